What follows belongs to an exercise in optimizing a design on an open flow for small area, a short achievable clock period and few clock cycles; a production flow would make more cautious choices.
Only simulation tests tie the RTL to the original design; equivalence was not proved.
The runs stand in the order in which they began. Some may have run side by side, so a run need not build on the results above it, and the first need not be the original design.
Some runs may be left out. An edit can pass the tests and still lose a function that they never use.

`design.v`:
```
module mul_csa(input logic [63:0] a, input logic [63:0] b, output logic [63:0] s, output logic [63:0] c);
  wire one0 = b[0] ^ 1'b0;
  wire two0 = (b[1] & ~b[0] & ~1'b0) | (~b[1] & b[0] & 1'b0);
  wire neg0 = b[1];
  wire p0_0 = (one0 & a[0]) ^ neg0;
  wire p0_1 = ((one0 & a[1]) | (two0 & a[0])) ^ neg0;
  wire p0_2 = ((one0 & a[2]) | (two0 & a[1])) ^ neg0;
  wire p0_3 = ((one0 & a[3]) | (two0 & a[2])) ^ neg0;
  wire p0_4 = ((one0 & a[4]) | (two0 & a[3])) ^ neg0;
  wire p0_5 = ((one0 & a[5]) | (two0 & a[4])) ^ neg0;
  wire p0_6 = ((one0 & a[6]) | (two0 & a[5])) ^ neg0;
  wire p0_7 = ((one0 & a[7]) | (two0 & a[6])) ^ neg0;
  wire p0_8 = ((one0 & a[8]) | (two0 & a[7])) ^ neg0;
  wire p0_9 = ((one0 & a[9]) | (two0 & a[8])) ^ neg0;
  wire p0_10 = ((one0 & a[10]) | (two0 & a[9])) ^ neg0;
  wire p0_11 = ((one0 & a[11]) | (two0 & a[10])) ^ neg0;
  wire p0_12 = ((one0 & a[12]) | (two0 & a[11])) ^ neg0;
  wire p0_13 = ((one0 & a[13]) | (two0 & a[12])) ^ neg0;
  wire p0_14 = ((one0 & a[14]) | (two0 & a[13])) ^ neg0;
  wire p0_15 = ((one0 & a[15]) | (two0 & a[14])) ^ neg0;
  wire p0_16 = ((one0 & a[16]) | (two0 & a[15])) ^ neg0;
  wire p0_17 = ((one0 & a[17]) | (two0 & a[16])) ^ neg0;
  wire p0_18 = ((one0 & a[18]) | (two0 & a[17])) ^ neg0;
  wire p0_19 = ((one0 & a[19]) | (two0 & a[18])) ^ neg0;
  wire p0_20 = ((one0 & a[20]) | (two0 & a[19])) ^ neg0;
  wire p0_21 = ((one0 & a[21]) | (two0 & a[20])) ^ neg0;
  wire p0_22 = ((one0 & a[22]) | (two0 & a[21])) ^ neg0;
  wire p0_23 = ((one0 & a[23]) | (two0 & a[22])) ^ neg0;
  wire p0_24 = ((one0 & a[24]) | (two0 & a[23])) ^ neg0;
  wire p0_25 = ((one0 & a[25]) | (two0 & a[24])) ^ neg0;
  wire p0_26 = ((one0 & a[26]) | (two0 & a[25])) ^ neg0;
  wire p0_27 = ((one0 & a[27]) | (two0 & a[26])) ^ neg0;
  wire p0_28 = ((one0 & a[28]) | (two0 & a[27])) ^ neg0;
  wire p0_29 = ((one0 & a[29]) | (two0 & a[28])) ^ neg0;
  wire p0_30 = ((one0 & a[30]) | (two0 & a[29])) ^ neg0;
  wire p0_31 = ((one0 & a[31]) | (two0 & a[30])) ^ neg0;
  wire p0_32 = ((one0 & a[32]) | (two0 & a[31])) ^ neg0;
  wire p0_33 = ((one0 & a[33]) | (two0 & a[32])) ^ neg0;
  wire p0_34 = ((one0 & a[34]) | (two0 & a[33])) ^ neg0;
  wire p0_35 = ((one0 & a[35]) | (two0 & a[34])) ^ neg0;
  wire p0_36 = ((one0 & a[36]) | (two0 & a[35])) ^ neg0;
  wire p0_37 = ((one0 & a[37]) | (two0 & a[36])) ^ neg0;
  wire p0_38 = ((one0 & a[38]) | (two0 & a[37])) ^ neg0;
  wire p0_39 = ((one0 & a[39]) | (two0 & a[38])) ^ neg0;
  wire p0_40 = ((one0 & a[40]) | (two0 & a[39])) ^ neg0;
  wire p0_41 = ((one0 & a[41]) | (two0 & a[40])) ^ neg0;
  wire p0_42 = ((one0 & a[42]) | (two0 & a[41])) ^ neg0;
  wire p0_43 = ((one0 & a[43]) | (two0 & a[42])) ^ neg0;
  wire p0_44 = ((one0 & a[44]) | (two0 & a[43])) ^ neg0;
  wire p0_45 = ((one0 & a[45]) | (two0 & a[44])) ^ neg0;
  wire p0_46 = ((one0 & a[46]) | (two0 & a[45])) ^ neg0;
  wire p0_47 = ((one0 & a[47]) | (two0 & a[46])) ^ neg0;
  wire p0_48 = ((one0 & a[48]) | (two0 & a[47])) ^ neg0;
  wire p0_49 = ((one0 & a[49]) | (two0 & a[48])) ^ neg0;
  wire p0_50 = ((one0 & a[50]) | (two0 & a[49])) ^ neg0;
  wire p0_51 = ((one0 & a[51]) | (two0 & a[50])) ^ neg0;
  wire p0_52 = ((one0 & a[52]) | (two0 & a[51])) ^ neg0;
  wire p0_53 = ((one0 & a[53]) | (two0 & a[52])) ^ neg0;
  wire p0_54 = ((one0 & a[54]) | (two0 & a[53])) ^ neg0;
  wire p0_55 = ((one0 & a[55]) | (two0 & a[54])) ^ neg0;
  wire p0_56 = ((one0 & a[56]) | (two0 & a[55])) ^ neg0;
  wire p0_57 = ((one0 & a[57]) | (two0 & a[56])) ^ neg0;
  wire p0_58 = ((one0 & a[58]) | (two0 & a[57])) ^ neg0;
  wire p0_59 = ((one0 & a[59]) | (two0 & a[58])) ^ neg0;
  wire p0_60 = ((one0 & a[60]) | (two0 & a[59])) ^ neg0;
  wire p0_61 = ((one0 & a[61]) | (two0 & a[60])) ^ neg0;
  wire p0_62 = ((one0 & a[62]) | (two0 & a[61])) ^ neg0;
  wire p0_63 = ((one0 & a[63]) | (two0 & a[62])) ^ neg0;
  wire one1 = b[2] ^ b[1];
  wire two1 = (b[3] & ~b[2] & ~b[1]) | (~b[3] & b[2] & b[1]);
  wire neg1 = b[3];
  wire p1_2 = (one1 & a[0]) ^ neg1;
  wire p1_3 = ((one1 & a[1]) | (two1 & a[0])) ^ neg1;
  wire p1_4 = ((one1 & a[2]) | (two1 & a[1])) ^ neg1;
  wire p1_5 = ((one1 & a[3]) | (two1 & a[2])) ^ neg1;
  wire p1_6 = ((one1 & a[4]) | (two1 & a[3])) ^ neg1;
  wire p1_7 = ((one1 & a[5]) | (two1 & a[4])) ^ neg1;
  wire p1_8 = ((one1 & a[6]) | (two1 & a[5])) ^ neg1;
  wire p1_9 = ((one1 & a[7]) | (two1 & a[6])) ^ neg1;
  wire p1_10 = ((one1 & a[8]) | (two1 & a[7])) ^ neg1;
  wire p1_11 = ((one1 & a[9]) | (two1 & a[8])) ^ neg1;
  wire p1_12 = ((one1 & a[10]) | (two1 & a[9])) ^ neg1;
  wire p1_13 = ((one1 & a[11]) | (two1 & a[10])) ^ neg1;
  wire p1_14 = ((one1 & a[12]) | (two1 & a[11])) ^ neg1;
  wire p1_15 = ((one1 & a[13]) | (two1 & a[12])) ^ neg1;
  wire p1_16 = ((one1 & a[14]) | (two1 & a[13])) ^ neg1;
  wire p1_17 = ((one1 & a[15]) | (two1 & a[14])) ^ neg1;
  wire p1_18 = ((one1 & a[16]) | (two1 & a[15])) ^ neg1;
  wire p1_19 = ((one1 & a[17]) | (two1 & a[16])) ^ neg1;
  wire p1_20 = ((one1 & a[18]) | (two1 & a[17])) ^ neg1;
  wire p1_21 = ((one1 & a[19]) | (two1 & a[18])) ^ neg1;
  wire p1_22 = ((one1 & a[20]) | (two1 & a[19])) ^ neg1;
  wire p1_23 = ((one1 & a[21]) | (two1 & a[20])) ^ neg1;
  wire p1_24 = ((one1 & a[22]) | (two1 & a[21])) ^ neg1;
  wire p1_25 = ((one1 & a[23]) | (two1 & a[22])) ^ neg1;
  wire p1_26 = ((one1 & a[24]) | (two1 & a[23])) ^ neg1;
  wire p1_27 = ((one1 & a[25]) | (two1 & a[24])) ^ neg1;
  wire p1_28 = ((one1 & a[26]) | (two1 & a[25])) ^ neg1;
  wire p1_29 = ((one1 & a[27]) | (two1 & a[26])) ^ neg1;
  wire p1_30 = ((one1 & a[28]) | (two1 & a[27])) ^ neg1;
  wire p1_31 = ((one1 & a[29]) | (two1 & a[28])) ^ neg1;
  wire p1_32 = ((one1 & a[30]) | (two1 & a[29])) ^ neg1;
  wire p1_33 = ((one1 & a[31]) | (two1 & a[30])) ^ neg1;
  wire p1_34 = ((one1 & a[32]) | (two1 & a[31])) ^ neg1;
  wire p1_35 = ((one1 & a[33]) | (two1 & a[32])) ^ neg1;
  wire p1_36 = ((one1 & a[34]) | (two1 & a[33])) ^ neg1;
  wire p1_37 = ((one1 & a[35]) | (two1 & a[34])) ^ neg1;
  wire p1_38 = ((one1 & a[36]) | (two1 & a[35])) ^ neg1;
  wire p1_39 = ((one1 & a[37]) | (two1 & a[36])) ^ neg1;
  wire p1_40 = ((one1 & a[38]) | (two1 & a[37])) ^ neg1;
  wire p1_41 = ((one1 & a[39]) | (two1 & a[38])) ^ neg1;
  wire p1_42 = ((one1 & a[40]) | (two1 & a[39])) ^ neg1;
  wire p1_43 = ((one1 & a[41]) | (two1 & a[40])) ^ neg1;
  wire p1_44 = ((one1 & a[42]) | (two1 & a[41])) ^ neg1;
  wire p1_45 = ((one1 & a[43]) | (two1 & a[42])) ^ neg1;
  wire p1_46 = ((one1 & a[44]) | (two1 & a[43])) ^ neg1;
  wire p1_47 = ((one1 & a[45]) | (two1 & a[44])) ^ neg1;
  wire p1_48 = ((one1 & a[46]) | (two1 & a[45])) ^ neg1;
  wire p1_49 = ((one1 & a[47]) | (two1 & a[46])) ^ neg1;
  wire p1_50 = ((one1 & a[48]) | (two1 & a[47])) ^ neg1;
  wire p1_51 = ((one1 & a[49]) | (two1 & a[48])) ^ neg1;
  wire p1_52 = ((one1 & a[50]) | (two1 & a[49])) ^ neg1;
  wire p1_53 = ((one1 & a[51]) | (two1 & a[50])) ^ neg1;
  wire p1_54 = ((one1 & a[52]) | (two1 & a[51])) ^ neg1;
  wire p1_55 = ((one1 & a[53]) | (two1 & a[52])) ^ neg1;
  wire p1_56 = ((one1 & a[54]) | (two1 & a[53])) ^ neg1;
  wire p1_57 = ((one1 & a[55]) | (two1 & a[54])) ^ neg1;
  wire p1_58 = ((one1 & a[56]) | (two1 & a[55])) ^ neg1;
  wire p1_59 = ((one1 & a[57]) | (two1 & a[56])) ^ neg1;
  wire p1_60 = ((one1 & a[58]) | (two1 & a[57])) ^ neg1;
  wire p1_61 = ((one1 & a[59]) | (two1 & a[58])) ^ neg1;
  wire p1_62 = ((one1 & a[60]) | (two1 & a[59])) ^ neg1;
  wire p1_63 = ((one1 & a[61]) | (two1 & a[60])) ^ neg1;
  wire one2 = b[4] ^ b[3];
  wire two2 = (b[5] & ~b[4] & ~b[3]) | (~b[5] & b[4] & b[3]);
  wire neg2 = b[5];
  wire p2_4 = (one2 & a[0]) ^ neg2;
  wire p2_5 = ((one2 & a[1]) | (two2 & a[0])) ^ neg2;
  wire p2_6 = ((one2 & a[2]) | (two2 & a[1])) ^ neg2;
  wire p2_7 = ((one2 & a[3]) | (two2 & a[2])) ^ neg2;
  wire p2_8 = ((one2 & a[4]) | (two2 & a[3])) ^ neg2;
  wire p2_9 = ((one2 & a[5]) | (two2 & a[4])) ^ neg2;
  wire p2_10 = ((one2 & a[6]) | (two2 & a[5])) ^ neg2;
  wire p2_11 = ((one2 & a[7]) | (two2 & a[6])) ^ neg2;
  wire p2_12 = ((one2 & a[8]) | (two2 & a[7])) ^ neg2;
  wire p2_13 = ((one2 & a[9]) | (two2 & a[8])) ^ neg2;
  wire p2_14 = ((one2 & a[10]) | (two2 & a[9])) ^ neg2;
  wire p2_15 = ((one2 & a[11]) | (two2 & a[10])) ^ neg2;
  wire p2_16 = ((one2 & a[12]) | (two2 & a[11])) ^ neg2;
  wire p2_17 = ((one2 & a[13]) | (two2 & a[12])) ^ neg2;
  wire p2_18 = ((one2 & a[14]) | (two2 & a[13])) ^ neg2;
  wire p2_19 = ((one2 & a[15]) | (two2 & a[14])) ^ neg2;
  wire p2_20 = ((one2 & a[16]) | (two2 & a[15])) ^ neg2;
  wire p2_21 = ((one2 & a[17]) | (two2 & a[16])) ^ neg2;
  wire p2_22 = ((one2 & a[18]) | (two2 & a[17])) ^ neg2;
  wire p2_23 = ((one2 & a[19]) | (two2 & a[18])) ^ neg2;
  wire p2_24 = ((one2 & a[20]) | (two2 & a[19])) ^ neg2;
  wire p2_25 = ((one2 & a[21]) | (two2 & a[20])) ^ neg2;
  wire p2_26 = ((one2 & a[22]) | (two2 & a[21])) ^ neg2;
  wire p2_27 = ((one2 & a[23]) | (two2 & a[22])) ^ neg2;
  wire p2_28 = ((one2 & a[24]) | (two2 & a[23])) ^ neg2;
  wire p2_29 = ((one2 & a[25]) | (two2 & a[24])) ^ neg2;
  wire p2_30 = ((one2 & a[26]) | (two2 & a[25])) ^ neg2;
  wire p2_31 = ((one2 & a[27]) | (two2 & a[26])) ^ neg2;
  wire p2_32 = ((one2 & a[28]) | (two2 & a[27])) ^ neg2;
  wire p2_33 = ((one2 & a[29]) | (two2 & a[28])) ^ neg2;
  wire p2_34 = ((one2 & a[30]) | (two2 & a[29])) ^ neg2;
  wire p2_35 = ((one2 & a[31]) | (two2 & a[30])) ^ neg2;
  wire p2_36 = ((one2 & a[32]) | (two2 & a[31])) ^ neg2;
  wire p2_37 = ((one2 & a[33]) | (two2 & a[32])) ^ neg2;
  wire p2_38 = ((one2 & a[34]) | (two2 & a[33])) ^ neg2;
  wire p2_39 = ((one2 & a[35]) | (two2 & a[34])) ^ neg2;
  wire p2_40 = ((one2 & a[36]) | (two2 & a[35])) ^ neg2;
  wire p2_41 = ((one2 & a[37]) | (two2 & a[36])) ^ neg2;
  wire p2_42 = ((one2 & a[38]) | (two2 & a[37])) ^ neg2;
  wire p2_43 = ((one2 & a[39]) | (two2 & a[38])) ^ neg2;
  wire p2_44 = ((one2 & a[40]) | (two2 & a[39])) ^ neg2;
  wire p2_45 = ((one2 & a[41]) | (two2 & a[40])) ^ neg2;
  wire p2_46 = ((one2 & a[42]) | (two2 & a[41])) ^ neg2;
  wire p2_47 = ((one2 & a[43]) | (two2 & a[42])) ^ neg2;
  wire p2_48 = ((one2 & a[44]) | (two2 & a[43])) ^ neg2;
  wire p2_49 = ((one2 & a[45]) | (two2 & a[44])) ^ neg2;
  wire p2_50 = ((one2 & a[46]) | (two2 & a[45])) ^ neg2;
  wire p2_51 = ((one2 & a[47]) | (two2 & a[46])) ^ neg2;
  wire p2_52 = ((one2 & a[48]) | (two2 & a[47])) ^ neg2;
  wire p2_53 = ((one2 & a[49]) | (two2 & a[48])) ^ neg2;
  wire p2_54 = ((one2 & a[50]) | (two2 & a[49])) ^ neg2;
  wire p2_55 = ((one2 & a[51]) | (two2 & a[50])) ^ neg2;
  wire p2_56 = ((one2 & a[52]) | (two2 & a[51])) ^ neg2;
  wire p2_57 = ((one2 & a[53]) | (two2 & a[52])) ^ neg2;
  wire p2_58 = ((one2 & a[54]) | (two2 & a[53])) ^ neg2;
  wire p2_59 = ((one2 & a[55]) | (two2 & a[54])) ^ neg2;
  wire p2_60 = ((one2 & a[56]) | (two2 & a[55])) ^ neg2;
  wire p2_61 = ((one2 & a[57]) | (two2 & a[56])) ^ neg2;
  wire p2_62 = ((one2 & a[58]) | (two2 & a[57])) ^ neg2;
  wire p2_63 = ((one2 & a[59]) | (two2 & a[58])) ^ neg2;
  wire one3 = b[6] ^ b[5];
  wire two3 = (b[7] & ~b[6] & ~b[5]) | (~b[7] & b[6] & b[5]);
  wire neg3 = b[7];
  wire p3_6 = (one3 & a[0]) ^ neg3;
  wire p3_7 = ((one3 & a[1]) | (two3 & a[0])) ^ neg3;
  wire p3_8 = ((one3 & a[2]) | (two3 & a[1])) ^ neg3;
  wire p3_9 = ((one3 & a[3]) | (two3 & a[2])) ^ neg3;
  wire p3_10 = ((one3 & a[4]) | (two3 & a[3])) ^ neg3;
  wire p3_11 = ((one3 & a[5]) | (two3 & a[4])) ^ neg3;
  wire p3_12 = ((one3 & a[6]) | (two3 & a[5])) ^ neg3;
  wire p3_13 = ((one3 & a[7]) | (two3 & a[6])) ^ neg3;
  wire p3_14 = ((one3 & a[8]) | (two3 & a[7])) ^ neg3;
  wire p3_15 = ((one3 & a[9]) | (two3 & a[8])) ^ neg3;
  wire p3_16 = ((one3 & a[10]) | (two3 & a[9])) ^ neg3;
  wire p3_17 = ((one3 & a[11]) | (two3 & a[10])) ^ neg3;
  wire p3_18 = ((one3 & a[12]) | (two3 & a[11])) ^ neg3;
  wire p3_19 = ((one3 & a[13]) | (two3 & a[12])) ^ neg3;
  wire p3_20 = ((one3 & a[14]) | (two3 & a[13])) ^ neg3;
  wire p3_21 = ((one3 & a[15]) | (two3 & a[14])) ^ neg3;
  wire p3_22 = ((one3 & a[16]) | (two3 & a[15])) ^ neg3;
  wire p3_23 = ((one3 & a[17]) | (two3 & a[16])) ^ neg3;
  wire p3_24 = ((one3 & a[18]) | (two3 & a[17])) ^ neg3;
  wire p3_25 = ((one3 & a[19]) | (two3 & a[18])) ^ neg3;
  wire p3_26 = ((one3 & a[20]) | (two3 & a[19])) ^ neg3;
  wire p3_27 = ((one3 & a[21]) | (two3 & a[20])) ^ neg3;
  wire p3_28 = ((one3 & a[22]) | (two3 & a[21])) ^ neg3;
  wire p3_29 = ((one3 & a[23]) | (two3 & a[22])) ^ neg3;
  wire p3_30 = ((one3 & a[24]) | (two3 & a[23])) ^ neg3;
  wire p3_31 = ((one3 & a[25]) | (two3 & a[24])) ^ neg3;
  wire p3_32 = ((one3 & a[26]) | (two3 & a[25])) ^ neg3;
  wire p3_33 = ((one3 & a[27]) | (two3 & a[26])) ^ neg3;
  wire p3_34 = ((one3 & a[28]) | (two3 & a[27])) ^ neg3;
  wire p3_35 = ((one3 & a[29]) | (two3 & a[28])) ^ neg3;
  wire p3_36 = ((one3 & a[30]) | (two3 & a[29])) ^ neg3;
  wire p3_37 = ((one3 & a[31]) | (two3 & a[30])) ^ neg3;
  wire p3_38 = ((one3 & a[32]) | (two3 & a[31])) ^ neg3;
  wire p3_39 = ((one3 & a[33]) | (two3 & a[32])) ^ neg3;
  wire p3_40 = ((one3 & a[34]) | (two3 & a[33])) ^ neg3;
  wire p3_41 = ((one3 & a[35]) | (two3 & a[34])) ^ neg3;
  wire p3_42 = ((one3 & a[36]) | (two3 & a[35])) ^ neg3;
  wire p3_43 = ((one3 & a[37]) | (two3 & a[36])) ^ neg3;
  wire p3_44 = ((one3 & a[38]) | (two3 & a[37])) ^ neg3;
  wire p3_45 = ((one3 & a[39]) | (two3 & a[38])) ^ neg3;
  wire p3_46 = ((one3 & a[40]) | (two3 & a[39])) ^ neg3;
  wire p3_47 = ((one3 & a[41]) | (two3 & a[40])) ^ neg3;
  wire p3_48 = ((one3 & a[42]) | (two3 & a[41])) ^ neg3;
  wire p3_49 = ((one3 & a[43]) | (two3 & a[42])) ^ neg3;
  wire p3_50 = ((one3 & a[44]) | (two3 & a[43])) ^ neg3;
  wire p3_51 = ((one3 & a[45]) | (two3 & a[44])) ^ neg3;
  wire p3_52 = ((one3 & a[46]) | (two3 & a[45])) ^ neg3;
  wire p3_53 = ((one3 & a[47]) | (two3 & a[46])) ^ neg3;
  wire p3_54 = ((one3 & a[48]) | (two3 & a[47])) ^ neg3;
  wire p3_55 = ((one3 & a[49]) | (two3 & a[48])) ^ neg3;
  wire p3_56 = ((one3 & a[50]) | (two3 & a[49])) ^ neg3;
  wire p3_57 = ((one3 & a[51]) | (two3 & a[50])) ^ neg3;
  wire p3_58 = ((one3 & a[52]) | (two3 & a[51])) ^ neg3;
  wire p3_59 = ((one3 & a[53]) | (two3 & a[52])) ^ neg3;
  wire p3_60 = ((one3 & a[54]) | (two3 & a[53])) ^ neg3;
  wire p3_61 = ((one3 & a[55]) | (two3 & a[54])) ^ neg3;
  wire p3_62 = ((one3 & a[56]) | (two3 & a[55])) ^ neg3;
  wire p3_63 = ((one3 & a[57]) | (two3 & a[56])) ^ neg3;
  wire one4 = b[8] ^ b[7];
  wire two4 = (b[9] & ~b[8] & ~b[7]) | (~b[9] & b[8] & b[7]);
  wire neg4 = b[9];
  wire p4_8 = (one4 & a[0]) ^ neg4;
  wire p4_9 = ((one4 & a[1]) | (two4 & a[0])) ^ neg4;
  wire p4_10 = ((one4 & a[2]) | (two4 & a[1])) ^ neg4;
  wire p4_11 = ((one4 & a[3]) | (two4 & a[2])) ^ neg4;
  wire p4_12 = ((one4 & a[4]) | (two4 & a[3])) ^ neg4;
  wire p4_13 = ((one4 & a[5]) | (two4 & a[4])) ^ neg4;
  wire p4_14 = ((one4 & a[6]) | (two4 & a[5])) ^ neg4;
  wire p4_15 = ((one4 & a[7]) | (two4 & a[6])) ^ neg4;
  wire p4_16 = ((one4 & a[8]) | (two4 & a[7])) ^ neg4;
  wire p4_17 = ((one4 & a[9]) | (two4 & a[8])) ^ neg4;
  wire p4_18 = ((one4 & a[10]) | (two4 & a[9])) ^ neg4;
  wire p4_19 = ((one4 & a[11]) | (two4 & a[10])) ^ neg4;
  wire p4_20 = ((one4 & a[12]) | (two4 & a[11])) ^ neg4;
  wire p4_21 = ((one4 & a[13]) | (two4 & a[12])) ^ neg4;
  wire p4_22 = ((one4 & a[14]) | (two4 & a[13])) ^ neg4;
  wire p4_23 = ((one4 & a[15]) | (two4 & a[14])) ^ neg4;
  wire p4_24 = ((one4 & a[16]) | (two4 & a[15])) ^ neg4;
  wire p4_25 = ((one4 & a[17]) | (two4 & a[16])) ^ neg4;
  wire p4_26 = ((one4 & a[18]) | (two4 & a[17])) ^ neg4;
  wire p4_27 = ((one4 & a[19]) | (two4 & a[18])) ^ neg4;
  wire p4_28 = ((one4 & a[20]) | (two4 & a[19])) ^ neg4;
  wire p4_29 = ((one4 & a[21]) | (two4 & a[20])) ^ neg4;
  wire p4_30 = ((one4 & a[22]) | (two4 & a[21])) ^ neg4;
  wire p4_31 = ((one4 & a[23]) | (two4 & a[22])) ^ neg4;
  wire p4_32 = ((one4 & a[24]) | (two4 & a[23])) ^ neg4;
  wire p4_33 = ((one4 & a[25]) | (two4 & a[24])) ^ neg4;
  wire p4_34 = ((one4 & a[26]) | (two4 & a[25])) ^ neg4;
  wire p4_35 = ((one4 & a[27]) | (two4 & a[26])) ^ neg4;
  wire p4_36 = ((one4 & a[28]) | (two4 & a[27])) ^ neg4;
  wire p4_37 = ((one4 & a[29]) | (two4 & a[28])) ^ neg4;
  wire p4_38 = ((one4 & a[30]) | (two4 & a[29])) ^ neg4;
  wire p4_39 = ((one4 & a[31]) | (two4 & a[30])) ^ neg4;
  wire p4_40 = ((one4 & a[32]) | (two4 & a[31])) ^ neg4;
  wire p4_41 = ((one4 & a[33]) | (two4 & a[32])) ^ neg4;
  wire p4_42 = ((one4 & a[34]) | (two4 & a[33])) ^ neg4;
  wire p4_43 = ((one4 & a[35]) | (two4 & a[34])) ^ neg4;
  wire p4_44 = ((one4 & a[36]) | (two4 & a[35])) ^ neg4;
  wire p4_45 = ((one4 & a[37]) | (two4 & a[36])) ^ neg4;
  wire p4_46 = ((one4 & a[38]) | (two4 & a[37])) ^ neg4;
  wire p4_47 = ((one4 & a[39]) | (two4 & a[38])) ^ neg4;
  wire p4_48 = ((one4 & a[40]) | (two4 & a[39])) ^ neg4;
  wire p4_49 = ((one4 & a[41]) | (two4 & a[40])) ^ neg4;
  wire p4_50 = ((one4 & a[42]) | (two4 & a[41])) ^ neg4;
  wire p4_51 = ((one4 & a[43]) | (two4 & a[42])) ^ neg4;
  wire p4_52 = ((one4 & a[44]) | (two4 & a[43])) ^ neg4;
  wire p4_53 = ((one4 & a[45]) | (two4 & a[44])) ^ neg4;
  wire p4_54 = ((one4 & a[46]) | (two4 & a[45])) ^ neg4;
  wire p4_55 = ((one4 & a[47]) | (two4 & a[46])) ^ neg4;
  wire p4_56 = ((one4 & a[48]) | (two4 & a[47])) ^ neg4;
  wire p4_57 = ((one4 & a[49]) | (two4 & a[48])) ^ neg4;
  wire p4_58 = ((one4 & a[50]) | (two4 & a[49])) ^ neg4;
  wire p4_59 = ((one4 & a[51]) | (two4 & a[50])) ^ neg4;
  wire p4_60 = ((one4 & a[52]) | (two4 & a[51])) ^ neg4;
  wire p4_61 = ((one4 & a[53]) | (two4 & a[52])) ^ neg4;
  wire p4_62 = ((one4 & a[54]) | (two4 & a[53])) ^ neg4;
  wire p4_63 = ((one4 & a[55]) | (two4 & a[54])) ^ neg4;
  wire one5 = b[10] ^ b[9];
  wire two5 = (b[11] & ~b[10] & ~b[9]) | (~b[11] & b[10] & b[9]);
  wire neg5 = b[11];
  wire p5_10 = (one5 & a[0]) ^ neg5;
  wire p5_11 = ((one5 & a[1]) | (two5 & a[0])) ^ neg5;
  wire p5_12 = ((one5 & a[2]) | (two5 & a[1])) ^ neg5;
  wire p5_13 = ((one5 & a[3]) | (two5 & a[2])) ^ neg5;
  wire p5_14 = ((one5 & a[4]) | (two5 & a[3])) ^ neg5;
  wire p5_15 = ((one5 & a[5]) | (two5 & a[4])) ^ neg5;
  wire p5_16 = ((one5 & a[6]) | (two5 & a[5])) ^ neg5;
  wire p5_17 = ((one5 & a[7]) | (two5 & a[6])) ^ neg5;
  wire p5_18 = ((one5 & a[8]) | (two5 & a[7])) ^ neg5;
  wire p5_19 = ((one5 & a[9]) | (two5 & a[8])) ^ neg5;
  wire p5_20 = ((one5 & a[10]) | (two5 & a[9])) ^ neg5;
  wire p5_21 = ((one5 & a[11]) | (two5 & a[10])) ^ neg5;
  wire p5_22 = ((one5 & a[12]) | (two5 & a[11])) ^ neg5;
  wire p5_23 = ((one5 & a[13]) | (two5 & a[12])) ^ neg5;
  wire p5_24 = ((one5 & a[14]) | (two5 & a[13])) ^ neg5;
  wire p5_25 = ((one5 & a[15]) | (two5 & a[14])) ^ neg5;
  wire p5_26 = ((one5 & a[16]) | (two5 & a[15])) ^ neg5;
  wire p5_27 = ((one5 & a[17]) | (two5 & a[16])) ^ neg5;
  wire p5_28 = ((one5 & a[18]) | (two5 & a[17])) ^ neg5;
  wire p5_29 = ((one5 & a[19]) | (two5 & a[18])) ^ neg5;
  wire p5_30 = ((one5 & a[20]) | (two5 & a[19])) ^ neg5;
  wire p5_31 = ((one5 & a[21]) | (two5 & a[20])) ^ neg5;
  wire p5_32 = ((one5 & a[22]) | (two5 & a[21])) ^ neg5;
  wire p5_33 = ((one5 & a[23]) | (two5 & a[22])) ^ neg5;
  wire p5_34 = ((one5 & a[24]) | (two5 & a[23])) ^ neg5;
  wire p5_35 = ((one5 & a[25]) | (two5 & a[24])) ^ neg5;
  wire p5_36 = ((one5 & a[26]) | (two5 & a[25])) ^ neg5;
  wire p5_37 = ((one5 & a[27]) | (two5 & a[26])) ^ neg5;
  wire p5_38 = ((one5 & a[28]) | (two5 & a[27])) ^ neg5;
  wire p5_39 = ((one5 & a[29]) | (two5 & a[28])) ^ neg5;
  wire p5_40 = ((one5 & a[30]) | (two5 & a[29])) ^ neg5;
  wire p5_41 = ((one5 & a[31]) | (two5 & a[30])) ^ neg5;
  wire p5_42 = ((one5 & a[32]) | (two5 & a[31])) ^ neg5;
  wire p5_43 = ((one5 & a[33]) | (two5 & a[32])) ^ neg5;
  wire p5_44 = ((one5 & a[34]) | (two5 & a[33])) ^ neg5;
  wire p5_45 = ((one5 & a[35]) | (two5 & a[34])) ^ neg5;
  wire p5_46 = ((one5 & a[36]) | (two5 & a[35])) ^ neg5;
  wire p5_47 = ((one5 & a[37]) | (two5 & a[36])) ^ neg5;
  wire p5_48 = ((one5 & a[38]) | (two5 & a[37])) ^ neg5;
  wire p5_49 = ((one5 & a[39]) | (two5 & a[38])) ^ neg5;
  wire p5_50 = ((one5 & a[40]) | (two5 & a[39])) ^ neg5;
  wire p5_51 = ((one5 & a[41]) | (two5 & a[40])) ^ neg5;
  wire p5_52 = ((one5 & a[42]) | (two5 & a[41])) ^ neg5;
  wire p5_53 = ((one5 & a[43]) | (two5 & a[42])) ^ neg5;
  wire p5_54 = ((one5 & a[44]) | (two5 & a[43])) ^ neg5;
  wire p5_55 = ((one5 & a[45]) | (two5 & a[44])) ^ neg5;
  wire p5_56 = ((one5 & a[46]) | (two5 & a[45])) ^ neg5;
  wire p5_57 = ((one5 & a[47]) | (two5 & a[46])) ^ neg5;
  wire p5_58 = ((one5 & a[48]) | (two5 & a[47])) ^ neg5;
  wire p5_59 = ((one5 & a[49]) | (two5 & a[48])) ^ neg5;
  wire p5_60 = ((one5 & a[50]) | (two5 & a[49])) ^ neg5;
  wire p5_61 = ((one5 & a[51]) | (two5 & a[50])) ^ neg5;
  wire p5_62 = ((one5 & a[52]) | (two5 & a[51])) ^ neg5;
  wire p5_63 = ((one5 & a[53]) | (two5 & a[52])) ^ neg5;
  wire one6 = b[12] ^ b[11];
  wire two6 = (b[13] & ~b[12] & ~b[11]) | (~b[13] & b[12] & b[11]);
  wire neg6 = b[13];
  wire p6_12 = (one6 & a[0]) ^ neg6;
  wire p6_13 = ((one6 & a[1]) | (two6 & a[0])) ^ neg6;
  wire p6_14 = ((one6 & a[2]) | (two6 & a[1])) ^ neg6;
  wire p6_15 = ((one6 & a[3]) | (two6 & a[2])) ^ neg6;
  wire p6_16 = ((one6 & a[4]) | (two6 & a[3])) ^ neg6;
  wire p6_17 = ((one6 & a[5]) | (two6 & a[4])) ^ neg6;
  wire p6_18 = ((one6 & a[6]) | (two6 & a[5])) ^ neg6;
  wire p6_19 = ((one6 & a[7]) | (two6 & a[6])) ^ neg6;
  wire p6_20 = ((one6 & a[8]) | (two6 & a[7])) ^ neg6;
  wire p6_21 = ((one6 & a[9]) | (two6 & a[8])) ^ neg6;
  wire p6_22 = ((one6 & a[10]) | (two6 & a[9])) ^ neg6;
  wire p6_23 = ((one6 & a[11]) | (two6 & a[10])) ^ neg6;
  wire p6_24 = ((one6 & a[12]) | (two6 & a[11])) ^ neg6;
  wire p6_25 = ((one6 & a[13]) | (two6 & a[12])) ^ neg6;
  wire p6_26 = ((one6 & a[14]) | (two6 & a[13])) ^ neg6;
  wire p6_27 = ((one6 & a[15]) | (two6 & a[14])) ^ neg6;
  wire p6_28 = ((one6 & a[16]) | (two6 & a[15])) ^ neg6;
  wire p6_29 = ((one6 & a[17]) | (two6 & a[16])) ^ neg6;
  wire p6_30 = ((one6 & a[18]) | (two6 & a[17])) ^ neg6;
  wire p6_31 = ((one6 & a[19]) | (two6 & a[18])) ^ neg6;
  wire p6_32 = ((one6 & a[20]) | (two6 & a[19])) ^ neg6;
  wire p6_33 = ((one6 & a[21]) | (two6 & a[20])) ^ neg6;
  wire p6_34 = ((one6 & a[22]) | (two6 & a[21])) ^ neg6;
  wire p6_35 = ((one6 & a[23]) | (two6 & a[22])) ^ neg6;
  wire p6_36 = ((one6 & a[24]) | (two6 & a[23])) ^ neg6;
  wire p6_37 = ((one6 & a[25]) | (two6 & a[24])) ^ neg6;
  wire p6_38 = ((one6 & a[26]) | (two6 & a[25])) ^ neg6;
  wire p6_39 = ((one6 & a[27]) | (two6 & a[26])) ^ neg6;
  wire p6_40 = ((one6 & a[28]) | (two6 & a[27])) ^ neg6;
  wire p6_41 = ((one6 & a[29]) | (two6 & a[28])) ^ neg6;
  wire p6_42 = ((one6 & a[30]) | (two6 & a[29])) ^ neg6;
  wire p6_43 = ((one6 & a[31]) | (two6 & a[30])) ^ neg6;
  wire p6_44 = ((one6 & a[32]) | (two6 & a[31])) ^ neg6;
  wire p6_45 = ((one6 & a[33]) | (two6 & a[32])) ^ neg6;
  wire p6_46 = ((one6 & a[34]) | (two6 & a[33])) ^ neg6;
  wire p6_47 = ((one6 & a[35]) | (two6 & a[34])) ^ neg6;
  wire p6_48 = ((one6 & a[36]) | (two6 & a[35])) ^ neg6;
  wire p6_49 = ((one6 & a[37]) | (two6 & a[36])) ^ neg6;
  wire p6_50 = ((one6 & a[38]) | (two6 & a[37])) ^ neg6;
  wire p6_51 = ((one6 & a[39]) | (two6 & a[38])) ^ neg6;
  wire p6_52 = ((one6 & a[40]) | (two6 & a[39])) ^ neg6;
  wire p6_53 = ((one6 & a[41]) | (two6 & a[40])) ^ neg6;
  wire p6_54 = ((one6 & a[42]) | (two6 & a[41])) ^ neg6;
  wire p6_55 = ((one6 & a[43]) | (two6 & a[42])) ^ neg6;
  wire p6_56 = ((one6 & a[44]) | (two6 & a[43])) ^ neg6;
  wire p6_57 = ((one6 & a[45]) | (two6 & a[44])) ^ neg6;
  wire p6_58 = ((one6 & a[46]) | (two6 & a[45])) ^ neg6;
  wire p6_59 = ((one6 & a[47]) | (two6 & a[46])) ^ neg6;
  wire p6_60 = ((one6 & a[48]) | (two6 & a[47])) ^ neg6;
  wire p6_61 = ((one6 & a[49]) | (two6 & a[48])) ^ neg6;
  wire p6_62 = ((one6 & a[50]) | (two6 & a[49])) ^ neg6;
  wire p6_63 = ((one6 & a[51]) | (two6 & a[50])) ^ neg6;
  wire one7 = b[14] ^ b[13];
  wire two7 = (b[15] & ~b[14] & ~b[13]) | (~b[15] & b[14] & b[13]);
  wire neg7 = b[15];
  wire p7_14 = (one7 & a[0]) ^ neg7;
  wire p7_15 = ((one7 & a[1]) | (two7 & a[0])) ^ neg7;
  wire p7_16 = ((one7 & a[2]) | (two7 & a[1])) ^ neg7;
  wire p7_17 = ((one7 & a[3]) | (two7 & a[2])) ^ neg7;
  wire p7_18 = ((one7 & a[4]) | (two7 & a[3])) ^ neg7;
  wire p7_19 = ((one7 & a[5]) | (two7 & a[4])) ^ neg7;
  wire p7_20 = ((one7 & a[6]) | (two7 & a[5])) ^ neg7;
  wire p7_21 = ((one7 & a[7]) | (two7 & a[6])) ^ neg7;
  wire p7_22 = ((one7 & a[8]) | (two7 & a[7])) ^ neg7;
  wire p7_23 = ((one7 & a[9]) | (two7 & a[8])) ^ neg7;
  wire p7_24 = ((one7 & a[10]) | (two7 & a[9])) ^ neg7;
  wire p7_25 = ((one7 & a[11]) | (two7 & a[10])) ^ neg7;
  wire p7_26 = ((one7 & a[12]) | (two7 & a[11])) ^ neg7;
  wire p7_27 = ((one7 & a[13]) | (two7 & a[12])) ^ neg7;
  wire p7_28 = ((one7 & a[14]) | (two7 & a[13])) ^ neg7;
  wire p7_29 = ((one7 & a[15]) | (two7 & a[14])) ^ neg7;
  wire p7_30 = ((one7 & a[16]) | (two7 & a[15])) ^ neg7;
  wire p7_31 = ((one7 & a[17]) | (two7 & a[16])) ^ neg7;
  wire p7_32 = ((one7 & a[18]) | (two7 & a[17])) ^ neg7;
  wire p7_33 = ((one7 & a[19]) | (two7 & a[18])) ^ neg7;
  wire p7_34 = ((one7 & a[20]) | (two7 & a[19])) ^ neg7;
  wire p7_35 = ((one7 & a[21]) | (two7 & a[20])) ^ neg7;
  wire p7_36 = ((one7 & a[22]) | (two7 & a[21])) ^ neg7;
  wire p7_37 = ((one7 & a[23]) | (two7 & a[22])) ^ neg7;
  wire p7_38 = ((one7 & a[24]) | (two7 & a[23])) ^ neg7;
  wire p7_39 = ((one7 & a[25]) | (two7 & a[24])) ^ neg7;
  wire p7_40 = ((one7 & a[26]) | (two7 & a[25])) ^ neg7;
  wire p7_41 = ((one7 & a[27]) | (two7 & a[26])) ^ neg7;
  wire p7_42 = ((one7 & a[28]) | (two7 & a[27])) ^ neg7;
  wire p7_43 = ((one7 & a[29]) | (two7 & a[28])) ^ neg7;
  wire p7_44 = ((one7 & a[30]) | (two7 & a[29])) ^ neg7;
  wire p7_45 = ((one7 & a[31]) | (two7 & a[30])) ^ neg7;
  wire p7_46 = ((one7 & a[32]) | (two7 & a[31])) ^ neg7;
  wire p7_47 = ((one7 & a[33]) | (two7 & a[32])) ^ neg7;
  wire p7_48 = ((one7 & a[34]) | (two7 & a[33])) ^ neg7;
  wire p7_49 = ((one7 & a[35]) | (two7 & a[34])) ^ neg7;
  wire p7_50 = ((one7 & a[36]) | (two7 & a[35])) ^ neg7;
  wire p7_51 = ((one7 & a[37]) | (two7 & a[36])) ^ neg7;
  wire p7_52 = ((one7 & a[38]) | (two7 & a[37])) ^ neg7;
  wire p7_53 = ((one7 & a[39]) | (two7 & a[38])) ^ neg7;
  wire p7_54 = ((one7 & a[40]) | (two7 & a[39])) ^ neg7;
  wire p7_55 = ((one7 & a[41]) | (two7 & a[40])) ^ neg7;
  wire p7_56 = ((one7 & a[42]) | (two7 & a[41])) ^ neg7;
  wire p7_57 = ((one7 & a[43]) | (two7 & a[42])) ^ neg7;
  wire p7_58 = ((one7 & a[44]) | (two7 & a[43])) ^ neg7;
  wire p7_59 = ((one7 & a[45]) | (two7 & a[44])) ^ neg7;
  wire p7_60 = ((one7 & a[46]) | (two7 & a[45])) ^ neg7;
  wire p7_61 = ((one7 & a[47]) | (two7 & a[46])) ^ neg7;
  wire p7_62 = ((one7 & a[48]) | (two7 & a[47])) ^ neg7;
  wire p7_63 = ((one7 & a[49]) | (two7 & a[48])) ^ neg7;
  wire one8 = b[16] ^ b[15];
  wire two8 = (b[17] & ~b[16] & ~b[15]) | (~b[17] & b[16] & b[15]);
  wire neg8 = b[17];
  wire p8_16 = (one8 & a[0]) ^ neg8;
  wire p8_17 = ((one8 & a[1]) | (two8 & a[0])) ^ neg8;
  wire p8_18 = ((one8 & a[2]) | (two8 & a[1])) ^ neg8;
  wire p8_19 = ((one8 & a[3]) | (two8 & a[2])) ^ neg8;
  wire p8_20 = ((one8 & a[4]) | (two8 & a[3])) ^ neg8;
  wire p8_21 = ((one8 & a[5]) | (two8 & a[4])) ^ neg8;
  wire p8_22 = ((one8 & a[6]) | (two8 & a[5])) ^ neg8;
  wire p8_23 = ((one8 & a[7]) | (two8 & a[6])) ^ neg8;
  wire p8_24 = ((one8 & a[8]) | (two8 & a[7])) ^ neg8;
  wire p8_25 = ((one8 & a[9]) | (two8 & a[8])) ^ neg8;
  wire p8_26 = ((one8 & a[10]) | (two8 & a[9])) ^ neg8;
  wire p8_27 = ((one8 & a[11]) | (two8 & a[10])) ^ neg8;
  wire p8_28 = ((one8 & a[12]) | (two8 & a[11])) ^ neg8;
  wire p8_29 = ((one8 & a[13]) | (two8 & a[12])) ^ neg8;
  wire p8_30 = ((one8 & a[14]) | (two8 & a[13])) ^ neg8;
  wire p8_31 = ((one8 & a[15]) | (two8 & a[14])) ^ neg8;
  wire p8_32 = ((one8 & a[16]) | (two8 & a[15])) ^ neg8;
  wire p8_33 = ((one8 & a[17]) | (two8 & a[16])) ^ neg8;
  wire p8_34 = ((one8 & a[18]) | (two8 & a[17])) ^ neg8;
  wire p8_35 = ((one8 & a[19]) | (two8 & a[18])) ^ neg8;
  wire p8_36 = ((one8 & a[20]) | (two8 & a[19])) ^ neg8;
  wire p8_37 = ((one8 & a[21]) | (two8 & a[20])) ^ neg8;
  wire p8_38 = ((one8 & a[22]) | (two8 & a[21])) ^ neg8;
  wire p8_39 = ((one8 & a[23]) | (two8 & a[22])) ^ neg8;
  wire p8_40 = ((one8 & a[24]) | (two8 & a[23])) ^ neg8;
  wire p8_41 = ((one8 & a[25]) | (two8 & a[24])) ^ neg8;
  wire p8_42 = ((one8 & a[26]) | (two8 & a[25])) ^ neg8;
  wire p8_43 = ((one8 & a[27]) | (two8 & a[26])) ^ neg8;
  wire p8_44 = ((one8 & a[28]) | (two8 & a[27])) ^ neg8;
  wire p8_45 = ((one8 & a[29]) | (two8 & a[28])) ^ neg8;
  wire p8_46 = ((one8 & a[30]) | (two8 & a[29])) ^ neg8;
  wire p8_47 = ((one8 & a[31]) | (two8 & a[30])) ^ neg8;
  wire p8_48 = ((one8 & a[32]) | (two8 & a[31])) ^ neg8;
  wire p8_49 = ((one8 & a[33]) | (two8 & a[32])) ^ neg8;
  wire p8_50 = ((one8 & a[34]) | (two8 & a[33])) ^ neg8;
  wire p8_51 = ((one8 & a[35]) | (two8 & a[34])) ^ neg8;
  wire p8_52 = ((one8 & a[36]) | (two8 & a[35])) ^ neg8;
  wire p8_53 = ((one8 & a[37]) | (two8 & a[36])) ^ neg8;
  wire p8_54 = ((one8 & a[38]) | (two8 & a[37])) ^ neg8;
  wire p8_55 = ((one8 & a[39]) | (two8 & a[38])) ^ neg8;
  wire p8_56 = ((one8 & a[40]) | (two8 & a[39])) ^ neg8;
  wire p8_57 = ((one8 & a[41]) | (two8 & a[40])) ^ neg8;
  wire p8_58 = ((one8 & a[42]) | (two8 & a[41])) ^ neg8;
  wire p8_59 = ((one8 & a[43]) | (two8 & a[42])) ^ neg8;
  wire p8_60 = ((one8 & a[44]) | (two8 & a[43])) ^ neg8;
  wire p8_61 = ((one8 & a[45]) | (two8 & a[44])) ^ neg8;
  wire p8_62 = ((one8 & a[46]) | (two8 & a[45])) ^ neg8;
  wire p8_63 = ((one8 & a[47]) | (two8 & a[46])) ^ neg8;
  wire one9 = b[18] ^ b[17];
  wire two9 = (b[19] & ~b[18] & ~b[17]) | (~b[19] & b[18] & b[17]);
  wire neg9 = b[19];
  wire p9_18 = (one9 & a[0]) ^ neg9;
  wire p9_19 = ((one9 & a[1]) | (two9 & a[0])) ^ neg9;
  wire p9_20 = ((one9 & a[2]) | (two9 & a[1])) ^ neg9;
  wire p9_21 = ((one9 & a[3]) | (two9 & a[2])) ^ neg9;
  wire p9_22 = ((one9 & a[4]) | (two9 & a[3])) ^ neg9;
  wire p9_23 = ((one9 & a[5]) | (two9 & a[4])) ^ neg9;
  wire p9_24 = ((one9 & a[6]) | (two9 & a[5])) ^ neg9;
  wire p9_25 = ((one9 & a[7]) | (two9 & a[6])) ^ neg9;
  wire p9_26 = ((one9 & a[8]) | (two9 & a[7])) ^ neg9;
  wire p9_27 = ((one9 & a[9]) | (two9 & a[8])) ^ neg9;
  wire p9_28 = ((one9 & a[10]) | (two9 & a[9])) ^ neg9;
  wire p9_29 = ((one9 & a[11]) | (two9 & a[10])) ^ neg9;
  wire p9_30 = ((one9 & a[12]) | (two9 & a[11])) ^ neg9;
  wire p9_31 = ((one9 & a[13]) | (two9 & a[12])) ^ neg9;
  wire p9_32 = ((one9 & a[14]) | (two9 & a[13])) ^ neg9;
  wire p9_33 = ((one9 & a[15]) | (two9 & a[14])) ^ neg9;
  wire p9_34 = ((one9 & a[16]) | (two9 & a[15])) ^ neg9;
  wire p9_35 = ((one9 & a[17]) | (two9 & a[16])) ^ neg9;
  wire p9_36 = ((one9 & a[18]) | (two9 & a[17])) ^ neg9;
  wire p9_37 = ((one9 & a[19]) | (two9 & a[18])) ^ neg9;
  wire p9_38 = ((one9 & a[20]) | (two9 & a[19])) ^ neg9;
  wire p9_39 = ((one9 & a[21]) | (two9 & a[20])) ^ neg9;
  wire p9_40 = ((one9 & a[22]) | (two9 & a[21])) ^ neg9;
  wire p9_41 = ((one9 & a[23]) | (two9 & a[22])) ^ neg9;
  wire p9_42 = ((one9 & a[24]) | (two9 & a[23])) ^ neg9;
  wire p9_43 = ((one9 & a[25]) | (two9 & a[24])) ^ neg9;
  wire p9_44 = ((one9 & a[26]) | (two9 & a[25])) ^ neg9;
  wire p9_45 = ((one9 & a[27]) | (two9 & a[26])) ^ neg9;
  wire p9_46 = ((one9 & a[28]) | (two9 & a[27])) ^ neg9;
  wire p9_47 = ((one9 & a[29]) | (two9 & a[28])) ^ neg9;
  wire p9_48 = ((one9 & a[30]) | (two9 & a[29])) ^ neg9;
  wire p9_49 = ((one9 & a[31]) | (two9 & a[30])) ^ neg9;
  wire p9_50 = ((one9 & a[32]) | (two9 & a[31])) ^ neg9;
  wire p9_51 = ((one9 & a[33]) | (two9 & a[32])) ^ neg9;
  wire p9_52 = ((one9 & a[34]) | (two9 & a[33])) ^ neg9;
  wire p9_53 = ((one9 & a[35]) | (two9 & a[34])) ^ neg9;
  wire p9_54 = ((one9 & a[36]) | (two9 & a[35])) ^ neg9;
  wire p9_55 = ((one9 & a[37]) | (two9 & a[36])) ^ neg9;
  wire p9_56 = ((one9 & a[38]) | (two9 & a[37])) ^ neg9;
  wire p9_57 = ((one9 & a[39]) | (two9 & a[38])) ^ neg9;
  wire p9_58 = ((one9 & a[40]) | (two9 & a[39])) ^ neg9;
  wire p9_59 = ((one9 & a[41]) | (two9 & a[40])) ^ neg9;
  wire p9_60 = ((one9 & a[42]) | (two9 & a[41])) ^ neg9;
  wire p9_61 = ((one9 & a[43]) | (two9 & a[42])) ^ neg9;
  wire p9_62 = ((one9 & a[44]) | (two9 & a[43])) ^ neg9;
  wire p9_63 = ((one9 & a[45]) | (two9 & a[44])) ^ neg9;
  wire one10 = b[20] ^ b[19];
  wire two10 = (b[21] & ~b[20] & ~b[19]) | (~b[21] & b[20] & b[19]);
  wire neg10 = b[21];
  wire p10_20 = (one10 & a[0]) ^ neg10;
  wire p10_21 = ((one10 & a[1]) | (two10 & a[0])) ^ neg10;
  wire p10_22 = ((one10 & a[2]) | (two10 & a[1])) ^ neg10;
  wire p10_23 = ((one10 & a[3]) | (two10 & a[2])) ^ neg10;
  wire p10_24 = ((one10 & a[4]) | (two10 & a[3])) ^ neg10;
  wire p10_25 = ((one10 & a[5]) | (two10 & a[4])) ^ neg10;
  wire p10_26 = ((one10 & a[6]) | (two10 & a[5])) ^ neg10;
  wire p10_27 = ((one10 & a[7]) | (two10 & a[6])) ^ neg10;
  wire p10_28 = ((one10 & a[8]) | (two10 & a[7])) ^ neg10;
  wire p10_29 = ((one10 & a[9]) | (two10 & a[8])) ^ neg10;
  wire p10_30 = ((one10 & a[10]) | (two10 & a[9])) ^ neg10;
  wire p10_31 = ((one10 & a[11]) | (two10 & a[10])) ^ neg10;
  wire p10_32 = ((one10 & a[12]) | (two10 & a[11])) ^ neg10;
  wire p10_33 = ((one10 & a[13]) | (two10 & a[12])) ^ neg10;
  wire p10_34 = ((one10 & a[14]) | (two10 & a[13])) ^ neg10;
  wire p10_35 = ((one10 & a[15]) | (two10 & a[14])) ^ neg10;
  wire p10_36 = ((one10 & a[16]) | (two10 & a[15])) ^ neg10;
  wire p10_37 = ((one10 & a[17]) | (two10 & a[16])) ^ neg10;
  wire p10_38 = ((one10 & a[18]) | (two10 & a[17])) ^ neg10;
  wire p10_39 = ((one10 & a[19]) | (two10 & a[18])) ^ neg10;
  wire p10_40 = ((one10 & a[20]) | (two10 & a[19])) ^ neg10;
  wire p10_41 = ((one10 & a[21]) | (two10 & a[20])) ^ neg10;
  wire p10_42 = ((one10 & a[22]) | (two10 & a[21])) ^ neg10;
  wire p10_43 = ((one10 & a[23]) | (two10 & a[22])) ^ neg10;
  wire p10_44 = ((one10 & a[24]) | (two10 & a[23])) ^ neg10;
  wire p10_45 = ((one10 & a[25]) | (two10 & a[24])) ^ neg10;
  wire p10_46 = ((one10 & a[26]) | (two10 & a[25])) ^ neg10;
  wire p10_47 = ((one10 & a[27]) | (two10 & a[26])) ^ neg10;
  wire p10_48 = ((one10 & a[28]) | (two10 & a[27])) ^ neg10;
  wire p10_49 = ((one10 & a[29]) | (two10 & a[28])) ^ neg10;
  wire p10_50 = ((one10 & a[30]) | (two10 & a[29])) ^ neg10;
  wire p10_51 = ((one10 & a[31]) | (two10 & a[30])) ^ neg10;
  wire p10_52 = ((one10 & a[32]) | (two10 & a[31])) ^ neg10;
  wire p10_53 = ((one10 & a[33]) | (two10 & a[32])) ^ neg10;
  wire p10_54 = ((one10 & a[34]) | (two10 & a[33])) ^ neg10;
  wire p10_55 = ((one10 & a[35]) | (two10 & a[34])) ^ neg10;
  wire p10_56 = ((one10 & a[36]) | (two10 & a[35])) ^ neg10;
  wire p10_57 = ((one10 & a[37]) | (two10 & a[36])) ^ neg10;
  wire p10_58 = ((one10 & a[38]) | (two10 & a[37])) ^ neg10;
  wire p10_59 = ((one10 & a[39]) | (two10 & a[38])) ^ neg10;
  wire p10_60 = ((one10 & a[40]) | (two10 & a[39])) ^ neg10;
  wire p10_61 = ((one10 & a[41]) | (two10 & a[40])) ^ neg10;
  wire p10_62 = ((one10 & a[42]) | (two10 & a[41])) ^ neg10;
  wire p10_63 = ((one10 & a[43]) | (two10 & a[42])) ^ neg10;
  wire one11 = b[22] ^ b[21];
  wire two11 = (b[23] & ~b[22] & ~b[21]) | (~b[23] & b[22] & b[21]);
  wire neg11 = b[23];
  wire p11_22 = (one11 & a[0]) ^ neg11;
  wire p11_23 = ((one11 & a[1]) | (two11 & a[0])) ^ neg11;
  wire p11_24 = ((one11 & a[2]) | (two11 & a[1])) ^ neg11;
  wire p11_25 = ((one11 & a[3]) | (two11 & a[2])) ^ neg11;
  wire p11_26 = ((one11 & a[4]) | (two11 & a[3])) ^ neg11;
  wire p11_27 = ((one11 & a[5]) | (two11 & a[4])) ^ neg11;
  wire p11_28 = ((one11 & a[6]) | (two11 & a[5])) ^ neg11;
  wire p11_29 = ((one11 & a[7]) | (two11 & a[6])) ^ neg11;
  wire p11_30 = ((one11 & a[8]) | (two11 & a[7])) ^ neg11;
  wire p11_31 = ((one11 & a[9]) | (two11 & a[8])) ^ neg11;
  wire p11_32 = ((one11 & a[10]) | (two11 & a[9])) ^ neg11;
  wire p11_33 = ((one11 & a[11]) | (two11 & a[10])) ^ neg11;
  wire p11_34 = ((one11 & a[12]) | (two11 & a[11])) ^ neg11;
  wire p11_35 = ((one11 & a[13]) | (two11 & a[12])) ^ neg11;
  wire p11_36 = ((one11 & a[14]) | (two11 & a[13])) ^ neg11;
  wire p11_37 = ((one11 & a[15]) | (two11 & a[14])) ^ neg11;
  wire p11_38 = ((one11 & a[16]) | (two11 & a[15])) ^ neg11;
  wire p11_39 = ((one11 & a[17]) | (two11 & a[16])) ^ neg11;
  wire p11_40 = ((one11 & a[18]) | (two11 & a[17])) ^ neg11;
  wire p11_41 = ((one11 & a[19]) | (two11 & a[18])) ^ neg11;
  wire p11_42 = ((one11 & a[20]) | (two11 & a[19])) ^ neg11;
  wire p11_43 = ((one11 & a[21]) | (two11 & a[20])) ^ neg11;
  wire p11_44 = ((one11 & a[22]) | (two11 & a[21])) ^ neg11;
  wire p11_45 = ((one11 & a[23]) | (two11 & a[22])) ^ neg11;
  wire p11_46 = ((one11 & a[24]) | (two11 & a[23])) ^ neg11;
  wire p11_47 = ((one11 & a[25]) | (two11 & a[24])) ^ neg11;
  wire p11_48 = ((one11 & a[26]) | (two11 & a[25])) ^ neg11;
  wire p11_49 = ((one11 & a[27]) | (two11 & a[26])) ^ neg11;
  wire p11_50 = ((one11 & a[28]) | (two11 & a[27])) ^ neg11;
  wire p11_51 = ((one11 & a[29]) | (two11 & a[28])) ^ neg11;
  wire p11_52 = ((one11 & a[30]) | (two11 & a[29])) ^ neg11;
  wire p11_53 = ((one11 & a[31]) | (two11 & a[30])) ^ neg11;
  wire p11_54 = ((one11 & a[32]) | (two11 & a[31])) ^ neg11;
  wire p11_55 = ((one11 & a[33]) | (two11 & a[32])) ^ neg11;
  wire p11_56 = ((one11 & a[34]) | (two11 & a[33])) ^ neg11;
  wire p11_57 = ((one11 & a[35]) | (two11 & a[34])) ^ neg11;
  wire p11_58 = ((one11 & a[36]) | (two11 & a[35])) ^ neg11;
  wire p11_59 = ((one11 & a[37]) | (two11 & a[36])) ^ neg11;
  wire p11_60 = ((one11 & a[38]) | (two11 & a[37])) ^ neg11;
  wire p11_61 = ((one11 & a[39]) | (two11 & a[38])) ^ neg11;
  wire p11_62 = ((one11 & a[40]) | (two11 & a[39])) ^ neg11;
  wire p11_63 = ((one11 & a[41]) | (two11 & a[40])) ^ neg11;
  wire one12 = b[24] ^ b[23];
  wire two12 = (b[25] & ~b[24] & ~b[23]) | (~b[25] & b[24] & b[23]);
  wire neg12 = b[25];
  wire p12_24 = (one12 & a[0]) ^ neg12;
  wire p12_25 = ((one12 & a[1]) | (two12 & a[0])) ^ neg12;
  wire p12_26 = ((one12 & a[2]) | (two12 & a[1])) ^ neg12;
  wire p12_27 = ((one12 & a[3]) | (two12 & a[2])) ^ neg12;
  wire p12_28 = ((one12 & a[4]) | (two12 & a[3])) ^ neg12;
  wire p12_29 = ((one12 & a[5]) | (two12 & a[4])) ^ neg12;
  wire p12_30 = ((one12 & a[6]) | (two12 & a[5])) ^ neg12;
  wire p12_31 = ((one12 & a[7]) | (two12 & a[6])) ^ neg12;
  wire p12_32 = ((one12 & a[8]) | (two12 & a[7])) ^ neg12;
  wire p12_33 = ((one12 & a[9]) | (two12 & a[8])) ^ neg12;
  wire p12_34 = ((one12 & a[10]) | (two12 & a[9])) ^ neg12;
  wire p12_35 = ((one12 & a[11]) | (two12 & a[10])) ^ neg12;
  wire p12_36 = ((one12 & a[12]) | (two12 & a[11])) ^ neg12;
  wire p12_37 = ((one12 & a[13]) | (two12 & a[12])) ^ neg12;
  wire p12_38 = ((one12 & a[14]) | (two12 & a[13])) ^ neg12;
  wire p12_39 = ((one12 & a[15]) | (two12 & a[14])) ^ neg12;
  wire p12_40 = ((one12 & a[16]) | (two12 & a[15])) ^ neg12;
  wire p12_41 = ((one12 & a[17]) | (two12 & a[16])) ^ neg12;
  wire p12_42 = ((one12 & a[18]) | (two12 & a[17])) ^ neg12;
  wire p12_43 = ((one12 & a[19]) | (two12 & a[18])) ^ neg12;
  wire p12_44 = ((one12 & a[20]) | (two12 & a[19])) ^ neg12;
  wire p12_45 = ((one12 & a[21]) | (two12 & a[20])) ^ neg12;
  wire p12_46 = ((one12 & a[22]) | (two12 & a[21])) ^ neg12;
  wire p12_47 = ((one12 & a[23]) | (two12 & a[22])) ^ neg12;
  wire p12_48 = ((one12 & a[24]) | (two12 & a[23])) ^ neg12;
  wire p12_49 = ((one12 & a[25]) | (two12 & a[24])) ^ neg12;
  wire p12_50 = ((one12 & a[26]) | (two12 & a[25])) ^ neg12;
  wire p12_51 = ((one12 & a[27]) | (two12 & a[26])) ^ neg12;
  wire p12_52 = ((one12 & a[28]) | (two12 & a[27])) ^ neg12;
  wire p12_53 = ((one12 & a[29]) | (two12 & a[28])) ^ neg12;
  wire p12_54 = ((one12 & a[30]) | (two12 & a[29])) ^ neg12;
  wire p12_55 = ((one12 & a[31]) | (two12 & a[30])) ^ neg12;
  wire p12_56 = ((one12 & a[32]) | (two12 & a[31])) ^ neg12;
  wire p12_57 = ((one12 & a[33]) | (two12 & a[32])) ^ neg12;
  wire p12_58 = ((one12 & a[34]) | (two12 & a[33])) ^ neg12;
  wire p12_59 = ((one12 & a[35]) | (two12 & a[34])) ^ neg12;
  wire p12_60 = ((one12 & a[36]) | (two12 & a[35])) ^ neg12;
  wire p12_61 = ((one12 & a[37]) | (two12 & a[36])) ^ neg12;
  wire p12_62 = ((one12 & a[38]) | (two12 & a[37])) ^ neg12;
  wire p12_63 = ((one12 & a[39]) | (two12 & a[38])) ^ neg12;
  wire one13 = b[26] ^ b[25];
  wire two13 = (b[27] & ~b[26] & ~b[25]) | (~b[27] & b[26] & b[25]);
  wire neg13 = b[27];
  wire p13_26 = (one13 & a[0]) ^ neg13;
  wire p13_27 = ((one13 & a[1]) | (two13 & a[0])) ^ neg13;
  wire p13_28 = ((one13 & a[2]) | (two13 & a[1])) ^ neg13;
  wire p13_29 = ((one13 & a[3]) | (two13 & a[2])) ^ neg13;
  wire p13_30 = ((one13 & a[4]) | (two13 & a[3])) ^ neg13;
  wire p13_31 = ((one13 & a[5]) | (two13 & a[4])) ^ neg13;
  wire p13_32 = ((one13 & a[6]) | (two13 & a[5])) ^ neg13;
  wire p13_33 = ((one13 & a[7]) | (two13 & a[6])) ^ neg13;
  wire p13_34 = ((one13 & a[8]) | (two13 & a[7])) ^ neg13;
  wire p13_35 = ((one13 & a[9]) | (two13 & a[8])) ^ neg13;
  wire p13_36 = ((one13 & a[10]) | (two13 & a[9])) ^ neg13;
  wire p13_37 = ((one13 & a[11]) | (two13 & a[10])) ^ neg13;
  wire p13_38 = ((one13 & a[12]) | (two13 & a[11])) ^ neg13;
  wire p13_39 = ((one13 & a[13]) | (two13 & a[12])) ^ neg13;
  wire p13_40 = ((one13 & a[14]) | (two13 & a[13])) ^ neg13;
  wire p13_41 = ((one13 & a[15]) | (two13 & a[14])) ^ neg13;
  wire p13_42 = ((one13 & a[16]) | (two13 & a[15])) ^ neg13;
  wire p13_43 = ((one13 & a[17]) | (two13 & a[16])) ^ neg13;
  wire p13_44 = ((one13 & a[18]) | (two13 & a[17])) ^ neg13;
  wire p13_45 = ((one13 & a[19]) | (two13 & a[18])) ^ neg13;
  wire p13_46 = ((one13 & a[20]) | (two13 & a[19])) ^ neg13;
  wire p13_47 = ((one13 & a[21]) | (two13 & a[20])) ^ neg13;
  wire p13_48 = ((one13 & a[22]) | (two13 & a[21])) ^ neg13;
  wire p13_49 = ((one13 & a[23]) | (two13 & a[22])) ^ neg13;
  wire p13_50 = ((one13 & a[24]) | (two13 & a[23])) ^ neg13;
  wire p13_51 = ((one13 & a[25]) | (two13 & a[24])) ^ neg13;
  wire p13_52 = ((one13 & a[26]) | (two13 & a[25])) ^ neg13;
  wire p13_53 = ((one13 & a[27]) | (two13 & a[26])) ^ neg13;
  wire p13_54 = ((one13 & a[28]) | (two13 & a[27])) ^ neg13;
  wire p13_55 = ((one13 & a[29]) | (two13 & a[28])) ^ neg13;
  wire p13_56 = ((one13 & a[30]) | (two13 & a[29])) ^ neg13;
  wire p13_57 = ((one13 & a[31]) | (two13 & a[30])) ^ neg13;
  wire p13_58 = ((one13 & a[32]) | (two13 & a[31])) ^ neg13;
  wire p13_59 = ((one13 & a[33]) | (two13 & a[32])) ^ neg13;
  wire p13_60 = ((one13 & a[34]) | (two13 & a[33])) ^ neg13;
  wire p13_61 = ((one13 & a[35]) | (two13 & a[34])) ^ neg13;
  wire p13_62 = ((one13 & a[36]) | (two13 & a[35])) ^ neg13;
  wire p13_63 = ((one13 & a[37]) | (two13 & a[36])) ^ neg13;
  wire one14 = b[28] ^ b[27];
  wire two14 = (b[29] & ~b[28] & ~b[27]) | (~b[29] & b[28] & b[27]);
  wire neg14 = b[29];
  wire p14_28 = (one14 & a[0]) ^ neg14;
  wire p14_29 = ((one14 & a[1]) | (two14 & a[0])) ^ neg14;
  wire p14_30 = ((one14 & a[2]) | (two14 & a[1])) ^ neg14;
  wire p14_31 = ((one14 & a[3]) | (two14 & a[2])) ^ neg14;
  wire p14_32 = ((one14 & a[4]) | (two14 & a[3])) ^ neg14;
  wire p14_33 = ((one14 & a[5]) | (two14 & a[4])) ^ neg14;
  wire p14_34 = ((one14 & a[6]) | (two14 & a[5])) ^ neg14;
  wire p14_35 = ((one14 & a[7]) | (two14 & a[6])) ^ neg14;
  wire p14_36 = ((one14 & a[8]) | (two14 & a[7])) ^ neg14;
  wire p14_37 = ((one14 & a[9]) | (two14 & a[8])) ^ neg14;
  wire p14_38 = ((one14 & a[10]) | (two14 & a[9])) ^ neg14;
  wire p14_39 = ((one14 & a[11]) | (two14 & a[10])) ^ neg14;
  wire p14_40 = ((one14 & a[12]) | (two14 & a[11])) ^ neg14;
  wire p14_41 = ((one14 & a[13]) | (two14 & a[12])) ^ neg14;
  wire p14_42 = ((one14 & a[14]) | (two14 & a[13])) ^ neg14;
  wire p14_43 = ((one14 & a[15]) | (two14 & a[14])) ^ neg14;
  wire p14_44 = ((one14 & a[16]) | (two14 & a[15])) ^ neg14;
  wire p14_45 = ((one14 & a[17]) | (two14 & a[16])) ^ neg14;
  wire p14_46 = ((one14 & a[18]) | (two14 & a[17])) ^ neg14;
  wire p14_47 = ((one14 & a[19]) | (two14 & a[18])) ^ neg14;
  wire p14_48 = ((one14 & a[20]) | (two14 & a[19])) ^ neg14;
  wire p14_49 = ((one14 & a[21]) | (two14 & a[20])) ^ neg14;
  wire p14_50 = ((one14 & a[22]) | (two14 & a[21])) ^ neg14;
  wire p14_51 = ((one14 & a[23]) | (two14 & a[22])) ^ neg14;
  wire p14_52 = ((one14 & a[24]) | (two14 & a[23])) ^ neg14;
  wire p14_53 = ((one14 & a[25]) | (two14 & a[24])) ^ neg14;
  wire p14_54 = ((one14 & a[26]) | (two14 & a[25])) ^ neg14;
  wire p14_55 = ((one14 & a[27]) | (two14 & a[26])) ^ neg14;
  wire p14_56 = ((one14 & a[28]) | (two14 & a[27])) ^ neg14;
  wire p14_57 = ((one14 & a[29]) | (two14 & a[28])) ^ neg14;
  wire p14_58 = ((one14 & a[30]) | (two14 & a[29])) ^ neg14;
  wire p14_59 = ((one14 & a[31]) | (two14 & a[30])) ^ neg14;
  wire p14_60 = ((one14 & a[32]) | (two14 & a[31])) ^ neg14;
  wire p14_61 = ((one14 & a[33]) | (two14 & a[32])) ^ neg14;
  wire p14_62 = ((one14 & a[34]) | (two14 & a[33])) ^ neg14;
  wire p14_63 = ((one14 & a[35]) | (two14 & a[34])) ^ neg14;
  wire one15 = b[30] ^ b[29];
  wire two15 = (b[31] & ~b[30] & ~b[29]) | (~b[31] & b[30] & b[29]);
  wire neg15 = b[31];
  wire p15_30 = (one15 & a[0]) ^ neg15;
  wire p15_31 = ((one15 & a[1]) | (two15 & a[0])) ^ neg15;
  wire p15_32 = ((one15 & a[2]) | (two15 & a[1])) ^ neg15;
  wire p15_33 = ((one15 & a[3]) | (two15 & a[2])) ^ neg15;
  wire p15_34 = ((one15 & a[4]) | (two15 & a[3])) ^ neg15;
  wire p15_35 = ((one15 & a[5]) | (two15 & a[4])) ^ neg15;
  wire p15_36 = ((one15 & a[6]) | (two15 & a[5])) ^ neg15;
  wire p15_37 = ((one15 & a[7]) | (two15 & a[6])) ^ neg15;
  wire p15_38 = ((one15 & a[8]) | (two15 & a[7])) ^ neg15;
  wire p15_39 = ((one15 & a[9]) | (two15 & a[8])) ^ neg15;
  wire p15_40 = ((one15 & a[10]) | (two15 & a[9])) ^ neg15;
  wire p15_41 = ((one15 & a[11]) | (two15 & a[10])) ^ neg15;
  wire p15_42 = ((one15 & a[12]) | (two15 & a[11])) ^ neg15;
  wire p15_43 = ((one15 & a[13]) | (two15 & a[12])) ^ neg15;
  wire p15_44 = ((one15 & a[14]) | (two15 & a[13])) ^ neg15;
  wire p15_45 = ((one15 & a[15]) | (two15 & a[14])) ^ neg15;
  wire p15_46 = ((one15 & a[16]) | (two15 & a[15])) ^ neg15;
  wire p15_47 = ((one15 & a[17]) | (two15 & a[16])) ^ neg15;
  wire p15_48 = ((one15 & a[18]) | (two15 & a[17])) ^ neg15;
  wire p15_49 = ((one15 & a[19]) | (two15 & a[18])) ^ neg15;
  wire p15_50 = ((one15 & a[20]) | (two15 & a[19])) ^ neg15;
  wire p15_51 = ((one15 & a[21]) | (two15 & a[20])) ^ neg15;
  wire p15_52 = ((one15 & a[22]) | (two15 & a[21])) ^ neg15;
  wire p15_53 = ((one15 & a[23]) | (two15 & a[22])) ^ neg15;
  wire p15_54 = ((one15 & a[24]) | (two15 & a[23])) ^ neg15;
  wire p15_55 = ((one15 & a[25]) | (two15 & a[24])) ^ neg15;
  wire p15_56 = ((one15 & a[26]) | (two15 & a[25])) ^ neg15;
  wire p15_57 = ((one15 & a[27]) | (two15 & a[26])) ^ neg15;
  wire p15_58 = ((one15 & a[28]) | (two15 & a[27])) ^ neg15;
  wire p15_59 = ((one15 & a[29]) | (two15 & a[28])) ^ neg15;
  wire p15_60 = ((one15 & a[30]) | (two15 & a[29])) ^ neg15;
  wire p15_61 = ((one15 & a[31]) | (two15 & a[30])) ^ neg15;
  wire p15_62 = ((one15 & a[32]) | (two15 & a[31])) ^ neg15;
  wire p15_63 = ((one15 & a[33]) | (two15 & a[32])) ^ neg15;
  wire one16 = b[32] ^ b[31];
  wire two16 = (b[33] & ~b[32] & ~b[31]) | (~b[33] & b[32] & b[31]);
  wire neg16 = b[33];
  wire p16_32 = (one16 & a[0]) ^ neg16;
  wire p16_33 = ((one16 & a[1]) | (two16 & a[0])) ^ neg16;
  wire p16_34 = ((one16 & a[2]) | (two16 & a[1])) ^ neg16;
  wire p16_35 = ((one16 & a[3]) | (two16 & a[2])) ^ neg16;
  wire p16_36 = ((one16 & a[4]) | (two16 & a[3])) ^ neg16;
  wire p16_37 = ((one16 & a[5]) | (two16 & a[4])) ^ neg16;
  wire p16_38 = ((one16 & a[6]) | (two16 & a[5])) ^ neg16;
  wire p16_39 = ((one16 & a[7]) | (two16 & a[6])) ^ neg16;
  wire p16_40 = ((one16 & a[8]) | (two16 & a[7])) ^ neg16;
  wire p16_41 = ((one16 & a[9]) | (two16 & a[8])) ^ neg16;
  wire p16_42 = ((one16 & a[10]) | (two16 & a[9])) ^ neg16;
  wire p16_43 = ((one16 & a[11]) | (two16 & a[10])) ^ neg16;
  wire p16_44 = ((one16 & a[12]) | (two16 & a[11])) ^ neg16;
  wire p16_45 = ((one16 & a[13]) | (two16 & a[12])) ^ neg16;
  wire p16_46 = ((one16 & a[14]) | (two16 & a[13])) ^ neg16;
  wire p16_47 = ((one16 & a[15]) | (two16 & a[14])) ^ neg16;
  wire p16_48 = ((one16 & a[16]) | (two16 & a[15])) ^ neg16;
  wire p16_49 = ((one16 & a[17]) | (two16 & a[16])) ^ neg16;
  wire p16_50 = ((one16 & a[18]) | (two16 & a[17])) ^ neg16;
  wire p16_51 = ((one16 & a[19]) | (two16 & a[18])) ^ neg16;
  wire p16_52 = ((one16 & a[20]) | (two16 & a[19])) ^ neg16;
  wire p16_53 = ((one16 & a[21]) | (two16 & a[20])) ^ neg16;
  wire p16_54 = ((one16 & a[22]) | (two16 & a[21])) ^ neg16;
  wire p16_55 = ((one16 & a[23]) | (two16 & a[22])) ^ neg16;
  wire p16_56 = ((one16 & a[24]) | (two16 & a[23])) ^ neg16;
  wire p16_57 = ((one16 & a[25]) | (two16 & a[24])) ^ neg16;
  wire p16_58 = ((one16 & a[26]) | (two16 & a[25])) ^ neg16;
  wire p16_59 = ((one16 & a[27]) | (two16 & a[26])) ^ neg16;
  wire p16_60 = ((one16 & a[28]) | (two16 & a[27])) ^ neg16;
  wire p16_61 = ((one16 & a[29]) | (two16 & a[28])) ^ neg16;
  wire p16_62 = ((one16 & a[30]) | (two16 & a[29])) ^ neg16;
  wire p16_63 = ((one16 & a[31]) | (two16 & a[30])) ^ neg16;
  wire one17 = b[34] ^ b[33];
  wire two17 = (b[35] & ~b[34] & ~b[33]) | (~b[35] & b[34] & b[33]);
  wire neg17 = b[35];
  wire p17_34 = (one17 & a[0]) ^ neg17;
  wire p17_35 = ((one17 & a[1]) | (two17 & a[0])) ^ neg17;
  wire p17_36 = ((one17 & a[2]) | (two17 & a[1])) ^ neg17;
  wire p17_37 = ((one17 & a[3]) | (two17 & a[2])) ^ neg17;
  wire p17_38 = ((one17 & a[4]) | (two17 & a[3])) ^ neg17;
  wire p17_39 = ((one17 & a[5]) | (two17 & a[4])) ^ neg17;
  wire p17_40 = ((one17 & a[6]) | (two17 & a[5])) ^ neg17;
  wire p17_41 = ((one17 & a[7]) | (two17 & a[6])) ^ neg17;
  wire p17_42 = ((one17 & a[8]) | (two17 & a[7])) ^ neg17;
  wire p17_43 = ((one17 & a[9]) | (two17 & a[8])) ^ neg17;
  wire p17_44 = ((one17 & a[10]) | (two17 & a[9])) ^ neg17;
  wire p17_45 = ((one17 & a[11]) | (two17 & a[10])) ^ neg17;
  wire p17_46 = ((one17 & a[12]) | (two17 & a[11])) ^ neg17;
  wire p17_47 = ((one17 & a[13]) | (two17 & a[12])) ^ neg17;
  wire p17_48 = ((one17 & a[14]) | (two17 & a[13])) ^ neg17;
  wire p17_49 = ((one17 & a[15]) | (two17 & a[14])) ^ neg17;
  wire p17_50 = ((one17 & a[16]) | (two17 & a[15])) ^ neg17;
  wire p17_51 = ((one17 & a[17]) | (two17 & a[16])) ^ neg17;
  wire p17_52 = ((one17 & a[18]) | (two17 & a[17])) ^ neg17;
  wire p17_53 = ((one17 & a[19]) | (two17 & a[18])) ^ neg17;
  wire p17_54 = ((one17 & a[20]) | (two17 & a[19])) ^ neg17;
  wire p17_55 = ((one17 & a[21]) | (two17 & a[20])) ^ neg17;
  wire p17_56 = ((one17 & a[22]) | (two17 & a[21])) ^ neg17;
  wire p17_57 = ((one17 & a[23]) | (two17 & a[22])) ^ neg17;
  wire p17_58 = ((one17 & a[24]) | (two17 & a[23])) ^ neg17;
  wire p17_59 = ((one17 & a[25]) | (two17 & a[24])) ^ neg17;
  wire p17_60 = ((one17 & a[26]) | (two17 & a[25])) ^ neg17;
  wire p17_61 = ((one17 & a[27]) | (two17 & a[26])) ^ neg17;
  wire p17_62 = ((one17 & a[28]) | (two17 & a[27])) ^ neg17;
  wire p17_63 = ((one17 & a[29]) | (two17 & a[28])) ^ neg17;
  wire one18 = b[36] ^ b[35];
  wire two18 = (b[37] & ~b[36] & ~b[35]) | (~b[37] & b[36] & b[35]);
  wire neg18 = b[37];
  wire p18_36 = (one18 & a[0]) ^ neg18;
  wire p18_37 = ((one18 & a[1]) | (two18 & a[0])) ^ neg18;
  wire p18_38 = ((one18 & a[2]) | (two18 & a[1])) ^ neg18;
  wire p18_39 = ((one18 & a[3]) | (two18 & a[2])) ^ neg18;
  wire p18_40 = ((one18 & a[4]) | (two18 & a[3])) ^ neg18;
  wire p18_41 = ((one18 & a[5]) | (two18 & a[4])) ^ neg18;
  wire p18_42 = ((one18 & a[6]) | (two18 & a[5])) ^ neg18;
  wire p18_43 = ((one18 & a[7]) | (two18 & a[6])) ^ neg18;
  wire p18_44 = ((one18 & a[8]) | (two18 & a[7])) ^ neg18;
  wire p18_45 = ((one18 & a[9]) | (two18 & a[8])) ^ neg18;
  wire p18_46 = ((one18 & a[10]) | (two18 & a[9])) ^ neg18;
  wire p18_47 = ((one18 & a[11]) | (two18 & a[10])) ^ neg18;
  wire p18_48 = ((one18 & a[12]) | (two18 & a[11])) ^ neg18;
  wire p18_49 = ((one18 & a[13]) | (two18 & a[12])) ^ neg18;
  wire p18_50 = ((one18 & a[14]) | (two18 & a[13])) ^ neg18;
  wire p18_51 = ((one18 & a[15]) | (two18 & a[14])) ^ neg18;
  wire p18_52 = ((one18 & a[16]) | (two18 & a[15])) ^ neg18;
  wire p18_53 = ((one18 & a[17]) | (two18 & a[16])) ^ neg18;
  wire p18_54 = ((one18 & a[18]) | (two18 & a[17])) ^ neg18;
  wire p18_55 = ((one18 & a[19]) | (two18 & a[18])) ^ neg18;
  wire p18_56 = ((one18 & a[20]) | (two18 & a[19])) ^ neg18;
  wire p18_57 = ((one18 & a[21]) | (two18 & a[20])) ^ neg18;
  wire p18_58 = ((one18 & a[22]) | (two18 & a[21])) ^ neg18;
  wire p18_59 = ((one18 & a[23]) | (two18 & a[22])) ^ neg18;
  wire p18_60 = ((one18 & a[24]) | (two18 & a[23])) ^ neg18;
  wire p18_61 = ((one18 & a[25]) | (two18 & a[24])) ^ neg18;
  wire p18_62 = ((one18 & a[26]) | (two18 & a[25])) ^ neg18;
  wire p18_63 = ((one18 & a[27]) | (two18 & a[26])) ^ neg18;
  wire one19 = b[38] ^ b[37];
  wire two19 = (b[39] & ~b[38] & ~b[37]) | (~b[39] & b[38] & b[37]);
  wire neg19 = b[39];
  wire p19_38 = (one19 & a[0]) ^ neg19;
  wire p19_39 = ((one19 & a[1]) | (two19 & a[0])) ^ neg19;
  wire p19_40 = ((one19 & a[2]) | (two19 & a[1])) ^ neg19;
  wire p19_41 = ((one19 & a[3]) | (two19 & a[2])) ^ neg19;
  wire p19_42 = ((one19 & a[4]) | (two19 & a[3])) ^ neg19;
  wire p19_43 = ((one19 & a[5]) | (two19 & a[4])) ^ neg19;
  wire p19_44 = ((one19 & a[6]) | (two19 & a[5])) ^ neg19;
  wire p19_45 = ((one19 & a[7]) | (two19 & a[6])) ^ neg19;
  wire p19_46 = ((one19 & a[8]) | (two19 & a[7])) ^ neg19;
  wire p19_47 = ((one19 & a[9]) | (two19 & a[8])) ^ neg19;
  wire p19_48 = ((one19 & a[10]) | (two19 & a[9])) ^ neg19;
  wire p19_49 = ((one19 & a[11]) | (two19 & a[10])) ^ neg19;
  wire p19_50 = ((one19 & a[12]) | (two19 & a[11])) ^ neg19;
  wire p19_51 = ((one19 & a[13]) | (two19 & a[12])) ^ neg19;
  wire p19_52 = ((one19 & a[14]) | (two19 & a[13])) ^ neg19;
  wire p19_53 = ((one19 & a[15]) | (two19 & a[14])) ^ neg19;
  wire p19_54 = ((one19 & a[16]) | (two19 & a[15])) ^ neg19;
  wire p19_55 = ((one19 & a[17]) | (two19 & a[16])) ^ neg19;
  wire p19_56 = ((one19 & a[18]) | (two19 & a[17])) ^ neg19;
  wire p19_57 = ((one19 & a[19]) | (two19 & a[18])) ^ neg19;
  wire p19_58 = ((one19 & a[20]) | (two19 & a[19])) ^ neg19;
  wire p19_59 = ((one19 & a[21]) | (two19 & a[20])) ^ neg19;
  wire p19_60 = ((one19 & a[22]) | (two19 & a[21])) ^ neg19;
  wire p19_61 = ((one19 & a[23]) | (two19 & a[22])) ^ neg19;
  wire p19_62 = ((one19 & a[24]) | (two19 & a[23])) ^ neg19;
  wire p19_63 = ((one19 & a[25]) | (two19 & a[24])) ^ neg19;
  wire one20 = b[40] ^ b[39];
  wire two20 = (b[41] & ~b[40] & ~b[39]) | (~b[41] & b[40] & b[39]);
  wire neg20 = b[41];
  wire p20_40 = (one20 & a[0]) ^ neg20;
  wire p20_41 = ((one20 & a[1]) | (two20 & a[0])) ^ neg20;
  wire p20_42 = ((one20 & a[2]) | (two20 & a[1])) ^ neg20;
  wire p20_43 = ((one20 & a[3]) | (two20 & a[2])) ^ neg20;
  wire p20_44 = ((one20 & a[4]) | (two20 & a[3])) ^ neg20;
  wire p20_45 = ((one20 & a[5]) | (two20 & a[4])) ^ neg20;
  wire p20_46 = ((one20 & a[6]) | (two20 & a[5])) ^ neg20;
  wire p20_47 = ((one20 & a[7]) | (two20 & a[6])) ^ neg20;
  wire p20_48 = ((one20 & a[8]) | (two20 & a[7])) ^ neg20;
  wire p20_49 = ((one20 & a[9]) | (two20 & a[8])) ^ neg20;
  wire p20_50 = ((one20 & a[10]) | (two20 & a[9])) ^ neg20;
  wire p20_51 = ((one20 & a[11]) | (two20 & a[10])) ^ neg20;
  wire p20_52 = ((one20 & a[12]) | (two20 & a[11])) ^ neg20;
  wire p20_53 = ((one20 & a[13]) | (two20 & a[12])) ^ neg20;
  wire p20_54 = ((one20 & a[14]) | (two20 & a[13])) ^ neg20;
  wire p20_55 = ((one20 & a[15]) | (two20 & a[14])) ^ neg20;
  wire p20_56 = ((one20 & a[16]) | (two20 & a[15])) ^ neg20;
  wire p20_57 = ((one20 & a[17]) | (two20 & a[16])) ^ neg20;
  wire p20_58 = ((one20 & a[18]) | (two20 & a[17])) ^ neg20;
  wire p20_59 = ((one20 & a[19]) | (two20 & a[18])) ^ neg20;
  wire p20_60 = ((one20 & a[20]) | (two20 & a[19])) ^ neg20;
  wire p20_61 = ((one20 & a[21]) | (two20 & a[20])) ^ neg20;
  wire p20_62 = ((one20 & a[22]) | (two20 & a[21])) ^ neg20;
  wire p20_63 = ((one20 & a[23]) | (two20 & a[22])) ^ neg20;
  wire one21 = b[42] ^ b[41];
  wire two21 = (b[43] & ~b[42] & ~b[41]) | (~b[43] & b[42] & b[41]);
  wire neg21 = b[43];
  wire p21_42 = (one21 & a[0]) ^ neg21;
  wire p21_43 = ((one21 & a[1]) | (two21 & a[0])) ^ neg21;
  wire p21_44 = ((one21 & a[2]) | (two21 & a[1])) ^ neg21;
  wire p21_45 = ((one21 & a[3]) | (two21 & a[2])) ^ neg21;
  wire p21_46 = ((one21 & a[4]) | (two21 & a[3])) ^ neg21;
  wire p21_47 = ((one21 & a[5]) | (two21 & a[4])) ^ neg21;
  wire p21_48 = ((one21 & a[6]) | (two21 & a[5])) ^ neg21;
  wire p21_49 = ((one21 & a[7]) | (two21 & a[6])) ^ neg21;
  wire p21_50 = ((one21 & a[8]) | (two21 & a[7])) ^ neg21;
  wire p21_51 = ((one21 & a[9]) | (two21 & a[8])) ^ neg21;
  wire p21_52 = ((one21 & a[10]) | (two21 & a[9])) ^ neg21;
  wire p21_53 = ((one21 & a[11]) | (two21 & a[10])) ^ neg21;
  wire p21_54 = ((one21 & a[12]) | (two21 & a[11])) ^ neg21;
  wire p21_55 = ((one21 & a[13]) | (two21 & a[12])) ^ neg21;
  wire p21_56 = ((one21 & a[14]) | (two21 & a[13])) ^ neg21;
  wire p21_57 = ((one21 & a[15]) | (two21 & a[14])) ^ neg21;
  wire p21_58 = ((one21 & a[16]) | (two21 & a[15])) ^ neg21;
  wire p21_59 = ((one21 & a[17]) | (two21 & a[16])) ^ neg21;
  wire p21_60 = ((one21 & a[18]) | (two21 & a[17])) ^ neg21;
  wire p21_61 = ((one21 & a[19]) | (two21 & a[18])) ^ neg21;
  wire p21_62 = ((one21 & a[20]) | (two21 & a[19])) ^ neg21;
  wire p21_63 = ((one21 & a[21]) | (two21 & a[20])) ^ neg21;
  wire one22 = b[44] ^ b[43];
  wire two22 = (b[45] & ~b[44] & ~b[43]) | (~b[45] & b[44] & b[43]);
  wire neg22 = b[45];
  wire p22_44 = (one22 & a[0]) ^ neg22;
  wire p22_45 = ((one22 & a[1]) | (two22 & a[0])) ^ neg22;
  wire p22_46 = ((one22 & a[2]) | (two22 & a[1])) ^ neg22;
  wire p22_47 = ((one22 & a[3]) | (two22 & a[2])) ^ neg22;
  wire p22_48 = ((one22 & a[4]) | (two22 & a[3])) ^ neg22;
  wire p22_49 = ((one22 & a[5]) | (two22 & a[4])) ^ neg22;
  wire p22_50 = ((one22 & a[6]) | (two22 & a[5])) ^ neg22;
  wire p22_51 = ((one22 & a[7]) | (two22 & a[6])) ^ neg22;
  wire p22_52 = ((one22 & a[8]) | (two22 & a[7])) ^ neg22;
  wire p22_53 = ((one22 & a[9]) | (two22 & a[8])) ^ neg22;
  wire p22_54 = ((one22 & a[10]) | (two22 & a[9])) ^ neg22;
  wire p22_55 = ((one22 & a[11]) | (two22 & a[10])) ^ neg22;
  wire p22_56 = ((one22 & a[12]) | (two22 & a[11])) ^ neg22;
  wire p22_57 = ((one22 & a[13]) | (two22 & a[12])) ^ neg22;
  wire p22_58 = ((one22 & a[14]) | (two22 & a[13])) ^ neg22;
  wire p22_59 = ((one22 & a[15]) | (two22 & a[14])) ^ neg22;
  wire p22_60 = ((one22 & a[16]) | (two22 & a[15])) ^ neg22;
  wire p22_61 = ((one22 & a[17]) | (two22 & a[16])) ^ neg22;
  wire p22_62 = ((one22 & a[18]) | (two22 & a[17])) ^ neg22;
  wire p22_63 = ((one22 & a[19]) | (two22 & a[18])) ^ neg22;
  wire one23 = b[46] ^ b[45];
  wire two23 = (b[47] & ~b[46] & ~b[45]) | (~b[47] & b[46] & b[45]);
  wire neg23 = b[47];
  wire p23_46 = (one23 & a[0]) ^ neg23;
  wire p23_47 = ((one23 & a[1]) | (two23 & a[0])) ^ neg23;
  wire p23_48 = ((one23 & a[2]) | (two23 & a[1])) ^ neg23;
  wire p23_49 = ((one23 & a[3]) | (two23 & a[2])) ^ neg23;
  wire p23_50 = ((one23 & a[4]) | (two23 & a[3])) ^ neg23;
  wire p23_51 = ((one23 & a[5]) | (two23 & a[4])) ^ neg23;
  wire p23_52 = ((one23 & a[6]) | (two23 & a[5])) ^ neg23;
  wire p23_53 = ((one23 & a[7]) | (two23 & a[6])) ^ neg23;
  wire p23_54 = ((one23 & a[8]) | (two23 & a[7])) ^ neg23;
  wire p23_55 = ((one23 & a[9]) | (two23 & a[8])) ^ neg23;
  wire p23_56 = ((one23 & a[10]) | (two23 & a[9])) ^ neg23;
  wire p23_57 = ((one23 & a[11]) | (two23 & a[10])) ^ neg23;
  wire p23_58 = ((one23 & a[12]) | (two23 & a[11])) ^ neg23;
  wire p23_59 = ((one23 & a[13]) | (two23 & a[12])) ^ neg23;
  wire p23_60 = ((one23 & a[14]) | (two23 & a[13])) ^ neg23;
  wire p23_61 = ((one23 & a[15]) | (two23 & a[14])) ^ neg23;
  wire p23_62 = ((one23 & a[16]) | (two23 & a[15])) ^ neg23;
  wire p23_63 = ((one23 & a[17]) | (two23 & a[16])) ^ neg23;
  wire one24 = b[48] ^ b[47];
  wire two24 = (b[49] & ~b[48] & ~b[47]) | (~b[49] & b[48] & b[47]);
  wire neg24 = b[49];
  wire p24_48 = (one24 & a[0]) ^ neg24;
  wire p24_49 = ((one24 & a[1]) | (two24 & a[0])) ^ neg24;
  wire p24_50 = ((one24 & a[2]) | (two24 & a[1])) ^ neg24;
  wire p24_51 = ((one24 & a[3]) | (two24 & a[2])) ^ neg24;
  wire p24_52 = ((one24 & a[4]) | (two24 & a[3])) ^ neg24;
  wire p24_53 = ((one24 & a[5]) | (two24 & a[4])) ^ neg24;
  wire p24_54 = ((one24 & a[6]) | (two24 & a[5])) ^ neg24;
  wire p24_55 = ((one24 & a[7]) | (two24 & a[6])) ^ neg24;
  wire p24_56 = ((one24 & a[8]) | (two24 & a[7])) ^ neg24;
  wire p24_57 = ((one24 & a[9]) | (two24 & a[8])) ^ neg24;
  wire p24_58 = ((one24 & a[10]) | (two24 & a[9])) ^ neg24;
  wire p24_59 = ((one24 & a[11]) | (two24 & a[10])) ^ neg24;
  wire p24_60 = ((one24 & a[12]) | (two24 & a[11])) ^ neg24;
  wire p24_61 = ((one24 & a[13]) | (two24 & a[12])) ^ neg24;
  wire p24_62 = ((one24 & a[14]) | (two24 & a[13])) ^ neg24;
  wire p24_63 = ((one24 & a[15]) | (two24 & a[14])) ^ neg24;
  wire one25 = b[50] ^ b[49];
  wire two25 = (b[51] & ~b[50] & ~b[49]) | (~b[51] & b[50] & b[49]);
  wire neg25 = b[51];
  wire p25_50 = (one25 & a[0]) ^ neg25;
  wire p25_51 = ((one25 & a[1]) | (two25 & a[0])) ^ neg25;
  wire p25_52 = ((one25 & a[2]) | (two25 & a[1])) ^ neg25;
  wire p25_53 = ((one25 & a[3]) | (two25 & a[2])) ^ neg25;
  wire p25_54 = ((one25 & a[4]) | (two25 & a[3])) ^ neg25;
  wire p25_55 = ((one25 & a[5]) | (two25 & a[4])) ^ neg25;
  wire p25_56 = ((one25 & a[6]) | (two25 & a[5])) ^ neg25;
  wire p25_57 = ((one25 & a[7]) | (two25 & a[6])) ^ neg25;
  wire p25_58 = ((one25 & a[8]) | (two25 & a[7])) ^ neg25;
  wire p25_59 = ((one25 & a[9]) | (two25 & a[8])) ^ neg25;
  wire p25_60 = ((one25 & a[10]) | (two25 & a[9])) ^ neg25;
  wire p25_61 = ((one25 & a[11]) | (two25 & a[10])) ^ neg25;
  wire p25_62 = ((one25 & a[12]) | (two25 & a[11])) ^ neg25;
  wire p25_63 = ((one25 & a[13]) | (two25 & a[12])) ^ neg25;
  wire one26 = b[52] ^ b[51];
  wire two26 = (b[53] & ~b[52] & ~b[51]) | (~b[53] & b[52] & b[51]);
  wire neg26 = b[53];
  wire p26_52 = (one26 & a[0]) ^ neg26;
  wire p26_53 = ((one26 & a[1]) | (two26 & a[0])) ^ neg26;
  wire p26_54 = ((one26 & a[2]) | (two26 & a[1])) ^ neg26;
  wire p26_55 = ((one26 & a[3]) | (two26 & a[2])) ^ neg26;
  wire p26_56 = ((one26 & a[4]) | (two26 & a[3])) ^ neg26;
  wire p26_57 = ((one26 & a[5]) | (two26 & a[4])) ^ neg26;
  wire p26_58 = ((one26 & a[6]) | (two26 & a[5])) ^ neg26;
  wire p26_59 = ((one26 & a[7]) | (two26 & a[6])) ^ neg26;
  wire p26_60 = ((one26 & a[8]) | (two26 & a[7])) ^ neg26;
  wire p26_61 = ((one26 & a[9]) | (two26 & a[8])) ^ neg26;
  wire p26_62 = ((one26 & a[10]) | (two26 & a[9])) ^ neg26;
  wire p26_63 = ((one26 & a[11]) | (two26 & a[10])) ^ neg26;
  wire one27 = b[54] ^ b[53];
  wire two27 = (b[55] & ~b[54] & ~b[53]) | (~b[55] & b[54] & b[53]);
  wire neg27 = b[55];
  wire p27_54 = (one27 & a[0]) ^ neg27;
  wire p27_55 = ((one27 & a[1]) | (two27 & a[0])) ^ neg27;
  wire p27_56 = ((one27 & a[2]) | (two27 & a[1])) ^ neg27;
  wire p27_57 = ((one27 & a[3]) | (two27 & a[2])) ^ neg27;
  wire p27_58 = ((one27 & a[4]) | (two27 & a[3])) ^ neg27;
  wire p27_59 = ((one27 & a[5]) | (two27 & a[4])) ^ neg27;
  wire p27_60 = ((one27 & a[6]) | (two27 & a[5])) ^ neg27;
  wire p27_61 = ((one27 & a[7]) | (two27 & a[6])) ^ neg27;
  wire p27_62 = ((one27 & a[8]) | (two27 & a[7])) ^ neg27;
  wire p27_63 = ((one27 & a[9]) | (two27 & a[8])) ^ neg27;
  wire one28 = b[56] ^ b[55];
  wire two28 = (b[57] & ~b[56] & ~b[55]) | (~b[57] & b[56] & b[55]);
  wire neg28 = b[57];
  wire p28_56 = (one28 & a[0]) ^ neg28;
  wire p28_57 = ((one28 & a[1]) | (two28 & a[0])) ^ neg28;
  wire p28_58 = ((one28 & a[2]) | (two28 & a[1])) ^ neg28;
  wire p28_59 = ((one28 & a[3]) | (two28 & a[2])) ^ neg28;
  wire p28_60 = ((one28 & a[4]) | (two28 & a[3])) ^ neg28;
  wire p28_61 = ((one28 & a[5]) | (two28 & a[4])) ^ neg28;
  wire p28_62 = ((one28 & a[6]) | (two28 & a[5])) ^ neg28;
  wire p28_63 = ((one28 & a[7]) | (two28 & a[6])) ^ neg28;
  wire one29 = b[58] ^ b[57];
  wire two29 = (b[59] & ~b[58] & ~b[57]) | (~b[59] & b[58] & b[57]);
  wire neg29 = b[59];
  wire p29_58 = (one29 & a[0]) ^ neg29;
  wire p29_59 = ((one29 & a[1]) | (two29 & a[0])) ^ neg29;
  wire p29_60 = ((one29 & a[2]) | (two29 & a[1])) ^ neg29;
  wire p29_61 = ((one29 & a[3]) | (two29 & a[2])) ^ neg29;
  wire p29_62 = ((one29 & a[4]) | (two29 & a[3])) ^ neg29;
  wire p29_63 = ((one29 & a[5]) | (two29 & a[4])) ^ neg29;
  wire one30 = b[60] ^ b[59];
  wire two30 = (b[61] & ~b[60] & ~b[59]) | (~b[61] & b[60] & b[59]);
  wire neg30 = b[61];
  wire p30_60 = (one30 & a[0]) ^ neg30;
  wire p30_61 = ((one30 & a[1]) | (two30 & a[0])) ^ neg30;
  wire p30_62 = ((one30 & a[2]) | (two30 & a[1])) ^ neg30;
  wire p30_63 = ((one30 & a[3]) | (two30 & a[2])) ^ neg30;
  wire one31 = b[62] ^ b[61];
  wire two31 = (b[63] & ~b[62] & ~b[61]) | (~b[63] & b[62] & b[61]);
  wire neg31 = b[63];
  wire p31_62 = (one31 & a[0]) ^ neg31;
  wire p31_63 = ((one31 & a[1]) | (two31 & a[0])) ^ neg31;
  wire s0 = p0_54 ^ p1_54;
  wire c0 = p0_54 & p1_54;
  wire s1 = p0_55 ^ p1_55;
  wire c1 = p0_55 & p1_55;
  wire s2 = p0_56 ^ p1_56 ^ p2_56;
  wire c2 = (p0_56 & p1_56) | (p0_56 & p2_56) | (p1_56 & p2_56);
  wire s3 = p3_56 ^ p4_56;
  wire c3 = p3_56 & p4_56;
  wire s4 = p0_57 ^ p1_57 ^ p2_57;
  wire c4 = (p0_57 & p1_57) | (p0_57 & p2_57) | (p1_57 & p2_57);
  wire s5 = p3_57 ^ p4_57;
  wire c5 = p3_57 & p4_57;
  wire s6 = p0_58 ^ p1_58 ^ p2_58;
  wire c6 = (p0_58 & p1_58) | (p0_58 & p2_58) | (p1_58 & p2_58);
  wire s7 = p3_58 ^ p4_58 ^ p5_58;
  wire c7 = (p3_58 & p4_58) | (p3_58 & p5_58) | (p4_58 & p5_58);
  wire s8 = p6_58 ^ p7_58;
  wire c8 = p6_58 & p7_58;
  wire s9 = p0_59 ^ p1_59 ^ p2_59;
  wire c9 = (p0_59 & p1_59) | (p0_59 & p2_59) | (p1_59 & p2_59);
  wire s10 = p3_59 ^ p4_59 ^ p5_59;
  wire c10 = (p3_59 & p4_59) | (p3_59 & p5_59) | (p4_59 & p5_59);
  wire s11 = p6_59 ^ p7_59;
  wire c11 = p6_59 & p7_59;
  wire s12 = p0_60 ^ p1_60 ^ p2_60;
  wire c12 = (p0_60 & p1_60) | (p0_60 & p2_60) | (p1_60 & p2_60);
  wire s13 = p3_60 ^ p4_60 ^ p5_60;
  wire c13 = (p3_60 & p4_60) | (p3_60 & p5_60) | (p4_60 & p5_60);
  wire s14 = p6_60 ^ p7_60 ^ p8_60;
  wire c14 = (p6_60 & p7_60) | (p6_60 & p8_60) | (p7_60 & p8_60);
  wire s15 = p9_60 ^ p10_60;
  wire c15 = p9_60 & p10_60;
  wire s16 = p0_61 ^ p1_61 ^ p2_61;
  wire c16 = (p0_61 & p1_61) | (p0_61 & p2_61) | (p1_61 & p2_61);
  wire s17 = p3_61 ^ p4_61 ^ p5_61;
  wire c17 = (p3_61 & p4_61) | (p3_61 & p5_61) | (p4_61 & p5_61);
  wire s18 = p6_61 ^ p7_61 ^ p8_61;
  wire c18 = (p6_61 & p7_61) | (p6_61 & p8_61) | (p7_61 & p8_61);
  wire s19 = p9_61 ^ p10_61;
  wire c19 = p9_61 & p10_61;
  wire s20 = p0_62 ^ p1_62 ^ p2_62;
  wire c20 = (p0_62 & p1_62) | (p0_62 & p2_62) | (p1_62 & p2_62);
  wire s21 = p3_62 ^ p4_62 ^ p5_62;
  wire c21 = (p3_62 & p4_62) | (p3_62 & p5_62) | (p4_62 & p5_62);
  wire s22 = p6_62 ^ p7_62 ^ p8_62;
  wire c22 = (p6_62 & p7_62) | (p6_62 & p8_62) | (p7_62 & p8_62);
  wire s23 = p9_62 ^ p10_62 ^ p11_62;
  wire c23 = (p9_62 & p10_62) | (p9_62 & p11_62) | (p10_62 & p11_62);
  wire s24 = p12_62 ^ p13_62;
  wire c24 = p12_62 & p13_62;
  wire s25 = p0_63 ^ p1_63 ^ p2_63;
  wire s26 = p3_63 ^ p4_63 ^ p5_63;
  wire s27 = p6_63 ^ p7_63 ^ p8_63;
  wire s28 = p9_63 ^ p10_63 ^ p11_63;
  wire s29 = p12_63 ^ p13_63;
  wire s30 = p0_36 ^ p1_36;
  wire c30 = p0_36 & p1_36;
  wire s31 = p0_37 ^ p1_37;
  wire c31 = p0_37 & p1_37;
  wire s32 = p0_38 ^ p1_38 ^ p2_38;
  wire c32 = (p0_38 & p1_38) | (p0_38 & p2_38) | (p1_38 & p2_38);
  wire s33 = p3_38 ^ p4_38;
  wire c33 = p3_38 & p4_38;
  wire s34 = p0_39 ^ p1_39 ^ p2_39;
  wire c34 = (p0_39 & p1_39) | (p0_39 & p2_39) | (p1_39 & p2_39);
  wire s35 = p3_39 ^ p4_39;
  wire c35 = p3_39 & p4_39;
  wire s36 = p0_40 ^ p1_40 ^ p2_40;
  wire c36 = (p0_40 & p1_40) | (p0_40 & p2_40) | (p1_40 & p2_40);
  wire s37 = p3_40 ^ p4_40 ^ p5_40;
  wire c37 = (p3_40 & p4_40) | (p3_40 & p5_40) | (p4_40 & p5_40);
  wire s38 = p6_40 ^ p7_40;
  wire c38 = p6_40 & p7_40;
  wire s39 = p0_41 ^ p1_41 ^ p2_41;
  wire c39 = (p0_41 & p1_41) | (p0_41 & p2_41) | (p1_41 & p2_41);
  wire s40 = p3_41 ^ p4_41 ^ p5_41;
  wire c40 = (p3_41 & p4_41) | (p3_41 & p5_41) | (p4_41 & p5_41);
  wire s41 = p6_41 ^ p7_41;
  wire c41 = p6_41 & p7_41;
  wire s42 = p0_42 ^ p1_42 ^ p2_42;
  wire c42 = (p0_42 & p1_42) | (p0_42 & p2_42) | (p1_42 & p2_42);
  wire s43 = p3_42 ^ p4_42 ^ p5_42;
  wire c43 = (p3_42 & p4_42) | (p3_42 & p5_42) | (p4_42 & p5_42);
  wire s44 = p6_42 ^ p7_42 ^ p8_42;
  wire c44 = (p6_42 & p7_42) | (p6_42 & p8_42) | (p7_42 & p8_42);
  wire s45 = p9_42 ^ p10_42;
  wire c45 = p9_42 & p10_42;
  wire s46 = p0_43 ^ p1_43 ^ p2_43;
  wire c46 = (p0_43 & p1_43) | (p0_43 & p2_43) | (p1_43 & p2_43);
  wire s47 = p3_43 ^ p4_43 ^ p5_43;
  wire c47 = (p3_43 & p4_43) | (p3_43 & p5_43) | (p4_43 & p5_43);
  wire s48 = p6_43 ^ p7_43 ^ p8_43;
  wire c48 = (p6_43 & p7_43) | (p6_43 & p8_43) | (p7_43 & p8_43);
  wire s49 = p9_43 ^ p10_43;
  wire c49 = p9_43 & p10_43;
  wire s50 = p0_44 ^ p1_44 ^ p2_44;
  wire c50 = (p0_44 & p1_44) | (p0_44 & p2_44) | (p1_44 & p2_44);
  wire s51 = p3_44 ^ p4_44 ^ p5_44;
  wire c51 = (p3_44 & p4_44) | (p3_44 & p5_44) | (p4_44 & p5_44);
  wire s52 = p6_44 ^ p7_44 ^ p8_44;
  wire c52 = (p6_44 & p7_44) | (p6_44 & p8_44) | (p7_44 & p8_44);
  wire s53 = p9_44 ^ p10_44 ^ p11_44;
  wire c53 = (p9_44 & p10_44) | (p9_44 & p11_44) | (p10_44 & p11_44);
  wire s54 = p12_44 ^ p13_44;
  wire c54 = p12_44 & p13_44;
  wire s55 = p0_45 ^ p1_45 ^ p2_45;
  wire c55 = (p0_45 & p1_45) | (p0_45 & p2_45) | (p1_45 & p2_45);
  wire s56 = p3_45 ^ p4_45 ^ p5_45;
  wire c56 = (p3_45 & p4_45) | (p3_45 & p5_45) | (p4_45 & p5_45);
  wire s57 = p6_45 ^ p7_45 ^ p8_45;
  wire c57 = (p6_45 & p7_45) | (p6_45 & p8_45) | (p7_45 & p8_45);
  wire s58 = p9_45 ^ p10_45 ^ p11_45;
  wire c58 = (p9_45 & p10_45) | (p9_45 & p11_45) | (p10_45 & p11_45);
  wire s59 = p12_45 ^ p13_45;
  wire c59 = p12_45 & p13_45;
  wire s60 = p0_46 ^ p1_46 ^ p2_46;
  wire c60 = (p0_46 & p1_46) | (p0_46 & p2_46) | (p1_46 & p2_46);
  wire s61 = p3_46 ^ p4_46 ^ p5_46;
  wire c61 = (p3_46 & p4_46) | (p3_46 & p5_46) | (p4_46 & p5_46);
  wire s62 = p6_46 ^ p7_46 ^ p8_46;
  wire c62 = (p6_46 & p7_46) | (p6_46 & p8_46) | (p7_46 & p8_46);
  wire s63 = p9_46 ^ p10_46 ^ p11_46;
  wire c63 = (p9_46 & p10_46) | (p9_46 & p11_46) | (p10_46 & p11_46);
  wire s64 = p12_46 ^ p13_46 ^ p14_46;
  wire c64 = (p12_46 & p13_46) | (p12_46 & p14_46) | (p13_46 & p14_46);
  wire s65 = p15_46 ^ p16_46;
  wire c65 = p15_46 & p16_46;
  wire s66 = p0_47 ^ p1_47 ^ p2_47;
  wire c66 = (p0_47 & p1_47) | (p0_47 & p2_47) | (p1_47 & p2_47);
  wire s67 = p3_47 ^ p4_47 ^ p5_47;
  wire c67 = (p3_47 & p4_47) | (p3_47 & p5_47) | (p4_47 & p5_47);
  wire s68 = p6_47 ^ p7_47 ^ p8_47;
  wire c68 = (p6_47 & p7_47) | (p6_47 & p8_47) | (p7_47 & p8_47);
  wire s69 = p9_47 ^ p10_47 ^ p11_47;
  wire c69 = (p9_47 & p10_47) | (p9_47 & p11_47) | (p10_47 & p11_47);
  wire s70 = p12_47 ^ p13_47 ^ p14_47;
  wire c70 = (p12_47 & p13_47) | (p12_47 & p14_47) | (p13_47 & p14_47);
  wire s71 = p15_47 ^ p16_47;
  wire c71 = p15_47 & p16_47;
  wire s72 = p0_48 ^ p1_48 ^ p2_48;
  wire c72 = (p0_48 & p1_48) | (p0_48 & p2_48) | (p1_48 & p2_48);
  wire s73 = p3_48 ^ p4_48 ^ p5_48;
  wire c73 = (p3_48 & p4_48) | (p3_48 & p5_48) | (p4_48 & p5_48);
  wire s74 = p6_48 ^ p7_48 ^ p8_48;
  wire c74 = (p6_48 & p7_48) | (p6_48 & p8_48) | (p7_48 & p8_48);
  wire s75 = p9_48 ^ p10_48 ^ p11_48;
  wire c75 = (p9_48 & p10_48) | (p9_48 & p11_48) | (p10_48 & p11_48);
  wire s76 = p12_48 ^ p13_48 ^ p14_48;
  wire c76 = (p12_48 & p13_48) | (p12_48 & p14_48) | (p13_48 & p14_48);
  wire s77 = p15_48 ^ p16_48 ^ p17_48;
  wire c77 = (p15_48 & p16_48) | (p15_48 & p17_48) | (p16_48 & p17_48);
  wire s78 = p18_48 ^ p19_48;
  wire c78 = p18_48 & p19_48;
  wire s79 = p0_49 ^ p1_49 ^ p2_49;
  wire c79 = (p0_49 & p1_49) | (p0_49 & p2_49) | (p1_49 & p2_49);
  wire s80 = p3_49 ^ p4_49 ^ p5_49;
  wire c80 = (p3_49 & p4_49) | (p3_49 & p5_49) | (p4_49 & p5_49);
  wire s81 = p6_49 ^ p7_49 ^ p8_49;
  wire c81 = (p6_49 & p7_49) | (p6_49 & p8_49) | (p7_49 & p8_49);
  wire s82 = p9_49 ^ p10_49 ^ p11_49;
  wire c82 = (p9_49 & p10_49) | (p9_49 & p11_49) | (p10_49 & p11_49);
  wire s83 = p12_49 ^ p13_49 ^ p14_49;
  wire c83 = (p12_49 & p13_49) | (p12_49 & p14_49) | (p13_49 & p14_49);
  wire s84 = p15_49 ^ p16_49 ^ p17_49;
  wire c84 = (p15_49 & p16_49) | (p15_49 & p17_49) | (p16_49 & p17_49);
  wire s85 = p18_49 ^ p19_49;
  wire c85 = p18_49 & p19_49;
  wire s86 = p0_50 ^ p1_50 ^ p2_50;
  wire c86 = (p0_50 & p1_50) | (p0_50 & p2_50) | (p1_50 & p2_50);
  wire s87 = p3_50 ^ p4_50 ^ p5_50;
  wire c87 = (p3_50 & p4_50) | (p3_50 & p5_50) | (p4_50 & p5_50);
  wire s88 = p6_50 ^ p7_50 ^ p8_50;
  wire c88 = (p6_50 & p7_50) | (p6_50 & p8_50) | (p7_50 & p8_50);
  wire s89 = p9_50 ^ p10_50 ^ p11_50;
  wire c89 = (p9_50 & p10_50) | (p9_50 & p11_50) | (p10_50 & p11_50);
  wire s90 = p12_50 ^ p13_50 ^ p14_50;
  wire c90 = (p12_50 & p13_50) | (p12_50 & p14_50) | (p13_50 & p14_50);
  wire s91 = p15_50 ^ p16_50 ^ p17_50;
  wire c91 = (p15_50 & p16_50) | (p15_50 & p17_50) | (p16_50 & p17_50);
  wire s92 = p18_50 ^ p19_50 ^ p20_50;
  wire c92 = (p18_50 & p19_50) | (p18_50 & p20_50) | (p19_50 & p20_50);
  wire s93 = p21_50 ^ p22_50;
  wire c93 = p21_50 & p22_50;
  wire s94 = p0_51 ^ p1_51 ^ p2_51;
  wire c94 = (p0_51 & p1_51) | (p0_51 & p2_51) | (p1_51 & p2_51);
  wire s95 = p3_51 ^ p4_51 ^ p5_51;
  wire c95 = (p3_51 & p4_51) | (p3_51 & p5_51) | (p4_51 & p5_51);
  wire s96 = p6_51 ^ p7_51 ^ p8_51;
  wire c96 = (p6_51 & p7_51) | (p6_51 & p8_51) | (p7_51 & p8_51);
  wire s97 = p9_51 ^ p10_51 ^ p11_51;
  wire c97 = (p9_51 & p10_51) | (p9_51 & p11_51) | (p10_51 & p11_51);
  wire s98 = p12_51 ^ p13_51 ^ p14_51;
  wire c98 = (p12_51 & p13_51) | (p12_51 & p14_51) | (p13_51 & p14_51);
  wire s99 = p15_51 ^ p16_51 ^ p17_51;
  wire c99 = (p15_51 & p16_51) | (p15_51 & p17_51) | (p16_51 & p17_51);
  wire s100 = p18_51 ^ p19_51 ^ p20_51;
  wire c100 = (p18_51 & p19_51) | (p18_51 & p20_51) | (p19_51 & p20_51);
  wire s101 = p21_51 ^ p22_51;
  wire c101 = p21_51 & p22_51;
  wire s102 = p0_52 ^ p1_52 ^ p2_52;
  wire c102 = (p0_52 & p1_52) | (p0_52 & p2_52) | (p1_52 & p2_52);
  wire s103 = p3_52 ^ p4_52 ^ p5_52;
  wire c103 = (p3_52 & p4_52) | (p3_52 & p5_52) | (p4_52 & p5_52);
  wire s104 = p6_52 ^ p7_52 ^ p8_52;
  wire c104 = (p6_52 & p7_52) | (p6_52 & p8_52) | (p7_52 & p8_52);
  wire s105 = p9_52 ^ p10_52 ^ p11_52;
  wire c105 = (p9_52 & p10_52) | (p9_52 & p11_52) | (p10_52 & p11_52);
  wire s106 = p12_52 ^ p13_52 ^ p14_52;
  wire c106 = (p12_52 & p13_52) | (p12_52 & p14_52) | (p13_52 & p14_52);
  wire s107 = p15_52 ^ p16_52 ^ p17_52;
  wire c107 = (p15_52 & p16_52) | (p15_52 & p17_52) | (p16_52 & p17_52);
  wire s108 = p18_52 ^ p19_52 ^ p20_52;
  wire c108 = (p18_52 & p19_52) | (p18_52 & p20_52) | (p19_52 & p20_52);
  wire s109 = p21_52 ^ p22_52 ^ p23_52;
  wire c109 = (p21_52 & p22_52) | (p21_52 & p23_52) | (p22_52 & p23_52);
  wire s110 = p24_52 ^ p25_52;
  wire c110 = p24_52 & p25_52;
  wire s111 = p0_53 ^ p1_53 ^ p2_53;
  wire c111 = (p0_53 & p1_53) | (p0_53 & p2_53) | (p1_53 & p2_53);
  wire s112 = p3_53 ^ p4_53 ^ p5_53;
  wire c112 = (p3_53 & p4_53) | (p3_53 & p5_53) | (p4_53 & p5_53);
  wire s113 = p6_53 ^ p7_53 ^ p8_53;
  wire c113 = (p6_53 & p7_53) | (p6_53 & p8_53) | (p7_53 & p8_53);
  wire s114 = p9_53 ^ p10_53 ^ p11_53;
  wire c114 = (p9_53 & p10_53) | (p9_53 & p11_53) | (p10_53 & p11_53);
  wire s115 = p12_53 ^ p13_53 ^ p14_53;
  wire c115 = (p12_53 & p13_53) | (p12_53 & p14_53) | (p13_53 & p14_53);
  wire s116 = p15_53 ^ p16_53 ^ p17_53;
  wire c116 = (p15_53 & p16_53) | (p15_53 & p17_53) | (p16_53 & p17_53);
  wire s117 = p18_53 ^ p19_53 ^ p20_53;
  wire c117 = (p18_53 & p19_53) | (p18_53 & p20_53) | (p19_53 & p20_53);
  wire s118 = p21_53 ^ p22_53 ^ p23_53;
  wire c118 = (p21_53 & p22_53) | (p21_53 & p23_53) | (p22_53 & p23_53);
  wire s119 = p24_53 ^ p25_53;
  wire c119 = p24_53 & p25_53;
  wire s120 = s0 ^ p2_54 ^ p3_54;
  wire c120 = (s0 & p2_54) | (s0 & p3_54) | (p2_54 & p3_54);
  wire s121 = p4_54 ^ p5_54 ^ p6_54;
  wire c121 = (p4_54 & p5_54) | (p4_54 & p6_54) | (p5_54 & p6_54);
  wire s122 = p7_54 ^ p8_54 ^ p9_54;
  wire c122 = (p7_54 & p8_54) | (p7_54 & p9_54) | (p8_54 & p9_54);
  wire s123 = p10_54 ^ p11_54 ^ p12_54;
  wire c123 = (p10_54 & p11_54) | (p10_54 & p12_54) | (p11_54 & p12_54);
  wire s124 = p13_54 ^ p14_54 ^ p15_54;
  wire c124 = (p13_54 & p14_54) | (p13_54 & p15_54) | (p14_54 & p15_54);
  wire s125 = p16_54 ^ p17_54 ^ p18_54;
  wire c125 = (p16_54 & p17_54) | (p16_54 & p18_54) | (p17_54 & p18_54);
  wire s126 = p19_54 ^ p20_54 ^ p21_54;
  wire c126 = (p19_54 & p20_54) | (p19_54 & p21_54) | (p20_54 & p21_54);
  wire s127 = p22_54 ^ p23_54 ^ p24_54;
  wire c127 = (p22_54 & p23_54) | (p22_54 & p24_54) | (p23_54 & p24_54);
  wire s128 = p25_54 ^ p26_54 ^ p27_54;
  wire c128 = (p25_54 & p26_54) | (p25_54 & p27_54) | (p26_54 & p27_54);
  wire s129 = s1 ^ p2_55 ^ p3_55;
  wire c129 = (s1 & p2_55) | (s1 & p3_55) | (p2_55 & p3_55);
  wire s130 = p4_55 ^ p5_55 ^ p6_55;
  wire c130 = (p4_55 & p5_55) | (p4_55 & p6_55) | (p5_55 & p6_55);
  wire s131 = p7_55 ^ p8_55 ^ p9_55;
  wire c131 = (p7_55 & p8_55) | (p7_55 & p9_55) | (p8_55 & p9_55);
  wire s132 = p10_55 ^ p11_55 ^ p12_55;
  wire c132 = (p10_55 & p11_55) | (p10_55 & p12_55) | (p11_55 & p12_55);
  wire s133 = p13_55 ^ p14_55 ^ p15_55;
  wire c133 = (p13_55 & p14_55) | (p13_55 & p15_55) | (p14_55 & p15_55);
  wire s134 = p16_55 ^ p17_55 ^ p18_55;
  wire c134 = (p16_55 & p17_55) | (p16_55 & p18_55) | (p17_55 & p18_55);
  wire s135 = p19_55 ^ p20_55 ^ p21_55;
  wire c135 = (p19_55 & p20_55) | (p19_55 & p21_55) | (p20_55 & p21_55);
  wire s136 = p22_55 ^ p23_55 ^ p24_55;
  wire c136 = (p22_55 & p23_55) | (p22_55 & p24_55) | (p23_55 & p24_55);
  wire s137 = p25_55 ^ p26_55 ^ p27_55;
  wire c137 = (p25_55 & p26_55) | (p25_55 & p27_55) | (p26_55 & p27_55);
  wire s138 = s2 ^ s3 ^ p5_56;
  wire c138 = (s2 & s3) | (s2 & p5_56) | (s3 & p5_56);
  wire s139 = p6_56 ^ p7_56 ^ p8_56;
  wire c139 = (p6_56 & p7_56) | (p6_56 & p8_56) | (p7_56 & p8_56);
  wire s140 = p9_56 ^ p10_56 ^ p11_56;
  wire c140 = (p9_56 & p10_56) | (p9_56 & p11_56) | (p10_56 & p11_56);
  wire s141 = p12_56 ^ p13_56 ^ p14_56;
  wire c141 = (p12_56 & p13_56) | (p12_56 & p14_56) | (p13_56 & p14_56);
  wire s142 = p15_56 ^ p16_56 ^ p17_56;
  wire c142 = (p15_56 & p16_56) | (p15_56 & p17_56) | (p16_56 & p17_56);
  wire s143 = p18_56 ^ p19_56 ^ p20_56;
  wire c143 = (p18_56 & p19_56) | (p18_56 & p20_56) | (p19_56 & p20_56);
  wire s144 = p21_56 ^ p22_56 ^ p23_56;
  wire c144 = (p21_56 & p22_56) | (p21_56 & p23_56) | (p22_56 & p23_56);
  wire s145 = p24_56 ^ p25_56 ^ p26_56;
  wire c145 = (p24_56 & p25_56) | (p24_56 & p26_56) | (p25_56 & p26_56);
  wire s146 = p27_56 ^ p28_56 ^ neg28;
  wire c146 = (p27_56 & p28_56) | (p27_56 & neg28) | (p28_56 & neg28);
  wire s147 = s4 ^ s5 ^ p5_57;
  wire c147 = (s4 & s5) | (s4 & p5_57) | (s5 & p5_57);
  wire s148 = p6_57 ^ p7_57 ^ p8_57;
  wire c148 = (p6_57 & p7_57) | (p6_57 & p8_57) | (p7_57 & p8_57);
  wire s149 = p9_57 ^ p10_57 ^ p11_57;
  wire c149 = (p9_57 & p10_57) | (p9_57 & p11_57) | (p10_57 & p11_57);
  wire s150 = p12_57 ^ p13_57 ^ p14_57;
  wire c150 = (p12_57 & p13_57) | (p12_57 & p14_57) | (p13_57 & p14_57);
  wire s151 = p15_57 ^ p16_57 ^ p17_57;
  wire c151 = (p15_57 & p16_57) | (p15_57 & p17_57) | (p16_57 & p17_57);
  wire s152 = p18_57 ^ p19_57 ^ p20_57;
  wire c152 = (p18_57 & p19_57) | (p18_57 & p20_57) | (p19_57 & p20_57);
  wire s153 = p21_57 ^ p22_57 ^ p23_57;
  wire c153 = (p21_57 & p22_57) | (p21_57 & p23_57) | (p22_57 & p23_57);
  wire s154 = p24_57 ^ p25_57 ^ p26_57;
  wire c154 = (p24_57 & p25_57) | (p24_57 & p26_57) | (p25_57 & p26_57);
  wire s155 = p27_57 ^ p28_57 ^ c2;
  wire c155 = (p27_57 & p28_57) | (p27_57 & c2) | (p28_57 & c2);
  wire s156 = s6 ^ s7 ^ s8;
  wire c156 = (s6 & s7) | (s6 & s8) | (s7 & s8);
  wire s157 = p8_58 ^ p9_58 ^ p10_58;
  wire c157 = (p8_58 & p9_58) | (p8_58 & p10_58) | (p9_58 & p10_58);
  wire s158 = p11_58 ^ p12_58 ^ p13_58;
  wire c158 = (p11_58 & p12_58) | (p11_58 & p13_58) | (p12_58 & p13_58);
  wire s159 = p14_58 ^ p15_58 ^ p16_58;
  wire c159 = (p14_58 & p15_58) | (p14_58 & p16_58) | (p15_58 & p16_58);
  wire s160 = p17_58 ^ p18_58 ^ p19_58;
  wire c160 = (p17_58 & p18_58) | (p17_58 & p19_58) | (p18_58 & p19_58);
  wire s161 = p20_58 ^ p21_58 ^ p22_58;
  wire c161 = (p20_58 & p21_58) | (p20_58 & p22_58) | (p21_58 & p22_58);
  wire s162 = p23_58 ^ p24_58 ^ p25_58;
  wire c162 = (p23_58 & p24_58) | (p23_58 & p25_58) | (p24_58 & p25_58);
  wire s163 = p26_58 ^ p27_58 ^ p28_58;
  wire c163 = (p26_58 & p27_58) | (p26_58 & p28_58) | (p27_58 & p28_58);
  wire s164 = p29_58 ^ neg29 ^ c4;
  wire c164 = (p29_58 & neg29) | (p29_58 & c4) | (neg29 & c4);
  wire s165 = s9 ^ s10 ^ s11;
  wire c165 = (s9 & s10) | (s9 & s11) | (s10 & s11);
  wire s166 = p8_59 ^ p9_59 ^ p10_59;
  wire c166 = (p8_59 & p9_59) | (p8_59 & p10_59) | (p9_59 & p10_59);
  wire s167 = p11_59 ^ p12_59 ^ p13_59;
  wire c167 = (p11_59 & p12_59) | (p11_59 & p13_59) | (p12_59 & p13_59);
  wire s168 = p14_59 ^ p15_59 ^ p16_59;
  wire c168 = (p14_59 & p15_59) | (p14_59 & p16_59) | (p15_59 & p16_59);
  wire s169 = p17_59 ^ p18_59 ^ p19_59;
  wire c169 = (p17_59 & p18_59) | (p17_59 & p19_59) | (p18_59 & p19_59);
  wire s170 = p20_59 ^ p21_59 ^ p22_59;
  wire c170 = (p20_59 & p21_59) | (p20_59 & p22_59) | (p21_59 & p22_59);
  wire s171 = p23_59 ^ p24_59 ^ p25_59;
  wire c171 = (p23_59 & p24_59) | (p23_59 & p25_59) | (p24_59 & p25_59);
  wire s172 = p26_59 ^ p27_59 ^ p28_59;
  wire c172 = (p26_59 & p27_59) | (p26_59 & p28_59) | (p27_59 & p28_59);
  wire s173 = p29_59 ^ c6 ^ c7;
  wire c173 = (p29_59 & c6) | (p29_59 & c7) | (c6 & c7);
  wire s174 = s12 ^ s13 ^ s14;
  wire c174 = (s12 & s13) | (s12 & s14) | (s13 & s14);
  wire s175 = s15 ^ p11_60 ^ p12_60;
  wire c175 = (s15 & p11_60) | (s15 & p12_60) | (p11_60 & p12_60);
  wire s176 = p13_60 ^ p14_60 ^ p15_60;
  wire c176 = (p13_60 & p14_60) | (p13_60 & p15_60) | (p14_60 & p15_60);
  wire s177 = p16_60 ^ p17_60 ^ p18_60;
  wire c177 = (p16_60 & p17_60) | (p16_60 & p18_60) | (p17_60 & p18_60);
  wire s178 = p19_60 ^ p20_60 ^ p21_60;
  wire c178 = (p19_60 & p20_60) | (p19_60 & p21_60) | (p20_60 & p21_60);
  wire s179 = p22_60 ^ p23_60 ^ p24_60;
  wire c179 = (p22_60 & p23_60) | (p22_60 & p24_60) | (p23_60 & p24_60);
  wire s180 = p25_60 ^ p26_60 ^ p27_60;
  wire c180 = (p25_60 & p26_60) | (p25_60 & p27_60) | (p26_60 & p27_60);
  wire s181 = p28_60 ^ p29_60 ^ p30_60;
  wire c181 = (p28_60 & p29_60) | (p28_60 & p30_60) | (p29_60 & p30_60);
  wire s182 = neg30 ^ c9 ^ c10;
  wire c182 = (neg30 & c9) | (neg30 & c10) | (c9 & c10);
  wire s183 = s16 ^ s17 ^ s18;
  wire c183 = (s16 & s17) | (s16 & s18) | (s17 & s18);
  wire s184 = s19 ^ p11_61 ^ p12_61;
  wire c184 = (s19 & p11_61) | (s19 & p12_61) | (p11_61 & p12_61);
  wire s185 = p13_61 ^ p14_61 ^ p15_61;
  wire c185 = (p13_61 & p14_61) | (p13_61 & p15_61) | (p14_61 & p15_61);
  wire s186 = p16_61 ^ p17_61 ^ p18_61;
  wire c186 = (p16_61 & p17_61) | (p16_61 & p18_61) | (p17_61 & p18_61);
  wire s187 = p19_61 ^ p20_61 ^ p21_61;
  wire c187 = (p19_61 & p20_61) | (p19_61 & p21_61) | (p20_61 & p21_61);
  wire s188 = p22_61 ^ p23_61 ^ p24_61;
  wire c188 = (p22_61 & p23_61) | (p22_61 & p24_61) | (p23_61 & p24_61);
  wire s189 = p25_61 ^ p26_61 ^ p27_61;
  wire c189 = (p25_61 & p26_61) | (p25_61 & p27_61) | (p26_61 & p27_61);
  wire s190 = p28_61 ^ p29_61 ^ p30_61;
  wire c190 = (p28_61 & p29_61) | (p28_61 & p30_61) | (p29_61 & p30_61);
  wire s191 = c12 ^ c13 ^ c14;
  wire c191 = (c12 & c13) | (c12 & c14) | (c13 & c14);
  wire s192 = s20 ^ s21 ^ s22;
  wire c192 = (s20 & s21) | (s20 & s22) | (s21 & s22);
  wire s193 = s23 ^ s24 ^ p14_62;
  wire c193 = (s23 & s24) | (s23 & p14_62) | (s24 & p14_62);
  wire s194 = p15_62 ^ p16_62 ^ p17_62;
  wire c194 = (p15_62 & p16_62) | (p15_62 & p17_62) | (p16_62 & p17_62);
  wire s195 = p18_62 ^ p19_62 ^ p20_62;
  wire c195 = (p18_62 & p19_62) | (p18_62 & p20_62) | (p19_62 & p20_62);
  wire s196 = p21_62 ^ p22_62 ^ p23_62;
  wire c196 = (p21_62 & p22_62) | (p21_62 & p23_62) | (p22_62 & p23_62);
  wire s197 = p24_62 ^ p25_62 ^ p26_62;
  wire c197 = (p24_62 & p25_62) | (p24_62 & p26_62) | (p25_62 & p26_62);
  wire s198 = p27_62 ^ p28_62 ^ p29_62;
  wire c198 = (p27_62 & p28_62) | (p27_62 & p29_62) | (p28_62 & p29_62);
  wire s199 = p30_62 ^ p31_62 ^ neg31;
  wire c199 = (p30_62 & p31_62) | (p30_62 & neg31) | (p31_62 & neg31);
  wire s200 = c16 ^ c17 ^ c18;
  wire c200 = (c16 & c17) | (c16 & c18) | (c17 & c18);
  wire s201 = s25 ^ s26 ^ s27;
  wire s202 = s28 ^ s29 ^ p14_63;
  wire s203 = p15_63 ^ p16_63 ^ p17_63;
  wire s204 = p18_63 ^ p19_63 ^ p20_63;
  wire s205 = p21_63 ^ p22_63 ^ p23_63;
  wire s206 = p24_63 ^ p25_63 ^ p26_63;
  wire s207 = p27_63 ^ p28_63 ^ p29_63;
  wire s208 = p30_63 ^ p31_63 ^ c20;
  wire s209 = c21 ^ c22 ^ c23;
  wire s210 = p0_24 ^ p1_24;
  wire c210 = p0_24 & p1_24;
  wire s211 = p0_25 ^ p1_25;
  wire c211 = p0_25 & p1_25;
  wire s212 = p0_26 ^ p1_26 ^ p2_26;
  wire c212 = (p0_26 & p1_26) | (p0_26 & p2_26) | (p1_26 & p2_26);
  wire s213 = p3_26 ^ p4_26;
  wire c213 = p3_26 & p4_26;
  wire s214 = p0_27 ^ p1_27 ^ p2_27;
  wire c214 = (p0_27 & p1_27) | (p0_27 & p2_27) | (p1_27 & p2_27);
  wire s215 = p3_27 ^ p4_27;
  wire c215 = p3_27 & p4_27;
  wire s216 = p0_28 ^ p1_28 ^ p2_28;
  wire c216 = (p0_28 & p1_28) | (p0_28 & p2_28) | (p1_28 & p2_28);
  wire s217 = p3_28 ^ p4_28 ^ p5_28;
  wire c217 = (p3_28 & p4_28) | (p3_28 & p5_28) | (p4_28 & p5_28);
  wire s218 = p6_28 ^ p7_28;
  wire c218 = p6_28 & p7_28;
  wire s219 = p0_29 ^ p1_29 ^ p2_29;
  wire c219 = (p0_29 & p1_29) | (p0_29 & p2_29) | (p1_29 & p2_29);
  wire s220 = p3_29 ^ p4_29 ^ p5_29;
  wire c220 = (p3_29 & p4_29) | (p3_29 & p5_29) | (p4_29 & p5_29);
  wire s221 = p6_29 ^ p7_29;
  wire c221 = p6_29 & p7_29;
  wire s222 = p0_30 ^ p1_30 ^ p2_30;
  wire c222 = (p0_30 & p1_30) | (p0_30 & p2_30) | (p1_30 & p2_30);
  wire s223 = p3_30 ^ p4_30 ^ p5_30;
  wire c223 = (p3_30 & p4_30) | (p3_30 & p5_30) | (p4_30 & p5_30);
  wire s224 = p6_30 ^ p7_30 ^ p8_30;
  wire c224 = (p6_30 & p7_30) | (p6_30 & p8_30) | (p7_30 & p8_30);
  wire s225 = p9_30 ^ p10_30;
  wire c225 = p9_30 & p10_30;
  wire s226 = p0_31 ^ p1_31 ^ p2_31;
  wire c226 = (p0_31 & p1_31) | (p0_31 & p2_31) | (p1_31 & p2_31);
  wire s227 = p3_31 ^ p4_31 ^ p5_31;
  wire c227 = (p3_31 & p4_31) | (p3_31 & p5_31) | (p4_31 & p5_31);
  wire s228 = p6_31 ^ p7_31 ^ p8_31;
  wire c228 = (p6_31 & p7_31) | (p6_31 & p8_31) | (p7_31 & p8_31);
  wire s229 = p9_31 ^ p10_31;
  wire c229 = p9_31 & p10_31;
  wire s230 = p0_32 ^ p1_32 ^ p2_32;
  wire c230 = (p0_32 & p1_32) | (p0_32 & p2_32) | (p1_32 & p2_32);
  wire s231 = p3_32 ^ p4_32 ^ p5_32;
  wire c231 = (p3_32 & p4_32) | (p3_32 & p5_32) | (p4_32 & p5_32);
  wire s232 = p6_32 ^ p7_32 ^ p8_32;
  wire c232 = (p6_32 & p7_32) | (p6_32 & p8_32) | (p7_32 & p8_32);
  wire s233 = p9_32 ^ p10_32 ^ p11_32;
  wire c233 = (p9_32 & p10_32) | (p9_32 & p11_32) | (p10_32 & p11_32);
  wire s234 = p12_32 ^ p13_32;
  wire c234 = p12_32 & p13_32;
  wire s235 = p0_33 ^ p1_33 ^ p2_33;
  wire c235 = (p0_33 & p1_33) | (p0_33 & p2_33) | (p1_33 & p2_33);
  wire s236 = p3_33 ^ p4_33 ^ p5_33;
  wire c236 = (p3_33 & p4_33) | (p3_33 & p5_33) | (p4_33 & p5_33);
  wire s237 = p6_33 ^ p7_33 ^ p8_33;
  wire c237 = (p6_33 & p7_33) | (p6_33 & p8_33) | (p7_33 & p8_33);
  wire s238 = p9_33 ^ p10_33 ^ p11_33;
  wire c238 = (p9_33 & p10_33) | (p9_33 & p11_33) | (p10_33 & p11_33);
  wire s239 = p12_33 ^ p13_33;
  wire c239 = p12_33 & p13_33;
  wire s240 = p0_34 ^ p1_34 ^ p2_34;
  wire c240 = (p0_34 & p1_34) | (p0_34 & p2_34) | (p1_34 & p2_34);
  wire s241 = p3_34 ^ p4_34 ^ p5_34;
  wire c241 = (p3_34 & p4_34) | (p3_34 & p5_34) | (p4_34 & p5_34);
  wire s242 = p6_34 ^ p7_34 ^ p8_34;
  wire c242 = (p6_34 & p7_34) | (p6_34 & p8_34) | (p7_34 & p8_34);
  wire s243 = p9_34 ^ p10_34 ^ p11_34;
  wire c243 = (p9_34 & p10_34) | (p9_34 & p11_34) | (p10_34 & p11_34);
  wire s244 = p12_34 ^ p13_34 ^ p14_34;
  wire c244 = (p12_34 & p13_34) | (p12_34 & p14_34) | (p13_34 & p14_34);
  wire s245 = p15_34 ^ p16_34;
  wire c245 = p15_34 & p16_34;
  wire s246 = p0_35 ^ p1_35 ^ p2_35;
  wire c246 = (p0_35 & p1_35) | (p0_35 & p2_35) | (p1_35 & p2_35);
  wire s247 = p3_35 ^ p4_35 ^ p5_35;
  wire c247 = (p3_35 & p4_35) | (p3_35 & p5_35) | (p4_35 & p5_35);
  wire s248 = p6_35 ^ p7_35 ^ p8_35;
  wire c248 = (p6_35 & p7_35) | (p6_35 & p8_35) | (p7_35 & p8_35);
  wire s249 = p9_35 ^ p10_35 ^ p11_35;
  wire c249 = (p9_35 & p10_35) | (p9_35 & p11_35) | (p10_35 & p11_35);
  wire s250 = p12_35 ^ p13_35 ^ p14_35;
  wire c250 = (p12_35 & p13_35) | (p12_35 & p14_35) | (p13_35 & p14_35);
  wire s251 = p15_35 ^ p16_35;
  wire c251 = p15_35 & p16_35;
  wire s252 = s30 ^ p2_36 ^ p3_36;
  wire c252 = (s30 & p2_36) | (s30 & p3_36) | (p2_36 & p3_36);
  wire s253 = p4_36 ^ p5_36 ^ p6_36;
  wire c253 = (p4_36 & p5_36) | (p4_36 & p6_36) | (p5_36 & p6_36);
  wire s254 = p7_36 ^ p8_36 ^ p9_36;
  wire c254 = (p7_36 & p8_36) | (p7_36 & p9_36) | (p8_36 & p9_36);
  wire s255 = p10_36 ^ p11_36 ^ p12_36;
  wire c255 = (p10_36 & p11_36) | (p10_36 & p12_36) | (p11_36 & p12_36);
  wire s256 = p13_36 ^ p14_36 ^ p15_36;
  wire c256 = (p13_36 & p14_36) | (p13_36 & p15_36) | (p14_36 & p15_36);
  wire s257 = p16_36 ^ p17_36 ^ p18_36;
  wire c257 = (p16_36 & p17_36) | (p16_36 & p18_36) | (p17_36 & p18_36);
  wire s258 = s31 ^ p2_37 ^ p3_37;
  wire c258 = (s31 & p2_37) | (s31 & p3_37) | (p2_37 & p3_37);
  wire s259 = p4_37 ^ p5_37 ^ p6_37;
  wire c259 = (p4_37 & p5_37) | (p4_37 & p6_37) | (p5_37 & p6_37);
  wire s260 = p7_37 ^ p8_37 ^ p9_37;
  wire c260 = (p7_37 & p8_37) | (p7_37 & p9_37) | (p8_37 & p9_37);
  wire s261 = p10_37 ^ p11_37 ^ p12_37;
  wire c261 = (p10_37 & p11_37) | (p10_37 & p12_37) | (p11_37 & p12_37);
  wire s262 = p13_37 ^ p14_37 ^ p15_37;
  wire c262 = (p13_37 & p14_37) | (p13_37 & p15_37) | (p14_37 & p15_37);
  wire s263 = p16_37 ^ p17_37 ^ p18_37;
  wire c263 = (p16_37 & p17_37) | (p16_37 & p18_37) | (p17_37 & p18_37);
  wire s264 = s32 ^ s33 ^ p5_38;
  wire c264 = (s32 & s33) | (s32 & p5_38) | (s33 & p5_38);
  wire s265 = p6_38 ^ p7_38 ^ p8_38;
  wire c265 = (p6_38 & p7_38) | (p6_38 & p8_38) | (p7_38 & p8_38);
  wire s266 = p9_38 ^ p10_38 ^ p11_38;
  wire c266 = (p9_38 & p10_38) | (p9_38 & p11_38) | (p10_38 & p11_38);
  wire s267 = p12_38 ^ p13_38 ^ p14_38;
  wire c267 = (p12_38 & p13_38) | (p12_38 & p14_38) | (p13_38 & p14_38);
  wire s268 = p15_38 ^ p16_38 ^ p17_38;
  wire c268 = (p15_38 & p16_38) | (p15_38 & p17_38) | (p16_38 & p17_38);
  wire s269 = p18_38 ^ p19_38 ^ neg19;
  wire c269 = (p18_38 & p19_38) | (p18_38 & neg19) | (p19_38 & neg19);
  wire s270 = s34 ^ s35 ^ p5_39;
  wire c270 = (s34 & s35) | (s34 & p5_39) | (s35 & p5_39);
  wire s271 = p6_39 ^ p7_39 ^ p8_39;
  wire c271 = (p6_39 & p7_39) | (p6_39 & p8_39) | (p7_39 & p8_39);
  wire s272 = p9_39 ^ p10_39 ^ p11_39;
  wire c272 = (p9_39 & p10_39) | (p9_39 & p11_39) | (p10_39 & p11_39);
  wire s273 = p12_39 ^ p13_39 ^ p14_39;
  wire c273 = (p12_39 & p13_39) | (p12_39 & p14_39) | (p13_39 & p14_39);
  wire s274 = p15_39 ^ p16_39 ^ p17_39;
  wire c274 = (p15_39 & p16_39) | (p15_39 & p17_39) | (p16_39 & p17_39);
  wire s275 = p18_39 ^ p19_39 ^ c32;
  wire c275 = (p18_39 & p19_39) | (p18_39 & c32) | (p19_39 & c32);
  wire s276 = s36 ^ s37 ^ s38;
  wire c276 = (s36 & s37) | (s36 & s38) | (s37 & s38);
  wire s277 = p8_40 ^ p9_40 ^ p10_40;
  wire c277 = (p8_40 & p9_40) | (p8_40 & p10_40) | (p9_40 & p10_40);
  wire s278 = p11_40 ^ p12_40 ^ p13_40;
  wire c278 = (p11_40 & p12_40) | (p11_40 & p13_40) | (p12_40 & p13_40);
  wire s279 = p14_40 ^ p15_40 ^ p16_40;
  wire c279 = (p14_40 & p15_40) | (p14_40 & p16_40) | (p15_40 & p16_40);
  wire s280 = p17_40 ^ p18_40 ^ p19_40;
  wire c280 = (p17_40 & p18_40) | (p17_40 & p19_40) | (p18_40 & p19_40);
  wire s281 = p20_40 ^ neg20 ^ c34;
  wire c281 = (p20_40 & neg20) | (p20_40 & c34) | (neg20 & c34);
  wire s282 = s39 ^ s40 ^ s41;
  wire c282 = (s39 & s40) | (s39 & s41) | (s40 & s41);
  wire s283 = p8_41 ^ p9_41 ^ p10_41;
  wire c283 = (p8_41 & p9_41) | (p8_41 & p10_41) | (p9_41 & p10_41);
  wire s284 = p11_41 ^ p12_41 ^ p13_41;
  wire c284 = (p11_41 & p12_41) | (p11_41 & p13_41) | (p12_41 & p13_41);
  wire s285 = p14_41 ^ p15_41 ^ p16_41;
  wire c285 = (p14_41 & p15_41) | (p14_41 & p16_41) | (p15_41 & p16_41);
  wire s286 = p17_41 ^ p18_41 ^ p19_41;
  wire c286 = (p17_41 & p18_41) | (p17_41 & p19_41) | (p18_41 & p19_41);
  wire s287 = p20_41 ^ c36 ^ c37;
  wire c287 = (p20_41 & c36) | (p20_41 & c37) | (c36 & c37);
  wire s288 = s42 ^ s43 ^ s44;
  wire c288 = (s42 & s43) | (s42 & s44) | (s43 & s44);
  wire s289 = s45 ^ p11_42 ^ p12_42;
  wire c289 = (s45 & p11_42) | (s45 & p12_42) | (p11_42 & p12_42);
  wire s290 = p13_42 ^ p14_42 ^ p15_42;
  wire c290 = (p13_42 & p14_42) | (p13_42 & p15_42) | (p14_42 & p15_42);
  wire s291 = p16_42 ^ p17_42 ^ p18_42;
  wire c291 = (p16_42 & p17_42) | (p16_42 & p18_42) | (p17_42 & p18_42);
  wire s292 = p19_42 ^ p20_42 ^ p21_42;
  wire c292 = (p19_42 & p20_42) | (p19_42 & p21_42) | (p20_42 & p21_42);
  wire s293 = neg21 ^ c39 ^ c40;
  wire c293 = (neg21 & c39) | (neg21 & c40) | (c39 & c40);
  wire s294 = s46 ^ s47 ^ s48;
  wire c294 = (s46 & s47) | (s46 & s48) | (s47 & s48);
  wire s295 = s49 ^ p11_43 ^ p12_43;
  wire c295 = (s49 & p11_43) | (s49 & p12_43) | (p11_43 & p12_43);
  wire s296 = p13_43 ^ p14_43 ^ p15_43;
  wire c296 = (p13_43 & p14_43) | (p13_43 & p15_43) | (p14_43 & p15_43);
  wire s297 = p16_43 ^ p17_43 ^ p18_43;
  wire c297 = (p16_43 & p17_43) | (p16_43 & p18_43) | (p17_43 & p18_43);
  wire s298 = p19_43 ^ p20_43 ^ p21_43;
  wire c298 = (p19_43 & p20_43) | (p19_43 & p21_43) | (p20_43 & p21_43);
  wire s299 = c42 ^ c43 ^ c44;
  wire c299 = (c42 & c43) | (c42 & c44) | (c43 & c44);
  wire s300 = s50 ^ s51 ^ s52;
  wire c300 = (s50 & s51) | (s50 & s52) | (s51 & s52);
  wire s301 = s53 ^ s54 ^ p14_44;
  wire c301 = (s53 & s54) | (s53 & p14_44) | (s54 & p14_44);
  wire s302 = p15_44 ^ p16_44 ^ p17_44;
  wire c302 = (p15_44 & p16_44) | (p15_44 & p17_44) | (p16_44 & p17_44);
  wire s303 = p18_44 ^ p19_44 ^ p20_44;
  wire c303 = (p18_44 & p19_44) | (p18_44 & p20_44) | (p19_44 & p20_44);
  wire s304 = p21_44 ^ p22_44 ^ neg22;
  wire c304 = (p21_44 & p22_44) | (p21_44 & neg22) | (p22_44 & neg22);
  wire s305 = c46 ^ c47 ^ c48;
  wire c305 = (c46 & c47) | (c46 & c48) | (c47 & c48);
  wire s306 = s55 ^ s56 ^ s57;
  wire c306 = (s55 & s56) | (s55 & s57) | (s56 & s57);
  wire s307 = s58 ^ s59 ^ p14_45;
  wire c307 = (s58 & s59) | (s58 & p14_45) | (s59 & p14_45);
  wire s308 = p15_45 ^ p16_45 ^ p17_45;
  wire c308 = (p15_45 & p16_45) | (p15_45 & p17_45) | (p16_45 & p17_45);
  wire s309 = p18_45 ^ p19_45 ^ p20_45;
  wire c309 = (p18_45 & p19_45) | (p18_45 & p20_45) | (p19_45 & p20_45);
  wire s310 = p21_45 ^ p22_45 ^ c50;
  wire c310 = (p21_45 & p22_45) | (p21_45 & c50) | (p22_45 & c50);
  wire s311 = c51 ^ c52 ^ c53;
  wire c311 = (c51 & c52) | (c51 & c53) | (c52 & c53);
  wire s312 = s60 ^ s61 ^ s62;
  wire c312 = (s60 & s61) | (s60 & s62) | (s61 & s62);
  wire s313 = s63 ^ s64 ^ s65;
  wire c313 = (s63 & s64) | (s63 & s65) | (s64 & s65);
  wire s314 = p17_46 ^ p18_46 ^ p19_46;
  wire c314 = (p17_46 & p18_46) | (p17_46 & p19_46) | (p18_46 & p19_46);
  wire s315 = p20_46 ^ p21_46 ^ p22_46;
  wire c315 = (p20_46 & p21_46) | (p20_46 & p22_46) | (p21_46 & p22_46);
  wire s316 = p23_46 ^ neg23 ^ c55;
  wire c316 = (p23_46 & neg23) | (p23_46 & c55) | (neg23 & c55);
  wire s317 = c56 ^ c57 ^ c58;
  wire c317 = (c56 & c57) | (c56 & c58) | (c57 & c58);
  wire s318 = s66 ^ s67 ^ s68;
  wire c318 = (s66 & s67) | (s66 & s68) | (s67 & s68);
  wire s319 = s69 ^ s70 ^ s71;
  wire c319 = (s69 & s70) | (s69 & s71) | (s70 & s71);
  wire s320 = p17_47 ^ p18_47 ^ p19_47;
  wire c320 = (p17_47 & p18_47) | (p17_47 & p19_47) | (p18_47 & p19_47);
  wire s321 = p20_47 ^ p21_47 ^ p22_47;
  wire c321 = (p20_47 & p21_47) | (p20_47 & p22_47) | (p21_47 & p22_47);
  wire s322 = p23_47 ^ c60 ^ c61;
  wire c322 = (p23_47 & c60) | (p23_47 & c61) | (c60 & c61);
  wire s323 = c62 ^ c63 ^ c64;
  wire c323 = (c62 & c63) | (c62 & c64) | (c63 & c64);
  wire s324 = s72 ^ s73 ^ s74;
  wire c324 = (s72 & s73) | (s72 & s74) | (s73 & s74);
  wire s325 = s75 ^ s76 ^ s77;
  wire c325 = (s75 & s76) | (s75 & s77) | (s76 & s77);
  wire s326 = s78 ^ p20_48 ^ p21_48;
  wire c326 = (s78 & p20_48) | (s78 & p21_48) | (p20_48 & p21_48);
  wire s327 = p22_48 ^ p23_48 ^ p24_48;
  wire c327 = (p22_48 & p23_48) | (p22_48 & p24_48) | (p23_48 & p24_48);
  wire s328 = neg24 ^ c66 ^ c67;
  wire c328 = (neg24 & c66) | (neg24 & c67) | (c66 & c67);
  wire s329 = c68 ^ c69 ^ c70;
  wire c329 = (c68 & c69) | (c68 & c70) | (c69 & c70);
  wire s330 = s79 ^ s80 ^ s81;
  wire c330 = (s79 & s80) | (s79 & s81) | (s80 & s81);
  wire s331 = s82 ^ s83 ^ s84;
  wire c331 = (s82 & s83) | (s82 & s84) | (s83 & s84);
  wire s332 = s85 ^ p20_49 ^ p21_49;
  wire c332 = (s85 & p20_49) | (s85 & p21_49) | (p20_49 & p21_49);
  wire s333 = p22_49 ^ p23_49 ^ p24_49;
  wire c333 = (p22_49 & p23_49) | (p22_49 & p24_49) | (p23_49 & p24_49);
  wire s334 = c72 ^ c73 ^ c74;
  wire c334 = (c72 & c73) | (c72 & c74) | (c73 & c74);
  wire s335 = c75 ^ c76 ^ c77;
  wire c335 = (c75 & c76) | (c75 & c77) | (c76 & c77);
  wire s336 = s86 ^ s87 ^ s88;
  wire c336 = (s86 & s87) | (s86 & s88) | (s87 & s88);
  wire s337 = s89 ^ s90 ^ s91;
  wire c337 = (s89 & s90) | (s89 & s91) | (s90 & s91);
  wire s338 = s92 ^ s93 ^ p23_50;
  wire c338 = (s92 & s93) | (s92 & p23_50) | (s93 & p23_50);
  wire s339 = p24_50 ^ p25_50 ^ neg25;
  wire c339 = (p24_50 & p25_50) | (p24_50 & neg25) | (p25_50 & neg25);
  wire s340 = c79 ^ c80 ^ c81;
  wire c340 = (c79 & c80) | (c79 & c81) | (c80 & c81);
  wire s341 = c82 ^ c83 ^ c84;
  wire c341 = (c82 & c83) | (c82 & c84) | (c83 & c84);
  wire s342 = s94 ^ s95 ^ s96;
  wire c342 = (s94 & s95) | (s94 & s96) | (s95 & s96);
  wire s343 = s97 ^ s98 ^ s99;
  wire c343 = (s97 & s98) | (s97 & s99) | (s98 & s99);
  wire s344 = s100 ^ s101 ^ p23_51;
  wire c344 = (s100 & s101) | (s100 & p23_51) | (s101 & p23_51);
  wire s345 = p24_51 ^ p25_51 ^ c86;
  wire c345 = (p24_51 & p25_51) | (p24_51 & c86) | (p25_51 & c86);
  wire s346 = c87 ^ c88 ^ c89;
  wire c346 = (c87 & c88) | (c87 & c89) | (c88 & c89);
  wire s347 = c90 ^ c91 ^ c92;
  wire c347 = (c90 & c91) | (c90 & c92) | (c91 & c92);
  wire s348 = s102 ^ s103 ^ s104;
  wire c348 = (s102 & s103) | (s102 & s104) | (s103 & s104);
  wire s349 = s105 ^ s106 ^ s107;
  wire c349 = (s105 & s106) | (s105 & s107) | (s106 & s107);
  wire s350 = s108 ^ s109 ^ s110;
  wire c350 = (s108 & s109) | (s108 & s110) | (s109 & s110);
  wire s351 = p26_52 ^ neg26 ^ c94;
  wire c351 = (p26_52 & neg26) | (p26_52 & c94) | (neg26 & c94);
  wire s352 = c95 ^ c96 ^ c97;
  wire c352 = (c95 & c96) | (c95 & c97) | (c96 & c97);
  wire s353 = c98 ^ c99 ^ c100;
  wire c353 = (c98 & c99) | (c98 & c100) | (c99 & c100);
  wire s354 = s111 ^ s112 ^ s113;
  wire c354 = (s111 & s112) | (s111 & s113) | (s112 & s113);
  wire s355 = s114 ^ s115 ^ s116;
  wire c355 = (s114 & s115) | (s114 & s116) | (s115 & s116);
  wire s356 = s117 ^ s118 ^ s119;
  wire c356 = (s117 & s118) | (s117 & s119) | (s118 & s119);
  wire s357 = p26_53 ^ c102 ^ c103;
  wire c357 = (p26_53 & c102) | (p26_53 & c103) | (c102 & c103);
  wire s358 = c104 ^ c105 ^ c106;
  wire c358 = (c104 & c105) | (c104 & c106) | (c105 & c106);
  wire s359 = c107 ^ c108 ^ c109;
  wire c359 = (c107 & c108) | (c107 & c109) | (c108 & c109);
  wire s360 = s120 ^ s121 ^ s122;
  wire c360 = (s120 & s121) | (s120 & s122) | (s121 & s122);
  wire s361 = s123 ^ s124 ^ s125;
  wire c361 = (s123 & s124) | (s123 & s125) | (s124 & s125);
  wire s362 = s126 ^ s127 ^ s128;
  wire c362 = (s126 & s127) | (s126 & s128) | (s127 & s128);
  wire s363 = neg27 ^ c111 ^ c112;
  wire c363 = (neg27 & c111) | (neg27 & c112) | (c111 & c112);
  wire s364 = c113 ^ c114 ^ c115;
  wire c364 = (c113 & c114) | (c113 & c115) | (c114 & c115);
  wire s365 = c116 ^ c117 ^ c118;
  wire c365 = (c116 & c117) | (c116 & c118) | (c117 & c118);
  wire s366 = s129 ^ s130 ^ s131;
  wire c366 = (s129 & s130) | (s129 & s131) | (s130 & s131);
  wire s367 = s132 ^ s133 ^ s134;
  wire c367 = (s132 & s133) | (s132 & s134) | (s133 & s134);
  wire s368 = s135 ^ s136 ^ s137;
  wire c368 = (s135 & s136) | (s135 & s137) | (s136 & s137);
  wire s369 = c0 ^ c120 ^ c121;
  wire c369 = (c0 & c120) | (c0 & c121) | (c120 & c121);
  wire s370 = c122 ^ c123 ^ c124;
  wire c370 = (c122 & c123) | (c122 & c124) | (c123 & c124);
  wire s371 = c125 ^ c126 ^ c127;
  wire c371 = (c125 & c126) | (c125 & c127) | (c126 & c127);
  wire s372 = s138 ^ s139 ^ s140;
  wire c372 = (s138 & s139) | (s138 & s140) | (s139 & s140);
  wire s373 = s141 ^ s142 ^ s143;
  wire c373 = (s141 & s142) | (s141 & s143) | (s142 & s143);
  wire s374 = s144 ^ s145 ^ s146;
  wire c374 = (s144 & s145) | (s144 & s146) | (s145 & s146);
  wire s375 = c1 ^ c129 ^ c130;
  wire c375 = (c1 & c129) | (c1 & c130) | (c129 & c130);
  wire s376 = c131 ^ c132 ^ c133;
  wire c376 = (c131 & c132) | (c131 & c133) | (c132 & c133);
  wire s377 = c134 ^ c135 ^ c136;
  wire c377 = (c134 & c135) | (c134 & c136) | (c135 & c136);
  wire s378 = s147 ^ s148 ^ s149;
  wire c378 = (s147 & s148) | (s147 & s149) | (s148 & s149);
  wire s379 = s150 ^ s151 ^ s152;
  wire c379 = (s150 & s151) | (s150 & s152) | (s151 & s152);
  wire s380 = s153 ^ s154 ^ s155;
  wire c380 = (s153 & s154) | (s153 & s155) | (s154 & s155);
  wire s381 = c3 ^ c138 ^ c139;
  wire c381 = (c3 & c138) | (c3 & c139) | (c138 & c139);
  wire s382 = c140 ^ c141 ^ c142;
  wire c382 = (c140 & c141) | (c140 & c142) | (c141 & c142);
  wire s383 = c143 ^ c144 ^ c145;
  wire c383 = (c143 & c144) | (c143 & c145) | (c144 & c145);
  wire s384 = s156 ^ s157 ^ s158;
  wire c384 = (s156 & s157) | (s156 & s158) | (s157 & s158);
  wire s385 = s159 ^ s160 ^ s161;
  wire c385 = (s159 & s160) | (s159 & s161) | (s160 & s161);
  wire s386 = s162 ^ s163 ^ s164;
  wire c386 = (s162 & s163) | (s162 & s164) | (s163 & s164);
  wire s387 = c5 ^ c147 ^ c148;
  wire c387 = (c5 & c147) | (c5 & c148) | (c147 & c148);
  wire s388 = c149 ^ c150 ^ c151;
  wire c388 = (c149 & c150) | (c149 & c151) | (c150 & c151);
  wire s389 = c152 ^ c153 ^ c154;
  wire c389 = (c152 & c153) | (c152 & c154) | (c153 & c154);
  wire s390 = s165 ^ s166 ^ s167;
  wire c390 = (s165 & s166) | (s165 & s167) | (s166 & s167);
  wire s391 = s168 ^ s169 ^ s170;
  wire c391 = (s168 & s169) | (s168 & s170) | (s169 & s170);
  wire s392 = s171 ^ s172 ^ s173;
  wire c392 = (s171 & s172) | (s171 & s173) | (s172 & s173);
  wire s393 = c8 ^ c156 ^ c157;
  wire c393 = (c8 & c156) | (c8 & c157) | (c156 & c157);
  wire s394 = c158 ^ c159 ^ c160;
  wire c394 = (c158 & c159) | (c158 & c160) | (c159 & c160);
  wire s395 = c161 ^ c162 ^ c163;
  wire c395 = (c161 & c162) | (c161 & c163) | (c162 & c163);
  wire s396 = s174 ^ s175 ^ s176;
  wire c396 = (s174 & s175) | (s174 & s176) | (s175 & s176);
  wire s397 = s177 ^ s178 ^ s179;
  wire c397 = (s177 & s178) | (s177 & s179) | (s178 & s179);
  wire s398 = s180 ^ s181 ^ s182;
  wire c398 = (s180 & s181) | (s180 & s182) | (s181 & s182);
  wire s399 = c11 ^ c165 ^ c166;
  wire c399 = (c11 & c165) | (c11 & c166) | (c165 & c166);
  wire s400 = c167 ^ c168 ^ c169;
  wire c400 = (c167 & c168) | (c167 & c169) | (c168 & c169);
  wire s401 = c170 ^ c171 ^ c172;
  wire c401 = (c170 & c171) | (c170 & c172) | (c171 & c172);
  wire s402 = s183 ^ s184 ^ s185;
  wire c402 = (s183 & s184) | (s183 & s185) | (s184 & s185);
  wire s403 = s186 ^ s187 ^ s188;
  wire c403 = (s186 & s187) | (s186 & s188) | (s187 & s188);
  wire s404 = s189 ^ s190 ^ s191;
  wire c404 = (s189 & s190) | (s189 & s191) | (s190 & s191);
  wire s405 = c15 ^ c174 ^ c175;
  wire c405 = (c15 & c174) | (c15 & c175) | (c174 & c175);
  wire s406 = c176 ^ c177 ^ c178;
  wire c406 = (c176 & c177) | (c176 & c178) | (c177 & c178);
  wire s407 = c179 ^ c180 ^ c181;
  wire c407 = (c179 & c180) | (c179 & c181) | (c180 & c181);
  wire s408 = s192 ^ s193 ^ s194;
  wire c408 = (s192 & s193) | (s192 & s194) | (s193 & s194);
  wire s409 = s195 ^ s196 ^ s197;
  wire c409 = (s195 & s196) | (s195 & s197) | (s196 & s197);
  wire s410 = s198 ^ s199 ^ s200;
  wire c410 = (s198 & s199) | (s198 & s200) | (s199 & s200);
  wire s411 = c19 ^ c183 ^ c184;
  wire c411 = (c19 & c183) | (c19 & c184) | (c183 & c184);
  wire s412 = c185 ^ c186 ^ c187;
  wire c412 = (c185 & c186) | (c185 & c187) | (c186 & c187);
  wire s413 = c188 ^ c189 ^ c190;
  wire c413 = (c188 & c189) | (c188 & c190) | (c189 & c190);
  wire s414 = s201 ^ s202 ^ s203;
  wire s415 = s204 ^ s205 ^ s206;
  wire s416 = s207 ^ s208 ^ s209;
  wire s417 = c24 ^ c192 ^ c193;
  wire s418 = c194 ^ c195 ^ c196;
  wire s419 = c197 ^ c198 ^ c199;
  wire s420 = p0_16 ^ p1_16;
  wire c420 = p0_16 & p1_16;
  wire s421 = p0_17 ^ p1_17;
  wire c421 = p0_17 & p1_17;
  wire s422 = p0_18 ^ p1_18 ^ p2_18;
  wire c422 = (p0_18 & p1_18) | (p0_18 & p2_18) | (p1_18 & p2_18);
  wire s423 = p3_18 ^ p4_18;
  wire c423 = p3_18 & p4_18;
  wire s424 = p0_19 ^ p1_19 ^ p2_19;
  wire c424 = (p0_19 & p1_19) | (p0_19 & p2_19) | (p1_19 & p2_19);
  wire s425 = p3_19 ^ p4_19;
  wire c425 = p3_19 & p4_19;
  wire s426 = p0_20 ^ p1_20 ^ p2_20;
  wire c426 = (p0_20 & p1_20) | (p0_20 & p2_20) | (p1_20 & p2_20);
  wire s427 = p3_20 ^ p4_20 ^ p5_20;
  wire c427 = (p3_20 & p4_20) | (p3_20 & p5_20) | (p4_20 & p5_20);
  wire s428 = p6_20 ^ p7_20;
  wire c428 = p6_20 & p7_20;
  wire s429 = p0_21 ^ p1_21 ^ p2_21;
  wire c429 = (p0_21 & p1_21) | (p0_21 & p2_21) | (p1_21 & p2_21);
  wire s430 = p3_21 ^ p4_21 ^ p5_21;
  wire c430 = (p3_21 & p4_21) | (p3_21 & p5_21) | (p4_21 & p5_21);
  wire s431 = p6_21 ^ p7_21;
  wire c431 = p6_21 & p7_21;
  wire s432 = p0_22 ^ p1_22 ^ p2_22;
  wire c432 = (p0_22 & p1_22) | (p0_22 & p2_22) | (p1_22 & p2_22);
  wire s433 = p3_22 ^ p4_22 ^ p5_22;
  wire c433 = (p3_22 & p4_22) | (p3_22 & p5_22) | (p4_22 & p5_22);
  wire s434 = p6_22 ^ p7_22 ^ p8_22;
  wire c434 = (p6_22 & p7_22) | (p6_22 & p8_22) | (p7_22 & p8_22);
  wire s435 = p9_22 ^ p10_22;
  wire c435 = p9_22 & p10_22;
  wire s436 = p0_23 ^ p1_23 ^ p2_23;
  wire c436 = (p0_23 & p1_23) | (p0_23 & p2_23) | (p1_23 & p2_23);
  wire s437 = p3_23 ^ p4_23 ^ p5_23;
  wire c437 = (p3_23 & p4_23) | (p3_23 & p5_23) | (p4_23 & p5_23);
  wire s438 = p6_23 ^ p7_23 ^ p8_23;
  wire c438 = (p6_23 & p7_23) | (p6_23 & p8_23) | (p7_23 & p8_23);
  wire s439 = p9_23 ^ p10_23;
  wire c439 = p9_23 & p10_23;
  wire s440 = s210 ^ p2_24 ^ p3_24;
  wire c440 = (s210 & p2_24) | (s210 & p3_24) | (p2_24 & p3_24);
  wire s441 = p4_24 ^ p5_24 ^ p6_24;
  wire c441 = (p4_24 & p5_24) | (p4_24 & p6_24) | (p5_24 & p6_24);
  wire s442 = p7_24 ^ p8_24 ^ p9_24;
  wire c442 = (p7_24 & p8_24) | (p7_24 & p9_24) | (p8_24 & p9_24);
  wire s443 = p10_24 ^ p11_24 ^ p12_24;
  wire c443 = (p10_24 & p11_24) | (p10_24 & p12_24) | (p11_24 & p12_24);
  wire s444 = s211 ^ p2_25 ^ p3_25;
  wire c444 = (s211 & p2_25) | (s211 & p3_25) | (p2_25 & p3_25);
  wire s445 = p4_25 ^ p5_25 ^ p6_25;
  wire c445 = (p4_25 & p5_25) | (p4_25 & p6_25) | (p5_25 & p6_25);
  wire s446 = p7_25 ^ p8_25 ^ p9_25;
  wire c446 = (p7_25 & p8_25) | (p7_25 & p9_25) | (p8_25 & p9_25);
  wire s447 = p10_25 ^ p11_25 ^ p12_25;
  wire c447 = (p10_25 & p11_25) | (p10_25 & p12_25) | (p11_25 & p12_25);
  wire s448 = s212 ^ s213 ^ p5_26;
  wire c448 = (s212 & s213) | (s212 & p5_26) | (s213 & p5_26);
  wire s449 = p6_26 ^ p7_26 ^ p8_26;
  wire c449 = (p6_26 & p7_26) | (p6_26 & p8_26) | (p7_26 & p8_26);
  wire s450 = p9_26 ^ p10_26 ^ p11_26;
  wire c450 = (p9_26 & p10_26) | (p9_26 & p11_26) | (p10_26 & p11_26);
  wire s451 = p12_26 ^ p13_26 ^ neg13;
  wire c451 = (p12_26 & p13_26) | (p12_26 & neg13) | (p13_26 & neg13);
  wire s452 = s214 ^ s215 ^ p5_27;
  wire c452 = (s214 & s215) | (s214 & p5_27) | (s215 & p5_27);
  wire s453 = p6_27 ^ p7_27 ^ p8_27;
  wire c453 = (p6_27 & p7_27) | (p6_27 & p8_27) | (p7_27 & p8_27);
  wire s454 = p9_27 ^ p10_27 ^ p11_27;
  wire c454 = (p9_27 & p10_27) | (p9_27 & p11_27) | (p10_27 & p11_27);
  wire s455 = p12_27 ^ p13_27 ^ c212;
  wire c455 = (p12_27 & p13_27) | (p12_27 & c212) | (p13_27 & c212);
  wire s456 = s216 ^ s217 ^ s218;
  wire c456 = (s216 & s217) | (s216 & s218) | (s217 & s218);
  wire s457 = p8_28 ^ p9_28 ^ p10_28;
  wire c457 = (p8_28 & p9_28) | (p8_28 & p10_28) | (p9_28 & p10_28);
  wire s458 = p11_28 ^ p12_28 ^ p13_28;
  wire c458 = (p11_28 & p12_28) | (p11_28 & p13_28) | (p12_28 & p13_28);
  wire s459 = p14_28 ^ neg14 ^ c214;
  wire c459 = (p14_28 & neg14) | (p14_28 & c214) | (neg14 & c214);
  wire s460 = s219 ^ s220 ^ s221;
  wire c460 = (s219 & s220) | (s219 & s221) | (s220 & s221);
  wire s461 = p8_29 ^ p9_29 ^ p10_29;
  wire c461 = (p8_29 & p9_29) | (p8_29 & p10_29) | (p9_29 & p10_29);
  wire s462 = p11_29 ^ p12_29 ^ p13_29;
  wire c462 = (p11_29 & p12_29) | (p11_29 & p13_29) | (p12_29 & p13_29);
  wire s463 = p14_29 ^ c216 ^ c217;
  wire c463 = (p14_29 & c216) | (p14_29 & c217) | (c216 & c217);
  wire s464 = s222 ^ s223 ^ s224;
  wire c464 = (s222 & s223) | (s222 & s224) | (s223 & s224);
  wire s465 = s225 ^ p11_30 ^ p12_30;
  wire c465 = (s225 & p11_30) | (s225 & p12_30) | (p11_30 & p12_30);
  wire s466 = p13_30 ^ p14_30 ^ p15_30;
  wire c466 = (p13_30 & p14_30) | (p13_30 & p15_30) | (p14_30 & p15_30);
  wire s467 = neg15 ^ c219 ^ c220;
  wire c467 = (neg15 & c219) | (neg15 & c220) | (c219 & c220);
  wire s468 = s226 ^ s227 ^ s228;
  wire c468 = (s226 & s227) | (s226 & s228) | (s227 & s228);
  wire s469 = s229 ^ p11_31 ^ p12_31;
  wire c469 = (s229 & p11_31) | (s229 & p12_31) | (p11_31 & p12_31);
  wire s470 = p13_31 ^ p14_31 ^ p15_31;
  wire c470 = (p13_31 & p14_31) | (p13_31 & p15_31) | (p14_31 & p15_31);
  wire s471 = c222 ^ c223 ^ c224;
  wire c471 = (c222 & c223) | (c222 & c224) | (c223 & c224);
  wire s472 = s230 ^ s231 ^ s232;
  wire c472 = (s230 & s231) | (s230 & s232) | (s231 & s232);
  wire s473 = s233 ^ s234 ^ p14_32;
  wire c473 = (s233 & s234) | (s233 & p14_32) | (s234 & p14_32);
  wire s474 = p15_32 ^ p16_32 ^ neg16;
  wire c474 = (p15_32 & p16_32) | (p15_32 & neg16) | (p16_32 & neg16);
  wire s475 = c226 ^ c227 ^ c228;
  wire c475 = (c226 & c227) | (c226 & c228) | (c227 & c228);
  wire s476 = s235 ^ s236 ^ s237;
  wire c476 = (s235 & s236) | (s235 & s237) | (s236 & s237);
  wire s477 = s238 ^ s239 ^ p14_33;
  wire c477 = (s238 & s239) | (s238 & p14_33) | (s239 & p14_33);
  wire s478 = p15_33 ^ p16_33 ^ c230;
  wire c478 = (p15_33 & p16_33) | (p15_33 & c230) | (p16_33 & c230);
  wire s479 = c231 ^ c232 ^ c233;
  wire c479 = (c231 & c232) | (c231 & c233) | (c232 & c233);
  wire s480 = s240 ^ s241 ^ s242;
  wire c480 = (s240 & s241) | (s240 & s242) | (s241 & s242);
  wire s481 = s243 ^ s244 ^ s245;
  wire c481 = (s243 & s244) | (s243 & s245) | (s244 & s245);
  wire s482 = p17_34 ^ neg17 ^ c235;
  wire c482 = (p17_34 & neg17) | (p17_34 & c235) | (neg17 & c235);
  wire s483 = c236 ^ c237 ^ c238;
  wire c483 = (c236 & c237) | (c236 & c238) | (c237 & c238);
  wire s484 = s246 ^ s247 ^ s248;
  wire c484 = (s246 & s247) | (s246 & s248) | (s247 & s248);
  wire s485 = s249 ^ s250 ^ s251;
  wire c485 = (s249 & s250) | (s249 & s251) | (s250 & s251);
  wire s486 = p17_35 ^ c240 ^ c241;
  wire c486 = (p17_35 & c240) | (p17_35 & c241) | (c240 & c241);
  wire s487 = c242 ^ c243 ^ c244;
  wire c487 = (c242 & c243) | (c242 & c244) | (c243 & c244);
  wire s488 = s252 ^ s253 ^ s254;
  wire c488 = (s252 & s253) | (s252 & s254) | (s253 & s254);
  wire s489 = s255 ^ s256 ^ s257;
  wire c489 = (s255 & s256) | (s255 & s257) | (s256 & s257);
  wire s490 = neg18 ^ c246 ^ c247;
  wire c490 = (neg18 & c246) | (neg18 & c247) | (c246 & c247);
  wire s491 = c248 ^ c249 ^ c250;
  wire c491 = (c248 & c249) | (c248 & c250) | (c249 & c250);
  wire s492 = s258 ^ s259 ^ s260;
  wire c492 = (s258 & s259) | (s258 & s260) | (s259 & s260);
  wire s493 = s261 ^ s262 ^ s263;
  wire c493 = (s261 & s262) | (s261 & s263) | (s262 & s263);
  wire s494 = c30 ^ c252 ^ c253;
  wire c494 = (c30 & c252) | (c30 & c253) | (c252 & c253);
  wire s495 = c254 ^ c255 ^ c256;
  wire c495 = (c254 & c255) | (c254 & c256) | (c255 & c256);
  wire s496 = s264 ^ s265 ^ s266;
  wire c496 = (s264 & s265) | (s264 & s266) | (s265 & s266);
  wire s497 = s267 ^ s268 ^ s269;
  wire c497 = (s267 & s268) | (s267 & s269) | (s268 & s269);
  wire s498 = c31 ^ c258 ^ c259;
  wire c498 = (c31 & c258) | (c31 & c259) | (c258 & c259);
  wire s499 = c260 ^ c261 ^ c262;
  wire c499 = (c260 & c261) | (c260 & c262) | (c261 & c262);
  wire s500 = s270 ^ s271 ^ s272;
  wire c500 = (s270 & s271) | (s270 & s272) | (s271 & s272);
  wire s501 = s273 ^ s274 ^ s275;
  wire c501 = (s273 & s274) | (s273 & s275) | (s274 & s275);
  wire s502 = c33 ^ c264 ^ c265;
  wire c502 = (c33 & c264) | (c33 & c265) | (c264 & c265);
  wire s503 = c266 ^ c267 ^ c268;
  wire c503 = (c266 & c267) | (c266 & c268) | (c267 & c268);
  wire s504 = s276 ^ s277 ^ s278;
  wire c504 = (s276 & s277) | (s276 & s278) | (s277 & s278);
  wire s505 = s279 ^ s280 ^ s281;
  wire c505 = (s279 & s280) | (s279 & s281) | (s280 & s281);
  wire s506 = c35 ^ c270 ^ c271;
  wire c506 = (c35 & c270) | (c35 & c271) | (c270 & c271);
  wire s507 = c272 ^ c273 ^ c274;
  wire c507 = (c272 & c273) | (c272 & c274) | (c273 & c274);
  wire s508 = s282 ^ s283 ^ s284;
  wire c508 = (s282 & s283) | (s282 & s284) | (s283 & s284);
  wire s509 = s285 ^ s286 ^ s287;
  wire c509 = (s285 & s286) | (s285 & s287) | (s286 & s287);
  wire s510 = c38 ^ c276 ^ c277;
  wire c510 = (c38 & c276) | (c38 & c277) | (c276 & c277);
  wire s511 = c278 ^ c279 ^ c280;
  wire c511 = (c278 & c279) | (c278 & c280) | (c279 & c280);
  wire s512 = s288 ^ s289 ^ s290;
  wire c512 = (s288 & s289) | (s288 & s290) | (s289 & s290);
  wire s513 = s291 ^ s292 ^ s293;
  wire c513 = (s291 & s292) | (s291 & s293) | (s292 & s293);
  wire s514 = c41 ^ c282 ^ c283;
  wire c514 = (c41 & c282) | (c41 & c283) | (c282 & c283);
  wire s515 = c284 ^ c285 ^ c286;
  wire c515 = (c284 & c285) | (c284 & c286) | (c285 & c286);
  wire s516 = s294 ^ s295 ^ s296;
  wire c516 = (s294 & s295) | (s294 & s296) | (s295 & s296);
  wire s517 = s297 ^ s298 ^ s299;
  wire c517 = (s297 & s298) | (s297 & s299) | (s298 & s299);
  wire s518 = c45 ^ c288 ^ c289;
  wire c518 = (c45 & c288) | (c45 & c289) | (c288 & c289);
  wire s519 = c290 ^ c291 ^ c292;
  wire c519 = (c290 & c291) | (c290 & c292) | (c291 & c292);
  wire s520 = s300 ^ s301 ^ s302;
  wire c520 = (s300 & s301) | (s300 & s302) | (s301 & s302);
  wire s521 = s303 ^ s304 ^ s305;
  wire c521 = (s303 & s304) | (s303 & s305) | (s304 & s305);
  wire s522 = c49 ^ c294 ^ c295;
  wire c522 = (c49 & c294) | (c49 & c295) | (c294 & c295);
  wire s523 = c296 ^ c297 ^ c298;
  wire c523 = (c296 & c297) | (c296 & c298) | (c297 & c298);
  wire s524 = s306 ^ s307 ^ s308;
  wire c524 = (s306 & s307) | (s306 & s308) | (s307 & s308);
  wire s525 = s309 ^ s310 ^ s311;
  wire c525 = (s309 & s310) | (s309 & s311) | (s310 & s311);
  wire s526 = c54 ^ c300 ^ c301;
  wire c526 = (c54 & c300) | (c54 & c301) | (c300 & c301);
  wire s527 = c302 ^ c303 ^ c304;
  wire c527 = (c302 & c303) | (c302 & c304) | (c303 & c304);
  wire s528 = s312 ^ s313 ^ s314;
  wire c528 = (s312 & s313) | (s312 & s314) | (s313 & s314);
  wire s529 = s315 ^ s316 ^ s317;
  wire c529 = (s315 & s316) | (s315 & s317) | (s316 & s317);
  wire s530 = c59 ^ c306 ^ c307;
  wire c530 = (c59 & c306) | (c59 & c307) | (c306 & c307);
  wire s531 = c308 ^ c309 ^ c310;
  wire c531 = (c308 & c309) | (c308 & c310) | (c309 & c310);
  wire s532 = s318 ^ s319 ^ s320;
  wire c532 = (s318 & s319) | (s318 & s320) | (s319 & s320);
  wire s533 = s321 ^ s322 ^ s323;
  wire c533 = (s321 & s322) | (s321 & s323) | (s322 & s323);
  wire s534 = c65 ^ c312 ^ c313;
  wire c534 = (c65 & c312) | (c65 & c313) | (c312 & c313);
  wire s535 = c314 ^ c315 ^ c316;
  wire c535 = (c314 & c315) | (c314 & c316) | (c315 & c316);
  wire s536 = s324 ^ s325 ^ s326;
  wire c536 = (s324 & s325) | (s324 & s326) | (s325 & s326);
  wire s537 = s327 ^ s328 ^ s329;
  wire c537 = (s327 & s328) | (s327 & s329) | (s328 & s329);
  wire s538 = c71 ^ c318 ^ c319;
  wire c538 = (c71 & c318) | (c71 & c319) | (c318 & c319);
  wire s539 = c320 ^ c321 ^ c322;
  wire c539 = (c320 & c321) | (c320 & c322) | (c321 & c322);
  wire s540 = s330 ^ s331 ^ s332;
  wire c540 = (s330 & s331) | (s330 & s332) | (s331 & s332);
  wire s541 = s333 ^ s334 ^ s335;
  wire c541 = (s333 & s334) | (s333 & s335) | (s334 & s335);
  wire s542 = c78 ^ c324 ^ c325;
  wire c542 = (c78 & c324) | (c78 & c325) | (c324 & c325);
  wire s543 = c326 ^ c327 ^ c328;
  wire c543 = (c326 & c327) | (c326 & c328) | (c327 & c328);
  wire s544 = s336 ^ s337 ^ s338;
  wire c544 = (s336 & s337) | (s336 & s338) | (s337 & s338);
  wire s545 = s339 ^ s340 ^ s341;
  wire c545 = (s339 & s340) | (s339 & s341) | (s340 & s341);
  wire s546 = c85 ^ c330 ^ c331;
  wire c546 = (c85 & c330) | (c85 & c331) | (c330 & c331);
  wire s547 = c332 ^ c333 ^ c334;
  wire c547 = (c332 & c333) | (c332 & c334) | (c333 & c334);
  wire s548 = s342 ^ s343 ^ s344;
  wire c548 = (s342 & s343) | (s342 & s344) | (s343 & s344);
  wire s549 = s345 ^ s346 ^ s347;
  wire c549 = (s345 & s346) | (s345 & s347) | (s346 & s347);
  wire s550 = c93 ^ c336 ^ c337;
  wire c550 = (c93 & c336) | (c93 & c337) | (c336 & c337);
  wire s551 = c338 ^ c339 ^ c340;
  wire c551 = (c338 & c339) | (c338 & c340) | (c339 & c340);
  wire s552 = s348 ^ s349 ^ s350;
  wire c552 = (s348 & s349) | (s348 & s350) | (s349 & s350);
  wire s553 = s351 ^ s352 ^ s353;
  wire c553 = (s351 & s352) | (s351 & s353) | (s352 & s353);
  wire s554 = c101 ^ c342 ^ c343;
  wire c554 = (c101 & c342) | (c101 & c343) | (c342 & c343);
  wire s555 = c344 ^ c345 ^ c346;
  wire c555 = (c344 & c345) | (c344 & c346) | (c345 & c346);
  wire s556 = s354 ^ s355 ^ s356;
  wire c556 = (s354 & s355) | (s354 & s356) | (s355 & s356);
  wire s557 = s357 ^ s358 ^ s359;
  wire c557 = (s357 & s358) | (s357 & s359) | (s358 & s359);
  wire s558 = c110 ^ c348 ^ c349;
  wire c558 = (c110 & c348) | (c110 & c349) | (c348 & c349);
  wire s559 = c350 ^ c351 ^ c352;
  wire c559 = (c350 & c351) | (c350 & c352) | (c351 & c352);
  wire s560 = s360 ^ s361 ^ s362;
  wire c560 = (s360 & s361) | (s360 & s362) | (s361 & s362);
  wire s561 = s363 ^ s364 ^ s365;
  wire c561 = (s363 & s364) | (s363 & s365) | (s364 & s365);
  wire s562 = c119 ^ c354 ^ c355;
  wire c562 = (c119 & c354) | (c119 & c355) | (c354 & c355);
  wire s563 = c356 ^ c357 ^ c358;
  wire c563 = (c356 & c357) | (c356 & c358) | (c357 & c358);
  wire s564 = s366 ^ s367 ^ s368;
  wire c564 = (s366 & s367) | (s366 & s368) | (s367 & s368);
  wire s565 = s369 ^ s370 ^ s371;
  wire c565 = (s369 & s370) | (s369 & s371) | (s370 & s371);
  wire s566 = c128 ^ c360 ^ c361;
  wire c566 = (c128 & c360) | (c128 & c361) | (c360 & c361);
  wire s567 = c362 ^ c363 ^ c364;
  wire c567 = (c362 & c363) | (c362 & c364) | (c363 & c364);
  wire s568 = s372 ^ s373 ^ s374;
  wire c568 = (s372 & s373) | (s372 & s374) | (s373 & s374);
  wire s569 = s375 ^ s376 ^ s377;
  wire c569 = (s375 & s376) | (s375 & s377) | (s376 & s377);
  wire s570 = c137 ^ c366 ^ c367;
  wire c570 = (c137 & c366) | (c137 & c367) | (c366 & c367);
  wire s571 = c368 ^ c369 ^ c370;
  wire c571 = (c368 & c369) | (c368 & c370) | (c369 & c370);
  wire s572 = s378 ^ s379 ^ s380;
  wire c572 = (s378 & s379) | (s378 & s380) | (s379 & s380);
  wire s573 = s381 ^ s382 ^ s383;
  wire c573 = (s381 & s382) | (s381 & s383) | (s382 & s383);
  wire s574 = c146 ^ c372 ^ c373;
  wire c574 = (c146 & c372) | (c146 & c373) | (c372 & c373);
  wire s575 = c374 ^ c375 ^ c376;
  wire c575 = (c374 & c375) | (c374 & c376) | (c375 & c376);
  wire s576 = s384 ^ s385 ^ s386;
  wire c576 = (s384 & s385) | (s384 & s386) | (s385 & s386);
  wire s577 = s387 ^ s388 ^ s389;
  wire c577 = (s387 & s388) | (s387 & s389) | (s388 & s389);
  wire s578 = c155 ^ c378 ^ c379;
  wire c578 = (c155 & c378) | (c155 & c379) | (c378 & c379);
  wire s579 = c380 ^ c381 ^ c382;
  wire c579 = (c380 & c381) | (c380 & c382) | (c381 & c382);
  wire s580 = s390 ^ s391 ^ s392;
  wire c580 = (s390 & s391) | (s390 & s392) | (s391 & s392);
  wire s581 = s393 ^ s394 ^ s395;
  wire c581 = (s393 & s394) | (s393 & s395) | (s394 & s395);
  wire s582 = c164 ^ c384 ^ c385;
  wire c582 = (c164 & c384) | (c164 & c385) | (c384 & c385);
  wire s583 = c386 ^ c387 ^ c388;
  wire c583 = (c386 & c387) | (c386 & c388) | (c387 & c388);
  wire s584 = s396 ^ s397 ^ s398;
  wire c584 = (s396 & s397) | (s396 & s398) | (s397 & s398);
  wire s585 = s399 ^ s400 ^ s401;
  wire c585 = (s399 & s400) | (s399 & s401) | (s400 & s401);
  wire s586 = c173 ^ c390 ^ c391;
  wire c586 = (c173 & c390) | (c173 & c391) | (c390 & c391);
  wire s587 = c392 ^ c393 ^ c394;
  wire c587 = (c392 & c393) | (c392 & c394) | (c393 & c394);
  wire s588 = s402 ^ s403 ^ s404;
  wire c588 = (s402 & s403) | (s402 & s404) | (s403 & s404);
  wire s589 = s405 ^ s406 ^ s407;
  wire c589 = (s405 & s406) | (s405 & s407) | (s406 & s407);
  wire s590 = c182 ^ c396 ^ c397;
  wire c590 = (c182 & c396) | (c182 & c397) | (c396 & c397);
  wire s591 = c398 ^ c399 ^ c400;
  wire c591 = (c398 & c399) | (c398 & c400) | (c399 & c400);
  wire s592 = s408 ^ s409 ^ s410;
  wire c592 = (s408 & s409) | (s408 & s410) | (s409 & s410);
  wire s593 = s411 ^ s412 ^ s413;
  wire c593 = (s411 & s412) | (s411 & s413) | (s412 & s413);
  wire s594 = c191 ^ c402 ^ c403;
  wire c594 = (c191 & c402) | (c191 & c403) | (c402 & c403);
  wire s595 = c404 ^ c405 ^ c406;
  wire c595 = (c404 & c405) | (c404 & c406) | (c405 & c406);
  wire s596 = s414 ^ s415 ^ s416;
  wire s597 = s417 ^ s418 ^ s419;
  wire s598 = c200 ^ c408 ^ c409;
  wire s599 = c410 ^ c411 ^ c412;
  wire s600 = p0_10 ^ p1_10;
  wire c600 = p0_10 & p1_10;
  wire s601 = p0_11 ^ p1_11;
  wire c601 = p0_11 & p1_11;
  wire s602 = p0_12 ^ p1_12 ^ p2_12;
  wire c602 = (p0_12 & p1_12) | (p0_12 & p2_12) | (p1_12 & p2_12);
  wire s603 = p3_12 ^ p4_12;
  wire c603 = p3_12 & p4_12;
  wire s604 = p0_13 ^ p1_13 ^ p2_13;
  wire c604 = (p0_13 & p1_13) | (p0_13 & p2_13) | (p1_13 & p2_13);
  wire s605 = p3_13 ^ p4_13;
  wire c605 = p3_13 & p4_13;
  wire s606 = p0_14 ^ p1_14 ^ p2_14;
  wire c606 = (p0_14 & p1_14) | (p0_14 & p2_14) | (p1_14 & p2_14);
  wire s607 = p3_14 ^ p4_14 ^ p5_14;
  wire c607 = (p3_14 & p4_14) | (p3_14 & p5_14) | (p4_14 & p5_14);
  wire s608 = p6_14 ^ p7_14;
  wire c608 = p6_14 & p7_14;
  wire s609 = p0_15 ^ p1_15 ^ p2_15;
  wire c609 = (p0_15 & p1_15) | (p0_15 & p2_15) | (p1_15 & p2_15);
  wire s610 = p3_15 ^ p4_15 ^ p5_15;
  wire c610 = (p3_15 & p4_15) | (p3_15 & p5_15) | (p4_15 & p5_15);
  wire s611 = p6_15 ^ p7_15;
  wire c611 = p6_15 & p7_15;
  wire s612 = s420 ^ p2_16 ^ p3_16;
  wire c612 = (s420 & p2_16) | (s420 & p3_16) | (p2_16 & p3_16);
  wire s613 = p4_16 ^ p5_16 ^ p6_16;
  wire c613 = (p4_16 & p5_16) | (p4_16 & p6_16) | (p5_16 & p6_16);
  wire s614 = p7_16 ^ p8_16 ^ neg8;
  wire c614 = (p7_16 & p8_16) | (p7_16 & neg8) | (p8_16 & neg8);
  wire s615 = s421 ^ p2_17 ^ p3_17;
  wire c615 = (s421 & p2_17) | (s421 & p3_17) | (p2_17 & p3_17);
  wire s616 = p4_17 ^ p5_17 ^ p6_17;
  wire c616 = (p4_17 & p5_17) | (p4_17 & p6_17) | (p5_17 & p6_17);
  wire s617 = p7_17 ^ p8_17 ^ c420;
  wire c617 = (p7_17 & p8_17) | (p7_17 & c420) | (p8_17 & c420);
  wire s618 = s422 ^ s423 ^ p5_18;
  wire c618 = (s422 & s423) | (s422 & p5_18) | (s423 & p5_18);
  wire s619 = p6_18 ^ p7_18 ^ p8_18;
  wire c619 = (p6_18 & p7_18) | (p6_18 & p8_18) | (p7_18 & p8_18);
  wire s620 = p9_18 ^ neg9 ^ c421;
  wire c620 = (p9_18 & neg9) | (p9_18 & c421) | (neg9 & c421);
  wire s621 = s424 ^ s425 ^ p5_19;
  wire c621 = (s424 & s425) | (s424 & p5_19) | (s425 & p5_19);
  wire s622 = p6_19 ^ p7_19 ^ p8_19;
  wire c622 = (p6_19 & p7_19) | (p6_19 & p8_19) | (p7_19 & p8_19);
  wire s623 = p9_19 ^ c422 ^ c423;
  wire c623 = (p9_19 & c422) | (p9_19 & c423) | (c422 & c423);
  wire s624 = s426 ^ s427 ^ s428;
  wire c624 = (s426 & s427) | (s426 & s428) | (s427 & s428);
  wire s625 = p8_20 ^ p9_20 ^ p10_20;
  wire c625 = (p8_20 & p9_20) | (p8_20 & p10_20) | (p9_20 & p10_20);
  wire s626 = neg10 ^ c424 ^ c425;
  wire c626 = (neg10 & c424) | (neg10 & c425) | (c424 & c425);
  wire s627 = s429 ^ s430 ^ s431;
  wire c627 = (s429 & s430) | (s429 & s431) | (s430 & s431);
  wire s628 = p8_21 ^ p9_21 ^ p10_21;
  wire c628 = (p8_21 & p9_21) | (p8_21 & p10_21) | (p9_21 & p10_21);
  wire s629 = c426 ^ c427 ^ c428;
  wire c629 = (c426 & c427) | (c426 & c428) | (c427 & c428);
  wire s630 = s432 ^ s433 ^ s434;
  wire c630 = (s432 & s433) | (s432 & s434) | (s433 & s434);
  wire s631 = s435 ^ p11_22 ^ neg11;
  wire c631 = (s435 & p11_22) | (s435 & neg11) | (p11_22 & neg11);
  wire s632 = c429 ^ c430 ^ c431;
  wire c632 = (c429 & c430) | (c429 & c431) | (c430 & c431);
  wire s633 = s436 ^ s437 ^ s438;
  wire c633 = (s436 & s437) | (s436 & s438) | (s437 & s438);
  wire s634 = s439 ^ p11_23 ^ c432;
  wire c634 = (s439 & p11_23) | (s439 & c432) | (p11_23 & c432);
  wire s635 = c433 ^ c434 ^ c435;
  wire c635 = (c433 & c434) | (c433 & c435) | (c434 & c435);
  wire s636 = s440 ^ s441 ^ s442;
  wire c636 = (s440 & s441) | (s440 & s442) | (s441 & s442);
  wire s637 = s443 ^ neg12 ^ c436;
  wire c637 = (s443 & neg12) | (s443 & c436) | (neg12 & c436);
  wire s638 = c437 ^ c438 ^ c439;
  wire c638 = (c437 & c438) | (c437 & c439) | (c438 & c439);
  wire s639 = s444 ^ s445 ^ s446;
  wire c639 = (s444 & s445) | (s444 & s446) | (s445 & s446);
  wire s640 = s447 ^ c210 ^ c440;
  wire c640 = (s447 & c210) | (s447 & c440) | (c210 & c440);
  wire s641 = c441 ^ c442 ^ c443;
  wire c641 = (c441 & c442) | (c441 & c443) | (c442 & c443);
  wire s642 = s448 ^ s449 ^ s450;
  wire c642 = (s448 & s449) | (s448 & s450) | (s449 & s450);
  wire s643 = s451 ^ c211 ^ c444;
  wire c643 = (s451 & c211) | (s451 & c444) | (c211 & c444);
  wire s644 = c445 ^ c446 ^ c447;
  wire c644 = (c445 & c446) | (c445 & c447) | (c446 & c447);
  wire s645 = s452 ^ s453 ^ s454;
  wire c645 = (s452 & s453) | (s452 & s454) | (s453 & s454);
  wire s646 = s455 ^ c213 ^ c448;
  wire c646 = (s455 & c213) | (s455 & c448) | (c213 & c448);
  wire s647 = c449 ^ c450 ^ c451;
  wire c647 = (c449 & c450) | (c449 & c451) | (c450 & c451);
  wire s648 = s456 ^ s457 ^ s458;
  wire c648 = (s456 & s457) | (s456 & s458) | (s457 & s458);
  wire s649 = s459 ^ c215 ^ c452;
  wire c649 = (s459 & c215) | (s459 & c452) | (c215 & c452);
  wire s650 = c453 ^ c454 ^ c455;
  wire c650 = (c453 & c454) | (c453 & c455) | (c454 & c455);
  wire s651 = s460 ^ s461 ^ s462;
  wire c651 = (s460 & s461) | (s460 & s462) | (s461 & s462);
  wire s652 = s463 ^ c218 ^ c456;
  wire c652 = (s463 & c218) | (s463 & c456) | (c218 & c456);
  wire s653 = c457 ^ c458 ^ c459;
  wire c653 = (c457 & c458) | (c457 & c459) | (c458 & c459);
  wire s654 = s464 ^ s465 ^ s466;
  wire c654 = (s464 & s465) | (s464 & s466) | (s465 & s466);
  wire s655 = s467 ^ c221 ^ c460;
  wire c655 = (s467 & c221) | (s467 & c460) | (c221 & c460);
  wire s656 = c461 ^ c462 ^ c463;
  wire c656 = (c461 & c462) | (c461 & c463) | (c462 & c463);
  wire s657 = s468 ^ s469 ^ s470;
  wire c657 = (s468 & s469) | (s468 & s470) | (s469 & s470);
  wire s658 = s471 ^ c225 ^ c464;
  wire c658 = (s471 & c225) | (s471 & c464) | (c225 & c464);
  wire s659 = c465 ^ c466 ^ c467;
  wire c659 = (c465 & c466) | (c465 & c467) | (c466 & c467);
  wire s660 = s472 ^ s473 ^ s474;
  wire c660 = (s472 & s473) | (s472 & s474) | (s473 & s474);
  wire s661 = s475 ^ c229 ^ c468;
  wire c661 = (s475 & c229) | (s475 & c468) | (c229 & c468);
  wire s662 = c469 ^ c470 ^ c471;
  wire c662 = (c469 & c470) | (c469 & c471) | (c470 & c471);
  wire s663 = s476 ^ s477 ^ s478;
  wire c663 = (s476 & s477) | (s476 & s478) | (s477 & s478);
  wire s664 = s479 ^ c234 ^ c472;
  wire c664 = (s479 & c234) | (s479 & c472) | (c234 & c472);
  wire s665 = c473 ^ c474 ^ c475;
  wire c665 = (c473 & c474) | (c473 & c475) | (c474 & c475);
  wire s666 = s480 ^ s481 ^ s482;
  wire c666 = (s480 & s481) | (s480 & s482) | (s481 & s482);
  wire s667 = s483 ^ c239 ^ c476;
  wire c667 = (s483 & c239) | (s483 & c476) | (c239 & c476);
  wire s668 = c477 ^ c478 ^ c479;
  wire c668 = (c477 & c478) | (c477 & c479) | (c478 & c479);
  wire s669 = s484 ^ s485 ^ s486;
  wire c669 = (s484 & s485) | (s484 & s486) | (s485 & s486);
  wire s670 = s487 ^ c245 ^ c480;
  wire c670 = (s487 & c245) | (s487 & c480) | (c245 & c480);
  wire s671 = c481 ^ c482 ^ c483;
  wire c671 = (c481 & c482) | (c481 & c483) | (c482 & c483);
  wire s672 = s488 ^ s489 ^ s490;
  wire c672 = (s488 & s489) | (s488 & s490) | (s489 & s490);
  wire s673 = s491 ^ c251 ^ c484;
  wire c673 = (s491 & c251) | (s491 & c484) | (c251 & c484);
  wire s674 = c485 ^ c486 ^ c487;
  wire c674 = (c485 & c486) | (c485 & c487) | (c486 & c487);
  wire s675 = s492 ^ s493 ^ s494;
  wire c675 = (s492 & s493) | (s492 & s494) | (s493 & s494);
  wire s676 = s495 ^ c257 ^ c488;
  wire c676 = (s495 & c257) | (s495 & c488) | (c257 & c488);
  wire s677 = c489 ^ c490 ^ c491;
  wire c677 = (c489 & c490) | (c489 & c491) | (c490 & c491);
  wire s678 = s496 ^ s497 ^ s498;
  wire c678 = (s496 & s497) | (s496 & s498) | (s497 & s498);
  wire s679 = s499 ^ c263 ^ c492;
  wire c679 = (s499 & c263) | (s499 & c492) | (c263 & c492);
  wire s680 = c493 ^ c494 ^ c495;
  wire c680 = (c493 & c494) | (c493 & c495) | (c494 & c495);
  wire s681 = s500 ^ s501 ^ s502;
  wire c681 = (s500 & s501) | (s500 & s502) | (s501 & s502);
  wire s682 = s503 ^ c269 ^ c496;
  wire c682 = (s503 & c269) | (s503 & c496) | (c269 & c496);
  wire s683 = c497 ^ c498 ^ c499;
  wire c683 = (c497 & c498) | (c497 & c499) | (c498 & c499);
  wire s684 = s504 ^ s505 ^ s506;
  wire c684 = (s504 & s505) | (s504 & s506) | (s505 & s506);
  wire s685 = s507 ^ c275 ^ c500;
  wire c685 = (s507 & c275) | (s507 & c500) | (c275 & c500);
  wire s686 = c501 ^ c502 ^ c503;
  wire c686 = (c501 & c502) | (c501 & c503) | (c502 & c503);
  wire s687 = s508 ^ s509 ^ s510;
  wire c687 = (s508 & s509) | (s508 & s510) | (s509 & s510);
  wire s688 = s511 ^ c281 ^ c504;
  wire c688 = (s511 & c281) | (s511 & c504) | (c281 & c504);
  wire s689 = c505 ^ c506 ^ c507;
  wire c689 = (c505 & c506) | (c505 & c507) | (c506 & c507);
  wire s690 = s512 ^ s513 ^ s514;
  wire c690 = (s512 & s513) | (s512 & s514) | (s513 & s514);
  wire s691 = s515 ^ c287 ^ c508;
  wire c691 = (s515 & c287) | (s515 & c508) | (c287 & c508);
  wire s692 = c509 ^ c510 ^ c511;
  wire c692 = (c509 & c510) | (c509 & c511) | (c510 & c511);
  wire s693 = s516 ^ s517 ^ s518;
  wire c693 = (s516 & s517) | (s516 & s518) | (s517 & s518);
  wire s694 = s519 ^ c293 ^ c512;
  wire c694 = (s519 & c293) | (s519 & c512) | (c293 & c512);
  wire s695 = c513 ^ c514 ^ c515;
  wire c695 = (c513 & c514) | (c513 & c515) | (c514 & c515);
  wire s696 = s520 ^ s521 ^ s522;
  wire c696 = (s520 & s521) | (s520 & s522) | (s521 & s522);
  wire s697 = s523 ^ c299 ^ c516;
  wire c697 = (s523 & c299) | (s523 & c516) | (c299 & c516);
  wire s698 = c517 ^ c518 ^ c519;
  wire c698 = (c517 & c518) | (c517 & c519) | (c518 & c519);
  wire s699 = s524 ^ s525 ^ s526;
  wire c699 = (s524 & s525) | (s524 & s526) | (s525 & s526);
  wire s700 = s527 ^ c305 ^ c520;
  wire c700 = (s527 & c305) | (s527 & c520) | (c305 & c520);
  wire s701 = c521 ^ c522 ^ c523;
  wire c701 = (c521 & c522) | (c521 & c523) | (c522 & c523);
  wire s702 = s528 ^ s529 ^ s530;
  wire c702 = (s528 & s529) | (s528 & s530) | (s529 & s530);
  wire s703 = s531 ^ c311 ^ c524;
  wire c703 = (s531 & c311) | (s531 & c524) | (c311 & c524);
  wire s704 = c525 ^ c526 ^ c527;
  wire c704 = (c525 & c526) | (c525 & c527) | (c526 & c527);
  wire s705 = s532 ^ s533 ^ s534;
  wire c705 = (s532 & s533) | (s532 & s534) | (s533 & s534);
  wire s706 = s535 ^ c317 ^ c528;
  wire c706 = (s535 & c317) | (s535 & c528) | (c317 & c528);
  wire s707 = c529 ^ c530 ^ c531;
  wire c707 = (c529 & c530) | (c529 & c531) | (c530 & c531);
  wire s708 = s536 ^ s537 ^ s538;
  wire c708 = (s536 & s537) | (s536 & s538) | (s537 & s538);
  wire s709 = s539 ^ c323 ^ c532;
  wire c709 = (s539 & c323) | (s539 & c532) | (c323 & c532);
  wire s710 = c533 ^ c534 ^ c535;
  wire c710 = (c533 & c534) | (c533 & c535) | (c534 & c535);
  wire s711 = s540 ^ s541 ^ s542;
  wire c711 = (s540 & s541) | (s540 & s542) | (s541 & s542);
  wire s712 = s543 ^ c329 ^ c536;
  wire c712 = (s543 & c329) | (s543 & c536) | (c329 & c536);
  wire s713 = c537 ^ c538 ^ c539;
  wire c713 = (c537 & c538) | (c537 & c539) | (c538 & c539);
  wire s714 = s544 ^ s545 ^ s546;
  wire c714 = (s544 & s545) | (s544 & s546) | (s545 & s546);
  wire s715 = s547 ^ c335 ^ c540;
  wire c715 = (s547 & c335) | (s547 & c540) | (c335 & c540);
  wire s716 = c541 ^ c542 ^ c543;
  wire c716 = (c541 & c542) | (c541 & c543) | (c542 & c543);
  wire s717 = s548 ^ s549 ^ s550;
  wire c717 = (s548 & s549) | (s548 & s550) | (s549 & s550);
  wire s718 = s551 ^ c341 ^ c544;
  wire c718 = (s551 & c341) | (s551 & c544) | (c341 & c544);
  wire s719 = c545 ^ c546 ^ c547;
  wire c719 = (c545 & c546) | (c545 & c547) | (c546 & c547);
  wire s720 = s552 ^ s553 ^ s554;
  wire c720 = (s552 & s553) | (s552 & s554) | (s553 & s554);
  wire s721 = s555 ^ c347 ^ c548;
  wire c721 = (s555 & c347) | (s555 & c548) | (c347 & c548);
  wire s722 = c549 ^ c550 ^ c551;
  wire c722 = (c549 & c550) | (c549 & c551) | (c550 & c551);
  wire s723 = s556 ^ s557 ^ s558;
  wire c723 = (s556 & s557) | (s556 & s558) | (s557 & s558);
  wire s724 = s559 ^ c353 ^ c552;
  wire c724 = (s559 & c353) | (s559 & c552) | (c353 & c552);
  wire s725 = c553 ^ c554 ^ c555;
  wire c725 = (c553 & c554) | (c553 & c555) | (c554 & c555);
  wire s726 = s560 ^ s561 ^ s562;
  wire c726 = (s560 & s561) | (s560 & s562) | (s561 & s562);
  wire s727 = s563 ^ c359 ^ c556;
  wire c727 = (s563 & c359) | (s563 & c556) | (c359 & c556);
  wire s728 = c557 ^ c558 ^ c559;
  wire c728 = (c557 & c558) | (c557 & c559) | (c558 & c559);
  wire s729 = s564 ^ s565 ^ s566;
  wire c729 = (s564 & s565) | (s564 & s566) | (s565 & s566);
  wire s730 = s567 ^ c365 ^ c560;
  wire c730 = (s567 & c365) | (s567 & c560) | (c365 & c560);
  wire s731 = c561 ^ c562 ^ c563;
  wire c731 = (c561 & c562) | (c561 & c563) | (c562 & c563);
  wire s732 = s568 ^ s569 ^ s570;
  wire c732 = (s568 & s569) | (s568 & s570) | (s569 & s570);
  wire s733 = s571 ^ c371 ^ c564;
  wire c733 = (s571 & c371) | (s571 & c564) | (c371 & c564);
  wire s734 = c565 ^ c566 ^ c567;
  wire c734 = (c565 & c566) | (c565 & c567) | (c566 & c567);
  wire s735 = s572 ^ s573 ^ s574;
  wire c735 = (s572 & s573) | (s572 & s574) | (s573 & s574);
  wire s736 = s575 ^ c377 ^ c568;
  wire c736 = (s575 & c377) | (s575 & c568) | (c377 & c568);
  wire s737 = c569 ^ c570 ^ c571;
  wire c737 = (c569 & c570) | (c569 & c571) | (c570 & c571);
  wire s738 = s576 ^ s577 ^ s578;
  wire c738 = (s576 & s577) | (s576 & s578) | (s577 & s578);
  wire s739 = s579 ^ c383 ^ c572;
  wire c739 = (s579 & c383) | (s579 & c572) | (c383 & c572);
  wire s740 = c573 ^ c574 ^ c575;
  wire c740 = (c573 & c574) | (c573 & c575) | (c574 & c575);
  wire s741 = s580 ^ s581 ^ s582;
  wire c741 = (s580 & s581) | (s580 & s582) | (s581 & s582);
  wire s742 = s583 ^ c389 ^ c576;
  wire c742 = (s583 & c389) | (s583 & c576) | (c389 & c576);
  wire s743 = c577 ^ c578 ^ c579;
  wire c743 = (c577 & c578) | (c577 & c579) | (c578 & c579);
  wire s744 = s584 ^ s585 ^ s586;
  wire c744 = (s584 & s585) | (s584 & s586) | (s585 & s586);
  wire s745 = s587 ^ c395 ^ c580;
  wire c745 = (s587 & c395) | (s587 & c580) | (c395 & c580);
  wire s746 = c581 ^ c582 ^ c583;
  wire c746 = (c581 & c582) | (c581 & c583) | (c582 & c583);
  wire s747 = s588 ^ s589 ^ s590;
  wire c747 = (s588 & s589) | (s588 & s590) | (s589 & s590);
  wire s748 = s591 ^ c401 ^ c584;
  wire c748 = (s591 & c401) | (s591 & c584) | (c401 & c584);
  wire s749 = c585 ^ c586 ^ c587;
  wire c749 = (c585 & c586) | (c585 & c587) | (c586 & c587);
  wire s750 = s592 ^ s593 ^ s594;
  wire c750 = (s592 & s593) | (s592 & s594) | (s593 & s594);
  wire s751 = s595 ^ c407 ^ c588;
  wire c751 = (s595 & c407) | (s595 & c588) | (c407 & c588);
  wire s752 = c589 ^ c590 ^ c591;
  wire c752 = (c589 & c590) | (c589 & c591) | (c590 & c591);
  wire s753 = s596 ^ s597 ^ s598;
  wire s754 = s599 ^ c413 ^ c592;
  wire s755 = c593 ^ c594 ^ c595;
  wire s756 = p0_6 ^ p1_6;
  wire c756 = p0_6 & p1_6;
  wire s757 = p0_7 ^ p1_7;
  wire c757 = p0_7 & p1_7;
  wire s758 = p0_8 ^ p1_8 ^ p2_8;
  wire c758 = (p0_8 & p1_8) | (p0_8 & p2_8) | (p1_8 & p2_8);
  wire s759 = p3_8 ^ p4_8;
  wire c759 = p3_8 & p4_8;
  wire s760 = p0_9 ^ p1_9 ^ p2_9;
  wire c760 = (p0_9 & p1_9) | (p0_9 & p2_9) | (p1_9 & p2_9);
  wire s761 = p3_9 ^ p4_9;
  wire c761 = p3_9 & p4_9;
  wire s762 = s600 ^ p2_10 ^ p3_10;
  wire c762 = (s600 & p2_10) | (s600 & p3_10) | (p2_10 & p3_10);
  wire s763 = p4_10 ^ p5_10 ^ neg5;
  wire c763 = (p4_10 & p5_10) | (p4_10 & neg5) | (p5_10 & neg5);
  wire s764 = s601 ^ p2_11 ^ p3_11;
  wire c764 = (s601 & p2_11) | (s601 & p3_11) | (p2_11 & p3_11);
  wire s765 = p4_11 ^ p5_11 ^ c600;
  wire c765 = (p4_11 & p5_11) | (p4_11 & c600) | (p5_11 & c600);
  wire s766 = s602 ^ s603 ^ p5_12;
  wire c766 = (s602 & s603) | (s602 & p5_12) | (s603 & p5_12);
  wire s767 = p6_12 ^ neg6 ^ c601;
  wire c767 = (p6_12 & neg6) | (p6_12 & c601) | (neg6 & c601);
  wire s768 = s604 ^ s605 ^ p5_13;
  wire c768 = (s604 & s605) | (s604 & p5_13) | (s605 & p5_13);
  wire s769 = p6_13 ^ c602 ^ c603;
  wire c769 = (p6_13 & c602) | (p6_13 & c603) | (c602 & c603);
  wire s770 = s606 ^ s607 ^ s608;
  wire c770 = (s606 & s607) | (s606 & s608) | (s607 & s608);
  wire s771 = neg7 ^ c604 ^ c605;
  wire c771 = (neg7 & c604) | (neg7 & c605) | (c604 & c605);
  wire s772 = s609 ^ s610 ^ s611;
  wire c772 = (s609 & s610) | (s609 & s611) | (s610 & s611);
  wire s773 = c606 ^ c607 ^ c608;
  wire c773 = (c606 & c607) | (c606 & c608) | (c607 & c608);
  wire s774 = s612 ^ s613 ^ s614;
  wire c774 = (s612 & s613) | (s612 & s614) | (s613 & s614);
  wire s775 = c609 ^ c610 ^ c611;
  wire c775 = (c609 & c610) | (c609 & c611) | (c610 & c611);
  wire s776 = s615 ^ s616 ^ s617;
  wire c776 = (s615 & s616) | (s615 & s617) | (s616 & s617);
  wire s777 = c612 ^ c613 ^ c614;
  wire c777 = (c612 & c613) | (c612 & c614) | (c613 & c614);
  wire s778 = s618 ^ s619 ^ s620;
  wire c778 = (s618 & s619) | (s618 & s620) | (s619 & s620);
  wire s779 = c615 ^ c616 ^ c617;
  wire c779 = (c615 & c616) | (c615 & c617) | (c616 & c617);
  wire s780 = s621 ^ s622 ^ s623;
  wire c780 = (s621 & s622) | (s621 & s623) | (s622 & s623);
  wire s781 = c618 ^ c619 ^ c620;
  wire c781 = (c618 & c619) | (c618 & c620) | (c619 & c620);
  wire s782 = s624 ^ s625 ^ s626;
  wire c782 = (s624 & s625) | (s624 & s626) | (s625 & s626);
  wire s783 = c621 ^ c622 ^ c623;
  wire c783 = (c621 & c622) | (c621 & c623) | (c622 & c623);
  wire s784 = s627 ^ s628 ^ s629;
  wire c784 = (s627 & s628) | (s627 & s629) | (s628 & s629);
  wire s785 = c624 ^ c625 ^ c626;
  wire c785 = (c624 & c625) | (c624 & c626) | (c625 & c626);
  wire s786 = s630 ^ s631 ^ s632;
  wire c786 = (s630 & s631) | (s630 & s632) | (s631 & s632);
  wire s787 = c627 ^ c628 ^ c629;
  wire c787 = (c627 & c628) | (c627 & c629) | (c628 & c629);
  wire s788 = s633 ^ s634 ^ s635;
  wire c788 = (s633 & s634) | (s633 & s635) | (s634 & s635);
  wire s789 = c630 ^ c631 ^ c632;
  wire c789 = (c630 & c631) | (c630 & c632) | (c631 & c632);
  wire s790 = s636 ^ s637 ^ s638;
  wire c790 = (s636 & s637) | (s636 & s638) | (s637 & s638);
  wire s791 = c633 ^ c634 ^ c635;
  wire c791 = (c633 & c634) | (c633 & c635) | (c634 & c635);
  wire s792 = s639 ^ s640 ^ s641;
  wire c792 = (s639 & s640) | (s639 & s641) | (s640 & s641);
  wire s793 = c636 ^ c637 ^ c638;
  wire c793 = (c636 & c637) | (c636 & c638) | (c637 & c638);
  wire s794 = s642 ^ s643 ^ s644;
  wire c794 = (s642 & s643) | (s642 & s644) | (s643 & s644);
  wire s795 = c639 ^ c640 ^ c641;
  wire c795 = (c639 & c640) | (c639 & c641) | (c640 & c641);
  wire s796 = s645 ^ s646 ^ s647;
  wire c796 = (s645 & s646) | (s645 & s647) | (s646 & s647);
  wire s797 = c642 ^ c643 ^ c644;
  wire c797 = (c642 & c643) | (c642 & c644) | (c643 & c644);
  wire s798 = s648 ^ s649 ^ s650;
  wire c798 = (s648 & s649) | (s648 & s650) | (s649 & s650);
  wire s799 = c645 ^ c646 ^ c647;
  wire c799 = (c645 & c646) | (c645 & c647) | (c646 & c647);
  wire s800 = s651 ^ s652 ^ s653;
  wire c800 = (s651 & s652) | (s651 & s653) | (s652 & s653);
  wire s801 = c648 ^ c649 ^ c650;
  wire c801 = (c648 & c649) | (c648 & c650) | (c649 & c650);
  wire s802 = s654 ^ s655 ^ s656;
  wire c802 = (s654 & s655) | (s654 & s656) | (s655 & s656);
  wire s803 = c651 ^ c652 ^ c653;
  wire c803 = (c651 & c652) | (c651 & c653) | (c652 & c653);
  wire s804 = s657 ^ s658 ^ s659;
  wire c804 = (s657 & s658) | (s657 & s659) | (s658 & s659);
  wire s805 = c654 ^ c655 ^ c656;
  wire c805 = (c654 & c655) | (c654 & c656) | (c655 & c656);
  wire s806 = s660 ^ s661 ^ s662;
  wire c806 = (s660 & s661) | (s660 & s662) | (s661 & s662);
  wire s807 = c657 ^ c658 ^ c659;
  wire c807 = (c657 & c658) | (c657 & c659) | (c658 & c659);
  wire s808 = s663 ^ s664 ^ s665;
  wire c808 = (s663 & s664) | (s663 & s665) | (s664 & s665);
  wire s809 = c660 ^ c661 ^ c662;
  wire c809 = (c660 & c661) | (c660 & c662) | (c661 & c662);
  wire s810 = s666 ^ s667 ^ s668;
  wire c810 = (s666 & s667) | (s666 & s668) | (s667 & s668);
  wire s811 = c663 ^ c664 ^ c665;
  wire c811 = (c663 & c664) | (c663 & c665) | (c664 & c665);
  wire s812 = s669 ^ s670 ^ s671;
  wire c812 = (s669 & s670) | (s669 & s671) | (s670 & s671);
  wire s813 = c666 ^ c667 ^ c668;
  wire c813 = (c666 & c667) | (c666 & c668) | (c667 & c668);
  wire s814 = s672 ^ s673 ^ s674;
  wire c814 = (s672 & s673) | (s672 & s674) | (s673 & s674);
  wire s815 = c669 ^ c670 ^ c671;
  wire c815 = (c669 & c670) | (c669 & c671) | (c670 & c671);
  wire s816 = s675 ^ s676 ^ s677;
  wire c816 = (s675 & s676) | (s675 & s677) | (s676 & s677);
  wire s817 = c672 ^ c673 ^ c674;
  wire c817 = (c672 & c673) | (c672 & c674) | (c673 & c674);
  wire s818 = s678 ^ s679 ^ s680;
  wire c818 = (s678 & s679) | (s678 & s680) | (s679 & s680);
  wire s819 = c675 ^ c676 ^ c677;
  wire c819 = (c675 & c676) | (c675 & c677) | (c676 & c677);
  wire s820 = s681 ^ s682 ^ s683;
  wire c820 = (s681 & s682) | (s681 & s683) | (s682 & s683);
  wire s821 = c678 ^ c679 ^ c680;
  wire c821 = (c678 & c679) | (c678 & c680) | (c679 & c680);
  wire s822 = s684 ^ s685 ^ s686;
  wire c822 = (s684 & s685) | (s684 & s686) | (s685 & s686);
  wire s823 = c681 ^ c682 ^ c683;
  wire c823 = (c681 & c682) | (c681 & c683) | (c682 & c683);
  wire s824 = s687 ^ s688 ^ s689;
  wire c824 = (s687 & s688) | (s687 & s689) | (s688 & s689);
  wire s825 = c684 ^ c685 ^ c686;
  wire c825 = (c684 & c685) | (c684 & c686) | (c685 & c686);
  wire s826 = s690 ^ s691 ^ s692;
  wire c826 = (s690 & s691) | (s690 & s692) | (s691 & s692);
  wire s827 = c687 ^ c688 ^ c689;
  wire c827 = (c687 & c688) | (c687 & c689) | (c688 & c689);
  wire s828 = s693 ^ s694 ^ s695;
  wire c828 = (s693 & s694) | (s693 & s695) | (s694 & s695);
  wire s829 = c690 ^ c691 ^ c692;
  wire c829 = (c690 & c691) | (c690 & c692) | (c691 & c692);
  wire s830 = s696 ^ s697 ^ s698;
  wire c830 = (s696 & s697) | (s696 & s698) | (s697 & s698);
  wire s831 = c693 ^ c694 ^ c695;
  wire c831 = (c693 & c694) | (c693 & c695) | (c694 & c695);
  wire s832 = s699 ^ s700 ^ s701;
  wire c832 = (s699 & s700) | (s699 & s701) | (s700 & s701);
  wire s833 = c696 ^ c697 ^ c698;
  wire c833 = (c696 & c697) | (c696 & c698) | (c697 & c698);
  wire s834 = s702 ^ s703 ^ s704;
  wire c834 = (s702 & s703) | (s702 & s704) | (s703 & s704);
  wire s835 = c699 ^ c700 ^ c701;
  wire c835 = (c699 & c700) | (c699 & c701) | (c700 & c701);
  wire s836 = s705 ^ s706 ^ s707;
  wire c836 = (s705 & s706) | (s705 & s707) | (s706 & s707);
  wire s837 = c702 ^ c703 ^ c704;
  wire c837 = (c702 & c703) | (c702 & c704) | (c703 & c704);
  wire s838 = s708 ^ s709 ^ s710;
  wire c838 = (s708 & s709) | (s708 & s710) | (s709 & s710);
  wire s839 = c705 ^ c706 ^ c707;
  wire c839 = (c705 & c706) | (c705 & c707) | (c706 & c707);
  wire s840 = s711 ^ s712 ^ s713;
  wire c840 = (s711 & s712) | (s711 & s713) | (s712 & s713);
  wire s841 = c708 ^ c709 ^ c710;
  wire c841 = (c708 & c709) | (c708 & c710) | (c709 & c710);
  wire s842 = s714 ^ s715 ^ s716;
  wire c842 = (s714 & s715) | (s714 & s716) | (s715 & s716);
  wire s843 = c711 ^ c712 ^ c713;
  wire c843 = (c711 & c712) | (c711 & c713) | (c712 & c713);
  wire s844 = s717 ^ s718 ^ s719;
  wire c844 = (s717 & s718) | (s717 & s719) | (s718 & s719);
  wire s845 = c714 ^ c715 ^ c716;
  wire c845 = (c714 & c715) | (c714 & c716) | (c715 & c716);
  wire s846 = s720 ^ s721 ^ s722;
  wire c846 = (s720 & s721) | (s720 & s722) | (s721 & s722);
  wire s847 = c717 ^ c718 ^ c719;
  wire c847 = (c717 & c718) | (c717 & c719) | (c718 & c719);
  wire s848 = s723 ^ s724 ^ s725;
  wire c848 = (s723 & s724) | (s723 & s725) | (s724 & s725);
  wire s849 = c720 ^ c721 ^ c722;
  wire c849 = (c720 & c721) | (c720 & c722) | (c721 & c722);
  wire s850 = s726 ^ s727 ^ s728;
  wire c850 = (s726 & s727) | (s726 & s728) | (s727 & s728);
  wire s851 = c723 ^ c724 ^ c725;
  wire c851 = (c723 & c724) | (c723 & c725) | (c724 & c725);
  wire s852 = s729 ^ s730 ^ s731;
  wire c852 = (s729 & s730) | (s729 & s731) | (s730 & s731);
  wire s853 = c726 ^ c727 ^ c728;
  wire c853 = (c726 & c727) | (c726 & c728) | (c727 & c728);
  wire s854 = s732 ^ s733 ^ s734;
  wire c854 = (s732 & s733) | (s732 & s734) | (s733 & s734);
  wire s855 = c729 ^ c730 ^ c731;
  wire c855 = (c729 & c730) | (c729 & c731) | (c730 & c731);
  wire s856 = s735 ^ s736 ^ s737;
  wire c856 = (s735 & s736) | (s735 & s737) | (s736 & s737);
  wire s857 = c732 ^ c733 ^ c734;
  wire c857 = (c732 & c733) | (c732 & c734) | (c733 & c734);
  wire s858 = s738 ^ s739 ^ s740;
  wire c858 = (s738 & s739) | (s738 & s740) | (s739 & s740);
  wire s859 = c735 ^ c736 ^ c737;
  wire c859 = (c735 & c736) | (c735 & c737) | (c736 & c737);
  wire s860 = s741 ^ s742 ^ s743;
  wire c860 = (s741 & s742) | (s741 & s743) | (s742 & s743);
  wire s861 = c738 ^ c739 ^ c740;
  wire c861 = (c738 & c739) | (c738 & c740) | (c739 & c740);
  wire s862 = s744 ^ s745 ^ s746;
  wire c862 = (s744 & s745) | (s744 & s746) | (s745 & s746);
  wire s863 = c741 ^ c742 ^ c743;
  wire c863 = (c741 & c742) | (c741 & c743) | (c742 & c743);
  wire s864 = s747 ^ s748 ^ s749;
  wire c864 = (s747 & s748) | (s747 & s749) | (s748 & s749);
  wire s865 = c744 ^ c745 ^ c746;
  wire c865 = (c744 & c745) | (c744 & c746) | (c745 & c746);
  wire s866 = s750 ^ s751 ^ s752;
  wire c866 = (s750 & s751) | (s750 & s752) | (s751 & s752);
  wire s867 = c747 ^ c748 ^ c749;
  wire c867 = (c747 & c748) | (c747 & c749) | (c748 & c749);
  wire s868 = s753 ^ s754 ^ s755;
  wire s869 = c750 ^ c751 ^ c752;
  wire s870 = p0_4 ^ p1_4;
  wire c870 = p0_4 & p1_4;
  wire s871 = p0_5 ^ p1_5;
  wire c871 = p0_5 & p1_5;
  wire s872 = s756 ^ p2_6 ^ p3_6;
  wire c872 = (s756 & p2_6) | (s756 & p3_6) | (p2_6 & p3_6);
  wire s873 = s757 ^ p2_7 ^ p3_7;
  wire c873 = (s757 & p2_7) | (s757 & p3_7) | (p2_7 & p3_7);
  wire s874 = s758 ^ s759 ^ neg4;
  wire c874 = (s758 & s759) | (s758 & neg4) | (s759 & neg4);
  wire s875 = s760 ^ s761 ^ c758;
  wire c875 = (s760 & s761) | (s760 & c758) | (s761 & c758);
  wire s876 = s762 ^ s763 ^ c760;
  wire c876 = (s762 & s763) | (s762 & c760) | (s763 & c760);
  wire s877 = s764 ^ s765 ^ c762;
  wire c877 = (s764 & s765) | (s764 & c762) | (s765 & c762);
  wire s878 = s766 ^ s767 ^ c764;
  wire c878 = (s766 & s767) | (s766 & c764) | (s767 & c764);
  wire s879 = s768 ^ s769 ^ c766;
  wire c879 = (s768 & s769) | (s768 & c766) | (s769 & c766);
  wire s880 = s770 ^ s771 ^ c768;
  wire c880 = (s770 & s771) | (s770 & c768) | (s771 & c768);
  wire s881 = s772 ^ s773 ^ c770;
  wire c881 = (s772 & s773) | (s772 & c770) | (s773 & c770);
  wire s882 = s774 ^ s775 ^ c772;
  wire c882 = (s774 & s775) | (s774 & c772) | (s775 & c772);
  wire s883 = s776 ^ s777 ^ c774;
  wire c883 = (s776 & s777) | (s776 & c774) | (s777 & c774);
  wire s884 = s778 ^ s779 ^ c776;
  wire c884 = (s778 & s779) | (s778 & c776) | (s779 & c776);
  wire s885 = s780 ^ s781 ^ c778;
  wire c885 = (s780 & s781) | (s780 & c778) | (s781 & c778);
  wire s886 = s782 ^ s783 ^ c780;
  wire c886 = (s782 & s783) | (s782 & c780) | (s783 & c780);
  wire s887 = s784 ^ s785 ^ c782;
  wire c887 = (s784 & s785) | (s784 & c782) | (s785 & c782);
  wire s888 = s786 ^ s787 ^ c784;
  wire c888 = (s786 & s787) | (s786 & c784) | (s787 & c784);
  wire s889 = s788 ^ s789 ^ c786;
  wire c889 = (s788 & s789) | (s788 & c786) | (s789 & c786);
  wire s890 = s790 ^ s791 ^ c788;
  wire c890 = (s790 & s791) | (s790 & c788) | (s791 & c788);
  wire s891 = s792 ^ s793 ^ c790;
  wire c891 = (s792 & s793) | (s792 & c790) | (s793 & c790);
  wire s892 = s794 ^ s795 ^ c792;
  wire c892 = (s794 & s795) | (s794 & c792) | (s795 & c792);
  wire s893 = s796 ^ s797 ^ c794;
  wire c893 = (s796 & s797) | (s796 & c794) | (s797 & c794);
  wire s894 = s798 ^ s799 ^ c796;
  wire c894 = (s798 & s799) | (s798 & c796) | (s799 & c796);
  wire s895 = s800 ^ s801 ^ c798;
  wire c895 = (s800 & s801) | (s800 & c798) | (s801 & c798);
  wire s896 = s802 ^ s803 ^ c800;
  wire c896 = (s802 & s803) | (s802 & c800) | (s803 & c800);
  wire s897 = s804 ^ s805 ^ c802;
  wire c897 = (s804 & s805) | (s804 & c802) | (s805 & c802);
  wire s898 = s806 ^ s807 ^ c804;
  wire c898 = (s806 & s807) | (s806 & c804) | (s807 & c804);
  wire s899 = s808 ^ s809 ^ c806;
  wire c899 = (s808 & s809) | (s808 & c806) | (s809 & c806);
  wire s900 = s810 ^ s811 ^ c808;
  wire c900 = (s810 & s811) | (s810 & c808) | (s811 & c808);
  wire s901 = s812 ^ s813 ^ c810;
  wire c901 = (s812 & s813) | (s812 & c810) | (s813 & c810);
  wire s902 = s814 ^ s815 ^ c812;
  wire c902 = (s814 & s815) | (s814 & c812) | (s815 & c812);
  wire s903 = s816 ^ s817 ^ c814;
  wire c903 = (s816 & s817) | (s816 & c814) | (s817 & c814);
  wire s904 = s818 ^ s819 ^ c816;
  wire c904 = (s818 & s819) | (s818 & c816) | (s819 & c816);
  wire s905 = s820 ^ s821 ^ c818;
  wire c905 = (s820 & s821) | (s820 & c818) | (s821 & c818);
  wire s906 = s822 ^ s823 ^ c820;
  wire c906 = (s822 & s823) | (s822 & c820) | (s823 & c820);
  wire s907 = s824 ^ s825 ^ c822;
  wire c907 = (s824 & s825) | (s824 & c822) | (s825 & c822);
  wire s908 = s826 ^ s827 ^ c824;
  wire c908 = (s826 & s827) | (s826 & c824) | (s827 & c824);
  wire s909 = s828 ^ s829 ^ c826;
  wire c909 = (s828 & s829) | (s828 & c826) | (s829 & c826);
  wire s910 = s830 ^ s831 ^ c828;
  wire c910 = (s830 & s831) | (s830 & c828) | (s831 & c828);
  wire s911 = s832 ^ s833 ^ c830;
  wire c911 = (s832 & s833) | (s832 & c830) | (s833 & c830);
  wire s912 = s834 ^ s835 ^ c832;
  wire c912 = (s834 & s835) | (s834 & c832) | (s835 & c832);
  wire s913 = s836 ^ s837 ^ c834;
  wire c913 = (s836 & s837) | (s836 & c834) | (s837 & c834);
  wire s914 = s838 ^ s839 ^ c836;
  wire c914 = (s838 & s839) | (s838 & c836) | (s839 & c836);
  wire s915 = s840 ^ s841 ^ c838;
  wire c915 = (s840 & s841) | (s840 & c838) | (s841 & c838);
  wire s916 = s842 ^ s843 ^ c840;
  wire c916 = (s842 & s843) | (s842 & c840) | (s843 & c840);
  wire s917 = s844 ^ s845 ^ c842;
  wire c917 = (s844 & s845) | (s844 & c842) | (s845 & c842);
  wire s918 = s846 ^ s847 ^ c844;
  wire c918 = (s846 & s847) | (s846 & c844) | (s847 & c844);
  wire s919 = s848 ^ s849 ^ c846;
  wire c919 = (s848 & s849) | (s848 & c846) | (s849 & c846);
  wire s920 = s850 ^ s851 ^ c848;
  wire c920 = (s850 & s851) | (s850 & c848) | (s851 & c848);
  wire s921 = s852 ^ s853 ^ c850;
  wire c921 = (s852 & s853) | (s852 & c850) | (s853 & c850);
  wire s922 = s854 ^ s855 ^ c852;
  wire c922 = (s854 & s855) | (s854 & c852) | (s855 & c852);
  wire s923 = s856 ^ s857 ^ c854;
  wire c923 = (s856 & s857) | (s856 & c854) | (s857 & c854);
  wire s924 = s858 ^ s859 ^ c856;
  wire c924 = (s858 & s859) | (s858 & c856) | (s859 & c856);
  wire s925 = s860 ^ s861 ^ c858;
  wire c925 = (s860 & s861) | (s860 & c858) | (s861 & c858);
  wire s926 = s862 ^ s863 ^ c860;
  wire c926 = (s862 & s863) | (s862 & c860) | (s863 & c860);
  wire s927 = s864 ^ s865 ^ c862;
  wire c927 = (s864 & s865) | (s864 & c862) | (s865 & c862);
  wire s928 = s866 ^ s867 ^ c864;
  wire c928 = (s866 & s867) | (s866 & c864) | (s867 & c864);
  wire s929 = s868 ^ s869 ^ c866;
  wire s930 = p0_2 ^ p1_2;
  wire c930 = p0_2 & p1_2;
  wire s931 = p0_3 ^ p1_3;
  wire c931 = p0_3 & p1_3;
  wire s932 = s870 ^ p2_4 ^ neg2;
  wire c932 = (s870 & p2_4) | (s870 & neg2) | (p2_4 & neg2);
  wire s933 = s871 ^ p2_5 ^ c870;
  wire c933 = (s871 & p2_5) | (s871 & c870) | (p2_5 & c870);
  wire s934 = s872 ^ neg3 ^ c871;
  wire c934 = (s872 & neg3) | (s872 & c871) | (neg3 & c871);
  wire s935 = s873 ^ c756 ^ c872;
  wire c935 = (s873 & c756) | (s873 & c872) | (c756 & c872);
  wire s936 = s874 ^ c757 ^ c873;
  wire c936 = (s874 & c757) | (s874 & c873) | (c757 & c873);
  wire s937 = s875 ^ c759 ^ c874;
  wire c937 = (s875 & c759) | (s875 & c874) | (c759 & c874);
  wire s938 = s876 ^ c761 ^ c875;
  wire c938 = (s876 & c761) | (s876 & c875) | (c761 & c875);
  wire s939 = s877 ^ c763 ^ c876;
  wire c939 = (s877 & c763) | (s877 & c876) | (c763 & c876);
  wire s940 = s878 ^ c765 ^ c877;
  wire c940 = (s878 & c765) | (s878 & c877) | (c765 & c877);
  wire s941 = s879 ^ c767 ^ c878;
  wire c941 = (s879 & c767) | (s879 & c878) | (c767 & c878);
  wire s942 = s880 ^ c769 ^ c879;
  wire c942 = (s880 & c769) | (s880 & c879) | (c769 & c879);
  wire s943 = s881 ^ c771 ^ c880;
  wire c943 = (s881 & c771) | (s881 & c880) | (c771 & c880);
  wire s944 = s882 ^ c773 ^ c881;
  wire c944 = (s882 & c773) | (s882 & c881) | (c773 & c881);
  wire s945 = s883 ^ c775 ^ c882;
  wire c945 = (s883 & c775) | (s883 & c882) | (c775 & c882);
  wire s946 = s884 ^ c777 ^ c883;
  wire c946 = (s884 & c777) | (s884 & c883) | (c777 & c883);
  wire s947 = s885 ^ c779 ^ c884;
  wire c947 = (s885 & c779) | (s885 & c884) | (c779 & c884);
  wire s948 = s886 ^ c781 ^ c885;
  wire c948 = (s886 & c781) | (s886 & c885) | (c781 & c885);
  wire s949 = s887 ^ c783 ^ c886;
  wire c949 = (s887 & c783) | (s887 & c886) | (c783 & c886);
  wire s950 = s888 ^ c785 ^ c887;
  wire c950 = (s888 & c785) | (s888 & c887) | (c785 & c887);
  wire s951 = s889 ^ c787 ^ c888;
  wire c951 = (s889 & c787) | (s889 & c888) | (c787 & c888);
  wire s952 = s890 ^ c789 ^ c889;
  wire c952 = (s890 & c789) | (s890 & c889) | (c789 & c889);
  wire s953 = s891 ^ c791 ^ c890;
  wire c953 = (s891 & c791) | (s891 & c890) | (c791 & c890);
  wire s954 = s892 ^ c793 ^ c891;
  wire c954 = (s892 & c793) | (s892 & c891) | (c793 & c891);
  wire s955 = s893 ^ c795 ^ c892;
  wire c955 = (s893 & c795) | (s893 & c892) | (c795 & c892);
  wire s956 = s894 ^ c797 ^ c893;
  wire c956 = (s894 & c797) | (s894 & c893) | (c797 & c893);
  wire s957 = s895 ^ c799 ^ c894;
  wire c957 = (s895 & c799) | (s895 & c894) | (c799 & c894);
  wire s958 = s896 ^ c801 ^ c895;
  wire c958 = (s896 & c801) | (s896 & c895) | (c801 & c895);
  wire s959 = s897 ^ c803 ^ c896;
  wire c959 = (s897 & c803) | (s897 & c896) | (c803 & c896);
  wire s960 = s898 ^ c805 ^ c897;
  wire c960 = (s898 & c805) | (s898 & c897) | (c805 & c897);
  wire s961 = s899 ^ c807 ^ c898;
  wire c961 = (s899 & c807) | (s899 & c898) | (c807 & c898);
  wire s962 = s900 ^ c809 ^ c899;
  wire c962 = (s900 & c809) | (s900 & c899) | (c809 & c899);
  wire s963 = s901 ^ c811 ^ c900;
  wire c963 = (s901 & c811) | (s901 & c900) | (c811 & c900);
  wire s964 = s902 ^ c813 ^ c901;
  wire c964 = (s902 & c813) | (s902 & c901) | (c813 & c901);
  wire s965 = s903 ^ c815 ^ c902;
  wire c965 = (s903 & c815) | (s903 & c902) | (c815 & c902);
  wire s966 = s904 ^ c817 ^ c903;
  wire c966 = (s904 & c817) | (s904 & c903) | (c817 & c903);
  wire s967 = s905 ^ c819 ^ c904;
  wire c967 = (s905 & c819) | (s905 & c904) | (c819 & c904);
  wire s968 = s906 ^ c821 ^ c905;
  wire c968 = (s906 & c821) | (s906 & c905) | (c821 & c905);
  wire s969 = s907 ^ c823 ^ c906;
  wire c969 = (s907 & c823) | (s907 & c906) | (c823 & c906);
  wire s970 = s908 ^ c825 ^ c907;
  wire c970 = (s908 & c825) | (s908 & c907) | (c825 & c907);
  wire s971 = s909 ^ c827 ^ c908;
  wire c971 = (s909 & c827) | (s909 & c908) | (c827 & c908);
  wire s972 = s910 ^ c829 ^ c909;
  wire c972 = (s910 & c829) | (s910 & c909) | (c829 & c909);
  wire s973 = s911 ^ c831 ^ c910;
  wire c973 = (s911 & c831) | (s911 & c910) | (c831 & c910);
  wire s974 = s912 ^ c833 ^ c911;
  wire c974 = (s912 & c833) | (s912 & c911) | (c833 & c911);
  wire s975 = s913 ^ c835 ^ c912;
  wire c975 = (s913 & c835) | (s913 & c912) | (c835 & c912);
  wire s976 = s914 ^ c837 ^ c913;
  wire c976 = (s914 & c837) | (s914 & c913) | (c837 & c913);
  wire s977 = s915 ^ c839 ^ c914;
  wire c977 = (s915 & c839) | (s915 & c914) | (c839 & c914);
  wire s978 = s916 ^ c841 ^ c915;
  wire c978 = (s916 & c841) | (s916 & c915) | (c841 & c915);
  wire s979 = s917 ^ c843 ^ c916;
  wire c979 = (s917 & c843) | (s917 & c916) | (c843 & c916);
  wire s980 = s918 ^ c845 ^ c917;
  wire c980 = (s918 & c845) | (s918 & c917) | (c845 & c917);
  wire s981 = s919 ^ c847 ^ c918;
  wire c981 = (s919 & c847) | (s919 & c918) | (c847 & c918);
  wire s982 = s920 ^ c849 ^ c919;
  wire c982 = (s920 & c849) | (s920 & c919) | (c849 & c919);
  wire s983 = s921 ^ c851 ^ c920;
  wire c983 = (s921 & c851) | (s921 & c920) | (c851 & c920);
  wire s984 = s922 ^ c853 ^ c921;
  wire c984 = (s922 & c853) | (s922 & c921) | (c853 & c921);
  wire s985 = s923 ^ c855 ^ c922;
  wire c985 = (s923 & c855) | (s923 & c922) | (c855 & c922);
  wire s986 = s924 ^ c857 ^ c923;
  wire c986 = (s924 & c857) | (s924 & c923) | (c857 & c923);
  wire s987 = s925 ^ c859 ^ c924;
  wire c987 = (s925 & c859) | (s925 & c924) | (c859 & c924);
  wire s988 = s926 ^ c861 ^ c925;
  wire c988 = (s926 & c861) | (s926 & c925) | (c861 & c925);
  wire s989 = s927 ^ c863 ^ c926;
  wire c989 = (s927 & c863) | (s927 & c926) | (c863 & c926);
  wire s990 = s928 ^ c865 ^ c927;
  wire c990 = (s928 & c865) | (s928 & c927) | (c865 & c927);
  wire s991 = s929 ^ c867 ^ c928;
  assign s = {s991, s990, s989, s988, s987, s986, s985, s984, s983, s982, s981, s980, s979, s978, s977, s976, s975, s974, s973, s972, s971, s970, s969, s968, s967, s966, s965, s964, s963, s962, s961, s960, s959, s958, s957, s956, s955, s954, s953, s952, s951, s950, s949, s948, s947, s946, s945, s944, s943, s942, s941, s940, s939, s938, s937, s936, s935, s934, s933, s932, s931, s930, p0_1, p0_0};
  assign c = {c990, c989, c988, c987, c986, c985, c984, c983, c982, c981, c980, c979, c978, c977, c976, c975, c974, c973, c972, c971, c970, c969, c968, c967, c966, c965, c964, c963, c962, c961, c960, c959, c958, c957, c956, c955, c954, c953, c952, c951, c950, c949, c948, c947, c946, c945, c944, c943, c942, c941, c940, c939, c938, c937, c936, c935, c934, c933, c932, c931, c930, neg1, 1'b0, neg0};
endmodule
`timescale 1ns/10ps
module cpu(clk, reset, imem_addr, imem_data, dmem_addr, dmem_we, dmem_wdata, dmem_rdata);
	input logic clk, reset;
	output logic [7:0] imem_addr;
	input logic [31:0] imem_data;
	output logic [6:0] dmem_addr;
	output logic dmem_we;
	output logic [63:0] dmem_wdata;
	input logic [63:0] dmem_rdata;
	logic [7:0]  pc, pcD;           
	logic [31:0] ir;
	logic [63:0] mres, msd;         
	logic [4:0]  mrd;
	logic        mwr, mfwd, mld, mmul, mst;
	logic        fn, fv;            
	logic [30:0][63:0] rf;
	logic [31:0][63:0] rfv;          
	assign rfv = {64'b0, rf};
	assign imem_addr  = pc;
	assign dmem_addr  = mres[9:3];
	assign dmem_we    = mst;
	assign dmem_wdata = msd;
	logic i_addi, i_adds, i_subs, i_mul, i_lsl, i_lsr, i_ldur, i_stur, i_b, i_blt, i_cbz;
	assign i_addi = ir[31:22] == 10'b1001000100;
	assign i_adds = ir[31:21] == 11'b10101011000;
	assign i_b    = ir[31:26] == 6'b000101;
	assign i_blt  = ir[31:24] == 8'b01010100 && ir[4:0] == 5'b01011;
	assign i_cbz  = ir[31:24] == 8'b10110100;
	assign i_ldur = ir[31:21] == 11'b11111000010 && ir[11:10] == 2'b0;
	assign i_lsl  = ir[31:21] == 11'b11010011011 && ir[20:16] == 5'b0;
	assign i_lsr  = ir[31:21] == 11'b11010011010 && ir[20:16] == 5'b0;
	assign i_mul  = ir[31:21] == 11'b10011011000 && ir[14:10] == 5'h1F;   
	assign i_stur = ir[31:21] == 11'b11111000000 && ir[11:10] == 2'b0;
	assign i_subs = ir[31:21] == 11'b11101011000 && ir[15:10] == 6'b0;
	logic [4:0] rd, rn, rb;
	assign rd = ir[4:0];
	assign rn = ir[9:5];
	assign rb = ir[25] ? ir[20:16] : ir[4:0];
	logic uses_rn, uses_rb, writes;
	assign uses_rn = i_addi | i_adds | i_subs | i_mul | i_lsl | i_lsr | i_ldur | i_stur;
	assign uses_rb = i_adds | i_subs | i_mul | i_stur | i_cbz;
	assign writes  = (i_addi | i_adds | i_subs | i_mul | i_lsl | i_lsr | i_ldur) && rd != 5'd31;
	logic stall;
	assign stall = mmul && ((uses_rn && mrd == rn) || (uses_rb && mrd == rb));
	logic [63:0] rdA, rdB, opA, opB;
	logic [31:0] selA, selB;
	assign selA = 32'b1 << rn;
	assign selB = 32'b1 << rb;
	always_comb begin
		rdA = 64'b0;
		rdB = 64'b0;
		for (int k = 0; k < 31; k++) begin
			rdA = rdA | ({64{selA[k]}} & rf[k]);
			rdB = rdB | ({64{selB[k]}} & rf[k]);
		end
	end
	assign opA = (mfwd && mrd == rn) ? mres : rdA;
	assign opB = (mfwd && mrd == rb) ? mres : rdB;
	logic [63:0] bsel, bx, sum, shl, shr, mulS, mulC;
	logic cout, ovf;
	assign bsel = i_addi ? {52'b0, ir[21:10]} : (i_ldur | i_stur) ? {{55{ir[20]}}, ir[20:12]} : opB;
	assign bx   = i_subs ? ~opB : bsel;
	assign {cout, sum} = {1'b0, opA} + {1'b0, bx} + {64'b0, i_subs};
	assign ovf  = (opA[63] == bx[63]) && (sum[63] != opA[63]);
	assign shl  = opA << ir[15:10];
	assign shr  = opA >> ir[15:10];
	mul_csa mult (.a(opA), .b(opB), .s(mulS), .c(mulC));
	logic [63:0] res_n, sd_n;
	assign res_n = i_mul ? mulS : i_lsl ? shl : i_lsr ? shr : sum;
	assign sd_n  = i_mul ? mulC : opB;
	logic taken;
	logic [7:0] off, pc_n;
	assign taken = i_b | (i_blt & (fn ^ fv)) | (i_cbz & ~|opB);
	assign off   = i_b ? ir[7:0] : ir[12:5];
	assign pc_n  = taken ? pcD + off : pc + 8'd1;
	always_ff @(posedge clk) begin
		if (reset) begin
			pc <= 8'd0;
			ir <= 32'b0;
		end else if (!stall) begin
			pc <= pc_n;
			ir <= imem_data;
		end
	end
	always_ff @(posedge clk)
		if (!stall) pcD <= pc;
	always_ff @(posedge clk)
		if (!stall && (i_adds | i_subs)) begin
			fn <= sum[63];
			fv <= ovf;
		end
	always_ff @(posedge clk) begin
		if (reset || stall) begin
			mwr  <= 1'b0;
			mfwd <= 1'b0;
			mst  <= 1'b0;
			mmul <= 1'b0;
		end else begin
			mwr  <= writes;
			mfwd <= writes & ~i_ldur & ~i_mul;
			mst  <= i_stur;
			mmul <= writes & i_mul;
		end
	end
	always_ff @(posedge clk) begin
		mld  <= i_ldur;
		mrd  <= rd;
		mres <= res_n;
		msd  <= sd_n;
	end
	logic [63:0] wb;
	assign wb = mld ? dmem_rdata : mmul ? mres + msd : mres;
	genvar g;
	generate
		for (g = 0; g < 31; g++) begin : regs
			always_ff @(posedge clk)
				if (mwr && mrd == g) rf[g] <= wb;
		end
	endgenerate
endmodule
```
`run.sh`:
```
#!/bin/bash
# synth_recipe.tcl (not shown) runs the flow's synth.tcl, then flattens the netlist and writes it again
# the make line also repeats each setting of config.mk as NAME=value (left out here)
make -C /OpenROAD-flow-scripts/flow DESIGN_CONFIG=/design/flow/config.mk WORK_HOME=/design/flow/orfs CLKGATE_MAP_FILE= SYNTH_SCRIPT=/design/flow/synth_recipe.tcl finish
```
`config.mk`:
```
export PLATFORM = sky130hd
export DESIGN_NAME = cpu
export DESIGN_NICKNAME = cpu
export VERILOG_FILES = /design/flow/design.v
export SDC_FILE = /design/flow/constraint.sdc
export NUM_CORES = 4
export LEC_CHECK = 0
export ABC_AREA = 1
export CAP_MARGIN = 20
export CORE_MARGIN = 2
export CORE_UTILIZATION = 40
export PLACE_DENSITY = 0.6
export SLEW_MARGIN = 20
```
`constraint.sdc`:
```
create_clock -name core_clock -period 34.0 [get_ports {clk}]
set_input_delay 6.8000 -clock core_clock [delete_from_list [all_inputs] [get_ports {clk}]]
set_output_delay 6.8000 -clock core_clock [all_outputs]
set_load 0.01 [all_outputs]
```
==> flow_metrics.py, run 1 <==
metrics = {
    "worst_setup_path": {
        "path_class": "reg2reg",
        "setup.worst_path.start_class": "flop",
        "critical_path_required_ns": 34.76,
        "cp_slowest_stage_delay_ns": 0.87,
        "cp_data_arrival_time_ns": 13.62,
        "end_kind": "flop",
        "critical_path_buf_inv_count": 13,
        "crit_fanout": 51,
        "crit_slowest_cell": "a41oi_1",
        "cp_common_cell": "buf_4",
        "crit_family": "buffers and inverters",
    },
    "grt": {
        "grt_pass1_wl_mm": 1300,
        "grt_max_degree": 80,
        "antenna_found_initial": 114,
        "grt_remaining_overflow": 0,
        "grt_pass1_vias": 148000,
        "grtUsageTotal_pct": 48.0,
    },
    "logic_synthesis": {
        "syn_avg_cell_area_um2": 8.48,
        "synth-edff-count": 1994,
        "ys_seq_elements": 2172,
        "async_flop_share_pct": 0,
        "synthTopCellsByArea": "edfxtp_1, fa_1, nand2_1",
        "netlist_area_um2": 158000,
        "seq_area_frac_synth_pct": 40.1,
        "synth_top_area_share_pct": 37.9,
        "syn-num-nets": 19800,
        "yosysTopAreaCell": "edfxtp_1",
        "ys_types": 65,
        "synth_ff_type": "edfxtp_1",
        "syn-instance-count": 18700,
        "ys_warn_count": 1,
    },
    "clock_tree": {
        "clock_path_buffers": 4,
        "holdBufCountCts": 0,
        "cts_resized": 0,
        "cts_tree": "done",
        "post_cts_buffers": 0,
        "htree_levels": 4,
        "cts.sinks": 2172,
        "numCtsBuffers": 244,
        "cts_root_buffer": "clkbuf_16",
        "cts.clk_slew.worst_paths_ns": 0.07,
        "clk_latency_ns": 1.10,
    },
    "status": {
        "status": "complete, no violations",
    },
    "drt": {
        "ant_nets": 0,
        "totalWireLength_mm": 989,
        "drt-pass1-iter-count": 13,
        "drt_first_iter_violations": 33600,
        "routedWlPerCell_um": 40.9,
        "via_per_inst": 6.73,
        "num_vias": 163000,
        "remaining_drc_errors": 0,
    },
    "final_layout": {
        "nNetsFinal": 19800,
        "area_delta_synth_final_pct": 12.0,
        "most-common-layout-cells": "nand2_1, inv_1, edfxtp_1",
        "fill_cells": 38900,
        "drive_gt1_share_pct": 7.78,
        "layout_commonest_cell": "nand2_1",
    },
    "timing": {
        "slew-limit-headroom_pct": 6.58,
        "finalSetupTns_ns": 0,
        "worst_pin_slew_ns": 1.40,
        "finClkSkew_ns": 0.167,
        "clock.fmax_mhz": 77.8,
        "hold_slack_ns": 0.387,
        "fin_crit_ns": 12.86,
        "hold_viol": 0,
        "rsz0062_at_grt": "no",
        "setup_viol": 0,
        "slew_viol_final": 0,
        "fin_crit_sh_pct": 37.8,
    },
    "place": {
        "io_buffers": 177,
        "dp_hpwl_mm": 685,
        "gp_congestion": 1.11,
    },
    "floorplan": {
        "die_h_um": 633,
        "die_x_um": 633,
        "core_um2": 393000,
        "ios": 178,
        "rows": 230,
        "die-area_um2": 401000,
        "initial_core_util_pct": 40.2,
    },
    "min_path": {
        "min_path_type": "reg2reg",
    },
    "run": {
        "drv_cap": 0,
    },
}
==> cell usage after synthesis, drive strengths merged (32+ instances only) <==
cell and number:
nor3 75, xor2 1083, a211oi 80, o211ai 71
a31oi 92, a21oi 440, or2 34, edfxtp 1994
fa 885, nand4 318, dfxtp 178, nand3 795
ha 194, clkinv 32, buf 425, a22oi 68
a22o 55, inv 2145, nor4 32, a221oi 213
clkbuf 740, o2111ai 51, nor2 1673, o22ai 1186
nand2 4437, o21ai 1140, xnor2 46
==> routing by layer <==
metal | wire length, um | up-vias | global-route usage (%)
li1 | - | 62900 | -
met2 | 384000 | 17200 | 65.4
met3 | 168000 | 5315 | 23.9
met4 | 119000 | 66 | 45.0
met5 | 2200 | - | 3.33
met1 | 316000 | 77100 | 53.9
==> per-stage QoR <==
stage	worst slack [ns]	util, %	cells	instance area [um^2]
finish	21.14	45.1	24200	177000
detailed placement	22.01	42.8	23600	168000
global route	21.31	45.0	24100	177000
CTS	21.97	45.0	24000	177000
global placement	21.88	42.8	23600	168000
floorplan	25.91	-	18700	158000
==> flip-flops by register name, summed over array words and instances (netlist names), 5 cells and up <==
register / flops
pcD: 8
msd: 64
pc: 8
ir: 32
mrd: 5
rf: 1984
mres: 64
==> kinds of logic (layout without fill, tap and decap cells) <==
| family | count (synthesis) | in the layout | synth area share [%] |
|---|---|---|---|
| compound gates | 3523 | 3523 | 13.6 |
| xor+xnor | 1129 | 1129 | 6.25 |
| fa+ha+maj | 1079 | 1079 | 12.7 |
| buf+inv | 3342 | 3495 | 8.12 |
| flops | 2172 | 2172 | 40.1 |
| mux | 18 | 18 | 0.114 |
| other cells | 0 | 121 | 0 |
| simple gates | 7403 | 7403 | 19.1 |
==> final timing paths <==
path	from	end	slack (ns)	cells past startpoint
setup / recovery	ir[25]	mres[25]	21.14	34
setup reg to reg	ir[25]	mres[25]	21.14	34
hold / removal	ir[0]	mrd[0]	0.39	0
hold reg to reg	ir[0]	mrd[0]	0.39	0
==> cell type report <==
class	count	area, um^2	share of cell area, %
diodes	121	303	0.171
clock inverters	182	2140	1.21
multi-input cells	13200	83100	46.9
clock buffers	273	6310	3.56
flip-flops and latches	2172	63500	35.8
inverters	2177	8190	4.62
well taps	5220	6530	3.69
repair buffers	863	7190	4.06
Testbench counts, summed over its fixed seeds: cycles 70,079.
Power of run 1 is not shown: default switching activity piles up to over one toggle a cycle in this logic, so the estimate is an artifact.
## Run 2: large edit since run 1, in outline
design.v: 3229 -> 3026 lines; modules unchanged: 0
  mul_csa: edited, 3109 -> 2869 lines, shown in part
  cpu: edited, 119 -> 156 lines
==> module mul_csa, changes in run 2, first 42 of 3520 lines <==
@@ -1,4 +1,4 @@
-module mul_csa(input logic [63:0] a, input logic [63:0] b, output logic [63:0] s, output logic [63:0] c);
+module mul_csa(input logic [63:0] a, input logic [63:0] b, output logic [3:0][63:0] r);
   wire one0 = b[0] ^ 1'b0;
   wire two0 = (b[1] & ~b[0] & ~1'b0) | (~b[1] & b[0] & 1'b0);
   wire neg0 = b[1];
@@ -1155,50 +1155,50 @@
   wire c0 = p0_54 & p1_54;
   wire s1 = p0_55 ^ p1_55;
   wire c1 = p0_55 & p1_55;
-  wire s2 = p0_56 ^ p1_56 ^ p2_56;
-  wire c2 = (p0_56 & p1_56) | (p0_56 & p2_56) | (p1_56 & p2_56);
+  wire s2, c2;
+  assign {c2, s2} = {1'b0, p0_56} + {1'b0, p1_56} + {1'b0, p2_56};
   wire s3 = p3_56 ^ p4_56;
   wire c3 = p3_56 & p4_56;
-  wire s4 = p0_57 ^ p1_57 ^ p2_57;
-  wire c4 = (p0_57 & p1_57) | (p0_57 & p2_57) | (p1_57 & p2_57);
+  wire s4, c4;
+  assign {c4, s4} = {1'b0, p0_57} + {1'b0, p1_57} + {1'b0, p2_57};
   wire s5 = p3_57 ^ p4_57;
   wire c5 = p3_57 & p4_57;
-  wire s6 = p0_58 ^ p1_58 ^ p2_58;
-  wire c6 = (p0_58 & p1_58) | (p0_58 & p2_58) | (p1_58 & p2_58);
-  wire s7 = p3_58 ^ p4_58 ^ p5_58;
-  wire c7 = (p3_58 & p4_58) | (p3_58 & p5_58) | (p4_58 & p5_58);
+  wire s6, c6;
+  assign {c6, s6} = {1'b0, p0_58} + {1'b0, p1_58} + {1'b0, p2_58};
+  wire s7, c7;
+  assign {c7, s7} = {1'b0, p3_58} + {1'b0, p4_58} + {1'b0, p5_58};
   wire s8 = p6_58 ^ p7_58;
   wire c8 = p6_58 & p7_58;
-  wire s9 = p0_59 ^ p1_59 ^ p2_59;
-  wire c9 = (p0_59 & p1_59) | (p0_59 & p2_59) | (p1_59 & p2_59);
-  wire s10 = p3_59 ^ p4_59 ^ p5_59;
-  wire c10 = (p3_59 & p4_59) | (p3_59 & p5_59) | (p4_59 & p5_59);
+  wire s9, c9;
+  assign {c9, s9} = {1'b0, p0_59} + {1'b0, p1_59} + {1'b0, p2_59};
+  wire s10, c10;
+  assign {c10, s10} = {1'b0, p3_59} + {1'b0, p4_59} + {1'b0, p5_59};
   wire s11 = p6_59 ^ p7_59;
   wire c11 = p6_59 & p7_59;
==> module cpu as of run 2 <==
module cpu(clk, reset, imem_addr, imem_data, dmem_addr, dmem_we, dmem_wdata, dmem_rdata);
	input logic clk, reset;
	output logic [7:0] imem_addr;
	input logic [31:0] imem_data;
	output logic [6:0] dmem_addr;
	output logic dmem_we;
	output logic [63:0] dmem_wdata;
	input logic [63:0] dmem_rdata;
	logic [7:0]  pc, pcD;           
	logic [31:0] ir;
	logic [30:0] selA, selB;        
	logic        fwdA, fwdB;        
	logic        haz;               
	logic [63:0] mres, msd;         
	logic [63:0] mx2, mx3;          
	logic [6:0]  maddr;             
	logic [4:0]  mrd;
	logic        mwr, mld, mmul, mrev, mst;
	logic        fn, fv;            
	logic [30:0][63:0] rf;
	assign imem_addr  = pc;
	assign dmem_addr  = maddr;
	assign dmem_we    = mst;
	assign dmem_wdata = msd;
	function automatic logic [10:0] dec(input logic [31:0] x);
		dec[10] = x[31:22] == 10'b1001000100;
		dec[9]  = x[31:21] == 11'b10101011000;
		dec[8]  = x[31:21] == 11'b11101011000 && x[15:10] == 6'b0;
		dec[7]  = x[31:21] == 11'b10011011000 && x[14:10] == 5'h1F;   
		dec[6]  = x[31:21] == 11'b11010011011 && x[20:16] == 5'b0;
		dec[5]  = x[31:21] == 11'b11010011010 && x[20:16] == 5'b0;
		dec[4]  = x[31:21] == 11'b11111000010 && x[11:10] == 2'b0;
		dec[3]  = x[31:21] == 11'b11111000000 && x[11:10] == 2'b0;
		dec[2]  = x[31:26] == 6'b000101;
		dec[1]  = x[31:24] == 8'b01010100 && x[4:0] == 5'b01011;
		dec[0]  = x[31:24] == 8'b10110100;
	endfunction
	logic i_addi, i_adds, i_subs, i_mul, i_lsl, i_lsr, i_ldur, i_stur, i_b, i_blt, i_cbz;
	assign {i_addi, i_adds, i_subs, i_mul, i_lsl, i_lsr, i_ldur, i_stur, i_b, i_blt, i_cbz} = dec(ir);
	logic [4:0] rd;
	assign rd = ir[4:0];
	logic writes, alu_wr, mul_wr;
	assign writes = (i_addi | i_adds | i_subs | i_mul | i_lsl | i_lsr | i_ldur) && rd != 5'd31;
	assign alu_wr = writes & ~i_ldur & ~i_mul & ~i_lsl & ~i_lsr;
	assign mul_wr = writes & (i_mul | i_lsl | i_lsr);
	logic stall;
	assign stall = haz;
	logic [10:0] nd;
	logic [4:0]  n_rn, n_rb;
	logic        n_usesA, n_usesB;
	assign nd = dec(imem_data);
	assign n_rn = imem_data[9:5];
	assign n_rb = imem_data[25] ? imem_data[20:16] : imem_data[4:0];
	assign n_usesA = |{nd[10:3]};
	assign n_usesB = nd[9] | nd[8] | nd[7] | nd[3] | nd[0];
	logic [31:0] n_selA, n_selB;
	assign n_selA = 32'b1 << n_rn;
	assign n_selB = 32'b1 << n_rb;
	logic taken;
	logic [7:0] off, pc_n;
	assign taken = i_b | (i_blt & (fn ^ fv)) | (i_cbz & ~|opB);
	assign off   = i_b ? ir[7:0] : ir[12:5];
	assign pc_n  = taken ? pcD + off : pc + 8'd1;
	always_ff @(posedge clk) begin
		if (reset) begin
			pc <= 8'd0;
			ir <= 32'b0;
		end else if (!stall) begin
			pc <= pc_n;
			ir <= imem_data;
		end
	end
	always_ff @(posedge clk)
		if (!stall) begin
			pcD  <= pc;
			selA <= n_selA[30:0];
			selB <= n_selB[30:0];
		end
	always_ff @(posedge clk) begin
		if (reset || stall) begin
			fwdA <= 1'b0;
			fwdB <= 1'b0;
			haz  <= 1'b0;
		end else begin
			fwdA <= alu_wr && rd == n_rn;
			fwdB <= alu_wr && rd == n_rb;
			haz  <= mul_wr && ((n_usesA && rd == n_rn) || (n_usesB && rd == n_rb));
		end
	end
	logic [63:0] rdA, rdB, opA, opB;
	always_comb begin
		rdA = 64'b0;
		rdB = 64'b0;
		for (int k = 0; k < 31; k++) begin
			rdA = rdA | ({64{selA[k]}} & rf[k]);
			rdB = rdB | ({64{selB[k]}} & rf[k]);
		end
	end
	assign opA = fwdA ? mres : rdA;
	assign opB = fwdB ? mres : rdB;
	logic [63:0] bsel, bx, sum;
	logic [3:0][63:0] mrow;
	logic cout, ovf;
	assign bsel = i_addi ? {52'b0, ir[21:10]} : (i_ldur | i_stur) ? {{55{ir[20]}}, ir[20:12]} : opB;
	assign bx   = i_subs ? ~opB : bsel;
	assign {cout, sum} = {1'b0, opA} + {1'b0, bx} + {64'b0, i_subs};
	assign ovf  = (opA[63] == bx[63]) && (sum[63] != opA[63]);
	logic [63:0] revA, mulA, mulB;
	logic use_mul;
	assign use_mul = i_mul | i_lsl | i_lsr;
	always_comb for (int k = 0; k < 64; k++) revA[k] = opA[63 - k];
	assign mulA = i_lsr ? revA : opA;
	assign mulB = (i_lsl | i_lsr) ? (64'b1 << ir[15:10]) : opB;
	mul_csa mult (.a(mulA), .b(mulB), .r(mrow));
	logic [63:0] res_n, sd_n;
	assign res_n = use_mul ? mrow[0] : sum;
	assign sd_n  = use_mul ? mrow[1] : opB;
	always_ff @(posedge clk)
		if (!stall && (i_adds | i_subs)) begin
			fn <= sum[63];
			fv <= ovf;
		end
	always_ff @(posedge clk) begin
		if (reset || stall) begin
			mwr  <= 1'b0;
			mst  <= 1'b0;
			mmul <= 1'b0;
			mrev <= 1'b0;
		end else begin
			mwr  <= writes;
			mst  <= i_stur;
			mmul <= mul_wr;
			mrev <= i_lsr;
		end
	end
	always_ff @(posedge clk) begin
		mld   <= i_ldur;
		mrd   <= rd;
		mres  <= res_n;
		msd   <= sd_n;
		maddr <= sum[9:3];
		mx2   <= mrow[2];
		mx3   <= mrow[3];
	end
	logic [63:0] prod, revP, wb;
	assign prod = mres + msd + mx2 + mx3;
	always_comb for (int k = 0; k < 64; k++) revP[k] = prod[63 - k];
	assign wb = mld ? dmem_rdata : mmul ? (mrev ? revP : prod) : mres;
	genvar g;
	generate
		for (g = 0; g < 31; g++) begin : regs
			always_ff @(posedge clk)
				if (mwr && mrd == g) rf[g] <= wb;
		end
	endgenerate
endmodule
--- a/config.mk
+++ b/config.mk
@@ -6,8 +6,8 @@
 export NUM_CORES = 4
 export LEC_CHECK = 0
 export ABC_AREA = 1
-export CAP_MARGIN = 20
+export CAP_MARGIN = 40
 export CORE_MARGIN = 2
 export CORE_UTILIZATION = 40
 export PLACE_DENSITY = 0.6
-export SLEW_MARGIN = 20
+export SLEW_MARGIN = 60
==> flow_metrics.py, run 2 <==
metrics = {
    "clock_tree": {
        "cts.clk_slew.worst_paths_ns": 0.07,
        "cts_root_buffer": "clkbuf_16",
        "cts.sinks": 2364,
        "clk_latency_ns": 0.97,
        "holdBufCountCts": 0,
        "clock_path_buffers": 4,
        "numCtsBuffers": 271,
        "htree_levels": 5,
        "post_cts_buffers": 0,
        "cts_tree": "done",
        "cts_resized": 0,
    },
    "timing": {
        "fin_crit_ns": 9.19,
        "slew-limit-headroom_pct": 49.5,
        "fin_crit_sh_pct": 27.0,
        "hold_viol": 0,
        "rsz0062_at_grt": "no",
        "finalSetupTns_ns": 0,
        "clock.fmax_mhz": 109,
        "finClkSkew_ns": 0.0668,
        "worst_pin_slew_ns": 0.757,
        "setup_viol": 0,
        "slew_viol_final": 0,
    },
    "worst_setup_path": {
        "end_kind": "output port",
        "critical_path_buf_inv_count": 1,
        "crit_family": "flip-flops",
        "r2r-end": "mres[63]",
        "crit_fanout": 2,
        "rrSetupSlack_ns": 24.93,
        "crit_chain": "clkdlybuf4s50_1",
        "critical_path_required_ns": 27.20,
        "rr_startpoint": "selB[14]",
        "setup.worst_path.start_class": "flop",
        "path_class": "reg2out",
        "cp_slowest_stage_delay_ns": 0.74,
        "worstRegToRegCells": 38,
        "cp_data_arrival_time_ns": 2.39,
        "crit_slowest_cell": "dfxtp_1",
    },
    "run": {
        "drv_cap": 0,
    },
    "final_layout": {
        "layout_commonest_cell": "nand2_1",
        "area_delta_synth_final_pct": 13.5,
        "drive_gt1_share_pct": 7.96,
        "most-common-layout-cells": "nand2_1, edfxtp_1, inv_1",
        "largestRegisters": "rf: 1984 flops, mres: 64 flops, msd: 64 flops",
        "regMostFlops": "rf",
        "largest_register_ffs": 1984,
        "fill_cells": 38300,
        "nNetsFinal": 19800,
    },
    "min_path": {
        "hold_start": "ir[3]",
        "hold-path-cell-count": 0,
        "min_path_type": "reg2reg",
        "hold_path_end": "mrd[3]",
    },
    "floorplan": {
        "die_h_um": 633,
        "die-area_um2": 400000,
        "ios": 178,
        "die_x_um": 633,
        "rows": 230,
        "initial_core_util_pct": 40.2,
        "core_um2": 393000,
    },
    "grt": {
        "grt_pass1_vias": 143000,
        "gr-usage-met1_pct": 55.8,
        "grtUsageTotal_pct": 43.9,
        "grt_max_degree": 65,
        "use_met2_pct": 56.4,
        "grt_remaining_overflow": 0,
        "grt_use_met3_pct": 21.7,
        "antenna_found_initial": 55,
        "grt_pass1_wl_mm": 1200,
        "top_usage_layer": "met2",
    },
    "logic_synthesis": {
        "syn-num-nets": 19800,
        "ys_top_cells_by_count": "nand2_1, edfxtp_1, inv_1",
        "synth-edff-count": 2056,
        "ys_types": 61,
        "synthTopCellsByArea": "edfxtp_1, nand2_1, fa_1",
        "seq_area_frac_synth_pct": 42.9,
        "ys_seq_elements": 2364,
        "syn-instance-count": 18600,
        "synth_ff_type": "edfxtp_1",
        "ys_warn_count": 1,
        "syn_avg_cell_area_um2": 8.51,
        "yosysMostFrequentCell": "nand2_1",
        "synth_top_area_share_pct": 39.0,
        "async_flop_share_pct": 0,
        "netlist_area_um2": 158000,
        "yosysTopAreaCell": "edfxtp_1",
    },
    "drt": {
        "drt_first_iter_violations": 33300,
        "totalWireLength_mm": 908,
        "ant_nets": 0,
        "via_per_inst": 6.54,
        "remaining_drc_errors": 0,
        "routedWlPerCell_um": 37.7,
        "drt-pass1-iter-count": 14,
        "num_vias": 157000,
    },
    "place": {
        "dp_hpwl_mm": 592,
        "gp_congestion": 1.11,
        "io_buffers": 177,
    },
    "status": {
        "status": "complete, no violations",
    },
}
-- run 2: cells by family after synthesis --
logic type,Yosys count,synth area share [%]
simple gates,9317,23.5
buf+inv,2542,6.44
flops,2364,42.9
compound gates,2149,8.02
xor+xnor,1134,6.28
fa+ha+maj,1083,12.8
mux,4,0.0261
-- run 2: area by class of cell --
class	instances	area, um^2	area share (%)
clock buffer	340	7310	4.07
sequential	2364	67900	37.8
inverter	1463	5530	3.08
timing repair buffer	826	8890	4.95
clock inverter	138	1530	0.852
tap	5220	6530	3.64
multi-input combinational	13700	81700	45.5
antenna	39	97.6	0.0544
-- run 2: how the worst max path moves through the flow --
stage / to / start / slack (ns) / depth (start not counted)
after floorplan: selB[24] / imem_data[25] / 25.69 / 7
after global routing: dmem_wdata[18] / msd[18] / 24.87 / 1
after global placement: selB[18] / imem_data[25] / 24.61 / 6
after detailed placement: selB[18] / imem_data[25] / 24.58 / 6
final: dmem_wdata[18] / msd[18] / 24.81 / 1
after CTS: dmem_wdata[4] / msd[4] / 24.85 / 1
-- run 2: per-stage QoR --
step	std cells	area, um^2	worst slack, ns	util [%]	hold slack [ns]
final	24100	180000	24.81	45.7	0.410
after global routing	24000	179000	24.87	45.7	0.417
after CTS	24000	179000	24.85	45.4	0.404
after detailed placement	23500	170000	24.58	43.2	0.410
after global placement	23400	167000	24.61	42.4	0.402
after floorplan	18600	158000	25.69	-	0.351
-- run 2: per-layer routing --
layer	share of wire, %	routed length [um]
met5	0.12	1060
met2	37	332000
met4	9.7	88500
met1	34	312000
met3	19	174000
Testbench counts for the RTL of run 2, summed over its fixed seeds: cycles 70,492.
Power of run 2 is not shown: the default activity estimate is doubtful for this run.
==> inputs of run 3 (changes only) <==
--- a/design.v
+++ b/design.v
@@ -1,3 +1,29 @@
+module bk_add64(input logic [63:0] a, input logic [63:0] b, input logic ci, output logic [63:0] s, output logic co);
+	logic [63:0] p, g;
+	logic [63:0] G, P;      
+	logic [64:0] c;
+	always_comb begin
+		p = a ^ b;
+		g = a & b;
+		g[0] = g[0] | (p[0] & ci);
+		G = g;
+		P = p;
+		for (int l = 1; l < 64; l = l * 2)
+			for (int i = 2 * l - 1; i < 64; i = i + 2 * l) begin
+				G[i] = G[i] | (P[i] & G[i - l]);
+				P[i] = P[i] & P[i - l];
+			end
+		for (int l = 16; l >= 1; l = l / 2)
+			for (int i = 3 * l - 1; i < 64; i = i + 2 * l) begin
+				G[i] = G[i] | (P[i] & G[i - l]);
+				P[i] = P[i] & P[i - l];
+			end
+		c[0] = ci;
+		for (int i = 0; i < 64; i++) c[i + 1] = G[i];
+		s = p ^ c[63:0];
+		co = c[64];
+	end
+endmodule
 module mul_csa(input logic [63:0] a, input logic [63:0] b, output logic [3:0][63:0] r);
   wire one0 = b[0] ^ 1'b0;
   wire two0 = (b[1] & ~b[0] & ~1'b0) | (~b[1] & b[0] & 1'b0);
@@ -2973,7 +2999,7 @@
 	logic cout, ovf;
 	assign bsel = i_addi ? {52'b0, ir[21:10]} : (i_ldur | i_stur) ? {{55{ir[20]}}, ir[20:12]} : opB;
 	assign bx   = i_subs ? ~opB : bsel;
-	assign {cout, sum} = {1'b0, opA} + {1'b0, bx} + {64'b0, i_subs};
+	bk_add64 alu_add (.a(opA), .b(bx), .ci(i_subs), .s(sum), .co(cout));
 	assign ovf  = (opA[63] == bx[63]) && (sum[63] != opA[63]);
 	logic [63:0] revA, mulA, mulB;
 	logic use_mul;
@@ -3013,7 +3039,13 @@
 		mx3   <= mrow[3];
 	end
 	logic [63:0] prod, revP, wb;
-	assign prod = mres + msd + mx2 + mx3;
+	logic [63:0] t1s, t1c, t2s, t2c;
+	logic pco;
+	assign t1s = mres ^ msd ^ mx2;
+	assign t1c = {(mres[62:0] & msd[62:0]) | (mres[62:0] & mx2[62:0]) | (msd[62:0] & mx2[62:0]), 1'b0};
+	assign t2s = t1s ^ t1c ^ mx3;
+	assign t2c = {(t1s[62:0] & t1c[62:0]) | (t1s[62:0] & mx3[62:0]) | (t1c[62:0] & mx3[62:0]), 1'b0};
+	bk_add64 mul_add (.a(t2s), .b(t2c), .ci(1'b0), .s(prod), .co(pco));
 	always_comb for (int k = 0; k < 64; k++) revP[k] = prod[63 - k];
 	assign wb = mld ? dmem_rdata : mmul ? (mrev ? revP : prod) : mres;
 	genvar g;
==> flow_metrics.py, run 3 <==
metrics = {
    "logic_synthesis": {
        "seq_area_frac_synth_pct": 44.0,
        "synth-edff-count": 2056,
        "netlist_area_um2": 154000,
        "syn-instance-count": 17600,
        "ys_top_cells_by_count": "nand2_1, edfxtp_1, inv_1",
        "synth_ff_type": "edfxtp_1",
        "syn-num-nets": 18800,
        "ys_seq_elements": 2364,
        "syn_avg_cell_area_um2": 8.79,
        "ys_types": 64,
        "synthTopCellsByArea": "edfxtp_1, nand2_1, fa_1",
        "synth_top_area_share_pct": 40.0,
        "async_flop_share_pct": 0,
        "yosysMostFrequentCell": "nand2_1",
        "ys_warn_count": 2,
        "yosysTopAreaCell": "edfxtp_1",
    },
    "worst_setup_path": {
        "crit_slowest_cell": "clkdlybuf4s50_1",
        "path_class": "reg2out",
        "critPathLaunch": "msd[46]",
        "critical_path_required_ns": 27.20,
        "cp_data_arrival_time_ns": 2.41,
        "crit_chain": "clkdlybuf4s50_1",
        "rr_startpoint": "msd[4]",
        "cp_slowest_stage_delay_ns": 0.77,
        "crit_fanout": 2,
        "setup.worst_path.start_class": "flop",
        "end_kind": "output port",
        "crit_family": "buffers and inverters",
        "critical_path_buf_inv_count": 1,
    },
    "grt": {
        "grt_remaining_overflow": 0,
        "grt_pass1_vias": 137000,
        "grt_pass1_wl_mm": 1120,
        "grtUsageTotal_pct": 41.4,
        "antenna_found_initial": 37,
        "grt_max_degree": 74,
    },
    "clock_tree": {
        "cts_root_buffer": "clkbuf_16",
        "post_cts_buffers": 0,
        "holdBufCountCts": 0,
        "clock_path_buffers": 4,
        "cts_tree": "done",
        "htree_levels": 5,
        "numCtsBuffers": 268,
        "cts.clk_slew.worst_paths_ns": 0.06,
        "clk_latency_ns": 1.00,
        "cts_resized": 0,
        "cts.sinks": 2364,
    },
    "final_layout": {
        "multiInputGateArea_um2": 78400,
        "design_area_um2": 175000,
        "area_delta_synth_final_pct": 13.3,
        "most-common-layout-cells": "nand2_1, edfxtp_1, inv_1",
        "largestRegisters": "rf: 1984 flops, mres: 64 flops, msd: 64 flops",
        "layout_commonest_cell": "nand2_1",
        "largest_register_ffs": 1984,
        "regArea_um2": 67900,
        "fill_cells": 37100,
        "nNetsFinal": 18800,
        "regMostFlops": "rf",
        "drive_gt1_share_pct": 7.69,
    },
    "timing": {
        "rsz0062_at_grt": "no",
        "fin_ws_ns": 24.79,
        "fin_crit_ns": 9.21,
        "hold_slack_ns": 0.446,
        "finClkSkew_ns": 0.0751,
        "fin_crit_sh_pct": 27.1,
        "worst_pin_slew_ns": 0.765,
        "slew-limit-headroom_pct": 49.0,
        "hold_viol": 0,
        "setup_viol": 0,
        "finalSetupTns_ns": 0,
        "clock.fmax_mhz": 109,
        "slew_viol_final": 0,
    },
    "run": {
        "drv_cap": 0,
    },
    "drt": {
        "highest_layer": "met5",
        "num_vias": 148000,
        "wl_met2_mm": 312,
        "via_per_inst": 6.45,
        "remaining_drc_errors": 0,
        "drt-pass1-iter-count": 11,
        "routedWlPerCell_um": 36.4,
        "dr_wl_met3_mm": 156,
        "ant_nets": 0,
        "totalWireLength_mm": 833,
        "wl_met1_mm": 285,
        "drt_first_iter_violations": 29200,
    },
    "floorplan": {
        "die_h_um": 625,
        "ios": 178,
        "die-area_um2": 391000,
        "die_x_um": 625,
        "rows": 228,
        "core_um2": 385000,
        "initial_core_util_pct": 40.1,
    },
    "place": {
        "gp_congestion": 1.07,
        "placed_area_um2": 166000,
        "place_ws_ns": 24.98,
        "io_buffers": 177,
        "dp_hpwl_mm": 536,
    },
    "min_path": {
        "hold_start": "ir[2]",
        "min_path_type": "reg2reg",
    },
    "status": {
        "status": "complete, no violations",
    },
}
[run 3: changes by cell type in the layout (fill, tap and decap cells not counted), moves of 20 or more]
cell      delta
nand3_1     -86
o211ai_1    -43
inv_1      -181
a221oi_1    +29
nor3_1      -26
nor2_1      -60
nand2_1    -482
a31oi_1     -33
xnor2_1     -28
clkinv_1    +20
or2_2       -27
fa_1        +62
[run 3: per-layer routing]
layer | vias up | GRT usage [%]
li1 | 57800 | -
met3 | 3780 | 19.9
met4 | 52 | 30.8
met5 | - | 2.38
met2 | 15400 | 54.0
met1 | 70700 | 52.0
[run 3: layout make-up]
type                       instances  share of cell area (%)
multi-input combinational      12800                    44.8
timing repair buffer             812                    4.92
clock inverter                   157                   0.909
clock buffer                     318                    4.04
tap                             5060                    3.62
inverter                        1297                    2.83
antenna                           40                  0.0572
sequential                      2364                    38.8
[run 3: final timing paths]
path | endpoint | slack (ns) | cells past startpoint
worst max-delay path | dmem_wdata[46] | 24.79 | 1
worst min-delay path | mrd[2] | 0.45 | 0
worst max register to register | rf[1408] | 25.02 | 34
worst min register to register | mrd[2] | 0.45 | 0
[run 3: cell families (layout without fill, tap and decap cells)]
kind of cell / count (synthesis) / in the layout / share of synthesized area [%]
XOR/XNOR: 1114 / 1114 / 6.32
AO/OA/AOI/OAI: 2009 / 2009 / 7.68
other: 0 / 40 / 0
multiplexers: 8 / 8 / 0.0519
buffers and inverters: 2359 / 2584 / 6.02
flip-flops: 2364 / 2364 / 44.0
AND/OR/NAND/NOR: 8573 / 8573 / 22.1
adder cells (fa/ha/maj): 1140 / 1140 / 13.9
[run 3: per-stage QoR]
step | instances | util [%]
after global routing | 22900 | 45.5
after detailed placement | 22400 | 43.1
after floorplan | 17600 | -
final | 22900 | 45.5
after global placement | 22200 | 42.3
after CTS | 22800 | 45.3
Testbench counts for the RTL of run 3, summed over its fixed seeds: cycles 70,492.
Power of run 3 is not shown: the default activity estimate is doubtful for this run.
==> inputs of run 4 (changes only) <==
==> flow/run.sh (new file) <==
#!/bin/bash
# Layout flow: the standard ORFS flow (standard.sh: same synthesis, floorplan, power
# grid, placement, CTS and routing, same clock period and SDC), with two changes to how
# the layout is optimised:
#  - SETUP_SLACK_MARGIN asks ORFS's timing repair to leave 25.5 ns of slack on the 34 ns
#    clock, so it sizes and buffers the design for a period of about 8.5 ns;
#  - the port buffers that buffer_ports inserts are plain buffers (buf_2, which repair may
#    resize) rather than its default delay-buffer cell.
# make's full output goes to standard_flow.log here; ORFS's per-step logs stay under orfs/logs.
set -euo pipefail
bash standard.sh SETUP_SLACK_MARGIN=25.5 TNS_END_PERCENT=20 \
  "BUFFER_PORTS_ARGS=-buffer_cell sky130_fd_sc_hd__buf_2" finish > standard_flow.log 2>&1
==> standard.sh (new file) <==
#!/bin/bash
# synth_recipe.tcl (not shown) runs the flow's synth.tcl, then flattens the netlist and writes it again
# the make line also repeats each setting of config.mk as NAME=value (left out here)
make -C /OpenROAD-flow-scripts/flow DESIGN_CONFIG=/design/flow/config.mk WORK_HOME=/design/flow/orfs CLKGATE_MAP_FILE= SYNTH_SCRIPT=/design/flow/synth_recipe.tcl "${@:-finish}"
removed: run.sh
==> flow_metrics.py, run 4 <==
metrics = {
    "clock_tree": {
        "cts.sinks": 2364,
        "clock_path_buffers": 4,
        "cts_root_buffer": "clkbuf_16",
        "clk_latency_ns": 0.97,
        "numCtsBuffers": 275,
        "htree_levels": 5,
        "holdBufCountCts": 0,
        "cts_tree": "done",
        "cts.clk_slew.worst_paths_ns": 0.06,
        "post_cts_buffers": 0,
    },
    "drt": {
        "drt_first_iter_violations": 31300,
        "via_per_inst": 6.42,
        "remaining_drc_errors": 0,
        "num_vias": 147000,
        "routedWlPerCell_um": 37.0,
        "ant_nets": 0,
        "drt-pass1-iter-count": 8,
        "totalWireLength_mm": 845,
    },
    "timing": {
        "finalSetupTns_ns": 0,
        "setup_viol": 0,
        "fin_crit_sh_pct": 25.5,
        "slew-limit-headroom_pct": 50.8,
        "rsz0062_at_grt": "yes",
        "finClkSkew_ns": 0.0571,
        "hold_viol": 0,
        "fin_crit_ns": 8.69,
        "slew_viol_final": 0,
        "fin_ws_ns": 25.31,
        "clock.fmax_mhz": 115,
        "worst_pin_slew_ns": 0.738,
    },
    "logic_synthesis": {
        "synthTopCellsByArea": "edfxtp_1, nand2_1, fa_1",
        "ys_types": 64,
        "ys_top_cells_by_count": "nand2_1, edfxtp_1, inv_1",
        "async_flop_share_pct": 0,
        "synth_top_area_share_pct": 40.0,
        "netlist_area_um2": 154000,
        "yosysTopAreaCell": "edfxtp_1",
        "ys_seq_elements": 2364,
        "synth_ff_type": "edfxtp_1",
        "syn_avg_cell_area_um2": 8.79,
        "syn-instance-count": 17600,
        "ys_warn_count": 2,
        "syn-num-nets": 18800,
        "yosysMostFrequentCell": "nand2_1",
        "synth-edff-count": 2056,
        "seq_area_frac_synth_pct": 44.0,
    },
    "floorplan": {
        "initial_core_util_pct": 40.1,
        "ios": 178,
        "die_h_um": 625,
        "die-area_um2": 391000,
        "die_x_um": 625,
        "core_um2": 385000,
        "rows": 228,
    },
    "final_layout": {
        "area_delta_synth_final_pct": 12.6,
        "regMostFlops": "rf",
        "most-common-layout-cells": "nand2_1, edfxtp_1, inv_1",
        "nNetsFinal": 18800,
        "largestRegisters": "rf: 1984 flops, mres: 64 flops, msd: 64 flops",
        "layout_commonest_cell": "nand2_1",
        "drive_gt1_share_pct": 8.67,
        "largest_register_ffs": 1984,
    },
    "grt": {
        "grt_remaining_overflow": 0,
        "grt_pass1_vias": 136000,
        "grt_max_degree": 73,
        "grtUsageTotal_pct": 42.0,
        "gr-usage-met1_pct": 54.0,
        "top_usage_layer": "met2",
        "grt_pass1_wl_mm": 1130,
        "antenna_found_initial": 52,
        "grt_use_met3_pct": 18.6,
        "use_met2_pct": 55.0,
    },
    "worst_setup_path": {
        "rrSetupSlack_ns": 25.33,
        "critPathLaunch": "msd[43]",
        "cp_slowest_stage_delay_ns": 0.70,
        "path_class": "reg2out",
        "crit_fanout": 3,
        "crit_slowest_cell": "dfxtp_1",
        "critical_path_buf_inv_count": 1,
        "rr_startpoint": "selB[26]",
        "setup.worst_path.start_class": "flop",
        "cp_data_arrival_time_ns": 1.89,
        "crit_family": "flip-flops",
        "worstRegToRegCells": 28,
        "critical_path_required_ns": 27.20,
        "r2r-end": "mres[62]",
        "crit_cells": 1,
        "end_kind": "output port",
        "crit_chain": "buf_2",
        "critical_path.endpoint": "dmem_wdata[43]",
    },
    "place": {
        "gp_congestion": 1.08,
        "dp_hpwl_mm": 539,
        "place_ws_ns": 25.35,
        "io_buffers": 177,
    },
    "status": {
        "status": "complete, no violations",
    },
    "run": {
        "drv_cap": 0,
    },
    "min_path": {
        "hold_start": "ir[0]",
        "min_path_type": "reg2reg",
    },
}
run 4: timing repair:
| item | in CTS | in global routing |
|---|---|---|
| pin swaps | 0 | 0 |
| resized for setup | 3 | 4 |
| endpoints found under the setup margin | 18 | 76 |
run 4: final cells by class:
type	count	area [um^2]
Fill cell	36900	211000
Inverter	1297	4910
Timing Repair Buffer	778	7410
Clock inverter	143	1450
Antenna cell	33	82.6
Tap cell	5060	6330
Clock buffer	339	7270
Multi-Input combinational cell	12800	78500
Sequential cell	2364	67900
run 4: worst min path at each step:
stage | end | cells after the start
floorplan | mrd[0] | 0
global placement | mrd[0] | 0
detailed placement | mrd[0] | 0
CTS | mrd[0] | 0
global route | mrd[0] | 0
finish | mrd[0] | 0
run 4: per-layer routing:
metal | up-vias | share of wire [%]
met5 | - | 0.072
met4 | 39 | 9.3
met3 | 3570 | 19
met2 | 15400 | 38
met1 | 70100 | 34
li1 | 57700 | -
run 4: worst reg2reg max path: cells and delay by family, from the launching register on:
family	cells	cell delay [ns]
adder cells (fa/ha/maj)	6	2.97
buffers and inverters	8	2.94
AND/OR/NAND/NOR	11	1.85
AO/OA/AOI/OAI	2	0.27
XOR/XNOR	1	0.19
flip-flops	1	0.34
run 4: per-stage QoR:
stage | std cells | area, um^2 | utilization (%) | hold slack, ns
floorplan | 17600 | 154000 | - | 0.364
global placement | 22200 | 162000 | 42.1 | 0.423
detailed placement | 22300 | 165000 | 42.8 | 0.429
CTS | 22800 | 173000 | 45.0 | 0.440
global route | 22800 | 174000 | 45.2 | 0.449
finish | 22900 | 174000 | 45.2 | 0.446
run 4: cells by family (layout without fill, tap and decap cells):
family                     after synthesis  after routing  synth area share [%]
muxes                                    8              8                0.0519
buffers and inverters                 2359           2557                  6.02
xor gates and xnor gates              1114           1114                  6.32
and+or+nand+nor                       8573           8573                  22.1
other                                    0             33                     0
adders and majority gates             1140           1140                  13.9
AOI/OAI and AO/OA                     2009           2009                  7.68
DFF                                   2364           2364                  44.0
Power of run 4 is not shown: the default activity estimate is doubtful for this run.
==> inputs of run 5 (changes only) <==
--- a/design.v
+++ b/design.v
@@ -2906,9 +2906,8 @@
 	logic [31:0] ir;
 	logic [30:0] selA, selB;        
 	logic        fwdA, fwdB;        
-	logic        haz;               
 	logic [63:0] mres, msd;         
-	logic [63:0] mx2, mx3;          
+	logic [63:0] mx1, mx2, mx3;     
 	logic [6:0]  maddr;             
 	logic [4:0]  mrd;
 	logic        mwr, mld, mmul, mrev, mst;
@@ -2939,8 +2938,6 @@
 	assign writes = (i_addi | i_adds | i_subs | i_mul | i_lsl | i_lsr | i_ldur) && rd != 5'd31;
 	assign alu_wr = writes & ~i_ldur & ~i_mul & ~i_lsl & ~i_lsr;
 	assign mul_wr = writes & (i_mul | i_lsl | i_lsr);
-	logic stall;
-	assign stall = haz;
 	logic [10:0] nd;
 	logic [4:0]  n_rn, n_rb;
 	logic        n_usesA, n_usesB;
@@ -2957,31 +2954,23 @@
 	assign taken = i_b | (i_blt & (fn ^ fv)) | (i_cbz & ~|opB);
 	assign off   = i_b ? ir[7:0] : ir[12:5];
 	assign pc_n  = taken ? pcD + off : pc + 8'd1;
+	logic bubble;
+	assign bubble = mul_wr && ((n_usesA && rd == n_rn) || (n_usesB && rd == n_rb));
 	always_ff @(posedge clk) begin
 		if (reset) begin
 			pc <= 8'd0;
 			ir <= 32'b0;
-		end else if (!stall) begin
-			pc <= pc_n;
-			ir <= imem_data;
+		end else begin
+			if (!bubble) pc <= pc_n;
+			ir <= bubble ? 32'b0 : imem_data;
 		end
 	end
-	always_ff @(posedge clk)
-		if (!stall) begin
-			pcD  <= pc;
-			selA <= n_selA[30:0];
-			selB <= n_selB[30:0];
-		end
 	always_ff @(posedge clk) begin
-		if (reset || stall) begin
-			fwdA <= 1'b0;
-			fwdB <= 1'b0;
-			haz  <= 1'b0;
-		end else begin
-			fwdA <= alu_wr && rd == n_rn;
-			fwdB <= alu_wr && rd == n_rb;
-			haz  <= mul_wr && ((n_usesA && rd == n_rn) || (n_usesB && rd == n_rb));
-		end
+		pcD  <= pc;
+		selA <= n_selA[30:0];
+		selB <= n_selB[30:0];
+		fwdA <= alu_wr && rd == n_rn;
+		fwdB <= alu_wr && rd == n_rb;
 	end
 	logic [63:0] rdA, rdB, opA, opB;
 	always_comb begin
@@ -3008,16 +2997,15 @@
 	assign mulA = i_lsr ? revA : opA;
 	assign mulB = (i_lsl | i_lsr) ? (64'b1 << ir[15:10]) : opB;
 	mul_csa mult (.a(mulA), .b(mulB), .r(mrow));
-	logic [63:0] res_n, sd_n;
+	logic [63:0] res_n;
 	assign res_n = use_mul ? mrow[0] : sum;
-	assign sd_n  = use_mul ? mrow[1] : opB;
 	always_ff @(posedge clk)
-		if (!stall && (i_adds | i_subs)) begin
+		if (i_adds | i_subs) begin
 			fn <= sum[63];
 			fv <= ovf;
 		end
 	always_ff @(posedge clk) begin
-		if (reset || stall) begin
+		if (reset) begin
 			mwr  <= 1'b0;
 			mst  <= 1'b0;
 			mmul <= 1'b0;
@@ -3033,16 +3021,17 @@
 		mld   <= i_ldur;
 		mrd   <= rd;
 		mres  <= res_n;
-		msd   <= sd_n;
+		msd   <= opB;
 		maddr <= sum[9:3];
+		mx1   <= mrow[1];
 		mx2   <= mrow[2];
 		mx3   <= mrow[3];
 	end
 	logic [63:0] prod, revP, wb;
 	logic [63:0] t1s, t1c, t2s, t2c;
 	logic pco;
-	assign t1s = mres ^ msd ^ mx2;
-	assign t1c = {(mres[62:0] & msd[62:0]) | (mres[62:0] & mx2[62:0]) | (msd[62:0] & mx2[62:0]), 1'b0};
+	assign t1s = mres ^ mx1 ^ mx2;
+	assign t1c = {(mres[62:0] & mx1[62:0]) | (mres[62:0] & mx2[62:0]) | (mx1[62:0] & mx2[62:0]), 1'b0};
 	assign t2s = t1s ^ t1c ^ mx3;
 	assign t2c = {(t1s[62:0] & t1c[62:0]) | (t1s[62:0] & mx3[62:0]) | (t1c[62:0] & mx3[62:0]), 1'b0};
 	bk_add64 mul_add (.a(t2s), .b(t2c), .ci(1'b0), .s(prod), .co(pco));
==> flow/run.sh (replaced) <==
#!/bin/bash
# Layout flow: the standard ORFS flow (standard.sh: same synthesis, floorplan, power
# grid, placement, CTS and routing, same clock period and SDC), with two changes to how
# the layout is optimised:
#  - SETUP_SLACK_MARGIN asks ORFS's timing repair to leave 25.8 ns of slack on the 34 ns
#    clock, so it sizes and buffers the design for a period of about 8.2 ns, on every
#    violating endpoint (TNS_END_PERCENT=100);
#  - the port buffers that buffer_ports inserts are plain buffers (buf_2, which repair may
#    resize) rather than its default delay-buffer cell.
# make's full output goes to standard_flow.log here; ORFS's per-step logs stay under orfs/logs.
set -euo pipefail
bash standard.sh SETUP_SLACK_MARGIN=25.8 TNS_END_PERCENT=100 \
  "BUFFER_PORTS_ARGS=-buffer_cell sky130_fd_sc_hd__buf_2" finish > standard_flow.log 2>&1
--- a/config.mk
+++ b/config.mk
@@ -6,8 +6,8 @@
 export NUM_CORES = 4
 export LEC_CHECK = 0
 export ABC_AREA = 1
-export CAP_MARGIN = 40
+export CAP_MARGIN = 20
 export CORE_MARGIN = 2
-export CORE_UTILIZATION = 40
+export CORE_UTILIZATION = 45
 export PLACE_DENSITY = 0.6
-export SLEW_MARGIN = 60
+export SLEW_MARGIN = 20
==> flow_metrics.py, run 5 <==
metrics = {
    "worst_setup_path": {
        "end_kind": "flop",
        "crit_slowest_cell": "fa_1",
        "cp_slowest_stage_delay_ns": 0.62,
        "path_class": "reg2reg",
        "rrSetupSlack_ns": 25.55,
        "critical_path.endpoint": "mres[63]",
        "worstRegToRegCells": 30,
        "r2r-end": "mres[63]",
        "critPathLaunch": "selA[2]",
        "critical_path_required_ns": 34.84,
        "cp_data_arrival_time_ns": 9.29,
        "crit_fanout": 24,
        "setup.worst_path.start_class": "flop",
        "cp_common_cell": "nand2_1",
        "rr_startpoint": "selA[2]",
    },
    "logic_synthesis": {
        "ys_seq_elements": 2426,
        "syn-instance-count": 17600,
        "async_flop_share_pct": 0,
        "synth_ff_type": "edfxtp_1",
        "yosysTopAreaCell": "edfxtp_1",
        "seq_area_frac_synth_pct": 44.3,
        "ys_warn_count": 2,
        "syn_avg_cell_area_um2": 8.79,
        "netlist_area_um2": 154000,
        "ys_types": 59,
        "synth_top_area_share_pct": 38.6,
        "ys_top_cells_by_count": "nand2_1, edfxtp_1, inv_1",
        "synth-edff-count": 1986,
        "synthTopCellsByArea": "edfxtp_1, nand2_1, fa_1",
        "yosysMostFrequentCell": "nand2_1",
        "syn-num-nets": 18800,
    },
    "floorplan": {
        "die-area_um2": 348000,
        "die_h_um": 590,
        "core_um2": 342000,
        "rows": 215,
        "ios": 178,
        "initial_core_util_pct": 45.1,
        "die_x_um": 590,
    },
    "grt": {
        "grt_pass1_wl_mm": 1110,
        "antenna_found_initial": 50,
        "grt_max_degree": 77,
        "grt_pass1_vias": 136000,
        "grtUsageTotal_pct": 46.5,
        "grt_remaining_overflow": 0,
    },
    "drt": {
        "routedWlPerCell_um": 37.3,
        "totalWireLength_mm": 833,
        "num_vias": 147000,
        "via_per_inst": 6.61,
        "drt_first_iter_violations": 32200,
        "remaining_drc_errors": 0,
        "ant_nets": 0,
        "drt-pass1-iter-count": 10,
    },
    "timing": {
        "fin_crit_ns": 8.45,
        "fin_crit_sh_pct": 24.9,
        "finalSetupTns_ns": 0,
        "worst_pin_slew_ns": 1.42,
        "slew_viol_final": 0,
        "clock.fmax_mhz": 118,
        "setup_viol": 0,
        "slew-limit-headroom_pct": 5.16,
        "hold_viol": 0,
        "hold_slack_ns": 0.431,
        "finClkSkew_ns": 0.0992,
        "rsz0062_at_grt": "yes",
    },
    "place": {
        "io_buffers": 177,
        "gp_congestion": 1.10,
        "dp_cells": 21700,
        "dp_hpwl_mm": 512,
    },
    "final_layout": {
        "area_delta_synth_final_pct": 11.0,
        "final_util_pct": 50.1,
        "drive_gt1_share_pct": 8.17,
        "regMostFlops": "rf",
        "nNetsFinal": 18700,
        "final_cells": 22300,
        "most-common-layout-cells": "nand2_1, edfxtp_1, inv_1",
        "largest_register_ffs": 1984,
        "layout_commonest_cell": "nand2_1",
        "largestRegisters": "rf: 1984 flops, mres: 64 flops, msd: 64 flops",
    },
    "clock_tree": {
        "holdBufCountCts": 0,
        "htree_levels": 5,
        "clk_latency_ns": 1.00,
        "clock_path_buffers": 4,
        "cts.sinks": 2426,
        "cts.clk_slew.worst_paths_ns": 0.07,
        "numCtsBuffers": 283,
        "cts_tree": "done",
        "cts_root_buffer": "clkbuf_16",
    },
    "min_path": {
        "min_path_type": "reg2reg",
        "hold_start": "ir[3]",
    },
    "run": {
        "drv_cap": 0,
    },
    "status": {
        "status": "complete, no violations",
    },
}
run 5: cell count changes in the layout (fill, tap and decap cells not counted), moves of 31 or more:
cell      previous run  this run
a21oi_1            341       285
inv_1             1196      1129
edfxtp_1          2056      1986
dfxtp_4              3        83
buf_6              173        79
o21ai_0            379       333
nand2_1           6383      6637
buf_2              182       123
buf_12              51        20
buf_4              298       427
buf_8               52        11
run 5: routing by layer:
metal / up-vias / GRT usage [%] / share of wire [%]
met1: 70200 / 59.7 / 34
met3: 3781 / 22.7 / 19
met2: 16100 / 60.1 / 37
met5: - / 1.20 / 0.088
li1: 57400 / - / -
met4: 49 / 33.5 / 9.3
run 5: cells by family after synthesis:
| group | count (synthesis) | share of synthesized area (%) |
|---|---|---|
| AND/OR/NAND/NOR | 8815 | 22.7 |
| multiplexers | 6 | 0.0389 |
| buffers and inverters | 2268 | 5.84 |
| XOR/XNOR | 1129 | 6.40 |
| flip-flops | 2426 | 44.3 |
| AO/OA/AOI/OAI | 1804 | 6.87 |
| adder cells (fa/ha/maj) | 1138 | 13.8 |
run 5: worst max-delay path: cells and delay by family (launching register included):
family / cells / cell delay [ns]
xor+xnor: 5 / 1.10
fa+ha+maj: 4 / 2.18
buf+inv: 7 / 1.86
flops: 1 / 0.58
compound gates: 2 / 0.82
simple gates: 12 / 1.59
run 5: area by class of cell:
| type | instances | area [um^2] |
|---|---|---|
| Timing Repair Buffer | 663 | 5330 |
| Sequential cell | 2426 | 68800 |
| Tap cell | 4557 | 5700 |
| Clock buffer | 354 | 7640 |
| Inverter | 1218 | 4630 |
| Clock inverter | 135 | 1290 |
| Antenna cell | 56 | 140 |
| Fill cell | 32300 | 171000 |
| Multi-Input combinational cell | 12900 | 77900 |
run 5: how the worst min path moves through the flow:
stage                     endpoint  cells after the start
after floorplan             mrd[4]                      0
after global placement      pcD[7]                      0
after detailed placement    pcD[7]                      0
after CTS                   mrd[3]                      0
after global routing        mrd[3]                      0
final                       mrd[3]                      0
run 5: repair_timing:
| item | 4_1_cts | 5_1_grt |
|---|---|---|
| pin swaps | 1 | 2 |
| gates resized for setup | 155 | 79 |
| buffers inserted | 9 | 23 |
| endpoints found under the setup margin | 184 | 170 |
| cloned | 1 | 0 |
run 5: metrics by stage:
step | instance area, um^2 | worst slack, ns
6_report | 171000 | 25.55
5_1_grt | 171000 | 25.73
4_1_cts | 171000 | 25.72
3_5_place_dp | 161000 | 24.20
3_3_place_gp | 161000 | 24.15
2_1_floorplan | 155000 | 25.64
Testbench counts for the RTL of run 5, summed over its fixed seeds: cycles 70,492.
Power of run 5 is not shown: the default activity estimate is doubtful for this run.
==> inputs of run 6 (changes only) <==
--- a/config.mk
+++ b/config.mk
@@ -8,6 +8,8 @@
 export ABC_AREA = 1
 export CAP_MARGIN = 20
 export CORE_MARGIN = 2
-export CORE_UTILIZATION = 45
-export PLACE_DENSITY = 0.6
+export CORE_UTILIZATION = 55
+export CTS_CLUSTER_DIAMETER = 70
+export CTS_CLUSTER_SIZE = 14
+export PLACE_DENSITY = 0.65
 export SLEW_MARGIN = 20
==> flow_metrics.py, run 6 <==
metrics = {
    "drt": {
        "ant_nets": 0,
        "via_per_inst": 6.86,
        "num_vias": 147000,
        "drt_first_iter_violations": 30900,
        "drt-pass1-iter-count": 10,
        "remaining_drc_errors": 0,
        "routedWlPerCell_um": 38.5,
        "totalWireLength_mm": 822,
    },
    "floorplan": {
        "die-area_um2": 285000,
        "ios": 178,
        "core_um2": 279000,
        "rows": 194,
        "die_x_um": 534,
        "die_h_um": 534,
        "initial_core_util_pct": 55.3,
    },
    "worst_setup_path": {
        "cp_data_arrival_time_ns": 9.38,
        "setup.worst_path.start_class": "flop",
        "crit_slowest_cell": "clkinvlp_2",
        "crit_fanout": 26,
        "critical_path_required_ns": 34.79,
        "path_class": "reg2reg",
        "cp_common_cell": "fa_1",
        "cp_slowest_stage_delay_ns": 1.01,
        "rrSetupSlack_ns": 25.41,
        "end_kind": "flop",
        "crit_chain": "buf_4, buf_4, nand2_1, nand4_1, nor2_1, nand4_1, nand2_1, inv_1, nand2_1, o21ai_1, clkinvlp_2, o22ai_1, xor2_1, fa_1, fa_1, fa_1, fa_1, fa_1, o21ai_0",
    },
    "timing": {
        "finClkSkew_ns": 0.102,
        "fin_ws_ns": 25.41,
        "setup_viol": 0,
        "clock.fmax_mhz": 116,
        "rsz0062_at_grt": "yes",
        "slew_viol_final": 0,
        "worst_pin_slew_ns": 1.41,
        "fin_crit_ns": 8.59,
        "finalSetupTns_ns": 0,
        "hold_viol": 0,
        "fin_crit_sh_pct": 25.3,
        "slew-limit-headroom_pct": 4.97,
    },
    "clock_tree": {
        "cts_tree": "done",
        "cts.sinks": 2426,
        "clk_latency_ns": 1.00,
        "numCtsBuffers": 214,
        "cts.clk_slew.worst_paths_ns": 0.07,
        "htree_levels": 4,
        "cts_root_buffer": "clkbuf_16",
        "clock_path_buffers": 4,
        "holdBufCountCts": 0,
    },
    "logic_synthesis": {
        "synthMuxAreaShare_pct": 0.0389,
        "ys_warn_count": 2,
        "synth_top_area_share_pct": 38.6,
        "yosysTopAreaCell": "edfxtp_1",
        "synth_compound_area_share_pct": 6.87,
        "synthAdderAreaFrac_pct": 13.8,
        "synth_ff_type": "edfxtp_1",
        "synth_top_family_by_area": "simple AND/OR/NAND/NOR gates",
        "netlist_area_um2": 154000,
        "ys_types": 59,
        "ys_seq_elements": 2426,
        "syn-instance-count": 17600,
        "seq_area_frac_synth_pct": 44.3,
        "synthTopCellsByArea": "edfxtp_1, nand2_1, fa_1",
        "syn_avg_cell_area_um2": 8.79,
        "ys_top_cells_by_count": "nand2_1, edfxtp_1, inv_1",
        "synth-xor-area-share_pct": 6.40,
        "async_flop_share_pct": 0,
        "yosysMostFrequentCell": "nand2_1",
        "yosys.area_share.simple_pct": 22.7,
        "syn-num-nets": 18800,
        "synth-edff-count": 1986,
    },
    "grt": {
        "grt_pass1_wl_mm": 1090,
        "grtUsageTotal_pct": 56.0,
        "grt_remaining_overflow": 0,
        "grt_max_degree": 70,
        "grt_pass1_vias": 134000,
        "antenna_found_initial": 70,
    },
    "final_layout": {
        "fill_cells": 24800,
        "multiInputGateArea_um2": 78000,
        "drive_gt1_share_pct": 7.45,
        "nNetsFinal": 18700,
        "largest_register_ffs": 1984,
        "most-common-layout-cells": "nand2_1, edfxtp_1, inv_1",
        "regArea_um2": 68800,
        "regMostFlops": "rf",
        "area_delta_synth_final_pct": 8.61,
        "layout_commonest_cell": "nand2_1",
        "largestRegisters": "rf: 1984 flops, mres: 64 flops, msd: 64 flops",
    },
    "min_path": {
        "min_path_type": "reg2reg",
    },
    "status": {
        "status": "complete, no violations",
    },
    "place": {
        "gp_congestion": 1.05,
        "io_buffers": 177,
        "place_ws_ns": 24.26,
        "dp_hpwl_mm": 520,
    },
    "run": {
        "drv_cap": 0,
    },
}
[run 6: kinds of logic after synthesis]
family	count (synthesis)
and+or+nand+nor	8815
DFF	2426
buffers and inverters	2268
muxes	6
xor gates and xnor gates	1129
AOI/OAI and AO/OA	1804
adders and majority gates	1138
[run 6: through the flow]
step                utilization, %  area [um^2]  hold slack (ns)  std cells
finish                        60.1       168000            0.442      21400
global route                  60.0       168000            0.436      21300
floorplan                        -       155000            0.363      17600
global placement              57.3       160000            0.390      20900
detailed placement            57.3       160000            0.388      20900
CTS                           59.8       167000            0.437      21300
[run 6: final timing paths]
check,from,to,cells after the start
max reg2reg,selA[22],mres[44],19
min reg2reg,ir[4],mrd[4],0
max,selA[22],mres[44],19
min,ir[4],mrd[4],0
[run 6: per-layer routing]
layer  vias up  global-route usage (%)  wire [um]
met3      4340                    27.1     159000
met5         -                   0.266        380
met1     69000                    69.4     266000
met4        42                    44.3      84400
met2     16000                    73.8     311000
li1      57200                       -          -
[run 6: cell type report]
type | count | share of cell area, %
clock buffers | 320 | 3.49
repair buffers | 658 | 3.09
diodes | 62 | 0.0925
well taps | 3724 | 2.78
inverters | 1218 | 2.76
repair inverters | 1 | 0.00298
clock inverters | 43 | 0.275
multi-input cells | 12900 | 46.5
flip-flops and latches | 2426 | 41.0
[run 6: worst max-delay path, delay by kind of cell, from the launching register on]
kind            cells  cell delay [ns]
compound gates      3             1.08
xor+xnor            1             0.21
fa+ha+maj           5             2.72
buf+inv             4             2.56
flops               1             0.72
simple gates        6             1.04
[run 6: what timing repair did]
| item | in CTS | in global routing |
|---|---|---|
| cloned | 1 | 8 |
| setup buffers | 11 | 18 |
| pin swaps | 3 | 7 |
| gates resized for setup | 160 | 74 |
| endpoints found under the setup margin | 170 | 469 |
Power of run 6 is not shown: the default activity estimate is doubtful for this run.
==> inputs of run 7 (changes only) <==
==> flow/run.sh (replaced) <==
#!/bin/bash
# Layout flow: the standard ORFS flow (standard.sh: same synthesis, floorplan, power
# grid, placement, CTS and routing, same clock period and SDC), with two changes to how
# the layout is optimised:
#  - SETUP_SLACK_MARGIN asks ORFS's timing repair to leave 26.1 ns of slack on the 34 ns
#    clock, so it sizes and buffers the design for a period of about 7.9 ns, on every
#    violating endpoint (TNS_END_PERCENT=100);
#  - the port buffers that buffer_ports inserts are plain buffers (buf_2, which repair may
#    resize) rather than its default delay-buffer cell.
# make's full output goes to standard_flow.log here; ORFS's per-step logs stay under orfs/logs.
set -euo pipefail
bash standard.sh SETUP_SLACK_MARGIN=26.1 TNS_END_PERCENT=100 \
  "BUFFER_PORTS_ARGS=-buffer_cell sky130_fd_sc_hd__buf_2" finish > standard_flow.log 2>&1
--- a/config.mk
+++ b/config.mk
@@ -9,7 +9,7 @@
 export CAP_MARGIN = 20
 export CORE_MARGIN = 2
 export CORE_UTILIZATION = 55
-export CTS_CLUSTER_DIAMETER = 70
-export CTS_CLUSTER_SIZE = 14
+export CTS_CLUSTER_DIAMETER = 90
+export CTS_CLUSTER_SIZE = 20
 export PLACE_DENSITY = 0.65
 export SLEW_MARGIN = 20
==> flow_metrics.py, run 7 <==
metrics = {
    "timing": {
        "clock.fmax_mhz": 121,
        "setup_viol": 0,
        "worst_pin_slew_ns": 1.33,
        "rsz0062_at_grt": "yes",
        "slew-limit-headroom_pct": 11.0,
        "finClkSkew_ns": 0.0935,
        "fin_crit_sh_pct": 24.4,
        "fin_crit_ns": 8.29,
        "slew_viol_final": 0,
        "hold_viol": 0,
        "fin_ws_ns": 25.71,
        "finalSetupTns_ns": 0,
    },
    "logic_synthesis": {
        "ys_types": 59,
        "synth_top_area_share_pct": 38.6,
        "netlist_area_um2": 154000,
        "ys_top_cells_by_count": "nand2_1, edfxtp_1, inv_1",
        "synth_ff_type": "edfxtp_1",
        "yosysMostFrequentCell": "nand2_1",
        "ys_seq_elements": 2426,
        "syn-instance-count": 17600,
        "yosysTopAreaCell": "edfxtp_1",
        "async_flop_share_pct": 0,
        "syn_avg_cell_area_um2": 8.79,
        "seq_area_frac_synth_pct": 44.3,
        "synth-edff-count": 1986,
        "ys_warn_count": 2,
        "syn-num-nets": 18800,
        "synthTopCellsByArea": "edfxtp_1, nand2_1, fa_1",
    },
    "grt": {
        "grt_remaining_overflow": 0,
        "grt_max_degree": 65,
        "grtUsageTotal_pct": 57.0,
        "grt_pass1_wl_mm": 1110,
        "grt_pass1_vias": 135000,
        "antenna_found_initial": 56,
    },
    "clock_tree": {
        "cts.clk_slew.worst_paths_ns": 0.09,
        "numCtsBuffers": 159,
        "cts.sinks": 2426,
        "holdBufCountCts": 0,
        "clock_path_buffers": 4,
        "htree_levels": 4,
        "clk_latency_ns": 0.96,
        "cts_tree": "done",
        "cts_root_buffer": "clkbuf_16",
    },
    "status": {
        "status": "complete, no violations",
    },
    "final_layout": {
        "multiInputGateArea_um2": 78000,
        "largestRegisters": "rf: 1984 flops, mres: 64 flops, msd: 64 flops",
        "drive_gt1_share_pct": 7.54,
        "largest_register_ffs": 1984,
        "regArea_um2": 68800,
        "fill_cells": 24900,
        "area_delta_synth_final_pct": 8.04,
        "most-common-layout-cells": "nand2_1, edfxtp_1, inv_1",
        "regMostFlops": "rf",
        "nNetsFinal": 18600,
        "design_area_um2": 167000,
        "layout_commonest_cell": "nand2_1",
    },
    "worst_setup_path": {
        "end_kind": "output port",
        "critical_path_buf_inv_count": 1,
        "setup.worst_path.start_class": "flop",
        "crit_fanout": 1,
        "crit_slowest_cell": "dfxtp_4",
        "critical_path_required_ns": 27.20,
        "cp_slowest_stage_delay_ns": 0.44,
        "crit_family": "flip-flops",
        "path_class": "reg2out",
        "cp_data_arrival_time_ns": 1.49,
        "rrSetupSlack_ns": 25.84,
        "crit_chain": "buf_6",
    },
    "floorplan": {
        "rows": 194,
        "ios": 178,
        "initial_core_util_pct": 55.3,
        "core_um2": 279000,
        "die_h_um": 534,
        "die-area_um2": 285000,
        "die_x_um": 534,
    },
    "drt": {
        "drt_first_iter_violations": 30300,
        "num_vias": 148000,
        "remaining_drc_errors": 0,
        "drt-pass1-iter-count": 13,
        "routedWlPerCell_um": 39.4,
        "via_per_inst": 6.96,
        "ant_nets": 0,
        "totalWireLength_mm": 839,
    },
    "place": {
        "place_ws_ns": 24.24,
        "io_buffers": 177,
        "dp_hpwl_mm": 524,
        "gp_congestion": 1.07,
        "placed_area_um2": 160000,
    },
    "run": {
        "drv_cap": 0,
    },
    "min_path": {
        "min_path_type": "reg2reg",
    },
}
## run 7: logic make-up after synthesis
family / count (synthesis) / share of synthesized area [%]
AND/OR/NAND/NOR: 8815 / 22.7
flip-flops: 2426 / 44.3
buffers and inverters: 2268 / 5.84
AO/OA/AOI/OAI: 1804 / 6.87
adder cells (fa/ha/maj): 1138 / 13.8
XOR/XNOR: 1129 / 6.40
multiplexers: 6 / 0.0389
## run 7: per-stage QoR
step / hold WS (ns) / util, % / cells
finish: 0.451 / 59.7 / 21300
detailed placement: 0.390 / 57.3 / 20900
global route: 0.446 / 59.7 / 21200
floorplan: 0.363 / - / 17600
CTS: 0.444 / 59.4 / 21200
global placement: 0.391 / 57.3 / 20900
## run 7: layer usage
| metal | global-route usage [%] | part of all wire, % | up-vias |
|---|---|---|---|
| li1 | - | - | 57100 |
| met1 | 69.6 | 32 | 69700 |
| met2 | 75.2 | 38 | 16600 |
| met3 | 29.3 | 19 | 5032 |
| met4 | 44.9 | 11 | 54 |
| met5 | 1.12 | 0.12 | - |
## run 7: worst paths after layout
path | cells past startpoint | end | startpoint
max reg2reg | 30 | mres[63] | selA[15]
min reg2reg | 0 | mrd[1] | ir[1]
min | 0 | mrd[1] | ir[1]
max | 1 | dmem_wdata[27] | msd[27]
## run 7: cell type report
type / count / share of cell area, %
clock buffer: 235 / 2.65
clock inverter: 37 / 0.274
multi-input combinational: 12900 / 46.7
antenna: 87 / 0.130
sequential: 2426 / 41.2
timing repair buffer: 690 / 3.37
inverter: 1218 / 2.79
tap: 3724 / 2.79
## run 7: repair_timing
action,4_1_cts,5_1_grt
pin swaps,4,6
endpoints found under the setup margin,323,577
buffers inserted,14,26
gates cloned,1,4
resized for setup,227,104
Power of run 7 is left out: the tool's default activity adds up to more than one toggle a clock period on the data nets, which glitch-free logic cannot reach.
==> inputs of run 8 (changes only) <==
--- a/design.v
+++ b/design.v
@@ -24,7 +24,7 @@
 		co = c[64];
 	end
 endmodule
-module mul_csa(input logic [63:0] a, input logic [63:0] b, output logic [3:0][63:0] r);
+module mul_csa(input logic [63:0] a, input logic [63:0] b, output logic [5:0][63:0] r);
   wire one0 = b[0] ^ 1'b0;
   wire two0 = (b[1] & ~b[0] & ~1'b0) | (~b[1] & b[0] & 1'b0);
   wire neg0 = b[1];
@@ -2662,236 +2662,12 @@
   wire s753 = s596 ^ s597 ^ s598;
   wire s754 = s599 ^ c413 ^ c592;
   wire s755 = c593 ^ c594 ^ c595;
-  wire s756 = p0_6 ^ p1_6;
-  wire c756 = p0_6 & p1_6;
-  wire s757 = p0_7 ^ p1_7;
-  wire c757 = p0_7 & p1_7;
-  wire s758, c758;
-  assign {c758, s758} = {1'b0, p0_8} + {1'b0, p1_8} + {1'b0, p2_8};
-  wire s759 = p3_8 ^ p4_8;
-  wire c759 = p3_8 & p4_8;
-  wire s760, c760;
-  assign {c760, s760} = {1'b0, p0_9} + {1'b0, p1_9} + {1'b0, p2_9};
-  wire s761 = p3_9 ^ p4_9;
-  wire c761 = p3_9 & p4_9;
-  wire s762, c762;
-  assign {c762, s762} = {1'b0, s600} + {1'b0, p2_10} + {1'b0, p3_10};
-  wire s763, c763;
-  assign {c763, s763} = {1'b0, p4_10} + {1'b0, p5_10} + {1'b0, neg5};
-  wire s764, c764;
-  assign {c764, s764} = {1'b0, s601} + {1'b0, p2_11} + {1'b0, p3_11};
-  wire s765, c765;
-  assign {c765, s765} = {1'b0, p4_11} + {1'b0, p5_11} + {1'b0, c600};
-  wire s766, c766;
-  assign {c766, s766} = {1'b0, s602} + {1'b0, s603} + {1'b0, p5_12};
-  wire s767, c767;
-  assign {c767, s767} = {1'b0, p6_12} + {1'b0, neg6} + {1'b0, c601};
-  wire s768, c768;
-  assign {c768, s768} = {1'b0, s604} + {1'b0, s605} + {1'b0, p5_13};
-  wire s769, c769;
-  assign {c769, s769} = {1'b0, p6_13} + {1'b0, c602} + {1'b0, c603};
-  wire s770, c770;
-  assign {c770, s770} = {1'b0, s606} + {1'b0, s607} + {1'b0, s608};
-  wire s771, c771;
-  assign {c771, s771} = {1'b0, neg7} + {1'b0, c604} + {1'b0, c605};
-  wire s772, c772;
-  assign {c772, s772} = {1'b0, s609} + {1'b0, s610} + {1'b0, s611};
-  wire s773, c773;
-  assign {c773, s773} = {1'b0, c606} + {1'b0, c607} + {1'b0, c608};
-  wire s774, c774;
-  assign {c774, s774} = {1'b0, s612} + {1'b0, s613} + {1'b0, s614};
-  wire s775, c775;
-  assign {c775, s775} = {1'b0, c609} + {1'b0, c610} + {1'b0, c611};
-  wire s776, c776;
-  assign {c776, s776} = {1'b0, s615} + {1'b0, s616} + {1'b0, s617};
-  wire s777, c777;
-  assign {c777, s777} = {1'b0, c612} + {1'b0, c613} + {1'b0, c614};
-  wire s778, c778;
-  assign {c778, s778} = {1'b0, s618} + {1'b0, s619} + {1'b0, s620};
-  wire s779, c779;
-  assign {c779, s779} = {1'b0, c615} + {1'b0, c616} + {1'b0, c617};
-  wire s780, c780;
-  assign {c780, s780} = {1'b0, s621} + {1'b0, s622} + {1'b0, s623};
-  wire s781, c781;
-  assign {c781, s781} = {1'b0, c618} + {1'b0, c619} + {1'b0, c620};
-  wire s782, c782;
-  assign {c782, s782} = {1'b0, s624} + {1'b0, s625} + {1'b0, s626};
-  wire s783, c783;
-  assign {c783, s783} = {1'b0, c621} + {1'b0, c622} + {1'b0, c623};
-  wire s784, c784;
-  assign {c784, s784} = {1'b0, s627} + {1'b0, s628} + {1'b0, s629};
-  wire s785, c785;
-  assign {c785, s785} = {1'b0, c624} + {1'b0, c625} + {1'b0, c626};
-  wire s786, c786;
-  assign {c786, s786} = {1'b0, s630} + {1'b0, s631} + {1'b0, s632};
-  wire s787, c787;
-  assign {c787, s787} = {1'b0, c627} + {1'b0, c628} + {1'b0, c629};
-  wire s788, c788;
-  assign {c788, s788} = {1'b0, s633} + {1'b0, s634} + {1'b0, s635};
-  wire s789, c789;
-  assign {c789, s789} = {1'b0, c630} + {1'b0, c631} + {1'b0, c632};
-  wire s790, c790;
-  assign {c790, s790} = {1'b0, s636} + {1'b0, s637} + {1'b0, s638};
-  wire s791, c791;
-  assign {c791, s791} = {1'b0, c633} + {1'b0, c634} + {1'b0, c635};
-  wire s792, c792;
-  assign {c792, s792} = {1'b0, s639} + {1'b0, s640} + {1'b0, s641};
-  wire s793, c793;
-  assign {c793, s793} = {1'b0, c636} + {1'b0, c637} + {1'b0, c638};
-  wire s794, c794;
-  assign {c794, s794} = {1'b0, s642} + {1'b0, s643} + {1'b0, s644};
-  wire s795, c795;
-  assign {c795, s795} = {1'b0, c639} + {1'b0, c640} + {1'b0, c641};
-  wire s796, c796;
-  assign {c796, s796} = {1'b0, s645} + {1'b0, s646} + {1'b0, s647};
-  wire s797, c797;
-  assign {c797, s797} = {1'b0, c642} + {1'b0, c643} + {1'b0, c644};
-  wire s798, c798;
-  assign {c798, s798} = {1'b0, s648} + {1'b0, s649} + {1'b0, s650};
-  wire s799, c799;
-  assign {c799, s799} = {1'b0, c645} + {1'b0, c646} + {1'b0, c647};
-  wire s800, c800;
-  assign {c800, s800} = {1'b0, s651} + {1'b0, s652} + {1'b0, s653};
-  wire s801, c801;
-  assign {c801, s801} = {1'b0, c648} + {1'b0, c649} + {1'b0, c650};
-  wire s802, c802;
-  assign {c802, s802} = {1'b0, s654} + {1'b0, s655} + {1'b0, s656};
-  wire s803, c803;
-  assign {c803, s803} = {1'b0, c651} + {1'b0, c652} + {1'b0, c653};
-  wire s804, c804;
-  assign {c804, s804} = {1'b0, s657} + {1'b0, s658} + {1'b0, s659};
-  wire s805, c805;
-  assign {c805, s805} = {1'b0, c654} + {1'b0, c655} + {1'b0, c656};
-  wire s806, c806;
-  assign {c806, s806} = {1'b0, s660} + {1'b0, s661} + {1'b0, s662};
-  wire s807, c807;
-  assign {c807, s807} = {1'b0, c657} + {1'b0, c658} + {1'b0, c659};
-  wire s808, c808;
-  assign {c808, s808} = {1'b0, s663} + {1'b0, s664} + {1'b0, s665};
-  wire s809, c809;
-  assign {c809, s809} = {1'b0, c660} + {1'b0, c661} + {1'b0, c662};
-  wire s810, c810;
-  assign {c810, s810} = {1'b0, s666} + {1'b0, s667} + {1'b0, s668};
-  wire s811, c811;
-  assign {c811, s811} = {1'b0, c663} + {1'b0, c664} + {1'b0, c665};
-  wire s812, c812;
-  assign {c812, s812} = {1'b0, s669} + {1'b0, s670} + {1'b0, s671};
-  wire s813, c813;
-  assign {c813, s813} = {1'b0, c666} + {1'b0, c667} + {1'b0, c668};
-  wire s814, c814;
-  assign {c814, s814} = {1'b0, s672} + {1'b0, s673} + {1'b0, s674};
-  wire s815, c815;
-  assign {c815, s815} = {1'b0, c669} + {1'b0, c670} + {1'b0, c671};
-  wire s816, c816;
-  assign {c816, s816} = {1'b0, s675} + {1'b0, s676} + {1'b0, s677};
-  wire s817, c817;
-  assign {c817, s817} = {1'b0, c672} + {1'b0, c673} + {1'b0, c674};
-  wire s818, c818;
-  assign {c818, s818} = {1'b0, s678} + {1'b0, s679} + {1'b0, s680};
-  wire s819, c819;
-  assign {c819, s819} = {1'b0, c675} + {1'b0, c676} + {1'b0, c677};
-  wire s820, c820;
-  assign {c820, s820} = {1'b0, s681} + {1'b0, s682} + {1'b0, s683};
-  wire s821, c821;
-  assign {c821, s821} = {1'b0, c678} + {1'b0, c679} + {1'b0, c680};
-  wire s822, c822;
-  assign {c822, s822} = {1'b0, s684} + {1'b0, s685} + {1'b0, s686};
-  wire s823, c823;
-  assign {c823, s823} = {1'b0, c681} + {1'b0, c682} + {1'b0, c683};
-  wire s824, c824;
-  assign {c824, s824} = {1'b0, s687} + {1'b0, s688} + {1'b0, s689};
-  wire s825, c825;
-  assign {c825, s825} = {1'b0, c684} + {1'b0, c685} + {1'b0, c686};
-  wire s826, c826;
-  assign {c826, s826} = {1'b0, s690} + {1'b0, s691} + {1'b0, s692};
-  wire s827, c827;
-  assign {c827, s827} = {1'b0, c687} + {1'b0, c688} + {1'b0, c689};
-  wire s828, c828;
-  assign {c828, s828} = {1'b0, s693} + {1'b0, s694} + {1'b0, s695};
-  wire s829, c829;
-  assign {c829, s829} = {1'b0, c690} + {1'b0, c691} + {1'b0, c692};
-  wire s830, c830;
-  assign {c830, s830} = {1'b0, s696} + {1'b0, s697} + {1'b0, s698};
-  wire s831, c831;
-  assign {c831, s831} = {1'b0, c693} + {1'b0, c694} + {1'b0, c695};
-  wire s832, c832;
-  assign {c832, s832} = {1'b0, s699} + {1'b0, s700} + {1'b0, s701};
-  wire s833, c833;
-  assign {c833, s833} = {1'b0, c696} + {1'b0, c697} + {1'b0, c698};
-  wire s834, c834;
-  assign {c834, s834} = {1'b0, s702} + {1'b0, s703} + {1'b0, s704};
-  wire s835, c835;
-  assign {c835, s835} = {1'b0, c699} + {1'b0, c700} + {1'b0, c701};
-  wire s836, c836;
-  assign {c836, s836} = {1'b0, s705} + {1'b0, s706} + {1'b0, s707};
-  wire s837, c837;
-  assign {c837, s837} = {1'b0, c702} + {1'b0, c703} + {1'b0, c704};
-  wire s838, c838;
-  assign {c838, s838} = {1'b0, s708} + {1'b0, s709} + {1'b0, s710};
-  wire s839, c839;
-  assign {c839, s839} = {1'b0, c705} + {1'b0, c706} + {1'b0, c707};
-  wire s840, c840;
-  assign {c840, s840} = {1'b0, s711} + {1'b0, s712} + {1'b0, s713};
-  wire s841, c841;
-  assign {c841, s841} = {1'b0, c708} + {1'b0, c709} + {1'b0, c710};
-  wire s842, c842;
-  assign {c842, s842} = {1'b0, s714} + {1'b0, s715} + {1'b0, s716};
-  wire s843, c843;
-  assign {c843, s843} = {1'b0, c711} + {1'b0, c712} + {1'b0, c713};
-  wire s844, c844;
-  assign {c844, s844} = {1'b0, s717} + {1'b0, s718} + {1'b0, s719};
-  wire s845, c845;
-  assign {c845, s845} = {1'b0, c714} + {1'b0, c715} + {1'b0, c716};
-  wire s846, c846;
-  assign {c846, s846} = {1'b0, s720} + {1'b0, s721} + {1'b0, s722};
-  wire s847, c847;
-  assign {c847, s847} = {1'b0, c717} + {1'b0, c718} + {1'b0, c719};
-  wire s848, c848;
-  assign {c848, s848} = {1'b0, s723} + {1'b0, s724} + {1'b0, s725};
-  wire s849, c849;
-  assign {c849, s849} = {1'b0, c720} + {1'b0, c721} + {1'b0, c722};
-  wire s850, c850;
-  assign {c850, s850} = {1'b0, s726} + {1'b0, s727} + {1'b0, s728};
-  wire s851, c851;
-  assign {c851, s851} = {1'b0, c723} + {1'b0, c724} + {1'b0, c725};
-  wire s852, c852;
-  assign {c852, s852} = {1'b0, s729} + {1'b0, s730} + {1'b0, s731};
-  wire s853, c853;
-  assign {c853, s853} = {1'b0, c726} + {1'b0, c727} + {1'b0, c728};
-  wire s854, c854;
-  assign {c854, s854} = {1'b0, s732} + {1'b0, s733} + {1'b0, s734};
-  wire s855, c855;
-  assign {c855, s855} = {1'b0, c729} + {1'b0, c730} + {1'b0, c731};
-  wire s856, c856;
-  assign {c856, s856} = {1'b0, s735} + {1'b0, s736} + {1'b0, s737};
-  wire s857, c857;
-  assign {c857, s857} = {1'b0, c732} + {1'b0, c733} + {1'b0, c734};
-  wire s858, c858;
-  assign {c858, s858} = {1'b0, s738} + {1'b0, s739} + {1'b0, s740};
-  wire s859, c859;
-  assign {c859, s859} = {1'b0, c735} + {1'b0, c736} + {1'b0, c737};
-  wire s860, c860;
-  assign {c860, s860} = {1'b0, s741} + {1'b0, s742} + {1'b0, s743};
-  wire s861, c861;
-  assign {c861, s861} = {1'b0, c738} + {1'b0, c739} + {1'b0, c740};
-  wire s862, c862;
-  assign {c862, s862} = {1'b0, s744} + {1'b0, s745} + {1'b0, s746};
-  wire s863, c863;
-  assign {c863, s863} = {1'b0, c741} + {1'b0, c742} + {1'b0, c743};
-  wire s864, c864;
-  assign {c864, s864} = {1'b0, s747} + {1'b0, s748} + {1'b0, s749};
-  wire s865, c865;
-  assign {c865, s865} = {1'b0, c744} + {1'b0, c745} + {1'b0, c746};
-  wire s866, c866;
-  assign {c866, s866} = {1'b0, s750} + {1'b0, s751} + {1'b0, s752};
-  wire s867, c867;
-  assign {c867, s867} = {1'b0, c747} + {1'b0, c748} + {1'b0, c749};
-  wire s868 = s753 ^ s754 ^ s755;
-  wire s869 = c750 ^ c751 ^ c752;
-  assign r[0] = {s868, s866, s864, s862, s860, s858, s856, s854, s852, s850, s848, s846, s844, s842, s840, s838, s836, s834, s832, s830, s828, s826, s824, s822, s820, s818, s816, s814, s812, s810, s808, s806, s804, s802, s800, s798, s796, s794, s792, s790, s788, s786, s784, s782, s780, s778, s776, s774, s772, s770, s768, s766, s764, s762, s760, s758, s757, s756, p0_5, p0_4, p0_3, p0_2, p0_1, p0_0};
-  assign r[1] = {s869, s867, s865, s863, s861, s859, s857, s855, s853, s851, s849, s847, s845, s843, s841, s839, s837, s835, s833, s831, s829, s827, s825, s823, s821, s819, s817, s815, s813, s811, s809, s807, s805, s803, s801, s799, s797, s795, s793, s791, s789, s787, s785, s783, s781, s779, s777, s775, s773, s771, s769, s767, s765, s763, s761, s759, p2_7, p2_6, p1_5, p1_4, p1_3, p1_2, 1'b0, neg0};
-  assign r[2] = {c866, c864, c862, c860, c858, c856, c854, c852, c850, c848, c846, c844, c842, c840, c838, c836, c834, c832, c830, c828, c826, c824, c822, c820, c818, c816, c814, c812, c810, c808, c806, c804, c802, c800, c798, c796, c794, c792, c790, c788, c786, c784, c782, c780, c778, c776, c774, c772, c770, c768, c766, c764, c762, c760, c758, neg4, p3_7, p3_6, p2_5, p2_4, 1'b0, neg1, 1'b0, 1'b0};
-  assign r[3] = {c867, c865, c863, c861, c859, c857, c855, c853, c851, c849, c847, c845, c843, c841, c839, c837, c835, c833, c831, c829, c827, c825, c823, c821, c819, c817, c815, c813, c811, c809, c807, c805, c803, c801, c799, c797, c795, c793, c791, c789, c787, c785, c783, c781, c779, c777, c775, c773, c771, c769, c767, c765, c763, c761, c759, c757, c756, neg3, 1'b0, neg2, 1'b0, 1'b0, 1'b0, 1'b0};
+  assign r[0] = {s753, s750, s747, s744, s741, s738, s735, s732, s729, s726, s723, s720, s717, s714, s711, s708, s705, s702, s699, s696, s693, s690, s687, s684, s681, s678, s675, s672, s669, s666, s663, s660, s657, s654, s651, s648, s645, s642, s639, s636, s633, s630, s627, s624, s621, s618, s615, s612, s609, s606, s604, s602, s601, s600, p0_9, p0_8, p0_7, p0_6, p0_5, p0_4, p0_3, p0_2, p0_1, p0_0};
+  assign r[1] = {s754, s751, s748, s745, s742, s739, s736, s733, s730, s727, s724, s721, s718, s715, s712, s709, s706, s703, s700, s697, s694, s691, s688, s685, s682, s679, s676, s673, s670, s667, s664, s661, s658, s655, s652, s649, s646, s643, s640, s637, s634, s631, s628, s625, s622, s619, s616, s613, s610, s607, s605, s603, p2_11, p2_10, p1_9, p1_8, p1_7, p1_6, p1_5, p1_4, p1_3, p1_2, 1'b0, neg0};
+  assign r[2] = {s755, s752, s749, s746, s743, s740, s737, s734, s731, s728, s725, s722, s719, s716, s713, s710, s707, s704, s701, s698, s695, s692, s689, s686, s683, s680, s677, s674, s671, s668, s665, s662, s659, s656, s653, s650, s647, s644, s641, s638, s635, s632, s629, s626, s623, s620, s617, s614, s611, s608, p5_13, p5_12, p3_11, p3_10, p2_9, p2_8, p2_7, p2_6, p2_5, p2_4, 1'b0, neg1, 1'b0, 1'b0};
+  assign r[3] = {c750, c747, c744, c741, c738, c735, c732, c729, c726, c723, c720, c717, c714, c711, c708, c705, c702, c699, c696, c693, c690, c687, c684, c681, c678, c675, c672, c669, c666, c663, c660, c657, c654, c651, c648, c645, c642, c639, c636, c633, c630, c627, c624, c621, c618, c615, c612, c609, c606, neg7, p6_13, p6_12, p4_11, p4_10, p3_9, p3_8, p3_7, p3_6, 1'b0, neg2, 1'b0, 1'b0, 1'b0, 1'b0};
+  assign r[4] = {c751, c748, c745, c742, c739, c736, c733, c730, c727, c724, c721, c718, c715, c712, c709, c706, c703, c700, c697, c694, c691, c688, c685, c682, c679, c676, c673, c670, c667, c664, c661, c658, c655, c652, c649, c646, c643, c640, c637, c634, c631, c628, c625, c622, c619, c616, c613, c610, c607, c604, c602, neg6, p5_11, p5_10, p4_9, p4_8, 1'b0, neg3, 1'b0, 1'b0, 1'b0, 1'b0, 1'b0, 1'b0};
+  assign r[5] = {c752, c749, c746, c743, c740, c737, c734, c731, c728, c725, c722, c719, c716, c713, c710, c707, c704, c701, c698, c695, c692, c689, c686, c683, c680, c677, c674, c671, c668, c665, c662, c659, c656, c653, c650, c647, c644, c641, c638, c635, c632, c629, c626, c623, c620, c617, c614, c611, c608, c605, c603, c601, c600, neg5, 1'b0, neg4, 1'b0, 1'b0, 1'b0, 1'b0, 1'b0, 1'b0, 1'b0, 1'b0};
 endmodule
 `timescale 1ns/10ps
 module cpu(clk, reset, imem_addr, imem_data, dmem_addr, dmem_we, dmem_wdata, dmem_rdata);
@@ -2907,7 +2683,7 @@
 	logic [30:0] selA, selB;        
 	logic        fwdA, fwdB;        
 	logic [63:0] mres, msd;         
-	logic [63:0] mx1, mx2, mx3;     
+	logic [63:0] mx1, mx2, mx3, mx4, mx5;   
 	logic [6:0]  maddr;             
 	logic [4:0]  mrd;
 	logic        mwr, mld, mmul, mrev, mst;
@@ -2984,7 +2760,7 @@
 	assign opA = fwdA ? mres : rdA;
 	assign opB = fwdB ? mres : rdB;
 	logic [63:0] bsel, bx, sum;
-	logic [3:0][63:0] mrow;
+	logic [5:0][63:0] mrow;
 	logic cout, ovf;
 	assign bsel = i_addi ? {52'b0, ir[21:10]} : (i_ldur | i_stur) ? {{55{ir[20]}}, ir[20:12]} : opB;
 	assign bx   = i_subs ? ~opB : bsel;
@@ -3026,15 +2802,11 @@
 		mx1   <= mrow[1];
 		mx2   <= mrow[2];
 		mx3   <= mrow[3];
+		mx4   <= mrow[4];
+		mx5   <= mrow[5];
 	end
 	logic [63:0] prod, revP, wb;
-	logic [63:0] t1s, t1c, t2s, t2c;
-	logic pco;
-	assign t1s = mres ^ mx1 ^ mx2;
-	assign t1c = {(mres[62:0] & mx1[62:0]) | (mres[62:0] & mx2[62:0]) | (mx1[62:0] & mx2[62:0]), 1'b0};
-	assign t2s = t1s ^ t1c ^ mx3;
-	assign t2c = {(t1s[62:0] & t1c[62:0]) | (t1s[62:0] & mx3[62:0]) | (t1c[62:0] & mx3[62:0]), 1'b0};
-	bk_add64 mul_add (.a(t2s), .b(t2c), .ci(1'b0), .s(prod), .co(pco));
+	assign prod = mres + mx1 + mx2 + mx3 + mx4 + mx5;
 	always_comb for (int k = 0; k < 64; k++) revP[k] = prod[63 - k];
 	assign wb = mld ? dmem_rdata : mmul ? (mrev ? revP : prod) : mres;
 	genvar g;
==> flow/run.sh (replaced) <==
#!/bin/bash
# Layout flow: the standard ORFS flow (standard.sh: same synthesis, floorplan, power
# grid, placement, CTS and routing, same clock period and SDC), with two changes to how
# the layout is optimised:
#  - SETUP_SLACK_MARGIN asks ORFS's timing repair to leave 25.8 ns of slack on the 34 ns
#    clock, so it sizes and buffers the design for a period of about 8.2 ns, on every
#    violating endpoint (TNS_END_PERCENT=100);
#  - the port buffers that buffer_ports inserts are plain buffers (buf_2, which repair may
#    resize) rather than its default delay-buffer cell.
# make's full output goes to standard_flow.log here; ORFS's per-step logs stay under orfs/logs.
set -euo pipefail
bash standard.sh SETUP_SLACK_MARGIN=25.8 TNS_END_PERCENT=100 \
  "BUFFER_PORTS_ARGS=-buffer_cell sky130_fd_sc_hd__buf_2" finish > standard_flow.log 2>&1
--- a/config.mk
+++ b/config.mk
@@ -9,7 +9,7 @@
 export CAP_MARGIN = 20
 export CORE_MARGIN = 2
 export CORE_UTILIZATION = 55
-export CTS_CLUSTER_DIAMETER = 90
-export CTS_CLUSTER_SIZE = 20
+export CTS_CLUSTER_DIAMETER = 70
+export CTS_CLUSTER_SIZE = 14
 export PLACE_DENSITY = 0.65
 export SLEW_MARGIN = 20
==> flow_metrics.py, run 8 <==
metrics = {
    "place": {
        "place_ws_ns": 24.55,
        "dp_cells": 21100,
        "io_buffers": 177,
        "dp_hpwl_mm": 532,
        "gp_congestion": 1.07,
    },
    "worst_setup_path": {
        "crit_slowest_cell": "dfxtp_4",
        "path_class": "reg2reg",
        "cp_common_cell": "fa_1",
        "cp_slowest_stage_delay_ns": 0.81,
        "setup.worst_path.start_class": "flop",
        "cp_data_arrival_time_ns": 9.27,
        "end_kind": "flop",
        "crit_fanout": 24,
        "crit_chain": "buf_4, nand2_1, nand2_1, nor2_1, nand2_1, nor2_1, nand2_1, nand3_1, nand2_2, buf_4, inv_2, nand3_1, nand2_2, o22ai_1, xor2_1, fa_1, fa_1, inv_1, fa_1, inv_1, fa_1, fa_1, a21oi_1",
        "critical_path_required_ns": 34.80,
    },
    "grt": {
        "antenna_found_initial": 53,
        "grtUsageTotal_pct": 56.9,
        "grt_remaining_overflow": 0,
        "grt_pass1_vias": 138000,
        "grt_pass1_wl_mm": 1130,
        "grt_max_degree": 69,
    },
    "final_layout": {
        "most-common-layout-cells": "nand2_1, edfxtp_1, inv_1",
        "fill_cells": 25400,
        "area_delta_synth_final_pct": 8.47,
        "nNetsFinal": 18800,
        "final_cells": 21600,
        "largestRegisters": "rf: 1984 flops, mres: 64 flops, msd: 64 flops",
        "drive_gt1_share_pct": 7.41,
        "largest_register_ffs": 1984,
        "regMostFlops": "rf",
        "multiInputGateArea_um2": 78500,
        "regArea_um2": 71100,
        "layout_commonest_cell": "nand2_1",
    },
    "drt": {
        "drt-pass1-iter-count": 12,
        "routedWlPerCell_um": 39.4,
        "ant_nets": 0,
        "remaining_drc_errors": 0,
        "via_per_inst": 6.94,
        "num_vias": 150000,
        "totalWireLength_mm": 850,
        "drt_first_iter_violations": 32000,
    },
    "min_path": {
        "min_path_type": "reg2reg",
    },
    "timing": {
        "rsz0062_at_grt": "yes",
        "slew-limit-headroom_pct": 11.2,
        "fin_crit_sh_pct": 24.9,
        "hold_viol": 0,
        "finClkSkew_ns": 0.0783,
        "setup_viol": 0,
        "fin_ws_ns": 25.54,
        "slew_viol_final": 0,
        "fin_crit_ns": 8.46,
        "clock.fmax_mhz": 118,
        "finalSetupTns_ns": 0,
        "worst_pin_slew_ns": 1.33,
    },
    "status": {
        "status": "complete, no violations",
    },
    "logic_synthesis": {
        "synthTopCellsByArea": "edfxtp_1, nand2_1, fa_1",
        "netlist_area_um2": 158000,
        "syn-num-nets": 19000,
        "syn-instance-count": 17800,
        "synth-edff-count": 1986,
        "ys_seq_elements": 2538,
        "yosysTopAreaCell": "edfxtp_1",
        "synth_top_area_share_pct": 37.8,
        "ys_warn_count": 2,
        "seq_area_frac_synth_pct": 44.8,
        "ys_top_cells_by_count": "nand2_1, edfxtp_1, inv_1",
        "yosysMostFrequentCell": "nand2_1",
        "async_flop_share_pct": 0,
        "synth_ff_type": "edfxtp_1",
        "syn_avg_cell_area_um2": 8.86,
        "ys_types": 69,
    },
    "clock_tree": {
        "clk_latency_ns": 0.99,
        "cts_root_buffer": "clkbuf_16",
        "clock_path_buffers": 4,
        "cts_tree": "done",
        "cts.clk_slew.worst_paths_ns": 0.08,
        "htree_levels": 4,
        "numCtsBuffers": 221,
        "cts.sinks": 2538,
    },
    "floorplan": {
        "die_h_um": 540,
        "die_x_um": 540,
        "core_um2": 285000,
        "initial_core_util_pct": 55.3,
        "die-area_um2": 291000,
        "ios": 178,
        "rows": 196,
    },
    "run": {
        "drv_cap": 0,
    },
}
## run 8: cell count changes in the layout (fill, tap and decap cells not counted), sizes merged, moves of 30 or more
cell	before	now
nand2	6699	6447
buf	686	604
nor2	1129	1173
inv	1203	1286
a221oi	3	50
a21oi	352	412
clkbuf	239	342
nand3	476	537
a22o	34	64
o21ai	354	317
dfxtp	440	552
o211ai	13	48
## run 8: path summary, 6_finish.rpt
path,start,endpoint,slack (ns),depth (start not counted)
worst min register to register,pc[4],pcD[4],0.49,1
worst max register to register,selB[9],mres[62],25.54,23
worst max-delay path,selB[9],mres[62],25.54,23
worst min-delay path,pc[4],pcD[4],0.49,1
## run 8: kinds of logic (layout without fill, tap and decap cells)
| kind of cell | Yosys count | count (layout) | synth area share [%] |
|---|---|---|---|
| adder cells (fa/ha/maj) | 1114 | 1114 | 13.2 |
| AND/OR/NAND/NOR | 8724 | 8725 | 22.2 |
| flip-flops | 2538 | 2538 | 44.8 |
| multiplexers | 5 | 5 | 0.0317 |
| XOR/XNOR | 1118 | 1118 | 6.21 |
| buffers and inverters | 2333 | 2285 | 5.99 |
| other | 0 | 62 | 0 |
| AO/OA/AOI/OAI | 1981 | 1981 | 7.58 |
## run 8: critical path, delay by kind of cell, from the launching register on
| kind | cells | cell delay, ns |
|---|---|---|
| compound gates | 2 | 0.47 |
| xor+xnor | 1 | 0.13 |
| fa+ha+maj | 5 | 2.68 |
| buf+inv | 5 | 2.05 |
| flops | 1 | 0.81 |
| simple gates | 10 | 1.99 |
## run 8: per-layer routing
metal	up-vias	share of wire [%]	global-route usage, %
li1	58200	-	-
met1	70200	32	70.3
met2	16800	37	73.6
met3	4693	20	29.1
met4	45	11	45.8
met5	-	0.093	0.822
## run 8: timing repair
item                                    in CTS  in global routing
endpoints found under the setup margin     105                100
resized for setup                          152                 34
cloned                                       0                  1
buffers inserted                             8                  1
endpoints found under the hold margin        0                  0
hold buffers                                 0                  0
pin swaps                                    0                  2
## run 8: per-stage QoR
step / hold slack [ns] / utilization, % / instance area, um^2
global route: 0.498 / 60.0 / 171000
CTS: 0.487 / 59.9 / 171000
finish: 0.488 / 60.0 / 171000
global placement: 0.378 / 57.2 / 163000
detailed placement: 0.384 / 57.3 / 163000
floorplan: 0.364 / - / 158000
## run 8: cell type report
cell class | instances | share of cell area, %
Multi-Input combinational cell | 12900 | 45.9
Sequential cell | 2538 | 41.5
Clock buffer | 342 | 3.58
Timing Repair Buffer | 604 | 2.90
Inverter | 1294 | 2.86
Tap cell | 3762 | 2.75
Clock inverter | 45 | 0.431
Antenna cell | 62 | 0.0906
Testbench counts for the RTL of run 8, summed over its fixed seeds: cycles 70,492.
Power of run 8 is left out for the same reason.

## what the ideal ports hide
The flow's constraints put no driver on any port. The routed layouts listed below were extracted and timed again, unchanged, in two steps. Step 1 sets driving cells, clkbuf_16 on the clock port and buf_2 on the other inputs (assumed; they add their load-dependent delay and slew). Step 2 times the ports against the registers' clock, not the clock port: input delays grow and output delays shrink by t, the midpoint of the rising clock arrivals with the driver on. Three values: no drivers, after step 1, after step 2; two values: the first two.
| run | shift t [ns] | setup slack, ns | clock arrival spread, ns | pins driven straight from the clock port |
|---|---|---|---|---|
| run 1 | 1.127 | 21.141 / 21.141 / 21.141 | 0.167 / 0.167 | 1 |
| run 2 | 1.063 | 24.808 / 24.686 / 24.568 | 0.067 / 0.067 | 1 |
| run 3 | 1.075 | 24.792 / 24.679 / 24.792 | 0.076 / 0.075 | 1 |
| run 4 | 1.078 | 25.315 / 25.173 / 25.254 | 0.058 / 0.059 | 1 |
| run 5 | 1.062 | 25.549 / 25.549 / 25.061 | 0.099 / 0.099 | 1 |
| run 6 | 1.065 | 25.414 / 25.414 / 24.973 | 0.102 / 0.103 | 1 |
| run 7 | 1.026 | 25.705 / 25.590 / 25.329 | 0.094 / 0.094 | 1 |
| run 8 | 1.067 | 25.535 / 25.535 / 24.986 | 0.082 / 0.081 | 1 |
After both steps setup and hold are still met in every run listed. For run 8, which loses most, drivers alone change the setup slack by 0.000 ns; drivers and shift together by -0.549 ns.
